Context: an optimization exercise on an open-source flow, tuned for small area, a short achievable clock period and few clock cycles. The choices shown serve that exercise and are no tape-out recipe. At most, simulation tests tie the RTL to the original design; equivalence was not proved. The runs stand in the order in which they began. Some may have run side by side, so a run need not build on the results above it, and the first need not be the original design. The series may have gaps, and a smaller design here may also do less where the tests do not look. The RTL of runs 8 to 10, 15, 17 and 18 was laid out without a check of its function.

$ cat flow/config.mk
export PLATFORM = sky130hd
export DESIGN_NAME = dpsk_modem
export DESIGN_NICKNAME = dpsk_modem
export VERILOG_FILES = /design/flow/design.v
export SDC_FILE = /design/flow/constraint.sdc
export NUM_CORES = 4
export LEC_CHECK = 0
export CAP_MARGIN = 20
export CORE_MARGIN = 2
export CORE_UTILIZATION = 40
export SLEW_MARGIN = 20
$ cat flow/run.sh
#!/bin/bash
# synth_recipe.tcl (not shown) runs the flow's synth.tcl, then flattens the netlist and writes it again
# the make line also repeats each setting of config.mk as NAME=value (left out here)
make -C /OpenROAD-flow-scripts/flow DESIGN_CONFIG=/design/flow/config.mk WORK_HOME=/design/flow/orfs CLKGATE_MAP_FILE= SYNTH_SCRIPT=/design/flow/synth_recipe.tcl finish
$ cat flow/constraint.sdc
create_clock -name core_clock -period 14.0 [get_ports {clk}]
set_input_delay 2.8000 -clock core_clock [delete_from_list [all_inputs] [get_ports {clk}]]
set_output_delay 2.8000 -clock core_clock [all_outputs]
set_load 0.01 [all_outputs]
$ cat flow/design.v
`timescale 1ns/1ps
module mapper #(
  parameter logic signed [15:0] AMP_BPSK = 16'sd32767,  
  parameter logic signed [15:0] AMP_QPSK = 16'sd23170   
)(
  input  logic clk_bb,
  input  logic rst_n,
  input  logic        in_valid,
  output logic        in_ready,
  input  logic [7:0]  in_data,
  input  logic        in_last,
  output logic        out_valid,
  input  logic        out_ready,
  output logic [31:0] out_data,    
  output logic        out_last,
  input  logic        cfg_qpsk,     
  input  logic        cfg_bypass    
);
  typedef logic signed [15:0] iq_comp_t;
  logic ctrl_enable;
  logic ctrl_bypass;
  logic eff_qpsk;   
  assign ctrl_enable = 1'b1;
  assign ctrl_bypass = cfg_bypass;
  assign eff_qpsk    = cfg_qpsk;
  logic [7:0] bit_buf;
  logic [3:0] bits_avail;      
  logic       last_pending;    
  iq_comp_t   hold_I, hold_Q;
  logic       hold_last, hold_valid;
  logic [1:0] hold_bits_used;
  logic need2;
  logic [1:0] K;
  always_comb begin
    need2 = (ctrl_bypass) ? 1'b0 : eff_qpsk;
    K     = need2 ? 2'd2 : 2'd1;
  end
  assign in_ready  = ctrl_enable & (bits_avail == 4'd0) & (~hold_valid);
  assign out_valid = hold_valid;
  assign out_data  = {hold_I, hold_Q};   
  assign out_last  = hold_last;
  logic     b0, b1;
  iq_comp_t i_tmp, q_tmp;
  always_comb begin
    b0 = bit_buf[0];
    b1 = need2 ? bit_buf[1] : 1'b0;
    if (ctrl_bypass || !eff_qpsk) begin
      i_tmp = (b0 == 1'b0) ? AMP_BPSK : -AMP_BPSK;
      q_tmp = '0;
    end else begin
      case ({b1,b0})  
        2'b00: begin i_tmp =  AMP_QPSK; q_tmp =  AMP_QPSK; end  
        2'b01: begin i_tmp = -AMP_QPSK; q_tmp =  AMP_QPSK; end  
        2'b11: begin i_tmp = -AMP_QPSK; q_tmp = -AMP_QPSK; end  
        default: begin i_tmp =  AMP_QPSK; q_tmp = -AMP_QPSK; end  
      endcase
    end
  end
  always_ff @(posedge clk_bb or negedge rst_n) begin
    if (!rst_n) begin
      bit_buf        <= '0;
      bits_avail     <= 4'd0;
      last_pending   <= 1'b0;
      hold_I         <= '0;
      hold_Q         <= '0;
      hold_last      <= 1'b0;
      hold_valid     <= 1'b0;
      hold_bits_used <= 2'd0;
    end else begin
      if (in_valid && in_ready) begin
        bit_buf      <= in_data;    
        bits_avail   <= 4'd8;
        last_pending <= in_last;
      end
      if (!hold_valid && ctrl_enable && (bits_avail >= K)) begin
        hold_I         <= i_tmp;
        hold_Q         <= q_tmp;
        hold_bits_used <= K;
        hold_last      <= (last_pending && (bits_avail == K));
        hold_valid     <= 1'b1;
      end
      if (hold_valid && out_ready) begin
        hold_valid  <= 1'b0;
        bit_buf     <= bit_buf >> hold_bits_used;
        bits_avail  <= bits_avail - hold_bits_used;
        if (hold_last) last_pending <= 1'b0;
      end
    end
  end
endmodule
`timescale 1ns/1ps
module diff_encoder #(
  parameter logic signed [15:0] ONE_Q15 = 16'sd32767    
)(
  input  logic clk_bb,
  input  logic rst_n,
  input  logic        in_valid,
  output logic        in_ready,
  input  logic [31:0] in_data,      
  input  logic        in_last,
  output logic        out_valid,
  input  logic        out_ready,
  output logic [31:0] out_data,     
  output logic        out_last,
  input  logic        cfg_dqpsk     
);
  typedef logic signed [15:0] iq16_t;
  typedef logic signed [31:0] i32_t;
  typedef logic signed [32:0] i33_t;
  localparam i33_t ROUND_CONST = 33'sd16384;   
  logic ctrl_enable;
  assign ctrl_enable = 1'b1;
  logic eff_dqpsk;
  always_comb begin
    eff_dqpsk = cfg_dqpsk;
  end
  iq16_t prev_I;
  iq16_t prev_Q;
  iq16_t in_I_raw;
  iq16_t in_Q_raw;
  iq16_t inc_I;      
  iq16_t inc_Q;
  assign in_I_raw = in_data[31:16];
  assign in_Q_raw = in_data[15:0];
  always_comb begin
    if (eff_dqpsk) begin
      inc_I = in_I_raw;
      inc_Q = in_Q_raw;
    end else begin
      inc_I = in_I_raw[15] ? -ONE_Q15 : ONE_Q15;
      inc_Q = 16'sd0;
    end
  end
  logic inc_is_p1, inc_is_m1, inc_is_pj, inc_is_mj;
  always_comb begin
    inc_is_p1 = (inc_I ==  ONE_Q15) && (inc_Q == 16'sd0);
    inc_is_m1 = (inc_I == -ONE_Q15) && (inc_Q == 16'sd0);
    inc_is_pj = (inc_I == 16'sd0)    && (inc_Q ==  ONE_Q15);
    inc_is_mj = (inc_I == 16'sd0)    && (inc_Q == -ONE_Q15);
  end
  i32_t p_re_re;
  i32_t p_im_im;
  i32_t p_re_im;
  i32_t p_im_re;
  i33_t acc_re;
  i33_t acc_im;
  i33_t acc_re_rnd;
  i33_t acc_im_rnd;
  logic signed [16:0] out_re_17;
  logic signed [16:0] out_im_17;
  iq16_t calc_out_I_generic;
  iq16_t calc_out_Q_generic;
  always_comb begin
    p_re_re = $signed(prev_I) * $signed(inc_I);
    p_im_im = $signed(prev_Q) * $signed(inc_Q);
    p_re_im = $signed(prev_I) * $signed(inc_Q);
    p_im_re = $signed(prev_Q) * $signed(inc_I);
    acc_re = $signed(p_re_re) - $signed(p_im_im);   
    acc_im = $signed(p_re_im) + $signed(p_im_re);
    acc_re_rnd = acc_re + (acc_re[32] ? -ROUND_CONST : ROUND_CONST);
    acc_im_rnd = acc_im + (acc_im[32] ? -ROUND_CONST : ROUND_CONST);
    out_re_17 = acc_re_rnd >>> 15;   
    out_im_17 = acc_im_rnd >>> 15;
    if (out_re_17 > 17'sd32767) calc_out_I_generic = 16'sd32767;
    else if (out_re_17 < -17'sd32768) calc_out_I_generic = -16'sd32768;
    else calc_out_I_generic = out_re_17[15:0];
    if (out_im_17 > 17'sd32767) calc_out_Q_generic = 16'sd32767;
    else if (out_im_17 < -17'sd32768) calc_out_Q_generic = -16'sd32768;
    else calc_out_Q_generic = out_im_17[15:0];
  end
  iq16_t calc_out_I_fast;
  iq16_t calc_out_Q_fast;
  logic  use_fast;
  always_comb begin
    use_fast = (inc_is_p1 | inc_is_m1 | inc_is_pj | inc_is_mj);
    calc_out_I_fast = prev_I;
    calc_out_Q_fast = prev_Q;
    if (inc_is_p1) begin
      calc_out_I_fast = prev_I;
      calc_out_Q_fast = prev_Q;
    end else if (inc_is_m1) begin
      calc_out_I_fast = -prev_I;
      calc_out_Q_fast = -prev_Q;
    end else if (inc_is_pj) begin
      calc_out_I_fast = -prev_Q;
      calc_out_Q_fast =  prev_I;
    end else if (inc_is_mj) begin
      calc_out_I_fast =  prev_Q;
      calc_out_Q_fast = -prev_I;
    end
  end
  iq16_t hold_I;
  iq16_t hold_Q;
  logic  hold_last;
  logic  hold_valid;
  assign in_ready  = ctrl_enable & (~hold_valid);
  assign out_valid = hold_valid;
  assign out_data  = {hold_I, hold_Q};
  assign out_last  = hold_last;
  always_ff @(posedge clk_bb or negedge rst_n) begin
    if (!rst_n) begin
      prev_I      <= ONE_Q15;   
      prev_Q      <= 16'sd0;
      hold_I      <= '0;
      hold_Q      <= '0;
      hold_last   <= 1'b0;
      hold_valid  <= 1'b0;
    end else begin
      if (in_valid && in_ready) begin
        if (use_fast) begin
          hold_I <= calc_out_I_fast;
          hold_Q <= calc_out_Q_fast;
        end else begin
          hold_I <= calc_out_I_generic;
          hold_Q <= calc_out_Q_generic;
        end
        hold_last  <= in_last;
        hold_valid <= 1'b1;
      end
      if (hold_valid && out_ready) begin
        hold_valid <= 1'b0;
        prev_I     <= hold_I;
        prev_Q     <= hold_Q;
      end
    end
  end
endmodule
`timescale 1ns/1ps
module diff_decoder #(
  parameter logic signed [15:0] ONE_Q15 = 16'sd32767    
)(
  input  logic clk_bb,
  input  logic rst_n,
  input  logic        in_valid,
  output logic        in_ready,
  input  logic [31:0] in_data,      
  input  logic        in_last,
  output logic        out_valid,
  input  logic        out_ready,
  output logic [31:0] out_data,     
  output logic        out_last
);
  typedef logic signed [15:0] iq16_t;
  typedef logic signed [31:0] i32_t;
  typedef logic signed [32:0] i33_t;
  localparam i33_t ROUND_CONST = 33'sd16384;  
  logic ctrl_enable;
  assign ctrl_enable = 1'b1;
  iq16_t prev_I;
  iq16_t prev_Q;
  iq16_t y_I_in;
  iq16_t y_Q_in;
  assign y_I_in = in_data[31:16];
  assign y_Q_in = in_data[15:0];
  logic y_is_p1, y_is_m1, y_is_pj, y_is_mj;
  always_comb begin
    y_is_p1 = (y_I_in ==  ONE_Q15) && (y_Q_in == 16'sd0);
    y_is_m1 = (y_I_in == -ONE_Q15) && (y_Q_in == 16'sd0);
    y_is_pj = (y_I_in == 16'sd0)    && (y_Q_in ==  ONE_Q15);
    y_is_mj = (y_I_in == 16'sd0)    && (y_Q_in == -ONE_Q15);
  end
  i32_t p_yI_prevI;
  i32_t p_yQ_prevQ;
  i32_t p_yQ_prevI;
  i32_t p_yI_prevQ;
  i33_t acc_re;
  i33_t acc_im;
  i33_t acc_re_rnd;
  i33_t acc_im_rnd;
  logic signed [16:0] d_re_17;
  logic signed [16:0] d_im_17;
  iq16_t d_I_generic;
  iq16_t d_Q_generic;
  always_comb begin
    p_yI_prevI = $signed(y_I_in) * $signed(prev_I);
    p_yQ_prevQ = $signed(y_Q_in) * $signed(prev_Q);
    p_yQ_prevI = $signed(y_Q_in) * $signed(prev_I);
    p_yI_prevQ = $signed(y_I_in) * $signed(prev_Q);
    acc_re = $signed(p_yI_prevI) + $signed(p_yQ_prevQ);
    acc_im = $signed(p_yQ_prevI) - $signed(p_yI_prevQ);
    acc_re_rnd = acc_re + (acc_re[32] ? -ROUND_CONST : ROUND_CONST);
    acc_im_rnd = acc_im + (acc_im[32] ? -ROUND_CONST : ROUND_CONST);
    d_re_17 = acc_re_rnd >>> 15;
    d_im_17 = acc_im_rnd >>> 15;
    if (d_re_17 > 17'sd32767)       d_I_generic = 16'sd32767;
    else if (d_re_17 < -17'sd32768) d_I_generic = -16'sd32768;
    else                            d_I_generic = d_re_17[15:0];
    if (d_im_17 > 17'sd32767)       d_Q_generic = 16'sd32767;
    else if (d_im_17 < -17'sd32768) d_Q_generic = -16'sd32768;
    else                            d_Q_generic = d_im_17[15:0];
  end
  iq16_t d_I_fast;
  iq16_t d_Q_fast;
  logic  use_fast;
  always_comb begin
    use_fast = (y_is_p1 | y_is_m1 | y_is_pj | y_is_mj);
    d_I_fast = prev_I;  
    d_Q_fast = prev_Q;
    if (y_is_p1) begin
      d_I_fast =  prev_I;
      d_Q_fast = -prev_Q;
    end else if (y_is_m1) begin
      d_I_fast = -prev_I;
      d_Q_fast =  prev_Q;
    end else if (y_is_pj) begin
      d_I_fast =  prev_Q;
      d_Q_fast =  prev_I;
    end else if (y_is_mj) begin
      d_I_fast = -prev_Q;
      d_Q_fast = -prev_I;
    end
  end
  iq16_t hold_I;
  iq16_t hold_Q;
  logic  hold_last;
  logic  hold_valid;
  iq16_t latched_yI;
  iq16_t latched_yQ;
  assign in_ready  = ctrl_enable & (~hold_valid);
  assign out_valid = hold_valid;
  assign out_data  = {hold_I, hold_Q};
  assign out_last  = hold_last;
  always_ff @(posedge clk_bb or negedge rst_n) begin
    if (!rst_n) begin
      prev_I      <= ONE_Q15;   
      prev_Q      <= 16'sd0;
      hold_I      <= '0;
      hold_Q      <= '0;
      hold_last   <= 1'b0;
      hold_valid  <= 1'b0;
      latched_yI  <= 16'sd0;
      latched_yQ  <= 16'sd0;
    end else begin
      if (in_valid && in_ready) begin
        if (use_fast) begin
          hold_I <= d_I_fast;
          hold_Q <= d_Q_fast;
        end else begin
          hold_I <= d_I_generic;
          hold_Q <= d_Q_generic;
        end
        hold_last  <= in_last;
        hold_valid <= 1'b1;
        latched_yI <= y_I_in;
        latched_yQ <= y_Q_in;
      end
      if (hold_valid && out_ready) begin
        hold_valid <= 1'b0;
        prev_I     <= latched_yI;
        prev_Q     <= latched_yQ;
      end
    end
  end
endmodule
`timescale 1ns/1ps
module slicer (
  input  logic clk_bb,
  input  logic rst_n,
  input  logic        in_valid,
  output logic        in_ready,
  input  logic [31:0] in_data,      
  input  logic        in_last,
  output logic        out_valid,
  input  logic        out_ready,
  output logic [7:0]  out_data,
  output logic        out_last,
  input  logic        cfg_qpsk,     
  input  logic        cfg_bypass    
);
  logic        ctrl_enable;
  logic        ctrl_bypass;
  assign ctrl_enable = 1'b1;
  assign ctrl_bypass = cfg_bypass;
  logic       eff_qpsk;
  logic       need2;
  logic [1:0] K;
  always_comb begin
    eff_qpsk = cfg_qpsk;
    need2    = (~ctrl_bypass) & eff_qpsk;  
    K        = need2 ? 2'd2 : 2'd1;
  end
  logic signed [15:0] I_in;
  logic signed [15:0] Q_in;
  logic               calc_b0;
  logic               calc_b1;
  assign I_in = in_data[31:16];
  assign Q_in = in_data[15:0];
  always_comb begin
    calc_b0 = I_in[15];                
    calc_b1 = need2 ? Q_in[15] : 1'b0;
  end
  logic [7:0] byte_buf;
  logic [3:0] bits_filled;             
  logic [3:0] sum_bits;
  logic       would_make_full;
  logic       pipeline_blocked;
  logic [7:0] next_byte_fill;
  logic       frame_last_pending;
  logic       this_last_for_byte;
  always_comb begin
    sum_bits         = bits_filled + K;
    would_make_full  = (sum_bits == 4'd8);
    pipeline_blocked = (out_valid & ~out_ready);
    next_byte_fill   = byte_buf;
    next_byte_fill[bits_filled[2:0]] = calc_b0;
    if (need2) next_byte_fill[bits_filled[2:0] + 3'd1] = calc_b1;
    this_last_for_byte = would_make_full & (in_last | frame_last_pending);
  end
  assign in_ready = ctrl_enable &
                    ( (sum_bits < 4'd8) | ( (sum_bits == 4'd8) & ~pipeline_blocked ) );
  always_ff @(posedge clk_bb or negedge rst_n) begin
    if (!rst_n) begin
      byte_buf            <= 8'h00;
      bits_filled         <= 4'd0;
      frame_last_pending  <= 1'b0;
      out_valid           <= 1'b0;
      out_data            <= 8'h00;
      out_last            <= 1'b0;
    end else begin
      if (out_valid && out_ready) begin
        out_valid  <= 1'b0;
      end
      if (in_valid && in_ready) begin
        if (in_last) frame_last_pending <= 1'b1;
        if (would_make_full) begin
          out_data            <= next_byte_fill;
          out_valid           <= 1'b1;
          out_last            <= this_last_for_byte;
          byte_buf            <= 8'h00;
          bits_filled         <= 4'd0;
          frame_last_pending  <= 1'b0;  
        end else begin
          byte_buf    <= next_byte_fill;
          bits_filled <= bits_filled + K;
        end
      end
    end
  end
endmodule
`timescale 1ns/1ps
module dpsk_modem (
  input  logic        clk,
  input  logic        rst_n,
  input  logic        cfg_qpsk,      
  input  logic        cfg_bypass,    
  input  logic        tx_in_valid,
  output logic        tx_in_ready,
  input  logic [7:0]  tx_in_data,
  input  logic        tx_in_last,
  output logic        tx_out_valid,
  input  logic        tx_out_ready,
  output logic [31:0] tx_out_data,
  output logic        tx_out_last,
  input  logic        rx_in_valid,
  output logic        rx_in_ready,
  input  logic [31:0] rx_in_data,
  input  logic        rx_in_last,
  output logic        rx_out_valid,
  input  logic        rx_out_ready,
  output logic [7:0]  rx_out_data,
  output logic        rx_out_last
);
  logic        map_valid, map_ready, map_last;
  logic [31:0] map_data;
  mapper u_mapper (
    .clk_bb    (clk),
    .rst_n     (rst_n),
    .in_valid  (tx_in_valid),
    .in_ready  (tx_in_ready),
    .in_data   (tx_in_data),
    .in_last   (tx_in_last),
    .out_valid (map_valid),
    .out_ready (map_ready),
    .out_data  (map_data),
    .out_last  (map_last),
    .cfg_qpsk  (cfg_qpsk),
    .cfg_bypass(cfg_bypass)
  );
  diff_encoder u_denc (
    .clk_bb    (clk),
    .rst_n     (rst_n),
    .in_valid  (map_valid),
    .in_ready  (map_ready),
    .in_data   (map_data),
    .in_last   (map_last),
    .out_valid (tx_out_valid),
    .out_ready (tx_out_ready),
    .out_data  (tx_out_data),
    .out_last  (tx_out_last),
    .cfg_dqpsk (cfg_qpsk)
  );
  logic        dd_valid, dd_ready, dd_last;
  logic [31:0] dd_data;
  diff_decoder u_ddec (
    .clk_bb    (clk),
    .rst_n     (rst_n),
    .in_valid  (rx_in_valid),
    .in_ready  (rx_in_ready),
    .in_data   (rx_in_data),
    .in_last   (rx_in_last),
    .out_valid (dd_valid),
    .out_ready (dd_ready),
    .out_data  (dd_data),
    .out_last  (dd_last)
  );
  slicer u_slicer (
    .clk_bb    (clk),
    .rst_n     (rst_n),
    .in_valid  (dd_valid),
    .in_ready  (dd_ready),
    .in_data   (dd_data),
    .in_last   (dd_last),
    .out_valid (rx_out_valid),
    .out_ready (rx_out_ready),
    .out_data  (rx_out_data),
    .out_last  (rx_out_last),
    .cfg_qpsk  (cfg_qpsk),
    .cfg_bypass(cfg_bypass)
  );
endmodule
==> results of run 1 <==
==> area by class of cell <==
cell class | instances | area, um^2 | area share (%)
multi-input cells | 5519 | 68290 | 76.86
inverters | 2470 | 9276 | 10.44
flip-flops and latches | 180 | 4542 | 5.112
well taps | 2788 | 3488 | 3.926
repair buffers | 302 | 2645 | 2.977
clock buffers | 18 | 429.2 | 0.4830
clock inverters | 14 | 170.2 | 0.1915
diodes | 3 | 7.507 | 0.008449
==> timing repair <==
action	4_1_cts	5_1_grt
endpoints found under the setup margin	1	16
pin swaps	1	2
hold buffers	0	0
setup buffers	1	1
gates resized for setup	2	22
==> layer usage <==
layer	track usage, %	vias to the layer above
li1	-	24540
met1	31.84	29500
met2	36.34	1707
met3	3.570	278
met4	5.354	6
met5	0	-
==> cells by family (layout without fill, tap and decap cells) <==
logic type      Yosys count  after routing
other cells               0              3
mux                     113            113
buf+inv                2826           2804
flops                   180            180
simple gates           1767           1767
compound gates          486            486
fa+ha+maj              2916           2916
xor+xnor                237            237
==> worst paths after layout <==
kind	startpoint	to	slack (ns)
max in group asynchronous	rst_n	u_mapper.bit_buf[7]	10.22
worst max-delay path	rx_in_data[20]	u_ddec.hold_Q[15]	0.57
worst min register to register	u_mapper.hold_last	u_mapper.last_pending	0.45
worst max register to register	u_mapper.hold_I[15]	u_denc.hold_I[4]	2.36
worst min-delay path	u_mapper.hold_last	u_mapper.last_pending	0.45
min in group asynchronous	rst_n	u_ddec.prev_Q[13]	2.24
==> cells in the final DEF (no fill, tap or decap), drive strengths merged, types with 26 or more instances in the layout <==
cell type	synthesis	final
inv	2466	2471
fa	2228	2228
nand2	874	874
ha	688	688
and2	403	403
buf	14	216
nor2	187	187
xnor2	165	165
dfrtp	150	150
a21oi	127	127
o21ai	105	105
mux2	101	101
nand2b	78	78
clkdlybuf4s50	0	78
xor2	70	70
a21o	53	53
and3	48	48
nor3	38	38
nor2b	30	30
dfstp	30	30
nand4	27	27
nand3	26	26
==> sequential cells by signal, summed over array words and instances, names as in the netlist, 16 cells and up <==
signal / count
u_ddec.latched_yQ: 16
u_ddec.prev_Q: 16
u_ddec.latched_yI: 16
u_denc.hold_Q: 16
u_denc.prev_I: 16
u_denc.hold_I: 16
u_denc.prev_Q: 16
u_ddec.prev_I: 16
==> critical path: cells and delay by family <==
| family | cells | cell delay, ns |
|---|---|---|
| AO/OA/AOI/OAI | 16 | 3.94 |
| XOR/XNOR | 3 | 0.71 |
| adder cells (fa/ha/maj) | 10 | 4.38 |
| buffers and inverters | 9 | 1.78 |
| AND/OR/NAND/NOR | 2 | 0.23 |
==> cell usage after synthesis, types with 9 or more instances <==
| cell type | count |
|---|---|
| a211oi_1 | 12 |
| a21o_1 | 53 |
| a21oi_1 | 125 |
| a22oi_1 | 14 |
| a31oi_1 | 21 |
| and2_1 | 401 |
| and3_1 | 48 |
| clkbuf_1 | 342 |
| dfrtp_1 | 150 |
| dfstp_2 | 30 |
| fa_1 | 2228 |
| ha_1 | 688 |
| inv_1 | 2466 |
| mux2_2 | 101 |
| mux2i_1 | 12 |
| nand2_1 | 873 |
| nand2b_1 | 78 |
| nand3_1 | 26 |
| nand4_1 | 27 |
| nor2_1 | 185 |
| nor2b_1 | 30 |
| nor3_1 | 37 |
| nor4_1 | 18 |
| o21a_1 | 22 |
| o21ai_0 | 99 |
| o21bai_1 | 14 |
| o22a_1 | 12 |
| o22ai_1 | 21 |
| o31ai_1 | 10 |
| or3_1 | 9 |
| xnor2_1 | 163 |
| xor2_1 | 68 |
==> through the flow <==
stage,setup TNS [ns],std cells,cell area [um^2]
2_1_floorplan,0,8525,83360
3_3_place_gp,-0.9444,11260,88130
3_5_place_dp,-1.666,11260,88140
4_1_cts,0,11290,88760
5_1_grt,0,11290,88840
6_report,0,11290,88850
==> flow_summary.json, run 1 <==
{
  "synth_area_um2": 83350,
  "core_area_um2": 207100,
  "cpPeakStageDelay_ns": 0.66,
  "syn2layout_area_growth_pct": 6.598,
  "fillers": 19980,
  "final_layout_size_suffix_gt1_share_pct": 5.010,
  "end_kind": "flip-flop",
  "io-pin-count": 96,
  "rsz0062_at_grt": "false",
  "synth_compound_area_share_pct": 3.798,
  "ff2ff_path_depth": 48,
  "cts_tree": "yes",
  "ys.flop_type": "dfrtp_1",
  "muxShareOfSynthArea_pct": 1.509,
  "worstMarginPinSlew_ns": 1.127,
  "synth-seq-area-share_pct": 5.449,
  "row_count": 167,
  "antenna_left": 0,
  "cts_root_buf": "clkbuf_16",
  "clkSlewWorstSetupHoldPaths_ns": 0.10,
  "die_h_um": 460.5,
  "grt_pass1_vias": 63030,
  "gr-total-overflow": 0,
  "routed.top_layer": "met5",
  "fin_ws_ns": 0.5695,
  "dr.pass1.iters": 5,
  "cts_num_sinks": 180,
  "insertion_delay_ns": 0.57,
  "yosys.area_share.adder_pct": 63.84,
  "post-place-ws_ns": -0.9966,
  "drt_wl_total_um": 223900,
  "fin_util_pct": 42.91,
  "met2_length_um": 106200,
  "drt_iter0_drc": 3575,
  "cp-start-kind": "input pin",
  "crit_fanout": 20,
  "finalCritPeriodShare_pct": 95.93,
  "synthCells": 8525,
  "port_buffers": 95,
  "ys_async_sr_fraction_pct": 100.0,
  "whs_path_depth": 1,
  "slew-limit-headroom_pct": 24.87,
  "cpMostUsedCell": "fa_1",
  "cts.path.max_buffers": 2,
  "globalRouteTotalUtil_pct": 22.53,
  "htree_levels": 4,
  "synth_top_area_share_pct": 53.51,
  "fmax_ghz": 0.07446,
  "hold_violations": 0,
  "antenna_found_initial": 8,
  "skew_ns": 0.03198,
  "worst_ep_required_time_ns": 14.47,
  "die_w_um": 460.5,
  "synth_area_per_cell_um2": 9.777,
  "status": "complete, no violations",
  "wl_met1_um": 97420,
  "synth_warnings": 4,
  "drc": 0,
  "period_minus_slack_ns": 13.43,
  "nets": 11460,
  "cp_slowest_cell": "clkdlybuf4s50_1",
  "routed-via-count": 56030,
  "synth_top_area_cell": "fa_1",
  "ys_ff_latch": 180,
  "synth-edff-count": 0,
  "fp.dieArea_um2": 212000,
  "critPathKind": "input pin to flip-flop",
  "yosysUniqueCellTypes": 85,
  "grt_pass1_wl_um": 366500,
  "synth-xor-area-share_pct": 2.586,
  "via_per_inst": 4.961,
  "synthTopCellsByArea": "fa_1 54%, inv_1 11%, ha_1 10%",
  "dp_hpwl_um": 189800,
  "setup_viol": 0,
  "synth_nets": 11490,
  "cap_violations": 0,
  "timing.hold.ws_ns": 0.4518,
  "numCtsBuffers": 17,
  "slew_viol_final": 0,
  "yosys.area_share.simple_pct": 10.06,
  "hold_class": "flip-flop to flip-flop",
  "routed-wl-met3_um": 14670,
  "critPathArrivalTime_ns": 13.90,
  "initial_core_util_pct": 40.25,
  "grt_max_degree": 68,
  "wl_per_cell_um": 19.83,
  "gp_congestion": 0.9589,
  "synth_top_family_by_area": "adder cells"
}
Testbench counts, summed over its fixed seeds: cycles 5,104.
Power of run 1 is left out: the tool's default activity adds up to more than one toggle a clock period on the data nets, which glitch-free logic cannot reach.
==> inputs of run 2 (changes only) <==
==> flow/design.v (replaced) <==
`timescale 1ns/1ps
module tx_rnd (
  input  logic signed [17:0] s,
  output logic signed [15:0] y
);
  logic signed [33:0] m;
  logic signed [33:0] r;
  always_comb begin
    m = s * 34'sd23170;
    r = m + (s[17] ? -34'sd16384 : 34'sd16384);
    if (s >= 18'sd46342)       y = 16'sd32767;
    else if (s <= -18'sd46342) y = -16'sd32768;
    else                       y = r[30:15];
  end
endmodule
module tx_path (
  input  logic        clk,
  input  logic        rst_n,
  input  logic        cfg_qpsk,
  input  logic        cfg_bypass,
  input  logic        in_valid,
  output logic        in_ready,
  input  logic [7:0]  in_data,
  input  logic        in_last,
  output logic        out_valid,
  input  logic        out_ready,
  output logic [31:0] out_data,
  output logic        out_last
);
  logic qpsk;                          
  assign qpsk = cfg_qpsk & ~cfg_bypass;
  logic [7:0] cur;
  logic [3:0] ccnt;                    
  logic       clast;
  logic [7:0] nxt;
  logic       nv, nlast;
  logic signed [15:0] pI, pQ;
  logic               ov, olast;
  assign in_ready  = ~nv;
  assign out_valid = ov;
  assign out_data  = {pI, pQ};
  assign out_last  = olast;
  logic adv, cur_free, acc;
  assign adv      = (ccnt != 4'd0) & (~ov | out_ready);
  assign cur_free = (ccnt == 4'd0) | (adv & (ccnt == 4'd1));
  assign acc      = in_valid & ~nv;
  logic b0, b1;
  assign b0 = cur[0];
  assign b1 = cur[1];
  logic signed [17:0] eI, eQ, sI, sQ;
  always_comb begin
    eI = pI;
    eQ = pQ;
    sI = (b0 ? -eI : eI) + (b1 ? eQ : -eQ);
    sQ = (b1 ? -eI : eI) + (b0 ? -eQ : eQ);
  end
  logic signed [15:0] qI, qQ;
  tx_rnd u_rI (.s(sI), .y(qI));
  tx_rnd u_rQ (.s(sQ), .y(qQ));
  logic signed [15:0] nI, nQ;
  always_comb begin
    if (qpsk) begin
      nI = qI;
      nQ = qQ;
    end else if (b0) begin
      nI = -pI;
      nQ = -pQ;
    end else begin
      nI = pI;
      nQ = pQ;
    end
  end
  always_ff @(posedge clk or negedge rst_n) begin
    if (!rst_n) begin
      pI    <= 16'sd32767;
      pQ    <= 16'sd0;
      ov    <= 1'b0;
      olast <= 1'b0;
      ccnt  <= 4'd0;
      clast <= 1'b0;
      nv    <= 1'b0;
      nlast <= 1'b0;
    end else begin
      if (adv) begin
        pI    <= nI;
        pQ    <= nQ;
        ov    <= 1'b1;
        olast <= clast & (ccnt == 4'd1);
      end else if (out_ready) begin
        ov    <= 1'b0;
      end
      if (cur_free) begin
        if (nv) begin
          ccnt  <= qpsk ? 4'd4 : 4'd8;
          clast <= nlast;
        end else if (acc) begin
          ccnt  <= qpsk ? 4'd4 : 4'd8;
          clast <= in_last;
        end else begin
          ccnt  <= 4'd0;
        end
      end else if (adv) begin
        ccnt <= ccnt - 4'd1;
      end
      if (cur_free & nv) nv <= 1'b0;
      else if (acc & ~cur_free) begin
        nv    <= 1'b1;
        nlast <= in_last;
      end
    end
  end
  always_ff @(posedge clk) begin
    if (cur_free & nv)       cur <= nxt;
    else if (cur_free & acc) cur <= in_data;
    else if (adv)            cur <= qpsk ? {2'b00, cur[7:2]} : {1'b0, cur[7:1]};
    if (acc & ~cur_free) nxt <= in_data;
  end
endmodule
`timescale 1ns/1ps
module rx_path (
  input  logic        clk,
  input  logic        rst_n,
  input  logic        cfg_qpsk,
  input  logic        cfg_bypass,
  input  logic        in_valid,
  output logic        in_ready,
  input  logic [31:0] in_data,
  input  logic        in_last,
  output logic        out_valid,
  input  logic        out_ready,
  output logic [7:0]  out_data,
  output logic        out_last
);
  logic qpsk;                          
  assign qpsk = cfg_qpsk & ~cfg_bypass;
  logic signed [15:0] yI, yQ, pI, pQ;
  logic               v1, l1;
  logic               rdy;
  logic               acc;
  assign in_ready = rdy;
  assign acc      = in_valid & rdy;
  logic signed [31:0] re, im;
  always_comb begin
    re = yI * pI + yQ * pQ;
    im = yQ * pI - yI * pQ;
  end
  logic signed [15:0] npI, npQ;
  assign npI = -pI;
  assign npQ = -pQ;
  logic y_p1, y_m1, y_pj, y_mj;
  assign y_p1 = (yI ==  16'sd32767) && (yQ == 16'sd0);
  assign y_m1 = (yI == -16'sd32767) && (yQ == 16'sd0);
  assign y_pj = (yI == 16'sd0) && (yQ ==  16'sd32767);
  assign y_mj = (yI == 16'sd0) && (yQ == -16'sd32767);
  logic b0, b1;
  always_comb begin
    if (y_p1)      begin b0 = pI[15];  b1 = npQ[15]; end
    else if (y_m1) begin b0 = npI[15]; b1 = pQ[15];  end
    else if (y_pj) begin b0 = pQ[15];  b1 = pI[15];  end
    else if (y_mj) begin b0 = npQ[15]; b1 = npI[15]; end
    else           begin b0 = re[31];  b1 = im[31];  end
  end
  logic [7:0] pk;                      
  logic [3:0] fill;                    
  logic       plast;
  logic [7:0] ob;
  logic       obv, oblast;
  assign out_valid = obv;
  assign out_data  = ob;
  assign out_last  = oblast;
  logic [3:0] K;
  assign K = qpsk ? 4'd2 : 4'd1;
  logic [7:0] pk_sh;
  assign pk_sh = qpsk ? {b1, b0, pk[7:2]} : {b0, pk[7:1]};
  logic obfree, pend, done;
  assign obfree = ~obv | out_ready;
  assign pend   = (fill == 4'd8);
  assign done   = v1 & (fill + K == 4'd8);
  logic [3:0] fill_n;
  logic       obv_n, plast_n, oblast_n, ob_load;
  always_comb begin
    fill_n   = fill;
    obv_n    = obv & ~out_ready;
    plast_n  = plast;
    oblast_n = oblast;
    ob_load  = 1'b0;
    if (pend) begin
      if (obfree) begin
        ob_load  = 1'b1;
        obv_n    = 1'b1;
        oblast_n = plast;
        fill_n   = v1 ? K : 4'd0;
        plast_n  = v1 & l1;
      end
    end else if (v1) begin
      if (done) begin
        if (obfree) begin
          ob_load  = 1'b1;
          obv_n    = 1'b1;
          oblast_n = plast | l1;
          fill_n   = 4'd0;
          plast_n  = 1'b0;
        end else begin
          fill_n   = 4'd8;
          plast_n  = plast | l1;
        end
      end else begin
        fill_n  = fill + K;
        plast_n = plast | l1;
      end
    end
  end
  logic [4:0] occ_n;
  assign occ_n = (acc ? {1'b0, K} : 5'd0) + {1'b0, fill_n} + (obv_n ? 5'd8 : 5'd0);
  always_ff @(posedge clk or negedge rst_n) begin
    if (!rst_n) begin
      yI     <= 16'sd32767;
      yQ     <= 16'sd0;
      v1     <= 1'b0;
      l1     <= 1'b0;
      rdy    <= 1'b1;
      fill   <= 4'd0;
      plast  <= 1'b0;
      obv    <= 1'b0;
      oblast <= 1'b0;
    end else begin
      v1 <= acc;
      if (acc) begin
        yI <= in_data[31:16];
        yQ <= in_data[15:0];
        l1 <= in_last;
      end
      rdy    <= (occ_n + {1'b0, K}) <= 5'd16;
      fill   <= fill_n;
      plast  <= plast_n;
      obv    <= obv_n;
      oblast <= oblast_n;
    end
  end
  always_ff @(posedge clk) begin
    if (acc) begin
      pI <= yI;
      pQ <= yQ;
    end
    if (v1 & ~(pend & ~obfree)) pk <= pk_sh;
    if (ob_load) ob <= pend ? pk : pk_sh;
  end
endmodule
`timescale 1ns/1ps
module dpsk_modem (
  input  logic        clk,
  input  logic        rst_n,
  input  logic        cfg_qpsk,      
  input  logic        cfg_bypass,    
  input  logic        tx_in_valid,
  output logic        tx_in_ready,
  input  logic [7:0]  tx_in_data,
  input  logic        tx_in_last,
  output logic        tx_out_valid,
  input  logic        tx_out_ready,
  output logic [31:0] tx_out_data,
  output logic        tx_out_last,
  input  logic        rx_in_valid,
  output logic        rx_in_ready,
  input  logic [31:0] rx_in_data,
  input  logic        rx_in_last,
  output logic        rx_out_valid,
  input  logic        rx_out_ready,
  output logic [7:0]  rx_out_data,
  output logic        rx_out_last
);
  tx_path u_tx (
    .clk       (clk),
    .rst_n     (rst_n),
    .cfg_qpsk  (cfg_qpsk),
    .cfg_bypass(cfg_bypass),
    .in_valid  (tx_in_valid),
    .in_ready  (tx_in_ready),
    .in_data   (tx_in_data),
    .in_last   (tx_in_last),
    .out_valid (tx_out_valid),
    .out_ready (tx_out_ready),
    .out_data  (tx_out_data),
    .out_last  (tx_out_last)
  );
  rx_path u_rx (
    .clk       (clk),
    .rst_n     (rst_n),
    .cfg_qpsk  (cfg_qpsk),
    .cfg_bypass(cfg_bypass),
    .in_valid  (rx_in_valid),
    .in_ready  (rx_in_ready),
    .in_data   (rx_in_data),
    .in_last   (rx_in_last),
    .out_valid (rx_out_valid),
    .out_ready (rx_out_ready),
    .out_data  (rx_out_data),
    .out_last  (rx_out_last)
  );
endmodule
==> run 2 against run 1 <==
  * Still clean on timing, DRC and antenna
  * Fmax grew 25%
  * Global-route usage grew 0.66 points
  * Die area shrank 30%
  * Flip-flop and latch count shrank 33
  * Hold slack gained 0.035 ns
  * Area after synthesis shrank 30%
  * Count of clock-buffer cells in the layout shrank 1
  * Setup slack gained 2.7 ns
  * Cell area shrank 31%
  * Sequential share of layout area grew 1.4 points
  * Critical path depth shrank 2
  * First-iteration DRC count shrank 22%
  * Highest routed layer unchanged
==> flow_summary.json, run 2 <==
{
  "status": "complete, no violations",
  "dp_hpwl_um": 125800,
  "drt_wl_total_um": 162800,
  "worst_ep_required_time_ns": 14.44,
  "crit_fanout": 23,
  "cts_num_sinks": 147,
  "hold_violations": 0,
  "wl_per_cell_um": 20.38,
  "fmax_ghz": 0.09278,
  "period_minus_slack_ns": 10.78,
  "end_kind": "flip-flop",
  "fillers": 14130,
  "synth_common_cells": "1349 x inv_1, 1284 x fa_1, 768 x nand2_1, 616 x ha_1, 381 x and2_1",
  "synth-seq-area-share_pct": 6.963,
  "synthCells": 6157,
  "die_h_um": 384.8,
  "reg2reg_to": "u_tx.pQ[14]",
  "cts_root_buf": "clkbuf_16",
  "ctsResizeCount": 0,
  "r2r_setup_slack_ns": 3.22,
  "numCtsBuffers": 17,
  "htree_levels": 4,
  "synth_top_area_share_pct": 44.33,
  "synth_warnings": 3,
  "row_count": 139,
  "timing.hold.ws_ns": 0.4866,
  "finalCritPeriodShare_pct": 76.98,
  "critPathKind": "flip-flop to flip-flop",
  "setup_tns_ns": 0,
  "synth_area_per_cell_um2": 9.419,
  "clkSlewWorstSetupHoldPaths_ns": 0.08,
  "most-common-layout-cells": "1348 x inv_1, 1284 x fa_1, 768 x nand2_1",
  "ys_async_sr_fraction_pct": 56.46,
  "synth.most_common_cell": "inv_1",
  "synth_top_area_cell": "fa_1",
  "cap_violations": 0,
  "worstMarginPinSlew_ns": 1.115,
  "ctsHoldBuffers": 0,
  "via_per_inst": 5.273,
  "port_buffers": 95,
  "globalRouteTotalUtil_pct": 23.19,
  "dr.pass1.iters": 6,
  "fp.dieArea_um2": 148000,
  "slew-limit-headroom_pct": 25.47,
  "ys.flop_type": "edfxtp_1",
  "cts_tree": "yes",
  "critPathArrivalTime_ns": 11.21,
  "drc": 0,
  "antenna_found_initial": 8,
  "io-pin-count": 96,
  "routed-via-count": 42130,
  "setup_viol": 0,
  "nets": 8023,
  "drt_iter0_drc": 2776,
  "regToRegStartpoint": "u_tx.pI[1]",
  "crit_path_start": "u_tx.pI[1]",
  "cp-start-kind": "flip-flop",
  "grt_pass1_vias": 45840,
  "initial_core_util_pct": 40.32,
  "hold_class": "flip-flop to flip-flop",
  "slew_viol_final": 0,
  "synthTopCellsByArea": "fa_1 44%, ha_1 13%, inv_1 8.7%",
  "rsz0062_at_grt": "false",
  "yosysUniqueCellTypes": 109,
  "ff2ff_path_depth": 38,
  "insertion_delay_ns": 0.56,
  "cpPeakStageDelay_ns": 0.59,
  "cpMostUsedCell": "ha_1",
  "synth_area_um2": 57990,
  "synth_nets": 8107,
  "ys_ff_latch": 147,
  "syn2layout_area_growth_pct": 6.166,
  "gr-total-overflow": 0,
  "final_layout_size_suffix_gt1_share_pct": 4.354,
  "grt_pass1_wl_um": 264000,
  "final_common_cell": "inv_1",
  "antenna_left": 0,
  "synth-edff-count": 64,
  "skew_ns": 0.02368,
  "postCtsSetupRepairBufs": 0,
  "cts.path.max_buffers": 2,
  "grt_max_degree": 51,
  "core_area_um2": 143800,
  "gp_congestion": 0.9115,
  "die_w_um": 384.8,
  "cp_slowest_cell": "inv_1",
  "crit_end": "u_tx.pQ[14]"
}
[run 2: worst min-delay path by stage]
stage,from,to,cells after the start
2_1_floorplan,u_rx.yQ[10],u_rx.pQ[10],0
3_3_place_gp,u_tx.clast,u_tx.clast,2
3_5_place_dp,u_tx.clast,u_tx.clast,2
4_1_cts,u_tx.clast,u_tx.clast,2
5_1_grt,u_rx.yQ[5],u_rx.yQ[5],1
6_report,u_tx.clast,u_tx.clast,2
[run 2: layout make-up]
cell class	count	area, um^2	share of cell area (%)
antenna	2	5.005	0.008129
clock buffer	17	425.4	0.6910
clock inverter	15	186.4	0.3028
inverter	1351	5076	8.245
multi-input combinational	4364	47740	77.55
sequential	147	4038	6.558
tap	1903	2381	3.867
timing repair buffer	192	1712	2.780
[run 2: metal layers]
layer	up-vias	GRT usage [%]	part of all wire, %
met3	286	3.568	6.8
met1	21830	30.67	41
li1	18570	-	-
met4	2	6.814	3.2
met2	1448	39.29	49
met5	-	0	0.0080
[run 2: logic make-up after synthesis]
| kind of cell | Yosys count | share of synthesized area, % |
|---|---|---|
| AO/OA/AOI/OAI | 543 | 6.609 |
| buffers and inverters | 1646 | 10.74 |
| AND/OR/NAND/NOR | 1651 | 13.76 |
| flip-flops | 147 | 6.963 |
| XOR/XNOR | 227 | 3.500 |
| multiplexers | 42 | 0.7983 |
| adder cells (fa/ha/maj) | 1901 | 57.64 |
[run 2: stage by stage]
step | util, % | worst slack, ns | cell area [um^2] | cells
2_1_floorplan | - | 4.225 | 57990 | 6157
3_3_place_gp | 42.33 | 3.481 | 60880 | 7953
3_5_place_dp | 42.37 | 3.323 | 60940 | 7956
4_1_cts | 42.79 | 3.295 | 61550 | 7988
5_1_grt | 42.80 | 2.515 | 61560 | 7989
6_report | 42.81 | 3.222 | 61570 | 7991
[run 2: worst max-delay path: cells and delay by family (launching register included)]
kind | cells | cell delay [ns]
and+or+nand+nor | 16 | 3.87
adders and majority gates | 10 | 3.80
AOI/OAI and AO/OA | 5 | 1.35
buffers and inverters | 4 | 0.86
DFF | 1 | 0.40
xor gates and xnor gates | 3 | 0.39
Testbench counts for the RTL of run 2, summed over its fixed seeds: cycles 2,336.
Power of run 2 is left out for the same reason.
## Run 3: large edit since run 2, in outline
flow/design.v: 300 -> 3249 lines; modules unchanged: 1
  tx_path: edited, 103 -> 96 lines
  tx_calc: new, 282 lines, not shown
  rx_path: edited, 129 -> 146 lines
  rx_sign: new, 2671 lines, shown in part
  removed: tx_rnd
==> module tx_path, changes in run 3 <==
@@ -33,14 +33,7 @@
   assign b0 = cur[0];
   assign b1 = cur[1];
-  logic signed [17:0] eI, eQ, sI, sQ;
-  always_comb begin
-    eI = pI;
-    eQ = pQ;
-    sI = (b0 ? -eI : eI) + (b1 ? eQ : -eQ);
-    sQ = (b1 ? -eI : eI) + (b0 ? -eQ : eQ);
-  end
   logic signed [15:0] qI, qQ;
-  tx_rnd u_rI (.s(sI), .y(qI));
-  tx_rnd u_rQ (.s(sQ), .y(qQ));
+  tx_calc u_cI (.pI(pI), .pQ(pQ), .nA(b0), .nB(~b1), .y(qI));
+  tx_calc u_cQ (.pI(pI), .pQ(pQ), .nA(b1), .nB(b0),  .y(qQ));
   logic signed [15:0] nI, nQ;
   always_comb begin
==> module rx_path, changes in run 3 <==
@@ -15,5 +15,7 @@
   logic qpsk;                          
   assign qpsk = cfg_qpsk & ~cfg_bypass;
-  logic signed [15:0] yI, yQ, pI, pQ;
+  logic signed [15:0] yI, yQ;
+  logic [7:0]         pIn, pIo, pIt, pQn, pQo, pQt;
+  logic               nsI, nsQ;      
   logic               v1, l1;
   logic               rdy;
@@ -21,12 +23,25 @@
   assign in_ready = rdy;
   assign acc      = in_valid & rdy;
-  logic signed [31:0] re, im;
+  logic [7:0] eIn, eIo, eIt, eQn, eQo, eQt;
+  logic [16:0] yIx, yQx;
+  assign yIx = {yI, 1'b0};
+  assign yQx = {yQ, 1'b0};
   always_comb begin
-    re = yI * pI + yQ * pQ;
-    im = yQ * pI - yI * pQ;
+    for (int i = 0; i < 8; i++) begin
+      eIn[i] = yIx[2*i+2];
+      eIo[i] = yIx[2*i+1] ^ yIx[2*i];
+      eIt[i] = (yIx[2*i+2] & ~yIx[2*i+1] & ~yIx[2*i]) | (~yIx[2*i+2] & yIx[2*i+1] & yIx[2*i]);
+      eQn[i] = yQx[2*i+2];
+      eQo[i] = yQx[2*i+1] ^ yQx[2*i];
+      eQt[i] = (yQx[2*i+2] & ~yQx[2*i+1] & ~yQx[2*i]) | (~yQx[2*i+2] & yQx[2*i+1] & yQx[2*i]);
+    end
   end
-  logic signed [15:0] npI, npQ;
-  assign npI = -pI;
-  assign npQ = -pQ;
+  logic sre, sim;
+  rx_sign u_sign (
+    .yI(yI), .yQ(yQ),
+    .pIn(pIn), .pIo(pIo), .pIt(pIt),
+    .pQn(pQn), .pQo(pQo), .pQt(pQt),
+    .sre(sre), .sim(sim)
+  );
   logic y_p1, y_m1, y_pj, y_mj;
   assign y_p1 = (yI ==  16'sd32767) && (yQ == 16'sd0);
@@ -36,9 +51,9 @@
   logic b0, b1;
   always_comb begin
-    if (y_p1)      begin b0 = pI[15];  b1 = npQ[15]; end
-    else if (y_m1) begin b0 = npI[15]; b1 = pQ[15];  end
-    else if (y_pj) begin b0 = pQ[15];  b1 = pI[15];  end
-    else if (y_mj) begin b0 = npQ[15]; b1 = npI[15]; end
-    else           begin b0 = re[31];  b1 = im[31];  end
+    if (y_p1)      begin b0 = pIn[7]; b1 = nsQ;    end
+    else if (y_m1) begin b0 = nsI;    b1 = pQn[7]; end
+    else if (y_pj) begin b0 = pQn[7]; b1 = pIn[7]; end
+    else if (y_mj) begin b0 = nsQ;    b1 = nsI;    end
+    else           begin b0 = sre;    b1 = sim;    end
   end
   logic [7:0] pk;                      
@@ -121,6 +136,8 @@
   always_ff @(posedge clk) begin
     if (acc) begin
-      pI <= yI;
-      pQ <= yQ;
+      pIn <= eIn; pIo <= eIo; pIt <= eIt;
+      pQn <= eQn; pQo <= eQo; pQt <= eQt;
+      nsI <= ((yI != 16'sd0) & ~yI[15]) | (yI == -16'sd32768);
+      nsQ <= ((yQ != 16'sd0) & ~yQ[15]) | (yQ == -16'sd32768);
     end
     if (v1 & ~(pend & ~obfree)) pk <= pk_sh;
==> module rx_sign as of run 3, first 42 of 2671 lines <==
module rx_sign (
  input  logic [15:0] yI, yQ,
  input  logic [7:0]  pIn, pIo, pIt,    
  input  logic [7:0]  pQn, pQo, pQt,    
  output logic        sre, sim
);
  wire re0_n0 = pIn[0];
  wire re0_m0_0 = pIo[0] & yI[0];
  wire re0_x0_0 = re0_m0_0 ^ re0_n0;
  wire re0_m0_1 = (pIo[0] & yI[1]) | (pIt[0] & yI[0]);
  wire re0_x0_1 = re0_m0_1 ^ re0_n0;
  wire re0_m0_2 = (pIo[0] & yI[2]) | (pIt[0] & yI[1]);
  wire re0_x0_2 = re0_m0_2 ^ re0_n0;
  wire re0_m0_3 = (pIo[0] & yI[3]) | (pIt[0] & yI[2]);
  wire re0_x0_3 = re0_m0_3 ^ re0_n0;
  wire re0_m0_4 = (pIo[0] & yI[4]) | (pIt[0] & yI[3]);
  wire re0_x0_4 = re0_m0_4 ^ re0_n0;
  wire re0_m0_5 = (pIo[0] & yI[5]) | (pIt[0] & yI[4]);
  wire re0_x0_5 = re0_m0_5 ^ re0_n0;
  wire re0_m0_6 = (pIo[0] & yI[6]) | (pIt[0] & yI[5]);
  wire re0_x0_6 = re0_m0_6 ^ re0_n0;
  wire re0_m0_7 = (pIo[0] & yI[7]) | (pIt[0] & yI[6]);
  wire re0_x0_7 = re0_m0_7 ^ re0_n0;
  wire re0_m0_8 = (pIo[0] & yI[8]) | (pIt[0] & yI[7]);
  wire re0_x0_8 = re0_m0_8 ^ re0_n0;
  wire re0_m0_9 = (pIo[0] & yI[9]) | (pIt[0] & yI[8]);
  wire re0_x0_9 = re0_m0_9 ^ re0_n0;
  wire re0_m0_10 = (pIo[0] & yI[10]) | (pIt[0] & yI[9]);
  wire re0_x0_10 = re0_m0_10 ^ re0_n0;
  wire re0_m0_11 = (pIo[0] & yI[11]) | (pIt[0] & yI[10]);
  wire re0_x0_11 = re0_m0_11 ^ re0_n0;
  wire re0_m0_12 = (pIo[0] & yI[12]) | (pIt[0] & yI[11]);
  wire re0_x0_12 = re0_m0_12 ^ re0_n0;
  wire re0_m0_13 = (pIo[0] & yI[13]) | (pIt[0] & yI[12]);
  wire re0_x0_13 = re0_m0_13 ^ re0_n0;
  wire re0_m0_14 = (pIo[0] & yI[14]) | (pIt[0] & yI[13]);
  wire re0_x0_14 = re0_m0_14 ^ re0_n0;
  wire re0_m0_15 = (pIo[0] & yI[15]) | (pIt[0] & yI[14]);
  wire re0_x0_15 = re0_m0_15 ^ re0_n0;
  wire re0_m0_16 = (pIo[0] | pIt[0]) & yI[15];
  wire re0_x0_16 = ~(re0_m0_16 ^ re0_n0);
  wire re0_n1 = pIn[1];
==> run 3 against run 2 <==
  * Global-route usage increased by 3.1 points
  * Setup slack improved by 2.6 ns
  * Cell count decreased by 30%
  * First-iteration DRC count increased by 27%
  * Largest cell class unchanged
  * Synthesized cell count decreased by 28%
  * Cell area decreased by 30%
  * Sequential share of layout area increased by 4.1 points
  * Count of clock-buffer cells in the layout increased by 3
  * Register-to-register slack improved by 2.6 ns
  * Critical endpoint is now u_rx.ob[6]
  * Die area decreased by 30%
==> flow_summary.json, run 3 <==
{
  "setup_viol": 0,
  "crit_fanout": 25,
  "synth_common_cells": "720 x inv_1, 586 x fa_1, 533 x xnor2_1, 487 x a22oi_1, 259 x ha_1",
  "antenna_cells": 0,
  "slew-limit-headroom_pct": 25.04,
  "ctsResizeCount": 0,
  "synthTopCellsByArea": "fa_1 29%, xnor2_1 12%, a22oi_1 9.1%",
  "antenna_left": 0,
  "synthCells": 4443,
  "ys_async_sr_fraction_pct": 50.30,
  "io-pin-count": 96,
  "port_buffers": 95,
  "row_count": 116,
  "dp_hpwl_um": 89480,
  "wl_per_cell_um": 23.92,
  "syn2layout_area_growth_pct": 6.377,
  "yosysUniqueCellTypes": 100,
  "gp_congestion": 0.9241,
  "synth.most_common_cell": "inv_1",
  "cts_num_sinks": 165,
  "ys.flop_type": "edfxtp_1",
  "synth_top_area_share_pct": 29.05,
  "post-place-ws_ns": 5.920,
  "routed-via-count": 33420,
  "nets": 5191,
  "cts.path.max_buffers": 2,
  "via_per_inst": 5.960,
  "period_minus_slack_ns": 8.133,
  "setup_tns_ns": 0,
  "gr-total-overflow": 0,
  "dr.pass1.iters": 9,
  "ctsHoldBuffers": 0,
  "cp-start-kind": "flip-flop",
  "worstMarginPinSlew_ns": 1.124,
  "ff2ff_path_depth": 23,
  "most-common-layout-cells": "720 x inv_1, 586 x fa_1, 533 x xnor2_1",
  "core_area_um2": 100100,
  "final_common_cell": "inv_1",
  "synth-seq-area-share_pct": 11.34,
  "end_kind": "flip-flop",
  "finalCritPeriodShare_pct": 58.09,
  "slew_viol_final": 0,
  "insertion_delay_ns": 0.52,
  "numCtsBuffers": 17,
  "drc": 0,
  "critPathKind": "flip-flop to flip-flop",
  "htree_levels": 4,
  "status": "complete, no violations",
  "ys_ff_latch": 165,
  "fin_ws_ns": 5.867,
  "synth-edff-count": 82,
  "synth_nets": 5338,
  "cts_tree": "yes",
  "synth_top_area_cell": "fa_1",
  "grt_pass1_wl_um": 207600,
  "globalRouteTotalUtil_pct": 26.25,
  "fp.dieArea_um2": 103500,
  "die_h_um": 321.7,
  "worst_ep_required_time_ns": 14.26,
  "postCtsSetupRepairBufs": 0,
  "synth_warnings": 2,
  "antenna_found_initial": 2,
  "whs_path_depth": 1,
  "skew_ns": 0.01653,
  "synth_area_um2": 40380,
  "cts_root_buf": "clkbuf_16",
  "rsz0062_at_grt": "false",
  "drt_wl_total_um": 134100,
  "grt_pass1_vias": 34240,
  "grt_max_degree": 60,
  "initial_core_util_pct": 40.32,
  "critPathArrivalTime_ns": 8.39,
  "synth_area_per_cell_um2": 9.089,
  "clkSlewWorstSetupHoldPaths_ns": 0.08,
  "final_layout_size_suffix_gt1_share_pct": 6.336,
  "fmax_ghz": 0.1230,
  "die_w_um": 321.7,
  "drt_iter0_drc": 3516,
  "hold_class": "flip-flop to flip-flop",
  "hold_violations": 0,
  "cap_violations": 0
}
[run 3: cell count changes in the layout (fill, tap and decap cells not counted), sizes merged, moves of 357 or more]
cell | before | now
inv | 1359 | 740
ha | 616 | 259
fa | 1284 | 586
nand2 | 768 | 153
xnor2 | 166 | 534
a22oi | 2 | 487
and2 | 382 | 24
[run 3: path summary, 6_finish.rpt]
path                             start          end  slack (ns)
max in group asynchronous        rst_n   u_tx.pQ[6]       10.37
max reg2reg                u_rx.pIn[6]   u_rx.ob[6]        5.87
min in group asynchronous        rst_n  u_rx.yQ[13]        2.28
max                        u_rx.pIn[6]   u_rx.ob[6]        5.87
min                         u_rx.yQ[9]   u_rx.yQ[9]        0.51
min reg2reg                 u_rx.yQ[9]   u_rx.yQ[9]        0.51
[run 3: final cells by class]
cell class,instances,area (um^2)
Fill cell,9977,57190
Multi-Input combinational cell,3180,31680
Sequential cell,165,4578
Inverter,734,2755
Timing Repair Buffer,198,1737
Tap cell,1298,1624
Clock buffer,20,478.0
Clock inverter,12,107.6
[run 3: layer usage]
layer	global-route usage [%]	vias to the layer above	routed length, um
li1	-	14420	-
met1	33.92	16760	52270
met2	43.10	1822	62690
met3	4.502	417	12420
met4	11.60	0	6744
met5	0	-	0
[run 3: metrics by stage]
| step | instances | util, % | hold WS [ns] | area, um^2 |
|---|---|---|---|---|
| after floorplan | 4443 | - | 0.4231 | 40380 |
| after global placement | 5573 | 42.27 | 0.4905 | 42330 |
| after detailed placement | 5575 | 42.30 | 0.4973 | 42360 |
| after CTS | 5607 | 42.89 | 0.5131 | 42950 |
| after global routing | 5607 | 42.89 | 0.5340 | 42960 |
| final | 5607 | 42.89 | 0.5118 | 42960 |
[run 3: cell families (layout without fill, tap and decap cells)]
kind of cell | count (synthesis) | after routing | share of synthesized area (%)
compound gates | 1022 | 1022 | 17.80
xor+xnor | 689 | 689 | 14.98
fa+ha+maj | 845 | 845 | 37.08
buf+inv | 1098 | 964 | 10.30
flops | 165 | 165 | 11.34
mux | 48 | 48 | 1.298
simple gates | 576 | 576 | 7.210
[run 3: worst max-delay path: stages (launching register included)]
cell and delay [ns]:
edfxtp_1 1.04, inv_2 0.66, xnor2_1 0.32, fa_1 0.43
fa_1 0.57, inv_1 0.06, fa_1 0.48, inv_1 0.05
fa_1 0.36, inv_1 0.08, fa_1 0.42, fa_1 0.44
ha_1 0.32, a21o_1 0.18, a21oi_1 0.13, nor2b_1 0.06
o21ai_0 0.13, a21oi_1 0.13, a2111oi_0 0.58, o21ai_0 0.26
xnor2_1 0.51, o21a_1 0.25, o21ai_0 0.13, mux2_2 0.28
Testbench counts for the RTL of run 3, summed over its fixed seeds: cycles 2,336.
Power of run 3 is left out for the same reason.
## Run 4: large edit since run 3, in outline
flow/design.v: 3249 -> 4337 lines; modules unchanged: 0
  tx_path: edited, 96 -> 94 lines
  tx_rnd_u: new, 637 lines, not shown
  tx_rnd_w: new, 661 lines, shown in part
  rx_path: edited, 146 -> 186 lines, not shown
  rx_sign: edited, 2671 -> 2705 lines
  dpsk_modem: edited, 51 -> 51 lines
  removed: tx_calc
==> module tx_path, changes in run 4 <==
@@ -2,6 +2,5 @@
   input  logic        clk,
   input  logic        rst_n,
-  input  logic        cfg_qpsk,
-  input  logic        cfg_bypass,
+  input  logic        qpsk,          
   input  logic        in_valid,
   output logic        in_ready,
@@ -13,6 +12,4 @@
   output logic        out_last
 );
-  logic qpsk;                          
-  assign qpsk = cfg_qpsk & ~cfg_bypass;
   logic [7:0] cur;
   logic [3:0] ccnt;                    
@@ -33,17 +30,18 @@
   assign b0 = cur[0];
   assign b1 = cur[1];
-  logic signed [15:0] qI, qQ;
-  tx_calc u_cI (.pI(pI), .pQ(pQ), .nA(b0), .nB(~b1), .y(qI));
-  tx_calc u_cQ (.pI(pI), .pQ(pQ), .nA(b1), .nB(b0),  .y(qQ));
+  logic [15:0] ru, rnu, rw, rnw;
+  tx_rnd_u u_ru (.pI(pI), .pQ(pQ), .r(ru), .rn(rnu));
+  tx_rnd_w u_rw (.pI(pI), .pQ(pQ), .r(rw), .rn(rnw));
   logic signed [15:0] nI, nQ;
   always_comb begin
     if (qpsk) begin
-      nI = qI;
-      nQ = qQ;
-    end else if (b0) begin
-      nI = -pI;
-      nQ = -pQ;
+      case ({b1, b0})
+        2'b00: begin nI = rw;  nQ = ru;  end
+        2'b01: begin nI = rnu; nQ = rw;  end
+        2'b11: begin nI = rnw; nQ = rnu; end
+        default: begin nI = ru; nQ = rnw; end
+      endcase
     end else begin
-      nI = pI;
+      nI = b0 ? (pI ^ 16'hfffe) : pI;
       nQ = pQ;
     end
==> module tx_rnd_w as of run 4, first 42 of 661 lines <==
module tx_rnd_w (
  input  logic [15:0] pI, pQ,
  output logic [15:0] r,
  output logic [15:0] rn
);
  wire [17:0] x = {{2{pI[15]}}, pI} - {{2{pQ[15]}}, pQ};
  wire [15:0] lo = {1'b0, pI[14:0]} + {1'b0, ~pQ[14:0]} + 16'd1;
  wire neg = (pI[15] & ~pQ[15]) | ((pI[15] ^ ~pQ[15]) & ~lo[15]);
  wire sat_p = $signed(x) >= 18'sd46342;
  wire sat_n = $signed(x) <= -18'sd46342;
  wire t_s0, t_c0;
  assign t_s0 = 1'b1 ^ pI[11] ^ ~pQ[11];
  assign t_c0 = (1'b1 & pI[11]) | (1'b1 & ~pQ[11]) | (pI[11] & ~pQ[11]);
  wire t_s1, t_c1;
  assign t_s1 = pI[12] ^ ~pQ[12] ^ pI[6];
  assign t_c1 = (pI[12] & ~pQ[12]) | (pI[12] & pI[6]) | (~pQ[12] & pI[6]);
  wire t_s2, t_c2;
  assign t_s2 = pI[13] ^ ~pQ[13] ^ pI[7];
  assign t_c2 = (pI[13] & ~pQ[13]) | (pI[13] & pI[7]) | (~pQ[13] & pI[7]);
  wire t_s3, t_c3;
  assign t_s3 = ~pQ[7] ^ pI[5] ^ ~pQ[5];
  assign t_c3 = (~pQ[7] & pI[5]) | (~pQ[7] & ~pQ[5]) | (pI[5] & ~pQ[5]);
  wire t_s4, t_c4;
  assign t_s4 = pI[14] ^ ~pQ[14] ^ pI[8];
  assign t_c4 = (pI[14] & ~pQ[14]) | (pI[14] & pI[8]) | (~pQ[14] & pI[8]);
  wire t_s5, t_c5;
  assign t_s5 = ~pQ[8] ^ pI[6] ^ ~pQ[6];
  assign t_c5 = (~pQ[8] & pI[6]) | (~pQ[8] & ~pQ[6]) | (pI[6] & ~pQ[6]);
  wire t_s6, t_c6;
  assign t_s6 = pI[4] ^ ~pQ[4] ^ pI[3];
  assign t_c6 = (pI[4] & ~pQ[4]) | (pI[4] & pI[3]) | (~pQ[4] & pI[3]);
  wire t_s7, t_c7;
  assign t_s7 = ~pI[15] ^ pQ[15] ^ pI[9];
  assign t_c7 = (~pI[15] & pQ[15]) | (~pI[15] & pI[9]) | (pQ[15] & pI[9]);
  wire t_s8, t_c8;
  assign t_s8 = ~pQ[9] ^ pI[7] ^ ~pQ[7];
  assign t_c8 = (~pQ[9] & pI[7]) | (~pQ[9] & ~pQ[7]) | (pI[7] & ~pQ[7]);
  wire t_s9, t_c9;
  assign t_s9 = pI[5] ^ ~pQ[5] ^ pI[4];
  assign t_c9 = (pI[5] & ~pQ[5]) | (pI[5] & pI[4]) | (~pQ[5] & pI[4]);
  wire t_s10, t_c10;
  assign t_s10 = 1'b1 ^ pI[10] ^ ~pQ[10];
==> module rx_sign, changes in run 4 <==
@@ -3,5 +3,7 @@
   input  logic [7:0]  pIn, pIo, pIt,    
   input  logic [7:0]  pQn, pQo, pQt,    
-  output logic        sre, sim
+  output logic [7:0]  reG, imG,         
+  output logic [7:1]  reP, imP,         
+  output logic        reX, imX           
 );
   wire re0_n0 = pIn[0];
@@ -1335,6 +1337,22 @@
   wire [31:0] re_a = {re_c231, re_c230, re_c229, re_c228, re_c227, re_c226, re_c225, re_c224, re_c223, re_c222, re_c221, re_c220, re_c219, re_c218, re_c217, re_c216, re_c215, re_c214, re_c213, re_c212, re_c211, re_c210, re_c209, re_c208, re_c207, re_c206, re_c205, re_c204, re_c203, re_c202, re_k23, re_h23};
   wire [31:0] re_b = {re_k22, re_s231, re_s230, re_s229, re_s228, re_s227, re_s226, re_s225, re_s224, re_s223, re_s222, re_s221, re_s220, re_s219, re_s218, re_s217, re_s216, re_s215, re_s214, re_s213, re_s212, re_s211, re_s210, re_s209, re_s208, re_s207, re_s206, re_s205, re_s204, re_s203, re_s202, re1_x0_0};
-  wire [31:0] re_f = {1'b0, re_a[30:0]} + {1'b0, re_b[30:0]};
-  assign sre = re_a[31] ^ re_b[31] ^ re_f[31];
+  wire [30:0] re_g = re_a[30:0] & re_b[30:0];
+  wire [30:0] re_p = re_a[30:0] ^ re_b[30:0];
+  assign reG[0] = (re_g[3] | (re_p[3] & (re_g[2] | (re_p[2] & (re_g[1] | (re_p[1] & re_g[0]))))));
+  assign reG[1] = (re_g[7] | (re_p[7] & (re_g[6] | (re_p[6] & (re_g[5] | (re_p[5] & re_g[4]))))));
+  assign reP[1] = re_p[7] & re_p[6] & re_p[5] & re_p[4];
+  assign reG[2] = (re_g[11] | (re_p[11] & (re_g[10] | (re_p[10] & (re_g[9] | (re_p[9] & re_g[8]))))));
+  assign reP[2] = re_p[11] & re_p[10] & re_p[9] & re_p[8];
+  assign reG[3] = (re_g[15] | (re_p[15] & (re_g[14] | (re_p[14] & (re_g[13] | (re_p[13] & re_g[12]))))));
+  assign reP[3] = re_p[15] & re_p[14] & re_p[13] & re_p[12];
+  assign reG[4] = (re_g[19] | (re_p[19] & (re_g[18] | (re_p[18] & (re_g[17] | (re_p[17] & re_g[16]))))));
+  assign reP[4] = re_p[19] & re_p[18] & re_p[17] & re_p[16];
+  assign reG[5] = (re_g[23] | (re_p[23] & (re_g[22] | (re_p[22] & (re_g[21] | (re_p[21] & re_g[20]))))));
+  assign reP[5] = re_p[23] & re_p[22] & re_p[21] & re_p[20];
+  assign reG[6] = (re_g[27] | (re_p[27] & (re_g[26] | (re_p[26] & (re_g[25] | (re_p[25] & re_g[24]))))));
+  assign reP[6] = re_p[27] & re_p[26] & re_p[25] & re_p[24];
+  assign reG[7] = (re_g[30] | (re_p[30] & (re_g[29] | (re_p[29] & re_g[28]))));
+  assign reP[7] = re_p[30] & re_p[29] & re_p[28];
+  assign reX = re_a[31] ^ re_b[31];
   wire im0_n0 = pIn[0];
   wire im0_m0_0 = pIo[0] & yQ[0];
@@ -2667,5 +2685,21 @@
   wire [31:0] im_a = {im_c231, im_c230, im_c229, im_c228, im_c227, im_c226, im_c225, im_c224, im_c223, im_c222, im_c221, im_c220, im_c219, im_c218, im_c217, im_c216, im_c215, im_c214, im_c213, im_c212, im_c211, im_c210, im_c209, im_c208, im_c207, im_c206, im_c205, im_c204, im_c203, im_c202, im_k23, im_h23};
   wire [31:0] im_b = {im_k22, im_s231, im_s230, im_s229, im_s228, im_s227, im_s226, im_s225, im_s224, im_s223, im_s222, im_s221, im_s220, im_s219, im_s218, im_s217, im_s216, im_s215, im_s214, im_s213, im_s212, im_s211, im_s210, im_s209, im_s208, im_s207, im_s206, im_s205, im_s204, im_s203, im_s202, im1_x0_0};
-  wire [31:0] im_f = {1'b0, im_a[30:0]} + {1'b0, im_b[30:0]};
-  assign sim = im_a[31] ^ im_b[31] ^ im_f[31];
+  wire [30:0] im_g = im_a[30:0] & im_b[30:0];
+  wire [30:0] im_p = im_a[30:0] ^ im_b[30:0];
+  assign imG[0] = (im_g[3] | (im_p[3] & (im_g[2] | (im_p[2] & (im_g[1] | (im_p[1] & im_g[0]))))));
+  assign imG[1] = (im_g[7] | (im_p[7] & (im_g[6] | (im_p[6] & (im_g[5] | (im_p[5] & im_g[4]))))));
+  assign imP[1] = im_p[7] & im_p[6] & im_p[5] & im_p[4];
+  assign imG[2] = (im_g[11] | (im_p[11] & (im_g[10] | (im_p[10] & (im_g[9] | (im_p[9] & im_g[8]))))));
+  assign imP[2] = im_p[11] & im_p[10] & im_p[9] & im_p[8];
+  assign imG[3] = (im_g[15] | (im_p[15] & (im_g[14] | (im_p[14] & (im_g[13] | (im_p[13] & im_g[12]))))));
+  assign imP[3] = im_p[15] & im_p[14] & im_p[13] & im_p[12];
+  assign imG[4] = (im_g[19] | (im_p[19] & (im_g[18] | (im_p[18] & (im_g[17] | (im_p[17] & im_g[16]))))));
+  assign imP[4] = im_p[19] & im_p[18] & im_p[17] & im_p[16];
+  assign imG[5] = (im_g[23] | (im_p[23] & (im_g[22] | (im_p[22] & (im_g[21] | (im_p[21] & im_g[20]))))));
+  assign imP[5] = im_p[23] & im_p[22] & im_p[21] & im_p[20];
+  assign imG[6] = (im_g[27] | (im_p[27] & (im_g[26] | (im_p[26] & (im_g[25] | (im_p[25] & im_g[24]))))));
+  assign imP[6] = im_p[27] & im_p[26] & im_p[25] & im_p[24];
+  assign imG[7] = (im_g[30] | (im_p[30] & (im_g[29] | (im_p[29] & im_g[28]))));
+  assign imP[7] = im_p[30] & im_p[29] & im_p[28];
+  assign imX = im_a[31] ^ im_b[31];
 endmodule
==> module dpsk_modem, changes in run 4 <==
@@ -21,9 +21,10 @@
   output logic        rx_out_last
 );
+  logic qpsk;
+  always_ff @(posedge clk) qpsk <= cfg_qpsk & ~cfg_bypass;
   tx_path u_tx (
     .clk       (clk),
     .rst_n     (rst_n),
-    .cfg_qpsk  (cfg_qpsk),
-    .cfg_bypass(cfg_bypass),
+    .qpsk      (qpsk),
     .in_valid  (tx_in_valid),
     .in_ready  (tx_in_ready),
@@ -38,6 +39,5 @@
     .clk       (clk),
     .rst_n     (rst_n),
-    .cfg_qpsk  (cfg_qpsk),
-    .cfg_bypass(cfg_bypass),
+    .qpsk      (qpsk),
     .in_valid  (rx_in_valid),
     .in_ready  (rx_in_ready),
==> run 4 against run 3 <==
  * Die area increased by 12%
  * Clock skew grew 0.038 ns
  * Still clean
  * Area after synthesis increased by 12%
  * Via count is 10% higher
  * Global-route usage up 1.9 points
  * Largest cell class unchanged
  * Cell area is 13% higher
  * Flip-flop and latch count grew 38
==> flow_summary.json, run 4 <==
{
  "io-pin-count": 96,
  "worstMarginPinSlew_ns": 1.190,
  "synth.most_common_cell": "inv_1",
  "hold_violations": 0,
  "slew_viol_final": 0,
  "antenna_left": 0,
  "synth-edff-count": 83,
  "synth_area_per_cell_um2": 9.307,
  "initial_core_util_pct": 40.37,
  "core_area_um2": 112500,
  "insertion_delay_ns": 0.66,
  "die_w_um": 341.0,
  "status": "complete, no violations",
  "gp_congestion": 1.005,
  "die_h_um": 341.0,
  "dp_hpwl_um": 115300,
  "fillers": 10980,
  "row_count": 123,
  "ctsHoldBuffers": 0,
  "dr.pass1.iters": 8,
  "skew_ns": 0.05419,
  "synth_warnings": 5,
  "r2r_setup_slack_ns": 5.98,
  "port_buffers": 95,
  "clkSlewWorstSetupHoldPaths_ns": 0.07,
  "slew-limit-headroom_pct": 20.51,
  "synth_top_area_cell": "fa_1",
  "period_minus_slack_ns": 8.020,
  "final_common_cell": "inv_1",
  "synthCells": 4880,
  "wl_per_cell_um": 25.99,
  "regArea_um2": 5350,
  "critPathArrivalTime_ns": 8.53,
  "yosysUniqueCellTypes": 98,
  "cts_tree": "yes",
  "drt_iter0_drc": 3621,
  "final_layout_size_suffix_gt1_share_pct": 6.024,
  "via_per_inst": 5.875,
  "drt_wl_total_um": 163300,
  "nets": 5850,
  "setup_viol": 0,
  "syn2layout_area_growth_pct": 7.256,
  "cts_root_buf": "clkbuf_16",
  "synth_nets": 5972,
  "numCtsBuffers": 29,
  "synth_area_um2": 45420,
  "synth_top_area_share_pct": 31.87,
  "routed-via-count": 36910,
  "hold_class": "flip-flop to flip-flop",
  "synth_common_cells": "918 x inv_1, 723 x fa_1, 517 x xnor2_1, 484 x a22oi_1, 319 x ha_1",
  "antenna_found_initial": 2,
  "end_kind": "flip-flop",
  "critPathKind": "flip-flop to flip-flop",
  "htree_levels": 1,
  "ys.flop_type": "edfxtp_1",
  "grt_max_degree": 43,
  "fp.dieArea_um2": 116300,
  "gr-total-overflow": 0,
  "cp-start-kind": "flip-flop",
  "fmax_ghz": 0.1247,
  "ys_async_sr_fraction_pct": 40.89,
  "worst_ep_required_time_ns": 14.51,
  "rsz0062_at_grt": "false",
  "globalRouteTotalUtil_pct": 28.15,
  "most-common-layout-cells": "917 x inv_1, 723 x fa_1, 517 x xnor2_1",
  "cap_violations": 0,
  "grt_pass1_wl_um": 247400,
  "synthTopCellsByArea": "fa_1 32%, xnor2_1 10%, ha_1 8.8%",
  "multiInputGateArea_um2": 35210,
  "ys_ff_latch": 203,
  "ctsResizeCount": 0,
  "cts.path.max_buffers": 3,
  "postCtsSetupRepairBufs": 0,
  "synth-seq-area-share_pct": 11.78,
  "finalCritPeriodShare_pct": 57.28,
  "drc": 0,
  "cts_num_sinks": 203,
  "crit_fanout": 9,
  "setup_tns_ns": 0,
  "grt_pass1_vias": 38770
}
-- run 4: cell count changes after synthesis, moves of 16 or more --
cell | before | now
xnor2_1 | 533 | 517
o21ai_0 | 113 | 145
fa_1 | 586 | 723
nor2_1 | 122 | 151
o21ai_1 | 22 | 3
ha_1 | 259 | 319
nor3_1 | 49 | 33
nor2b_1 | 19 | 37
dfxtp_1 | 0 | 37
buf_1 | 120 | 93
clkbuf_1 | 226 | 248
xor2_1 | 154 | 117
nand2b_1 | 25 | 47
inv_1 | 720 | 918
-- run 4: cell type report --
class / instances / share of cell area, %
Inverter: 929 / 7.158
Clock buffer: 38 / 1.621
Tap cell: 1500 / 3.853
Sequential cell: 203 / 10.98
Timing Repair Buffer: 208 / 3.688
Antenna cell: 1 / 0.005137
Multi-Input combinational cell: 3387 / 72.28
Clock inverter: 16 / 0.4110
-- run 4: final timing paths --
kind / depth (start not counted) / to / from
min in group asynchronous: 1 / u_tx.pQ[12] / rst_n
worst min-delay path: 0 / u_rx.l2 / u_rx.l1
worst min register to register: 0 / u_rx.l2 / u_rx.l1
worst max register to register: 23 / u_tx.pI[15] / u_tx.pQ[13]
worst max-delay path: 23 / u_tx.pI[15] / u_tx.pQ[13]
max in group asynchronous: 2 / u_rx.yQ[14] / rst_n
-- run 4: cells by family (layout without fill, tap and decap cells) --
family                   Yosys count  after routing  synth area share (%)
AO/OA/AOI/OAI                   1065           1065                 16.51
XOR/XNOR                         639            639                 12.43
adder cells (fa/ha/maj)         1042           1042                 40.66
buffers and inverters           1290           1191                 10.75
flip-flops                       203            203                 11.78
multiplexers                      58             58                 1.394
other                              0              1                     0
AND/OR/NAND/NOR                  583            583                 6.482
-- run 4: critical path, cell delays in order, from the launching register on --
cell	delay, ns
dfrtp_1	0.80
inv_1	0.42
ha_1	0.61
inv_1	0.31
fa_1	0.56
fa_1	0.38
ha_1	0.19
inv_1	0.08
fa_1	0.43
fa_1	0.50
inv_1	0.04
ha_1	0.27
ha_1	0.37
and3_1	0.21
nand2_1	0.08
nor3_1	0.17
o21ai_0	0.20
a211oi_1	0.97
o21ai_0	0.24
nand4_1	0.14
or3b_1	0.42
nand3_1	0.11
a221oi_1	0.09
o41ai_1	0.29
-- run 4: through the flow --
step           hold WS [ns]  setup slack, ns  utilization, %  std cells  area [um^2]
6_report             0.3373            5.980           43.30       6282        48710
3_3_place_gp         0.3254            6.158           42.41       6227        47710
2_1_floorplan        0.3233            7.440               -       4880        45420
3_5_place_dp         0.3333            6.150           42.42       6227        47720
4_1_cts              0.3402            6.102           43.30       6281        48710
5_1_grt              0.3550            5.578           43.30       6281        48710
-- run 4: per-layer routing --
layer	vias up	wire (um)	GRT usage, %
met5	-	23	0
met4	4	7602	11.76
met3	444	16310	5.554
met2	2031	73370	44.18
met1	18760	65980	37.95
li1	15670	-	-
Testbench counts for the RTL of run 4, summed over its fixed seeds: cycles 2,352.
Power of run 4 is left out for the same reason.
==> inputs of run 5 (changes only) <==
==> flow/flow/run.sh (new file) <==
#!/bin/bash
set -e
cd "$(dirname "$0")/.."
export SETUP_SLACK_MARGIN=${SETUP_SLACK_MARGIN:-8.5}
bash standard.sh > standard.log 2>&1
==> flow/standard.sh (new file) <==
#!/bin/bash
# synth_recipe.tcl (not shown) runs the flow's synth.tcl, then flattens the netlist and writes it again
# the make line also repeats each setting of config.mk as NAME=value (left out here)
make -C /OpenROAD-flow-scripts/flow DESIGN_CONFIG=/design/flow/config.mk WORK_HOME=/design/flow/orfs CLKGATE_MAP_FILE= SYNTH_SCRIPT=/design/flow/synth_recipe.tcl "${@:-finish}"
removed: flow/run.sh
==> run 5 against run 4 <==
  * Cell count grew 2.8%
  * First-iteration DRC count grew 17%
  * Largest cell class unchanged
  * Hold slack gained 0.0066 ns
  * Synthesized cell count is the same
  * Still clean
  * Critical endpoint is now u_tx.pQ[15]
  * Highest routed layer is now met4
  * Flip-flop and latch count is the same
==> flow_summary.json, run 5 <==
{
  "synth_area_um2": 45420,
  "clkSlewWorstSetupHoldPaths_ns": 0.07,
  "ys_ff_latch": 203,
  "gp_congestion": 1.007,
  "dp_hpwl_um": 113500,
  "synth.most_common_cell": "inv_1",
  "antenna_cells": 0,
  "regToRegStartpoint": "u_tx.pI[4]",
  "synthTopCellsByArea": "fa_1 32%, xnor2_1 10%, ha_1 8.8%",
  "row_count": 123,
  "fp.dieArea_um2": 116300,
  "final_common_cell": "inv_1",
  "end_kind": "flip-flop",
  "worst_ep_required_time_ns": 14.48,
  "most-common-layout-cells": "865 x inv_1, 702 x fa_1, 505 x xnor2_1",
  "io-pin-count": 96,
  "insertion_delay_ns": 0.63,
  "fin_ws_ns": 7.584,
  "hold_violations": 0,
  "reg2reg_to": "u_tx.pQ[15]",
  "synth-edff-count": 83,
  "synth-seq-area-share_pct": 11.78,
  "syn2layout_area_growth_pct": 14.68,
  "synth_warnings": 5,
  "cts_root_buf": "clkbuf_16",
  "nets": 6028,
  "antenna_found_initial": 3,
  "synth_top_area_cell": "fa_1",
  "gr-total-overflow": 0,
  "yosysUniqueCellTypes": 98,
  "rsz0062_at_grt": "true",
  "drt_iter0_drc": 4220,
  "antenna_left": 0,
  "cts.path.max_buffers": 3,
  "core_area_um2": 112500,
  "die_h_um": 341.0,
  "finalCritPeriodShare_pct": 45.83,
  "grt_pass1_wl_um": 254000,
  "htree_levels": 1,
  "r2r_setup_slack_ns": 7.58,
  "period_minus_slack_ns": 6.416,
  "skew_ns": 0.02341,
  "synth_top_area_share_pct": 31.87,
  "slew-limit-headroom_pct": 4.835,
  "die_w_um": 341.0,
  "cap_violations": 0,
  "critPathArrivalTime_ns": 6.90,
  "synthCells": 4880,
  "slew_viol_final": 0,
  "routed-via-count": 38370,
  "cp-start-kind": "flip-flop",
  "crit_fanout": 3,
  "ys.flop_type": "edfxtp_1",
  "min_from": "u_rx.l1",
  "final_cell_area_um2": 52080,
  "numCtsBuffers": 27,
  "min_to": "u_rx.l2",
  "initial_core_util_pct": 40.37,
  "worstMarginPinSlew_ns": 1.425,
  "ys_async_sr_fraction_pct": 40.89,
  "dpl-instance-area_um2": 48320,
  "synth_nets": 5972,
  "final_layout_size_suffix_gt1_share_pct": 15.11,
  "port_buffers": 95,
  "synth_area_per_cell_um2": 9.307,
  "drc": 0,
  "fmax_ghz": 0.1559,
  "wl_per_cell_um": 26.25,
  "synth_common_cells": "918 x inv_1, 723 x fa_1, 517 x xnor2_1, 484 x a22oi_1, 319 x ha_1",
  "post-place-ws_ns": 6.654,
  "setup_tns_ns": 0,
  "grt_max_degree": 55,
  "crit_path_start": "u_tx.pI[4]",
  "grt_pass1_vias": 39720,
  "critPathKind": "flip-flop to flip-flop",
  "ff2ff_path_depth": 26,
  "globalRouteTotalUtil_pct": 28.91,
  "whs_path_depth": 0,
  "setup_viol": 0,
  "cts_tree": "yes",
  "fillers": 10630,
  "cts_num_sinks": 203,
  "drt_wl_total_um": 169500,
  "status": "complete, no violations",
  "via_per_inst": 5.943,
  "hold_class": "flip-flop to flip-flop",
  "dr.pass1.iters": 6
}
run 5: cell count changes in the layout (fill, tap and decap cells not counted), sizes merged, moves of 2 or more:
cell | previous run | this run
buf | 114 | 294
bufinv | 3 | 1
clkinvlp | 2 | 23
inv | 928 | 905
run 5: logic make-up after synthesis:
group / after synthesis / share of synthesized area [%]
buffers and inverters: 1290 / 10.75
AOI/OAI and AO/OA: 1065 / 16.51
adders and majority gates: 1042 / 40.66
xor gates and xnor gates: 639 / 12.43
and+or+nand+nor: 583 / 6.482
DFF: 203 / 11.78
muxes: 58 / 1.394
run 5: metrics by stage:
stage | util, % | hold WS, ns | cells
final | 46.30 | 0.3438 | 6457
after global routing | 46.30 | 0.3514 | 6457
after CTS | 45.49 | 0.3439 | 6411
after detailed placement | 42.95 | 0.3373 | 6222
after global placement | 42.95 | 0.3272 | 6222
after floorplan | - | 0.3233 | 4880
run 5: per-layer routing:
layer  vias to the layer above  part of all wire, %  GRT usage [%]
met5                         -                    0              0
met2                      2403                   45          45.18
met4                         0                  5.5          13.24
li1                      16040                    -              -
met1                     19340                   39          38.03
met3                       592                   11          6.762
run 5: area by class of cell:
type	count	area (um^2)	share of cell area (%)
timing repair buffer	388	3329	6.393
clock buffer	37	744.5	1.429
inverter	929	3597	6.907
multi-input combinational	3387	36970	70.98
clock inverter	13	122.6	0.2354
tap	1500	1877	3.604
sequential	203	5441	10.45
run 5: critical path, cell delays in order, from the launching register on:
cell and delay, ns:
dfstp_4 0.68, clkinvlp_4 0.11, buf_4 0.14, fa_2 0.58, inv_4 0.06, ha_4 0.26, inv_2 0.03, fa_1 0.51
inv_2 0.05, ha_4 0.15, fa_1 0.47, inv_1 0.05, fa_1 0.49, inv_2 0.05, ha_4 0.26, ha_4 0.20
a21oi_4 0.17, o21ai_4 0.11, nand2b_4 0.15, a221o_1 0.37, a31oi_4 0.28, a31oi_4 0.14, xnor2_2 0.29, a21boi_2 0.13
a211o_1 0.30, o21ai_1 0.13, o22ai_1 0.13
run 5: timing repair:
item,CTS,global route
buffers inserted,139,46
hold buffers,0,0
gates resized for setup,194,99
pin swaps,126,85
endpoints found under the setup margin,41,35
run 5: how the worst max path moves through the flow:
stage | to
floorplan | u_tx.pQ[14]
global placement | u_tx.pQ[15]
detailed placement | u_tx.pQ[15]
CTS | u_tx.pQ[14]
global route | u_tx.pI[10]
finish | u_tx.pQ[15]
Power of run 5 is left out for the same reason.
==> inputs of run 6 (changes only) <==
==> flow/flow/run.sh (replaced) <==
#!/bin/bash
set -e
cd "$(dirname "$0")/.."
export SETUP_SLACK_MARGIN=${SETUP_SLACK_MARGIN:-7.5}
bash standard.sh > standard.log 2>&1
==> run 6 against run 5 <==
  * Still clean
  * Synthesized cell count unchanged
  * Cell area down 1.9%
  * Non-clock buffer count down 35
  * Cell count down 0.48%
  * Critical path depth down 1
  * Fmax down 1.2%
  * Clock skew up 0.0089 ns
  * Register-to-register slack worse by 0.08 ns
  * Hold slack worse by 0.0012 ns
  * Sequential share of layout area up 0.16 points
  * Critical endpoint unchanged
  * Largest cell class unchanged
==> flow_summary.json, run 6 <==
{
  "ys_ff_latch": 203,
  "end_kind": "flip-flop",
  "io-pin-count": 96,
  "status": "complete, no violations",
  "period_minus_slack_ns": 6.493,
  "worst_ep_required_time_ns": 14.48,
  "fmax_ghz": 0.1540,
  "fin_ws_ns": 7.507,
  "drc": 0,
  "worstMarginPinSlew_ns": 1.167,
  "fp.dieArea_um2": 116300,
  "cp_slowest_cell": "dfstp_4",
  "core_area_um2": 112500,
  "synth_nets": 5972,
  "final_layout_size_suffix_gt1_share_pct": 12.69,
  "synth_area_per_cell_um2": 9.307,
  "insertion_delay_ns": 0.64,
  "finalCritPeriodShare_pct": 46.38,
  "final_common_cell": "inv_1",
  "skew_ns": 0.03232,
  "gp_congestion": 1.001,
  "regToRegStartpoint": "u_tx.pI[4]",
  "synth_top_area_cell": "fa_1",
  "cts_num_sinks": 203,
  "dr.pass1.iters": 9,
  "synth_area_um2": 45420,
  "wl_per_cell_um": 26.22,
  "cp_top_family": "adder cells",
  "slew_viol_final": 0,
  "r2r_setup_slack_ns": 7.51,
  "clkSlewWorstSetupHoldPaths_ns": 0.06,
  "reg2reg_to": "u_tx.pQ[15]",
  "syn2layout_area_growth_pct": 12.45,
  "crit_buf_inv": 7,
  "cpPeakStageDelay_ns": 0.67,
  "slew-limit-headroom_pct": 22.05,
  "die_h_um": 341.0,
  "cts_root_buf": "clkbuf_16",
  "synth_top_area_share_pct": 31.87,
  "grt_max_degree": 54,
  "dp_hpwl_um": 112500,
  "antenna_left": 0,
  "min_to": "u_rx.l2",
  "globalRouteTotalUtil_pct": 28.80,
  "ff2ff_path_depth": 25,
  "gr-total-overflow": 0,
  "antenna_cells": 0,
  "yosysUniqueCellTypes": 98,
  "whs_path_depth": 0,
  "critPathKind": "flip-flop to flip-flop",
  "setup_tns_ns": 0,
  "ys_async_sr_fraction_pct": 40.89,
  "drt_iter0_drc": 4135,
  "hold_class": "flip-flop to flip-flop",
  "grt_pass1_vias": 39640,
  "synth.most_common_cell": "inv_1",
  "cap_violations": 0,
  "setup_viol": 0,
  "synthCells": 4880,
  "most-common-layout-cells": "869 x inv_1, 706 x fa_1, 512 x xnor2_1",
  "htree_levels": 1,
  "drt_wl_total_um": 168500,
  "nets": 5995,
  "via_per_inst": 5.958,
  "rsz0062_at_grt": "true",
  "crit_fanout": 5,
  "critPathArrivalTime_ns": 6.98,
  "port_buffers": 95,
  "hold_violations": 0,
  "synth-edff-count": 83,
  "ys.flop_type": "edfxtp_1",
  "grt_pass1_wl_um": 253100,
  "row_count": 123,
  "cts_tree": "yes",
  "antenna_found_initial": 0,
  "fillers": 10640,
  "synth-seq-area-share_pct": 11.78,
  "routed-via-count": 38290,
  "cp-start-kind": "flip-flop",
  "synthTopCellsByArea": "fa_1 32%, xnor2_1 10%, ha_1 8.8%",
  "initial_core_util_pct": 40.37,
  "synth_common_cells": "918 x inv_1, 723 x fa_1, 517 x xnor2_1, 484 x a22oi_1, 319 x ha_1",
  "synth_warnings": 5,
  "numCtsBuffers": 29,
  "cts.path.max_buffers": 3,
  "min_from": "u_rx.l1",
  "cpMostUsedCell": "fa_1",
  "die_w_um": 341.0,
  "post-place-ws_ns": 6.105
}
-- run 6: changes by cell type in the layout (fill, tap and decap cells not counted), moves of 9 or more --
cell | previous run | this run
clkinvlp_4 | 23 | 34
ha_4 | 46 | 37
ha_1 | 258 | 275
buf_6 | 23 | 8
a21oi_1 | 112 | 123
buf_4 | 263 | 247
-- run 6: worst max-delay path by stage --
stage	start	end	slack [ns]	cells after the start
2_1_floorplan	u_tx.pI[15]	u_tx.pQ[14]	7.54	23
3_3_place_gp	u_tx.pQ[11]	u_tx.pQ[14]	6.27	23
3_5_place_dp	u_tx.pQ[11]	u_tx.pQ[14]	6.11	23
4_1_cts	u_tx.pI[4]	u_tx.pQ[14]	7.49	25
5_1_grt	u_tx.pI[6]	u_tx.pI[13]	7.40	26
6_report	u_tx.pI[4]	u_tx.pQ[15]	7.51	25
-- run 6: layout make-up --
cell class	count	area [um^2]	area share [%]
well taps	1500	1877	3.675
repair buffers	353	2965	5.806
inverters	929	3598	7.046
multi-input cells	3387	36210	70.91
clock buffers	35	768.2	1.504
clock inverters	19	232.7	0.4557
flip-flops and latches	203	5416	10.61
-- run 6: metrics by stage --
| stage | hold slack (ns) | utilization (%) | instance area, um^2 | cells |
|---|---|---|---|---|
| after CTS | 0.3478 | 44.27 | 49800 | 6352 |
| after global placement | 0.3320 | 42.38 | 47680 | 6220 |
| after detailed placement | 0.3358 | 42.39 | 47690 | 6220 |
| after global routing | 0.3529 | 45.40 | 51070 | 6426 |
| final | 0.3427 | 45.40 | 51070 | 6426 |
| after floorplan | 0.3233 | - | 45440 | 4880 |
-- run 6: worst reg2reg max path, cell delays in order (launching register included) --
cell and delay (ns):
dfstp_4 0.67, clkinvlp_4 0.14, buf_6 0.15, fa_1 0.57, inv_1 0.07, ha_2 0.19
ha_4 0.26, inv_1 0.05, fa_1 0.53, fa_1 0.44, fa_1 0.53, inv_2 0.05
ha_4 0.27, ha_4 0.21, and3_4 0.17, a221o_1 0.38, a21oi_4 0.21, a211oi_2 0.09
buf_4 0.18, o21ai_2 0.14, a31oi_1 0.09, or3b_4 0.43, buf_6 0.14, mux2i_1 0.11
o311ai_1 0.15, o22ai_1 0.14
-- run 6: timing repair --
item                       4_1_cts  5_1_grt
resized for setup              113      143
cloned                           0        0
hold buffers                     0        0
pin swaps                       33       81
buffers inserted                78       74
setup endpoints to repair       30       31
-- run 6: logic make-up (layout without fill, tap and decap cells) --
kind of cell	after synthesis	count (layout)	synth area share, %
adder cells (fa/ha/maj)	1042	1042	40.66
flip-flops	203	203	11.78
XOR/XNOR	639	639	12.43
buffers and inverters	1290	1336	10.75
AO/OA/AOI/OAI	1065	1065	16.51
multiplexers	58	58	1.394
AND/OR/NAND/NOR	583	583	6.482
-- run 6: routing by layer --
layer  track usage (%)  wire, um  vias up
li1                  -         -    15950
met5                 0         0        -
met2             45.09     75660     2467
met4             13.06      9207        0
met3             6.094     18280      583
met1             38.28     65380    19280
Power of run 6 is left out for the same reason.
==> inputs of run 7 (changes only) <==
==> flow/flow/run.sh (replaced) <==
#!/bin/bash
set -e
cd "$(dirname "$0")/.."
export SETUP_SLACK_MARGIN=${SETUP_SLACK_MARGIN:-10}
bash standard.sh > standard.log 2>&1
==> run 7 against run 6 <==
  * Wire length is 9.5% higher
  * Core utilization grew 5.8 points
  * Synthesized cell count is the same
  * Highest routed layer is now met5
==> flow_summary.json, run 7 <==
{
  "numCtsBuffers": 26,
  "critPathArrivalTime_ns": 6.97,
  "gr-total-overflow": 0,
  "slew-limit-headroom_pct": 29.35,
  "final_layout_size_suffix_gt1_share_pct": 25.52,
  "skew_ns": 0.02878,
  "end_kind": "flip-flop",
  "globalRouteTotalUtil_pct": 31.18,
  "initial_core_util_pct": 40.37,
  "synth-edff-count": 83,
  "syn2layout_area_growth_pct": 26.71,
  "cap_violations": 0,
  "cp_slowest_cell": "dfstp_4",
  "ctsHoldBuffers": 0,
  "crit_buf_inv": 8,
  "nets": 6307,
  "wl_per_cell_um": 27.39,
  "synthTopCellsByArea": "fa_1 32%, xnor2_1 10%, ha_1 8.8%",
  "finalCritPeriodShare_pct": 46.19,
  "setup_tns_ns": 0,
  "worstMarginPinSlew_ns": 1.057,
  "hold_violations": 0,
  "synth_top_area_cell": "fa_1",
  "grt_max_degree": 55,
  "synth_common_cells": "918 x inv_1, 723 x fa_1, 517 x xnor2_1, 484 x a22oi_1, 319 x ha_1",
  "fmax_ghz": 0.1546,
  "ys.flop_type": "edfxtp_1",
  "status": "complete, no violations",
  "cts.path.max_buffers": 3,
  "fp.dieArea_um2": 116300,
  "io-pin-count": 96,
  "port_buffers": 95,
  "synth_area_per_cell_um2": 9.307,
  "routed-via-count": 40720,
  "critPathKind": "flip-flop to flip-flop",
  "die_h_um": 341.0,
  "ys_ff_latch": 203,
  "r2r_setup_slack_ns": 7.53,
  "grt_pass1_wl_um": 271000,
  "dpl-instance-area_um2": 48640,
  "clkSlewWorstSetupHoldPaths_ns": 0.07,
  "synth_warnings": 5,
  "synth_area_um2": 45420,
  "drt_iter0_drc": 5052,
  "cp_top_family": "adder cells",
  "synthCells": 4880,
  "drc": 0,
  "gp_congestion": 0.9781,
  "synth.most_common_cell": "inv_1",
  "antenna_found_initial": 15,
  "core_area_um2": 112500,
  "antenna_left": 0,
  "dp_hpwl_um": 110300,
  "yosysUniqueCellTypes": 98,
  "ys_async_sr_fraction_pct": 40.89,
  "worst_ep_required_time_ns": 14.51,
  "synth-seq-area-share_pct": 11.78,
  "cts_num_sinks": 203,
  "row_count": 123,
  "cp-start-kind": "flip-flop",
  "rsz0062_at_grt": "true",
  "period_minus_slack_ns": 6.466,
  "multiInputGateArea_um2": 38140,
  "slew_viol_final": 0,
  "cpPeakStageDelay_ns": 0.68,
  "htree_levels": 1,
  "hold_class": "flip-flop to flip-flop",
  "insertion_delay_ns": 0.64,
  "die_w_um": 341.0,
  "synth_top_area_share_pct": 31.87,
  "cts_tree": "yes",
  "most-common-layout-cells": "816 x inv_1, 639 x fa_1, 494 x xnor2_1",
  "final_cell_area_um2": 57550,
  "dr.pass1.iters": 9,
  "setup_viol": 0,
  "regArea_um2": 5466,
  "cts_root_buf": "clkbuf_16",
  "grt_pass1_vias": 41510,
  "synth_nets": 5972,
  "crit_fanout": 5,
  "via_per_inst": 6.043,
  "final_common_cell": "inv_1",
  "fillers": 10100,
  "drt_wl_total_um": 184600
}
==> run 7: worst paths after layout <==
path                       cells after the start       start           to
setup / recovery                              27  u_tx.pI[4]  u_tx.pQ[14]
hold / removal                                 0     u_rx.l1      u_rx.l2
setup reg to reg                              27  u_tx.pI[4]  u_tx.pQ[14]
hold reg to reg                                0     u_rx.l1      u_rx.l2
max in group asynchronous                      2       rst_n   u_tx.pQ[5]
min in group asynchronous                      1       rst_n   u_rx.plast
==> run 7: area by class of cell <==
| class | instances | area share (%) |
|---|---|---|
| Multi-Input combinational cell | 3387 | 66.28 |
| Timing Repair Buffer | 668 | 13.10 |
| Sequential cell | 203 | 9.499 |
| Inverter | 929 | 6.373 |
| Tap cell | 1500 | 3.261 |
| Clock buffer | 32 | 1.205 |
| Clock inverter | 16 | 0.2653 |
| Antenna cell | 4 | 0.01739 |
==> run 7: logic make-up (layout without fill, tap and decap cells) <==
group | count (synthesis) | after routing | share of synthesized area [%]
adders and majority gates | 1042 | 1042 | 40.66
buffers and inverters | 1290 | 1645 | 10.75
other | 0 | 4 | 0
and+or+nand+nor | 583 | 583 | 6.482
DFF | 203 | 203 | 11.78
AOI/OAI and AO/OA | 1065 | 1065 | 16.51
muxes | 58 | 58 | 1.394
xor gates and xnor gates | 639 | 639 | 12.43
==> run 7: per-stage QoR <==
step | util (%) | hold WS [ns] | setup WS [ns] | cells
final | 51.15 | 0.3442 | 7.534 | 6739
after global routing | 51.15 | 0.3599 | 7.414 | 6736
after CTS | 49.85 | 0.3454 | 7.609 | 6670
after detailed placement | 43.24 | 0.3318 | 6.762 | 6218
after global placement | 43.24 | 0.3295 | 6.767 | 6218
after floorplan | - | 0.3233 | 7.922 | 4880
==> run 7: routing by layer <==
metal  routed length, um  global-route usage [%]
met1               69590                   41.15
met2               76790                   45.41
met3               25440                   10.36
met4               12580                   15.86
met5                 185                  0.6944
==> run 7: what timing repair did <==
action | 4_1_cts | 5_1_grt
endpoints found under the setup margin | 170 | 98
gates resized for setup | 844 | 220
pin swaps | 232 | 218
gates cloned | 39 | 3
setup buffers | 365 | 62
Power of run 7 is left out for the same reason.
## Run 8: large edit since run 7, in outline
flow/design.v: 4337 -> 3661 lines; modules unchanged: 4
  tx_rnd_u: edited, 637 -> 311 lines, shown in part
  tx_rnd_w: edited, 661 -> 311 lines, not shown
==> module tx_rnd_u, changes in run 8, first 49 of 829 lines <==
@@ -5,616 +5,290 @@
 );
   wire [17:0] x = {{2{pI[15]}}, pI} + {{2{pQ[15]}}, pQ};
-  wire [15:0] lo = {1'b0, pI[14:0]} + {1'b0, pQ[14:0]};
-  wire neg = (pI[15] & pQ[15]) | ((pI[15] ^ pQ[15]) & ~lo[15]);
   wire sat_p = $signed(x) >= 18'sd46342;
   wire sat_n = $signed(x) <= -18'sd46342;
   wire t_h0, t_k0;
-  assign t_h0 = 1'b1 ^ pI[14];
-  assign t_k0 = 1'b1 & pI[14];
-  wire t_h1, t_k1;
-  assign t_h1 = 1'b1 ^ ~pI[15];
-  assign t_k1 = 1'b1 & ~pI[15];
-  wire t_h2, t_k2;
-  assign t_h2 = pI[11] ^ pQ[11];
-  assign t_k2 = pI[11] & pQ[11];
+  assign t_h0 = 1'b1 ^ x[13];
+  assign t_k0 = 1'b1 & x[13];
   wire t_s0, t_c0;
-  assign t_s0 = pI[12] ^ pQ[12] ^ pI[6];
-  assign t_c0 = (pI[12] & pQ[12]) | (pI[12] & pI[6]) | (pQ[12] & pI[6]);
+  assign t_s0 = 1'b1 ^ x[14] ^ x[8];
+  assign t_c0 = (1'b1 & x[14]) | (1'b1 & x[8]) | (x[14] & x[8]);
   wire t_s1, t_c1;
-  assign t_s1 = 1'b1 ^ pI[13] ^ pQ[13];
-  assign t_c1 = (1'b1 & pI[13]) | (1'b1 & pQ[13]) | (pI[13] & pQ[13]);
+  assign t_s1 = 1'b1 ^ x[15] ^ x[9];
+  assign t_c1 = (1'b1 & x[15]) | (1'b1 & x[9]) | (x[15] & x[9]);
   wire t_s2, t_c2;
-  assign t_s2 = pI[7] ^ pQ[7] ^ pI[5];
-  assign t_c2 = (pI[7] & pQ[7]) | (pI[7] & pI[5]) | (pQ[7] & pI[5]);
+  assign t_s2 = 1'b1 ^ x[16] ^ x[10];
+  assign t_c2 = (1'b1 & x[16]) | (1'b1 & x[10]) | (x[16] & x[10]);
+  wire t_h1, t_k1;
+  assign t_h1 = ~x[17] ^ x[11];
+  assign t_k1 = ~x[17] & x[11];
+  wire t_h2, t_k2;
+  assign t_h2 = 1'b1 ^ x[12];
+  assign t_k2 = 1'b1 & x[12];
   wire t_h3, t_k3;
-  assign t_h3 = pQ[5] ^ pI[3];
-  assign t_k3 = pQ[5] & pI[3];
+  assign t_h3 = 1'b1 ^ x[13];
+  assign t_k3 = 1'b1 & x[13];
+  wire t_h4, t_k4;
+  assign t_h4 = 1'b1 ^ x[14];
+  assign t_k4 = 1'b1 & x[14];
+  wire t_h5, t_k5;
+  assign t_h5 = 1'b1 ^ x[15];
==> flow/flow/run.sh (replaced) <==
#!/bin/bash
set -e
cd "$(dirname "$0")/.."
export SETUP_SLACK_MARGIN=${SETUP_SLACK_MARGIN:-8.5}
bash standard.sh > standard.log 2>&1
==> run 8 against run 7 <==
  * Global-route usage fell by 4.1 points
  * Sequential share of layout area rose by 1.7 points
  * Cell area shrank 17%
  * Non-clock buffer count is 314 lower
  * Area after synthesis down 8.7%
  * Die area down 8.6%
  * Critical path depth increased by 3
  * Register-to-register slack worse by 0.51 ns
  * Highest routed layer is now met4
==> flow_summary.json, run 8 <==
{
  "wl_per_cell_um": 24.44,
  "worst_ep_required_time_ns": 14.55,
  "final_common_cell": "inv_1",
  "r2r_setup_slack_ns": 7.03,
  "die_w_um": 326.0,
  "antenna_cells": 0,
  "synth_top_area_share_pct": 27.36,
  "period_minus_slack_ns": 6.974,
  "numCtsBuffers": 30,
  "synth_area_per_cell_um2": 9.116,
  "synth_area_um2": 41480,
  "yosysUniqueCellTypes": 117,
  "drc": 0,
  "io-pin-count": 96,
  "dp_hpwl_um": 98680,
  "antenna_found_initial": 0,
  "setup_viol": 0,
  "slew-limit-headroom_pct": 28.04,
  "port_buffers": 95,
  "drt_iter0_drc": 3744,
  "slew_viol_final": 0,
  "ys_async_sr_fraction_pct": 40.89,
  "critPathArrivalTime_ns": 7.52,
  "ctsHoldBuffers": 0,
  "ff2ff_path_depth": 30,
  "insertion_delay_ns": 0.66,
  "synth_warnings": 5,
  "cpPeakStageDelay_ns": 0.60,
  "fmax_ghz": 0.1434,
  "row_count": 118,
  "synth_nets": 5426,
  "grt_pass1_vias": 36530,
  "status": "complete, no violations",
  "die_h_um": 326.0,
  "dr.pass1.iters": 9,
  "most-common-layout-cells": "694 x inv_1, 557 x fa_1, 498 x xnor2_1",
  "syn2layout_area_growth_pct": 14.95,
  "core_area_um2": 103200,
  "dpl-instance-area_um2": 44080,
  "gp_congestion": 0.9578,
  "via_per_inst": 5.942,
  "synthCells": 4551,
  "ys_ff_latch": 203,
  "final_cell_area_um2": 47690,
  "skew_ns": 0.02777,
  "clkSlewWorstSetupHoldPaths_ns": 0.07,
  "end_kind": "flip-flop",
  "cap_violations": 0,
  "hold_class": "flip-flop to flip-flop",
  "gr-total-overflow": 0,
  "crit_end": "u_tx.pQ[11]",
  "synth_top_area_cell": "fa_1",
  "crit_fanout": 4,
  "synth-edff-count": 83,
  "rsz0062_at_grt": "true",
  "hold_violations": 0,
  "cts_root_buf": "clkbuf_16",
  "antenna_left": 0,
  "setup_tns_ns": 0,
  "fp.dieArea_um2": 106300,
  "worstMarginPinSlew_ns": 1.079,
  "synth.most_common_cell": "inv_1",
  "htree_levels": 1,
  "cts_tree": "yes",
  "cp-start-kind": "flip-flop",
  "ys.flop_type": "edfxtp_1",
  "synthTopCellsByArea": "fa_1 27%, xnor2_1 11%, a22oi_1 8.7%",
  "reg2reg_to": "u_tx.pQ[11]",
  "nets": 5441,
  "synth_common_cells": "721 x inv_1, 567 x fa_1, 513 x xnor2_1, 483 x a22oi_1, 258 x ha_1",
  "initial_core_util_pct": 40.20,
  "drt_wl_total_um": 145900,
  "finalCritPeriodShare_pct": 49.81,
  "crit_path_start": "u_tx.pI[0]",
  "critPathKind": "flip-flop to flip-flop",
  "grt_max_degree": 49,
  "grt_pass1_wl_um": 223600,
  "cp_slowest_cell": "dfstp_2",
  "cts_num_sinks": 203,
  "synth-seq-area-share_pct": 12.89,
  "regToRegStartpoint": "u_tx.pI[0]",
  "final_layout_size_suffix_gt1_share_pct": 15.93,
  "cts.path.max_buffers": 3,
  "globalRouteTotalUtil_pct": 27.04,
  "routed-via-count": 35480
}
-- run 8: changes by cell type in the layout (fill, tap and decap cells not counted), moves of 69 or more --
cell,previous run,this run
a22oi_2,71,2
buf_4,349,235
buf_6,109,16
fa_1,639,557
inv_1,816,694
fa_2,84,10
a22oi_1,413,482
-- run 8: through the flow --
step                std cells  hold WS (ns)  setup WS [ns]  utilization [%]
finish                   5970        0.3414          7.026            46.21
global route             5970        0.3509          6.786            46.21
CTS                      5923        0.3436          7.025            45.34
detailed placement       5768        0.3299          5.999            42.71
global placement         5768        0.3252          6.166            42.71
floorplan                4551        0.3233          7.327                -
-- run 8: final cells by class --
| class | instances | area, um^2 |
|---|---|---|
| multi-input combinational | 3237 | 33760 |
| inverter | 740 | 2836 |
| clock inverter | 17 | 138.9 |
| tap | 1380 | 1727 |
| sequential | 203 | 5361 |
| timing repair buffer | 354 | 3070 |
| clock buffer | 39 | 794.5 |
| fill | 9816 | 55510 |
-- run 8: critical path: cells and delay by family (launching register included) --
| kind | cells | cell delay [ns] |
|---|---|---|
| xor gates and xnor gates | 2 | 0.34 |
| and+or+nand+nor | 6 | 0.76 |
| adders and majority gates | 7 | 2.60 |
| AOI/OAI and AO/OA | 9 | 1.89 |
| DFF | 1 | 0.60 |
| buffers and inverters | 6 | 0.68 |
-- run 8: logic make-up after synthesis --
kind of cell             share of synthesized area, %
multiplexers                                    1.644
AO/OA/AOI/OAI                                   18.64
buffers and inverters                           10.21
XOR/XNOR                                        13.44
adder cells (fa/ha/maj)                         35.17
flip-flops                                      12.89
AND/OR/NAND/NOR                                 8.002
-- run 8: how the worst min path moves through the flow --
stage,startpoint,endpoint,slack [ns],depth (start not counted)
global route,u_rx.l1,u_rx.l2,0.35,0
detailed placement,u_rx.l1,u_rx.l2,0.33,0
finish,u_rx.l1,u_rx.l2,0.34,0
global placement,u_rx.l1,u_rx.l2,0.33,0
CTS,u_rx.l1,u_rx.l2,0.34,0
floorplan,u_rx.l1,u_rx.l2,0.32,0
-- run 8: metal layers --
| metal | global-route usage, % | share of wire [%] | vias to the layer above |
|---|---|---|---|
| met5 | 0 | 0 | - |
| met4 | 10.86 | 4.5 | 0 |
| met3 | 4.920 | 9.2 | 438 |
| met2 | 43.91 | 47 | 1908 |
| met1 | 35.59 | 40 | 17860 |
| li1 | - | - | 15270 |
-- run 8: timing repair --
action                     in CTS  in global routing
gates resized for setup       197                102
cloned                          3                  0
setup buffers                  96                 47
setup endpoints to repair      37                 34
pin swaps                     102                 60
Power of run 8 is left out for the same reason.
==> inputs of run 9 (changes only) <==
--- a/flow/design.v
+++ b/flow/design.v
@@ -777,21 +777,16 @@
     else           begin fb0 = nsQ;    fb1 = nsI;    end
   end
-  logic [7:0] reG2, imG2;
-  logic [7:1] reP2, imP2;
-  logic       reX2, imX2;
-  logic       fast2, fb02, fb12;
-  logic       v2, l2;
   logic cre, cim;
   always_comb begin
-    cre = reG2[0];
-    cim = imG2[0];
+    cre = reG[0];
+    cim = imG[0];
     for (int i = 1; i < 8; i++) begin
-      cre = reG2[i] | (reP2[i] & cre);
-      cim = imG2[i] | (imP2[i] & cim);
+      cre = reG[i] | (reP[i] & cre);
+      cim = imG[i] | (imP[i] & cim);
     end
   end
   logic b0, b1;
-  assign b0 = fast2 ? fb02 : (reX2 ^ cre);
-  assign b1 = fast2 ? fb12 : (imX2 ^ cim);
+  assign b0 = fast ? fb0 : (reX ^ cre);
+  assign b1 = fast ? fb1 : (imX ^ cim);
   logic [7:0] pk;                      
   logic [3:0] fill;                    
@@ -806,5 +801,5 @@
   logic pend, done;
   assign pend = (fill == 4'd8);
-  assign done = v2 & (fill + K == 4'd8);
+  assign done = v1 & (fill + K == 4'd8);
   logic [3:0] fill_n, fill_w;
   logic       obv_n, obv_w, plast_n, oblast_n, ob_load;
@@ -820,22 +815,22 @@
         obv_n    = 1'b1;
         oblast_n = plast;
-        fill_n   = v2 ? K : 4'd0;
-        plast_n  = v2 & l2;
+        fill_n   = v1 ? K : 4'd0;
+        plast_n  = v1 & l1;
       end
-    end else if (v2) begin
+    end else if (v1) begin
       if (done) begin
         if (~obv | out_ready) begin
           ob_load  = 1'b1;
           obv_n    = 1'b1;
-          oblast_n = plast | l2;
+          oblast_n = plast | l1;
           fill_n   = 4'd0;
           plast_n  = 1'b0;
         end else begin
           fill_n   = 4'd8;
-          plast_n  = plast | l2;
+          plast_n  = plast | l1;
         end
       end else begin
         fill_n  = fill + K;
-        plast_n = plast | l2;
+        plast_n = plast | l1;
       end
     end
@@ -845,7 +840,7 @@
       if (~obv) begin
         obv_w  = 1'b1;
-        fill_w = v2 ? K : 4'd0;
+        fill_w = v1 ? K : 4'd0;
       end
-    end else if (v2) begin
+    end else if (v1) begin
       if (done) begin
         if (~obv) begin
@@ -861,5 +856,5 @@
   end
   logic [4:0] occ_w;
-  assign occ_w = {1'b0, K} + (v1 ? {1'b0, K} : 5'd0) + {1'b0, fill_w} + (obv_w ? 5'd8 : 5'd0);
+  assign occ_w = {1'b0, K} + {1'b0, fill_w} + (obv_w ? 5'd8 : 5'd0);
   always_ff @(posedge clk or negedge rst_n) begin
     if (!rst_n) begin
@@ -867,5 +862,4 @@
       yQ     <= 16'sd0;
       v1     <= 1'b0;
-      v2     <= 1'b0;
       rdy    <= 1'b1;
       fill   <= 4'd0;
@@ -875,5 +869,4 @@
     end else begin
       v1 <= acc;
-      v2 <= v1;
       if (acc) begin
         yI <= in_data[31:16];
@@ -895,9 +888,5 @@
       nsQ <= ((yQ != 16'sd0) & ~yQ[15]) | (yQ == -16'sd32768);
     end
-    l2    <= l1;
-    reG2  <= reG;  reP2 <= reP;  reX2 <= reX;
-    imG2  <= imG;  imP2 <= imP;  imX2 <= imX;
-    fast2 <= fast; fb02 <= fb0;  fb12 <= fb1;
-    if (v2 & ~(pend & obv & ~out_ready)) pk <= pk_sh;
+    if (v1 & ~(pend & obv & ~out_ready)) pk <= pk_sh;
     if (ob_load) ob <= pend ? pk : pk_sh;
   end
==> flow/flow/run.sh (replaced) <==
#!/bin/bash
set -e
cd "$(dirname "$0")/.."
export SETUP_SLACK_MARGIN=${SETUP_SLACK_MARGIN:-7.5}
bash standard.sh > standard.log 2>&1
==> run 9 against run 8 <==
  * Still clean on timing, DRC and antenna
  * Cell count shrank 0.17%
  * Area after synthesis is 2.3% lower
  * Global-route usage increased by 1.9 points
  * Clock skew down 0.013 ns
  * Hold slack gained 0.15 ns
  * Flip-flop and latch count shrank 37
  * Critical path depth shrank 2
  * Core utilization rose by 2.2 points
  * Synthesized cell count decreased by 1.3%
  * Register-to-register slack gained 0.05 ns
  * Cell area is 1.8% higher
  * Die area is 2.3% lower
  * Critical endpoint is now u_tx.pQ[15]
==> flow_summary.json, run 9 <==
{
  "critPathKind": "flip-flop to flip-flop",
  "die_w_um": 322.3,
  "ys_async_sr_fraction_pct": 49.40,
  "dr.pass1.iters": 7,
  "fmax_ghz": 0.1445,
  "synthTopCellsByArea": "fa_1 28%, xnor2_1 12%, a22oi_1 9.0%",
  "synth.most_common_cell": "inv_1",
  "synth_area_um2": 40520,
  "antenna_found_initial": 6,
  "gp_congestion": 0.9205,
  "ctsHoldBuffers": 0,
  "synthCells": 4490,
  "cts.path.max_buffers": 2,
  "grt_max_degree": 53,
  "most-common-layout-cells": "667 x inv_1, 550 x fa_1, 528 x xnor2_1",
  "final_layout_size_suffix_gt1_share_pct": 18.73,
  "routed-via-count": 35990,
  "ys.flop_type": "edfxtp_1",
  "cts_root_buf": "clkbuf_16",
  "fp.dieArea_um2": 103900,
  "port_buffers": 95,
  "final_cells": 5960,
  "period_minus_slack_ns": 6.922,
  "via_per_inst": 6.039,
  "crit_buf_inv": 4,
  "setup_viol": 0,
  "end_kind": "flip-flop",
  "row_count": 116,
  "critPathArrivalTime_ns": 7.30,
  "clkSlewWorstSetupHoldPaths_ns": 0.08,
  "synth-edff-count": 83,
  "antenna_left": 0,
  "skew_ns": 0.01495,
  "antenna_cells": 0,
  "final_common_cell": "inv_1",
  "slew_viol_final": 0,
  "placedCellCount": 5673,
  "hold_class": "flip-flop to flip-flop",
  "drt_wl_total_um": 152300,
  "syn2layout_area_growth_pct": 19.81,
  "dp_hpwl_um": 93230,
  "cts_tree": "yes",
  "crit_fanout": 8,
  "post-place-ws_ns": 5.869,
  "io-pin-count": 96,
  "rsz0062_at_grt": "true",
  "status": "complete, no violations",
  "cp_slowest_cell": "fa_1",
  "finalCritPeriodShare_pct": 49.44,
  "ys_ff_latch": 166,
  "gr-total-overflow": 0,
  "synth_nets": 5355,
  "synth-seq-area-share_pct": 11.36,
  "hold_violations": 0,
  "cap_violations": 0,
  "worst_ep_required_time_ns": 14.37,
  "die_h_um": 322.3,
  "synth_area_per_cell_um2": 9.025,
  "globalRouteTotalUtil_pct": 28.90,
  "initial_core_util_pct": 40.40,
  "core_area_um2": 100300,
  "drt_iter0_drc": 4224,
  "yosysUniqueCellTypes": 122,
  "setup_tns_ns": 0,
  "nets": 5455,
  "synth_top_area_share_pct": 27.67,
  "multiInputGateArea_um2": 33840,
  "regArea_um2": 4678,
  "numCtsBuffers": 17,
  "cts_num_sinks": 166,
  "cp_top_family": "adder cells",
  "grt_pass1_vias": 36650,
  "fillers": 9396,
  "synth_warnings": 5,
  "htree_levels": 4,
  "cp-start-kind": "flip-flop",
  "worstMarginPinSlew_ns": 1.296,
  "slew-limit-headroom_pct": 12.97,
  "insertion_delay_ns": 0.46,
  "synth_common_cells": "691 x inv_1, 560 x fa_1, 543 x xnor2_1, 488 x a22oi_1, 255 x ha_1",
  "drc": 0,
  "cpPeakStageDelay_ns": 0.55,
  "fin_ws_ns": 7.078,
  "wl_per_cell_um": 25.55,
  "grt_pass1_wl_um": 227500,
  "synth_top_area_cell": "fa_1"
}
[run 9: cell types whose count changed after synthesis, moves of 10 or more]
cell	previous run	this run
xnor2_1	513	543
xor2_1	115	99
a31oi_1	28	18
dfxtp_1	37	1
nand2_1	142	176
a21o_1	42	32
nand3b_1	15	5
inv_1	721	691
nand2b_1	51	32
nand3_1	47	35
nor2_1	147	171
[run 9: stage by stage]
stage	instance area [um^2]	utilization, %	hold WS [ns]
3_5_place_dp	42590	42.47	0.4716
2_1_floorplan	40690	-	0.4231
4_1_cts	46850	46.71	0.4898
3_3_place_gp	42590	42.47	0.4628
6_report	48550	48.41	0.4876
5_1_grt	48550	48.41	0.5245
[run 9: cell type report]
class                      instances  area share, %
multi-input combinational       3238          69.71
timing repair buffer             453          10.10
sequential                       166          9.636
inverter                         714          5.760
tap                             1357          3.497
clock buffer                      17         0.8763
clock inverter                    15         0.4175
[run 9: kinds of logic after synthesis]
| logic type | after synthesis | synth area share [%] |
|---|---|---|
| compound gates | 1078 | 19.15 |
| xor+xnor | 646 | 14.07 |
| fa+ha+maj | 816 | 35.57 |
| buf+inv | 1086 | 10.34 |
| flops | 166 | 11.36 |
| mux | 57 | 1.569 |
| simple gates | 641 | 7.954 |
[run 9: layer usage]
layer  GRT usage, %  part of all wire, %
met1          39.37                   40
met2          43.72                   43
met3          7.352                   12
met4          11.72                  5.1
met5              0                 0.10
[run 9: path summary, 6_finish.rpt]
check                           slack (ns)      endpoint  depth (start not counted)       start
max in group asynchronous            10.60   u_tx.pQ[13]                          2       rst_n
worst min register to register        0.49    u_tx.clast                          2  u_tx.clast
worst max register to register        7.08   u_tx.pQ[15]                         28  u_tx.pQ[2]
min in group asynchronous             2.37  u_rx.fill[1]                          1       rst_n
worst max-delay path                  7.08   u_tx.pQ[15]                         28  u_tx.pQ[2]
worst min-delay path                  0.49    u_tx.clast                          2  u_tx.clast
[run 9: worst min-delay path, stage by stage, from the launching register on]
cell and delay (ns):
dfrtp_1 0.35, nand2_1 0.05, o21ai_0 0.06
[run 9: what timing repair did]
action	CTS	global route
gates resized for setup	399	208
hold endpoints to repair	0	0
gates cloned	12	11
pin swaps	100	94
endpoints found under the setup margin	36	36
buffers inserted	169	63
Power of run 9 is left out for the same reason.
## Run 10: large edit since run 9, in outline
flow/design.v: 3650 -> 4181 lines; modules unchanged: 3
  tx_rnd_u: edited, 311 -> 556 lines, not shown
  tx_rnd_w: edited, 311 -> 586 lines, shown in part
  rx_path: edited, 175 -> 186 lines
==> module tx_rnd_w, changes in run 10, first 49 of 770 lines <==
@@ -5,290 +5,565 @@
 );
   wire [17:0] x = {{2{pI[15]}}, pI} - {{2{pQ[15]}}, pQ};
+  wire [15:0] lo = {1'b0, pI[14:0]} + {1'b0, ~pQ[14:0]} + 16'd1;
+  wire neg = (pI[15] & ~pQ[15]) | ((pI[15] ^ ~pQ[15]) & ~lo[15]);
   wire sat_p = $signed(x) >= 18'sd46342;
   wire sat_n = $signed(x) <= -18'sd46342;
-  wire t_h0, t_k0;
-  assign t_h0 = 1'b1 ^ x[13];
-  assign t_k0 = 1'b1 & x[13];
   wire t_s0, t_c0;
-  assign t_s0 = 1'b1 ^ x[14] ^ x[8];
-  assign t_c0 = (1'b1 & x[14]) | (1'b1 & x[8]) | (x[14] & x[8]);
+  assign t_s0 = 1'b1 ^ pI[11] ^ pI[5];
+  assign t_c0 = (1'b1 & pI[11]) | (1'b1 & pI[5]) | (pI[11] & pI[5]);
   wire t_s1, t_c1;
-  assign t_s1 = 1'b1 ^ x[15] ^ x[9];
-  assign t_c1 = (1'b1 & x[15]) | (1'b1 & x[9]) | (x[15] & x[9]);
+  assign t_s1 = pI[12] ^ pI[6] ^ pI[4];
+  assign t_c1 = (pI[12] & pI[6]) | (pI[12] & pI[4]) | (pI[6] & pI[4]);
   wire t_s2, t_c2;
-  assign t_s2 = 1'b1 ^ x[16] ^ x[10];
-  assign t_c2 = (1'b1 & x[16]) | (1'b1 & x[10]) | (x[16] & x[10]);
-  wire t_h1, t_k1;
-  assign t_h1 = ~x[17] ^ x[11];
-  assign t_k1 = ~x[17] & x[11];
-  wire t_h2, t_k2;
-  assign t_h2 = 1'b1 ^ x[12];
-  assign t_k2 = 1'b1 & x[12];
-  wire t_h3, t_k3;
-  assign t_h3 = 1'b1 ^ x[13];
-  assign t_k3 = 1'b1 & x[13];
-  wire t_h4, t_k4;
-  assign t_h4 = 1'b1 ^ x[14];
-  assign t_k4 = 1'b1 & x[14];
-  wire t_h5, t_k5;
-  assign t_h5 = 1'b1 ^ x[15];
-  assign t_k5 = 1'b1 & x[15];
-  wire t_h6, t_k6;
-  assign t_h6 = 1'b1 ^ x[16];
-  assign t_k6 = 1'b1 & x[16];
-  wire t_h7, t_k7;
-  assign t_h7 = x[11] ^ x[5];
-  assign t_k7 = x[11] & x[5];
+  assign t_s2 = pI[13] ^ pI[7] ^ pI[5];
+  assign t_c2 = (pI[13] & pI[7]) | (pI[13] & pI[5]) | (pI[7] & pI[5]);
   wire t_s3, t_c3;
-  assign t_s3 = x[12] ^ x[6] ^ x[4];
-  assign t_c3 = (x[12] & x[6]) | (x[12] & x[4]) | (x[6] & x[4]);
==> module rx_path, changes in run 10 <==
@@ -59,16 +59,21 @@
     else           begin fb0 = nsQ;    fb1 = nsI;    end
   end
+  logic [7:0] reG2, imG2;
+  logic [7:1] reP2, imP2;
+  logic       reX2, imX2;
+  logic       fast2, fb02, fb12;
+  logic       v2, l2;
   logic cre, cim;
   always_comb begin
-    cre = reG[0];
-    cim = imG[0];
+    cre = reG2[0];
+    cim = imG2[0];
     for (int i = 1; i < 8; i++) begin
-      cre = reG[i] | (reP[i] & cre);
-      cim = imG[i] | (imP[i] & cim);
+      cre = reG2[i] | (reP2[i] & cre);
+      cim = imG2[i] | (imP2[i] & cim);
     end
   end
   logic b0, b1;
-  assign b0 = fast ? fb0 : (reX ^ cre);
-  assign b1 = fast ? fb1 : (imX ^ cim);
+  assign b0 = fast2 ? fb02 : (reX2 ^ cre);
+  assign b1 = fast2 ? fb12 : (imX2 ^ cim);
   logic [7:0] pk;                      
   logic [3:0] fill;                    
@@ -83,5 +88,5 @@
   logic pend, done;
   assign pend = (fill == 4'd8);
-  assign done = v1 & (fill + K == 4'd8);
+  assign done = v2 & (fill + K == 4'd8);
   logic [3:0] fill_n, fill_w;
   logic       obv_n, obv_w, plast_n, oblast_n, ob_load;
@@ -97,22 +102,22 @@
         obv_n    = 1'b1;
         oblast_n = plast;
-        fill_n   = v1 ? K : 4'd0;
-        plast_n  = v1 & l1;
+        fill_n   = v2 ? K : 4'd0;
+        plast_n  = v2 & l2;
       end
-    end else if (v1) begin
+    end else if (v2) begin
       if (done) begin
         if (~obv | out_ready) begin
           ob_load  = 1'b1;
           obv_n    = 1'b1;
-          oblast_n = plast | l1;
+          oblast_n = plast | l2;
           fill_n   = 4'd0;
           plast_n  = 1'b0;
         end else begin
           fill_n   = 4'd8;
-          plast_n  = plast | l1;
+          plast_n  = plast | l2;
         end
       end else begin
         fill_n  = fill + K;
-        plast_n = plast | l1;
+        plast_n = plast | l2;
       end
     end
@@ -122,7 +127,7 @@
       if (~obv) begin
         obv_w  = 1'b1;
-        fill_w = v1 ? K : 4'd0;
+        fill_w = v2 ? K : 4'd0;
       end
-    end else if (v1) begin
+    end else if (v2) begin
       if (done) begin
         if (~obv) begin
@@ -138,5 +143,5 @@
   end
   logic [4:0] occ_w;
-  assign occ_w = {1'b0, K} + {1'b0, fill_w} + (obv_w ? 5'd8 : 5'd0);
+  assign occ_w = {1'b0, K} + (v1 ? {1'b0, K} : 5'd0) + {1'b0, fill_w} + (obv_w ? 5'd8 : 5'd0);
   always_ff @(posedge clk or negedge rst_n) begin
     if (!rst_n) begin
@@ -144,4 +149,5 @@
       yQ     <= 16'sd0;
       v1     <= 1'b0;
+      v2     <= 1'b0;
       rdy    <= 1'b1;
       fill   <= 4'd0;
@@ -151,4 +157,5 @@
     end else begin
       v1 <= acc;
+      v2 <= v1;
       if (acc) begin
         yI <= in_data[31:16];
@@ -170,5 +177,9 @@
       nsQ <= ((yQ != 16'sd0) & ~yQ[15]) | (yQ == -16'sd32768);
     end
-    if (v1 & ~(pend & obv & ~out_ready)) pk <= pk_sh;
+    l2    <= l1;
+    reG2  <= reG;  reP2 <= reP;  reX2 <= reX;
+    imG2  <= imG;  imP2 <= imP;  imX2 <= imX;
+    fast2 <= fast; fb02 <= fb0;  fb12 <= fb1;
+    if (v2 & ~(pend & obv & ~out_ready)) pk <= pk_sh;
     if (ob_load) ob <= pend ? pk : pk_sh;
   end
==> run 10 against run 9 <==
  * Largest cell class unchanged
  * Clock skew increased by 0.037 ns
  * Area after synthesis increased by 11%
  * Critical path type unchanged
  * Register-to-register slack better by 0.46 ns
  * Core utilization down 4.0 points
  * Sequential share of layout area rose by 1.4 points
  * Flip-flop and latch count rose by 37
  * Highest routed layer is now met4
  * Global-route usage shrank 2.1 points
  * Wire length rose by 2.0%
  * Cell area grew 1.5%
  * Still clean on timing, DRC and antenna
  * Count of clock-buffer cells in the layout increased by 24
==> flow_summary.json, run 10 <==
{
  "status": "complete, no violations",
  "period_minus_slack_ns": 6.460,
  "wl_per_cell_um": 24.57,
  "cts_num_sinks": 203,
  "clkSlewWorstSetupHoldPaths_ns": 0.06,
  "antenna_left": 0,
  "synth_top_area_cell": "fa_1",
  "met2_length_um": 71000,
  "critPathArrivalTime_ns": 6.97,
  "gr-total-overflow": 0,
  "synth_area_um2": 44860,
  "yosysUniqueCellTypes": 117,
  "synth.most_common_cell": "inv_1",
  "row_count": 122,
  "grt_max_degree": 53,
  "fillers": 10750,
  "routed.top_layer": "met4",
  "drt_wl_total_um": 155300,
  "routed-via-count": 36830,
  "insertion_delay_ns": 0.64,
  "cts.path.max_buffers": 3,
  "nets": 5844,
  "routed-wl-met3_um": 14570,
  "core_area_um2": 111000,
  "synth_common_cells": "902 x inv_1, 709 x fa_1, 521 x xnor2_1, 487 x a22oi_1, 278 x ha_1",
  "initial_core_util_pct": 40.42,
  "cap_violations": 0,
  "cp-start-kind": "flip-flop",
  "synth_nets": 5872,
  "dp_hpwl_um": 105700,
  "finalCritPeriodShare_pct": 46.15,
  "ys.flop_type": "edfxtp_1",
  "cts_root_buf": "clkbuf_16",
  "setup_tns_ns": 0,
  "wl_met1_um": 61310,
  "most-common-layout-cells": "872 x inv_1, 705 x fa_1, 520 x xnor2_1",
  "synth_area_per_cell_um2": 9.278,
  "slew_viol_final": 0,
  "final_layout_size_suffix_gt1_share_pct": 9.977,
  "via_per_inst": 5.827,
  "ys_ff_latch": 203,
  "numCtsBuffers": 30,
  "gp_congestion": 0.9824,
  "synthTopCellsByArea": "fa_1 32%, xnor2_1 10%, a22oi_1 8.2%",
  "hold_violations": 0,
  "critPathKind": "flip-flop to flip-flop",
  "grt_pass1_wl_um": 237400,
  "antenna_found_initial": 1,
  "synth-seq-area-share_pct": 11.92,
  "final_common_cell": "inv_1",
  "globalRouteTotalUtil_pct": 26.75,
  "worst_ep_required_time_ns": 14.51,
  "fmax_ghz": 0.1548,
  "skew_ns": 0.05169,
  "synth-edff-count": 83,
  "synthCells": 4835,
  "worstMarginPinSlew_ns": 1.181,
  "dr.pass1.iters": 6,
  "drc": 0,
  "setup_viol": 0,
  "fp.dieArea_um2": 114800,
  "io-pin-count": 96,
  "die_h_um": 338.9,
  "synth_warnings": 5,
  "cts_tree": "yes",
  "hold_class": "flip-flop to flip-flop",
  "grt_pass1_vias": 38200,
  "drt_iter0_drc": 3393,
  "rsz0062_at_grt": "true",
  "slew-limit-headroom_pct": 21.28,
  "die_w_um": 338.9,
  "port_buffers": 95,
  "synth_top_area_share_pct": 31.64,
  "crit_fanout": 4,
  "htree_levels": 1,
  "ys_async_sr_fraction_pct": 40.89,
  "end_kind": "flip-flop",
  "syn2layout_area_growth_pct": 9.896
}
## run 10: changes by cell type in the layout (fill, tap and decap cells not counted), sizes merged, moves of 14 or more
cell | before | now
clkinvlp | 5 | 30
nand2b | 34 | 48
nand2 | 178 | 149
inv | 712 | 885
fa | 560 | 709
buf | 333 | 211
xnor2 | 545 | 522
ha | 255 | 278
nor2 | 178 | 139
o21ai | 153 | 168
dfxtp | 1 | 37
a21o | 32 | 55
## run 10: area by class of cell
class,instances,area (um^2),area share (%)
clock inverters,15,185.2,0.3756
multi-input cells,3355,34920,70.84
flip-flops and latches,203,5428,11.01
repair buffers,305,2544,5.160
well taps,1488,1862,3.777
diodes,1,2.502,0.005076
inverters,912,3532,7.165
clock buffers,41,823.3,1.670
## run 10: worst paths after layout
| kind | start | to | slack, ns | depth (start not counted) |
|---|---|---|---|---|
| max reg2reg | u_tx.pI[8] | u_tx.pI[14] | 7.54 | 23 |
| max | u_tx.pI[8] | u_tx.pI[14] | 7.54 | 23 |
| min in group asynchronous | rst_n | u_rx.yI[15] | 2.15 | 1 |
| min reg2reg | u_rx.l1 | u_rx.l2 | 0.34 | 0 |
| max in group asynchronous | rst_n | u_tx.pQ[15] | 10.46 | 2 |
| min | u_rx.l1 | u_rx.l2 | 0.34 | 0 |
## run 10: worst max-delay path, cell delays in order (launching register included)
cell	delay, ns
dfstp_4	0.68
clkinvlp_4	0.13
buf_4	0.15
fa_1	0.47
inv_1	0.05
fa_2	0.45
fa_1	0.41
fa_1	0.49
inv_1	0.05
fa_1	0.48
inv_1	0.05
ha_1	0.31
ha_4	0.24
a21o_1	0.19
a311oi_2	0.33
a21oi_2	0.12
o2bb2ai_2	0.16
or4_4	0.53
a31oi_2	0.19
xnor2_1	0.15
nand2_2	0.11
a221oi_2	0.30
o21ai_1	0.13
o32ai_2	0.21
## run 10: what timing repair did
item                                    in CTS  in global routing
setup buffers                               55                 47
hold buffers                                 0                  0
endpoints found under the setup margin      23                 22
gates resized for setup                     60                 62
pin swaps                                    4                 14
## run 10: kinds of logic after synthesis
kind of cell | after synthesis | share of synthesized area, %
AOI/OAI and AO/OA | 1088 | 17.14
xor gates and xnor gates | 632 | 12.36
adders and majority gates | 988 | 39.42
buffers and inverters | 1277 | 10.88
DFF | 203 | 11.92
muxes | 67 | 1.662
and+or+nand+nor | 580 | 6.622
## run 10: per-layer routing
layer | track usage, % | vias to the layer above
met5 | 0 | -
met4 | 12.12 | 0
met3 | 5.260 | 486
met2 | 43.00 | 2108
met1 | 34.81 | 18450
li1 | - | 15780
## run 10: stage by stage
| stage | cell area, um^2 | std cells | worst slack, ns | hold WS (ns) | util [%] |
|---|---|---|---|---|---|
| after floorplan | 44860 | 4835 | 7.584 | 0.3233 | - |
| after global placement | 47040 | 6161 | 6.695 | 0.3255 | 42.39 |
| after detailed placement | 47040 | 6161 | 6.536 | 0.3278 | 42.39 |
| after CTS | 48670 | 6272 | 7.501 | 0.3399 | 43.86 |
| after global routing | 49290 | 6319 | 7.372 | 0.3476 | 44.42 |
| final | 49300 | 6320 | 7.540 | 0.3388 | 44.42 |
Power of run 10 is left out for the same reason.
--- run 11: outline of the changes from run 10 ---
flow/design.v: 4181 -> 3654 lines; modules unchanged: 3
  tx_rnd_u: edited, 556 -> 311 lines, shown in part
  tx_rnd_w: edited, 586 -> 311 lines, not shown
  rx_path: edited, 186 -> 179 lines
==> module tx_rnd_u, changes in run 11, first 50 of 738 lines <==
@@ -5,535 +5,290 @@
 );
   wire [17:0] x = {{2{pI[15]}}, pI} + {{2{pQ[15]}}, pQ};
-  wire [15:0] lo = {1'b0, pI[14:0]} + {1'b0, pQ[14:0]};
-  wire neg = (pI[15] & pQ[15]) | ((pI[15] ^ pQ[15]) & ~lo[15]);
   wire sat_p = $signed(x) >= 18'sd46342;
   wire sat_n = $signed(x) <= -18'sd46342;
   wire t_h0, t_k0;
-  assign t_h0 = pI[11] ^ pI[5];
-  assign t_k0 = pI[11] & pI[5];
+  assign t_h0 = 1'b1 ^ x[13];
+  assign t_k0 = 1'b1 & x[13];
   wire t_s0, t_c0;
-  assign t_s0 = pI[12] ^ pI[6] ^ pI[4];
-  assign t_c0 = (pI[12] & pI[6]) | (pI[12] & pI[4]) | (pI[6] & pI[4]);
+  assign t_s0 = 1'b1 ^ x[14] ^ x[8];
+  assign t_c0 = (1'b1 & x[14]) | (1'b1 & x[8]) | (x[14] & x[8]);
   wire t_s1, t_c1;
-  assign t_s1 = 1'b1 ^ pI[13] ^ pI[7];
-  assign t_c1 = (1'b1 & pI[13]) | (1'b1 & pI[7]) | (pI[13] & pI[7]);
+  assign t_s1 = 1'b1 ^ x[15] ^ x[9];
+  assign t_c1 = (1'b1 & x[15]) | (1'b1 & x[9]) | (x[15] & x[9]);
   wire t_s2, t_c2;
-  assign t_s2 = pI[5] ^ pI[3] ^ pI[2];
-  assign t_c2 = (pI[5] & pI[3]) | (pI[5] & pI[2]) | (pI[3] & pI[2]);
+  assign t_s2 = 1'b1 ^ x[16] ^ x[10];
+  assign t_c2 = (1'b1 & x[16]) | (1'b1 & x[10]) | (x[16] & x[10]);
   wire t_h1, t_k1;
-  assign t_h1 = pI[0] ^ pQ[13];
-  assign t_k1 = pI[0] & pQ[13];
+  assign t_h1 = ~x[17] ^ x[11];
+  assign t_k1 = ~x[17] & x[11];
+  wire t_h2, t_k2;
+  assign t_h2 = 1'b1 ^ x[12];
+  assign t_k2 = 1'b1 & x[12];
+  wire t_h3, t_k3;
+  assign t_h3 = 1'b1 ^ x[13];
+  assign t_k3 = 1'b1 & x[13];
+  wire t_h4, t_k4;
+  assign t_h4 = 1'b1 ^ x[14];
+  assign t_k4 = 1'b1 & x[14];
+  wire t_h5, t_k5;
+  assign t_h5 = 1'b1 ^ x[15];
+  assign t_k5 = 1'b1 & x[15];
+  wire t_h6, t_k6;
+  assign t_h6 = 1'b1 ^ x[16];
+  assign t_k6 = 1'b1 & x[16];
+  wire t_h7, t_k7;
+  assign t_h7 = x[11] ^ x[5];
+  assign t_k7 = x[11] & x[5];
==> module rx_path as of run 11 <==
module rx_path (
  input  logic        clk,
  input  logic        rst_n,
  input  logic        qpsk,          
  input  logic        in_valid,
  output logic        in_ready,
  input  logic [31:0] in_data,
  input  logic        in_last,
  output logic        out_valid,
  input  logic        out_ready,
  output logic [7:0]  out_data,
  output logic        out_last
);
  logic [3:0] K;
  assign K = qpsk ? 4'd2 : 4'd1;
  logic signed [15:0] yI, yQ;
  logic [7:0]         pIn, pIo, pIt, pQn, pQo, pQt;
  logic               nsI, nsQ;      
  logic               v1, l1;
  logic               rdy;
  logic               acc;
  assign in_ready = rdy;
  assign acc      = in_valid & rdy;
  logic [7:0] eIn, eIo, eIt, eQn, eQo, eQt;
  logic [16:0] yIx, yQx;
  assign yIx = {yI, 1'b0};
  assign yQx = {yQ, 1'b0};
  always_comb begin
    for (int i = 0; i < 8; i++) begin
      eIn[i] = yIx[2*i+2];
      eIo[i] = yIx[2*i+1] ^ yIx[2*i];
      eIt[i] = (yIx[2*i+2] & ~yIx[2*i+1] & ~yIx[2*i]) | (~yIx[2*i+2] & yIx[2*i+1] & yIx[2*i]);
      eQn[i] = yQx[2*i+2];
      eQo[i] = yQx[2*i+1] ^ yQx[2*i];
      eQt[i] = (yQx[2*i+2] & ~yQx[2*i+1] & ~yQx[2*i]) | (~yQx[2*i+2] & yQx[2*i+1] & yQx[2*i]);
    end
  end
  logic [7:0] reG, imG;
  logic [7:1] reP, imP;
  logic       reX, imX;
  rx_sign u_sign (
    .yI(yI), .yQ(yQ),
    .pIn(pIn), .pIo(pIo), .pIt(pIt),
    .pQn(pQn), .pQo(pQo), .pQt(pQt),
    .reG(reG), .reP(reP), .reX(reX),
    .imG(imG), .imP(imP), .imX(imX)
  );
  logic y_p1, y_m1, y_pj, y_mj;
  assign y_p1 = (yI ==  16'sd32767) && (yQ == 16'sd0);
  assign y_m1 = (yI == -16'sd32767) && (yQ == 16'sd0);
  assign y_pj = (yI == 16'sd0) && (yQ ==  16'sd32767);
  assign y_mj = (yI == 16'sd0) && (yQ == -16'sd32767);
  logic fast, fb0, fb1;
  always_comb begin
    fast = y_p1 | y_m1 | y_pj | y_mj;
    if (y_p1)      begin fb0 = pIn[7]; fb1 = nsQ;    end
    else if (y_m1) begin fb0 = nsI;    fb1 = pQn[7]; end
    else if (y_pj) begin fb0 = pQn[7]; fb1 = pIn[7]; end
    else           begin fb0 = nsQ;    fb1 = nsI;    end
  end
  logic cre, cim;
  always_comb begin
    cre = reG[0];
    cim = imG[0];
    for (int i = 1; i < 8; i++) begin
      cre = reG[i] | (reP[i] & cre);
      cim = imG[i] | (imP[i] & cim);
    end
  end
  logic b0, b1;
  assign b0 = fast ? fb0 : (reX ^ cre);
  assign b1 = fast ? fb1 : (imX ^ cim);
  logic [7:0] pk;                      
  logic [3:0] fill;                    
  logic       plast;
  logic [7:0] ob;
  logic       obv, oblast;
  assign out_valid = obv;
  assign out_data  = ob;
  assign out_last  = oblast;
  logic [7:0] pk_sh;
  assign pk_sh = qpsk ? {b1, b0, pk[7:2]} : {b0, pk[7:1]};
  logic pend, done;
  assign pend = (fill == 4'd8);
  assign done = v1 & (fill + K == 4'd8);
  logic [3:0] fill_n, fill_w;
  logic       obv_n, obv_w, plast_n, oblast_n, ob_load;
  always_comb begin
    fill_n   = fill;
    obv_n    = obv & ~out_ready;
    plast_n  = plast;
    oblast_n = oblast;
    ob_load  = 1'b0;
    if (pend) begin
      if (~obv | out_ready) begin
        ob_load  = 1'b1;
        obv_n    = 1'b1;
        oblast_n = plast;
        fill_n   = v1 ? K : 4'd0;
        plast_n  = v1 & l1;
      end
    end else if (v1) begin
      if (done) begin
        if (~obv | out_ready) begin
          ob_load  = 1'b1;
          obv_n    = 1'b1;
          oblast_n = plast | l1;
          fill_n   = 4'd0;
          plast_n  = 1'b0;
        end else begin
          fill_n   = 4'd8;
          plast_n  = plast | l1;
        end
      end else begin
        fill_n  = fill + K;
        plast_n = plast | l1;
      end
    end
    fill_w = fill;
    obv_w  = obv;
    if (pend) begin
      if (~obv) begin
        obv_w  = 1'b1;
        fill_w = v1 ? K : 4'd0;
      end
    end else if (v1) begin
      if (done) begin
        if (~obv) begin
          obv_w  = 1'b1;
          fill_w = 4'd0;
        end else begin
          fill_w = 4'd8;
        end
      end else begin
        fill_w = fill + K;
      end
    end
  end
  logic [4:0] occ_w;
  assign occ_w = {1'b0, K} + {1'b0, fill_w} + (obv_w ? 5'd8 : 5'd0);
  always_ff @(posedge clk or negedge rst_n) begin
    if (!rst_n) begin
      pIn    <= 8'h7f;
      pIo    <= 8'h01;
      pIt    <= 8'h80;
      pQn    <= 8'h00;
      pQo    <= 8'h00;
      pQt    <= 8'h00;
      nsI    <= 1'b1;
      nsQ    <= 1'b0;
      v1     <= 1'b0;
      rdy    <= 1'b1;
      fill   <= 4'd0;
      plast  <= 1'b0;
      obv    <= 1'b0;
      oblast <= 1'b0;
    end else begin
      v1 <= acc;
      if (v1) begin
        pIn <= eIn; pIo <= eIo; pIt <= eIt;
        pQn <= eQn; pQo <= eQo; pQt <= eQt;
        nsI <= ((yI != 16'sd0) & ~yI[15]) | (yI == -16'sd32768);
        nsQ <= ((yQ != 16'sd0) & ~yQ[15]) | (yQ == -16'sd32768);
      end
      rdy    <= (occ_w + {1'b0, K}) <= 5'd16;
      fill   <= fill_n;
      plast  <= plast_n;
      obv    <= obv_n;
      oblast <= oblast_n;
    end
  end
  always_ff @(posedge clk) begin
    yI <= in_data[31:16];
    yQ <= in_data[15:0];
    l1 <= in_last;
    if (v1 & ~(pend & obv & ~out_ready)) pk <= pk_sh;
    if (ob_load) ob <= pend ? pk : pk_sh;
  end
endmodule
==> run 11 against run 10 <==
  * First-iteration DRC count is 23% higher
  * Flip-flop and latch count is 37 lower
  * Count of clock-buffer cells in the layout is 24 lower
  * Die area is 12% lower
  * Critical path type unchanged
  * Still clean on timing, DRC and antenna
  * Non-clock buffer count is 134 higher
  * Sequential share of layout area is 2.0 points lower
  * Largest cell class unchanged
  * Cell area is 4.0% lower
==> flow_summary.json, run 11 <==
{
  "cp_slowest_cell": "dfstp_2",
  "worstMarginPinSlew_ns": 1.151,
  "dr.pass1.iters": 9,
  "fmax_ghz": 0.1452,
  "synth_area_um2": 39550,
  "core_area_um2": 98130,
  "via_per_inst": 6.007,
  "grt_pass1_wl_um": 215500,
  "ctsHoldBuffers": 0,
  "finalCritPeriodShare_pct": 49.20,
  "final_layout_size_suffix_gt1_share_pct": 18.24,
  "initial_core_util_pct": 40.30,
  "insertion_delay_ns": 0.51,
  "cpPeakStageDelay_ns": 0.58,
  "synth_common_cells": "684 x inv_1, 568 x fa_1, 548 x xnor2_1, 486 x a22oi_1, 283 x clkbuf_1",
  "ys.flop_type": "dfrtp_1",
  "rsz0062_at_grt": "true",
  "crit_path_start": "u_tx.pI[0]",
  "hold_violations": 0,
  "synth_area_per_cell_um2": 8.855,
  "io-pin-count": 96,
  "setup_tns_ns": 0,
  "wl_met1_um": 57840,
  "critPathArrivalTime_ns": 7.27,
  "numCtsBuffers": 17,
  "slew-limit-headroom_pct": 22.72,
  "synthTopCellsByArea": "fa_1 29%, xnor2_1 12%, a22oi_1 9.2%",
  "fillers": 9231,
  "cts.path.max_buffers": 2,
  "syn2layout_area_growth_pct": 19.72,
  "cpMostUsedCell": "ha_4",
  "antenna_found_initial": 1,
  "met2_length_um": 63670,
  "status": "complete, no violations",
  "cts_root_buf": "clkbuf_16",
  "drt_wl_total_um": 143800,
  "synth-seq-area-share_pct": 10.56,
  "cts_tree": "yes",
  "routed-wl-met3_um": 15880,
  "row_count": 115,
  "ys_async_sr_fraction_pct": 60.24,
  "setup_viol": 0,
  "wl_per_cell_um": 24.64,
  "skew_ns": 0.03199,
  "end_kind": "flip-flop",
  "grt_max_degree": 58,
  "synth_warnings": 5,
  "crit_end": "u_tx.pQ[12]",
  "period_minus_slack_ns": 6.888,
  "worst_ep_required_time_ns": 14.38,
  "clkSlewWorstSetupHoldPaths_ns": 0.08,
  "yosysUniqueCellTypes": 104,
  "htree_levels": 4,
  "synth_top_area_cell": "fa_1",
  "synth.most_common_cell": "inv_1",
  "r2r_setup_slack_ns": 7.11,
  "ys_ff_latch": 166,
  "globalRouteTotalUtil_pct": 27.46,
  "synth-edff-count": 32,
  "cap_violations": 0,
  "cts_num_sinks": 166,
  "synth_nets": 5339,
  "antenna_left": 0,
  "slew_viol_final": 0,
  "crit_fanout": 4,
  "grt_pass1_vias": 35250,
  "synth_top_area_share_pct": 28.75,
  "gp_congestion": 0.9800,
  "drc": 0,
  "fp.dieArea_um2": 101400,
  "gr-total-overflow": 0,
  "drt_iter0_drc": 4172,
  "most-common-layout-cells": "660 x inv_1, 543 x fa_1, 523 x xnor2_1",
  "routed.top_layer": "met5",
  "final_common_cell": "inv_1",
  "port_buffers": 95,
  "critPathKind": "flip-flop to flip-flop",
  "hold_class": "flip-flop to flip-flop",
  "die_w_um": 318.4,
  "reg2reg_to": "u_tx.pQ[12]",
  "synthCells": 4466,
  "routed-via-count": 35080,
  "cp-start-kind": "flip-flop",
  "dp_hpwl_um": 90230,
  "nets": 5411,
  "die_h_um": 318.4,
  "regToRegStartpoint": "u_tx.pI[0]",
  "ff2ff_path_depth": 30
}
-- run 11: cell families (layout without fill, tap and decap cells) --
family / count (synthesis) / after routing / share of synthesized area, %
multiplexers: 37 / 37 / 0.9998
other: 0 / 1 / 0
buffers and inverters: 1089 / 1174 / 10.48
flip-flops: 166 / 166 / 10.56
AO/OA/AOI/OAI: 1083 / 1083 / 19.18
adder cells (fa/ha/maj): 823 / 823 / 36.82
AND/OR/NAND/NOR: 638 / 638 / 7.973
XOR/XNOR: 630 / 630 / 13.99
-- run 11: final cells by class --
type	instances	area (um^2)	share of cell area [%]
Multi-Input combinational cell	3211	33520	70.80
Timing Repair Buffer	439	4607	9.731
Sequential cell	166	4252	8.980
Inverter	703	2734	5.774
Tap cell	1287	1610	3.401
Clock buffer	17	425.4	0.8985
Clock inverter	15	193.9	0.4096
Antenna cell	1	2.502	0.005286
-- run 11: worst min-delay path by stage --
stage	start	end	slack, ns	cells after the start
2_1_floorplan	u_tx.clast	u_tx.clast	0.45	2
3_3_place_gp	u_rx.l1	u_rx.plast	0.47	2
3_5_place_dp	u_tx.clast	u_tx.clast	0.49	2
4_1_cts	u_rx.l1	u_rx.plast	0.50	2
5_1_grt	u_tx.nlast	u_tx.nlast	0.52	1
6_report	u_rx.l1	u_rx.plast	0.50	2
-- run 11: metal layers --
layer | GRT usage, % | up-vias
met2 | 42.48 | 2128
met3 | 5.635 | 381
met1 | 37.59 | 17560
met5 | 0.4728 | -
li1 | - | 15000
met4 | 10.73 | 2
-- run 11: worst max-delay path: cells and delay by family, from the launching register on --
kind                     cells  cell delay (ns)
AO/OA/AOI/OAI               13             2.34
XOR/XNOR                     1             0.15
adder cells (fa/ha/maj)      7             2.45
buffers and inverters        5             0.53
flip-flops                   1             0.58
AND/OR/NAND/NOR              4             0.72
-- run 11: what timing repair did --
item / CTS / global route
buffers inserted: 122 / 101
gates resized for setup: 414 / 242
endpoints found under the hold margin: 0 / 0
endpoints found under the setup margin: 36 / 32
gates cloned: 4 / 11
pin swaps: 141 / 140
-- run 11: through the flow --
stage                     worst slack (ns)  hold slack (ns)  util, %  area (um^2)  std cells
final                                7.112           0.5006    48.25        47340       5839
after global routing                 6.843           0.5189    48.24        47340       5838
after CTS                            7.244           0.5039    46.11        45250       5726
after detailed placement             5.655           0.4919    42.38        41590       5568
after global placement               5.775           0.4657    42.38        41580       5568
after floorplan                      7.451           0.4506        -        39720       4466
Testbench counts for the RTL of run 11, summed over its fixed seeds: cycles 2,336.
Power of run 11 is left out for the same reason.
## Run 12: large edit since run 11, in outline
flow/design.v: 3654 -> 4174 lines; modules unchanged: 4
  tx_rnd_u: edited, 311 -> 556 lines, not shown
  tx_rnd_w: edited, 311 -> 586 lines, shown in part
==> module tx_rnd_w, changes in run 12, first 49 of 770 lines <==
@@ -5,290 +5,565 @@
 );
   wire [17:0] x = {{2{pI[15]}}, pI} - {{2{pQ[15]}}, pQ};
+  wire [15:0] lo = {1'b0, pI[14:0]} + {1'b0, ~pQ[14:0]} + 16'd1;
+  wire neg = (pI[15] & ~pQ[15]) | ((pI[15] ^ ~pQ[15]) & ~lo[15]);
   wire sat_p = $signed(x) >= 18'sd46342;
   wire sat_n = $signed(x) <= -18'sd46342;
-  wire t_h0, t_k0;
-  assign t_h0 = 1'b1 ^ x[13];
-  assign t_k0 = 1'b1 & x[13];
   wire t_s0, t_c0;
-  assign t_s0 = 1'b1 ^ x[14] ^ x[8];
-  assign t_c0 = (1'b1 & x[14]) | (1'b1 & x[8]) | (x[14] & x[8]);
+  assign t_s0 = 1'b1 ^ pI[11] ^ pI[5];
+  assign t_c0 = (1'b1 & pI[11]) | (1'b1 & pI[5]) | (pI[11] & pI[5]);
   wire t_s1, t_c1;
-  assign t_s1 = 1'b1 ^ x[15] ^ x[9];
-  assign t_c1 = (1'b1 & x[15]) | (1'b1 & x[9]) | (x[15] & x[9]);
+  assign t_s1 = pI[12] ^ pI[6] ^ pI[4];
+  assign t_c1 = (pI[12] & pI[6]) | (pI[12] & pI[4]) | (pI[6] & pI[4]);
   wire t_s2, t_c2;
-  assign t_s2 = 1'b1 ^ x[16] ^ x[10];
-  assign t_c2 = (1'b1 & x[16]) | (1'b1 & x[10]) | (x[16] & x[10]);
-  wire t_h1, t_k1;
-  assign t_h1 = ~x[17] ^ x[11];
-  assign t_k1 = ~x[17] & x[11];
-  wire t_h2, t_k2;
-  assign t_h2 = 1'b1 ^ x[12];
-  assign t_k2 = 1'b1 & x[12];
-  wire t_h3, t_k3;
-  assign t_h3 = 1'b1 ^ x[13];
-  assign t_k3 = 1'b1 & x[13];
-  wire t_h4, t_k4;
-  assign t_h4 = 1'b1 ^ x[14];
-  assign t_k4 = 1'b1 & x[14];
-  wire t_h5, t_k5;
-  assign t_h5 = 1'b1 ^ x[15];
-  assign t_k5 = 1'b1 & x[15];
-  wire t_h6, t_k6;
-  assign t_h6 = 1'b1 ^ x[16];
-  assign t_k6 = 1'b1 & x[16];
-  wire t_h7, t_k7;
-  assign t_h7 = x[11] ^ x[5];
-  assign t_k7 = x[11] & x[5];
+  assign t_s2 = pI[13] ^ pI[7] ^ pI[5];
+  assign t_c2 = (pI[13] & pI[7]) | (pI[13] & pI[5]) | (pI[7] & pI[5]);
   wire t_s3, t_c3;
-  assign t_s3 = x[12] ^ x[6] ^ x[4];
-  assign t_c3 = (x[12] & x[6]) | (x[12] & x[4]) | (x[6] & x[4]);
==> run 12 against run 11 <==
  * Still clean
  * Non-clock buffer count fell by 53
  * Flip-flop and latch count did not move
  * Wire length rose by 17%
  * Via count rose by 9.0%
  * Largest cell class unchanged
  * Highest routed layer unchanged
==> flow_summary.json, run 12 <==
{
  "routed-wl-met3_um": 21190,
  "die_w_um": 334.7,
  "drc": 0,
  "synth_common_cells": "848 x inv_1, 713 x fa_1, 539 x xnor2_1, 484 x a22oi_1, 272 x ha_1",
  "end_kind": "flip-flop",
  "post-place-ws_ns": 5.538,
  "final_cells": 6290,
  "dr.pass1.iters": 8,
  "slew-limit-headroom_pct": 35.46,
  "synth_top_area_cell": "fa_1",
  "grt_pass1_vias": 38710,
  "grt_pass1_wl_um": 248500,
  "cts_tree": "yes",
  "fmax_ghz": 0.1518,
  "final_layout_size_suffix_gt1_share_pct": 13.45,
  "antenna_left": 0,
  "routed-via-count": 38240,
  "cts_root_buf": "clkbuf_16",
  "r2r_setup_slack_ns": 7.41,
  "io-pin-count": 96,
  "fillers": 10490,
  "htree_levels": 4,
  "gr-total-overflow": 0,
  "critPathKind": "flip-flop to flip-flop",
  "gp_congestion": 1.031,
  "synth-edff-count": 32,
  "die_h_um": 334.7,
  "cp_cell_sequence": "clkinvlp_4, fa_1, fa_1, inv_2, fa_2, fa_1, inv_1, fa_1, inv_2, fa_2, ha_4, a31o_4, a41oi_2, o211ai_1, o211ai_1, nand3_2, a221oi_4, xnor2_2, nand2_1, a221oi_2, a31oi_1, a32o_2",
  "status": "complete, no violations",
  "antenna_found_initial": 2,
  "fin_ws_ns": 7.413,
  "cp-start-kind": "flip-flop",
  "crit_fanout": 6,
  "ff2ff_path_depth": 22,
  "period_minus_slack_ns": 6.587,
  "setup_viol": 0,
  "nets": 5898,
  "ys_async_sr_fraction_pct": 60.24,
  "min_to": "u_tx.nlast",
  "port_buffers": 95,
  "most-common-layout-cells": "817 x inv_1, 695 x fa_1, 526 x xnor2_1",
  "skew_ns": 0.02613,
  "core_area_um2": 108700,
  "wl_met1_um": 68160,
  "synthCells": 4828,
  "rsz0062_at_grt": "true",
  "met2_length_um": 71480,
  "worst_ep_required_time_ns": 14.37,
  "cpMostUsedCell": "fa_1",
  "regToRegStartpoint": "u_tx.pI[0]",
  "row_count": 121,
  "synth_area_um2": 43750,
  "placedCellCount": 6088,
  "slew_viol_final": 0,
  "synth-seq-area-share_pct": 9.547,
  "antenna_cells": 0,
  "yosysUniqueCellTypes": 108,
  "syn2layout_area_growth_pct": 14.18,
  "dpl-instance-area_um2": 45950,
  "fp.dieArea_um2": 112000,
  "hold_violations": 0,
  "cap_violations": 0,
  "globalRouteTotalUtil_pct": 29.48,
  "synthTopCellsByArea": "fa_1 33%, xnor2_1 11%, a22oi_1 8.3%",
  "cts.path.max_buffers": 2,
  "synth_warnings": 5,
  "whs_path_depth": 1,
  "setup_tns_ns": 0,
  "via_per_inst": 6.080,
  "wl_per_cell_um": 26.76,
  "min_from": "u_tx.nlast",
  "routed.top_layer": "met5",
  "initial_core_util_pct": 40.24,
  "final_cell_area_um2": 49950,
  "ys.flop_type": "dfrtp_1",
  "multiInputGateArea_um2": 35810,
  "grt_max_degree": 69,
  "drt_iter0_drc": 4886,
  "cpPeakStageDelay_ns": 0.67,
  "crit_path_start": "u_tx.pI[0]",
  "critPathArrivalTime_ns": 6.96,
  "cts_num_sinks": 166,
  "insertion_delay_ns": 0.49,
  "dp_hpwl_um": 108800,
  "reg2reg_to": "u_tx.pQ[15]",
  "synth_top_area_share_pct": 32.63,
  "hold_class": "flip-flop to flip-flop",
  "numCtsBuffers": 17,
  "synth_area_per_cell_um2": 9.061,
  "ys_ff_latch": 166,
  "drt_wl_total_um": 168300,
  "synth_nets": 5863,
  "cp_slowest_cell": "dfstp_4",
  "regArea_um2": 4303,
  "final_common_cell": "inv_1",
  "clkSlewWorstSetupHoldPaths_ns": 0.10,
  "worstMarginPinSlew_ns": 0.9681,
  "finalCritPeriodShare_pct": 47.05,
  "synth.most_common_cell": "inv_1"
}
==> run 12: final cells by class <==
class	instances	area share, %
multi-input combinational	3429	71.70
sequential	166	8.615
timing repair buffer	386	8.154
inverter	863	6.784
tap	1414	3.542
clock buffer	17	0.8517
clock inverter	15	0.3507
==> run 12: stage by stage <==
step	hold slack [ns]	utilization, %
CTS	0.5155	44.07
global route	0.5371	45.95
detailed placement	0.4882	42.27
global placement	0.4818	42.27
finish	0.5201	45.95
floorplan	0.4506	-
==> run 12: worst max-delay path: cells and delay by family, from the launching register on <==
kind / cells / cell delay, ns
compound gates: 8 / 2.03
xor+xnor: 1 / 0.16
buf+inv: 4 / 0.28
flops: 1 / 0.67
simple gates: 2 / 0.37
fa+ha+maj: 7 / 2.97
==> run 12: repair_timing <==
action                     in CTS  in global routing
setup endpoints to repair      29                 28
buffers inserted               64                 94
resized for setup             185                251
cloned                          2                 10
hold buffers                    0                  0
pin swaps                      19                 99
==> run 12: kinds of logic after synthesis <==
group | share of synthesized area (%)
buf+inv | 10.75
simple gates | 8.051
xor+xnor | 12.34
flops | 9.547
compound gates | 18.18
fa+ha+maj | 40.41
mux | 0.7208
==> run 12: metal layers <==
metal  track usage (%)  vias up
met5                 0        -
met4             9.856        6
met3             7.986      481
met2             44.21     2469
met1             41.05    19290
li1                  -    16000
==> run 12: how the worst max path moves through the flow <==
stage	endpoint	slack [ns]	cells after the start
floorplan	u_rx.ob[7]	7.51	25
global placement	u_rx.ob[7]	5.78	21
detailed placement	u_rx.ob[7]	5.54	21
CTS	u_rx.ob[7]	7.44	24
global route	u_tx.pI[13]	7.24	24
finish	u_tx.pQ[15]	7.41	22
Testbench counts for the RTL of run 12, summed over its fixed seeds: cycles 2,336.
Power of run 12 is left out for the same reason.
==> inputs of run 13 (changes only) <==
--- a/flow/design.v
+++ b/flow/design.v
@@ -1297,16 +1297,21 @@
     else           begin fb0 = nsQ;    fb1 = nsI;    end
   end
+  logic [7:0] reG2, imG2;
+  logic [7:1] reP2, imP2;
+  logic       reX2, imX2;
+  logic       fast2, fb02, fb12;
+  logic       v2, l2;
   logic cre, cim;
   always_comb begin
-    cre = reG[0];
-    cim = imG[0];
+    cre = reG2[0];
+    cim = imG2[0];
     for (int i = 1; i < 8; i++) begin
-      cre = reG[i] | (reP[i] & cre);
-      cim = imG[i] | (imP[i] & cim);
+      cre = reG2[i] | (reP2[i] & cre);
+      cim = imG2[i] | (imP2[i] & cim);
     end
   end
   logic b0, b1;
-  assign b0 = fast ? fb0 : (reX ^ cre);
-  assign b1 = fast ? fb1 : (imX ^ cim);
+  assign b0 = fast2 ? fb02 : (reX2 ^ cre);
+  assign b1 = fast2 ? fb12 : (imX2 ^ cim);
   logic [7:0] pk;                      
   logic [3:0] fill;                    
@@ -1321,5 +1326,5 @@
   logic pend, done;
   assign pend = (fill == 4'd8);
-  assign done = v1 & (fill + K == 4'd8);
+  assign done = v2 & (fill + K == 4'd8);
   logic [3:0] fill_n, fill_w;
   logic       obv_n, obv_w, plast_n, oblast_n, ob_load;
@@ -1335,22 +1340,22 @@
         obv_n    = 1'b1;
         oblast_n = plast;
-        fill_n   = v1 ? K : 4'd0;
-        plast_n  = v1 & l1;
+        fill_n   = v2 ? K : 4'd0;
+        plast_n  = v2 & l2;
       end
-    end else if (v1) begin
+    end else if (v2) begin
       if (done) begin
         if (~obv | out_ready) begin
           ob_load  = 1'b1;
           obv_n    = 1'b1;
-          oblast_n = plast | l1;
+          oblast_n = plast | l2;
           fill_n   = 4'd0;
           plast_n  = 1'b0;
         end else begin
           fill_n   = 4'd8;
-          plast_n  = plast | l1;
+          plast_n  = plast | l2;
         end
       end else begin
         fill_n  = fill + K;
-        plast_n = plast | l1;
+        plast_n = plast | l2;
       end
     end
@@ -1360,7 +1365,7 @@
       if (~obv) begin
         obv_w  = 1'b1;
-        fill_w = v1 ? K : 4'd0;
+        fill_w = v2 ? K : 4'd0;
       end
-    end else if (v1) begin
+    end else if (v2) begin
       if (done) begin
         if (~obv) begin
@@ -1376,5 +1381,5 @@
   end
   logic [4:0] occ_w;
-  assign occ_w = {1'b0, K} + {1'b0, fill_w} + (obv_w ? 5'd8 : 5'd0);
+  assign occ_w = {1'b0, K} + (v1 ? {1'b0, K} : 5'd0) + {1'b0, fill_w} + (obv_w ? 5'd8 : 5'd0);
   always_ff @(posedge clk or negedge rst_n) begin
     if (!rst_n) begin
@@ -1388,4 +1393,5 @@
       nsQ    <= 1'b0;
       v1     <= 1'b0;
+      v2     <= 1'b0;
       rdy    <= 1'b1;
       fill   <= 4'd0;
@@ -1395,4 +1401,5 @@
     end else begin
       v1 <= acc;
+      v2 <= v1;
       if (v1) begin
         pIn <= eIn; pIo <= eIo; pIt <= eIt;
@@ -1412,5 +1419,9 @@
     yQ <= in_data[15:0];
     l1 <= in_last;
-    if (v1 & ~(pend & obv & ~out_ready)) pk <= pk_sh;
+    l2    <= l1;
+    reG2  <= reG;  reP2 <= reP;  reX2 <= reX;
+    imG2  <= imG;  imP2 <= imP;  imX2 <= imX;
+    fast2 <= fast; fb02 <= fb0;  fb12 <= fb1;
+    if (v2 & ~(pend & obv & ~out_ready)) pk <= pk_sh;
     if (ob_load) ob <= pend ? pk : pk_sh;
   end
==> run 13 against run 12 <==
  * Fmax is 3.8% higher
  * Clock skew grew 0.0038 ns
  * Via count decreased by 4.5%
  * Flip-flop and latch count rose by 37
  * Critical path depth stayed put
  * Global-route usage decreased by 2.8 points
  * Count of clock-buffer cells in the layout is 20 higher
  * Area after synthesis is 1.3% higher
  * Setup slack improved by 0.24 ns
  * Die area is 1.2% higher
  * Critical endpoint is now u_tx.pQ[14]
==> flow_summary.json, run 13 <==
{
  "status": "complete, no violations",
  "grt_pass1_vias": 37620,
  "port_buffers": 95,
  "grt_pass1_wl_um": 231400,
  "synth_area_per_cell_um2": 9.044,
  "ys_ff_latch": 203,
  "wl_per_cell_um": 23.75,
  "synth_nets": 5935,
  "die_h_um": 336.8,
  "cpMostUsedCell": "fa_1",
  "die_w_um": 336.8,
  "via_per_inst": 5.759,
  "synth_top_area_cell": "fa_1",
  "cap_violations": 0,
  "numCtsBuffers": 28,
  "routed-via-count": 36530,
  "hold_violations": 0,
  "cts_tree": "yes",
  "cpPeakStageDelay_ns": 0.69,
  "ys_async_sr_fraction_pct": 49.75,
  "dp_hpwl_um": 102100,
  "gp_congestion": 0.9499,
  "synth_top_area_share_pct": 32.04,
  "slew-limit-headroom_pct": 26.62,
  "htree_levels": 1,
  "insertion_delay_ns": 0.61,
  "cp-start-kind": "flip-flop",
  "antenna_cells": 0,
  "io-pin-count": 96,
  "end_kind": "flip-flop",
  "crit_buf_inv": 4,
  "synthTopCellsByArea": "fa_1 32%, xnor2_1 11%, a22oi_1 8.2%",
  "cts_num_sinks": 203,
  "finalCritPeriodShare_pct": 45.33,
  "globalRouteTotalUtil_pct": 26.63,
  "core_area_um2": 110200,
  "ys.flop_type": "dfrtp_1",
  "cts.path.max_buffers": 3,
  "antenna_left": 0,
  "nets": 5870,
  "synth-edff-count": 32,
  "cp_slowest_cell": "dfstp_4",
  "setup_viol": 0,
  "setup_tns_ns": 0,
  "synth_common_cells": "889 x inv_1, 709 x fa_1, 539 x xnor2_1, 486 x a22oi_1, 302 x clkbuf_1",
  "yosysUniqueCellTypes": 99,
  "slew_viol_final": 0,
  "drc": 0,
  "clkSlewWorstSetupHoldPaths_ns": 0.06,
  "synthCells": 4898,
  "antenna_found_initial": 2,
  "synth-seq-area-share_pct": 11.11,
  "period_minus_slack_ns": 6.346,
  "synth.most_common_cell": "inv_1",
  "worstMarginPinSlew_ns": 1.073,
  "skew_ns": 0.02997,
  "cp_top_family": "adder cells",
  "initial_core_util_pct": 40.19,
  "rsz0062_at_grt": "true",
  "grt_max_degree": 59,
  "fmax_ghz": 0.1576,
  "gr-total-overflow": 0,
  "drt_iter0_drc": 3472,
  "synth_warnings": 5,
  "critPathArrivalTime_ns": 6.83,
  "dr.pass1.iters": 6,
  "most-common-layout-cells": "864 x inv_1, 706 x fa_1, 537 x xnor2_1",
  "worst_ep_required_time_ns": 14.48,
  "critPathKind": "flip-flop to flip-flop",
  "crit_fanout": 5,
  "cp_cell_sequence": "clkinvlp_4, fa_1, fa_1, inv_1, fa_1, fa_1, inv_1, fa_1, inv_1, ha_1, ha_1, a21o_1, a21o_1, a21o_1, a31oi_2, a31oi_1, a311o_1, xor2_2, nand3_2, a211oi_2, o21ai_1, a32o_1",
  "hold_class": "flip-flop to flip-flop",
  "final_layout_size_suffix_gt1_share_pct": 8.486,
  "fp.dieArea_um2": 113400,
  "final_common_cell": "inv_1",
  "syn2layout_area_growth_pct": 9.547,
  "fillers": 10890,
  "drt_wl_total_um": 150700,
  "cts_root_buf": "clkbuf_16",
  "synth_area_um2": 44300,
  "row_count": 122
}
[run 13: path summary, 6_finish.rpt]
check	from	to	slack, ns	depth (start not counted)
max in group asynchronous	rst_n	u_rx.pQn[2]	10.30	2
setup reg to reg	u_tx.pI[5]	u_tx.pQ[14]	7.65	22
min in group asynchronous	rst_n	u_tx.nv	2.23	1
hold / removal	u_rx.l1	u_rx.l2	0.36	0
hold reg to reg	u_rx.l1	u_rx.l2	0.36	0
setup / recovery	u_tx.pI[5]	u_tx.pQ[14]	7.65	22
[run 13: layer usage]
metal	wire (um)	global-route usage [%]
met1	59350	34.14
met2	70440	43.81
met3	13000	4.647
met4	7862	12.22
met5	22	0
[run 13: logic make-up (layout without fill, tap and decap cells)]
family,count (synthesis),after routing,synth area share (%)
buffers and inverters,1282,1239,10.91
AOI/OAI and AO/OA,1123,1123,17.67
adders and majority gates,988,988,39.92
and+or+nand+nor,633,633,6.968
xor gates and xnor gates,630,630,12.46
DFF,203,203,11.11
muxes,39,39,0.9660
[run 13: cell type report]
type | instances | area [um^2] | share of cell area [%]
repair buffers | 281 | 2352 | 4.847
well taps | 1488 | 1862 | 3.837
multi-input cells | 3413 | 34820 | 71.75
clock buffers | 37 | 818.3 | 1.686
clock inverters | 15 | 172.7 | 0.3558
flip-flops and latches | 203 | 5007 | 10.32
inverters | 906 | 3495 | 7.202
[run 13: through the flow]
stage          hold WS (ns)  utilization (%)  instances  setup slack, ns  instance area [um^2]
4_1_cts              0.3644            43.65       6320            7.469                 48100
5_1_grt              0.3681            44.03       6343            7.454                 48530
2_1_floorplan        0.3096                -       4898            7.968                 44300
3_5_place_dp         0.3431            42.16       6206            6.874                 46460
3_3_place_gp         0.3492            42.15       6206            6.943                 46460
6_report             0.3628            44.03       6343            7.654                 48530
[run 13: what timing repair did]
action                     4_1_cts  5_1_grt
setup buffers                   62       23
hold buffers                     0        0
setup endpoints to repair       26       30
pin swaps                        0       14
resized for setup               52       64
Testbench counts for the RTL of run 13, summed over its fixed seeds: cycles 2,352.
Power of run 13 is left out for the same reason.
==> inputs of run 14 (changes only) <==
--- a/flow/config.mk
+++ b/flow/config.mk
@@ -8,4 +8,4 @@
 export CAP_MARGIN = 20
 export CORE_MARGIN = 2
-export CORE_UTILIZATION = 40
+export CORE_UTILIZATION = 60
 export SLEW_MARGIN = 20
==> run 14 against run 13 <==
  * Non-clock buffer count did not move
  * Clock skew fell by 0.0045 ns
  * Critical path depth rose by 2
  * Core utilization rose by 22 points
  * Via count rose by 0.70%
  * Still clean on timing, DRC and antenna
  * Area after synthesis did not move
  * Global-route usage rose by 14 points
  * Flip-flop and latch count did not move
  * Critical path type unchanged
  * Setup slack got worse by 0.026 ns
  * Wire length barely moved
  * Count of clock-buffer cells in the layout fell by 3
  * Sequential share of layout area rose by 0.16 points
==> flow_summary.json, run 14 <==
{
  "synth_common_cells": "889 x inv_1, 709 x fa_1, 539 x xnor2_1, 486 x a22oi_1, 302 x clkbuf_1",
  "cts.path.max_buffers": 3,
  "cp-start-kind": "flip-flop",
  "worst_ep_required_time_ns": 14.42,
  "synth_top_area_share_pct": 32.04,
  "wl_per_cell_um": 25.92,
  "skew_ns": 0.02545,
  "grt_pass1_vias": 38120,
  "antenna_left": 0,
  "dr.pass1.iters": 27,
  "synth-edff-count": 32,
  "yosysUniqueCellTypes": 99,
  "final_layout_size_suffix_gt1_share_pct": 8.840,
  "nets": 5869,
  "core_area_um2": 73080,
  "critPathKind": "flip-flop to flip-flop",
  "cts_root_buf": "clkbuf_16",
  "rsz0062_at_grt": "true",
  "drc": 0,
  "final_common_cell": "inv_1",
  "htree_levels": 1,
  "finalCritPeriodShare_pct": 45.51,
  "ys.flop_type": "dfrtp_1",
  "synth.most_common_cell": "inv_1",
  "critPathArrivalTime_ns": 6.79,
  "most-common-layout-cells": "861 x inv_1, 707 x fa_1, 535 x xnor2_1",
  "setup_viol": 0,
  "antenna_found_initial": 0,
  "routed-via-count": 36780,
  "grt_max_degree": 83,
  "gr-total-overflow": 0,
  "status": "complete, no violations",
  "synthTopCellsByArea": "fa_1 32%, xnor2_1 11%, a22oi_1 8.2%",
  "period_minus_slack_ns": 6.372,
  "fmax_ghz": 0.1569,
  "die_h_um": 275.7,
  "fillers": 6206,
  "cts_tree": "yes",
  "row_count": 99,
  "syn2layout_area_growth_pct": 8.214,
  "synth_top_area_cell": "fa_1",
  "port_buffers": 95,
  "insertion_delay_ns": 0.61,
  "globalRouteTotalUtil_pct": 40.34,
  "worstMarginPinSlew_ns": 1.110,
  "drt_iter0_drc": 3967,
  "end_kind": "flip-flop",
  "synth-seq-area-share_pct": 11.11,
  "synthCells": 4898,
  "cpPeakStageDelay_ns": 0.65,
  "cap_violations": 0,
  "hold_violations": 0,
  "crit_fanout": 9,
  "io-pin-count": 96,
  "cp_cell_sequence": "clkinvlp_4, buf_4, ha_1, fa_1, inv_1, fa_1, inv_1, fa_1, inv_1, fa_1, inv_1, ha_1, ha_4, a21o_1, a21oi_2, o21ai_1, o41a_1, a211o_1, a21oi_2, xnor2_2, a21oi_2, or2_4, a221oi_2, o32ai_1",
  "numCtsBuffers": 27,
  "synth_area_um2": 44300,
  "die_w_um": 275.7,
  "clkSlewWorstSetupHoldPaths_ns": 0.06,
  "cts_num_sinks": 203,
  "cp_slowest_cell": "dfrtp_2",
  "synth_nets": 5935,
  "fp.dieArea_um2": 76020,
  "dp_hpwl_um": 101000,
  "grt_pass1_wl_um": 230600,
  "drt_wl_total_um": 150700,
  "slew_viol_final": 0,
  "synth_warnings": 5,
  "slew-limit-headroom_pct": 25.00,
  "ys_ff_latch": 203,
  "antenna_cells": 0,
  "ys_async_sr_fraction_pct": 49.75,
  "initial_core_util_pct": 60.61,
  "hold_class": "flip-flop to flip-flop",
  "synth_area_per_cell_um2": 9.044,
  "gp_congestion": 1.011,
  "setup_tns_ns": 0,
  "via_per_inst": 6.329
}
[run 14: cell counts after synthesis]
Identical to the previous run, type by type.
[run 14: per-layer routing]
metal	part of all wire, %	up-vias	routed length (um)	track usage (%)
li1	-	15850	-	-
met1	36	18170	54570	49.29
met2	46	2162	69930	65.75
met3	9.7	598	14650	7.299
met4	7.6	0	11520	26.53
met5	0	-	0	0
[run 14: worst paths after layout]
kind,depth (start not counted),from,to,slack [ns]
worst max register to register,24,u_tx.pQ[14],u_tx.pI[15],7.63
max in group asynchronous,3,rst_n,u_rx.pQn[2],10.20
worst min register to register,0,u_rx.l1,u_rx.l2,0.35
worst max-delay path,24,u_tx.pQ[14],u_tx.pI[15],7.63
min in group asynchronous,1,rst_n,u_tx.ccnt[1],2.01
worst min-delay path,0,u_rx.l1,u_rx.l2,0.35
[run 14: kinds of logic (layout without fill, tap and decap cells)]
logic type                 after synthesis  in the layout  synth area share, %
adders and majority gates              988            988                39.92
and+or+nand+nor                        633            633                6.968
buffers and inverters                 1282           1237                10.91
AOI/OAI and AO/OA                     1123           1123                17.67
xor gates and xnor gates               630            630                12.46
DFF                                    203            203                11.11
muxes                                   39             39               0.9660
[run 14: area by class of cell]
type | instances | area, um^2 | share of cell area (%)
Timing Repair Buffer | 281 | 2361 | 4.925
Inverter | 906 | 3498 | 7.298
Tap cell | 959 | 1200 | 2.503
Clock buffer | 34 | 743.2 | 1.550
Sequential cell | 203 | 5024 | 10.48
Clock inverter | 16 | 247.7 | 0.5168
Multi-Input combinational cell | 3413 | 34860 | 72.73
[run 14: worst max-delay path: cells and delay by family (launching register included)]
| kind | cells | cell delay [ns] |
|---|---|---|
| AO/OA/AOI/OAI | 9 | 1.89 |
| adder cells (fa/ha/maj) | 7 | 2.51 |
| buffers and inverters | 6 | 0.68 |
| AND/OR/NAND/NOR | 1 | 0.29 |
| XOR/XNOR | 1 | 0.17 |
| flip-flops | 1 | 0.65 |
[run 14: per-stage QoR]
stage                     worst slack, ns  hold slack, ns  area [um^2]  utilization, %  instances
after floorplan                     7.968          0.3096        44300               -       4898
after global placement              6.722          0.3256        45770           62.63       5673
after detailed placement            6.727          0.3327        45770           62.63       5673
after CTS                           7.490          0.3475        47490           64.99       5791
after global routing                7.422          0.3554        47930           65.59       5812
final                               7.628          0.3499        47930           65.59       5812
[run 14: timing repair]
item	in CTS	in global routing
hold buffers	0	0
resized for setup	71	57
setup endpoints to repair	31	30
pin swaps	1	20
buffers inserted	68	21
Power of run 14 is left out for the same reason.
==> inputs of run 15 (changes only) <==
--- a/flow/design.v
+++ b/flow/design.v
@@ -31,20 +31,29 @@
   assign b0 = cur[0];
   assign b1 = cur[1];
-  logic [15:0] ru, rnu, rw, rnw;
-  tx_rnd_u u_ru (.pI(pI), .pQ(pQ), .r(ru), .rn(rnu));
-  tx_rnd_w u_rw (.pI(pI), .pQ(pQ), .r(rw), .rn(rnw));
+  logic [15:0] tu, su, cu, tw, sw, cw;
+  logic        fu, xu, fw, xw;
+  tx_rnd_u u_ru (.pI(pI), .pQ(pQ), .t(tu), .sat(fu), .sv(su), .ex(xu), .c(cu));
+  tx_rnd_w u_rw (.pI(pI), .pQ(pQ), .t(tw), .sat(fw), .sv(sw), .ex(xw), .c(cw));
+  logic        uI, iI, uQ, iQ, fI, fQ;
+  logic [15:0] FI, FQ;
   logic signed [15:0] nI, nQ;
   always_comb begin
+    uI = b1 ^ b0;
+    iI = b0;
+    uQ = ~(b1 ^ b0);
+    iQ = b1;
     if (qpsk) begin
-      case ({b1, b0})
-        2'b00: begin nI = rw;  nQ = ru;  end
-        2'b01: begin nI = rnu; nQ = rw;  end
-        2'b11: begin nI = rnw; nQ = rnu; end
-        default: begin nI = ru; nQ = rnw; end
-      endcase
+      fI = uI ? (fu | (iI & xu)) : (fw | (iI & xw));
+      FI = uI ? ((iI & xu) ? cu : (su ^ {16{iI}})) : ((iI & xw) ? cw : (sw ^ {16{iI}}));
+      fQ = uQ ? (fu | (iQ & xu)) : (fw | (iQ & xw));
+      FQ = uQ ? ((iQ & xu) ? cu : (su ^ {16{iQ}})) : ((iQ & xw) ? cw : (sw ^ {16{iQ}}));
     end else begin
-      nI = b0 ? (pI ^ 16'hfffe) : pI;
-      nQ = pQ;
+      fI = 1'b1;
+      FI = b0 ? (pI ^ 16'hfffe) : pI;
+      fQ = 1'b1;
+      FQ = pQ;
     end
+    nI = fI ? FI : ((uI ? tu : tw) ^ {16{iI}});
+    nQ = fQ ? FQ : ((uQ ? tu : tw) ^ {16{iQ}});
   end
   always_ff @(posedge clk or negedge rst_n) begin
@@ -96,6 +105,9 @@
 module tx_rnd_u (
   input  logic [15:0] pI, pQ,
-  output logic [15:0] r,
-  output logic [15:0] rn
+  output logic [15:0] t,        
+  output logic        sat,      
+  output logic [15:0] sv,       
+  output logic        ex,       
+  output logic [15:0] c
 );
   wire [17:0] x = {{2{pI[15]}}, pI} + {{2{pQ[15]}}, pQ};
@@ -632,7 +644,7 @@
   wire [29:0] tb = {t_h30, t_h29, t_h28, t_h27, t_h26, t_h25, t_h24, t_h23, t_h22, t_h21, t_h20, t_h19, t_h18, t_h17, t_h16, 1'b0, t_s127, t_s126, t_s125, t_s124, t_s123, t_s122, t_s121, t_h13, pQ[5], pQ[4], pQ[3], pQ[2], pQ[1], pQ[0]};
   wire [29:0] T = ta + tb;
-  assign r = sat_p ? 16'h7fff : sat_n ? 16'h8000 : T[29:14];
-  logic [15:0] c;
-  logic       ex;
+  assign t = T[29:14];
+  assign sat = sat_p | sat_n;
+  assign sv = sat_p ? 16'h7fff : 16'h8000;
   always_comb begin
     ex = (x[13:0] == 14'h2000);
@@ -648,10 +660,12 @@
     if (x == 18'd0) begin c = 16'h0000; ex = 1'b1; end
   end
-  assign rn = ex ? c : ~r;
 endmodule
 module tx_rnd_w (
   input  logic [15:0] pI, pQ,
-  output logic [15:0] r,
-  output logic [15:0] rn
+  output logic [15:0] t,        
+  output logic        sat,      
+  output logic [15:0] sv,       
+  output logic        ex,       
+  output logic [15:0] c
 );
   wire [17:0] x = {{2{pI[15]}}, pI} - {{2{pQ[15]}}, pQ};
@@ -1218,7 +1232,7 @@
   wire [29:0] tb = {t_h37, t_h36, t_h35, t_h34, t_h33, t_h32, t_h31, t_h30, t_h29, t_h28, t_h27, t_h26, t_h25, t_h24, t_h23, 1'b0, t_s130, t_s129, t_s128, t_s127, t_s126, t_s125, t_s124, t_s123, t_h22, t_h21, t_h20, t_h19, t_h18, ~pQ[0]};
   wire [29:0] T = ta + tb;
-  assign r = sat_p ? 16'h7fff : sat_n ? 16'h8000 : T[29:14];
-  logic [15:0] c;
-  logic       ex;
+  assign t = T[29:14];
+  assign sat = sat_p | sat_n;
+  assign sv = sat_p ? 16'h7fff : 16'h8000;
   always_comb begin
     ex = (x[13:0] == 14'h2000);
@@ -1234,5 +1248,4 @@
     if (x == 18'd0) begin c = 16'h0000; ex = 1'b1; end
   end
-  assign rn = ex ? c : ~r;
 endmodule
 `timescale 1ns/1ps
--- a/flow/config.mk
+++ b/flow/config.mk
@@ -8,4 +8,4 @@
 export CAP_MARGIN = 20
 export CORE_MARGIN = 2
-export CORE_UTILIZATION = 60
+export CORE_UTILIZATION = 40
 export SLEW_MARGIN = 20
==> run 15 against run 14 <==
  * Cell area grew 1.5%
  * Setup slack lost 0.042 ns
  * Register-to-register slack lost 0.04 ns
  * Area after synthesis grew 0.17%
  * Count of clock-buffer cells in the layout shrank 1
  * Non-clock buffer count grew 2
  * Critical path depth shrank 2
  * Sequential share of layout area shrank 0.18 points
  * Core utilization shrank 21 points
  * Hold slack lost 0.019 ns
  * Still clean on timing, DRC and antenna
==> flow_summary.json, run 15 <==
{
  "status": "complete, no violations",
  "critPathArrivalTime_ns": 6.90,
  "numCtsBuffers": 26,
  "syn2layout_area_growth_pct": 9.675,
  "critPathKind": "flip-flop to flip-flop",
  "ff2ff_path_depth": 22,
  "crit_fanout": 5,
  "min_to": "u_rx.l2",
  "final_cell_area_um2": 48670,
  "finalCritPeriodShare_pct": 45.81,
  "skew_ns": 0.03335,
  "whs_path_depth": 0,
  "cts_root_buf": "clkbuf_16",
  "drc": 0,
  "end_kind": "flip-flop",
  "synth.most_common_cell": "inv_1",
  "clkSlewWorstSetupHoldPaths_ns": 0.07,
  "hold_class": "flip-flop to flip-flop",
  "grt_max_degree": 65,
  "slew_viol_final": 0,
  "setup_tns_ns": 0,
  "globalRouteTotalUtil_pct": 26.49,
  "gr-total-overflow": 0,
  "synth_warnings": 5,
  "final_common_cell": "inv_1",
  "grt_pass1_vias": 37030,
  "gp_congestion": 0.9615,
  "io-pin-count": 96,
  "min_from": "u_rx.l1",
  "synth_top_area_share_pct": 31.99,
  "period_minus_slack_ns": 6.414,
  "fin_util_pct": 44.10,
  "die_w_um": 337.1,
  "dp_hpwl_um": 101600,
  "wl_per_cell_um": 23.77,
  "dpl-instance-area_um2": 46360,
  "antenna_left": 0,
  "htree_levels": 1,
  "grt_pass1_wl_um": 229900,
  "routed-via-count": 36470,
  "ys.flop_type": "dfrtp_1",
  "fillers": 10750,
  "cpMostUsedCell": "fa_1",
  "antenna_cells": 0,
  "fmax_ghz": 0.1559,
  "synth-seq-area-share_pct": 11.09,
  "cts.path.max_buffers": 3,
  "cp_slowest_cell": "dfstp_4",
  "synthCells": 4885,
  "synthTopCellsByArea": "fa_1 32%, xnor2_1 11%, a22oi_1 8.2%",
  "slew-limit-headroom_pct": 28.11,
  "cts_tree": "yes",
  "port_buffers": 95,
  "synth_common_cells": "897 x inv_1, 709 x fa_1, 545 x xnor2_1, 484 x a22oi_1, 278 x ha_1",
  "regToRegStartpoint": "u_tx.pI[7]",
  "ys_ff_latch": 203,
  "most-common-layout-cells": "866 x inv_1, 700 x fa_1, 537 x xnor2_1",
  "nets": 5858,
  "crit_buf_inv": 5,
  "synth-edff-count": 32,
  "synth_area_um2": 44370,
  "synth_nets": 5922,
  "drt_iter0_drc": 3091,
  "synth_area_per_cell_um2": 9.083,
  "yosysUniqueCellTypes": 107,
  "cap_violations": 0,
  "cp_top_family": "adder cells",
  "via_per_inst": 5.762,
  "final_layout_size_suffix_gt1_share_pct": 9.585,
  "cp_cell_sequence": "clkinvlp_4, buf_4, fa_1, fa_2, fa_1, inv_1, fa_1, inv_1, fa_1, inv_1, ha_1, ha_2, nand3_1, or3_4, a211oi_4, o31ai_4, xnor2_2, nand2_1, a21boi_2, a221oi_2, a41oi_2, mux2_4",
  "antenna_found_initial": 0,
  "r2r_setup_slack_ns": 7.59,
  "cp-start-kind": "flip-flop",
  "die_h_um": 337.1,
  "ctsHoldBuffers": 0,
  "worstMarginPinSlew_ns": 1.077,
  "reg2reg_to": "u_tx.pQ[12]",
  "rsz0062_at_grt": "true",
  "final_cells": 6329,
  "core_area_um2": 110400,
  "fp.dieArea_um2": 113600,
  "insertion_delay_ns": 0.62,
  "cts_num_sinks": 203,
  "dr.pass1.iters": 7,
  "row_count": 122,
  "drt_wl_total_um": 150400,
  "hold_violations": 0,
  "synth_top_area_cell": "fa_1",
  "cpPeakStageDelay_ns": 0.66,
  "initial_core_util_pct": 40.21,
  "worst_ep_required_time_ns": 14.49,
  "ys_async_sr_fraction_pct": 49.75,
  "placedCellCount": 6176,
  "setup_viol": 0
}
==> run 15: changes by cell type after synthesis, moves of 8 or more <==
| cell | previous run | this run |
|---|---|---|
| o21ai_0 | 138 | 154 |
| inv_1 | 889 | 897 |
| clkbuf_1 | 302 | 268 |
| nand2_1 | 165 | 149 |
| a21oi_1 | 180 | 154 |
| buf_1 | 69 | 89 |
| xor2_1 | 91 | 80 |
| a31oi_1 | 33 | 20 |
| a21o_1 | 56 | 46 |
==> run 15: cell type report <==
class	count	area [um^2]	share of cell area, %
clock inverters	15	175.2	0.3599
inverters	913	3528	7.250
repair buffers	283	2416	4.965
well taps	1488	1862	3.826
multi-input cells	3394	34980	71.88
clock buffers	33	686.9	1.411
flip-flops and latches	203	5015	10.30
==> run 15: logic make-up (layout without fill, tap and decap cells) <==
kind of cell    count (synthesis)  count (layout)  share of synthesized area, %
flops                         203             203                         11.09
simple gates                  639             639                         7.227
mux                            50              50                         1.224
compound gates               1092            1092                         17.23
fa+ha+maj                     988             988                         39.85
xor+xnor                      625             625                         12.34
buf+inv                      1288            1244                         11.04
==> run 15: metrics by stage <==
stage / hold slack, ns / setup WS, ns
floorplan: 0.3096 / 7.615
global placement: 0.3173 / 6.807
detailed placement: 0.3157 / 6.669
CTS: 0.3327 / 7.387
global route: 0.3447 / 7.395
finish: 0.3309 / 7.586
==> run 15: worst max path at each step <==
| stage | startpoint | to | slack [ns] | depth (start not counted) |
|---|---|---|---|---|
| finish | u_tx.pI[7] | u_tx.pQ[12] | 7.59 | 22 |
| global route | u_tx.pI[4] | u_tx.pQ[13] | 7.40 | 24 |
| CTS | u_tx.pI[10] | u_tx.pQ[12] | 7.39 | 23 |
| detailed placement | u_tx.pQ[1] | u_tx.pI[15] | 6.67 | 25 |
| global placement | u_tx.pQ[1] | u_tx.pI[14] | 6.81 | 26 |
| floorplan | u_tx.pI[2] | u_tx.pI[14] | 7.62 | 22 |
==> run 15: worst register-to-register path, stage by stage (launching register included) <==
cell,delay [ns]
dfstp_4,0.66
clkinvlp_4,0.12
buf_4,0.16
fa_1,0.57
fa_2,0.49
fa_1,0.41
inv_1,0.07
fa_1,0.40
inv_1,0.09
fa_1,0.41
inv_1,0.07
ha_1,0.24
ha_2,0.41
nand3_1,0.10
or3_4,0.38
a211oi_4,0.36
o31ai_4,0.15
xnor2_2,0.24
nand2_1,0.10
a21boi_2,0.20
a221oi_2,0.30
a41oi_2,0.07
mux2_4,0.28
==> run 15: timing repair <==
item | 4_1_cts | 5_1_grt
setup endpoints to repair | 29 | 30
resized for setup | 56 | 99
pin swaps | 2 | 44
cloned | 0 | 0
setup buffers | 50 | 55
==> run 15: per-layer routing <==
| metal | global-route usage, % | part of all wire (%) |
|---|---|---|
| met5 | 0 | 0 |
| met4 | 11.68 | 5.0 |
| met3 | 4.009 | 8.4 |
| met2 | 43.64 | 47 |
| met1 | 34.45 | 40 |
Power of run 15 is left out for the same reason.
==> inputs of run 16 (changes only) <==
==> flow/design.v: back to that of run 13 <==
==> flow/flow/run.sh (replaced) <==
#!/bin/bash
set -e
cd "$(dirname "$0")/.."
export SETUP_SLACK_MARGIN=${SETUP_SLACK_MARGIN:-8.0}
bash standard.sh > standard.log 2>&1
==> run 16 against run 15 <==
  * Via count up 1.7%
  * Global-route usage grew 0.63 points
  * Non-clock buffer count up 76
  * Sequential share of layout area fell by 0.29 points
  * Area after synthesis shrank 0.17%
  * Critical path depth grew 2
  * Still clean on timing, DRC and antenna
  * First-iteration DRC count up 4.7%
  * Critical endpoint is now u_tx.pI[14]
  * Critical path type unchanged
  * Cell count up 1.5%
==> flow_summary.json, run 16 <==
{
  "status": "complete, no violations",
  "synth-edff-count": 32,
  "final_cells": 6421,
  "period_minus_slack_ns": 6.211,
  "drt_wl_total_um": 153900,
  "setup_viol": 0,
  "die_w_um": 336.8,
  "antenna_left": 0,
  "nets": 5948,
  "synth_top_area_share_pct": 32.04,
  "routed-via-count": 37100,
  "synth-seq-area-share_pct": 11.11,
  "ys.flop_type": "dfrtp_1",
  "dp_hpwl_um": 102600,
  "final_common_cell": "inv_1",
  "gr-total-overflow": 0,
  "port_buffers": 95,
  "post-place-ws_ns": 6.493,
  "synthTopCellsByArea": "fa_1 32%, xnor2_1 11%, a22oi_1 8.2%",
  "gp_congestion": 0.9371,
  "grt_pass1_wl_um": 235500,
  "synth_nets": 5935,
  "cts_num_sinks": 203,
  "cap_violations": 0,
  "finalCritPeriodShare_pct": 44.37,
  "drt_iter0_drc": 3235,
  "rsz0062_at_grt": "true",
  "regArea_um2": 5025,
  "antenna_cells": 0,
  "fin_util_pct": 45.52,
  "synthCells": 4898,
  "fillers": 10620,
  "cp_slowest_cell": "dfstp_4",
  "final_layout_size_suffix_gt1_share_pct": 12.85,
  "crit_fanout": 5,
  "grt_max_degree": 77,
  "hold_class": "flip-flop to flip-flop",
  "cts_tree": "yes",
  "cp_cell_sequence": "clkinvlp_4, buf_6, fa_1, fa_2, inv_2, fa_2, fa_1, inv_2, fa_1, inv_2, ha_4, ha_4, a21o_1, a21o_1, a21o_1, a31oi_4, a31oi_1, a311o_1, xor2_2, nand3_2, buf_4, a21oi_2, or3_1, a31oi_1",
  "globalRouteTotalUtil_pct": 27.11,
  "io-pin-count": 96,
  "end_kind": "flip-flop",
  "synth_common_cells": "889 x inv_1, 709 x fa_1, 539 x xnor2_1, 486 x a22oi_1, 302 x clkbuf_1",
  "syn2layout_area_growth_pct": 13.27,
  "dr.pass1.iters": 6,
  "insertion_delay_ns": 0.62,
  "critPathKind": "flip-flop to flip-flop",
  "fin_ws_ns": 7.789,
  "ys_async_sr_fraction_pct": 49.75,
  "die_h_um": 336.8,
  "yosysUniqueCellTypes": 99,
  "synth_top_area_cell": "fa_1",
  "synth.most_common_cell": "inv_1",
  "synth_warnings": 5,
  "worst_ep_required_time_ns": 14.49,
  "hold_violations": 0,
  "initial_core_util_pct": 40.19,
  "htree_levels": 1,
  "fmax_ghz": 0.1610,
  "worstMarginPinSlew_ns": 1.140,
  "multiInputGateArea_um2": 35810,
  "ys_ff_latch": 203,
  "via_per_inst": 5.777,
  "drc": 0,
  "synth_area_per_cell_um2": 9.044,
  "skew_ns": 0.04985,
  "most-common-layout-cells": "846 x inv_1, 690 x fa_1, 532 x xnor2_1",
  "cts_root_buf": "clkbuf_16",
  "grt_pass1_vias": 38250,
  "numCtsBuffers": 28,
  "cts.path.max_buffers": 3,
  "row_count": 122,
  "setup_tns_ns": 0,
  "placedCellCount": 6209,
  "cpPeakStageDelay_ns": 0.66,
  "cp-start-kind": "flip-flop",
  "core_area_um2": 110200,
  "synth_area_um2": 44300,
  "slew-limit-headroom_pct": 23.82,
  "slew_viol_final": 0,
  "fp.dieArea_um2": 113400,
  "critPathArrivalTime_ns": 6.71,
  "wl_per_cell_um": 23.96,
  "antenna_found_initial": 0,
  "clkSlewWorstSetupHoldPaths_ns": 0.06
}
run 16: cell count changes in the layout (fill, tap and decap cells not counted), sizes merged, moves of 7 or more:
cell | previous run | this run
nor2 | 196 | 189
nand2 | 150 | 165
o21ai | 157 | 144
a31oi | 20 | 33
inv | 883 | 876
a21o | 46 | 56
a21oi | 155 | 180
xor2 | 80 | 91
mux2i | 25 | 18
o22ai | 20 | 13
buf | 189 | 265
a32o | 1 | 8
run 16: path summary, 6_finish.rpt:
check	cells after the start	slack (ns)	from	endpoint
min reg2reg	0	0.34	u_rx.l1	u_rx.l2
max in group asynchronous	2	10.33	rst_n	u_rx.pQn[2]
max	24	7.79	u_tx.pI[7]	u_tx.pI[14]
min	0	0.34	u_rx.l1	u_rx.l2
min in group asynchronous	1	2.25	rst_n	u_tx.ccnt[0]
max reg2reg	24	7.79	u_tx.pI[7]	u_tx.pI[14]
run 16: logic make-up (layout without fill, tap and decap cells):
family          Yosys count  after routing  share of synthesized area, %
simple gates            633            633                         6.968
compound gates         1123           1123                         17.67
mux                      39             39                        0.9660
flops                   203            203                         11.11
xor+xnor                630            630                         12.46
buf+inv                1282           1317                         10.91
fa+ha+maj               988            988                         39.92
run 16: stage by stage:
stage          cell area (um^2)  hold slack [ns]
2_1_floorplan             44310           0.3096
3_3_place_gp              46490           0.3225
3_5_place_dp              46490           0.3226
4_1_cts                   49130           0.3390
5_1_grt                   50170           0.3446
6_report                  50170           0.3384
run 16: area by class of cell:
| cell class | instances | area share (%) |
|---|---|---|
| Clock inverter | 14 | 0.2269 |
| Tap cell | 1488 | 3.711 |
| Inverter | 906 | 6.975 |
| Timing Repair Buffer | 359 | 6.102 |
| Sequential cell | 203 | 10.01 |
| Multi-Input combinational cell | 3413 | 71.38 |
| Clock buffer | 38 | 1.594 |
run 16: timing repair:
| action | in CTS | in global routing |
|---|---|---|
| pin swaps | 68 | 121 |
| hold buffers | 0 | 0 |
| resized for setup | 194 | 138 |
| buffers inserted | 113 | 47 |
| gates cloned | 0 | 0 |
| endpoints found under the setup margin | 40 | 34 |
run 16: critical path, delay by kind of cell, from the launching register on:
family                   cells  cell delay (ns)
buffers and inverters        6             0.56
XOR/XNOR                     1             0.17
flip-flops                   1             0.66
adder cells (fa/ha/maj)      7             2.81
AND/OR/NAND/NOR              2             0.54
AO/OA/AOI/OAI                8             1.39
run 16: routing by layer:
| metal | up-vias | track usage, % | wire [um] |
|---|---|---|---|
| met1 | 18670 | 34.58 | 60320 |
| li1 | 16000 | - | - |
| met3 | 476 | 4.262 | 12230 |
| met4 | 0 | 14.18 | 9226 |
| met5 | - | 0 | 0 |
| met2 | 1955 | 44.38 | 72080 |
Testbench counts for the RTL of run 16, summed over its fixed seeds: cycles 2,352.
Power of run 16 is left out for the same reason.
==> inputs of run 17 (changes only) <==
--- a/flow/design.v
+++ b/flow/design.v
@@ -1274,6 +1274,6 @@
     end
   end
-  logic [7:0] reG, imG;
-  logic [7:1] reP, imP;
+  logic [3:0] reG, imG;
+  logic [3:1] reP, imP;
   logic       reX, imX;
   rx_sign u_sign (
@@ -1297,6 +1297,6 @@
     else           begin fb0 = nsQ;    fb1 = nsI;    end
   end
-  logic [7:0] reG2, imG2;
-  logic [7:1] reP2, imP2;
+  logic [3:0] reG2, imG2;
+  logic [3:1] reP2, imP2;
   logic       reX2, imX2;
   logic       fast2, fb02, fb12;
@@ -1306,5 +1306,5 @@
     cre = reG2[0];
     cim = imG2[0];
-    for (int i = 1; i < 8; i++) begin
+    for (int i = 1; i < 4; i++) begin
       cre = reG2[i] | (reP2[i] & cre);
       cim = imG2[i] | (imP2[i] & cim);
@@ -1431,6 +1431,6 @@
   input  logic [7:0]  pIn, pIo, pIt,    
   input  logic [7:0]  pQn, pQo, pQt,    
-  output logic [7:0]  reG, imG,         
-  output logic [7:1]  reP, imP,         
+  output logic [3:0]  reG, imG,         
+  output logic [3:1]  reP, imP,         
   output logic        reX, imX           
 );
@@ -2767,19 +2767,11 @@
   wire [30:0] re_g = re_a[30:0] & re_b[30:0];
   wire [30:0] re_p = re_a[30:0] ^ re_b[30:0];
-  assign reG[0] = (re_g[3] | (re_p[3] & (re_g[2] | (re_p[2] & (re_g[1] | (re_p[1] & re_g[0]))))));
-  assign reG[1] = (re_g[7] | (re_p[7] & (re_g[6] | (re_p[6] & (re_g[5] | (re_p[5] & re_g[4]))))));
-  assign reP[1] = re_p[7] & re_p[6] & re_p[5] & re_p[4];
-  assign reG[2] = (re_g[11] | (re_p[11] & (re_g[10] | (re_p[10] & (re_g[9] | (re_p[9] & re_g[8]))))));
-  assign reP[2] = re_p[11] & re_p[10] & re_p[9] & re_p[8];
-  assign reG[3] = (re_g[15] | (re_p[15] & (re_g[14] | (re_p[14] & (re_g[13] | (re_p[13] & re_g[12]))))));
-  assign reP[3] = re_p[15] & re_p[14] & re_p[13] & re_p[12];
-  assign reG[4] = (re_g[19] | (re_p[19] & (re_g[18] | (re_p[18] & (re_g[17] | (re_p[17] & re_g[16]))))));
-  assign reP[4] = re_p[19] & re_p[18] & re_p[17] & re_p[16];
-  assign reG[5] = (re_g[23] | (re_p[23] & (re_g[22] | (re_p[22] & (re_g[21] | (re_p[21] & re_g[20]))))));
-  assign reP[5] = re_p[23] & re_p[22] & re_p[21] & re_p[20];
-  assign reG[6] = (re_g[27] | (re_p[27] & (re_g[26] | (re_p[26] & (re_g[25] | (re_p[25] & re_g[24]))))));
-  assign reP[6] = re_p[27] & re_p[26] & re_p[25] & re_p[24];
-  assign reG[7] = (re_g[30] | (re_p[30] & (re_g[29] | (re_p[29] & re_g[28]))));
-  assign reP[7] = re_p[30] & re_p[29] & re_p[28];
+  assign reG[0] = (re_g[7] | (re_p[7] & (re_g[6] | (re_p[6] & (re_g[5] | (re_p[5] & (re_g[4] | (re_p[4] & (re_g[3] | (re_p[3] & (re_g[2] | (re_p[2] & (re_g[1] | (re_p[1] & re_g[0]))))))))))))));
+  assign reG[1] = (re_g[15] | (re_p[15] & (re_g[14] | (re_p[14] & (re_g[13] | (re_p[13] & (re_g[12] | (re_p[12] & (re_g[11] | (re_p[11] & (re_g[10] | (re_p[10] & (re_g[9] | (re_p[9] & re_g[8]))))))))))))));
+  assign reP[1] = re_p[15] & re_p[14] & re_p[13] & re_p[12] & re_p[11] & re_p[10] & re_p[9] & re_p[8];
+  assign reG[2] = (re_g[23] | (re_p[23] & (re_g[22] | (re_p[22] & (re_g[21] | (re_p[21] & (re_g[20] | (re_p[20] & (re_g[19] | (re_p[19] & (re_g[18] | (re_p[18] & (re_g[17] | (re_p[17] & re_g[16]))))))))))))));
+  assign reP[2] = re_p[23] & re_p[22] & re_p[21] & re_p[20] & re_p[19] & re_p[18] & re_p[17] & re_p[16];
+  assign reG[3] = (re_g[30] | (re_p[30] & (re_g[29] | (re_p[29] & (re_g[28] | (re_p[28] & (re_g[27] | (re_p[27] & (re_g[26] | (re_p[26] & (re_g[25] | (re_p[25] & re_g[24]))))))))))));
+  assign reP[3] = re_p[30] & re_p[29] & re_p[28] & re_p[27] & re_p[26] & re_p[25] & re_p[24];
   assign reX = re_a[31] ^ re_b[31];
   wire im0_n0 = pIn[0];
@@ -4115,19 +4107,11 @@
   wire [30:0] im_g = im_a[30:0] & im_b[30:0];
   wire [30:0] im_p = im_a[30:0] ^ im_b[30:0];
-  assign imG[0] = (im_g[3] | (im_p[3] & (im_g[2] | (im_p[2] & (im_g[1] | (im_p[1] & im_g[0]))))));
-  assign imG[1] = (im_g[7] | (im_p[7] & (im_g[6] | (im_p[6] & (im_g[5] | (im_p[5] & im_g[4]))))));
-  assign imP[1] = im_p[7] & im_p[6] & im_p[5] & im_p[4];
-  assign imG[2] = (im_g[11] | (im_p[11] & (im_g[10] | (im_p[10] & (im_g[9] | (im_p[9] & im_g[8]))))));
-  assign imP[2] = im_p[11] & im_p[10] & im_p[9] & im_p[8];
-  assign imG[3] = (im_g[15] | (im_p[15] & (im_g[14] | (im_p[14] & (im_g[13] | (im_p[13] & im_g[12]))))));
-  assign imP[3] = im_p[15] & im_p[14] & im_p[13] & im_p[12];
-  assign imG[4] = (im_g[19] | (im_p[19] & (im_g[18] | (im_p[18] & (im_g[17] | (im_p[17] & im_g[16]))))));
-  assign imP[4] = im_p[19] & im_p[18] & im_p[17] & im_p[16];
-  assign imG[5] = (im_g[23] | (im_p[23] & (im_g[22] | (im_p[22] & (im_g[21] | (im_p[21] & im_g[20]))))));
-  assign imP[5] = im_p[23] & im_p[22] & im_p[21] & im_p[20];
-  assign imG[6] = (im_g[27] | (im_p[27] & (im_g[26] | (im_p[26] & (im_g[25] | (im_p[25] & im_g[24]))))));
-  assign imP[6] = im_p[27] & im_p[26] & im_p[25] & im_p[24];
-  assign imG[7] = (im_g[30] | (im_p[30] & (im_g[29] | (im_p[29] & im_g[28]))));
-  assign imP[7] = im_p[30] & im_p[29] & im_p[28];
+  assign imG[0] = (im_g[7] | (im_p[7] & (im_g[6] | (im_p[6] & (im_g[5] | (im_p[5] & (im_g[4] | (im_p[4] & (im_g[3] | (im_p[3] & (im_g[2] | (im_p[2] & (im_g[1] | (im_p[1] & im_g[0]))))))))))))));
+  assign imG[1] = (im_g[15] | (im_p[15] & (im_g[14] | (im_p[14] & (im_g[13] | (im_p[13] & (im_g[12] | (im_p[12] & (im_g[11] | (im_p[11] & (im_g[10] | (im_p[10] & (im_g[9] | (im_p[9] & im_g[8]))))))))))))));
+  assign imP[1] = im_p[15] & im_p[14] & im_p[13] & im_p[12] & im_p[11] & im_p[10] & im_p[9] & im_p[8];
+  assign imG[2] = (im_g[23] | (im_p[23] & (im_g[22] | (im_p[22] & (im_g[21] | (im_p[21] & (im_g[20] | (im_p[20] & (im_g[19] | (im_p[19] & (im_g[18] | (im_p[18] & (im_g[17] | (im_p[17] & im_g[16]))))))))))))));
+  assign imP[2] = im_p[23] & im_p[22] & im_p[21] & im_p[20] & im_p[19] & im_p[18] & im_p[17] & im_p[16];
+  assign imG[3] = (im_g[30] | (im_p[30] & (im_g[29] | (im_p[29] & (im_g[28] | (im_p[28] & (im_g[27] | (im_p[27] & (im_g[26] | (im_p[26] & (im_g[25] | (im_p[25] & im_g[24]))))))))))));
+  assign imP[3] = im_p[30] & im_p[29] & im_p[28] & im_p[27] & im_p[26] & im_p[25] & im_p[24];
   assign imX = im_a[31] ^ im_b[31];
 endmodule
==> flow/flow/run.sh (replaced) <==
#!/bin/bash
set -e
cd "$(dirname "$0")/.."
export SETUP_SLACK_MARGIN=${SETUP_SLACK_MARGIN:-7.5}
bash standard.sh > standard.log 2>&1
==> run 17 against run 16 <==
  * Still clean
  * Clock skew shrank 0.022 ns
  * Non-clock buffer count shrank 70
  * Wire length grew 5.2%
  * Synthesized cell count grew 0.47%
  * Global-route usage grew 1.7 points
  * Setup slack lost 0.50 ns
  * Count of clock-buffer cells in the layout shrank 21
  * Sequential share of layout area shrank 0.34 points
  * Critical path depth grew 1
  * Critical path type unchanged
  * Largest cell class unchanged
==> flow_summary.json, run 17 <==
{
  "synth_nets": 5960,
  "hold_class": "flip-flop to flip-flop",
  "port_buffers": 95,
  "timing.hold.ws_ns": 0.3304,
  "setup_tns_ns": 0,
  "end_kind": "flip-flop",
  "synthTopCellsByArea": "fa_1 32%, xnor2_1 11%, a22oi_1 8.2%",
  "dr.pass1.iters": 8,
  "synth_warnings": 5,
  "row_count": 121,
  "gp_congestion": 0.9804,
  "cts_root_buf": "clkbuf_16",
  "cpPeakStageDelay_ns": 0.69,
  "ctsHoldBuffers": 0,
  "dp_hpwl_um": 109600,
  "fp.dieArea_um2": 113000,
  "slew-limit-headroom_pct": 22.70,
  "cp-start-kind": "flip-flop",
  "cts_num_sinks": 187,
  "io-pin-count": 96,
  "hold_violations": 0,
  "skew_ns": 0.02826,
  "final_layout_size_suffix_gt1_share_pct": 9.432,
  "grt_pass1_wl_um": 244900,
  "fillers": 10750,
  "crit_fanout": 3,
  "synth-seq-area-share_pct": 10.43,
  "synth.most_common_cell": "inv_1",
  "cts.path.max_buffers": 2,
  "cp_slowest_cell": "dfstp_4",
  "rsz0062_at_grt": "true",
  "die_h_um": 336.2,
  "insertion_delay_ns": 0.54,
  "worst_ep_required_time_ns": 14.47,
  "grt_max_degree": 94,
  "multiInputGateArea_um2": 35300,
  "cpMostUsedCell": "fa_1",
  "cap_violations": 0,
  "drt_iter0_drc": 4171,
  "yosysUniqueCellTypes": 102,
  "antenna_left": 0,
  "ys_async_sr_fraction_pct": 54.01,
  "fmax_ghz": 0.1490,
  "final_cells": 6355,
  "worstMarginPinSlew_ns": 1.149,
  "slew_viol_final": 0,
  "synth_top_area_cell": "fa_1",
  "gr-total-overflow": 0,
  "most-common-layout-cells": "863 x inv_1, 708 x fa_1, 540 x xnor2_1",
  "clkSlewWorstSetupHoldPaths_ns": 0.10,
  "synth_common_cells": "891 x inv_1, 714 x fa_1, 546 x xnor2_1, 484 x a22oi_1, 275 x ha_1",
  "ys.flop_type": "dfrtp_1",
  "status": "complete, no violations",
  "drc": 0,
  "core_area_um2": 109200,
  "grt_pass1_vias": 38870,
  "synth_area_um2": 44130,
  "ys_ff_latch": 187,
  "regArea_um2": 4684,
  "wl_per_cell_um": 25.47,
  "numCtsBuffers": 17,
  "globalRouteTotalUtil_pct": 28.85,
  "placedCellCount": 6234,
  "die_w_um": 336.2,
  "period_minus_slack_ns": 6.712,
  "nets": 5903,
  "setup_viol": 0,
  "synth_area_per_cell_um2": 8.968,
  "synth-edff-count": 32,
  "routed-via-count": 37840,
  "critPathArrivalTime_ns": 7.18,
  "antenna_found_initial": 3,
  "htree_levels": 4,
  "finalCritPeriodShare_pct": 47.94,
  "final_common_cell": "inv_1",
  "synth_top_area_share_pct": 32.39,
  "critPathKind": "flip-flop to flip-flop",
  "synthCells": 4921,
  "initial_core_util_pct": 40.43,
  "cts_tree": "yes",
  "via_per_inst": 5.954,
  "drt_wl_total_um": 161900,
  "syn2layout_area_growth_pct": 9.694
}
run 17: kinds of logic (layout without fill, tap and decap cells):
logic type	after synthesis	in the layout	share of synthesized area, %
buf+inv	1273	1229	10.93
compound gates	1113	1113	17.46
fa+ha+maj	989	989	40.19
simple gates	716	716	8.047
xor+xnor	607	607	12.05
flops	187	187	10.43
mux	36	36	0.8988
other cells	0	2	0
run 17: final cells by class:
class | instances | share of cell area (%)
multi-input cells | 3461 | 72.92
flip-flops and latches | 187 | 9.677
inverters | 908 | 7.245
repair buffers | 289 | 4.983
well taps | 1476 | 3.815
clock buffers | 17 | 0.8788
clock inverters | 15 | 0.4730
diodes | 2 | 0.01034
run 17: critical path, delay by kind of cell (launching register included):
kind / cells / cell delay, ns
and+or+nand+nor: 4 / 1.22
DFF: 1 / 0.69
AOI/OAI and AO/OA: 6 / 1.23
xor gates and xnor gates: 1 / 0.23
adders and majority gates: 7 / 2.62
buffers and inverters: 7 / 0.66
run 17: metrics by stage:
step	util (%)	cell area [um^2]	worst slack, ns
CTS	43.93	47950	7.331
global route	44.34	48400	7.102
detailed placement	42.45	46330	6.311
floorplan	-	44130	7.511
global placement	42.45	46330	6.327
finish	44.35	48410	7.288
run 17: final timing paths:
check	startpoint	end	slack [ns]	depth (start not counted)
worst max-delay path	u_tx.pI[5]	u_tx.pI[14]	7.29	25
worst min-delay path	u_rx.l1	u_rx.l2	0.33	0
worst max register to register	u_tx.pI[5]	u_tx.pI[14]	7.29	25
worst min register to register	u_rx.l1	u_rx.l2	0.33	0
max in group asynchronous	rst_n	u_tx.pQ[15]	10.20	2
min in group asynchronous	rst_n	u_tx.nlast	2.28	1
run 17: routing by layer:
layer | global-route usage, % | part of all wire [%]
met2 | 43.96 | 44
met4 | 10.34 | 3.7
met3 | 7.785 | 11
met5 | 0 | 0.012
met1 | 39.30 | 41
run 17: timing repair:
action	CTS	global route
buffers inserted	71	16
gates resized for setup	104	71
pin swaps	21	29
endpoints found under the hold margin	0	0
setup endpoints to repair	32	34
Power of run 17 is left out for the same reason.
--- run 18: outline of the changes from run 17 ---
flow/design.v: 4169 -> 4095 lines; modules unchanged: 1
  tx_path: edited, 94 -> 94 lines
  tx_core: new, 1052 lines, shown in part
  rx_path: edited, 190 -> 190 lines
  rx_sign: edited, 2689 -> 2705 lines
  removed: tx_rnd_u, tx_rnd_w
==> module tx_path, changes in run 18 <==
@@ -31,6 +31,6 @@
   assign b1 = cur[1];
   logic [15:0] ru, rnu, rw, rnw;
-  tx_rnd_u u_ru (.pI(pI), .pQ(pQ), .r(ru), .rn(rnu));
-  tx_rnd_w u_rw (.pI(pI), .pQ(pQ), .r(rw), .rn(rnw));
+  tx_core u_core (.pI(pI), .pQ(pQ), .tI(pI), .tQ(pQ),
+                  .ru(ru), .rnu(rnu), .rw(rw), .rnw(rnw));
   logic signed [15:0] nI, nQ;
   always_comb begin
==> module tx_core as of run 18, first 51 of 1052 lines <==
module tx_core (
  input  logic [15:0] pI, pQ,       
  input  logic [15:0] tI, tQ,       
  output logic [15:0] ru, rnu, rw, rnw
);
  wire mI_h0, mI_k0;
  assign mI_h0 = 1'b1 ^ ~tI[15];
  assign mI_k0 = 1'b1 & ~tI[15];
  wire mI_h1, mI_k1;
  assign mI_h1 = 1'b1 ^ tI[10];
  assign mI_k1 = 1'b1 & tI[10];
  wire mI_h2, mI_k2;
  assign mI_h2 = 1'b1 ^ tI[11];
  assign mI_k2 = 1'b1 & tI[11];
  wire mI_h3, mI_k3;
  assign mI_h3 = 1'b1 ^ tI[12];
  assign mI_k3 = 1'b1 & tI[12];
  wire mI_h4, mI_k4;
  assign mI_h4 = 1'b1 ^ tI[13];
  assign mI_k4 = 1'b1 & tI[13];
  wire mI_h5, mI_k5;
  assign mI_h5 = 1'b1 ^ tI[14];
  assign mI_k5 = 1'b1 & tI[14];
  wire mI_h6, mI_k6;
  assign mI_h6 = tI[11] ^ tI[5];
  assign mI_k6 = tI[11] & tI[5];
  wire mI_s0, mI_c0;
  assign mI_s0 = tI[12] ^ tI[6] ^ tI[4];
  assign mI_c0 = (tI[12] & tI[6]) | (tI[12] & tI[4]) | (tI[6] & tI[4]);
  wire mI_s1, mI_c1;
  assign mI_s1 = tI[13] ^ tI[7] ^ tI[5];
  assign mI_c1 = (tI[13] & tI[7]) | (tI[13] & tI[5]) | (tI[7] & tI[5]);
  wire mI_h7, mI_k7;
  assign mI_h7 = tI[3] ^ tI[2];
  assign mI_k7 = tI[3] & tI[2];
  wire mI_s2, mI_c2;
  assign mI_s2 = tI[14] ^ tI[8] ^ tI[6];
  assign mI_c2 = (tI[14] & tI[8]) | (tI[14] & tI[6]) | (tI[8] & tI[6]);
  wire mI_s3, mI_c3;
  assign mI_s3 = tI[4] ^ tI[3] ^ tI[1];
  assign mI_c3 = (tI[4] & tI[3]) | (tI[4] & tI[1]) | (tI[3] & tI[1]);
  wire mI_s4, mI_c4;
  assign mI_s4 = tI[9] ^ tI[7] ^ tI[5];
  assign mI_c4 = (tI[9] & tI[7]) | (tI[9] & tI[5]) | (tI[7] & tI[5]);
  wire mI_s5, mI_c5;
  assign mI_s5 = tI[4] ^ tI[2] ^ mI_h0;
  assign mI_c5 = (tI[4] & tI[2]) | (tI[4] & mI_h0) | (tI[2] & mI_h0);
  wire mI_s6, mI_c6;
  assign mI_s6 = tI[8] ^ tI[6] ^ tI[5];
  assign mI_c6 = (tI[8] & tI[6]) | (tI[8] & tI[5]) | (tI[6] & tI[5]);
  wire mI_s7, mI_c7;
==> module rx_path, changes in run 18 <==
@@ -36,6 +36,6 @@
     end
   end
-  logic [3:0] reG, imG;
-  logic [3:1] reP, imP;
+  logic [7:0] reG, imG;
+  logic [7:1] reP, imP;
   logic       reX, imX;
   rx_sign u_sign (
@@ -59,6 +59,6 @@
     else           begin fb0 = nsQ;    fb1 = nsI;    end
   end
-  logic [3:0] reG2, imG2;
-  logic [3:1] reP2, imP2;
+  logic [7:0] reG2, imG2;
+  logic [7:1] reP2, imP2;
   logic       reX2, imX2;
   logic       fast2, fb02, fb12;
@@ -68,5 +68,5 @@
     cre = reG2[0];
     cim = imG2[0];
-    for (int i = 1; i < 4; i++) begin
+    for (int i = 1; i < 8; i++) begin
       cre = reG2[i] | (reP2[i] & cre);
       cim = imG2[i] | (imP2[i] & cim);
==> module rx_sign, changes in run 18 <==
@@ -3,6 +3,6 @@
   input  logic [7:0]  pIn, pIo, pIt,    
   input  logic [7:0]  pQn, pQo, pQt,    
-  output logic [3:0]  reG, imG,         
-  output logic [3:1]  reP, imP,         
+  output logic [7:0]  reG, imG,         
+  output logic [7:1]  reP, imP,         
   output logic        reX, imX           
 );
@@ -1339,11 +1339,19 @@
   wire [30:0] re_g = re_a[30:0] & re_b[30:0];
   wire [30:0] re_p = re_a[30:0] ^ re_b[30:0];
-  assign reG[0] = (re_g[7] | (re_p[7] & (re_g[6] | (re_p[6] & (re_g[5] | (re_p[5] & (re_g[4] | (re_p[4] & (re_g[3] | (re_p[3] & (re_g[2] | (re_p[2] & (re_g[1] | (re_p[1] & re_g[0]))))))))))))));
-  assign reG[1] = (re_g[15] | (re_p[15] & (re_g[14] | (re_p[14] & (re_g[13] | (re_p[13] & (re_g[12] | (re_p[12] & (re_g[11] | (re_p[11] & (re_g[10] | (re_p[10] & (re_g[9] | (re_p[9] & re_g[8]))))))))))))));
-  assign reP[1] = re_p[15] & re_p[14] & re_p[13] & re_p[12] & re_p[11] & re_p[10] & re_p[9] & re_p[8];
-  assign reG[2] = (re_g[23] | (re_p[23] & (re_g[22] | (re_p[22] & (re_g[21] | (re_p[21] & (re_g[20] | (re_p[20] & (re_g[19] | (re_p[19] & (re_g[18] | (re_p[18] & (re_g[17] | (re_p[17] & re_g[16]))))))))))))));
-  assign reP[2] = re_p[23] & re_p[22] & re_p[21] & re_p[20] & re_p[19] & re_p[18] & re_p[17] & re_p[16];
-  assign reG[3] = (re_g[30] | (re_p[30] & (re_g[29] | (re_p[29] & (re_g[28] | (re_p[28] & (re_g[27] | (re_p[27] & (re_g[26] | (re_p[26] & (re_g[25] | (re_p[25] & re_g[24]))))))))))));
-  assign reP[3] = re_p[30] & re_p[29] & re_p[28] & re_p[27] & re_p[26] & re_p[25] & re_p[24];
+  assign reG[0] = (re_g[3] | (re_p[3] & (re_g[2] | (re_p[2] & (re_g[1] | (re_p[1] & re_g[0]))))));
+  assign reG[1] = (re_g[7] | (re_p[7] & (re_g[6] | (re_p[6] & (re_g[5] | (re_p[5] & re_g[4]))))));
+  assign reP[1] = re_p[7] & re_p[6] & re_p[5] & re_p[4];
+  assign reG[2] = (re_g[11] | (re_p[11] & (re_g[10] | (re_p[10] & (re_g[9] | (re_p[9] & re_g[8]))))));
+  assign reP[2] = re_p[11] & re_p[10] & re_p[9] & re_p[8];
+  assign reG[3] = (re_g[15] | (re_p[15] & (re_g[14] | (re_p[14] & (re_g[13] | (re_p[13] & re_g[12]))))));
+  assign reP[3] = re_p[15] & re_p[14] & re_p[13] & re_p[12];
+  assign reG[4] = (re_g[19] | (re_p[19] & (re_g[18] | (re_p[18] & (re_g[17] | (re_p[17] & re_g[16]))))));
+  assign reP[4] = re_p[19] & re_p[18] & re_p[17] & re_p[16];
+  assign reG[5] = (re_g[23] | (re_p[23] & (re_g[22] | (re_p[22] & (re_g[21] | (re_p[21] & re_g[20]))))));
+  assign reP[5] = re_p[23] & re_p[22] & re_p[21] & re_p[20];
+  assign reG[6] = (re_g[27] | (re_p[27] & (re_g[26] | (re_p[26] & (re_g[25] | (re_p[25] & re_g[24]))))));
+  assign reP[6] = re_p[27] & re_p[26] & re_p[25] & re_p[24];
+  assign reG[7] = (re_g[30] | (re_p[30] & (re_g[29] | (re_p[29] & re_g[28]))));
+  assign reP[7] = re_p[30] & re_p[29] & re_p[28];
   assign reX = re_a[31] ^ re_b[31];
   wire im0_n0 = pIn[0];
@@ -2679,11 +2687,19 @@
   wire [30:0] im_g = im_a[30:0] & im_b[30:0];
   wire [30:0] im_p = im_a[30:0] ^ im_b[30:0];
-  assign imG[0] = (im_g[7] | (im_p[7] & (im_g[6] | (im_p[6] & (im_g[5] | (im_p[5] & (im_g[4] | (im_p[4] & (im_g[3] | (im_p[3] & (im_g[2] | (im_p[2] & (im_g[1] | (im_p[1] & im_g[0]))))))))))))));
-  assign imG[1] = (im_g[15] | (im_p[15] & (im_g[14] | (im_p[14] & (im_g[13] | (im_p[13] & (im_g[12] | (im_p[12] & (im_g[11] | (im_p[11] & (im_g[10] | (im_p[10] & (im_g[9] | (im_p[9] & im_g[8]))))))))))))));
-  assign imP[1] = im_p[15] & im_p[14] & im_p[13] & im_p[12] & im_p[11] & im_p[10] & im_p[9] & im_p[8];
-  assign imG[2] = (im_g[23] | (im_p[23] & (im_g[22] | (im_p[22] & (im_g[21] | (im_p[21] & (im_g[20] | (im_p[20] & (im_g[19] | (im_p[19] & (im_g[18] | (im_p[18] & (im_g[17] | (im_p[17] & im_g[16]))))))))))))));
-  assign imP[2] = im_p[23] & im_p[22] & im_p[21] & im_p[20] & im_p[19] & im_p[18] & im_p[17] & im_p[16];
-  assign imG[3] = (im_g[30] | (im_p[30] & (im_g[29] | (im_p[29] & (im_g[28] | (im_p[28] & (im_g[27] | (im_p[27] & (im_g[26] | (im_p[26] & (im_g[25] | (im_p[25] & im_g[24]))))))))))));
-  assign imP[3] = im_p[30] & im_p[29] & im_p[28] & im_p[27] & im_p[26] & im_p[25] & im_p[24];
+  assign imG[0] = (im_g[3] | (im_p[3] & (im_g[2] | (im_p[2] & (im_g[1] | (im_p[1] & im_g[0]))))));
+  assign imG[1] = (im_g[7] | (im_p[7] & (im_g[6] | (im_p[6] & (im_g[5] | (im_p[5] & im_g[4]))))));
+  assign imP[1] = im_p[7] & im_p[6] & im_p[5] & im_p[4];
+  assign imG[2] = (im_g[11] | (im_p[11] & (im_g[10] | (im_p[10] & (im_g[9] | (im_p[9] & im_g[8]))))));
+  assign imP[2] = im_p[11] & im_p[10] & im_p[9] & im_p[8];
+  assign imG[3] = (im_g[15] | (im_p[15] & (im_g[14] | (im_p[14] & (im_g[13] | (im_p[13] & im_g[12]))))));
+  assign imP[3] = im_p[15] & im_p[14] & im_p[13] & im_p[12];
+  assign imG[4] = (im_g[19] | (im_p[19] & (im_g[18] | (im_p[18] & (im_g[17] | (im_p[17] & im_g[16]))))));
+  assign imP[4] = im_p[19] & im_p[18] & im_p[17] & im_p[16];
+  assign imG[5] = (im_g[23] | (im_p[23] & (im_g[22] | (im_p[22] & (im_g[21] | (im_p[21] & im_g[20]))))));
+  assign imP[5] = im_p[23] & im_p[22] & im_p[21] & im_p[20];
+  assign imG[6] = (im_g[27] | (im_p[27] & (im_g[26] | (im_p[26] & (im_g[25] | (im_p[25] & im_g[24]))))));
+  assign imP[6] = im_p[27] & im_p[26] & im_p[25] & im_p[24];
+  assign imG[7] = (im_g[30] | (im_p[30] & (im_g[29] | (im_p[29] & im_g[28]))));
+  assign imP[7] = im_p[30] & im_p[29] & im_p[28];
   assign imX = im_a[31] ^ im_b[31];
 endmodule
==> run 18 against run 17 <==
  * Via count is 2.8% lower
  * Fmax is 1.5% higher
  * Core utilization is 0.34 points higher
  * Setup slack better by 0.10 ns
  * Clock skew is 0.0074 ns lower
  * Cell area is 0.21% higher
  * Register-to-register slack better by 0.10 ns
  * Hold slack better by 0.0016 ns
  * Count of clock-buffer cells in the layout is 16 higher
  * Synthesized cell count is 1.8% lower
  * Flip-flop and latch count is 16 higher
  * Critical path type unchanged
  * Highest routed layer unchanged
==> flow_summary.json, run 18 <==
{
  "fp.dieArea_um2": 111700,
  "initial_core_util_pct": 40.20,
  "numCtsBuffers": 29,
  "core_area_um2": 108600,
  "synth_nets": 5842,
  "critPathKind": "flip-flop to flip-flop",
  "ctsHoldBuffers": 0,
  "finalCritPeriodShare_pct": 47.21,
  "skew_ns": 0.02085,
  "grt_max_degree": 96,
  "synth_area_um2": 43640,
  "grt_pass1_wl_um": 236000,
  "drt_iter0_drc": 4236,
  "gr-total-overflow": 0,
  "ys.flop_type": "dfrtp_1",
  "grt_pass1_vias": 37600,
  "hold_violations": 0,
  "dp_hpwl_um": 104800,
  "antenna_found_initial": 6,
  "cpMostUsedCell": "fa_1",
  "synth_area_per_cell_um2": 9.029,
  "via_per_inst": 5.900,
  "synth-seq-area-share_pct": 11.28,
  "synth_warnings": 4,
  "cts.path.max_buffers": 3,
  "synth-edff-count": 32,
  "cts_root_buf": "clkbuf_16",
  "antenna_left": 0,
  "nets": 5802,
  "most-common-layout-cells": "792 x inv_1, 658 x fa_1, 529 x xnor2_1",
  "die_w_um": 334.3,
  "cp_cell_sequence": "clkinvlp_4, fa_2, fa_1, inv_2, fa_1, inv_2, fa_1, fa_1, fa_2, nand4b_1, or3_1, or3_4, a31oi_4, a21oi_4, buf_6, and4b_1, or3_1, nand2_2, a221oi_1, a32o_1",
  "final_layout_size_suffix_gt1_share_pct": 11.23,
  "cp-start-kind": "flip-flop",
  "regToRegStartpoint": "u_tx.pI[7]",
  "wl_met1_um": 60750,
  "dr.pass1.iters": 6,
  "yosysUniqueCellTypes": 101,
  "synthCells": 4833,
  "globalRouteTotalUtil_pct": 27.45,
  "wl_per_cell_um": 24.83,
  "synthTopCellsByArea": "fa_1 31%, xnor2_1 11%, a22oi_1 8.4%",
  "critPathArrivalTime_ns": 7.11,
  "crit_path_start": "u_tx.pI[7]",
  "cp_slowest_cell": "dfstp_4",
  "synth_common_cells": "828 x inv_1, 665 x fa_1, 538 x xnor2_1, 491 x a22oi_1, 294 x ha_1",
  "cpPeakStageDelay_ns": 0.64,
  "synth_top_area_share_pct": 30.51,
  "cts_num_sinks": 203,
  "worst_ep_required_time_ns": 14.50,
  "routed-wl-met3_um": 14380,
  "htree_levels": 1,
  "synth_top_area_cell": "fa_1",
  "slew_viol_final": 0,
  "min_from": "u_rx.l1",
  "status": "complete, no violations",
  "gp_congestion": 0.9781,
  "cap_violations": 0,
  "synth.most_common_cell": "inv_1",
  "final_common_cell": "inv_1",
  "hold_class": "flip-flop to flip-flop",
  "syn2layout_area_growth_pct": 11.17,
  "fillers": 10440,
  "insertion_delay_ns": 0.62,
  "drt_wl_total_um": 154800,
  "crit_fanout": 3,
  "rsz0062_at_grt": "true",
  "row_count": 121,
  "period_minus_slack_ns": 6.609,
  "met2_length_um": 69860,
  "slew-limit-headroom_pct": 16.37,
  "setup_tns_ns": 0,
  "die_h_um": 334.3,
  "clkSlewWorstSetupHoldPaths_ns": 0.06,
  "fmax_ghz": 0.1513,
  "worstMarginPinSlew_ns": 1.243,
  "setup_viol": 0,
  "routed.top_layer": "met5",
  "ys_async_sr_fraction_pct": 49.75,
  "routed-via-count": 36770,
  "port_buffers": 95,
  "drc": 0,
  "ys_ff_latch": 203,
  "cts_tree": "yes",
  "io-pin-count": 96,
  "end_kind": "flip-flop"
}
## run 18: changes by cell type after synthesis, sizes merged, moves of 19 or more
cell / previous run / this run
ha: 275 / 294
inv: 903 / 835
xor2: 61 / 86
fa: 714 / 665
nor2: 217 / 177
clkbuf: 245 / 274
## run 18: cell type report
type	count	area, um^2	area share [%]
inverter	844	3258	6.717
tap	1414	1769	3.647
antenna	2	5.005	0.01032
timing repair buffer	319	2676	5.517
clock buffer	33	740.7	1.527
multi-input combinational	3396	34820	71.78
sequential	203	4994	10.29
clock inverter	21	247.7	0.5107
## run 18: kinds of logic after synthesis
family / share of synthesized area (%)
flip-flops: 11.28
AO/OA/AOI/OAI: 18.40
multiplexers: 0.7168
adder cells (fa/ha/maj): 38.94
AND/OR/NAND/NOR: 7.243
buffers and inverters: 10.86
XOR/XNOR: 12.56
## run 18: metal layers
layer | up-vias | global-route usage, %
met2 | 2046 | 43.78
li1 | 15860 | -
met1 | 18350 | 35.26
met5 | - | 0
met4 | 4 | 14.16
met3 | 510 | 5.503
## run 18: through the flow
stage                     instances  setup slack [ns]  hold WS (ns)  area [um^2]  util [%]
after floorplan                4833             7.560        0.3096        43650         -
after global placement         6054             6.893        0.3154        45590     42.00
after detailed placement       6054             6.671        0.3313        45600     42.00
after CTS                      6190             7.478        0.3445        47690     43.93
after global routing           6230             7.227        0.3394        48500     44.68
final                          6232             7.391        0.3321        48510     44.69
## run 18: worst max-delay path: cells and delay by family (launching register included)
kind,cells,cell delay [ns]
AO/OA/AOI/OAI,4,0.85
adder cells (fa/ha/maj),6,3.06
buffers and inverters,4,0.36
flip-flops,1,0.64
AND/OR/NAND/NOR,6,1.60
## run 18: final timing paths
kind,endpoint,slack (ns),cells after the start
setup reg to reg,u_tx.pQ[11],7.39,20
setup / recovery,u_tx.pQ[11],7.39,20
hold / removal,u_rx.l2,0.33,0
hold reg to reg,u_rx.l2,0.33,0
min in group asynchronous,u_rx.oblast,2.23,1
max in group asynchronous,u_tx.pI[15],10.32,2
## run 18: timing repair
item                       4_1_cts  5_1_grt
setup endpoints to repair       29       28
resized for setup              103      114
setup buffers                   82       40
pin swaps                       21       76
Power of run 18 is left out for the same reason.
==> inputs of run 19 (changes only) <==
==> flow/design.v: back to that of run 13 <==
==> flow/flow/run.sh (replaced) <==
#!/bin/bash
set -e
cd "$(dirname "$0")/.."
export SETUP_SLACK_MARGIN=${SETUP_SLACK_MARGIN:-7.0}
bash standard.sh > standard.log 2>&1
==> run 19 against run 18 <==
  * Still clean
  * Cell area shrank 1.4%
  * Global-route usage shrank 1.2 points
  * Cell count increased by 0.98%
  * Flip-flop and latch count unchanged
  * Critical path depth up 2
  * Critical endpoint is now u_tx.pI[15]
==> flow_summary.json, run 19 <==
{
  "status": "complete, no violations",
  "crit_path_start": "u_tx.pI[12]",
  "cts_tree": "yes",
  "synth_nets": 5935,
  "whs_path_depth": 0,
  "core_area_um2": 110200,
  "fmax_ghz": 0.1450,
  "synth_warnings": 5,
  "drt_wl_total_um": 148600,
  "cp-start-kind": "flip-flop",
  "r2r_setup_slack_ns": 7.11,
  "setup_viol": 0,
  "critPathKind": "flip-flop to flip-flop",
  "synth_top_area_cell": "fa_1",
  "synth.most_common_cell": "inv_1",
  "synthTopCellsByArea": "fa_1 32%, xnor2_1 11%, a22oi_1 8.2%",
  "grt_pass1_wl_um": 228400,
  "worst_ep_required_time_ns": 14.48,
  "reg2reg_to": "u_tx.pI[15]",
  "synth_common_cells": "889 x inv_1, 709 x fa_1, 539 x xnor2_1, 486 x a22oi_1, 302 x clkbuf_1",
  "slew_viol_final": 0,
  "insertion_delay_ns": 0.61,
  "yosysUniqueCellTypes": 99,
  "gr-total-overflow": 0,
  "antenna_found_initial": 1,
  "via_per_inst": 5.765,
  "globalRouteTotalUtil_pct": 26.24,
  "drt_iter0_drc": 3599,
  "ctsHoldBuffers": 0,
  "finalCritPeriodShare_pct": 49.25,
  "antenna_cells": 0,
  "routed-via-count": 36280,
  "final_common_cell": "inv_1",
  "synth_area_um2": 44300,
  "regToRegStartpoint": "u_tx.pI[12]",
  "final_layout_size_suffix_gt1_share_pct": 6.306,
  "skew_ns": 0.03794,
  "initial_core_util_pct": 40.19,
  "critPathArrivalTime_ns": 7.38,
  "htree_levels": 1,
  "multiInputGateArea_um2": 34590,
  "end_kind": "flip-flop",
  "slew-limit-headroom_pct": 24.34,
  "period_minus_slack_ns": 6.895,
  "nets": 5820,
  "clkSlewWorstSetupHoldPaths_ns": 0.07,
  "ff2ff_path_depth": 22,
  "die_h_um": 336.8,
  "ys_async_sr_fraction_pct": 49.75,
  "synth-seq-area-share_pct": 11.11,
  "die_w_um": 336.8,
  "setup_tns_ns": 0,
  "worstMarginPinSlew_ns": 1.134,
  "wl_per_cell_um": 23.61,
  "cts.path.max_buffers": 3,
  "hold_violations": 0,
  "hold_class": "flip-flop to flip-flop",
  "io-pin-count": 96,
  "dp_hpwl_um": 102100,
  "port_buffers": 95,
  "synth_top_area_share_pct": 32.04,
  "antenna_left": 0,
  "fillers": 10910,
  "grt_pass1_vias": 37240,
  "cap_violations": 0,
  "rsz0062_at_grt": "true",
  "drc": 0,
  "numCtsBuffers": 28,
  "crit_end": "u_tx.pI[15]",
  "grt_max_degree": 59,
  "fp.dieArea_um2": 113400,
  "min_from": "u_rx.l1",
  "dr.pass1.iters": 6,
  "ys.flop_type": "dfrtp_1",
  "cts_num_sinks": 203,
  "synth_area_per_cell_um2": 9.044,
  "syn2layout_area_growth_pct": 8.002,
  "synth-edff-count": 32,
  "ys_ff_latch": 203,
  "row_count": 122,
  "cts_root_buf": "clkbuf_16",
  "gp_congestion": 0.9499,
  "synthCells": 4898,
  "regArea_um2": 4975,
  "most-common-layout-cells": "875 x inv_1, 709 x fa_1, 539 x xnor2_1",
  "crit_fanout": 8
}
## run 19: stage by stage
step	utilization [%]	hold WS, ns	instances	worst slack [ns]	cell area [um^2]
2_1_floorplan	-	0.3096	4898	7.968	44300
3_3_place_gp	42.15	0.3492	6206	6.943	46460
3_5_place_dp	42.16	0.3431	6206	6.874	46460
4_1_cts	43.06	0.3644	6258	7.060	47450
5_1_grt	43.41	0.3681	6293	6.946	47840
6_report	43.41	0.3629	6293	7.105	47840
## run 19: critical path: stages (launching register included)
cell        delay [ns]
dfstp_2           0.80
clkinvlp_4        0.29
fa_1              0.56
fa_1              0.57
inv_1             0.05
fa_1              0.37
fa_1              0.50
inv_1             0.05
fa_1              0.51
inv_1             0.08
fa_1              0.40
ha_1              0.22
a21o_1            0.17
a21oi_1           0.25
o21ai_0           0.15
a21o_1            0.24
a211o_1           0.30
a21oi_1           0.18
xnor2_1           0.21
a21oi_1           0.16
or2_2             0.33
a221oi_1          0.26
o32ai_1           0.14
## run 19: layout make-up
class                           instances  share of cell area (%)
Sequential cell                       203                   10.40
Timing Repair Buffer                  231                   4.117
Clock inverter                         15                  0.3609
Clock buffer                           37                   1.710
Inverter                              906                   7.218
Multi-Input combinational cell       3413                   72.30
Tap cell                             1488                   3.892
## run 19: kinds of logic after synthesis
kind of cell / synth area share [%]
flip-flops: 11.11
AO/OA/AOI/OAI: 17.67
buffers and inverters: 10.91
adder cells (fa/ha/maj): 39.92
multiplexers: 0.9660
AND/OR/NAND/NOR: 6.968
XOR/XNOR: 12.46
## run 19: what timing repair did
| item | in CTS | in global routing |
|---|---|---|
| buffers inserted | 0 | 35 |
| gates resized for setup | 1 | 37 |
| endpoints found under the setup margin | 3 | 22 |
| pin swaps | 0 | 0 |
## run 19: metal layers
| layer | routed length (um) | up-vias | GRT usage [%] |
|---|---|---|---|
| met5 | 8 | - | 0 |
| met4 | 7060 | 2 | 11.16 |
| met3 | 12670 | 422 | 4.233 |
| met2 | 70220 | 1910 | 43.65 |
| met1 | 58600 | 18180 | 33.81 |
| li1 | - | 15760 | - |
## run 19: how the worst min path moves through the flow
stage | endpoint | slack [ns]
global route | u_rx.l2 | 0.37
global placement | u_rx.l2 | 0.35
CTS | u_rx.l2 | 0.36
detailed placement | u_rx.l2 | 0.34
finish | u_rx.l2 | 0.36
floorplan | u_rx.l2 | 0.31
Testbench counts for the RTL of run 19, summed over its fixed seeds: cycles 2,352.
Power of run 19 is left out for the same reason.
==> inputs of run 20 (changes only) <==
==> flow/flow/run.sh (replaced) <==
#!/bin/bash
set -e
cd "$(dirname "$0")/.."
export SETUP_SLACK_MARGIN=${SETUP_SLACK_MARGIN:-7.5}
bash standard.sh > standard.log 2>&1
--- a/flow/config.mk
+++ b/flow/config.mk
@@ -9,3 +9,4 @@
 export CORE_MARGIN = 2
 export CORE_UTILIZATION = 40
+export PLACE_DENSITY = 0.8
 export SLEW_MARGIN = 20
==> run 20 against run 19 <==
  * Critical path depth increased by 2
  * Register-to-register slack improved by 0.46 ns
  * Non-clock buffer count increased by 38
  * Global-route usage shrank 0.85 points
  * Largest cell class unchanged
==> flow_summary.json, run 20 <==
{
  "status": "complete, no violations",
  "cp_slowest_cell": "dfstp_4",
  "setup_viol": 0,
  "cts_tree": "yes",
  "synth-edff-count": 32,
  "synth.most_common_cell": "inv_1",
  "synth_warnings": 5,
  "synth_nets": 5935,
  "antenna_left": 0,
  "antenna_found_initial": 0,
  "cts_root_buf": "clkbuf_16",
  "worst_ep_required_time_ns": 14.51,
  "dr.pass1.iters": 10,
  "slew-limit-headroom_pct": 23.84,
  "cts.path.max_buffers": 3,
  "grt_max_degree": 80,
  "drt_wl_total_um": 145100,
  "port_buffers": 95,
  "timing.hold.ws_ns": 0.3250,
  "synthCells": 4898,
  "whs_path_depth": 0,
  "fp.dieArea_um2": 113400,
  "slew_viol_final": 0,
  "globalRouteTotalUtil_pct": 25.39,
  "wl_per_cell_um": 22.93,
  "period_minus_slack_ns": 6.439,
  "critPathArrivalTime_ns": 6.95,
  "synth_area_um2": 44300,
  "gp_congestion": 0.9819,
  "post-place-ws_ns": 6.650,
  "crit_buf_inv": 6,
  "yosysUniqueCellTypes": 99,
  "row_count": 122,
  "finalCritPeriodShare_pct": 45.99,
  "cts_num_sinks": 203,
  "ctsHoldBuffers": 0,
  "setup_tns_ns": 0,
  "r2r_setup_slack_ns": 7.56,
  "worstMarginPinSlew_ns": 1.114,
  "die_w_um": 336.8,
  "clkSlewWorstSetupHoldPaths_ns": 0.07,
  "critPathKind": "flip-flop to flip-flop",
  "grt_pass1_vias": 39530,
  "cap_violations": 0,
  "synth_top_area_share_pct": 32.04,
  "final_cells": 6329,
  "numCtsBuffers": 27,
  "ys_ff_latch": 203,
  "cpPeakStageDelay_ns": 0.67,
  "ff2ff_path_depth": 24,
  "synth_area_per_cell_um2": 9.044,
  "crit_fanout": 3,
  "gr-total-overflow": 0,
  "cp_top_family": "adder cells",
  "insertion_delay_ns": 0.61,
  "routed-via-count": 37850,
  "synth-seq-area-share_pct": 11.11,
  "fin_ws_ns": 7.561,
  "antenna_cells": 0,
  "cp_cell_sequence": "clkinvlp_4, fa_1, inv_1, fa_1, inv_1, fa_1, inv_1, fa_1, inv_1, fa_1, inv_1, ha_1, ha_1, a21o_1, a21oi_1, o21ai_0, o41a_1, a211o_4, a21oi_2, xnor2_2, a21oi_2, a22o_1, a211oi_1, a32o_1",
  "dp_hpwl_um": 97220,
  "ys_async_sr_fraction_pct": 49.75,
  "drc": 0,
  "end_kind": "flip-flop",
  "syn2layout_area_growth_pct": 9.053,
  "die_h_um": 336.8,
  "placedCellCount": 6202,
  "grt_pass1_wl_um": 225200,
  "skew_ns": 0.03328,
  "cp-start-kind": "flip-flop",
  "core_area_um2": 110200,
  "io-pin-count": 96,
  "synth_common_cells": "889 x inv_1, 709 x fa_1, 539 x xnor2_1, 486 x a22oi_1, 302 x clkbuf_1",
  "initial_core_util_pct": 40.19,
  "ys.flop_type": "dfrtp_1",
  "worst-path-stages": 24,
  "hold_violations": 0,
  "hold_class": "flip-flop to flip-flop",
  "synthTopCellsByArea": "fa_1 32%, xnor2_1 11%, a22oi_1 8.2%",
  "via_per_inst": 5.981,
  "fmax_ghz": 0.1553,
  "htree_levels": 1,
  "synth_top_area_cell": "fa_1",
  "final_layout_size_suffix_gt1_share_pct": 8.159,
  "rsz0062_at_grt": "true",
  "drt_iter0_drc": 4971,
  "final_common_cell": "inv_1",
  "most-common-layout-cells": "866 x inv_1, 708 x fa_1, 537 x xnor2_1",
  "nets": 5857
}
-- run 20: per-stage QoR --
stage               util, %  instance area [um^2]
floorplan                 -                 44300
global placement      42.12                 46420
detailed placement    42.12                 46420
CTS                   43.49                 47930
global route          43.83                 48310
finish                43.83                 48310
-- run 20: worst paths after layout --
check	to	startpoint
max in group asynchronous	u_tx.pQ[10]	rst_n
min in group asynchronous	u_tx.pQ[4]	rst_n
min	u_rx.l2	u_rx.l1
max	u_tx.pQ[15]	u_tx.pI[10]
min reg2reg	u_rx.l2	u_rx.l1
max reg2reg	u_tx.pQ[15]	u_tx.pI[10]
-- run 20: area by class of cell --
cell class | instances | area, um^2
fill | 10400 | 61900
multi-input combinational | 3413 | 34840
sequential | 203 | 5005
inverter | 906 | 3491
timing repair buffer | 269 | 2267
tap | 1488 | 1862
clock buffer | 36 | 749.5
clock inverter | 14 | 96.34
-- run 20: worst reg2reg max path: cells and delay by family, from the launching register on --
family | cells | cell delay (ns)
adders and majority gates | 7 | 2.78
DFF | 1 | 0.67
xor gates and xnor gates | 1 | 0.16
AOI/OAI and AO/OA | 10 | 2.25
buffers and inverters | 6 | 0.49
-- run 20: per-layer routing --
layer / wire (um) / up-vias / global-route usage (%)
li1: - / 15840 / -
met1: 51750 / 18390 / 31.04
met2: 64160 / 2829 / 40.20
met3: 18500 / 796 / 6.815
met4: 10710 / 0 / 15.03
met5: 0 / - / 0
-- run 20: kinds of logic after synthesis --
family	after synthesis	synth area share, %
simple gates	633	6.968
compound gates	1123	17.67
mux	39	0.9660
fa+ha+maj	988	39.92
buf+inv	1282	10.91
xor+xnor	630	12.46
flops	203	11.11
-- run 20: what timing repair did --
action                                  4_1_cts  5_1_grt
endpoints found under the setup margin       32       30
pin swaps                                     3       10
setup buffers                                61       16
cloned                                        0        0
gates resized for setup                      55       61
Power of run 20 is left out for the same reason.
==> inputs of run 21 (changes only) <==
--- a/flow/config.mk
+++ b/flow/config.mk
@@ -6,7 +6,7 @@
 export NUM_CORES = 4
 export LEC_CHECK = 0
+export ABC_AREA = 1
 export CAP_MARGIN = 20
 export CORE_MARGIN = 2
 export CORE_UTILIZATION = 40
-export PLACE_DENSITY = 0.8
 export SLEW_MARGIN = 20
==> run 21 against run 20 <==
  * Hold slack improved by 0.0028 ns
  * Register-to-register slack improved by 0.11 ns
  * Core utilization barely moved
  * Cell count rose by 9.8%
  * Wire length rose by 9.5%
==> flow_summary.json, run 21 <==
{
  "status": "complete, no violations",
  "ys.flop_type": "dfrtp_1",
  "htree_levels": 1,
  "crit_path_start": "u_tx.pI[13]",
  "die_h_um": 337.7,
  "clkSlewWorstSetupHoldPaths_ns": 0.07,
  "worst_ep_required_time_ns": 14.52,
  "die_w_um": 337.7,
  "hold_violations": 0,
  "yosysUniqueCellTypes": 65,
  "r2r_setup_slack_ns": 7.67,
  "dp_hpwl_um": 117200,
  "ff2ff_path_depth": 25,
  "antenna_found_initial": 3,
  "worst-path-stages": 25,
  "fillers": 11140,
  "cpPeakStageDelay_ns": 0.76,
  "rsz0062_at_grt": "false",
  "fp.dieArea_um2": 114000,
  "cp_slowest_cell": "dfstp_2",
  "row_count": 122,
  "min_from": "u_rx.l1",
  "critPathKind": "flip-flop to flip-flop",
  "cp-start-kind": "flip-flop",
  "wl_per_cell_um": 22.86,
  "slew_viol_final": 0,
  "final_common_cell": "inv_1",
  "cap_violations": 0,
  "drt_wl_total_um": 158900,
  "regToRegStartpoint": "u_tx.pI[13]",
  "drc": 0,
  "drt_iter0_drc": 4233,
  "fmax_ghz": 0.1580,
  "syn2layout_area_growth_pct": 8.833,
  "antenna_left": 0,
  "ctsHoldBuffers": 0,
  "synth-edff-count": 32,
  "routed-via-count": 39150,
  "antenna_cells": 0,
  "ys_ff_latch": 203,
  "ys_async_sr_fraction_pct": 49.75,
  "gp_congestion": 0.9732,
  "cts_tree": "yes",
  "port_buffers": 95,
  "dr.pass1.iters": 7,
  "cts_root_buf": "clkbuf_16",
  "end_kind": "flip-flop",
  "worstMarginPinSlew_ns": 1.012,
  "numCtsBuffers": 28,
  "synth_warnings": 5,
  "crit_end": "u_tx.pQ[6]",
  "reg2reg_to": "u_tx.pQ[6]",
  "synth_common_cells": "1155 x inv_1, 709 x fa_1, 667 x nand2_1, 571 x xor2_1, 498 x o22ai_1",
  "initial_core_util_pct": 40.30,
  "synth.most_common_cell": "inv_1",
  "cts_num_sinks": 203,
  "synth_area_um2": 44530,
  "grt_max_degree": 75,
  "critPathArrivalTime_ns": 6.85,
  "insertion_delay_ns": 0.62,
  "globalRouteTotalUtil_pct": 27.94,
  "synth_nets": 6490,
  "grt_pass1_vias": 39370,
  "skew_ns": 0.02203,
  "synthTopCellsByArea": "fa_1 32%, xor2_1 11%, inv_1 9.7%",
  "final_layout_size_suffix_gt1_share_pct": 7.449,
  "synthCells": 5453,
  "synth_area_per_cell_um2": 8.167,
  "gr-total-overflow": 0,
  "most-common-layout-cells": "1133 x inv_1, 709 x fa_1, 667 x nand2_1",
  "grt_pass1_wl_um": 240300,
  "nets": 6479,
  "synth-seq-area-share_pct": 11.05,
  "synth_top_area_cell": "fa_1",
  "setup_tns_ns": 0,
  "synth_top_area_share_pct": 31.87,
  "via_per_inst": 5.631,
  "crit_fanout": 6,
  "setup_viol": 0,
  "hold_class": "flip-flop to flip-flop",
  "crit_buf_inv": 6,
  "core_area_um2": 110500,
  "io-pin-count": 96,
  "period_minus_slack_ns": 6.330,
  "slew-limit-headroom_pct": 31.81,
  "cp_top_family": "adder cells",
  "finalCritPeriodShare_pct": 45.22,
  "cts.path.max_buffers": 3
}
-- run 21: cell count changes in the layout (fill, tap and decap cells not counted), sizes merged, moves of 28 or more --
cell / previous run / this run
nand2: 165 / 709
xnor2: 539 / 18
o22ai: 13 / 500
a22oi: 486 / 3
xor2: 91 / 573
inv: 880 / 1169
nand3: 40 / 172
o21ai: 144 / 224
a21o: 56 / 12
nand2b: 36 / 0
nor2b: 29 / 0
a211oi: 29 / 1
-- run 21: layout make-up --
class | instances | area (um^2) | area share (%)
inverters | 1199 | 4576 | 9.441
well taps | 1488 | 1862 | 3.841
flip-flops and latches | 203 | 4971 | 10.26
clock buffers | 33 | 729.5 | 1.505
repair buffers | 262 | 2206 | 4.551
clock inverters | 19 | 178.9 | 0.3692
multi-input cells | 3748 | 33940 | 70.04
-- run 21: per-layer routing --
metal	up-vias	global-route usage [%]	share of wire (%)
li1	17110	-	-
met4	6	11.73	5.0
met5	-	0.1702	0.026
met2	2308	42.45	43
met1	19240	37.58	40
met3	479	7.348	12
-- run 21: repair_timing --
action                                 in CTS  in global routing
pin swaps                                   0                  2
endpoints found under the hold margin       0                  0
setup endpoints to repair                  25                 23
buffers inserted                            0                 69
resized for setup                           2                 46
-- run 21: worst min-delay path by stage --
stage               depth (start not counted)       to  slack, ns
floorplan                                   0  u_rx.l2       0.31
global placement                            0  u_rx.l2       0.31
detailed placement                          0  u_rx.l2       0.31
CTS                                         0  u_rx.l2       0.33
global route                                0  u_rx.l2       0.34
finish                                      0  u_rx.l2       0.33
-- run 21: per-stage QoR --
step           hold WS [ns]  worst slack, ns  utilization (%)  instances  area (um^2)
6_report             0.3277            7.670            43.85       6952        48470
5_1_grt              0.3359            7.467            43.85       6952        48470
4_1_cts              0.3279            7.504            43.23       6883        47780
3_5_place_dp         0.3128            7.085            42.40       6831        46860
3_3_place_gp         0.3127            7.105            42.40       6831        46860
2_1_floorplan        0.3096            8.504                -       5453        44530
-- run 21: cell families (layout without fill, tap and decap cells) --
logic type | count (synthesis) | after routing | synth area share, %
buffers and inverters | 1502 | 1513 | 12.87
and+or+nand+nor | 1195 | 1195 | 11.69
adders and majority gates | 987 | 987 | 39.68
AOI/OAI and AO/OA | 975 | 975 | 13.00
xor gates and xnor gates | 591 | 591 | 11.71
DFF | 203 | 203 | 11.05
Power of run 21 is left out for the same reason.
==> inputs of run 22 (changes only) <==
==> flow/design.v: back to that of run 12 <==
==> run 22 against run 21 <==
  * Still clean
  * Sequential share of layout area decreased by 1.2 points
  * Area after synthesis decreased by 3.5%
  * Count of clock-buffer cells in the layout decreased by 16
  * Non-clock buffer count increased by 51
  * First-iteration DRC count increased by 3.9%
  * Global-route usage increased by 1.0 points
  * Cell count decreased by 3.9%
  * Synthesized cell count decreased by 3.9%
  * Hold slack improved by 0.15 ns
  * Fmax increased by 0.92%
  * Core utilization increased by 0.33 points
==> flow_summary.json, run 22 <==
{
  "globalRouteTotalUtil_pct": 28.99,
  "synthCells": 5239,
  "clkSlewWorstSetupHoldPaths_ns": 0.08,
  "finalCritPeriodShare_pct": 44.81,
  "synthTopCellsByArea": "fa_1 33%, xor2_1 12%, inv_1 9.4%",
  "grt_max_degree": 72,
  "port_buffers": 95,
  "antenna_found_initial": 9,
  "slew_viol_final": 0,
  "fillers": 10620,
  "worst_ep_required_time_ns": 14.39,
  "grt_pass1_wl_um": 242300,
  "initial_core_util_pct": 40.26,
  "die_w_um": 331.8,
  "die_h_um": 331.8,
  "cp_top_family": "adder cells",
  "cts_num_sinks": 166,
  "core_area_um2": 106800,
  "wl_per_cell_um": 24.02,
  "cts_tree": "yes",
  "most-common-layout-cells": "1038 x inv_1, 712 x fa_1, 606 x nand2_1",
  "syn2layout_area_growth_pct": 9.728,
  "final_layout_size_suffix_gt1_share_pct": 8.450,
  "post-place-ws_ns": 7.154,
  "status": "complete, no violations",
  "dp_hpwl_um": 110900,
  "crit_fanout": 8,
  "row_count": 120,
  "slew-limit-headroom_pct": 29.45,
  "cts_root_buf": "clkbuf_16",
  "synth_top_area_cell": "fa_1",
  "crit_path_start": "u_tx.pQ[10]",
  "regToRegStartpoint": "u_tx.pQ[10]",
  "gp_congestion": 1.009,
  "synth_top_area_share_pct": 33.21,
  "ctsHoldBuffers": 0,
  "synth_area_um2": 42980,
  "drt_iter0_drc": 4396,
  "cap_violations": 0,
  "cp_slowest_cell": "inv_1",
  "cp-start-kind": "flip-flop",
  "numCtsBuffers": 17,
  "grt_pass1_vias": 38600,
  "htree_levels": 4,
  "via_per_inst": 5.729,
  "synth_common_cells": "1079 x inv_1, 713 x fa_1, 606 x nand2_1, 571 x xor2_1, 491 x o22ai_1",
  "final_common_cell": "inv_1",
  "critPathArrivalTime_ns": 6.67,
  "end_kind": "flip-flop",
  "synth.most_common_cell": "inv_1",
  "cts.path.max_buffers": 2,
  "fin_ws_ns": 7.727,
  "wl_met1_um": 64520,
  "fin_util_pct": 44.18,
  "fp.dieArea_um2": 110100,
  "routed-via-count": 38290,
  "dr.pass1.iters": 8,
  "synth-seq-area-share_pct": 9.716,
  "met2_length_um": 67600,
  "critPathKind": "flip-flop to flip-flop",
  "synth-edff-count": 32,
  "yosysUniqueCellTypes": 61,
  "fmax_ghz": 0.1594,
  "cpPeakStageDelay_ns": 0.53,
  "hold_violations": 0,
  "synth_area_per_cell_um2": 8.205,
  "drt_wl_total_um": 160500,
  "antenna_left": 0,
  "insertion_delay_ns": 0.48,
  "crit_buf_inv": 7,
  "period_minus_slack_ns": 6.273,
  "synth_nets": 6274,
  "ys_async_sr_fraction_pct": 60.24,
  "ys_ff_latch": 166,
  "routed-wl-met3_um": 20880,
  "setup_viol": 0,
  "ys.flop_type": "dfrtp_1",
  "hold_class": "flip-flop to flip-flop",
  "setup_tns_ns": 0,
  "drc": 0,
  "rsz0062_at_grt": "false",
  "synth_warnings": 5,
  "worstMarginPinSlew_ns": 1.049,
  "skew_ns": 0.02380,
  "io-pin-count": 96,
  "nets": 6300,
  "final_cell_area_um2": 47170,
  "min_from": "u_rx.rdy",
  "dpl-instance-area_um2": 45300,
  "routed.top_layer": "met5",
  "gr-total-overflow": 0
}
## run 22: cell types whose count changed after synthesis, moves of 14 or more
cell,previous run,this run
inv_1,1155,1079
nand2_1,667,606
dfxtp_1,70,34
o21ai_0,202,176
nand2_2,37,22
nand3_1,164,179
a21boi_1,1,15
## run 22: what timing repair did
item / in CTS / in global routing
setup buffers: 7 / 100
resized for setup: 12 / 105
pin swaps: 0 / 0
endpoints found under the setup margin: 10 / 25
## run 22: worst min-delay path, delay by kind of cell (launching register included)
family / cells / cell delay [ns]
simple gates: 1 / 0.05
buf+inv: 1 / 0.03
flops: 1 / 0.38
## run 22: through the flow
step / hold WS, ns / cells
CTS: 0.4797 / 6580
global placement: 0.4662 / 6541
floorplan: 0.4473 / 5239
finish: 0.4768 / 6683
global route: 0.4875 / 6681
detailed placement: 0.4622 / 6541
## run 22: kinds of logic (layout without fill, tap and decap cells)
logic type      Yosys count  after routing  synth area share (%)
compound gates          940            940                 13.04
xor+xnor                590            590                 12.07
fa+ha+maj               985            985                 41.12
buf+inv                1434           1473                 12.71
flops                   166            166                 9.716
other cells               0              2                     0
simple gates           1124           1124                 11.33
## run 22: layout make-up
| class | instances | area [um^2] | share of cell area, % |
|---|---|---|---|
| sequential | 166 | 4250 | 9.012 |
| clock inverter | 15 | 209.0 | 0.4430 |
| multi-input combinational | 3639 | 33410 | 70.84 |
| clock buffer | 17 | 425.4 | 0.9020 |
| timing repair buffer | 313 | 2711 | 5.749 |
| inverter | 1128 | 4398 | 9.325 |
| antenna | 2 | 5.005 | 0.01061 |
| tap | 1403 | 1755 | 3.722 |
## run 22: final timing paths
check / endpoint / slack (ns) / depth (start not counted)
hold reg to reg: u_rx.v1 / 0.48 / 2
setup / recovery: u_tx.pI[15] / 7.73 / 28
setup reg to reg: u_tx.pI[15] / 7.73 / 28
min in group asynchronous: u_rx.oblast / 2.26 / 1
hold / removal: u_rx.v1 / 0.48 / 2
max in group asynchronous: u_rx.pIo[4] / 10.27 / 2
## run 22: routing by layer
metal  track usage (%)  vias up
li1                  -    16560
met1             39.66    18680
met2             42.88     2510
met3             8.944      524
met4             10.93       18
met5            0.4776        -
Testbench counts for the RTL of run 22, summed over its fixed seeds: cycles 2,336.
Power of run 22 is left out for the same reason.
==> inputs of run 23 (changes only) <==
==> flow/flow/run.sh (replaced) <==
#!/bin/bash
set -e
cd "$(dirname "$0")/.."
export SETUP_SLACK_MARGIN=${SETUP_SLACK_MARGIN:-8.0}
bash standard.sh > standard.log 2>&1
==> run 23 against run 22 <==
  * Still clean
  * Count of clock-buffer cells in the layout unchanged
  * Area after synthesis unchanged
  * Setup slack improved by 0.29 ns
  * Wire length increased by 3.6%
  * Global-route usage increased by 0.43 points
  * Flip-flop and latch count unchanged
  * Clock skew decreased by 0.0014 ns
  * Sequential share of layout area decreased by 0.31 points
  * First-iteration DRC count increased by 6.4%
==> flow_summary.json, run 23 <==
{
  "nets": 6377,
  "routed.top_layer": "met5",
  "gr-total-overflow": 0,
  "hold_violations": 0,
  "crit_buf_inv": 2,
  "cp-start-kind": "flip-flop",
  "cts.path.max_buffers": 2,
  "ys_async_sr_fraction_pct": 60.24,
  "dp_hpwl_um": 110900,
  "cts_tree": "yes",
  "row_count": 120,
  "end_kind": "flip-flop",
  "rsz0062_at_grt": "true",
  "drt_iter0_drc": 4676,
  "worst_ep_required_time_ns": 14.25,
  "fmax_ghz": 0.1671,
  "cpPeakStageDelay_ns": 0.60,
  "cts_num_sinks": 166,
  "core_area_um2": 106800,
  "slew_viol_final": 0,
  "die_w_um": 331.8,
  "critPathKind": "flip-flop to flip-flop",
  "critPathArrivalTime_ns": 6.23,
  "final_layout_size_suffix_gt1_share_pct": 14.08,
  "numCtsBuffers": 17,
  "setup_viol": 0,
  "setup_tns_ns": 0,
  "die_h_um": 331.8,
  "antenna_left": 0,
  "cpMostUsedCell": "nand2_1",
  "synth_top_area_cell": "fa_1",
  "drc": 0,
  "final_common_cell": "inv_1",
  "port_buffers": 95,
  "drt_wl_total_um": 166300,
  "cts_root_buf": "clkbuf_16",
  "synth_nets": 6274,
  "synthTopCellsByArea": "fa_1 33%, xor2_1 12%, inv_1 9.4%",
  "routed-via-count": 39140,
  "htree_levels": 4,
  "ys_ff_latch": 166,
  "wl_per_cell_um": 24.60,
  "most-common-layout-cells": "1018 x inv_1, 694 x fa_1, 570 x nand2_1",
  "synth-seq-area-share_pct": 9.716,
  "grt_pass1_vias": 39050,
  "clkSlewWorstSetupHoldPaths_ns": 0.11,
  "io-pin-count": 96,
  "wl_met1_um": 65360,
  "yosysUniqueCellTypes": 61,
  "routed-wl-met3_um": 21930,
  "syn2layout_area_growth_pct": 15.61,
  "period_minus_slack_ns": 5.984,
  "ctsHoldBuffers": 0,
  "cp_top_family": "adder cells",
  "dr.pass1.iters": 9,
  "finalCritPeriodShare_pct": 42.75,
  "insertion_delay_ns": 0.48,
  "via_per_inst": 5.788,
  "globalRouteTotalUtil_pct": 29.42,
  "synth_common_cells": "1079 x inv_1, 713 x fa_1, 606 x nand2_1, 571 x xor2_1, 491 x o22ai_1",
  "synth.most_common_cell": "inv_1",
  "cap_violations": 0,
  "grt_max_degree": 72,
  "synth-edff-count": 32,
  "crit_fanout": 7,
  "synth_area_per_cell_um2": 8.205,
  "synth_area_um2": 42980,
  "gp_congestion": 1.009,
  "fp.dieArea_um2": 110100,
  "synth_warnings": 5,
  "ys.flop_type": "dfrtp_1",
  "slew-limit-headroom_pct": 31.88,
  "skew_ns": 0.02240,
  "worstMarginPinSlew_ns": 1.012,
  "status": "complete, no violations",
  "cp_slowest_cell": "dfstp_2",
  "grt_pass1_wl_um": 245700,
  "antenna_found_initial": 10,
  "met2_length_um": 70770,
  "synth_top_area_share_pct": 33.21,
  "initial_core_util_pct": 40.26,
  "synthCells": 5239,
  "hold_class": "flip-flop to flip-flop"
}
==> run 23: cell count changes in the layout (fill, tap and decap cells not counted), moves of 20 or more <==
cell     before   now
a21oi_1     158   135
nand3_1     177   153
nand2_1     606   570
ha_1        270   249
nand2_2      22    55
o22ai_1     491   470
nand3_2       9    31
inv_1      1038  1018
a21oi_2       5    27
buf_12        4    38
==> run 23: repair_timing <==
| item | 4_1_cts | 5_1_grt |
|---|---|---|
| pin swaps | 8 | 81 |
| buffers inserted | 96 | 78 |
| resized for setup | 196 | 373 |
| endpoints found under the setup margin | 30 | 31 |
| gates cloned | 0 | 11 |
==> run 23: per-stage QoR <==
step | area [um^2] | instances | utilization (%) | hold WS, ns | setup WS, ns
CTS | 47440 | 6669 | 44.44 | 0.4797 | 8.002
finish | 49690 | 6763 | 46.55 | 0.4771 | 8.016
global route | 49680 | 6759 | 46.54 | 0.4878 | 7.801
global placement | 45300 | 6541 | 42.43 | 0.4662 | 7.138
floorplan | 42980 | 5239 | - | 0.4473 | 8.298
detailed placement | 45300 | 6541 | 42.43 | 0.4622 | 7.154
==> run 23: path summary, 6_finish.rpt <==
check                                   end  cells past startpoint  slack (ns)        start
worst min register to register      u_rx.v1                      2        0.48     u_rx.rdy
worst max register to register   u_rx.pk[7]                     26        8.02  u_rx.pIo[0]
max in group asynchronous        u_tx.pQ[3]                      2       10.27        rst_n
min in group asynchronous       u_rx.oblast                      1        2.27        rst_n
worst max-delay path             u_rx.pk[7]                     26        8.02  u_rx.pIo[0]
worst min-delay path                u_rx.v1                      2        0.48     u_rx.rdy
==> run 23: routing by layer <==
metal	global-route usage [%]	up-vias
met3	9.050	536
met4	11.53	16
li1	-	16730
met5	0	-
met2	43.37	2626
met1	40.26	19230
==> run 23: final cells by class <==
type | instances | area (um^2)
Clock inverter | 15 | 209.0
Antenna cell | 5 | 12.51
Multi-Input combinational cell | 3639 | 34400
Sequential cell | 166 | 4322
Timing Repair Buffer | 390 | 4076
Fill cell | 10360 | 57060
Tap cell | 1403 | 1755
Clock buffer | 17 | 425.4
Inverter | 1128 | 4493
==> run 23: logic make-up (layout without fill, tap and decap cells) <==
logic type	Yosys count	in the layout	share of synthesized area [%]
other cells	0	5	0
simple gates	1124	1124	11.33
compound gates	940	940	13.04
flops	166	166	9.716
xor+xnor	590	590	12.07
fa+ha+maj	985	985	41.12
buf+inv	1434	1550	12.71
==> run 23: worst min-delay path: stages, from the launching register on <==
cell and delay (ns):
dfstp_2 0.38, nand2_1 0.05, inv_1 0.03
Power of run 23 is left out for the same reason.
## Run 24: large edit since run 23, in outline
flow/design.v: 4174 -> 4084 lines; modules unchanged: 3
  tx_path: edited, 94 -> 94 lines
  tx_core: new, 1052 lines, shown in part
  removed: tx_rnd_u, tx_rnd_w
==> module tx_path, changes in run 24 <==
@@ -31,6 +31,6 @@
   assign b1 = cur[1];
   logic [15:0] ru, rnu, rw, rnw;
-  tx_rnd_u u_ru (.pI(pI), .pQ(pQ), .r(ru), .rn(rnu));
-  tx_rnd_w u_rw (.pI(pI), .pQ(pQ), .r(rw), .rn(rnw));
+  tx_core u_core (.pI(pI), .pQ(pQ), .tI(pI), .tQ(pQ),
+                  .ru(ru), .rnu(rnu), .rw(rw), .rnw(rnw));
   logic signed [15:0] nI, nQ;
   always_comb begin
==> module tx_core as of run 24, first 51 of 1052 lines <==
module tx_core (
  input  logic [15:0] pI, pQ,       
  input  logic [15:0] tI, tQ,       
  output logic [15:0] ru, rnu, rw, rnw
);
  wire mI_h0, mI_k0;
  assign mI_h0 = 1'b1 ^ ~tI[15];
  assign mI_k0 = 1'b1 & ~tI[15];
  wire mI_h1, mI_k1;
  assign mI_h1 = 1'b1 ^ tI[10];
  assign mI_k1 = 1'b1 & tI[10];
  wire mI_h2, mI_k2;
  assign mI_h2 = 1'b1 ^ tI[11];
  assign mI_k2 = 1'b1 & tI[11];
  wire mI_h3, mI_k3;
  assign mI_h3 = 1'b1 ^ tI[12];
  assign mI_k3 = 1'b1 & tI[12];
  wire mI_h4, mI_k4;
  assign mI_h4 = 1'b1 ^ tI[13];
  assign mI_k4 = 1'b1 & tI[13];
  wire mI_h5, mI_k5;
  assign mI_h5 = 1'b1 ^ tI[14];
  assign mI_k5 = 1'b1 & tI[14];
  wire mI_h6, mI_k6;
  assign mI_h6 = tI[11] ^ tI[5];
  assign mI_k6 = tI[11] & tI[5];
  wire mI_s0, mI_c0;
  assign mI_s0 = tI[12] ^ tI[6] ^ tI[4];
  assign mI_c0 = (tI[12] & tI[6]) | (tI[12] & tI[4]) | (tI[6] & tI[4]);
  wire mI_s1, mI_c1;
  assign mI_s1 = tI[13] ^ tI[7] ^ tI[5];
  assign mI_c1 = (tI[13] & tI[7]) | (tI[13] & tI[5]) | (tI[7] & tI[5]);
  wire mI_h7, mI_k7;
  assign mI_h7 = tI[3] ^ tI[2];
  assign mI_k7 = tI[3] & tI[2];
  wire mI_s2, mI_c2;
  assign mI_s2 = tI[14] ^ tI[8] ^ tI[6];
  assign mI_c2 = (tI[14] & tI[8]) | (tI[14] & tI[6]) | (tI[8] & tI[6]);
  wire mI_s3, mI_c3;
  assign mI_s3 = tI[4] ^ tI[3] ^ tI[1];
  assign mI_c3 = (tI[4] & tI[3]) | (tI[4] & tI[1]) | (tI[3] & tI[1]);
  wire mI_s4, mI_c4;
  assign mI_s4 = tI[9] ^ tI[7] ^ tI[5];
  assign mI_c4 = (tI[9] & tI[7]) | (tI[9] & tI[5]) | (tI[7] & tI[5]);
  wire mI_s5, mI_c5;
  assign mI_s5 = tI[4] ^ tI[2] ^ mI_h0;
  assign mI_c5 = (tI[4] & tI[2]) | (tI[4] & mI_h0) | (tI[2] & mI_h0);
  wire mI_s6, mI_c6;
  assign mI_s6 = tI[8] ^ tI[6] ^ tI[5];
  assign mI_c6 = (tI[8] & tI[6]) | (tI[8] & tI[5]) | (tI[6] & tI[5]);
  wire mI_s7, mI_c7;
==> flow/flow/run.sh (replaced) <==
#!/bin/bash
set -e
cd "$(dirname "$0")/.."
export SETUP_SLACK_MARGIN=${SETUP_SLACK_MARGIN:-7.5}
bash standard.sh > standard.log 2>&1
==> run 24 against run 23 <==
  * Highest routed layer unchanged
  * Global-route usage rose by 0.89 points
  * Largest cell class unchanged
  * Critical path depth did not move
  * Via count fell by 3.3%
  * First-iteration DRC count fell by 9.7%
  * Hold slack improved by 0.012 ns
  * Cell count fell by 2.7%
==> flow_summary.json, run 24 <==
{
  "ys_ff_latch": 166,
  "globalRouteTotalUtil_pct": 30.31,
  "synth-seq-area-share_pct": 9.864,
  "cts_tree": "yes",
  "dr.pass1.iters": 9,
  "gr-total-overflow": 0,
  "critPathKind": "flip-flop to flip-flop",
  "numCtsBuffers": 17,
  "gp_congestion": 0.9783,
  "crit_fanout": 5,
  "drt_wl_total_um": 164700,
  "synth_common_cells": "1005 x inv_1, 662 x fa_1, 595 x nand2_1, 576 x xor2_1, 493 x o22ai_1",
  "cp_slowest_cell": "dfstp_4",
  "skew_ns": 0.01606,
  "insertion_delay_ns": 0.46,
  "finalCritPeriodShare_pct": 44.91,
  "fp.dieArea_um2": 108500,
  "drc": 0,
  "most-common-layout-cells": "960 x inv_1, 659 x fa_1, 588 x nand2_1",
  "worstMarginPinSlew_ns": 0.9874,
  "cpMostUsedCell": "nand3_1",
  "period_minus_slack_ns": 6.287,
  "synth_area_um2": 42340,
  "setup_viol": 0,
  "cts_num_sinks": 166,
  "initial_core_util_pct": 40.28,
  "slew_viol_final": 0,
  "fmax_ghz": 0.1591,
  "antenna_cells": 0,
  "antenna_found_initial": 1,
  "antenna_left": 0,
  "yosysUniqueCellTypes": 68,
  "synth_top_area_cell": "fa_1",
  "syn2layout_area_growth_pct": 10.40,
  "cts_root_buf": "clkbuf_16",
  "hold_class": "flip-flop to flip-flop",
  "synth_area_per_cell_um2": 8.190,
  "port_buffers": 95,
  "synthTopCellsByArea": "fa_1 31%, xor2_1 12%, inv_1 8.9%",
  "final_layout_size_suffix_gt1_share_pct": 9.515,
  "io-pin-count": 96,
  "status": "complete, no violations",
  "synthCells": 5170,
  "dp_hpwl_um": 114500,
  "wl_per_cell_um": 25.03,
  "ys_async_sr_fraction_pct": 60.24,
  "ys.flop_type": "dfrtp_1",
  "drt_iter0_drc": 4223,
  "critPathArrivalTime_ns": 6.68,
  "grt_max_degree": 80,
  "clkSlewWorstSetupHoldPaths_ns": 0.09,
  "slew-limit-headroom_pct": 34.17,
  "setup_tns_ns": 0,
  "worst_ep_required_time_ns": 14.39,
  "synth_top_area_share_pct": 31.30,
  "synth_warnings": 4,
  "die_h_um": 329.4,
  "final_common_cell": "inv_1",
  "row_count": 119,
  "synth-edff-count": 32,
  "hold_violations": 0,
  "cp-start-kind": "flip-flop",
  "synth_nets": 6175,
  "die_w_um": 329.4,
  "synth.most_common_cell": "inv_1",
  "cts.path.max_buffers": 2,
  "nets": 6184,
  "core_area_um2": 105100,
  "cpPeakStageDelay_ns": 0.65,
  "cap_violations": 0,
  "rsz0062_at_grt": "true",
  "end_kind": "flip-flop",
  "grt_pass1_wl_um": 245100,
  "via_per_inst": 5.748,
  "htree_levels": 4,
  "routed-via-count": 37840,
  "grt_pass1_vias": 37910
}
-- run 24: cell types whose count changed after synthesis, moves of 11 or more --
cell,change
inv_1,-74
fa_1,-51
ha_1,+21
a21oi_1,+20
nor2_1,-15
o21ai_0,-12
buf_4,+11
nand2_1,-11
-- run 24: layout make-up --
cell class | count | area, um^2
timing repair buffer | 312 | 2776
multi-input combinational | 3627 | 33170
clock inverter | 15 | 222.7
inverter | 1055 | 4120
sequential | 166 | 4293
tap | 1391 | 1740
clock buffer | 17 | 425.4
fill | 10610 | 58370
-- run 24: cells by family (layout without fill, tap and decap cells) --
family	count (synthesis)	count (layout)	share of synthesized area, %
AOI/OAI and AO/OA	971	971	13.76
and+or+nand+nor	1102	1102	11.34
buffers and inverters	1377	1399	12.57
DFF	166	166	9.864
xor gates and xnor gates	598	598	12.49
adders and majority gates	956	956	39.98
-- run 24: per-stage QoR --
| step | worst slack, ns | cells | area (um^2) | hold slack [ns] | util [%] |
|---|---|---|---|---|---|
| 6_report | 7.713 | 6583 | 46740 | 0.4892 | 44.47 |
| 3_3_place_gp | 6.778 | 6429 | 44400 | 0.4668 | 42.23 |
| 2_1_floorplan | 8.277 | 5170 | 42340 | 0.4473 | - |
| 5_1_grt | 7.419 | 6583 | 46740 | 0.5204 | 44.47 |
| 3_5_place_dp | 6.761 | 6429 | 44400 | 0.4722 | 42.23 |
| 4_1_cts | 7.485 | 6492 | 45430 | 0.4920 | 43.21 |
-- run 24: worst paths after layout --
check,from,slack (ns),to,cells after the start
setup / recovery,u_tx.pI[8],7.71,u_tx.pI[13],26
hold / removal,u_tx.nlast,0.49,u_tx.nlast,2
setup reg to reg,u_tx.pI[8],7.71,u_tx.pI[13],26
hold reg to reg,u_tx.nlast,0.49,u_tx.nlast,2
max in group asynchronous,rst_n,10.21,u_tx.pQ[1],2
min in group asynchronous,rst_n,2.28,u_rx.v1,1
-- run 24: repair_timing --
action / in CTS / in global routing
endpoints found under the setup margin: 24 / 26
hold buffers: 0 / 0
setup buffers: 31 / 90
pin swaps: 0 / 12
resized for setup: 48 / 172
cloned: 0 / 0
-- run 24: routing by layer --
layer	vias up	global-route usage, %	part of all wire (%)
met5	-	0	0.0079
met4	2	12.53	4.9
met3	483	8.124	12
met2	2331	44.60	42
met1	18580	42.08	41
li1	16450	-	-
-- run 24: critical path, delay by kind of cell, from the launching register on --
family	cells	cell delay, ns
AOI/OAI and AO/OA	4	0.58
adders and majority gates	7	3.08
buffers and inverters	5	0.59
DFF	1	0.65
and+or+nand+nor	10	1.31
Testbench counts for the RTL of run 24, summed over its fixed seeds: cycles 2,336.
Power of run 24 is left out for the same reason.
==> inputs of run 25 (changes only) <==
==> flow/design.v: back to that of run 11 <==
==> run 25 against run 24 <==
  * Cell area shrank 4.2%
  * Synthesized cell count is 1.4% lower
  * Via count down 2.3%
  * Largest cell class unchanged
==> flow_summary.json, run 25 <==
{
  "status": "complete, no violations",
  "critPathKind": "flip-flop to flip-flop",
  "dpl-instance-area_um2": 42480,
  "fmax_ghz": 0.1590,
  "cp_top_family": "adder cells",
  "end_kind": "flip-flop",
  "routed-via-count": 36970,
  "row_count": 116,
  "cpPeakStageDelay_ns": 0.56,
  "critPathArrivalTime_ns": 6.66,
  "whs_path_depth": 2,
  "synth_warnings": 5,
  "io-pin-count": 96,
  "gp_congestion": 0.9649,
  "antenna_left": 0,
  "clkSlewWorstSetupHoldPaths_ns": 0.08,
  "cap_violations": 0,
  "gr-total-overflow": 0,
  "core_area_um2": 100100,
  "fp.dieArea_um2": 103500,
  "fin_util_pct": 44.74,
  "ys_async_sr_fraction_pct": 60.24,
  "cts.path.max_buffers": 2,
  "drc": 0,
  "synth_area_per_cell_um2": 7.917,
  "grt_max_degree": 70,
  "dp_hpwl_um": 106800,
  "cp_slowest_cell": "dfstp_2",
  "slew-limit-headroom_pct": 36.71,
  "placedCellCount": 6289,
  "wl_per_cell_um": 23.86,
  "die_w_um": 321.7,
  "reg2reg_to": "u_tx.pQ[2]",
  "antenna_cells": 0,
  "crit_path_start": "u_tx.pI[0]",
  "grt_pass1_wl_um": 231800,
  "setup_viol": 0,
  "worstMarginPinSlew_ns": 0.9480,
  "synth_area_um2": 40380,
  "slew_viol_final": 0,
  "initial_core_util_pct": 40.32,
  "worst_ep_required_time_ns": 14.37,
  "nets": 5956,
  "setup_tns_ns": 0,
  "rsz0062_at_grt": "false",
  "r2r_setup_slack_ns": 7.71,
  "antenna_found_initial": 1,
  "grt_pass1_vias": 36700,
  "synthTopCellsByArea": "fa_1 28%, xor2_1 12%, inv_1 8.7%",
  "synth-seq-area-share_pct": 10.34,
  "regToRegStartpoint": "u_tx.pI[0]",
  "ys.flop_type": "dfrtp_1",
  "final_common_cell": "inv_1",
  "syn2layout_area_growth_pct": 10.96,
  "globalRouteTotalUtil_pct": 29.59,
  "synth-edff-count": 32,
  "synth.most_common_cell": "inv_1",
  "hold_class": "flip-flop to flip-flop",
  "most-common-layout-cells": "909 x inv_1, 655 x nand2_1, 568 x xor2_1",
  "synth_common_cells": "934 x inv_1, 675 x nand2_1, 575 x xor2_1, 568 x fa_1, 487 x o22ai_1",
  "cts_root_buf": "clkbuf_16",
  "synthCells": 5100,
  "ff2ff_path_depth": 31,
  "yosysUniqueCellTypes": 72,
  "crit_fanout": 4,
  "drt_wl_total_um": 152600,
  "synth_nets": 5973,
  "final_layout_size_suffix_gt1_share_pct": 10.62,
  "worst-path-stages": 31,
  "crit_buf_inv": 5,
  "crit_end": "u_tx.pQ[2]",
  "fillers": 10130,
  "drt_iter0_drc": 4302,
  "port_buffers": 95,
  "synth_top_area_share_pct": 28.16,
  "period_minus_slack_ns": 6.291,
  "finalCritPeriodShare_pct": 44.93,
  "ys_ff_latch": 166,
  "die_h_um": 321.7,
  "cp-start-kind": "flip-flop",
  "cts_tree": "yes",
  "htree_levels": 4,
  "cts_num_sinks": 166,
  "hold_violations": 0,
  "insertion_delay_ns": 0.49,
  "dr.pass1.iters": 6,
  "cpMostUsedCell": "nand2_1",
  "skew_ns": 0.01651,
  "synth_top_area_cell": "fa_1",
  "via_per_inst": 5.781,
  "final_cells": 6394,
  "final_cell_area_um2": 44800,
  "numCtsBuffers": 17
}
run 25: repair_timing:
action | CTS | global route
resized for setup | 53 | 209
setup endpoints to repair | 28 | 32
hold buffers | 0 | 0
pin swaps | 4 | 13
buffers inserted | 22 | 51
run 25: layout make-up:
cell class	instances	area [um^2]	share of cell area, %
clock buffers	17	425.4	0.9495
clock inverters	15	214.0	0.4776
inverters	988	3820	8.526
multi-input cells	3639	31990	71.40
flip-flops and latches	166	4223	9.426
well taps	1298	1624	3.625
repair buffers	271	2506	5.594
run 25: logic make-up after synthesis:
| logic type | count (synthesis) | share of synthesized area, % |
|---|---|---|
| simple gates | 1264 | 13.82 |
| compound gates | 948 | 14.04 |
| xor+xnor | 604 | 13.42 |
| buf+inv | 1295 | 12.31 |
| flops | 166 | 10.34 |
| fa+ha+maj | 823 | 36.06 |
run 25: how the worst min path moves through the flow:
| stage | startpoint | end | slack (ns) |
|---|---|---|---|
| after floorplan | u_tx.nlast | u_tx.nlast | 0.45 |
| after global placement | u_rx.rdy | u_rx.v1 | 0.46 |
| after detailed placement | u_rx.rdy | u_rx.v1 | 0.46 |
| after CTS | u_rx.rdy | u_rx.v1 | 0.48 |
| after global routing | u_rx.rdy | u_rx.v1 | 0.51 |
| final | u_rx.rdy | u_rx.v1 | 0.48 |
run 25: stage by stage:
step	setup slack (ns)	hold slack [ns]
floorplan	8.059	0.4495
global placement	7.076	0.4648
detailed placement	7.099	0.4618
CTS	7.500	0.4753
global route	7.490	0.5093
finish	7.709	0.4762
run 25: layer usage:
metal  GRT usage, %  part of all wire, %  up-vias
li1               -                    -    16200
met1          41.82                   42    18100
met2          43.15                   42     2300
met3          7.753                   12      365
met4          11.11                  4.0        2
met5              0               0.0085        -
run 25: tightest hold or removal path, stage by stage, from the launching register on:
cell     delay [ns]
dfstp_2        0.38
nand2_1        0.05
inv_1          0.03
Testbench counts for the RTL of run 25, summed over its fixed seeds: cycles 2,336.
Power of run 25 is left out for the same reason.
==> inputs of run 26 (changes only) <==
--- a/flow/design.v
+++ b/flow/design.v
@@ -31,20 +31,29 @@
   assign b0 = cur[0];
   assign b1 = cur[1];
-  logic [15:0] ru, rnu, rw, rnw;
-  tx_rnd_u u_ru (.pI(pI), .pQ(pQ), .r(ru), .rn(rnu));
-  tx_rnd_w u_rw (.pI(pI), .pQ(pQ), .r(rw), .rn(rnw));
+  logic [15:0] tu, su, cu, tw, sw, cw;
+  logic        fu, xu, fw, xw;
+  tx_rnd_u u_ru (.pI(pI), .pQ(pQ), .t(tu), .sat(fu), .sv(su), .ex(xu), .c(cu));
+  tx_rnd_w u_rw (.pI(pI), .pQ(pQ), .t(tw), .sat(fw), .sv(sw), .ex(xw), .c(cw));
+  logic        uI, iI, uQ, iQ, fI, fQ;
+  logic [15:0] FI, FQ;
   logic signed [15:0] nI, nQ;
   always_comb begin
+    uI = b1 ^ b0;
+    iI = b0;
+    uQ = ~(b1 ^ b0);
+    iQ = b1;
     if (qpsk) begin
-      case ({b1, b0})
-        2'b00: begin nI = rw;  nQ = ru;  end
-        2'b01: begin nI = rnu; nQ = rw;  end
-        2'b11: begin nI = rnw; nQ = rnu; end
-        default: begin nI = ru; nQ = rnw; end
-      endcase
+      fI = uI ? (fu | (iI & xu)) : (fw | (iI & xw));
+      FI = uI ? ((iI & xu) ? cu : (su ^ {16{iI}})) : ((iI & xw) ? cw : (sw ^ {16{iI}}));
+      fQ = uQ ? (fu | (iQ & xu)) : (fw | (iQ & xw));
+      FQ = uQ ? ((iQ & xu) ? cu : (su ^ {16{iQ}})) : ((iQ & xw) ? cw : (sw ^ {16{iQ}}));
     end else begin
-      nI = b0 ? (pI ^ 16'hfffe) : pI;
-      nQ = pQ;
+      fI = 1'b1;
+      FI = b0 ? (pI ^ 16'hfffe) : pI;
+      fQ = 1'b1;
+      FQ = pQ;
     end
+    nI = fI ? FI : ((uI ? tu : tw) ^ {16{iI}});
+    nQ = fQ ? FQ : ((uQ ? tu : tw) ^ {16{iQ}});
   end
   always_ff @(posedge clk or negedge rst_n) begin
@@ -96,6 +105,9 @@
 module tx_rnd_u (
   input  logic [15:0] pI, pQ,
-  output logic [15:0] r,
-  output logic [15:0] rn
+  output logic [15:0] t,        
+  output logic        sat,      
+  output logic [15:0] sv,       
+  output logic        ex,       
+  output logic [15:0] c
 );
   wire [17:0] x = {{2{pI[15]}}, pI} + {{2{pQ[15]}}, pQ};
@@ -387,7 +399,7 @@
   wire [29:0] tb = {t_h28, t_h27, t_h26, t_h25, t_h24, t_h23, t_h22, t_h21, t_h20, t_h19, t_h18, t_h17, t_h16, t_h15, t_h14, 1'b0, t_s48, t_s47, t_s46, t_s45, t_s44, x[0], x[1], x[0], 1'b0, 1'b0, 1'b0, 1'b0, 1'b0, 1'b0};
   wire [29:0] T = ta + tb;
-  assign r = sat_p ? 16'h7fff : sat_n ? 16'h8000 : T[29:14];
-  logic [15:0] c;
-  logic       ex;
+  assign t = T[29:14];
+  assign sat = sat_p | sat_n;
+  assign sv = sat_p ? 16'h7fff : 16'h8000;
   always_comb begin
     ex = (x[13:0] == 14'h2000);
@@ -403,10 +415,12 @@
     if (x == 18'd0) begin c = 16'h0000; ex = 1'b1; end
   end
-  assign rn = ex ? c : ~r;
 endmodule
 module tx_rnd_w (
   input  logic [15:0] pI, pQ,
-  output logic [15:0] r,
-  output logic [15:0] rn
+  output logic [15:0] t,        
+  output logic        sat,      
+  output logic [15:0] sv,       
+  output logic        ex,       
+  output logic [15:0] c
 );
   wire [17:0] x = {{2{pI[15]}}, pI} - {{2{pQ[15]}}, pQ};
@@ -698,7 +712,7 @@
   wire [29:0] tb = {t_h28, t_h27, t_h26, t_h25, t_h24, t_h23, t_h22, t_h21, t_h20, t_h19, t_h18, t_h17, t_h16, t_h15, t_h14, 1'b0, t_s48, t_s47, t_s46, t_s45, t_s44, x[0], x[1], x[0], 1'b0, 1'b0, 1'b0, 1'b0, 1'b0, 1'b0};
   wire [29:0] T = ta + tb;
-  assign r = sat_p ? 16'h7fff : sat_n ? 16'h8000 : T[29:14];
-  logic [15:0] c;
-  logic       ex;
+  assign t = T[29:14];
+  assign sat = sat_p | sat_n;
+  assign sv = sat_p ? 16'h7fff : 16'h8000;
   always_comb begin
     ex = (x[13:0] == 14'h2000);
@@ -714,5 +728,4 @@
     if (x == 18'd0) begin c = 16'h0000; ex = 1'b1; end
   end
-  assign rn = ex ? c : ~r;
 endmodule
 `timescale 1ns/1ps
==> run 26 against run 25 <==
  * Critical path type unchanged
  * Sequential share of layout area up 0.090 points
  * Synthesized cell count decreased by 1.2%
  * Global-route usage is 0.17 points higher
  * Clock skew increased by 0.0053 ns
  * Count of clock-buffer cells in the layout did not move
  * Largest cell class unchanged
==> flow_summary.json, run 26 <==
{
  "gp_congestion": 1.002,
  "dp_hpwl_um": 107200,
  "synth_top_area_share_pct": 28.78,
  "cap_violations": 0,
  "cpMostUsedCell": "nand2_1",
  "status": "complete, no violations",
  "final_common_cell": "inv_1",
  "synth_common_cells": "821 x inv_1, 776 x nand2_1, 574 x fa_1, 565 x xor2_1, 489 x o22ai_1",
  "htree_levels": 4,
  "port_buffers": 95,
  "insertion_delay_ns": 0.50,
  "row_count": 115,
  "cp_slowest_cell": "dfrtp_2",
  "skew_ns": 0.02186,
  "numCtsBuffers": 17,
  "ctsHoldBuffers": 0,
  "cts_root_buf": "clkbuf_16",
  "gr-total-overflow": 0,
  "antenna_found_initial": 6,
  "hold_violations": 0,
  "hold_class": "flip-flop to flip-flop",
  "synth.most_common_cell": "inv_1",
  "dr.pass1.iters": 6,
  "worst_ep_required_time_ns": 14.26,
  "most-common-layout-cells": "798 x inv_1, 742 x nand2_1, 570 x fa_1",
  "synth-seq-area-share_pct": 10.46,
  "cts.path.max_buffers": 2,
  "crit_buf_inv": 6,
  "regToRegStartpoint": "u_rx.pIo[4]",
  "globalRouteTotalUtil_pct": 29.76,
  "core_area_um2": 98710,
  "synthCells": 5039,
  "nets": 5914,
  "cpPeakStageDelay_ns": 0.51,
  "rsz0062_at_grt": "true",
  "syn2layout_area_growth_pct": 11.15,
  "cts_num_sinks": 166,
  "final_layout_size_suffix_gt1_share_pct": 10.48,
  "period_minus_slack_ns": 6.274,
  "io-pin-count": 96,
  "end_kind": "flip-flop",
  "synth-edff-count": 32,
  "worstMarginPinSlew_ns": 0.9448,
  "synth_top_area_cell": "fa_1",
  "routed-via-count": 37110,
  "grt_pass1_vias": 36880,
  "worst-path-stages": 29,
  "synth_area_um2": 39930,
  "fin_ws_ns": 7.726,
  "wl_per_cell_um": 24.22,
  "critPathKind": "flip-flop to flip-flop",
  "fp.dieArea_um2": 102400,
  "die_h_um": 319.9,
  "critPathArrivalTime_ns": 6.54,
  "synth_nets": 5918,
  "ys_async_sr_fraction_pct": 60.24,
  "grt_pass1_wl_um": 230500,
  "ys_ff_latch": 166,
  "grt_max_degree": 78,
  "cp-start-kind": "flip-flop",
  "yosysUniqueCellTypes": 68,
  "drt_wl_total_um": 153500,
  "finalCritPeriodShare_pct": 44.82,
  "drc": 0,
  "via_per_inst": 5.856,
  "clkSlewWorstSetupHoldPaths_ns": 0.09,
  "crit_path_start": "u_rx.pIo[4]",
  "fmax_ghz": 0.1594,
  "ff2ff_path_depth": 29,
  "synthTopCellsByArea": "fa_1 29%, xor2_1 12%, ha_1 8.0%",
  "setup_viol": 0,
  "reg2reg_to": "u_rx.pk[7]",
  "ys.flop_type": "dfrtp_1",
  "slew_viol_final": 0,
  "antenna_left": 0,
  "synth_area_per_cell_um2": 7.923,
  "r2r_setup_slack_ns": 7.73,
  "crit_end": "u_rx.pk[7]",
  "crit_fanout": 30,
  "post-place-ws_ns": 6.748,
  "drt_iter0_drc": 4195,
  "die_w_um": 319.9,
  "setup_tns_ns": 0,
  "initial_core_util_pct": 40.45,
  "slew-limit-headroom_pct": 36.62,
  "cp_top_family": "adder cells",
  "synth_warnings": 5,
  "cts_tree": "yes"
}
==> run 26: changes by cell type after synthesis, sizes merged, moves of 14 or more <==
cell,delta
xor2,-15
nor2,-47
nand3,+79
o21ai,-35
nand2,+70
a21oi,-35
a21boi,-14
inv,-120
or2,+22
==> run 26: what timing repair did <==
item                                    CTS  global route
hold endpoints to repair                  0             0
gates cloned                              0             1
pin swaps                                 3            33
gates resized for setup                  47           210
endpoints found under the setup margin   32            34
setup buffers                            12            71
==> run 26: logic make-up (layout without fill, tap and decap cells) <==
family          count (synthesis)  count (layout)  share of synthesized area (%)
other cells                     0               2                              0
simple gates                 1383            1383                          14.95
compound gates                886             886                          13.47
xor+xnor                      585             585                          12.97
buf+inv                      1190            1199                          11.38
fa+ha+maj                     829             829                          36.77
flops                         166             166                          10.46
==> run 26: worst min-delay path by stage <==
stage                from         end  slack, ns  cells after the start
6_report         u_rx.rdy     u_rx.v1       0.48                      2
5_1_grt          u_rx.rdy     u_rx.v1       0.49                      2
4_1_cts          u_rx.rdy     u_rx.v1       0.48                      2
3_5_place_dp     u_rx.rdy     u_rx.v1       0.46                      2
3_3_place_gp     u_rx.rdy     u_rx.v1       0.47                      2
2_1_floorplan  u_tx.nlast  u_tx.nlast       0.45                      2
==> run 26: layout make-up <==
| class | instances | area, um^2 |
|---|---|---|
| Sequential cell | 166 | 4223 |
| Clock buffer | 17 | 425.4 |
| Clock inverter | 15 | 173.9 |
| Multi-Input combinational cell | 3683 | 32000 |
| Inverter | 880 | 3401 |
| Tap cell | 1287 | 1610 |
| Antenna cell | 2 | 5.005 |
| Timing Repair Buffer | 287 | 2540 |
| Fill cell | 9906 | 54330 |
==> run 26: metal layers <==
metal | vias to the layer above | share of wire, % | GRT usage, %
met5 | - | 0.034 | 0
met4 | 8 | 4.8 | 11.60
li1 | 16170 | - | -
met3 | 500 | 13 | 9.416
met1 | 17960 | 40 | 40.27
met2 | 2474 | 42 | 44.18
==> run 26: worst register-to-register path, delay by kind of cell, from the launching register on <==
kind	cells	cell delay (ns)
flops	1	0.51
compound gates	1	0.19
fa+ha+maj	7	3.02
xor+xnor	1	0.19
buf+inv	6	0.81
simple gates	14	1.36
==> run 26: per-stage QoR <==
step / util [%] / instance area [um^2] / instances / hold WS, ns
after floorplan: - / 39930 / 5039 / 0.4539
after global placement: 42.63 / 42080 / 6219 / 0.4690
after detailed placement: 42.63 / 42080 / 6219 / 0.4632
after CTS: 43.51 / 42950 / 6263 / 0.4778
after global routing: 44.96 / 44380 / 6337 / 0.4925
final: 44.96 / 44380 / 6337 / 0.4795
Testbench counts for the RTL of run 26, summed over its fixed seeds: cycles 2,336.
Power of run 26 is left out for the same reason.
==> inputs of run 27 (changes only) <==
==> flow/design.v: back to that of run 11 <==
==> flow/flow/run.sh (replaced) <==
#!/bin/bash
set -e
cd "$(dirname "$0")/.."
export SETUP_SLACK_MARGIN=${SETUP_SLACK_MARGIN:-8.0}
bash standard.sh > standard.log 2>&1
==> run 27 against run 26 <==
  * Still clean on timing, DRC and antenna
  * Cell area up 8.2%
  * Hold slack worse by 0.0033 ns
  * Critical path depth up 1
  * Area after synthesis up 1.1%
==> flow_summary.json, run 27 <==
{
  "setup_viol": 0,
  "synth_top_family_by_area": "adder cells",
  "synth-xor-area-share_pct": 13.42,
  "yosysUniqueCellTypes": 72,
  "muxShareOfSynthArea_pct": 0,
  "htree_levels": 4,
  "synth_common_cells": "934 x inv_1, 675 x nand2_1, 575 x xor2_1, 568 x fa_1, 487 x o22ai_1",
  "worst_ep_required_time_ns": 14.25,
  "synth_warnings": 5,
  "hold_violations": 0,
  "die_h_um": 321.7,
  "antenna_found_initial": 2,
  "regArea_um2": 4248,
  "cts_root_buf": "clkbuf_16",
  "drc": 0,
  "ys.flop_type": "dfrtp_1",
  "wl_per_cell_um": 24.31,
  "cpPeakStageDelay_ns": 0.57,
  "cp_top_family": "adder cells",
  "numCtsBuffers": 17,
  "cts_num_sinks": 166,
  "crit_fanout": 3,
  "grt_pass1_vias": 37270,
  "yosys.area_share.adder_pct": 36.06,
  "worstMarginPinSlew_ns": 1.015,
  "final_layout_size_suffix_gt1_share_pct": 19.22,
  "slew_viol_final": 0,
  "grt_pass1_wl_um": 236000,
  "status": "complete, no violations",
  "fillers": 9761,
  "end_kind": "flip-flop",
  "slew-limit-headroom_pct": 31.91,
  "multiInputGateArea_um2": 33910,
  "synth-seq-area-share_pct": 10.34,
  "core_area_um2": 100100,
  "ctsHoldBuffers": 0,
  "io-pin-count": 96,
  "synth_top_area_cell": "fa_1",
  "crit_buf_inv": 5,
  "synth_compound_area_share_pct": 14.04,
  "synth_area_per_cell_um2": 7.917,
  "via_per_inst": 5.830,
  "port_buffers": 95,
  "grt_max_degree": 70,
  "globalRouteTotalUtil_pct": 30.18,
  "gr-total-overflow": 0,
  "dr.pass1.iters": 9,
  "critPathKind": "flip-flop to flip-flop",
  "cts.path.max_buffers": 2,
  "yosys.area_share.simple_pct": 13.82,
  "insertion_delay_ns": 0.49,
  "fp.dieArea_um2": 103500,
  "row_count": 116,
  "nets": 6057,
  "period_minus_slack_ns": 6.134,
  "most-common-layout-cells": "866 x inv_1, 559 x xor2_1, 549 x nand2_1",
  "cp_slowest_cell": "fa_1",
  "synth_area_um2": 40380,
  "skew_ns": 0.01579,
  "gp_congestion": 0.9649,
  "synthCells": 5100,
  "finalCritPeriodShare_pct": 43.81,
  "fmax_ghz": 0.1630,
  "ys_async_sr_fraction_pct": 60.24,
  "die_w_um": 321.7,
  "hold_class": "flip-flop to flip-flop",
  "drt_wl_total_um": 158000,
  "dp_hpwl_um": 106800,
  "final_common_cell": "inv_1",
  "cp-start-kind": "flip-flop",
  "clkSlewWorstSetupHoldPaths_ns": 0.09,
  "antenna_left": 0,
  "setup_tns_ns": 0,
  "drt_iter0_drc": 4438,
  "initial_core_util_pct": 40.32,
  "synth_top_area_share_pct": 28.16,
  "synth-edff-count": 32,
  "synth_nets": 5973,
  "r2r_setup_slack_ns": 7.87,
  "synthTopCellsByArea": "fa_1 28%, xor2_1 12%, inv_1 8.7%",
  "critPathArrivalTime_ns": 6.39,
  "cts_tree": "yes",
  "synth.most_common_cell": "inv_1",
  "cap_violations": 0,
  "syn2layout_area_growth_pct": 18.88,
  "routed-via-count": 37880,
  "rsz0062_at_grt": "true",
  "ys_ff_latch": 166
}
run 27: cell types whose count changed after synthesis, moves of 12 or more:
cell and change:
or2_2 -20, nand2_1 -101, nor2_1 +35, clkbuf_1 -13
nand2_2 +29, inv_1 +113, a21oi_1 +32, nand3_1 -86
o21ai_1 +21, o211ai_1 -12
run 27: path summary, 6_finish.rpt:
path / end / start / depth (start not counted)
min in group asynchronous: u_rx.pQn[6] / rst_n / 1
setup reg to reg: u_rx.pk[7] / u_rx.pIo[3] / 30
max in group asynchronous: u_tx.pQ[3] / rst_n / 2
hold reg to reg: u_rx.v1 / u_rx.rdy / 2
hold / removal: u_rx.v1 / u_rx.rdy / 2
setup / recovery: u_rx.pk[7] / u_rx.pIo[3] / 30
run 27: worst reg2reg max path, delay by kind of cell, from the launching register on:
| family | cells | cell delay, ns |
|---|---|---|
| AOI/OAI and AO/OA | 1 | 0.17 |
| xor gates and xnor gates | 1 | 0.19 |
| adders and majority gates | 7 | 3.25 |
| buffers and inverters | 5 | 0.57 |
| DFF | 1 | 0.42 |
| and+or+nand+nor | 16 | 1.29 |
run 27: kinds of logic after synthesis:
family,after synthesis
and+or+nand+nor,1264
DFF,166
xor gates and xnor gates,604
adders and majority gates,823
buffers and inverters,1295
AOI/OAI and AO/OA,948
run 27: repair_timing:
action / in CTS / in global routing
setup endpoints to repair: 35 / 36
pin swaps: 44 / 167
gates cloned: 3 / 2
hold endpoints to repair: 0 / 0
resized for setup: 342 / 459
setup buffers: 94 / 75
run 27: area by class of cell:
type                            instances  share of cell area [%]
Inverter                              988                   8.096
Multi-Input combinational cell       3639                   70.64
Tap cell                             1298                   3.383
Sequential cell                       166                   8.849
Antenna cell                            3                 0.01564
Clock buffer                           17                  0.8862
Timing Repair Buffer                  372                   7.684
Clock inverter                         15                  0.4457
run 27: metal layers:
| layer | vias to the layer above | global-route usage, % | wire length, um |
|---|---|---|---|
| met4 | 2 | 11.16 | 7000 |
| met2 | 2411 | 44.16 | 67260 |
| met1 | 18610 | 42.48 | 64360 |
| li1 | 16420 | - | - |
| met3 | 441 | 8.092 | 19350 |
| met5 | - | 0 | 13 |
run 27: through the flow:
stage / cell area, um^2 / cells / utilization [%] / setup WS, ns / hold slack, ns
global route: 47990 / 6495 / 47.92 / 7.627 / 0.5092
global placement: 42480 / 6289 / 42.42 / 7.076 / 0.4648
finish: 48000 / 6498 / 47.93 / 7.866 / 0.4762
floorplan: 40380 / 5100 / - / 8.059 / 0.4495
detailed placement: 42480 / 6289 / 42.42 / 7.099 / 0.4618
CTS: 45460 / 6418 / 45.39 / 7.993 / 0.4753
Testbench counts for the RTL of run 27, summed over its fixed seeds: cycles 2,336.
Power of run 27 is left out for the same reason.
==> inputs of run 28 (changes only) <==
--- a/flow/design.v
+++ b/flow/design.v
@@ -16,9 +16,6 @@
   logic [3:0] ccnt;                    
   logic       clast;
-  logic [7:0] nxt;
-  logic       nv, nlast;
   logic signed [15:0] pI, pQ;
   logic               ov, olast;
-  assign in_ready  = ~nv;
   assign out_valid = ov;
   assign out_data  = {pI, pQ};
@@ -27,24 +24,34 @@
   assign adv      = (ccnt != 4'd0) & (~ov | out_ready);
   assign cur_free = (ccnt == 4'd0) | (adv & (ccnt == 4'd1));
-  assign acc      = in_valid & ~nv;
+  assign acc      = in_valid & cur_free;
+  assign in_ready = cur_free;
   logic b0, b1;
   assign b0 = cur[0];
   assign b1 = cur[1];
-  logic [15:0] ru, rnu, rw, rnw;
-  tx_rnd_u u_ru (.pI(pI), .pQ(pQ), .r(ru), .rn(rnu));
-  tx_rnd_w u_rw (.pI(pI), .pQ(pQ), .r(rw), .rn(rnw));
+  logic [15:0] tu, su, cu, tw, sw, cw;
+  logic        fu, xu, fw, xw;
+  tx_rnd_u u_ru (.pI(pI), .pQ(pQ), .t(tu), .sat(fu), .sv(su), .ex(xu), .c(cu));
+  tx_rnd_w u_rw (.pI(pI), .pQ(pQ), .t(tw), .sat(fw), .sv(sw), .ex(xw), .c(cw));
+  logic        uI, iI, uQ, iQ, fI, fQ;
+  logic [15:0] FI, FQ;
   logic signed [15:0] nI, nQ;
   always_comb begin
+    uI = b1 ^ b0;
+    iI = b0;
+    uQ = ~(b1 ^ b0);
+    iQ = b1;
     if (qpsk) begin
-      case ({b1, b0})
-        2'b00: begin nI = rw;  nQ = ru;  end
-        2'b01: begin nI = rnu; nQ = rw;  end
-        2'b11: begin nI = rnw; nQ = rnu; end
-        default: begin nI = ru; nQ = rnw; end
-      endcase
+      fI = uI ? (fu | (iI & xu)) : (fw | (iI & xw));
+      FI = uI ? ((iI & xu) ? cu : (su ^ {16{iI}})) : ((iI & xw) ? cw : (sw ^ {16{iI}}));
+      fQ = uQ ? (fu | (iQ & xu)) : (fw | (iQ & xw));
+      FQ = uQ ? ((iQ & xu) ? cu : (su ^ {16{iQ}})) : ((iQ & xw) ? cw : (sw ^ {16{iQ}}));
     end else begin
-      nI = b0 ? (pI ^ 16'hfffe) : pI;
-      nQ = pQ;
+      fI = 1'b1;
+      FI = b0 ? (pI ^ 16'hfffe) : pI;
+      fQ = 1'b1;
+      FQ = pQ;
     end
+    nI = fI ? FI : ((uI ? tu : tw) ^ {16{iI}});
+    nQ = fQ ? FQ : ((uQ ? tu : tw) ^ {16{iQ}});
   end
   always_ff @(posedge clk or negedge rst_n) begin
@@ -56,6 +63,4 @@
       ccnt  <= 4'd0;
       clast <= 1'b0;
-      nv    <= 1'b0;
-      nlast <= 1'b0;
     end else begin
       if (adv) begin
@@ -67,35 +72,26 @@
         ov    <= 1'b0;
       end
-      if (cur_free) begin
-        if (nv) begin
-          ccnt  <= qpsk ? 4'd4 : 4'd8;
-          clast <= nlast;
-        end else if (acc) begin
-          ccnt  <= qpsk ? 4'd4 : 4'd8;
-          clast <= in_last;
-        end else begin
-          ccnt  <= 4'd0;
-        end
+      if (acc) begin
+        ccnt  <= qpsk ? 4'd4 : 4'd8;
+        clast <= in_last;
+      end else if (cur_free) begin
+        ccnt  <= 4'd0;
       end else if (adv) begin
         ccnt <= ccnt - 4'd1;
       end
-      if (cur_free & nv) nv <= 1'b0;
-      else if (acc & ~cur_free) begin
-        nv    <= 1'b1;
-        nlast <= in_last;
-      end
     end
   end
   always_ff @(posedge clk) begin
-    if (cur_free & nv)       cur <= nxt;
-    else if (cur_free & acc) cur <= in_data;
-    else if (adv)            cur <= qpsk ? {2'b00, cur[7:2]} : {1'b0, cur[7:1]};
-    if (acc & ~cur_free) nxt <= in_data;
+    if (acc)      cur <= in_data;
+    else if (adv) cur <= qpsk ? {2'b00, cur[7:2]} : {1'b0, cur[7:1]};
   end
 endmodule
 module tx_rnd_u (
   input  logic [15:0] pI, pQ,
-  output logic [15:0] r,
-  output logic [15:0] rn
+  output logic [15:0] t,        
+  output logic        sat,      
+  output logic [15:0] sv,       
+  output logic        ex,       
+  output logic [15:0] c
 );
   wire [17:0] x = {{2{pI[15]}}, pI} + {{2{pQ[15]}}, pQ};
@@ -387,7 +383,7 @@
   wire [29:0] tb = {t_h28, t_h27, t_h26, t_h25, t_h24, t_h23, t_h22, t_h21, t_h20, t_h19, t_h18, t_h17, t_h16, t_h15, t_h14, 1'b0, t_s48, t_s47, t_s46, t_s45, t_s44, x[0], x[1], x[0], 1'b0, 1'b0, 1'b0, 1'b0, 1'b0, 1'b0};
   wire [29:0] T = ta + tb;
-  assign r = sat_p ? 16'h7fff : sat_n ? 16'h8000 : T[29:14];
-  logic [15:0] c;
-  logic       ex;
+  assign t = T[29:14];
+  assign sat = sat_p | sat_n;
+  assign sv = sat_p ? 16'h7fff : 16'h8000;
   always_comb begin
     ex = (x[13:0] == 14'h2000);
@@ -403,10 +399,12 @@
     if (x == 18'd0) begin c = 16'h0000; ex = 1'b1; end
   end
-  assign rn = ex ? c : ~r;
 endmodule
 module tx_rnd_w (
   input  logic [15:0] pI, pQ,
-  output logic [15:0] r,
-  output logic [15:0] rn
+  output logic [15:0] t,        
+  output logic        sat,      
+  output logic [15:0] sv,       
+  output logic        ex,       
+  output logic [15:0] c
 );
   wire [17:0] x = {{2{pI[15]}}, pI} - {{2{pQ[15]}}, pQ};
@@ -698,7 +696,7 @@
   wire [29:0] tb = {t_h28, t_h27, t_h26, t_h25, t_h24, t_h23, t_h22, t_h21, t_h20, t_h19, t_h18, t_h17, t_h16, t_h15, t_h14, 1'b0, t_s48, t_s47, t_s46, t_s45, t_s44, x[0], x[1], x[0], 1'b0, 1'b0, 1'b0, 1'b0, 1'b0, 1'b0};
   wire [29:0] T = ta + tb;
-  assign r = sat_p ? 16'h7fff : sat_n ? 16'h8000 : T[29:14];
-  logic [15:0] c;
-  logic       ex;
+  assign t = T[29:14];
+  assign sat = sat_p | sat_n;
+  assign sv = sat_p ? 16'h7fff : 16'h8000;
   always_comb begin
     ex = (x[13:0] == 14'h2000);
@@ -714,5 +712,4 @@
     if (x == 18'd0) begin c = 16'h0000; ex = 1'b1; end
   end
-  assign rn = ex ? c : ~r;
 endmodule
 `timescale 1ns/1ps
==> flow/flow/run.sh (replaced) <==
#!/bin/bash
set -e
cd "$(dirname "$0")/.."
export SETUP_SLACK_MARGIN=${SETUP_SLACK_MARGIN:-7.5}
bash standard.sh > standard.log 2>&1
==> run 28 against run 27 <==
  * Wire length shrank 1.3%
  * Flip-flop and latch count is 10 lower
  * Critical path depth shrank 24
  * Die area down 2.4%
  * Fmax decreased by 3.2%
  * Cell count fell by 2.8%
  * Synthesized cell count shrank 1.9%
==> flow_summary.json, run 28 <==
{
  "ys_async_sr_fraction_pct": 62.82,
  "setup_viol": 0,
  "most-common-layout-cells": "798 x inv_1, 740 x nand2_1, 570 x fa_1",
  "drc": 0,
  "htree_levels": 4,
  "status": "complete, no violations",
  "die_w_um": 317.9,
  "dr.pass1.iters": 8,
  "wl_per_cell_um": 24.70,
  "synthTopCellsByArea": "fa_1 29%, xor2_1 13%, ha_1 8.1%",
  "row_count": 115,
  "final_cells": 6314,
  "slew_viol_final": 0,
  "insertion_delay_ns": 0.49,
  "grt_pass1_wl_um": 232600,
  "rsz0062_at_grt": "true",
  "drt_iter0_drc": 4531,
  "finalCritPeriodShare_pct": 45.28,
  "die_h_um": 317.9,
  "synthCells": 5001,
  "synth_common_cells": "833 x inv_1, 766 x nand2_1, 577 x xor2_1, 574 x fa_1, 489 x o22ai_1",
  "cpPeakStageDelay_ns": 0.25,
  "syn2layout_area_growth_pct": 12.34,
  "ys.flop_type": "dfrtp_1",
  "skew_ns": 0.03023,
  "min_to": "u_rx.v1",
  "cp_cell_sequence": "dlygate4sd2_1, nor2_2, nor2_2, nand2_1, nand2_2, buf_6",
  "cts_num_sinks": 156,
  "io-pin-count": 96,
  "fp.dieArea_um2": 101000,
  "critPathKind": "input pin to output port",
  "min_from": "u_rx.rdy",
  "yosysUniqueCellTypes": 57,
  "final_layout_size_suffix_gt1_share_pct": 11.34,
  "antenna_left": 0,
  "end_kind": "output port",
  "worstMarginPinSlew_ns": 0.8945,
  "synth-seq-area-share_pct": 9.863,
  "antenna_cells": 0,
  "cp_top_family": "buffers and inverters",
  "worst_ep_required_time_ns": 11.20,
  "synth_nets": 5881,
  "cts_root_buf": "clkbuf_16",
  "cpMostUsedCell": "nor2_2",
  "synth-edff-count": 24,
  "synth_warnings": 5,
  "period_minus_slack_ns": 6.339,
  "cp-start-kind": "input pin",
  "clkSlewWorstSetupHoldPaths_ns": 0.08,
  "ff2ff_path_depth": 31,
  "synth_top_area_cell": "fa_1",
  "nets": 5894,
  "fillers": 9689,
  "cts.path.max_buffers": 2,
  "ys_ff_latch": 156,
  "antenna_found_initial": 5,
  "core_area_um2": 97990,
  "final_cell_area_um2": 44270,
  "gp_congestion": 1.008,
  "initial_core_util_pct": 40.21,
  "placedCellCount": 6185,
  "whs_path_depth": 2,
  "dpl-instance-area_um2": 41570,
  "crit_fanout": 2,
  "synth_top_area_share_pct": 29.16,
  "routed-via-count": 37110,
  "drt_wl_total_um": 155900,
  "synth_area_per_cell_um2": 7.879,
  "fmax_ghz": 0.1578,
  "gr-total-overflow": 0,
  "regToRegStartpoint": "u_tx.pI[13]",
  "via_per_inst": 5.877,
  "synth.most_common_cell": "inv_1",
  "reg2reg_to": "u_tx.pI[5]",
  "cap_violations": 0,
  "cts_tree": "yes",
  "grt_max_degree": 64,
  "globalRouteTotalUtil_pct": 30.36,
  "crit_buf_inv": 2,
  "r2r_setup_slack_ns": 7.70,
  "critPathArrivalTime_ns": 3.54,
  "dp_hpwl_um": 108900,
  "numCtsBuffers": 17,
  "synth_area_um2": 39400,
  "setup_tns_ns": 0,
  "port_buffers": 95,
  "final_common_cell": "inv_1",
  "slew-limit-headroom_pct": 40.28,
  "hold_violations": 0,
  "grt_pass1_vias": 36680,
  "hold_class": "flip-flop to flip-flop",
  "cp_slowest_cell": "dlygate4sd2_1"
}
[run 28: cell types whose count changed in the layout (fill, tap and decap cells not counted), moves of 25 or more]
cell,before,now
buf_4,194,163
fa_1,545,570
ha_1,193,227
ha_4,59,20
inv_1,866,798
inv_2,57,32
nand2_1,549,740
nand2_2,135,29
nand3_1,123,239
nand3_2,52,12
o21ai_1,41,13
[run 28: kinds of logic (layout without fill, tap and decap cells)]
kind of cell,Yosys count,after routing,share of synthesized area (%)
compound gates,867,867,13.18
simple gates,1360,1361,14.89
fa+ha+maj,830,830,37.29
flops,156,156,9.863
xor+xnor,591,591,13.21
buf+inv,1197,1222,11.56
[run 28: how the worst max path moves through the flow]
stage                             end    startpoint  slack (ns)  cells after the start
final                     tx_in_ready  tx_out_ready        7.66                      6
after detailed placement   u_rx.pk[7]   u_rx.pIn[0]        6.78                     24
after CTS                  u_tx.pQ[9]    u_tx.pQ[0]        7.46                     33
after global placement     u_rx.ob[6]   u_rx.pIn[0]        6.77                     25
after floorplan           tx_in_ready  tx_out_ready        7.98                      4
after global routing       u_rx.ob[7]   u_rx.pIo[0]        7.42                     32
[run 28: metrics by stage]
step	hold slack [ns]	util [%]	setup WS (ns)
floorplan	0.4686	-	7.983
global placement	0.4858	42.42	6.767
detailed placement	0.4934	42.42	6.783
CTS	0.5072	43.62	7.459
global route	0.5377	45.17	7.419
finish	0.5059	45.17	7.661
[run 28: worst register-to-register path, delay by kind of cell, from the launching register on]
family / cells / cell delay (ns)
AOI/OAI and AO/OA: 2 / 0.29
and+or+nand+nor: 15 / 1.83
adders and majority gates: 7 / 2.47
xor gates and xnor gates: 1 / 0.46
buffers and inverters: 6 / 0.53
DFF: 1 / 0.64
[run 28: area by class of cell]
cell class / instances / area [um^2] / area share (%)
Clock inverter: 15 / 188.9 / 0.4268
Clock buffer: 17 / 425.4 / 0.9610
Multi-Input combinational cell: 3649 / 31950 / 72.17
Timing Repair Buffer: 297 / 2660 / 6.009
Inverter: 893 / 3488 / 7.881
Sequential cell: 156 / 3946 / 8.915
Tap cell: 1287 / 1610 / 3.638
[run 28: what timing repair did]
item	CTS	global route
endpoints found under the setup margin	32	34
pin swaps	12	16
gates resized for setup	86	254
setup buffers	24	72
hold buffers	0	0
cloned	1	0
[run 28: layer usage]
| layer | up-vias | routed length (um) | track usage [%] | part of all wire [%] |
|---|---|---|---|---|
| met5 | - | 66 | 0 | 0.042 |
| met1 | 18020 | 61470 | 40.37 | 39 |
| met3 | 534 | 19660 | 8.617 | 13 |
| met4 | 10 | 8966 | 14.89 | 5.7 |
| li1 | 16050 | - | - | - |
| met2 | 2492 | 65780 | 45.20 | 42 |
Testbench counts for the RTL of run 28, summed over its fixed seeds: cycles 2,336.
Power of run 28 is left out for the same reason.

==> static timing again, ports no longer ideal <==
In the flow no input, the clock included, has a driving cell. The finished layouts below were timed again as built, in two steps.
Step 1 (the two cells are an assumption about what drives the block):
set clk [get_ports {clk}]
set_driving_cell -lib_cell sky130_fd_sc_hd__clkbuf_16 $clk
set_driving_cell -lib_cell sky130_fd_sc_hd__buf_2 [delete_from_list [all_inputs] $clk]
Step 2, shift: input delay + t, output delay - t, t = (earliest + latest rising clock arrival at the registers) / 2. This alone moves slack from input paths to output paths.
Three values: ideal ports, drivers, drivers and shift; two values: the first two.
run | t (ns) | setup WS [ns] | hold slack, ns | worst setup path at the end | worst slew at a driven data input, ns
run 1 | 0.629 | 0.569 / 0.574 / -0.055 | 0.452 / 0.452 / 0.452 | input to register | 0.12
run 2 | 0.607 | 3.222 / 3.222 / 3.222 | 0.487 / 0.487 / 0.487 | register to register | 0.14
run 3 | 0.572 | 5.867 / 5.867 / 5.867 | 0.512 / 0.512 / 0.512 | register to register | 0.07
run 4 | 0.699 | 5.980 / 5.980 / 5.980 | 0.337 / 0.337 / 0.337 | register to register | 0.10
run 5 | 0.680 | 7.584 / 7.584 / 7.584 | 0.344 / 0.344 / 0.344 | register to register | 0.08
run 6 | 0.694 | 7.507 / 7.507 / 7.507 | 0.343 / 0.343 / 0.343 | register to register | 0.09
run 7 | 0.701 | 7.534 / 7.534 / 7.534 | 0.344 / 0.344 / 0.344 | register to register | 0.08
run 8 | 0.711 | 7.026 / 7.026 / 7.026 | 0.341 / 0.341 / 0.341 | register to register | 0.11
run 9 | 0.522 | 7.078 / 7.078 / 7.078 | 0.488 / 0.488 / 0.488 | register to register | 0.11
run 10 | 0.683 | 7.540 / 7.540 / 7.540 | 0.339 / 0.339 / 0.339 | register to register | 0.11
run 11 | 0.557 | 7.112 / 7.112 / 7.112 | 0.501 / 0.501 / 0.501 | register to register | 0.08
run 12 | 0.544 | 7.413 / 7.413 / 7.413 | 0.520 / 0.520 / 0.520 | register to register | 0.07
run 13 | 0.661 | 7.654 / 7.654 / 7.654 | 0.363 / 0.363 / 0.363 | register to register | 0.06
run 14 | 0.663 | 7.628 / 7.628 / 7.628 | 0.350 / 0.350 / 0.350 | register to register | 0.04
run 15 | 0.678 | 7.586 / 7.586 / 7.586 | 0.331 / 0.331 / 0.331 | register to register | 0.06
run 16 | 0.661 | 7.789 / 7.789 / 7.789 | 0.338 / 0.338 / 0.338 | register to register | 0.05
run 17 | 0.591 | 7.288 / 7.288 / 7.288 | 0.330 / 0.330 / 0.330 | register to register | 0.06
run 18 | 0.673 | 7.391 / 7.391 / 7.391 | 0.332 / 0.332 / 0.332 | register to register | 0.08
run 19 | 0.660 | 7.105 / 7.105 / 7.105 | 0.363 / 0.363 / 0.363 | register to register | 0.06
run 20 | 0.652 | 7.561 / 7.561 / 7.561 | 0.325 / 0.325 / 0.325 | register to register | 0.05
run 21 | 0.678 | 7.670 / 7.670 / 7.670 | 0.328 / 0.328 / 0.328 | register to register | 0.08
run 22 | 0.536 | 7.727 / 7.727 / 7.727 | 0.477 / 0.477 / 0.477 | register to register | 0.08
run 23 | 0.537 | 8.016 / 8.016 / 8.016 | 0.477 / 0.477 / 0.477 | register to register | 0.09
run 24 | 0.500 | 7.713 / 7.713 / 7.713 | 0.489 / 0.489 / 0.489 | register to register | 0.10
run 25 | 0.550 | 7.709 / 7.709 / 7.709 | 0.476 / 0.476 / 0.476 | register to register | 0.11
run 26 | 0.542 | 7.726 / 7.726 / 7.726 | 0.479 / 0.479 / 0.479 | register to register | 0.09
run 27 | 0.552 | 7.866 / 7.866 / 7.866 | 0.476 / 0.476 / 0.476 | register to register | 0.11
run 28 | 0.542 | 7.661 / 7.645 / 7.645 | 0.506 / 0.506 / 0.506 | input to output | 0.08
Met with ideal ports but missed after step 2: setup timing in run 1. The setup slack of run 1, which loses most, moves by +0.005 ns with the drivers and by -0.624 ns with both steps.
